Source: an optimization exercise on an open RTL-to-GDS flow (aim: small area, a short achievable clock period and few clock cycles per item). Production flows keep margins and buffers that such runs may drop. Where RTL was checked, it was by simulation tests only, not by an equivalence proof against the original. Order is by start time. A run may have started before the one above it ended, and the first run may already hold edits. The series may have gaps, and a smaller design here may also do less where the tests do not look. The RTL of runs 4 to 6, 15 to 21, 24, 33, 34, 40, 42 and 43 was laid out without a check of its function. No activity file was given, so power comes from the tool's default toggle rates.

==> flow/design.v <==
module DT(
	input 			clk, 
	input			reset,
	output	reg		done ,
	output	reg		sti_rd ,
	output	reg 	[9:0]	sti_addr ,
	input		[15:0]	sti_di,
	output	reg		res_wr ,
	output	reg		res_rd ,
	output	reg 	[13:0]	res_addr ,
	output	reg 	[7:0]	res_do,
	input		[7:0]	res_di,
	output reg fw_finish
	);
reg [3:0] current_State;
reg [3:0] next_State;
reg [7:0] minTemp;
reg [3:0] counter;
parameter INIT = 4'd0;
parameter READ_INIT = 4'd1;
parameter WRITE_INIT = 4'd2;
parameter WRITE_INIT_FINISH = 4'd3;  
parameter READ_F = 4'd4;  
parameter FORWARD = 4'd5;
parameter WRITE_F = 4'd6;  
parameter FORWARD_FINISH = 4'd7;
parameter READ_B = 4'd8;  
parameter BACKWARD = 4'd9;
parameter WRITE_B = 4'd10;  
parameter FINISH = 4'd11;
always@(posedge clk or negedge reset)
begin
	if(!reset) current_State <= INIT;
	else current_State <= next_State;
end
always@(*)
begin
	case(current_State)
	INIT:
	begin
		next_State = READ_INIT;
	end
	READ_INIT: 
	begin
		next_State = WRITE_INIT;
	end
	WRITE_INIT:
	begin
		if(counter == 4'd15)
		begin
			if(res_addr == 14'd16383) next_State = WRITE_INIT_FINISH;
			else next_State = READ_INIT;
		end
		else next_State = WRITE_INIT;
	end
	WRITE_INIT_FINISH: 
	begin
		next_State = READ_F;
	end
	READ_F:
	begin
		if(res_di) next_State = FORWARD;
		else
		begin
			if(res_addr == 14'd16254) next_State = FORWARD_FINISH;
			else next_State = READ_F;
		end 
	end
	FORWARD:
	begin
		if(counter == 4'd5) next_State = WRITE_F;
		else next_State = FORWARD;
	end
	WRITE_F:
	begin
		if(res_addr == 14'd16254) next_State = FORWARD_FINISH;
		else next_State = READ_F;
	end
	FORWARD_FINISH:
	begin
		next_State = READ_B;
	end
	READ_B:
	begin
		if(res_di) next_State = BACKWARD;
		else
		begin
			if(res_addr == 14'd128) next_State = FINISH;
			else next_State = READ_B;
		end
	end
	BACKWARD:
	begin
		if(counter == 4'd5) next_State = WRITE_B;
		else next_State = BACKWARD;
	end
	WRITE_B:
	begin
		if(res_addr == 14'd128) next_State = FINISH;
		else next_State = READ_B;
	end
	FINISH:
	begin
		next_State = FINISH;
	end
	default: next_State = INIT;
	endcase
end
always@(posedge clk or negedge reset)
begin
	if(!reset) fw_finish <= 1'd0;
	else if(current_State == FORWARD_FINISH) fw_finish <= 1'd1;
end
always@(posedge clk or negedge reset)
begin
	if(!reset) counter <= 4'd15;
	else if(next_State == READ_INIT) counter <= 4'd15;
	else if(next_State == WRITE_INIT || current_State == WRITE_INIT) counter <= counter - 4'd1;
	else if(next_State == FORWARD || next_State == BACKWARD) counter <= counter + 4'd1;
	else if(next_State == WRITE_F || next_State == WRITE_B) counter <= 4'd0;
end
always@(posedge clk or negedge reset)
begin
	if(!reset) sti_rd <= 1'd0;
	else if(next_State == READ_INIT) sti_rd <= 1'd1;
	else sti_rd <= 1'd0;
end
always@(posedge clk or negedge reset)
begin
	if(!reset) sti_addr <= 10'd0;
	else if(current_State == READ_INIT) sti_addr <= sti_addr + 1'd1;
end
always@(posedge clk or negedge reset)
begin
	if(!reset) res_rd <= 1'd0;
	else if(next_State == READ_F || next_State == FORWARD || next_State == READ_B || next_State == BACKWARD) res_rd <= 1'd1;
	else res_rd <= 1'd0;
end
always@(posedge clk or negedge reset)
begin
	if(!reset) res_wr <= 1'd0;
	else if(next_State == WRITE_INIT || next_State == WRITE_F || next_State == WRITE_B) res_wr <= 1'd1;
	else res_wr <= 1'd0;
end
always@(posedge clk or negedge reset)
begin
	if(!reset) res_addr <= 14'd16383;
	else if(next_State == WRITE_INIT) res_addr <= res_addr + 14'd1;
	else if(current_State == WRITE_INIT_FINISH) res_addr <= 14'd128;
	else if(current_State == FORWARD_FINISH) res_addr <= 14'd16255;
	else if(next_State == FORWARD || current_State == FORWARD)
	begin
		case(counter)
		4'd0: res_addr <= res_addr - 14'd129;
		4'd1: res_addr <= res_addr + 14'd1;
		4'd2: res_addr <= res_addr + 14'd1;
		4'd3: res_addr <= res_addr + 14'd126;
		4'd4: res_addr <= res_addr + 14'd1;
		endcase
	end
	else if(next_State == BACKWARD || current_State == BACKWARD)
	begin
		case(counter)
		4'd0: res_addr <= res_addr + 14'd129;
		4'd1: res_addr <= res_addr - 14'd1;
		4'd2: res_addr <= res_addr - 14'd1;
		4'd3: res_addr <= res_addr - 14'd126;
		4'd4: res_addr <= res_addr - 14'd1;
		endcase
	end
	else if(current_State == READ_F || current_State == WRITE_F) res_addr <= res_addr + 14'd1;
	else if(current_State == READ_B || current_State == WRITE_B) res_addr <= res_addr - 14'd1;
end
always@(posedge clk or negedge reset)
begin
	if(!reset) done <= 1'd0;
	else if(current_State == FINISH) done <= 1'd1;
end
wire [7:0] res_di_addOne;
assign res_di_addOne = res_di + 1'd1;
always@(posedge clk or negedge reset)
begin
	if(!reset) minTemp <= 8'd0;
	else if(current_State == FORWARD)
	begin
		if(counter == 4'd1)  minTemp <= res_di;
		else if(minTemp>res_di) minTemp <= res_di; 
	end
	else if(current_State == READ_B) minTemp <= res_di;
	else if(current_State == BACKWARD)
	begin
		if(minTemp>res_di_addOne) minTemp <= res_di_addOne;
	end
end
always@(posedge clk or negedge reset)
begin
	if(!reset) res_do <= 8'd0;
	else if(next_State == WRITE_INIT) res_do <= sti_di[counter];
	else if(next_State == WRITE_F) res_do <= minTemp + 8'd1;
	else if(next_State == WRITE_B) res_do <= minTemp;
end
endmodule
==> flow/run.sh <==
#!/bin/bash
# synth_recipe.tcl (not shown) runs the flow's synth.tcl, then flattens the netlist and writes it again
# the make line also repeats each setting of config.mk as NAME=value (left out here)
make -C /OpenROAD-flow-scripts/flow DESIGN_CONFIG=/design/flow/config.mk WORK_HOME=/design/flow/orfs CLKGATE_MAP_FILE= SYNTH_SCRIPT=/design/flow/synth_recipe.tcl finish
==> flow/config.mk <==
export PLATFORM = sky130hd
export DESIGN_NAME = DT
export DESIGN_NICKNAME = DT
export VERILOG_FILES = /design/flow/design.v
export SDC_FILE = /design/flow/constraint.sdc
export NUM_CORES = 4
export LEC_CHECK = 0
export CAP_MARGIN = 20
export CORE_MARGIN = 2
export CORE_UTILIZATION = 40
export PLACE_DENSITY = 0.6
export SLEW_MARGIN = 20
==> flow/constraint.sdc <==
create_clock -name core_clock -period 5.0 [get_ports {clk}]
set_input_delay 1.0000 -clock core_clock [delete_from_list [all_inputs] [get_ports {clk}]]
set_output_delay 1.0000 -clock core_clock [all_outputs]
set_load 0.01 [all_outputs]
==> flow_summary.yaml, run 1 <==
status:
  status: "timing/DRC/antenna clean"
finish:
  layout.cells.non_filler: 944
  fill_cells: 1405
  final_layout_size_suffix_gt1_share_pct: 9.737
  finish.net_count: 815
  final-seq-area_um2: 1349
  flow.area_growth_from_synthesis_pct: 13.45
  final_common_cell: "nor2_1"
  antenna_cells_inserted: 0
  final_core_utilization_pct: 46.21
  final_cell_mix: "nor2_1 (63), clkdlybuf4s50_1 (61), nand2_1 (57)"
  multiInputGateArea_um2: 4207
floorplan:
  core_um2: 14480
  die_y_um: 125.4
  starting_density_pct: 40.73
  die-area_um2: 15730
  top_level_ports: 63
  dieWidth_um: 125.4
  number_of_rows_in_the_core_area: 44
critical_path:
  worst-r2r-setup-slack_ns: 1.47
  end_kind: "flop"
  crit_required_ns: 5.19
  library_cell_appearing_most_often_on_the_critical_path: "nand3_1"
  path_max_fanout: 8
  critical-path-slowest-cell: "clkdlybuf4s50_1"
  regToRegEndpoint: "res_addr[2]"
  worst-endpoint-arrival_ns: 4.15
  timing.critical_path.max_delay_family: "simple AND/OR/NAND/NOR gates"
  critPathKind: "primary input to flop"
  worstSetupStartpointType: "primary input"
  cp_slowest_stage_delay_ns: 0.65
  r2r.worst_path.cells: 9
  path_cells: "clkdlybuf4s50_1 > nand3_1 > nor3_1 > nand3_1 > xnor2_1 > ha_1 > and4_1 > o21ai_0 > a221oi_1 > o2111ai_2 > mux2_2"
  wp_buf_inv: 1
  r2r_start: "counter[0]"
logic_synthesis:
  synthesis.instances: 739
  synth-edff-count: 0
  yosys.cell_types.count: 89
  yosys_most_used_dff: "dfrtp_1"
  yosys_warnings: 1
  ys_ff_latch: 53
  postSynth.asyncResetShare_pct: 100.0
  synth_area_um2: 5897
  synth-seq-area-share_pct: 22.87
  avgSynthCellArea_um2: 7.980
timing:
  period_minus_slack_ns: 3.959
  worst_clock_skew_ns: 0.007847
  finalMaxSlewViolations: 0
  max_slew_headroom_at_the_worst_pin_pct: 29.16
  fmax_mhz: 252.6
  tightest_slew_ns: 1.058
  finalHoldWorstSlack_ns: 0.4707
  final.period_utilization_pct: 79.18
  setup_tns_ns: 0
  grt_setup_unrepaired: "no"
  setup_slack_ns: 1.041
  final-setup-viol-count: 0
  hold_viol_final: 0
global_route:
  global_route.usage.total_pct: 23.90
  grt_pass1_vias: 5730
  antenna_found_initial: 0
  grt_first_pass_wirelength_mm: 30.78
  grt_max_degree: 31
  grt_remaining_overflow: 0
drt:
  route.vias.total: 6106
  route.detailed.wl_per_inst_um: 20.20
  drc: 0
  drtAntennaViolNets: 0
  firstDrtPassIters: 6
  drt_iter0_drc: 658
  routed_via_density: 6.468
  drt-total-wl_mm: 19.07
min_path:
  worstHoldPathType: "flop to flop"
  timing.hold.worst.start: "sti_addr[9]"
  hold_path_cell_cnt: 1
  min_delay_worst_endpoint: "sti_addr[9]"
placed_design:
  portBuffers: 62
  gp_routability_congestion: 0.9143
  dpl_worst_slack_ns: 0.7347
  dp_wirelength_mm: 13.51
  number_of_placed_instances_with_taps_included: 936
pwr:
  leak_pwr_nw: 2.564
  ir_worst_vdd_mv: 0.1995
  power.density_cell_area_nw_per_um2: 187.3
clock_network:
  ctsRootBufferMaster: "clkbuf_16"
  number_of_clock_buffers_inserted_by_tritoncts: 5
  cts_resized: 0
  clk-insertion-delay-late_ns: 0.30
  ctsHoldBuffers: 0
  htreeDepth: 2
  cts_tree: "built"
  clkSinkCount: 53
  cts.clk_slew.worst_paths_ns: 0.07
  post-cts-setup-buffer-count: 0
  cts_buffer_depth: 2
run:
  max_cap_viol_count: 0
Yosys cell counts, drive strengths merged, types with 8 or more instances:
cell type / instances / area (um^2)
nor2: 65 / 249.0
nand2: 58 / 220.2
o21ai: 57 / 285.3
a21oi: 41 / 205.2
dfrtp: 35 / 875.8
xnor2: 35 / 306.5
buf: 32 / 178.9
ha: 30 / 375.4
nand3: 29 / 150.1
clkbuf: 27 / 101.4
nor3: 25 / 130.1
a211oi: 20 / 150.1
inv: 19 / 71.32
dfstp: 18 / 473.0
nand4: 17 / 121.4
xor2: 16 / 140.1
o22ai: 14 / 87.58
and3: 10 / 62.56
o211ai: 10 / 75.07
or3: 10 / 62.56
a31oi: 9 / 56.30
a21o: 8 / 60.06
mux2: 8 / 90.09
nor2b: 8 / 50.05
nor4: 8 / 92.58
flip-flops by register name (all words and copies together) (netlist names):
register       cells
res_addr          14
sti_addr          10
counter            4
fw_finish          1
res_wr             1
done               1
res_rd             1
current_State      4
sti_rd             1
res_do             8
minTemp            8
stage by stage:
stage | cell area (um^2) | power, W
detailed placement | 6548 | 0.0008928
floorplan | 5897 | 0.0007793
global route | 6690 | 0.001326
finish | 6690 | 0.001253
global placement | 6548 | 0.0008844
CTS | 6690 | 0.001263
per-layer routing:
metal / share of wire [%] / GRT usage (%)
met5: 0 / 0
met4: 2.5 / 7.582
met3: 8.6 / 3.380
met2: 45 / 37.63
met1: 44 / 33.92
cell families (layout without fill, tap and decap cells):
family                     after synthesis  count (layout)  share of synthesized area, %
AOI/OAI and AO/OA                      235             235                         27.27
xor gates and xnor gates                51              51                         7.575
adders and majority gates               31              31                         6.535
buffers and inverters                   78              99                         5.962
DFF                                     53              53                         22.87
muxes                                   18              18                         4.286
and+or+nand+nor                        273             273                         25.50
worst max path at each step:
stage / from / to / slack (ns) / cells past startpoint
global placement: res_di[2] / minTemp[7] / 0.89 / 11
floorplan: res_di[2] / minTemp[1] / 1.43 / 11
global route: res_di[2] / minTemp[1] / 0.82 / 11
CTS: res_di[2] / minTemp[2] / 1.06 / 11
finish: res_di[2] / minTemp[2] / 1.04 / 11
detailed placement: res_di[2] / minTemp[2] / 0.73 / 11
area by class of cell:
| type | count | area share (%) |
|---|---|---|
| multi-input cells | 608 | 62.88 |
| clock inverters | 2 | 0.2057 |
| flip-flops and latches | 53 | 20.16 |
| repair buffers | 72 | 10.32 |
| inverters | 19 | 1.066 |
| well taps | 184 | 3.441 |
| clock buffers | 6 | 1.926 |
report_power, final:
group / internal, W / switching [W]
Clock: 0.000188 / 0.000172
Sequential: 0.000460 / 0.0000942
Combinational: 0.000158 / 0.000181
Testbench counts, summed over its fixed seeds: cycles 3,225,320, images 32.
==> run 2: changes to the inputs <==
==> flow/design.v (replaced) <==
module DT(
	input			clk,
	input			reset,
	output	reg		done,
	output	reg		sti_rd,
	output	reg	[9:0]	sti_addr,
	input		[15:0]	sti_di,
	output	reg		res_wr,
	output	reg		res_rd,
	output	reg	[13:0]	res_addr,
	output		[7:0]	res_do,
	input		[7:0]	res_di,
	output	reg		fw_finish
	);
localparam [3:0] S_INIT  = 4'd0,
                 S_FDEC  = 4'd1,
                 S_FRA   = 4'd2,
                 S_FRB   = 4'd3,
                 S_FW    = 4'd4,
                 S_FEND  = 4'd5,
                 S_BFIND = 4'd6,
                 S_BGO   = 4'd7,
                 S_BRU   = 4'd8,
                 S_BRV   = 4'd9,
                 S_BRL   = 4'd10,
                 S_BRF   = 4'd11,
                 S_BWN   = 4'd12,
                 S_DONE  = 4'd13;
function [5:0] min6;
	input [5:0] x, y;
	min6 = (x < y) ? x : y;
endfunction
function [3:0] lsb16;
	input [15:0] v;
	integer i;
	begin
		lsb16 = 4'd0;
		for (i = 15; i >= 0; i = i - 1)
			if (v[i]) lsb16 = i[3:0];
	end
endfunction
reg [3:0] st;
reg [5:0] do_r;
reg [5:0] a, b, m;	 
reg [3:0] k;		 
reg wv;			 
reg adj;		 
reg nc;			 
assign res_do = {2'b00, do_r};
wire [5:0] di = res_di[5:0];
wire x = sti_di[~k];
wire [15:0] masked = sti_di & (16'hFFFF << k);
wire [3:0] f = lsb16(masked);
reg [13:0] abase, aoff;
wire [13:0] anext = abase + aoff;
always @(*) begin
	abase = res_addr;
	aoff = 14'd1;
	case (st)
	S_FDEC: aoff = (!x || do_r == 6'd0) ? 14'd1 : (wv ? -14'd126 : -14'd128);
	S_FRA, S_FRB: aoff = 14'd1;
	S_FW: aoff = 14'd127;
	S_BGO: begin
		abase = {sti_addr, ~k};
		aoff = !adj ? 14'd0 : (wv ? 14'd127 : 14'd129);
	end
	S_BRU, S_BRV: aoff = -14'd1;
	S_BRL: aoff = -14'd127;
	default: aoff = 14'd126;
	endcase
end
wire [5:0] t1 = min6(m, do_r) + 6'd1;
always @(posedge clk or negedge reset) begin
	if (!reset) begin
		st <= S_INIT;
		done <= 1'b0;
		fw_finish <= 1'b0;
		sti_rd <= 1'b0;
		sti_addr <= 10'd0;
		res_wr <= 1'b0;
		res_rd <= 1'b0;
		res_addr <= 14'd16383;
		k <= 4'd0;
		wv <= 1'b0;
		adj <= 1'b0;
		nc <= 1'b0;
	end else begin
		sti_rd <= 1'b0;
		case (st)
		S_INIT: begin
			sti_rd <= 1'b1;
			st <= S_FDEC;
		end
		S_FDEC: begin
			res_addr <= anext;
			if (!x || do_r == 6'd0) begin
				res_wr <= 1'b1;
				res_rd <= 1'b0;
				wv <= 1'b0;
				k <= k + 4'd1;
				if (k == 4'd15) begin
					sti_rd <= 1'b1;
					sti_addr <= sti_addr + 10'd1;
				end
				if (res_addr == 14'd16382) st <= S_FEND;
			end else begin
				res_wr <= 1'b0;
				res_rd <= 1'b1;
				st <= wv ? S_FW : S_FRA;
			end
		end
		S_FRA: begin
			res_addr <= anext;
			st <= S_FRB;
		end
		S_FRB: begin
			res_addr <= anext;
			st <= S_FW;
		end
		S_FW: begin
			res_addr <= anext;
			res_wr <= 1'b1;
			res_rd <= 1'b0;
			wv <= 1'b1;
			k <= k + 4'd1;
			if (k == 4'd15) begin
				sti_rd <= 1'b1;
				sti_addr <= sti_addr + 10'd1;
			end
			st <= S_FDEC;
		end
		S_FEND: begin
			res_wr <= 1'b0;
			fw_finish <= 1'b1;
			sti_rd <= 1'b1;
			sti_addr <= 10'd1015;
			k <= 4'd0;
			adj <= 1'b0;
			wv <= 1'b0;
			st <= S_BFIND;
		end
		S_BFIND: begin
			res_wr <= 1'b0;
			res_rd <= 1'b0;
			if (masked == 16'd0) begin
				if (sti_addr == 10'd8) begin
					done <= 1'b1;
					st <= S_DONE;
				end else begin
					sti_rd <= 1'b1;
					sti_addr <= sti_addr - 10'd1;
					k <= 4'd0;
					adj <= 1'b0;
				end
			end else begin
				k <= f;
				adj <= adj && (f == k);
				st <= S_BGO;
			end
		end
		S_BGO: begin
			res_addr <= anext;
			if (!adj) begin
				res_wr <= 1'b1;
				wv <= 1'b0;
				adj <= 1'b1;
				k <= k + 4'd1;
				if (k == 4'd15) begin
					sti_rd <= 1'b1;
					sti_addr <= sti_addr - 10'd1;
				end
				st <= S_BFIND;
			end else begin
				res_rd <= 1'b1;
				st <= wv ? S_BRL : S_BRU;
			end
		end
		S_BRU: begin
			res_addr <= anext;
			st <= S_BRV;
		end
		S_BRV: begin
			res_addr <= anext;
			st <= S_BRL;
		end
		S_BRL: begin
			res_addr <= anext;
			wv <= 1'b1;
			nc <= (k != 4'd15) && sti_di[k + 4'd1];
			st <= S_BRF;
		end
		S_BRF: begin
			if (di > t1) begin
				res_wr <= 1'b1;
				res_rd <= 1'b0;
				st <= S_BWN;
			end else if (nc) begin
				res_addr <= res_addr + 14'd126;
				k <= k + 4'd1;
				st <= S_BRL;
			end else begin
				res_rd <= 1'b0;
				k <= k + 4'd1;
				if (k == 4'd15) begin
					sti_rd <= 1'b1;
					sti_addr <= sti_addr - 10'd1;
				end
				st <= S_BFIND;
			end
		end
		S_BWN: begin
			res_wr <= 1'b0;
			if (nc) begin
				res_rd <= 1'b1;
				res_addr <= res_addr + 14'd126;
				k <= k + 4'd1;
				st <= S_BRL;
			end else begin
				k <= k + 4'd1;
				if (k == 4'd15) begin
					sti_rd <= 1'b1;
					sti_addr <= sti_addr - 10'd1;
				end
				st <= S_BFIND;
			end
		end
		S_DONE: begin
			res_wr <= 1'b0;
			res_rd <= 1'b0;
		end
		default: st <= S_INIT;
		endcase
	end
end
always @(posedge clk) begin
	case (st)
	S_INIT: do_r <= 6'd0;
	S_FDEC: begin
		if (!x || do_r == 6'd0) do_r <= {5'd0, x};
		else if (wv) a <= min6(min6(a, b), do_r);
	end
	S_FRA: a <= di;
	S_FRB: begin
		b <= di;
		a <= min6(min6(a, do_r), di);
	end
	S_FW: begin
		do_r <= min6(a, di) + 6'd1;
		a <= b;
		b <= di;
	end
	S_BGO: begin
		if (!adj) do_r <= 6'd1;
		else if (wv) m <= min6(a, b);
	end
	S_BRU: a <= di;
	S_BRV: begin
		b <= di;
		m <= min6(a, di);
	end
	S_BRL: begin
		m <= min6(m, di);
		a <= b;
		b <= di;
	end
	S_BRF: begin
		do_r <= min6(di, t1);
		if (!(di > t1) && nc) m <= min6(a, b);
	end
	S_BWN: begin
		if (nc) m <= min6(a, b);
	end
	default: ;
	endcase
end
endmodule
==> flow_summary.yaml, run 2 <==
status:
  status: "timing/DRC/antenna clean"
floorplan:
  die-area_um2: 20130
  dieWidth_um: 141.9
  core_um2: 18710
  starting_density_pct: 40.65
  die_y_um: 141.9
  number_of_rows_in_the_core_area: 50
  top_level_ports: 63
min_path:
  timing.hold.worst.start: "fw_finish"
  hold_path_cell_cnt: 1
  worstHoldPathType: "flop to flop"
  min_delay_worst_endpoint: "fw_finish"
clock_network:
  ctsRootBufferMaster: "clkbuf_16"
  cts.clk_slew.worst_paths_ns: 0.05
  htreeDepth: 3
  number_of_clock_buffers_inserted_by_tritoncts: 9
  clkSinkCount: 64
  cts_buffer_depth: 2
  cts_tree: "built"
  clk-insertion-delay-late_ns: 0.35
logic_synthesis:
  yosys.cell_count.top_type: "nand2_1"
  yosys.cell_types.count: 80
  yosys-top-cells-count: "nand2_1 (106), nor2_1 (84), a21oi_1 (73)"
  postSynth.asyncResetShare_pct: 62.50
  yosysTopAreaCellShare_pct: 11.19
  synth-seq-area-share_pct: 22.87
  yosys_most_used_dff: "dfrtp_1"
  yosys_warnings: 1
  synth_area_um2: 7604
  synthesis.instances: 954
  synth_top_area_cell: "ha_1"
  avgSynthCellArea_um2: 7.970
  synth_area_leaders: "ha_1 (11%), edfxtp_1 (9.5%), dfrtp_1 (8.6%)"
  ys_ff_latch: 64
  synth-edff-count: 24
finish:
  multiInputGateArea_um2: 5479
  flow.area_growth_from_synthesis_pct: 18.66
  final_common_cell: "nand2_1"
  finish.net_count: 1131
  fill_cells: 1854
  final_cell_mix: "nand2_1 (106), nor2_1 (84), o21ai_0 (72), a21oi_1 (72), ha_1 (68)"
  antenna_cells_inserted: 0
  final_core_utilization_pct: 48.23
  max_flop_register: "res_addr"
  final-seq-area_um2: 1739
  final_layout_size_suffix_gt1_share_pct: 13.37
  layout.cells.non_filler: 1274
  max_ffs_per_register: 14
  biggestRegsByFlops: "res_addr (14), sti_addr (10)"
global_route:
  grt_remaining_overflow: 0
  grt_pass1_vias: 7153
  grt_max_degree: 52
  grt_first_pass_wirelength_mm: 38.87
  antenna_found_initial: 0
  global_route.usage.total_pct: 24.37
timing:
  setup_slack_ns: 0.2413
  hold_viol_final: 0
  final.period_utilization_pct: 95.17
  finalMaxSlewViolations: 0
  setup_tns_ns: 0
  fmax_mhz: 210.1
  max_slew_headroom_at_the_worst_pin_pct: 35.66
  final-setup-viol-count: 0
  period_minus_slack_ns: 4.759
  worst_clock_skew_ns: 0.009175
  tightest_slew_ns: 0.9651
critical_path:
  worst-r2r-setup-slack_ns: 0.28
  r2r.worst_path.cells: 20
  path_max_fanout: 5
  timing.critical_path.max_delay_family: "compound AO/OA/AOI/OAI gates"
  critical-path-slowest-cell: "clkdlybuf4s50_1"
  end_kind: "flop"
  critPathKind: "primary input to flop"
  worstSetupStartpointType: "primary input"
  wp_buf_inv: 2
  worst-endpoint-arrival_ns: 5.03
  r2r_start: "m[1]"
  path_cells: "clkdlybuf4s50_1 > mux4_2 > mux2i_1 > mux2_2 > a31oi_2 > nor3_1 > a21oi_1 > o221ai_2 > ha_1 > inv_1 > fa_1 > nor2b_1 > o21ai_0 > a21oi_1 > nor4_1 > o31ai_1 > mux2i_1 > o31ai_1 > nand2_1"
  cp_slowest_stage_delay_ns: 0.49
  crit_required_ns: 5.27
  regToRegEndpoint: "res_addr[0]"
drt:
  drt_iter0_drc: 742
  drc: 0
  routed_via_density: 6.035
  route.vias.total: 7689
  firstDrtPassIters: 6
  drt-total-wl_mm: 24.27
  drtAntennaViolNets: 0
  route.detailed.wl_per_inst_um: 19.05
placed_design:
  dp_wirelength_mm: 17.85
  number_of_placed_instances_with_taps_included: 1256
  gp_routability_congestion: 0.9141
  dpl_worst_slack_ns: -0.1183
  portBuffers: 58
run:
  max_cap_viol_count: 0
==> run 2: changes by cell type in the layout (fill, tap and decap cells not counted), sizes merged, moves of 20 or more <==
cell	before	now
a21oi	41	76
buf	11	62
edfxtp	0	24
ha	30	68
inv	20	43
nand2	58	106
o21ai	57	77
==> run 2: cell type report <==
cell class                 count  area share (%)
sequential                    64           19.28
inverter                      45           1.872
tap                          234           3.245
timing repair buffer         119           11.59
multi-input combinational    796           60.73
clock buffer                  10           2.649
clock inverter                 6          0.6379
==> run 2: how the worst max path moves through the flow <==
stage / startpoint / cells past startpoint / slack, ns / to
3_5_place_dp: sti_di[3] / 19 / -0.12 / res_addr[12]
6_report: sti_di[3] / 19 / 0.24 / res_addr[12]
2_1_floorplan: do_r[3] / 20 / 0.26 / m[0]
4_1_cts: m[1] / 20 / 0.21 / res_addr[0]
3_3_place_gp: sti_di[3] / 19 / -0.01 / res_addr[12]
5_1_grt: sti_di[3] / 19 / -0.05 / res_addr[12]
==> run 2: kinds of logic (layout without fill, tap and decap cells) <==
group | count (synthesis) | count (layout) | share of synthesized area [%]
flops | 64 | 64 | 22.87
compound gates | 311 | 311 | 27.56
simple gates | 331 | 331 | 20.73
fa+ha+maj | 70 | 70 | 11.72
other cells | 1 | 2 | 0.04932
buf+inv | 95 | 180 | 5.249
xor+xnor | 36 | 36 | 4.147
mux | 46 | 46 | 7.668
==> run 2: worst reg2reg max path: stages (launching register included) <==
cell and delay (ns):
edfxtp_1 0.44, ha_1 0.31, a211oi_1 0.21, o21bai_1 0.09, a21o_1 0.19, a21oi_2 0.22
mux2i_1 0.27, inv_1 0.07, ha_1 0.25, nand3_1 0.11, xor2_1 0.07, mux2_2 0.29
ha_1 0.29, a21o_1 0.19, a21oi_2 0.18, o21ai_2 0.09, and3_4 0.21, a2111oi_4 0.38
buf_12 0.21, and2_1 0.22, mux2_2 0.35
==> run 2: per-layer routing <==
metal  part of all wire (%)  track usage (%)  wire (um)  vias up
li1                       -                -          -     3724
met4                    2.1            5.842        512        0
met1                     46            33.57      11050     3648
met3                    6.0            4.556       1456       40
met5                      0                0          0        -
met2                     46            39.68      11260      277
==> run 2: what timing repair did <==
item	CTS	global route
endpoints found under the hold margin	0	0
hold buffers	0	0
buffers inserted	0	2
endpoints found under the setup margin	0	5
gates resized for setup	0	2
==> run 2: metrics by stage <==
stage / hold slack, ns / area [um^2]
floorplan: 0.4826 / 7607
global placement: 0.4531 / 8701
detailed placement: 0.4577 / 8701
CTS: 0.4758 / 8997
global route: 0.5008 / 9022
finish: 0.4718 / 9022
Testbench counts for the RTL of run 2, summed over its fixed seeds: cycles 1,042,110, images 32.
Power of run 2 is not shown: the default activity estimate is doubtful for this run.
==> run 3: changes to the inputs <==
--- a/flow/design.v
+++ b/flow/design.v
@@ -23,6 +23,6 @@
                  S_BRU   = 4'd8,
                  S_BRV   = 4'd9,
-                 S_BRL   = 4'd10,
-                 S_BRF   = 4'd11,
+                 S_BF    = 4'd10,
+                 S_BL    = 4'd11,
                  S_BWN   = 4'd12,
                  S_DONE  = 4'd13;
@@ -41,7 +41,8 @@
 endfunction
 reg [3:0] st;
-reg [5:0] do_r;
-reg [5:0] a, b, m;	 
+reg [5:0] do_r;		 
+reg [5:0] a, b;		 
 reg [3:0] k;		 
+reg xr;			 
 reg wv;			 
 reg adj;		 
@@ -49,26 +50,35 @@
 assign res_do = {2'b00, do_r};
 wire [5:0] di = res_di[5:0];
-wire x = sti_di[~k];
+wire [3:0] xi = (st == S_FW) ? 4'd15 - res_addr[3:0] : 4'd13 - res_addr[3:0];
+wire xn = sti_di[xi];
+wire fobj = xr && (do_r != 6'd0);
 wire [15:0] masked = sti_di & (16'hFFFF << k);
 wire [3:0] f = lsb16(masked);
+wire lt_adi = a < di;
+wire [5:0] min_adi = lt_adi ? a : di;
+wire [5:0] a_p1 = a + 6'd1;
+wire [5:0] di_p1 = di + 6'd1;
+wire [5:0] min_adi_p1 = lt_adi ? a_p1 : di_p1;
+wire [5:0] fm1 = do_r - 6'd1;
+wire bwrite = (a < fm1) || (di < fm1);
 reg [13:0] abase, aoff;
 wire [13:0] anext = abase + aoff;
 always @(*) begin
 	abase = res_addr;
-	aoff = 14'd1;
 	case (st)
-	S_FDEC: aoff = (!x || do_r == 6'd0) ? 14'd1 : (wv ? -14'd126 : -14'd128);
-	S_FRA, S_FRB: aoff = 14'd1;
+	S_FDEC: aoff = !fobj ? 14'd1 : (wv ? -14'd126 : -14'd128);
 	S_FW: aoff = 14'd127;
 	S_BGO: begin
 		abase = {sti_addr, ~k};
-		aoff = !adj ? 14'd0 : (wv ? 14'd127 : 14'd129);
-	end
-	S_BRU, S_BRV: aoff = -14'd1;
-	S_BRL: aoff = -14'd127;
-	default: aoff = 14'd126;
+		aoff = (adj && !wv) ? 14'd129 : 14'd0;
+	end
+	S_BRU: aoff = -14'd1;
+	S_BRV: aoff = -14'd128;
+	S_BF: aoff = 14'd127;
+	S_BL: aoff = -14'd128;
+	S_BWN: aoff = -14'd1;
+	default: aoff = 14'd1;
 	endcase
 end
-wire [5:0] t1 = min6(m, do_r) + 6'd1;
 always @(posedge clk or negedge reset) begin
 	if (!reset) begin
@@ -82,4 +92,5 @@
 		res_addr <= 14'd16383;
 		k <= 4'd0;
+		xr <= 1'b0;
 		wv <= 1'b0;
 		adj <= 1'b0;
@@ -90,23 +101,22 @@
 		S_INIT: begin
 			sti_rd <= 1'b1;
+			wv <= 1'b0;
+			xr <= 1'b0;
 			st <= S_FDEC;
 		end
 		S_FDEC: begin
 			res_addr <= anext;
-			if (!x || do_r == 6'd0) begin
-				res_wr <= 1'b1;
-				res_rd <= 1'b0;
+			res_wr <= !fobj;
+			res_rd <= fobj;
+			if (!fobj) begin
 				wv <= 1'b0;
-				k <= k + 4'd1;
-				if (k == 4'd15) begin
+				xr <= xn;
+				if (res_addr[3:0] == 4'd13) begin
 					sti_rd <= 1'b1;
 					sti_addr <= sti_addr + 10'd1;
 				end
 				if (res_addr == 14'd16382) st <= S_FEND;
-			end else begin
-				res_wr <= 1'b0;
-				res_rd <= 1'b1;
+			end else
 				st <= wv ? S_FW : S_FRA;
-			end
 		end
 		S_FRA: begin
@@ -123,6 +133,6 @@
 			res_rd <= 1'b0;
 			wv <= 1'b1;
-			k <= k + 4'd1;
-			if (k == 4'd15) begin
+			xr <= xn;
+			if (res_addr[3:0] == 4'd15) begin
 				sti_rd <= 1'b1;
 				sti_addr <= sti_addr + 10'd1;
@@ -173,5 +183,5 @@
 			end else begin
 				res_rd <= 1'b1;
-				st <= wv ? S_BRL : S_BRU;
+				st <= wv ? S_BF : S_BRU;
 			end
 		end
@@ -182,21 +192,22 @@
 		S_BRV: begin
 			res_addr <= anext;
-			st <= S_BRL;
-		end
-		S_BRL: begin
-			res_addr <= anext;
+			st <= S_BF;
+		end
+		S_BF: begin
+			res_addr <= anext;
+			nc <= (k != 4'd15) && sti_di[k + 4'd1];
+			st <= S_BL;
+		end
+		S_BL: begin
 			wv <= 1'b1;
-			nc <= (k != 4'd15) && sti_di[k + 4'd1];
-			st <= S_BRF;
-		end
-		S_BRF: begin
-			if (di > t1) begin
+			if (bwrite) begin
+				res_addr <= {sti_addr, ~k};
 				res_wr <= 1'b1;
 				res_rd <= 1'b0;
 				st <= S_BWN;
 			end else if (nc) begin
-				res_addr <= res_addr + 14'd126;
+				res_addr <= anext;
 				k <= k + 4'd1;
-				st <= S_BRL;
+				st <= S_BF;
 			end else begin
 				res_rd <= 1'b0;
@@ -211,11 +222,10 @@
 		S_BWN: begin
 			res_wr <= 1'b0;
+			k <= k + 4'd1;
 			if (nc) begin
 				res_rd <= 1'b1;
-				res_addr <= res_addr + 14'd126;
-				k <= k + 4'd1;
-				st <= S_BRL;
-			end else begin
-				k <= k + 4'd1;
+				res_addr <= anext;
+				st <= S_BF;
+			end else begin
 				if (k == 4'd15) begin
 					sti_rd <= 1'b1;
@@ -237,37 +247,33 @@
 	S_INIT: do_r <= 6'd0;
 	S_FDEC: begin
-		if (!x || do_r == 6'd0) do_r <= {5'd0, x};
-		else if (wv) a <= min6(min6(a, b), do_r);
-	end
-	S_FRA: a <= di;
+		if (!fobj) do_r <= {5'd0, xr};
+		else a <= wv ? min6(a, do_r) : do_r;
+	end
+	S_FRA: a <= min_adi;
 	S_FRB: begin
-		b <= di;
-		a <= min6(min6(a, do_r), di);
+		a <= min_adi;
+		b <= di;
 	end
 	S_FW: begin
-		do_r <= min6(a, di) + 6'd1;
-		a <= b;
+		do_r <= min_adi_p1;
+		a <= min6(b, di);
 		b <= di;
 	end
 	S_BGO: begin
 		if (!adj) do_r <= 6'd1;
-		else if (wv) m <= min6(a, b);
 	end
 	S_BRU: a <= di;
 	S_BRV: begin
-		b <= di;
-		m <= min6(a, di);
-	end
-	S_BRL: begin
-		m <= min6(m, di);
-		a <= b;
-		b <= di;
-	end
-	S_BRF: begin
-		do_r <= min6(di, t1);
-		if (!(di > t1) && nc) m <= min6(a, b);
-	end
-	S_BWN: begin
-		if (nc) m <= min6(a, b);
+		a <= min_adi;
+		b <= di;
+	end
+	S_BF: begin
+		a <= min6(a, do_r);
+		do_r <= di;
+	end
+	S_BL: begin
+		if (bwrite) do_r <= min_adi_p1;
+		a <= min6(b, di);
+		b <= di;
 	end
 	default: ;
==> flow_summary.yaml, run 3 <==
drt:
  routed_via_density: 6.186
  drc: 0
  drtAntennaViolNets: 0
  route.vias.total: 6600
  firstDrtPassIters: 5
  drt_iter0_drc: 588
  route.detailed.wl_per_inst_um: 19.94
  drt-total-wl_mm: 21.27
global_route:
  grt_first_pass_wirelength_mm: 33.62
  global_route.usage.total_pct: 25.24
  grt_max_degree: 47
  grt_pass1_vias: 6303
  antenna_found_initial: 0
  grt_remaining_overflow: 0
timing:
  hold_viol_final: 0
  setup_tns_ns: 0
  finalHoldWorstSlack_ns: 0.4753
  final.period_utilization_pct: 82.49
  worst_clock_skew_ns: 0.006909
  final-setup-viol-count: 0
  tightest_slew_ns: 0.9565
  finalMaxSlewViolations: 0
  period_minus_slack_ns: 4.125
  max_slew_headroom_at_the_worst_pin_pct: 35.65
  grt_setup_unrepaired: "no"
  fmax_mhz: 242.4
critical_path:
  critPathKind: "flop to flop"
  timing.critical_path.max_delay_family: "compound AO/OA/AOI/OAI gates"
  crit_required_ns: 5.27
  worst-r2r-setup-slack_ns: 0.88
  path_cells: "or3_1 > o21ai_1 > o31ai_1 > buf_4 > o21bai_1 > ha_1 > or4_1 > o21ai_0 > o21a_1 > o21ai_0 > a211oi_1 > o21ai_1"
  worst-endpoint-arrival_ns: 4.39
  cp_slowest_stage_delay_ns: 0.54
  r2r.worst_path.cells: 12
  critical-path-slowest-cell: "edfxtp_1"
  path_max_fanout: 7
  r2r_start: "do_r[2]"
  wp_buf_inv: 1
  regToRegEndpoint: "res_addr[11]"
  end_kind: "flop"
  worstSetupStartpointType: "flop"
logic_synthesis:
  yosys-top-cells-count: "nand2_1 (96), nor2_1 (63), a21oi_1 (59)"
  synth-seq-area-share_pct: 24.75
  synth-edff-count: 18
  synth_area_um2: 6400
  yosysTopAreaCellShare_pct: 10.56
  synthesis.instances: 802
  ys_ff_latch: 59
  yosys_most_used_dff: "dfrtp_1"
  synth_top_area_cell: "dfrtp_1"
  yosys.cell_types.count: 75
  avgSynthCellArea_um2: 7.980
  yosys.cell_count.top_type: "nand2_1"
  synth_area_leaders: "dfrtp_1 (11%), ha_1 (11%), edfxtp_1 (8.4%)"
  yosys_warnings: 1
  postSynth.asyncResetShare_pct: 69.49
finish:
  biggestRegsByFlops: "res_addr (14), sti_addr (10)"
  final-seq-area_um2: 1584
  antenna_cells_inserted: 0
  layout.cells.non_filler: 1067
  finish.net_count: 928
  flow.area_growth_from_synthesis_pct: 16.38
  fill_cells: 1558
  final_layout_size_suffix_gt1_share_pct: 7.521
  max_ffs_per_register: 14
  final_common_cell: "nand2_1"
  multiInputGateArea_um2: 4487
  max_flop_register: "res_addr"
  final_cell_mix: "nand2_1 (96), nor2_1 (63), a21oi_1 (59)"
  finalInstanceArea_um2: 7448
placed_design:
  number_of_placed_instances_with_taps_included: 1051
  placedInstanceArea_um2: 7176
  gp_routability_congestion: 0.9302
  dp_wirelength_mm: 15.52
  portBuffers: 58
clock_network:
  htreeDepth: 3
  ctsHoldBuffers: 0
  cts.clk_slew.worst_paths_ns: 0.05
  number_of_clock_buffers_inserted_by_tritoncts: 9
  clkSinkCount: 59
  ctsRootBufferMaster: "clkbuf_16"
  cts_buffer_depth: 2
  post-cts-setup-buffer-count: 0
  clk-insertion-delay-late_ns: 0.35
  cts_tree: "built"
  cts_resized: 0
floorplan:
  top_level_ports: 63
  dieWidth_um: 130.5
  die-area_um2: 17030
  core_um2: 15770
  starting_density_pct: 40.58
  number_of_rows_in_the_core_area: 46
  die_y_um: 130.5
min_path:
  timing.hold.worst.start: "fw_finish"
  hold_path_cell_cnt: 1
  min_delay_worst_endpoint: "fw_finish"
  worstHoldPathType: "flop to flop"
status:
  status: "timing/DRC/antenna clean"
run:
  max_cap_viol_count: 0
-- run 3: worst max path at each step --
| stage | depth (start not counted) | startpoint | to |
|---|---|---|---|
| finish | 12 | do_r[2] | res_addr[11] |
| global route | 12 | do_r[2] | res_addr[11] |
| CTS | 12 | do_r[2] | res_addr[11] |
| detailed placement | 13 | res_di[1] | do_r[4] |
| global placement | 13 | res_di[2] | do_r[4] |
| floorplan | 17 | st[1] | res_addr[10] |
-- run 3: cell type report --
class / count / share of cell area, %
well taps: 216 / 3.628
multi-input cells: 663 / 60.24
clock buffers: 9 / 3.024
flip-flops and latches: 59 / 21.27
inverters: 41 / 2.066
clock inverters: 7 / 0.6047
repair buffers: 72 / 9.172
-- run 3: logic make-up (layout without fill, tap and decap cells) --
group           count (synthesis)  after routing  synth area share [%]
compound gates                263            263                 27.04
buf+inv                        81            129                 5.200
simple gates                  282            282                 21.13
xor+xnor                       34             34                 4.653
fa+ha+maj                      56             56                 11.18
other cells                     1              2               0.05859
mux                            26             26                 5.982
flops                          59             59                 24.75
-- run 3: metrics by stage --
| step | worst slack (ns) | util [%] |
|---|---|---|
| after floorplan | 1.658 | - |
| after global placement | 0.8408 | 45.50 |
| after detailed placement | 0.7912 | 45.50 |
| after CTS | 0.9735 | 47.22 |
| after global routing | 0.7512 | 47.23 |
| final | 0.8753 | 47.23 |
-- run 3: per-layer routing --
layer  up-vias  track usage [%]  wire length (um)
met5         -                0                 0
met4         0            10.14               587
met3        51            3.950              1398
met2       324            40.44              9737
met1      3154            34.22              9548
li1       3071                -                 -
Testbench counts for the RTL of run 3, summed over its fixed seeds: cycles 1,042,110, images 32.
Power of run 3 is not shown: the default activity estimate is doubtful for this run.
==> run 4: changes to the inputs <==
--- a/flow/design.v
+++ b/flow/design.v
@@ -52,5 +52,5 @@
 wire [3:0] xi = (st == S_FW) ? 4'd15 - res_addr[3:0] : 4'd13 - res_addr[3:0];
 wire xn = sti_di[xi];
-wire fobj = xr && (do_r != 6'd0);
+reg fobj;		 
 wire [15:0] masked = sti_di & (16'hFFFF << k);
 wire [3:0] f = lsb16(masked);
@@ -62,21 +62,38 @@
 wire [5:0] fm1 = do_r - 6'd1;
 wire bwrite = (a < fm1) || (di < fm1);
-reg [13:0] abase, aoff;
-wire [13:0] anext = abase + aoff;
+reg [6:0] rsrc, csrc;
+reg [1:0] drow;		 
+reg [1:0] dcol;		 
+wire [6:0] rnext = rsrc + {{5{drow[1]}}, drow};
+wire [6:0] cnext = csrc + {{5{dcol[1] & dcol[0]}}, dcol};
+wire [13:0] anext = {rnext, cnext};
 always @(*) begin
-	abase = res_addr;
+	rsrc = res_addr[13:7];
+	csrc = res_addr[6:0];
+	drow = 2'd0;
+	dcol = 2'd1;
 	case (st)
-	S_FDEC: aoff = !fobj ? 14'd1 : (wv ? -14'd126 : -14'd128);
-	S_FW: aoff = 14'd127;
+	S_FDEC: begin
+		if (!fobj) begin
+			dcol = 2'd1;
+			drow = (res_addr[6:0] == 7'd127) ? 2'd1 : 2'd0;
+		end else begin
+			drow = 2'd3;
+			dcol = wv ? 2'd2 : 2'd0;
+		end
+	end
+	S_FW: begin drow = 2'd1; dcol = 2'd3; end
 	S_BGO: begin
-		abase = {sti_addr, ~k};
-		aoff = (adj && !wv) ? 14'd129 : 14'd0;
-	end
-	S_BRU: aoff = -14'd1;
-	S_BRV: aoff = -14'd128;
-	S_BF: aoff = 14'd127;
-	S_BL: aoff = -14'd128;
-	S_BWN: aoff = -14'd1;
-	default: aoff = 14'd1;
+		rsrc = sti_addr[9:3];
+		csrc = {sti_addr[2:0], ~k};
+		drow = (adj && !wv) ? 2'd1 : 2'd0;
+		dcol = (adj && !wv) ? 2'd1 : 2'd0;
+	end
+	S_BRU: dcol = 2'd3;
+	S_BRV: begin drow = 2'd3; dcol = 2'd0; end
+	S_BF: begin drow = 2'd1; dcol = 2'd3; end
+	S_BL: begin drow = 2'd3; dcol = 2'd0; end
+	S_BWN: dcol = 2'd3;
+	default: ;
 	endcase
 end
@@ -93,4 +110,5 @@
 		k <= 4'd0;
 		xr <= 1'b0;
+		fobj <= 1'b0;
 		wv <= 1'b0;
 		adj <= 1'b0;
@@ -103,4 +121,5 @@
 			wv <= 1'b0;
 			xr <= 1'b0;
+			fobj <= 1'b0;
 			st <= S_FDEC;
 		end
@@ -112,4 +131,5 @@
 				wv <= 1'b0;
 				xr <= xn;
+				fobj <= xn & xr;
 				if (res_addr[3:0] == 4'd13) begin
 					sti_rd <= 1'b1;
@@ -134,4 +154,5 @@
 			wv <= 1'b1;
 			xr <= xn;
+			fobj <= xn;
 			if (res_addr[3:0] == 4'd15) begin
 				sti_rd <= 1'b1;
--- a/flow/config.mk
+++ b/flow/config.mk
@@ -8,5 +8,5 @@
 export CAP_MARGIN = 20
 export CORE_MARGIN = 2
-export CORE_UTILIZATION = 40
-export PLACE_DENSITY = 0.6
+export CORE_UTILIZATION = 60
+export PLACE_DENSITY = 0.75
 export SLEW_MARGIN = 20
==> flow_summary.yaml, run 4 <==
status:
  status: "timing/DRC/antenna clean"
critical_path:
  path_max_fanout: 26
  cp_slowest_stage_delay_ns: 0.92
  path_cells: "inv_2 > nor2_1 > o21ai_0 > inv_1 > or3_1 > ha_1 > inv_1 > fa_1 > inv_1 > a21oi_1 > o21bai_1 > a21o_1 > a21oi_1 > xnor2_1 > o21ai_1"
  crit_required_ns: 5.29
  r2r_start: "st[0]"
  worstSetupStartpointType: "flop"
  end_kind: "flop"
  library_cell_appearing_most_often_on_the_critical_path: "inv_1"
  r2r.worst_path.cells: 15
  timing.critical_path.depth: 15
  worst-r2r-setup-slack_ns: 1.14
  worst-endpoint-arrival_ns: 4.16
  critical-path-slowest-cell: "dfrtp_1"
  critPathKind: "flop to flop"
  critical_path.endpoint: "res_addr[13]"
  regToRegEndpoint: "res_addr[13]"
  wp_buf_inv: 4
  setup.worst_path.start: "st[0]"
  timing.critical_path.max_delay_family: "compound AO/OA/AOI/OAI gates"
global_route:
  global_route.usage.total_pct: 33.76
  grt_pass1_vias: 5964
  grt_max_degree: 43
  globalRoute.busiestLayer: "met2"
  grt_first_pass_wirelength_mm: 30.70
  antenna_found_initial: 0
  grt_remaining_overflow: 0
  globalRouteMet1Util_pct: 44.80
  globalRouteMet3Util_pct: 6.744
  groute.layer.met2.usage_pct: 55.08
logic_synthesis:
  yosys_most_used_dff: "dfrtp_1"
  synth_area_um2: 6292
  yosys.cell_types.count: 77
  synth_area_leaders: "dfrtp_1 (11%), ha_1 (10%), edfxtp_1 (8.6%)"
  yosys.cell_count.top_type: "nand2_1"
  yosysTopAreaCellShare_pct: 11.14
  synth_top_area_cell: "dfrtp_1"
  yosys-top-cells-count: "nand2_1 (99), a21oi_1 (60), o21ai_0 (57)"
  avgSynthCellArea_um2: 8.193
  synth-seq-area-share_pct: 25.57
  synth-edff-count: 18
  postSynth.asyncResetShare_pct: 70.00
  ys_ff_latch: 60
  yosys_warnings: 1
  synthesis.instances: 768
clock_network:
  clk-insertion-delay-late_ns: 0.36
  htreeDepth: 3
  cts_tree: "built"
  ctsHoldBuffers: 0
  number_of_clock_buffers_inserted_by_tritoncts: 9
  cts_resized: 0
  post-cts-setup-buffer-count: 0
  cts_buffer_depth: 2
  cts.clk_slew.worst_paths_ns: 0.08
  ctsRootBufferMaster: "clkbuf_8"
  clkSinkCount: 60
floorplan:
  number_of_rows_in_the_core_area: 37
  die-area_um2: 11320
  core_um2: 10230
  die_y_um: 106.4
  dieWidth_um: 106.4
  starting_density_pct: 61.50
  top_level_ports: 63
finish:
  final_layout_size_suffix_gt1_share_pct: 7.975
  biggestRegsByFlops: "res_addr (14), sti_addr (10)"
  final_common_cell: "nand2_1"
  finish.net_count: 891
  final_core_utilization_pct: 69.88
  max_flop_register: "res_addr"
  flow.area_growth_from_synthesis_pct: 13.62
  max_ffs_per_register: 14
  antenna_cells_inserted: 0
  final_cell_mix: "nand2_1 (99), a21oi_1 (60), o21ai_0 (57), clkdlybuf4s50_1 (57), ha_1 (52)"
timing:
  worst_clock_skew_ns: 0.01430
  final-setup-viol-count: 0
  grt_setup_unrepaired: "no"
  hold_viol_final: 0
  final.period_utilization_pct: 77.28
  fmax_mhz: 258.8
  tightest_slew_ns: 0.9798
  finalMaxSlewViolations: 0
  setup_tns_ns: 0
  max_slew_headroom_at_the_worst_pin_pct: 34.18
  period_minus_slack_ns: 3.864
placed_design:
  portBuffers: 58
  gp_routability_congestion: 0.9353
  dp_wirelength_mm: 13.67
drt:
  drt-total-wl_mm: 18.47
  firstDrtPassIters: 5
  routed_via_density: 6.610
  drc: 0
  route.vias.total: 6286
  drtAntennaViolNets: 0
  route.detailed.wl_per_inst_um: 19.42
  drt_iter0_drc: 479
min_path:
  worstHoldPathType: "flop to flop"
run:
  max_cap_viol_count: 0
## run 4: changes by cell type in the layout (fill, tap and decap cells not counted), sizes merged, moves of 6 or more
| cell | before | now |
|---|---|---|
| nor2 | 63 | 49 |
| a21o | 8 | 21 |
| o21a | 14 | 3 |
| o21ai | 62 | 72 |
| o2111ai | 9 | 1 |
| and2 | 9 | 3 |
## run 4: kinds of logic (layout without fill, tap and decap cells)
family	Yosys count	in the layout	synth area share, %
other	1	2	0.05960
buffers and inverters	75	121	5.230
xor gates and xnor gates	31	31	4.315
DFF	60	60	25.57
and+or+nand+nor	260	260	19.81
adders and majority gates	55	55	11.29
AOI/OAI and AO/OA	253	253	26.09
muxes	33	33	7.636
## run 4: per-layer routing
metal / share of wire [%] / wire length [um] / vias to the layer above
met4: 2.5 / 461 / 0
met1: 42 / 7672 / 2964
met2: 47 / 8686 / 333
met3: 8.9 / 1648 / 56
met5: 0 / 0 / -
li1: - / - / 2933
## run 4: cell type report
type / count / area, um^2
multi-input cells: 634 / 4358
fillers: 825 / 3082
flip-flops and latches: 60 / 1609
repair buffers: 68 / 650.6
well taps: 136 / 170.2
inverters: 37 / 138.9
clock buffers: 9 / 123.9
clock inverters: 7 / 98.84
## run 4: worst min-delay path by stage
stage           endpoint  cells after the start  slack [ns]      start
2_1_floorplan         xr                      1        0.50         xr
3_3_place_gp   fw_finish                      1        0.45  fw_finish
3_5_place_dp   fw_finish                      1        0.46  fw_finish
4_1_cts             done                      1        0.47       done
5_1_grt             done                      1        0.50       done
6_report       fw_finish                      1        0.47  fw_finish
## run 4: metrics by stage
stage	worst slack, ns	area [um^2]	hold slack (ns)	cells
global placement	0.8457	6927	0.4497	935
floorplan	1.706	6296	0.4960	769
finish	1.136	7149	0.4678	951
global route	0.9137	7149	0.5004	951
CTS	1.188	7149	0.4740	951
detailed placement	0.8241	6927	0.4553	935
## run 4: worst register-to-register path, cell delays in order, from the launching register on
cell	delay [ns]
dfrtp_1	0.92
inv_2	0.21
nor2_1	0.30
o21ai_0	0.40
inv_1	0.34
or3_1	0.17
ha_1	0.16
inv_1	0.05
fa_1	0.39
inv_1	0.07
a21oi_1	0.06
o21bai_1	0.23
a21o_1	0.17
a21oi_1	0.08
xnor2_1	0.13
o21ai_1	0.12
Power of run 4 is not shown: the default activity estimate is doubtful for this run.
==> run 5: changes to the inputs <==
--- a/flow/config.mk
+++ b/flow/config.mk
@@ -6,7 +6,9 @@
 export NUM_CORES = 4
 export LEC_CHECK = 0
+export ABC_CLOCK_PERIOD_IN_PS = 2500
 export CAP_MARGIN = 20
 export CORE_MARGIN = 2
 export CORE_UTILIZATION = 60
 export PLACE_DENSITY = 0.75
+export SETUP_SLACK_MARGIN = 2.0
 export SLEW_MARGIN = 20
==> flow_summary.yaml, run 5 <==
status:
  status: "timing/DRC/antenna clean"
critical_path:
  path_cells: "inv_1 > ha_1 > xnor2_1 > ha_1 > o21a_1 > o211ai_1 > o21ai_2 > a21oi_4 > buf_6 > o31ai_1 > buf_4 > a22oi_1 > o21ai_0"
  setup.worst_path.start: "do_r[0]"
  worstSetupStartpointType: "flop"
  cp_slowest_stage_delay_ns: 0.45
  critPathKind: "flop to flop"
  critical_path.endpoint: "res_addr[4]"
  regToRegEndpoint: "res_addr[4]"
  end_kind: "flop"
  path_max_fanout: 13
  worst-r2r-setup-slack_ns: 1.97
  critical-path-slowest-cell: "edfxtp_1"
  crit_required_ns: 5.26
  r2r_start: "do_r[0]"
  worst-endpoint-arrival_ns: 3.30
  r2r.worst_path.cells: 13
  library_cell_appearing_most_often_on_the_critical_path: "ha_1"
timing:
  grt_setup_unrepaired: "yes"
  finalMaxSlewViolations: 0
  max_slew_headroom_at_the_worst_pin_pct: 28.66
  fmax_mhz: 329.7
  period_minus_slack_ns: 3.034
  hold_viol_final: 0
  tightest_slew_ns: 1.059
  final.period_utilization_pct: 60.67
  final-setup-viol-count: 0
  setup_tns_ns: 0
  finalHoldWorstSlack_ns: 0.4703
  worst_clock_skew_ns: 0.01371
global_route:
  grt_remaining_overflow: 0
  grt_pass1_vias: 6375
  grt_first_pass_wirelength_mm: 32.08
  global_route.usage.total_pct: 35.54
  grt_max_degree: 43
  antenna_found_initial: 0
run:
  max_cap_viol_count: 0
logic_synthesis:
  yosys.cell_types.count: 77
  synth_area_um2: 6292
  yosys_most_used_dff: "dfrtp_1"
  yosysTopAreaCellShare_pct: 11.14
  ys_ff_latch: 60
  synth-edff-count: 18
  synth_area_leaders: "dfrtp_1 (11%), ha_1 (10%), edfxtp_1 (8.6%)"
  synthesis.instances: 768
  avgSynthCellArea_um2: 8.193
  yosys-top-cells-count: "nand2_1 (99), a21oi_1 (60), o21ai_0 (57)"
  synth-seq-area-share_pct: 25.57
  synth_top_area_cell: "dfrtp_1"
  postSynth.asyncResetShare_pct: 70.00
  yosys.cell_count.top_type: "nand2_1"
  yosys_warnings: 1
finish:
  flow.area_growth_from_synthesis_pct: 27.30
  final_cell_mix: "nand2_1 (97), buf_4 (55), a21oi_1 (53)"
  final_core_utilization_pct: 78.29
  max_ffs_per_register: 14
  finalInstanceArea_um2: 8010
  max_flop_register: "res_addr"
  biggestRegsByFlops: "res_addr (14), sti_addr (10)"
  antenna_cells_inserted: 0
  final_layout_size_suffix_gt1_share_pct: 22.07
  fill_cells: 711
  finish.net_count: 946
  final_common_cell: "nand2_1"
drt:
  drt_iter0_drc: 739
  route.vias.total: 6825
  route.detailed.wl_per_inst_um: 20.74
  routed_via_density: 6.784
  drt-total-wl_mm: 20.87
  firstDrtPassIters: 8
  drtAntennaViolNets: 0
  drc: 0
placed_design:
  gp_routability_congestion: 0.9590
  placedInstanceArea_um2: 6943
  dp_wirelength_mm: 13.75
  portBuffers: 58
floorplan:
  core_um2: 10230
  dieWidth_um: 106.4
  number_of_rows_in_the_core_area: 37
  starting_density_pct: 61.50
  die-area_um2: 11320
  die_y_um: 106.4
  top_level_ports: 63
clock_network:
  ctsRootBufferMaster: "clkbuf_8"
  number_of_clock_buffers_inserted_by_tritoncts: 9
  clk-insertion-delay-late_ns: 0.35
  htreeDepth: 3
  clkSinkCount: 60
  cts_buffer_depth: 2
  cts_tree: "built"
  cts.clk_slew.worst_paths_ns: 0.08
min_path:
  worstHoldPathType: "flop to flop"
-- run 5: worst min path at each step --
stage                         start   endpoint  depth (start not counted)
after detailed placement  fw_finish  fw_finish                          1
after floorplan                  xr         xr                          1
after global routing           done       done                          1
after CTS                 fw_finish  fw_finish                          1
after global placement    fw_finish  fw_finish                          1
final                     fw_finish  fw_finish                          1
-- run 5: worst max-delay path, delay by kind of cell (launching register included) --
family | cells | cell delay, ns
adder cells (fa/ha/maj) | 2 | 0.52
buffers and inverters | 3 | 0.49
flip-flops | 1 | 0.45
AO/OA/AOI/OAI | 7 | 1.27
XOR/XNOR | 1 | 0.22
-- run 5: layout make-up --
cell class                      count  area, um^2  share of cell area (%)
Multi-Input combinational cell    636        4727                   59.01
Sequential cell                    60        1622                   20.24
Timing Repair Buffer              121        1114                   13.90
Tap cell                          136       170.2                   2.124
Clock buffer                       12       155.1                   1.937
Inverter                           37       150.1                   1.874
Clock inverter                      4       72.57                  0.9060
-- run 5: per-layer routing --
| layer | vias up | wire, um | GRT usage (%) |
|---|---|---|---|
| li1 | 3056 | - | - |
| met1 | 3213 | 8225 | 46.22 |
| met2 | 456 | 9770 | 57.88 |
| met3 | 100 | 1994 | 6.438 |
| met4 | 0 | 877 | 15.51 |
| met5 | - | 0 | 0 |
-- run 5: cells by family (layout without fill, tap and decap cells) --
kind of cell / Yosys count / in the layout / share of synthesized area (%)
compound gates: 253 / 254 / 26.09
xor+xnor: 31 / 31 / 4.315
fa+ha+maj: 55 / 55 / 11.29
buf+inv: 75 / 174 / 5.230
flops: 60 / 60 / 25.57
mux: 33 / 33 / 7.636
other cells: 1 / 2 / 0.05960
simple gates: 260 / 261 / 19.81
-- run 5: what timing repair did --
action,4_1_cts,5_1_grt
pin swaps,5,20
hold buffers,0,0
gates cloned,1,2
setup endpoints to repair,55,49
buffers inserted,14,38
gates resized for setup,56,80
-- run 5: per-stage QoR --
step / worst slack [ns] / cells
final: 1.967 / 1006
after CTS: 1.878 / 966
after global placement: 0.9056 / 935
after floorplan: 1.931 / 769
after global routing: 1.860 / 1006
after detailed placement: 0.8712 / 935
Power of run 5 is not shown: the default activity estimate is doubtful for this run.
==> run 6: changes to the inputs <==
--- a/flow/design.v
+++ b/flow/design.v
@@ -50,6 +50,7 @@
 assign res_do = {2'b00, do_r};
 wire [5:0] di = res_di[5:0];
-wire [3:0] xi = (st == S_FW) ? 4'd15 - res_addr[3:0] : 4'd13 - res_addr[3:0];
-wire xn = sti_di[xi];
+wire [15:0] srot = {sti_di[14:0], sti_di[15]};	 
+wire xn = srot[~k];
+wire [15:0] sshr = {1'b0, sti_di[15:1]};	 
 reg fobj;		 
 wire [15:0] masked = sti_di & (16'hFFFF << k);
@@ -132,5 +133,6 @@
 				xr <= xn;
 				fobj <= xn & xr;
-				if (res_addr[3:0] == 4'd13) begin
+				k <= k + 4'd1;
+				if (k == 4'd14) begin
 					sti_rd <= 1'b1;
 					sti_addr <= sti_addr + 10'd1;
@@ -155,5 +157,6 @@
 			xr <= xn;
 			fobj <= xn;
-			if (res_addr[3:0] == 4'd15) begin
+			k <= k + 4'd1;
+			if (k == 4'd14) begin
 				sti_rd <= 1'b1;
 				sti_addr <= sti_addr + 10'd1;
@@ -217,5 +220,5 @@
 		S_BF: begin
 			res_addr <= anext;
-			nc <= (k != 4'd15) && sti_di[k + 4'd1];
+			nc <= sshr[k];
 			st <= S_BL;
 		end
--- a/flow/config.mk
+++ b/flow/config.mk
@@ -6,5 +6,4 @@
 export NUM_CORES = 4
 export LEC_CHECK = 0
-export ABC_CLOCK_PERIOD_IN_PS = 2500
 export CAP_MARGIN = 20
 export CORE_MARGIN = 2
==> flow_summary.yaml, run 6 <==
critical_path:
  path_max_fanout: 6
  critical-path-slowest-cell: "dfrtp_4"
  path_cells: "buf_6 > and3b_2 > o31ai_4 > inv_4 > ha_1 > a21oi_2 > nand4b_1 > a21boi_2 > buf_4 > o21a_1 > nor3_2 > o21ai_0 > mux2_2"
  worst-r2r-setup-slack_ns: 1.94
  critPathKind: "flop to flop"
  worstSetupStartpointType: "flop"
  cp_slowest_stage_delay_ns: 0.54
  worst-endpoint-arrival_ns: 3.31
  end_kind: "flop"
  crit_required_ns: 5.24
drt:
  drt-total-wl_mm: 22.44
  route.detailed.wl_per_inst_um: 21.79
  routed_via_density: 6.811
  route.vias.total: 7015
  drt_iter0_drc: 1036
  firstDrtPassIters: 6
  drtAntennaViolNets: 0
  drc: 0
floorplan:
  number_of_rows_in_the_core_area: 37
  core_um2: 10180
  top_level_ports: 63
  die_y_um: 105.8
  starting_density_pct: 61.01
  dieWidth_um: 105.8
  die-area_um2: 11190
clock_network:
  clk-insertion-delay-late_ns: 0.36
  cts_tree: "built"
  ctsHoldBuffers: 0
  clkSinkCount: 60
  cts.clk_slew.worst_paths_ns: 0.07
  ctsRootBufferMaster: "clkbuf_8"
  cts_buffer_depth: 2
  htreeDepth: 3
  number_of_clock_buffers_inserted_by_tritoncts: 9
finish:
  antenna_cells_inserted: 0
  final_layout_size_suffix_gt1_share_pct: 26.51
  max_ffs_per_register: 14
  multiInputGateArea_um2: 4732
  biggestRegsByFlops: "res_addr (14), sti_addr (10)"
  finish.net_count: 969
  max_flop_register: "res_addr"
  final-seq-area_um2: 1624
  final_cell_mix: "nand2_1 (84), buf_4 (80), o21ai_0 (72)"
  flow.area_growth_from_synthesis_pct: 33.17
  final_common_cell: "nand2_1"
  layout.cells.non_filler: 1030
  fill_cells: 673
logic_synthesis:
  yosys.cell_count.top_type: "nand2_1"
  synth-edff-count: 18
  synth_area_leaders: "dfrtp_1 (11%), ha_1 (10%), edfxtp_1 (8.7%)"
  yosys-top-cells-count: "nand2_1 (88), o21ai_0 (78), nor2_1 (58)"
  synth-seq-area-share_pct: 25.90
  synthesis.instances: 765
  synth_area_um2: 6213
  avgSynthCellArea_um2: 8.122
  postSynth.asyncResetShare_pct: 70.00
  yosysTopAreaCellShare_pct: 11.28
  yosys_most_used_dff: "dfrtp_1"
  yosys.cell_types.count: 80
  yosys_warnings: 1
  synth_top_area_cell: "dfrtp_1"
  ys_ff_latch: 60
global_route:
  grt_max_degree: 43
  grt_first_pass_wirelength_mm: 33.55
  grt_pass1_vias: 6623
  grt_remaining_overflow: 0
  antenna_found_initial: 0
  global_route.usage.total_pct: 37.78
timing:
  tightest_slew_ns: 0.9456
  max_slew_headroom_at_the_worst_pin_pct: 36.58
  final.period_utilization_pct: 61.29
  finalMaxSlewViolations: 0
  final-setup-viol-count: 0
  grt_setup_unrepaired: "yes"
  worst_clock_skew_ns: 0.01251
  fmax_mhz: 326.3
  period_minus_slack_ns: 3.064
  setup_tns_ns: 0
  hold_viol_final: 0
placed_design:
  gp_routability_congestion: 0.9801
  number_of_placed_instances_with_taps_included: 933
  dp_wirelength_mm: 13.93
  portBuffers: 58
min_path:
  worstHoldPathType: "flop to flop"
status:
  status: "timing/DRC/antenna clean"
run:
  max_cap_viol_count: 0
==> run 6: cell types whose count changed after synthesis, moves of 9 or more <==
cell | before | now
a211o_1 | 1 | 11
o21ai_1 | 15 | 2
mux2i_1 | 15 | 4
o21ai_0 | 57 | 78
nand2_1 | 99 | 88
nor2_1 | 49 | 58
a21oi_1 | 60 | 50
==> run 6: per-stage QoR <==
step	instance area, um^2	utilization [%]	worst slack [ns]	hold slack [ns]
finish	8274	81.24	1.936	0.4863
global route	8274	81.24	1.902	0.5019
CTS	7700	75.60	1.980	0.4831
detailed placement	6963	68.37	0.7331	0.4610
global placement	6963	68.37	0.7732	0.4503
floorplan	6314	-	1.813	0.4882
==> run 6: cells by family after synthesis <==
group                      count (synthesis)  synth area share, %
adders and majority gates                 54                11.24
DFF                                       60                25.90
AOI/OAI and AO/OA                        272                29.64
buffers and inverters                     80                5.256
muxes                                     16                4.450
and+or+nand+nor                          256                19.80
other                                      1              0.06035
xor gates and xnor gates                  26                3.665
==> run 6: layout make-up <==
class	instances	area share, %
multi-input combinational	626	57.19
sequential	60	19.63
timing repair buffer	151	16.45
inverter	41	2.329
tap	136	2.057
clock buffer	11	1.709
clock inverter	5	0.6351
==> run 6: repair_timing <==
| item | 4_1_cts | 5_1_grt |
|---|---|---|
| setup buffers | 39 | 42 |
| setup endpoints to repair | 61 | 49 |
| resized for setup | 82 | 67 |
| pin swaps | 21 | 39 |
==> run 6: path summary, 6_finish.rpt <==
kind,from,cells past startpoint,endpoint
max,st[1],13,sti_addr[7]
min,done,1,done
max reg2reg,st[1],13,sti_addr[7]
min reg2reg,done,1,done
max in group asynchronous,reset,1,st[1]
min in group asynchronous,reset,1,xr
==> run 6: worst max-delay path, delay by kind of cell, from the launching register on <==
family	cells	cell delay [ns]
and+or+nand+nor	3	0.60
AOI/OAI and AO/OA	5	0.83
buffers and inverters	3	0.41
muxes	1	0.29
adders and majority gates	1	0.30
DFF	1	0.54
==> run 6: layer usage <==
metal / wire (um) / vias up / share of wire, % / track usage, %
met3: 2162 / 112 / 9.6 / 6.988
met2: 10500 / 485 / 47 / 61.98
met1: 8598 / 3334 / 38 / 48.01
li1: - / 3084 / - / -
met5: 0 / - / 0 / 0
met4: 1185 / 0 / 5.3 / 18.33
Power of run 6 is not shown: the default activity estimate is doubtful for this run.
==> run 7: changes to the inputs <==
--- a/flow/design.v
+++ b/flow/design.v
@@ -2,7 +2,7 @@
 	input			clk,
 	input			reset,
-	output	reg		done,
+	output			done,
 	output	reg		sti_rd,
-	output	reg	[9:0]	sti_addr,
+	output		[9:0]	sti_addr,
 	input		[15:0]	sti_di,
 	output	reg		res_wr,
@@ -11,5 +11,5 @@
 	output		[7:0]	res_do,
 	input		[7:0]	res_di,
-	output	reg		fw_finish
+	output			fw_finish
 	);
 localparam [3:0] S_INIT  = 4'd0,
@@ -19,12 +19,12 @@
                  S_FW    = 4'd4,
                  S_FEND  = 4'd5,
-                 S_BFIND = 4'd6,
-                 S_BGO   = 4'd7,
-                 S_BRU   = 4'd8,
-                 S_BRV   = 4'd9,
-                 S_BF    = 4'd10,
-                 S_BL    = 4'd11,
-                 S_BWN   = 4'd12,
-                 S_DONE  = 4'd13;
+                 S_BFIND = 4'd8,
+                 S_BGO   = 4'd9,
+                 S_BRU   = 4'd10,
+                 S_BRV   = 4'd11,
+                 S_BF    = 4'd12,
+                 S_BL    = 4'd13,
+                 S_BWN   = 4'd14,
+                 S_DONE  = 4'd15;
 function [5:0] min6;
 	input [5:0] x, y;
@@ -49,4 +49,9 @@
 reg nc;			 
 assign res_do = {2'b00, do_r};
+assign fw_finish = st[3];
+assign done = (st == S_DONE);
+reg [9:0] wcnt;
+assign sti_addr = wcnt ^ {10{st[3]}};
+wire [9:0] sti_step = wcnt + 10'd1;
 wire [5:0] di = res_di[5:0];
 wire [15:0] srot = {sti_di[14:0], sti_di[15]};	 
@@ -86,6 +91,6 @@
 	S_FW: begin drow = 2'd1; dcol = 2'd3; end
 	S_BGO: begin
-		rsrc = sti_addr[9:3];
-		csrc = {sti_addr[2:0], ~k};
+		rsrc = ~wcnt[9:3];
+		csrc = ~{wcnt[2:0], k};
 		drow = (adj && !wv) ? 2'd1 : 2'd0;
 		dcol = (adj && !wv) ? 2'd1 : 2'd0;
@@ -102,8 +107,6 @@
 	if (!reset) begin
 		st <= S_INIT;
-		done <= 1'b0;
-		fw_finish <= 1'b0;
 		sti_rd <= 1'b0;
-		sti_addr <= 10'd0;
+		wcnt <= 10'd0;
 		res_wr <= 1'b0;
 		res_rd <= 1'b0;
@@ -136,5 +139,5 @@
 				if (k == 4'd14) begin
 					sti_rd <= 1'b1;
-					sti_addr <= sti_addr + 10'd1;
+					wcnt <= sti_step;
 				end
 				if (res_addr == 14'd16382) st <= S_FEND;
@@ -160,5 +163,5 @@
 			if (k == 4'd14) begin
 				sti_rd <= 1'b1;
-				sti_addr <= sti_addr + 10'd1;
+				wcnt <= sti_step;
 			end
 			st <= S_FDEC;
@@ -166,7 +169,6 @@
 		S_FEND: begin
 			res_wr <= 1'b0;
-			fw_finish <= 1'b1;
 			sti_rd <= 1'b1;
-			sti_addr <= 10'd1015;
+			wcnt <= 10'd8;
 			k <= 4'd0;
 			adj <= 1'b0;
@@ -178,10 +180,9 @@
 			res_rd <= 1'b0;
 			if (masked == 16'd0) begin
-				if (sti_addr == 10'd8) begin
-					done <= 1'b1;
+				if (wcnt == 10'd1015) begin
 					st <= S_DONE;
 				end else begin
 					sti_rd <= 1'b1;
-					sti_addr <= sti_addr - 10'd1;
+					wcnt <= sti_step;
 					k <= 4'd0;
 					adj <= 1'b0;
@@ -202,5 +203,5 @@
 				if (k == 4'd15) begin
 					sti_rd <= 1'b1;
-					sti_addr <= sti_addr - 10'd1;
+					wcnt <= sti_step;
 				end
 				st <= S_BFIND;
@@ -226,5 +227,5 @@
 			wv <= 1'b1;
 			if (bwrite) begin
-				res_addr <= {sti_addr, ~k};
+				res_addr <= ~{wcnt, k};
 				res_wr <= 1'b1;
 				res_rd <= 1'b0;
@@ -239,5 +240,5 @@
 				if (k == 4'd15) begin
 					sti_rd <= 1'b1;
-					sti_addr <= sti_addr - 10'd1;
+					wcnt <= sti_step;
 				end
 				st <= S_BFIND;
@@ -254,5 +255,5 @@
 				if (k == 4'd15) begin
 					sti_rd <= 1'b1;
-					sti_addr <= sti_addr - 10'd1;
+					wcnt <= sti_step;
 				end
 				st <= S_BFIND;
--- a/flow/config.mk
+++ b/flow/config.mk
@@ -8,6 +8,6 @@
 export CAP_MARGIN = 20
 export CORE_MARGIN = 2
-export CORE_UTILIZATION = 60
-export PLACE_DENSITY = 0.75
+export CORE_UTILIZATION = 55
+export PLACE_DENSITY = 0.7
 export SETUP_SLACK_MARGIN = 2.0
 export SLEW_MARGIN = 20
==> flow_summary.yaml, run 7 <==
clock_network:
  cts.clk_slew.worst_paths_ns: 0.08
  cts_buffer_depth: 2
  cts_tree: "built"
  clk-insertion-delay-late_ns: 0.37
  ctsRootBufferMaster: "clkbuf_8"
  number_of_clock_buffers_inserted_by_tritoncts: 9
  htreeDepth: 3
  clkSinkCount: 58
logic_synthesis:
  synthesis.instances: 743
  synth_area_um2: 6122
  ys_ff_latch: 58
  yosysTopAreaCellShare_pct: 10.63
  postSynth.asyncResetShare_pct: 68.97
  synth_area_leaders: "dfrtp_1 (11%), ha_1 (9.0%), edfxtp_1 (8.8%)"
  yosys_warnings: 1
  avgSynthCellArea_um2: 8.240
  yosys-top-cells-count: "nand2_1 (66), a21oi_1 (65), nor2_1 (61)"
  synth-seq-area-share_pct: 25.46
  yosys_most_used_dff: "dfrtp_1"
  yosys.cell_count.top_type: "nand2_1"
  yosys.cell_types.count: 84
  synth-edff-count: 18
  synth_top_area_cell: "dfrtp_1"
finish:
  fill_cells: 874
  final_common_cell: "nand2_1"
  max_ffs_per_register: 14
  antenna_cells_inserted: 0
  multiInputGateArea_um2: 4584
  final_cell_mix: "nand2_1 (62), nor2_1 (59), a21oi_1 (53)"
  final-seq-area_um2: 1569
  final_layout_size_suffix_gt1_share_pct: 23.23
  max_flop_register: "res_addr"
  flow.area_growth_from_synthesis_pct: 24.75
  finish.net_count: 885
  biggestRegsByFlops: "res_addr (14), wcnt (10)"
floorplan:
  die-area_um2: 11990
  number_of_rows_in_the_core_area: 38
  top_level_ports: 63
  dieWidth_um: 109.5
  starting_density_pct: 56.48
  die_y_um: 109.5
  core_um2: 10840
timing:
  worst_clock_skew_ns: 0.01711
  final.period_utilization_pct: 59.63
  tightest_slew_ns: 0.9915
  final-setup-viol-count: 0
  finalMaxSlewViolations: 0
  setup_tns_ns: 0
  fmax_mhz: 335.4
  grt_setup_unrepaired: "yes"
  max_slew_headroom_at_the_worst_pin_pct: 33.90
  period_minus_slack_ns: 2.982
  hold_viol_final: 0
global_route:
  global_route.usage.total_pct: 33.65
  antenna_found_initial: 0
  grt_first_pass_wirelength_mm: 31.40
  grt_pass1_vias: 6186
  grt_remaining_overflow: 0
  grt_max_degree: 41
drt:
  drc: 0
  drt_iter0_drc: 703
  firstDrtPassIters: 7
  routed_via_density: 6.713
  route.detailed.wl_per_inst_um: 20.86
  drt-total-wl_mm: 19.99
  drtAntennaViolNets: 0
  route.vias.total: 6431
placed_design:
  gp_routability_congestion: 0.9733
  portBuffers: 58
  dp_wirelength_mm: 13.61
critical_path:
  regToRegEndpoint: "res_addr[13]"
  cp_slowest_stage_delay_ns: 0.48
  crit_required_ns: 5.31
  library_cell_appearing_most_often_on_the_critical_path: "a21oi_2"
  critPathKind: "flop to flop"
  critical-path-slowest-cell: "dfrtp_2"
  path_cells: "or3b_4 > a221oi_4 > inv_2 > o221ai_2 > ha_2 > inv_1 > fa_2 > nor2b_2 > o31ai_2 > a21oi_2 > xnor2_2 > nand2_1 > a21oi_2 > o22a_1"
  worst-r2r-setup-slack_ns: 2.02
  end_kind: "flop"
  path_max_fanout: 6
  worst-endpoint-arrival_ns: 3.29
  r2r_start: "st[3]"
  r2r.worst_path.cells: 14
  worstSetupStartpointType: "flop"
run:
  max_cap_viol_count: 0
min_path:
  min_delay_worst_endpoint: "res_addr[5]"
  worstHoldPathType: "flop to flop"
  hold_path_cell_cnt: 2
  timing.hold.worst.start: "res_addr[5]"
status:
  status: "timing/DRC/antenna clean"
==> run 7: worst max path at each step <==
stage               cells past startpoint  slack (ns)            to       from
floorplan                              13        1.99       do_r[4]  res_di[1]
global placement                        8        0.94   res_addr[4]  res_di[1]
detailed placement                      8        0.85  res_addr[11]  res_di[1]
CTS                                    14        2.01  res_addr[13]      st[3]
global route                           13        1.88  res_addr[13]      st[1]
finish                                 14        2.02  res_addr[13]      st[3]
==> run 7: what timing repair did <==
action                     4_1_cts  5_1_grt
buffers inserted                20       15
cloned                           1        0
gates resized for setup         47       57
hold buffers                     0        0
pin swaps                        9       30
setup endpoints to repair       67       47
==> run 7: final cells by class <==
class                   count  share of cell area, %
inverters                  35                  1.966
multi-input cells         603                  60.03
clock buffers              11                  1.982
clock inverters             5                 0.6881
repair buffers            106                  12.50
flip-flops and latches     58                  20.54
well taps                 140                  2.294
==> run 7: critical path: cells and delay by family, from the launching register on <==
kind	cells	cell delay (ns)
xor gates and xnor gates	1	0.14
AOI/OAI and AO/OA	6	0.93
and+or+nand+nor	3	0.66
buffers and inverters	2	0.14
DFF	1	0.48
adders and majority gates	2	0.58
==> run 7: layer usage <==
layer / track usage [%] / part of all wire, %
met4: 12.75 / 2.2
met2: 51.46 / 46
met3: 6.343 / 9.7
met5: 0 / 0
met1: 47.11 / 43
==> run 7: metrics by stage <==
step           instances  hold WS [ns]  worst slack (ns)  area [um^2]  utilization (%)
2_1_floorplan        744        0.5219             1.994         6266                -
3_3_place_gp         906        0.4917            0.9359         6867            63.34
3_5_place_dp         906        0.5261            0.8514         6867            63.34
4_1_cts              943        0.5441             2.008         7341            67.72
5_1_grt              958        0.5779             1.876         7637            70.45
6_report             958        0.5505             2.018         7637            70.45
==> run 7: logic make-up after synthesis <==
| logic type | synth area share, % |
|---|---|
| other cells | 0.06125 |
| xor+xnor | 4.006 |
| compound gates | 28.37 |
| buf+inv | 6.008 |
| simple gates | 20.23 |
| mux | 6.213 |
| fa+ha+maj | 9.646 |
| flops | 25.46 |
Testbench counts for the RTL of run 7, summed over its fixed seeds: cycles 1,042,110, images 32.
Power of run 7 is not shown: the default activity estimate is doubtful for this run.
==> run 8: changes to the inputs <==
--- a/flow/config.mk
+++ b/flow/config.mk
@@ -10,4 +10,4 @@
 export CORE_UTILIZATION = 55
 export PLACE_DENSITY = 0.7
-export SETUP_SLACK_MARGIN = 2.0
+export SETUP_SLACK_MARGIN = 1.5
 export SLEW_MARGIN = 20
==> flow_summary.yaml, run 8 <==
timing:
  worst_clock_skew_ns: 0.01360
  fmax_mhz: 284.8
  final.period_utilization_pct: 70.22
  finalMaxSlewViolations: 0
  setup_slack_ns: 1.489
  grt_setup_unrepaired: "yes"
  period_minus_slack_ns: 3.511
  setup_tns_ns: 0
  max_slew_headroom_at_the_worst_pin_pct: 31.10
  final-setup-viol-count: 0
  tightest_slew_ns: 1.023
  hold_viol_final: 0
logic_synthesis:
  ys_ff_latch: 58
  postSynth.asyncResetShare_pct: 68.97
  synth_simple_gate_area_share_pct: 20.23
  synth_area_leaders: "dfrtp_1 (11%), ha_1 (9.0%), edfxtp_1 (8.8%)"
  yosys_most_used_dff: "dfrtp_1"
  yosys-top-cells-count: "nand2_1 (66), a21oi_1 (65), nor2_1 (61)"
  synth-edff-count: 18
  synth-compound-area-share_pct: 28.37
  yosys.cell_types.count: 84
  synthesis.instances: 743
  adder_cell_area_share_of_the_yosys_netlist_pct: 9.646
  combinational_family_with_the_most_area_after_synthesis: "compound AO/OA/AOI/OAI gates"
  synth_area_um2: 6122
  post_synth_xor_area_fraction_pct: 4.006
  avgSynthCellArea_um2: 8.240
  yosys-mux-area-fraction_pct: 6.213
  synth_top_area_cell: "dfrtp_1"
  yosys.cell_count.top_type: "nand2_1"
  synth-seq-area-share_pct: 25.46
  yosysTopAreaCellShare_pct: 10.63
  yosys_warnings: 1
finish:
  final-seq-area_um2: 1565
  antenna_cells_inserted: 0
  max_flop_register: "res_addr"
  fill_cells: 950
  flow.area_growth_from_synthesis_pct: 15.96
  final_common_cell: "nand2_1"
  biggestRegsByFlops: "res_addr (14), wcnt (10)"
  final_cell_mix: "nand2_1 (66), a21oi_1 (62), nor2_1 (60)"
  final_layout_size_suffix_gt1_share_pct: 12.91
  multiInputGateArea_um2: 4265
  finish.net_count: 857
  max_ffs_per_register: 14
clock_network:
  number_of_clock_buffers_inserted_by_tritoncts: 9
  cts_buffer_depth: 2
  clkSinkCount: 58
  clk-insertion-delay-late_ns: 0.37
  ctsRootBufferMaster: "clkbuf_8"
  htreeDepth: 3
  cts_tree: "built"
  cts.clk_slew.worst_paths_ns: 0.07
  ctsHoldBuffers: 0
global_route:
  grt_first_pass_wirelength_mm: 29.24
  grt_pass1_vias: 5778
  grt_max_degree: 42
  antenna_found_initial: 0
  global_route.usage.total_pct: 31.25
  grt_remaining_overflow: 0
placed_design:
  portBuffers: 58
  dpl_worst_slack_ns: 0.9958
  gp_routability_congestion: 0.9395
  dp_wirelength_mm: 13.23
floorplan:
  dieWidth_um: 109.5
  die-area_um2: 11990
  top_level_ports: 63
  die_y_um: 109.5
  starting_density_pct: 56.48
  number_of_rows_in_the_core_area: 38
  core_um2: 10840
drt:
  drt-total-wl_mm: 18.15
  routed_via_density: 6.613
  route.detailed.wl_per_inst_um: 19.52
  drt_iter0_drc: 701
  drtAntennaViolNets: 0
  drc: 0
  route.vias.total: 6150
  firstDrtPassIters: 6
critical_path:
  worstSetupStartpointType: "primary input"
  worst-endpoint-arrival_ns: 3.80
  end_kind: "flop"
  path_max_fanout: 20
  critPathKind: "primary input to flop"
  crit_required_ns: 5.29
run:
  max_cap_viol_count: 0
status:
  status: "timing/DRC/antenna clean"
min_path:
  worstHoldPathType: "flop to flop"
==> run 8: cell counts after synthesis <==
Identical to the previous run, type by type.
==> run 8: per-layer routing <==
| metal | GRT usage, % | vias up | share of wire, % |
|---|---|---|---|
| li1 | - | 2888 | - |
| met1 | 42.18 | 2982 | 43 |
| met2 | 49.12 | 246 | 46 |
| met4 | 10.94 | 0 | 2.4 |
| met3 | 7.172 | 34 | 8.2 |
| met5 | 0 | - | 0 |
==> run 8: kinds of logic after synthesis <==
kind of cell / Yosys count
and+or+nand+nor: 250
other: 1
xor gates and xnor gates: 28
DFF: 58
AOI/OAI and AO/OA: 250
buffers and inverters: 84
muxes: 26
adders and majority gates: 46
==> run 8: path summary, 6_finish.rpt <==
path / start / to / slack (ns) / cells past startpoint
worst min-delay path: res_rd / res_rd / 0.52 / 1
min in group asynchronous: reset / wcnt[3] / 0.65 / 1
worst max-delay path: res_di[2] / wcnt[9] / 1.49 / 9
max in group asynchronous: reset / fobj / 3.92 / 1
worst max register to register: do_r[0] / wcnt[9] / 1.64 / 12
worst min register to register: res_rd / res_rd / 0.52 / 1
==> run 8: timing repair <==
item                       4_1_cts  5_1_grt
setup buffers                    2        5
setup endpoints to repair       13       30
pin swaps                        1        2
resized for setup                7       17
==> run 8: cell type report <==
type | count | share of cell area [%]
clock inverter | 2 | 0.4935
inverter | 35 | 1.851
tap | 140 | 2.467
sequential | 58 | 22.05
multi-input combinational | 602 | 60.08
timing repair buffer | 79 | 10.63
clock buffer | 14 | 2.432
==> run 8: critical path, cell delays in order <==
cell	delay (ns)
clkdlybuf4s50_1	0.53
ha_1	0.36
o211ai_1	0.08
a21oi_1	0.23
o32ai_2	0.20
a31oi_2	0.36
nand4b_4	0.32
or4_1	0.56
a21oi_1	0.16
==> run 8: metrics by stage <==
stage	instance area [um^2]	utilization [%]	instances	hold slack (ns)
floorplan	6126	-	744	0.5219
global placement	6760	62.36	907	0.4933
detailed placement	6760	62.36	907	0.5124
CTS	7005	64.62	925	0.5290
global route	7099	65.49	930	0.5579
finish	7099	65.49	930	0.5215
Power of run 8 is not shown: the default activity estimate is doubtful for this run.
==> run 9: changes to the inputs <==
==> flow/design.v (replaced) <==
module DT(
	input			clk,
	input			reset,
	output	reg		done,
	output	reg		sti_rd,
	output		[9:0]	sti_addr,
	input		[15:0]	sti_di,
	output	reg		res_wr,
	output	reg		res_rd,
	output	reg	[13:0]	res_addr,
	output		[7:0]	res_do,
	input		[7:0]	res_di,
	output	reg		fw_finish
	);
function lt6;
	input [5:0] x, y;
	reg [5:0] gt, lt;
	integer i;
	begin
		lt6 = 1'b0;
		for (i = 0; i < 6; i = i + 1)
			lt6 = (~x[i] & y[i]) | (~(x[i] & ~y[i]) & lt6);
	end
endfunction
function [5:0] min6;
	input [5:0] x, y;
	min6 = lt6(x, y) ? x : y;
endfunction
function [3:0] lsb16;
	input [15:0] v;
	integer i;
	begin
		lsb16 = 4'd0;
		for (i = 15; i >= 0; i = i - 1)
			if (v[i]) lsb16 = i[3:0];
	end
endfunction
reg s_init, s_fdec, s_fra, s_frb, s_fw, s_fend;
reg s_bfind, s_bgo, s_bru, s_brv, s_bf, s_bl, s_bwn;
reg [5:0] do_r;		 
reg [5:0] a, b;		 
reg [9:0] wcnt;		 
reg [3:0] k;		 
reg xr;			 
reg fobj;		 
reg wv;			 
reg adj;		 
reg nc;			 
assign res_do = {2'b00, do_r};
assign sti_addr = wcnt ^ {10{fw_finish}};
wire [5:0] di = res_di[5:0];
wire [15:0] srot = {sti_di[14:0], sti_di[15]};	 
wire xn = srot[~k];
wire [15:0] sshr = {1'b0, sti_di[15:1]};	 
wire [15:0] masked = sti_di & (16'hFFFF << k);
wire mz = (masked == 16'd0);
wire [3:0] f = lsb16(masked);
wire wend = (wcnt == 10'd1015);
wire flast = (res_addr == 14'd16382);
wire [5:0] min_adi = lt6(a, di) ? a : di;
wire [5:0] min_adi_p1 = min_adi + 6'd1;
wire [5:0] fm1 = do_r - 6'd1;
wire bwrite = lt6(a, fm1) || lt6(di, fm1);
wire fwr = (s_fdec & !fobj) | s_fw;		 
wire badv = (s_bgo & !adj) | (s_bl & !bwrite & !nc) | (s_bwn & !nc);	 
wire bnext = (s_bl & !bwrite & nc) | (s_bwn & nc);	 
wire [6:0] rsrc = s_bgo ? ~wcnt[9:3] : res_addr[13:7];
wire [6:0] csrc = s_bgo ? ~{wcnt[2:0], k} : res_addr[6:0];
wire r_up = (s_fdec & fobj) | s_brv | s_bl;
wire r_dn = s_fw | s_bf | (s_bgo & adj & !wv) | (s_fdec & !fobj & (res_addr[6:0] == 7'd127));
wire c_m1 = s_fw | s_bf | s_bru | s_bwn;
wire c_p1 = (s_fdec & !fobj) | s_fra | s_frb | (s_bgo & adj & !wv);
wire c_p2 = s_fdec & fobj & wv;
wire [6:0] rnext = rsrc + (r_up ? 7'h7f : {6'd0, r_dn});
wire [6:0] cnext = csrc + (c_m1 ? 7'h7f : {5'd0, c_p2, c_p1});
always @(posedge clk or negedge reset) begin
	if (!reset) begin
		s_init <= 1'b1;
		s_fdec <= 1'b0;
		s_fra <= 1'b0;
		s_frb <= 1'b0;
		s_fw <= 1'b0;
		s_fend <= 1'b0;
		s_bfind <= 1'b0;
		s_bgo <= 1'b0;
		s_bru <= 1'b0;
		s_brv <= 1'b0;
		s_bf <= 1'b0;
		s_bl <= 1'b0;
		s_bwn <= 1'b0;
		done <= 1'b0;
		fw_finish <= 1'b0;
		sti_rd <= 1'b0;
		res_wr <= 1'b0;
		res_rd <= 1'b0;
		res_addr <= 14'd16383;
		wcnt <= 10'd0;
		k <= 4'd0;
		xr <= 1'b0;
		fobj <= 1'b0;
		wv <= 1'b0;
	end else begin
		s_init <= 1'b0;
		s_fdec <= s_init | s_fw | (s_fdec & !fobj & !flast);
		s_fra <= s_fdec & fobj & !wv;
		s_frb <= s_fra;
		s_fw <= (s_fdec & fobj & wv) | s_frb;
		s_fend <= s_fdec & !fobj & flast;
		s_bfind <= s_fend | (s_bfind & mz & !wend) | badv;
		s_bgo <= s_bfind & !mz;
		s_bru <= s_bgo & adj & !wv;
		s_brv <= s_bru;
		s_bf <= (s_bgo & adj & wv) | s_brv | bnext;
		s_bl <= s_bf;
		s_bwn <= s_bl & bwrite;
		done <= done | (s_bfind & mz & wend);
		if (s_fend) fw_finish <= 1'b1;
		res_rd <= (s_fdec & fobj) | s_fra | s_frb | (s_bgo & adj) | s_bru | s_brv | s_bf | bnext;
		res_wr <= fwr | (s_bgo & !adj) | (s_bl & bwrite);
		res_addr <= (s_bl & bwrite) ? ~{wcnt, k} : {rnext, cnext};
		sti_rd <= s_init | (fwr & (k == 4'd14)) | s_fend | (s_bfind & mz & !wend) | (badv & (k == 4'd15));
		if (s_fend)
			wcnt <= 10'd8;
		else if ((fwr & (k == 4'd14)) | (s_bfind & mz & !wend) | (badv & (k == 4'd15)))
			wcnt <= wcnt + 10'd1;
		if (s_fend | (s_bfind & mz))
			k <= 4'd0;
		else if (s_bfind)
			k <= f;
		else if (fwr | (s_bgo & !adj) | (s_bl & !bwrite) | s_bwn)
			k <= k + 4'd1;
		if (fwr) xr <= xn;
		if (s_fdec & !fobj) fobj <= xn & xr;
		else if (s_fw) fobj <= xn;
		if ((s_fdec & !fobj) | s_fend | (s_bgo & !adj)) wv <= 1'b0;
		else if (s_fw | s_bl) wv <= 1'b1;
	end
end
always @(posedge clk) begin
	if (s_fend | (s_bfind & mz)) adj <= 1'b0;
	else if (s_bfind) adj <= adj & (f == k);
	else if (s_bgo) adj <= 1'b1;
	if (s_bf) nc <= sshr[k];
	if (s_init) do_r <= 6'd0;
	else if (s_fdec & !fobj) do_r <= {5'd0, xr};
	else if (s_fw) do_r <= min_adi_p1;
	else if (s_bgo & !adj) do_r <= 6'd1;
	else if (s_bf) do_r <= di;
	else if (s_bl & bwrite) do_r <= min_adi_p1;
	if (s_fdec & fobj) a <= wv ? min6(a, do_r) : do_r;
	else if (s_fra | s_frb | s_brv) a <= min_adi;
	else if (s_fw | s_bl) a <= min6(b, di);
	else if (s_bru) a <= di;
	else if (s_bf) a <= min6(a, do_r);
	if (s_frb | s_fw | s_brv | s_bl) b <= di;
end
endmodule
--- a/flow/config.mk
+++ b/flow/config.mk
@@ -10,4 +10,4 @@
 export CORE_UTILIZATION = 55
 export PLACE_DENSITY = 0.7
-export SETUP_SLACK_MARGIN = 1.5
+export SETUP_SLACK_MARGIN = 2.0
 export SLEW_MARGIN = 20
==> flow_summary.yaml, run 9 <==
status:
  status: "timing/DRC/antenna clean"
logic_synthesis:
  postSynth.asyncResetShare_pct: 71.01
  yosys_most_used_dff: "dfrtp_1"
  synth-compound-area-share_pct: 22.14
  yosys-top-cells-count: "nand2_1 (58), a21oi_1 (51), inv_1 (46)"
  synth-edff-count: 13
  synth_top_area_cell: "dfrtp_1"
  yosys_warnings: 1
  adder_cell_area_share_of_the_yosys_netlist_pct: 6.731
  synth-seq-area-share_pct: 32.82
  yosys.cell_types.count: 79
  yosys-mux-area-fraction_pct: 8.721
  combinational_family_with_the_most_area_after_synthesis: "compound AO/OA/AOI/OAI gates"
  avgSynthCellArea_um2: 8.696
  synthesis.instances: 622
  synth_area_leaders: "dfrtp_1 (16%), dfstp_2 (7.3%), edfxtp_1 (7.2%)"
  synth_area_um2: 5409
  yosysTopAreaCellShare_pct: 15.73
  yosys.cell_count.top_type: "nand2_1"
  ys_ff_latch: 69
  post_synth_xor_area_fraction_pct: 5.182
  synth_simple_gate_area_share_pct: 18.37
min_path:
  hold_path_cell_cnt: 1
  worstHoldPathType: "flop to flop"
timing:
  finalMaxSlewViolations: 0
  final.period_utilization_pct: 67.34
  grt_setup_unrepaired: "yes"
  setup_slack_ns: 1.633
  finalHoldWorstSlack_ns: 0.4691
  period_minus_slack_ns: 3.367
  tightest_slew_ns: 0.8927
  hold_viol_final: 0
  worst_clock_skew_ns: 0.01337
  final-setup-viol-count: 0
  setup_tns_ns: 0
  max_slew_headroom_at_the_worst_pin_pct: 40.48
  fmax_mhz: 297.0
critical_path:
  r2r.worst_path.cells: 15
  cp_slowest_stage_delay_ns: 0.56
  critPathKind: "flop to flop"
  regToRegEndpoint: "res_addr[13]"
  crit_required_ns: 5.29
  worst-r2r-setup-slack_ns: 1.63
  end_kind: "flop"
  worstSetupStartpointType: "flop"
  path_cells: "nand4_1 > or4_1 > nand4_1 > ha_2 > inv_2 > fa_2 > inv_2 > a21oi_2 > o21bai_1 > a21o_1 > a21oi_2 > xnor2_2 > xor2_1 > nor3_2 > a221oi_2"
  setup.worst_path.start: "res_addr[1]"
  path_max_fanout: 3
  critical_path.endpoint: "res_addr[13]"
  r2r_start: "res_addr[1]"
  critical-path-slowest-cell: "dfstp_2"
  worst-endpoint-arrival_ns: 3.65
clock_network:
  cts_tree: "built"
  cts.clk_slew.worst_paths_ns: 0.08
  clk-insertion-delay-late_ns: 0.37
  number_of_clock_buffers_inserted_by_tritoncts: 9
  ctsRootBufferMaster: "clkbuf_8"
  clkSinkCount: 69
  cts_buffer_depth: 2
  htreeDepth: 3
  ctsHoldBuffers: 0
global_route:
  grt_pass1_vias: 5007
  grt_max_degree: 50
  grt_remaining_overflow: 0
  antenna_found_initial: 0
  global_route.usage.total_pct: 31.52
  grt_first_pass_wirelength_mm: 25.66
placed_design:
  gp_routability_congestion: 1.012
  portBuffers: 58
  dp_wirelength_mm: 10.81
  dpl_worst_slack_ns: 0.9117
finish:
  biggestRegsByFlops: "res_addr (14), wcnt (10)"
  finish.net_count: 784
  flow.area_growth_from_synthesis_pct: 32.25
  max_flop_register: "res_addr"
  final_cell_mix: "buf_4 (60), nand2_1 (57), clkdlybuf4s50_1 (49)"
  final_common_cell: "buf_4"
  antenna_cells_inserted: 0
  final_layout_size_suffix_gt1_share_pct: 28.03
  max_ffs_per_register: 14
floorplan:
  starting_density_pct: 56.11
  die-area_um2: 10640
  die_y_um: 103.2
  core_um2: 9639
  dieWidth_um: 103.2
  number_of_rows_in_the_core_area: 36
  top_level_ports: 63
drt:
  drt-total-wl_mm: 16.92
  drt_iter0_drc: 333
  route.vias.total: 5378
  route.detailed.wl_per_inst_um: 19.34
  routed_via_density: 6.146
  drc: 0
  firstDrtPassIters: 4
  drtAntennaViolNets: 0
run:
  max_cap_viol_count: 0
run 9: how the worst min path moves through the flow:
| stage | startpoint | end | slack [ns] |
|---|---|---|---|
| 6_report | done | done | 0.47 |
| 5_1_grt | s_fra | s_frb | 0.49 |
| 4_1_cts | done | done | 0.47 |
| 3_5_place_dp | done | done | 0.45 |
| 3_3_place_gp | done | done | 0.44 |
| 2_1_floorplan | s_fra | s_frb | 0.39 |
run 9: repair_timing:
item                       CTS  global route
gates resized for setup     55            70
setup endpoints to repair   28            28
pin swaps                   17            31
setup buffers               40            28
cloned                       1             0
run 9: cells by family after synthesis:
family	Yosys count
xor+xnor	32
fa+ha+maj	29
other cells	1
buf+inv	79
compound gates	179
mux	35
simple gates	198
flops	69
run 9: layer usage:
layer | track usage, % | vias to the layer above | routed length (um)
met5 | 0 | - | 0
met2 | 53.40 | 227 | 8424
met3 | 4.167 | 47 | 935
li1 | - | 2496 | -
met4 | 16.70 | 0 | 693
met1 | 39.30 | 2608 | 6870
run 9: area by class of cell:
cell class / count / area, um^2
clock buffer: 10 / 127.6
clock inverter: 6 / 62.56
fill: 735 / 2486
inverter: 47 / 182.7
multi-input combinational: 477 / 3616
sequential: 69 / 1792
tap: 133 / 166.4
timing repair buffer: 133 / 1206
run 9: per-stage QoR:
stage                     util (%)  std cells  cell area (um^2)
after floorplan                  -        624              5475
after global placement       63.27        790              6098
after detailed placement     63.27        790              6098
after CTS                    69.48        847              6698
after global routing         74.21        875              7153
final                        74.21        875              7153
run 9: worst max-delay path: cells and delay by family, from the launching register on:
family	cells	cell delay (ns)
compound gates	5	0.65
xor+xnor	2	0.46
fa+ha+maj	2	0.56
buf+inv	2	0.10
flops	1	0.56
simple gates	4	0.95
Testbench counts for the RTL of run 9, summed over its fixed seeds: cycles 1,042,110, images 32.
Power of run 9 is not shown: the default activity estimate is doubtful for this run.
==> run 10: changes to the inputs <==
--- a/flow/config.mk
+++ b/flow/config.mk
@@ -10,4 +10,4 @@
 export CORE_UTILIZATION = 55
 export PLACE_DENSITY = 0.7
-export SETUP_SLACK_MARGIN = 2.0
+export SETUP_SLACK_MARGIN = 1.5
 export SLEW_MARGIN = 20
==> flow_summary.yaml, run 10 <==
status:
  status: "timing/DRC/antenna clean"
global_route:
  antenna_found_initial: 0
  grt_remaining_overflow: 0
  global_route.usage.total_pct: 28.79
  grt_pass1_vias: 4726
  grt_max_degree: 50
  grt_first_pass_wirelength_mm: 23.78
critical_path:
  path_max_fanout: 11
  critPathKind: "primary input to flop"
  crit_required_ns: 5.23
  worst-endpoint-arrival_ns: 3.63
  critical-path-slowest-cell: "or3_4"
  path_cells: "dlygate4sd2_1 > o211ai_1 > o21ai_0 > or3_4 > maj3_2 > mux2i_2 > inv_1 > ha_2 > nor2b_1 > a21oi_1 > a2111oi_0"
  end_kind: "flop"
  cp_slowest_stage_delay_ns: 0.39
  wp_buf_inv: 2
  worstSetupStartpointType: "primary input"
  timing.critical_path.max_delay_family: "compound AO/OA/AOI/OAI gates"
  timing.critical_path.depth: 11
  r2r.worst_path.cells: 13
logic_synthesis:
  yosys.cell_count.top_type: "nand2_1"
  synth-edff-count: 13
  avgSynthCellArea_um2: 8.696
  yosys_warnings: 1
  yosys.cell_types.count: 79
  synth_area_um2: 5409
  yosysTopAreaCellShare_pct: 15.73
  post_synth_xor_area_fraction_pct: 5.182
  combinational_family_with_the_most_area_after_synthesis: "compound AO/OA/AOI/OAI gates"
  yosys-mux-area-fraction_pct: 8.721
  synth-compound-area-share_pct: 22.14
  synth_top_area_cell: "dfrtp_1"
  yosys_most_used_dff: "dfrtp_1"
  ys_ff_latch: 69
  yosys-top-cells-count: "nand2_1 (58), a21oi_1 (51), inv_1 (46)"
  synth-seq-area-share_pct: 32.82
  adder_cell_area_share_of_the_yosys_netlist_pct: 6.731
  synthesis.instances: 622
  synth_area_leaders: "dfrtp_1 (16%), dfstp_2 (7.3%), edfxtp_1 (7.2%)"
  postSynth.asyncResetShare_pct: 71.01
  synth_simple_gate_area_share_pct: 18.37
floorplan:
  top_level_ports: 63
  core_um2: 9639
  number_of_rows_in_the_core_area: 36
  die-area_um2: 10640
  dieWidth_um: 103.2
  die_y_um: 103.2
  starting_density_pct: 56.11
drt:
  dr_wl_met2_mm: 7.338
  met1_length_mm: 6.395
  drc: 0
  route.detailed.wl_per_inst_um: 18.44
  route.vias.total: 4995
  maxUsedRoutingLayer: "met4"
  routed_via_density: 6.129
  drtAntennaViolNets: 0
  met3WireLength_um: 750
  firstDrtPassIters: 5
  drt-total-wl_mm: 15.03
  drt_iter0_drc: 294
timing:
  period_minus_slack_ns: 3.399
  grt_setup_unrepaired: "no"
  final.period_utilization_pct: 67.98
  hold_viol_final: 0
  fmax_mhz: 294.2
  max_slew_headroom_at_the_worst_pin_pct: 45.12
  finalMaxSlewViolations: 0
  setup_tns_ns: 0
  final-setup-viol-count: 0
  tightest_slew_ns: 0.8231
  worst_clock_skew_ns: 0.009553
finish:
  final_common_cell: "nand2_1"
  flow.area_growth_from_synthesis_pct: 18.69
  biggestRegsByFlops: "res_addr (14), wcnt (10)"
  final_layout_size_suffix_gt1_share_pct: 14.08
  antenna_cells_inserted: 0
  final_cell_mix: "nand2_1 (57), a21oi_1 (51), clkdlybuf4s50_1 (51)"
  final_core_utilization_pct: 66.60
  layout.cells.non_filler: 815
  finish.net_count: 724
  fill_cells: 882
  max_ffs_per_register: 14
  max_flop_register: "res_addr"
clock_network:
  clk-insertion-delay-late_ns: 0.34
  clkSinkCount: 69
  cts.clk_slew.worst_paths_ns: 0.07
  htreeDepth: 3
  cts_buffer_depth: 2
  ctsHoldBuffers: 0
  ctsRootBufferMaster: "clkbuf_8"
  cts_tree: "built"
  number_of_clock_buffers_inserted_by_tritoncts: 9
min_path:
  worstHoldPathType: "flop to flop"
  hold_path_cell_cnt: 0
placed_design:
  dp_wirelength_mm: 10.96
  portBuffers: 58
  gp_routability_congestion: 1.007
  number_of_placed_instances_with_taps_included: 791
run:
  max_cap_viol_count: 0
## run 10: cell count changes in the layout (fill, tap and decap cells not counted), moves of 4 or more
cell	previous run	this run
a21oi_1	44	51
a21oi_2	8	1
buf_4	60	14
buf_6	15	1
buf_8	4	0
dfrtp_1	27	33
dfrtp_2	6	1
nor2b_1	8	12
## run 10: layout make-up
type | instances | area [um^2] | share of cell area, %
tap | 133 | 166.4 | 2.592
clock inverter | 5 | 52.55 | 0.8186
sequential | 69 | 1777 | 27.67
timing repair buffer | 74 | 719.4 | 11.21
clock buffer | 11 | 131.4 | 2.046
multi-input combinational | 476 | 3397 | 52.91
inverter | 47 | 176.4 | 2.748
## run 10: worst paths after layout
kind,start,end,slack [ns]
worst min-delay path,s_fra,s_frb,0.46
min in group asynchronous,reset,sti_rd,0.75
worst min register to register,s_fra,s_frb,0.46
worst max-delay path,res_di[4],do_r[1],1.60
worst max register to register,do_r[0],wcnt[0],1.75
max in group asynchronous,reset,k[0],3.78
## run 10: logic make-up after synthesis
kind of cell,Yosys count
AO/OA/AOI/OAI,179
buffers and inverters,79
flip-flops,69
adder cells (fa/ha/maj),29
AND/OR/NAND/NOR,198
multiplexers,35
XOR/XNOR,32
other,1
## run 10: repair_timing
action,in CTS,in global routing
hold endpoints to repair,0,0
gates resized for setup,9,18
buffers inserted,4,4
pin swaps,3,8
setup endpoints to repair,7,16
## run 10: per-layer routing
layer,vias to the layer above,GRT usage [%]
met4,0,14.78
met2,176,46.75
met1,2412,38.06
met5,-,0
li1,2377,-
met3,30,3.562
## run 10: through the flow
step,setup WS [ns],cell area (um^2),hold slack [ns]
final,1.601,6420,0.4639
after global routing,1.513,6420,0.4687
after CTS,1.472,6307,0.4654
after detailed placement,0.9033,6072,0.4489
after global placement,0.8822,6072,0.4421
after floorplan,1.657,5416,0.3906
Power of run 10 is not shown: the default activity estimate is doubtful for this run.
==> run 11: changes to the inputs <==
--- a/flow/config.mk
+++ b/flow/config.mk
@@ -10,4 +10,4 @@
 export CORE_UTILIZATION = 55
 export PLACE_DENSITY = 0.7
-export SETUP_SLACK_MARGIN = 1.5
+export SETUP_SLACK_MARGIN = 1.75
 export SLEW_MARGIN = 20
==> flow_summary.yaml, run 11 <==
status:
  status: "timing/DRC/antenna clean"
logic_synthesis:
  synth_area_um2: 5409
  yosys.cell_types.count: 79
  synth-edff-count: 13
  postSynth.asyncResetShare_pct: 71.01
  avgSynthCellArea_um2: 8.696
  yosys_warnings: 1
  synth_top_area_cell: "dfrtp_1"
  synth_area_leaders: "dfrtp_1 (16%), dfstp_2 (7.3%), edfxtp_1 (7.2%)"
  yosys.cell_count.top_type: "nand2_1"
  ys_ff_latch: 69
  yosys_most_used_dff: "dfrtp_1"
  synthesis.instances: 622
  yosysTopAreaCellShare_pct: 15.73
  yosys-top-cells-count: "nand2_1 (58), a21oi_1 (51), inv_1 (46)"
  synth-seq-area-share_pct: 32.82
global_route:
  antenna_found_initial: 0
  global_route.usage.total_pct: 29.30
  grt_pass1_vias: 4635
  grt_first_pass_wirelength_mm: 23.95
  grt_remaining_overflow: 0
  grt_max_degree: 50
floorplan:
  top_level_ports: 63
  starting_density_pct: 56.11
  core_um2: 9639
  dieWidth_um: 103.2
  number_of_rows_in_the_core_area: 36
  die_y_um: 103.2
  die-area_um2: 10640
drt:
  drt_iter0_drc: 293
  drc: 0
  route.detailed.wl_per_inst_um: 18.64
  routed_via_density: 6.120
  drtAntennaViolNets: 0
  firstDrtPassIters: 5
  route.vias.total: 5012
  drt-total-wl_mm: 15.27
critical_path:
  cp_slowest_stage_delay_ns: 0.56
  end_kind: "flop"
  worstSetupStartpointType: "flop"
  critPathKind: "flop to flop"
  critical-path-slowest-cell: "dfstp_2"
  wp_buf_inv: 3
  path_cells: "nand4_1 > or4_1 > nand4_1 > ha_2 > inv_2 > fa_2 > inv_2 > a21oi_2 > o21bai_1 > a21o_1 > a21oi_2 > xnor2_2 > buf_4 > nand2_1 > mux2i_1 > a221oi_1"
  crit_required_ns: 5.27
  path_max_fanout: 3
  worst-endpoint-arrival_ns: 3.54
  timing.critical_path.max_delay_family: "simple AND/OR/NAND/NOR gates"
clock_network:
  ctsHoldBuffers: 0
  number_of_clock_buffers_inserted_by_tritoncts: 9
  ctsRootBufferMaster: "clkbuf_8"
  clk-insertion-delay-late_ns: 0.36
  cts.clk_slew.worst_paths_ns: 0.08
  clkSinkCount: 69
  cts_tree: "built"
  htreeDepth: 3
  cts_buffer_depth: 2
timing:
  finalMaxSlewViolations: 0
  final.period_utilization_pct: 65.48
  hold_viol_final: 0
  tightest_slew_ns: 0.9120
  period_minus_slack_ns: 3.274
  setup_tns_ns: 0
  final-setup-viol-count: 0
  max_slew_headroom_at_the_worst_pin_pct: 39.20
  fmax_mhz: 305.5
  grt_setup_unrepaired: "yes"
  worst_clock_skew_ns: 0.008769
finish:
  final_common_cell: "nand2_1"
  flow.area_growth_from_synthesis_pct: 19.87
  final_cell_mix: "nand2_1 (57), clkdlybuf4s50_1 (50), a21oi_1 (49)"
  max_flop_register: "res_addr"
  fill_cells: 834
  biggestRegsByFlops: "res_addr (14), wcnt (10)"
  final_layout_size_suffix_gt1_share_pct: 17.49
  antenna_cells_inserted: 0
  finish.net_count: 728
  finalInstanceArea_um2: 6484
  max_ffs_per_register: 14
placed_design:
  gp_routability_congestion: 0.9167
  dp_wirelength_mm: 10.83
  portBuffers: 58
  placedInstanceArea_um2: 6083
min_path:
  worstHoldPathType: "flop to flop"
run:
  max_cap_viol_count: 0
## run 11: cell count changes in the layout (fill, tap and decap cells not counted), sizes merged
cell	delta
buf	+6
clkbuf	+3
dlymetal6s2s	-3
clkinv	-2
dlygate4sd2	-2
a311o	+1
clkdlybuf4s50	-1
clkinvlp	+1
inv	+1
## run 11: through the flow
step / hold slack (ns) / std cells / utilization [%] / setup slack [ns]
2_1_floorplan: 0.3906 / 624 / - / 1.691
5_1_grt: 0.4714 / 819 / 67.26 / 1.609
3_5_place_dp: 0.4314 / 789 / 63.11 / 0.8605
4_1_cts: 0.4603 / 814 / 66.38 / 1.713
6_report: 0.4557 / 819 / 67.26 / 1.726
3_3_place_gp: 0.4346 / 789 / 63.11 / 0.9088
## run 11: cell families after synthesis
logic type	after synthesis	synth area share (%)
AND/OR/NAND/NOR	198	18.37
AO/OA/AOI/OAI	179	22.14
buffers and inverters	79	5.968
flip-flops	69	32.82
multiplexers	35	8.721
XOR/XNOR	32	5.182
adder cells (fa/ha/maj)	29	6.731
other	1	0.06933
## run 11: routing by layer
metal  share of wire (%)  global-route usage [%]  wire length [um]
met5                   0                       0                 0
met2                  48                   47.60              7370
met1                  43                   39.32              6594
met3                 5.0                   3.898               766
met4                 3.5                   13.06               534
## run 11: path summary, 6_finish.rpt
path	start	to	slack, ns	cells past startpoint
worst max-delay path	res_addr[1]	res_addr[13]	1.73	16
worst min-delay path	s_fra	s_frb	0.46	0
worst min register to register	s_fra	s_frb	0.46	0
worst max register to register	res_addr[1]	res_addr[13]	1.73	16
max in group asynchronous	reset	k[2]	3.78	2
min in group asynchronous	reset	wcnt[5]	0.74	2
## run 11: cell type report
| type | count | area, um^2 | share of cell area [%] |
|---|---|---|---|
| Sequential cell | 69 | 1779 | 27.44 |
| Clock inverter | 5 | 60.06 | 0.9263 |
| Tap cell | 133 | 166.4 | 2.567 |
| Timing Repair Buffer | 77 | 690.7 | 10.65 |
| Inverter | 47 | 180.2 | 2.779 |
| Clock buffer | 11 | 131.4 | 2.026 |
| Multi-Input combinational cell | 477 | 3476 | 53.61 |
## run 11: repair_timing
item                       in CTS  in global routing
pin swaps                       7                 19
hold endpoints to repair        0                  0
gates resized for setup        25                 31
setup endpoints to repair      24                 19
buffers inserted                9                  4
gates cloned                    0                  1
Power of run 11 is not shown: the default activity estimate is doubtful for this run.
==> run 12: changes to the inputs <==
==> flow/flow/run.sh (new file) <==
#!/bin/bash
# Standard layout, with plain buffers (instead of delay cells) on the ports.
set -o pipefail
bash standard.sh "BUFFER_PORTS_ARGS=-buffer_cell sky130_fd_sc_hd__buf_1" finish > flow.log 2>&1
==> flow/standard.sh (new file) <==
#!/bin/bash
# synth_recipe.tcl (not shown) runs the flow's synth.tcl, then flattens the netlist and writes it again
# the make line also repeats each setting of config.mk as NAME=value (left out here)
make -C /OpenROAD-flow-scripts/flow DESIGN_CONFIG=/design/flow/config.mk WORK_HOME=/design/flow/orfs CLKGATE_MAP_FILE= SYNTH_SCRIPT=/design/flow/synth_recipe.tcl "${@:-finish}"
--- a/flow/config.mk
+++ b/flow/config.mk
@@ -10,4 +10,4 @@
 export CORE_UTILIZATION = 55
 export PLACE_DENSITY = 0.7
-export SETUP_SLACK_MARGIN = 1.75
+export SETUP_SLACK_MARGIN = 1.5
 export SLEW_MARGIN = 20
removed: flow/run.sh
==> flow_summary.yaml, run 12 <==
status:
  status: "timing/DRC/antenna clean"
logic_synthesis:
  yosys_most_used_dff: "dfrtp_1"
  postSynth.asyncResetShare_pct: 71.01
  synth-compound-area-share_pct: 22.14
  ys_ff_latch: 69
  synth_simple_gate_area_share_pct: 18.37
  combinational_family_with_the_most_area_after_synthesis: "compound AO/OA/AOI/OAI gates"
  synth_area_leaders: "dfrtp_1 (16%), dfstp_2 (7.3%), edfxtp_1 (7.2%)"
  yosys-mux-area-fraction_pct: 8.721
  synth-edff-count: 13
  synth_top_area_cell: "dfrtp_1"
  yosys.cell_count.top_type: "nand2_1"
  avgSynthCellArea_um2: 8.696
  post_synth_xor_area_fraction_pct: 5.182
  yosys.cell_types.count: 79
  synth_area_um2: 5409
  yosysTopAreaCellShare_pct: 15.73
  synth-seq-area-share_pct: 32.82
  adder_cell_area_share_of_the_yosys_netlist_pct: 6.731
  yosys_warnings: 1
  synthesis.instances: 622
  yosys-top-cells-count: "nand2_1 (58), a21oi_1 (51), inv_1 (46)"
finish:
  final_cell_mix: "nand2_1 (58), buf_1 (57), a21oi_1 (51)"
  final-seq-area_um2: 1777
  final_layout_size_suffix_gt1_share_pct: 13.55
  biggestRegsByFlops: "res_addr (14), wcnt (10)"
  flow.area_growth_from_synthesis_pct: 11.84
  fill_cells: 858
  finish.net_count: 721
  antenna_cells_inserted: 0
  max_flop_register: "res_addr"
  final_core_utilization_pct: 62.76
  final_common_cell: "nand2_1"
  multiInputGateArea_um2: 3386
  max_ffs_per_register: 14
timing:
  tightest_slew_ns: 0.8981
  fmax_mhz: 296.6
  finalMaxSlewViolations: 0
  worst_clock_skew_ns: 0.01073
  period_minus_slack_ns: 3.371
  hold_viol_final: 0
  final.period_utilization_pct: 67.43
  grt_setup_unrepaired: "no"
  setup_tns_ns: 0
  max_slew_headroom_at_the_worst_pin_pct: 40.12
  final-setup-viol-count: 0
clock_network:
  number_of_clock_buffers_inserted_by_tritoncts: 9
  htreeDepth: 3
  clk-insertion-delay-late_ns: 0.35
  cts.clk_slew.worst_paths_ns: 0.08
  ctsRootBufferMaster: "clkbuf_8"
  clkSinkCount: 69
  cts_tree: "built"
  cts_buffer_depth: 2
placed_design:
  dp_wirelength_mm: 10.57
  gp_routability_congestion: 0.9655
  portBuffers: 58
min_path:
  worstHoldPathType: "flop to flop"
global_route:
  grt_max_degree: 50
  globalRoute.busiestLayer: "met2"
  antenna_found_initial: 0
  grt_remaining_overflow: 0
  globalRouteMet1Util_pct: 36.62
  groute.layer.met2.usage_pct: 46.00
  global_route.usage.total_pct: 28.06
  grt_pass1_vias: 4672
  globalRouteMet3Util_pct: 5.578
  grt_first_pass_wirelength_mm: 23.31
drt:
  routed_via_density: 6.147
  drc: 0
  drt_iter0_drc: 319
  drt-total-wl_mm: 14.82
  route.detailed.wl_per_inst_um: 18.25
  route.vias.total: 4991
  firstDrtPassIters: 5
  drtAntennaViolNets: 0
critical_path:
  end_kind: "flop"
  worstSetupStartpointType: "primary input"
  path_max_fanout: 8
  worst-endpoint-arrival_ns: 3.61
  critPathKind: "primary input to flop"
  crit_required_ns: 5.23
floorplan:
  dieWidth_um: 103.2
  top_level_ports: 63
  core_um2: 9639
  die-area_um2: 10640
  number_of_rows_in_the_core_area: 36
  die_y_um: 103.2
  starting_density_pct: 56.11
run:
  max_cap_viol_count: 0
## run 12: final timing paths
path                            startpoint  slack (ns)  cells after the start  endpoint
worst max register to register        k[1]        1.71                     11   wcnt[7]
max in group asynchronous            reset        3.79                      2      k[0]
min in group asynchronous            reset        0.76                      2   wcnt[7]
worst min-delay path                  done        0.46                      1      done
worst min register to register        done        0.46                      1      done
worst max-delay path             res_di[1]        1.63                     15   do_r[4]
## run 12: final cells by class
class                           instances  area share, %
Clock inverter                          4         0.8480
Sequential cell                        69          29.37
Timing Repair Buffer                   71          5.233
Tap cell                              133          2.751
Multi-Input combinational cell        476          55.97
Inverter                               47          2.916
Clock buffer                           12          2.916
## run 12: cells by family after synthesis
logic type | Yosys count
AO/OA/AOI/OAI | 179
flip-flops | 69
other | 1
adder cells (fa/ha/maj) | 29
multiplexers | 35
AND/OR/NAND/NOR | 198
XOR/XNOR | 32
buffers and inverters | 79
## run 12: what timing repair did
item / CTS / global route
pin swaps: 1 / 4
hold buffers: 0 / 0
resized for setup: 3 / 14
setup endpoints to repair: 9 / 14
buffers inserted: 2 / 5
## run 12: worst max-delay path, stage by stage
cell and delay, ns:
buf_1 0.07, buf_4 0.16, inv_2 0.11, maj3_2 0.23, a221oi_2 0.08, or3_4 0.42
maj3_2 0.38, mux2i_2 0.18, inv_1 0.07, ha_2 0.19, nand3_1 0.08, mux2i_1 0.20
xor2_1 0.19, o211ai_1 0.11, o211a_1 0.14
## run 12: per-layer routing
layer	wire length [um]	part of all wire [%]
met4	433	2.9
met1	6340	43
met3	939	6.3
met2	7108	48
met5	0	0
## run 12: through the flow
stage	hold WS (ns)	area, um^2	worst slack [ns]	cells
after detailed placement	0.4459	5700	1.129	789
after global placement	0.4410	5700	1.198	789
after CTS	0.4645	5954	1.544	807
after global routing	0.4735	6050	1.448	812
after floorplan	0.3906	5416	1.657	624
final	0.4588	6050	1.629	812
Power of run 12 is not shown: the default activity estimate is doubtful for this run.
==> run 13: changes to the inputs <==
--- a/flow/config.mk
+++ b/flow/config.mk
@@ -6,8 +6,9 @@
 export NUM_CORES = 4
 export LEC_CHECK = 0
+export ABC_AREA = 1
 export CAP_MARGIN = 20
 export CORE_MARGIN = 2
 export CORE_UTILIZATION = 55
 export PLACE_DENSITY = 0.7
-export SETUP_SLACK_MARGIN = 1.5
+export SETUP_SLACK_MARGIN = 2.0
 export SLEW_MARGIN = 20
==> flow_summary.yaml, run 13 <==
status:
  status: "timing/DRC/antenna clean"
critical_path:
  path_max_fanout: 16
  end_kind: "flop"
  r2r.worst_path.cells: 14
  worst-r2r-setup-slack_ns: 2.27
  r2r_start: "s_bgo"
  worstSetupStartpointType: "primary input"
  critPathKind: "primary input to flop"
  crit_required_ns: 5.22
  worst-endpoint-arrival_ns: 3.06
  regToRegEndpoint: "res_addr[6]"
logic_synthesis:
  yosys.cell_count.top_type: "nand2_1"
  yosysTopAreaCellShare_pct: 15.62
  yosys-top-cells-count: "nand2_1 (200), inv_1 (86), o21ai_0 (83)"
  adder_cell_area_share_of_the_yosys_netlist_pct: 5.099
  ys_ff_latch: 69
  yosys_warnings: 1
  synth_top_area_cell: "dfrtp_1"
  postSynth.asyncResetShare_pct: 71.01
  yosys.cell_types.count: 51
  synth-compound-area-share_pct: 16.40
  post_synth_xor_area_fraction_pct: 5.122
  synth_area_um2: 5448
  yosys-mux-area-fraction_pct: 0
  synth-seq-area-share_pct: 32.59
  yosys_most_used_dff: "dfrtp_1"
  synth_simple_gate_area_share_pct: 31.37
  avgSynthCellArea_um2: 6.896
  synth-edff-count: 13
  combinational_family_with_the_most_area_after_synthesis: "simple AND/OR/NAND/NOR gates"
  synth_area_leaders: "dfrtp_1 (16%), nand2_1 (14%), o21ai_0 (7.6%)"
  synthesis.instances: 790
global_route:
  grt_pass1_vias: 5026
  grt_remaining_overflow: 0
  grt_max_degree: 50
  antenna_found_initial: 0
  global_route.usage.total_pct: 28.23
  grt_first_pass_wirelength_mm: 24.58
timing:
  final-setup-viol-count: 0
  setup_tns_ns: 0
  grt_setup_unrepaired: "no"
  worst_clock_skew_ns: 0.01451
  tightest_slew_ns: 0.7500
  period_minus_slack_ns: 2.844
  finalMaxSlewViolations: 0
  finalHoldWorstSlack_ns: 0.4756
  fmax_mhz: 351.6
  max_slew_headroom_at_the_worst_pin_pct: 49.54
  hold_viol_final: 0
  final.period_utilization_pct: 56.88
clock_network:
  clk-insertion-delay-late_ns: 0.34
  cts_tree: "built"
  cts_buffer_depth: 2
  htreeDepth: 3
  ctsRootBufferMaster: "clkbuf_8"
  clkSinkCount: 69
  number_of_clock_buffers_inserted_by_tritoncts: 9
  cts.clk_slew.worst_paths_ns: 0.07
placed_design:
  placedInstanceArea_um2: 5699
  dp_wirelength_mm: 11.45
  gp_routability_congestion: 0.9713
  number_of_placed_instances_with_taps_included: 956
  portBuffers: 58
drt:
  route.vias.total: 5523
  drt_iter0_drc: 374
  drc: 0
  routed_via_density: 5.653
  route.detailed.wl_per_inst_um: 15.84
  drtAntennaViolNets: 0
  firstDrtPassIters: 5
  drt-total-wl_mm: 15.48
floorplan:
  die-area_um2: 10720
  die_y_um: 103.5
  top_level_ports: 63
  starting_density_pct: 56.25
  core_um2: 9684
  dieWidth_um: 103.5
  number_of_rows_in_the_core_area: 36
min_path:
  hold_path_cell_cnt: 1
  timing.hold.worst.start: "done"
  worstHoldPathType: "flop to flop"
  min_delay_worst_endpoint: "done"
run:
  max_cap_viol_count: 0
finish:
  finish.net_count: 886
  layout.cells.non_filler: 977
  flow.area_growth_from_synthesis_pct: 10.17
  max_flop_register: "res_addr"
  fill_cells: 912
  max_ffs_per_register: 14
  finalInstanceArea_um2: 6002
  final-seq-area_um2: 1780
  final_common_cell: "nand2_1"
  final_cell_mix: "nand2_1 (198), inv_1 (85), o21ai_0 (83)"
  antenna_cells_inserted: 0
  final_layout_size_suffix_gt1_share_pct: 9.123
  biggestRegsByFlops: "res_addr (14), wcnt (10)"
  multiInputGateArea_um2: 3217
[run 13: metrics by stage]
step / worst slack, ns / util [%]
floorplan: 2.421 / -
global placement: 1.663 / 58.85
detailed placement: 1.589 / 58.85
CTS: 1.999 / 61.20
global route: 2.009 / 61.98
finish: 2.156 / 61.98
[run 13: critical path, stage by stage]
cell and delay [ns]:
buf_1 0.28, inv_2 0.15, o22ai_1 0.18, nand3_1 0.10
nand3_1 0.08, nand2_1 0.05, nand2_1 0.06, nand2_2 0.17
o21ai_4 0.27, ha_1 0.22, nand3_1 0.10, nand2_1 0.09
nand2_1 0.05, o22ai_1 0.16, a21oi_1 0.09
[run 13: cell families (layout without fill, tap and decap cells)]
logic type      Yosys count  in the layout
xor+xnor                 31             31
fa+ha+maj                21             21
buf+inv                 123            175
other cells               1              3
flops                    69             69
compound gates          159            159
simple gates            386            386
[run 13: final cells by class]
cell class                 instances  area share [%]
sequential                        69           29.66
tap                              133           2.773
multi-input combinational        600           53.60
inverter                          94           6.004
clock buffer                      11           2.356
timing repair buffer              65           4.607
clock inverter                     5           1.001
[run 13: what timing repair did]
action | CTS | global route
setup endpoints to repair | 22 | 22
hold buffers | 0 | 0
buffers inserted | 1 | 4
pin swaps | 0 | 1
resized for setup | 6 | 10
[run 13: metal layers]
layer	vias up	share of wire (%)	global-route usage (%)
li1	2726	-	-
met1	2548	43	35.52
met2	206	48	47.07
met3	43	4.7	3.587
met4	0	4.0	15.93
met5	-	0	0
[run 13: worst max-delay path by stage]
stage	from	to	cells after the start
finish	res_di[1]	do_r[4]	15
global placement	k[0]	wcnt[4]	15
detailed placement	k[0]	wcnt[9]	15
global route	res_di[1]	do_r[4]	15
floorplan	res_di[1]	do_r[1]	14
CTS	s_fdec	res_addr[12]	14
Power of run 13 is not shown: the default activity estimate is doubtful for this run.
==> run 14: changes to the inputs <==
--- a/flow/config.mk
+++ b/flow/config.mk
@@ -11,4 +11,4 @@
 export CORE_UTILIZATION = 55
 export PLACE_DENSITY = 0.7
-export SETUP_SLACK_MARGIN = 2.0
+export SETUP_SLACK_MARGIN = 1.5
 export SLEW_MARGIN = 20
==> flow_summary.yaml, run 14 <==
clock_network:
  cts_tree: "built"
  number_of_clock_buffers_inserted_by_tritoncts: 9
  clk-insertion-delay-late_ns: 0.34
  cts.clk_slew.worst_paths_ns: 0.07
  ctsHoldBuffers: 0
  clkSinkCount: 69
  htreeDepth: 3
  cts_buffer_depth: 2
  ctsRootBufferMaster: "clkbuf_8"
placed_design:
  portBuffers: 58
  dpl_worst_slack_ns: 1.589
  gp_routability_congestion: 0.9713
  placedInstanceArea_um2: 5699
  dp_wirelength_mm: 11.45
logic_synthesis:
  yosys.cell_types.count: 51
  ys_ff_latch: 69
  yosys-mux-area-fraction_pct: 0
  synthesis.instances: 790
  synth_area_um2: 5448
  yosys_most_used_dff: "dfrtp_1"
  synth-seq-area-share_pct: 32.59
  adder_cell_area_share_of_the_yosys_netlist_pct: 5.099
  yosys.cell_count.top_type: "nand2_1"
  synth_area_leaders: "dfrtp_1 (16%), nand2_1 (14%), o21ai_0 (7.6%)"
  avgSynthCellArea_um2: 6.896
  synth_simple_gate_area_share_pct: 31.37
  yosys_warnings: 1
  synth-edff-count: 13
  combinational_family_with_the_most_area_after_synthesis: "simple AND/OR/NAND/NOR gates"
  postSynth.asyncResetShare_pct: 71.01
  synth_top_area_cell: "dfrtp_1"
  post_synth_xor_area_fraction_pct: 5.122
  yosys-top-cells-count: "nand2_1 (200), inv_1 (86), o21ai_0 (83)"
  synth-compound-area-share_pct: 16.40
  yosysTopAreaCellShare_pct: 15.62
global_route:
  grt_max_degree: 50
  grt_first_pass_wirelength_mm: 24.51
  global_route.usage.total_pct: 28.12
  antenna_found_initial: 0
  grt_remaining_overflow: 0
  grt_pass1_vias: 5018
timing:
  tightest_slew_ns: 0.6624
  period_minus_slack_ns: 3.146
  fmax_mhz: 317.9
  grt_setup_unrepaired: "no"
  final-setup-viol-count: 0
  setup_slack_ns: 1.854
  final.period_utilization_pct: 62.92
  finalMaxSlewViolations: 0
  worst_clock_skew_ns: 0.01566
  hold_viol_final: 0
  setup_tns_ns: 0
  max_slew_headroom_at_the_worst_pin_pct: 55.60
finish:
  final_common_cell: "nand2_1"
  final-seq-area_um2: 1778
  biggestRegsByFlops: "res_addr (14), wcnt (10)"
  max_flop_register: "res_addr"
  final_core_utilization_pct: 61.12
  fill_cells: 924
  final_layout_size_suffix_gt1_share_pct: 7.628
  finalInstanceArea_um2: 5919
  final_cell_mix: "nand2_1 (200), inv_1 (86), o21ai_0 (83)"
  finish.net_count: 881
  multiInputGateArea_um2: 3187
  max_ffs_per_register: 14
  antenna_cells_inserted: 0
  flow.area_growth_from_synthesis_pct: 8.659
floorplan:
  starting_density_pct: 56.25
  die-area_um2: 10720
  number_of_rows_in_the_core_area: 36
  core_um2: 9684
  dieWidth_um: 103.5
  die_y_um: 103.5
  top_level_ports: 63
critical_path:
  worst-endpoint-arrival_ns: 3.42
  cp_slowest_stage_delay_ns: 0.62
  end_kind: "flop"
  path_cells: "inv_1 > ha_1 > inv_1 > nor2_1 > o21ai_0 > nand2_1 > nor2_1 > nand2_1 > nor4_4 > nand2_1 > nor2_1 > nor3_4 > nand2_4 > nand2_1 > nand2_1"
  critPathKind: "flop to flop"
  crit_required_ns: 5.27
  path_max_fanout: 25
  library_cell_appearing_most_often_on_the_critical_path: "nand2_1"
  critical-path-slowest-cell: "dfrtp_2"
  worstSetupStartpointType: "flop"
status:
  status: "timing/DRC/antenna clean"
drt:
  route.detailed.wl_per_inst_um: 15.61
  drc: 0
  firstDrtPassIters: 6
  drt_iter0_drc: 415
  route.vias.total: 5521
  drtAntennaViolNets: 0
  drt-total-wl_mm: 15.18
  routed_via_density: 5.680
min_path:
  worstHoldPathType: "flop to flop"
run:
  max_cap_viol_count: 0
[run 14: cell counts after synthesis]
Identical to the previous run, type by type.
[run 14: kinds of logic after synthesis]
| kind of cell | after synthesis |
|---|---|
| AO/OA/AOI/OAI | 159 |
| XOR/XNOR | 31 |
| adder cells (fa/ha/maj) | 21 |
| buffers and inverters | 123 |
| flip-flops | 69 |
| other | 1 |
| AND/OR/NAND/NOR | 386 |
[run 14: final timing paths]
| kind | from | end | slack (ns) | depth (start not counted) |
|---|---|---|---|---|
| min in group asynchronous | reset | wcnt[8] | 0.77 | 2 |
| max in group asynchronous | reset | k[0] | 3.77 | 2 |
| worst min-delay path | done | done | 0.48 | 1 |
| worst max register to register | k[0] | wcnt[9] | 1.85 | 15 |
| worst min register to register | done | done | 0.48 | 1 |
| worst max-delay path | k[0] | wcnt[9] | 1.85 | 15 |
[run 14: repair_timing]
action / CTS / global route
resized for setup: 0 / 4
setup endpoints to repair: 0 / 13
setup buffers: 0 / 0
[run 14: area by class of cell]
| type | count | share of cell area, % |
|---|---|---|
| Clock inverter | 5 | 1.015 |
| Multi-Input combinational cell | 600 | 53.84 |
| Timing Repair Buffer | 60 | 3.953 |
| Tap cell | 133 | 2.811 |
| Inverter | 94 | 5.961 |
| Clock buffer | 11 | 2.389 |
| Sequential cell | 69 | 30.04 |
[run 14: metrics by stage]
step / hold slack, ns / std cells
after floorplan: 0.3971 / 792
after global placement: 0.4391 / 956
after detailed placement: 0.4364 / 956
after CTS: 0.4640 / 972
after global routing: 0.4926 / 972
final: 0.4758 / 972
[run 14: metal layers]
metal,global-route usage (%),wire [um],vias up
met5,0,0,-
met4,15.93,707,0
met3,3.587,846,48
met2,46.78,7273,213
met1,35.42,6348,2539
li1,-,-,2721
[run 14: worst max-delay path, delay by kind of cell, from the launching register on]
family | cells | cell delay, ns
and+or+nand+nor | 11 | 1.43
DFF | 1 | 0.62
adders and majority gates | 1 | 0.30
AOI/OAI and AO/OA | 1 | 0.31
buffers and inverters | 2 | 0.41
Power of run 14 is not shown: the default activity estimate is doubtful for this run.
==> run 15: changes to the inputs <==
--- a/flow/design.v
+++ b/flow/design.v
@@ -50,7 +50,6 @@
 assign sti_addr = wcnt ^ {10{fw_finish}};
 wire [5:0] di = res_di[5:0];
-wire [15:0] srot = {sti_di[14:0], sti_di[15]};	 
-wire xn = srot[~k];
-wire [15:0] sshr = {1'b0, sti_di[15:1]};	 
+wire [3:0] kn = k + (fw_finish ? 4'd1 : 4'd15);
+wire xn = sti_di[kn];		 
 wire [15:0] masked = sti_di & (16'hFFFF << k);
 wire mz = (masked == 16'd0);
@@ -96,5 +95,5 @@
 		res_addr <= 14'd16383;
 		wcnt <= 10'd0;
-		k <= 4'd0;
+		k <= 4'd15;
 		xr <= 1'b0;
 		fobj <= 1'b0;
@@ -119,8 +118,8 @@
 		res_wr <= fwr | (s_bgo & !adj) | (s_bl & bwrite);
 		res_addr <= (s_bl & bwrite) ? ~{wcnt, k} : {rnext, cnext};
-		sti_rd <= s_init | (fwr & (k == 4'd14)) | s_fend | (s_bfind & mz & !wend) | (badv & (k == 4'd15));
+		sti_rd <= s_init | (fwr & (k == 4'd1)) | s_fend | (s_bfind & mz & !wend) | (badv & (k == 4'd15));
 		if (s_fend)
 			wcnt <= 10'd8;
-		else if ((fwr & (k == 4'd14)) | (s_bfind & mz & !wend) | (badv & (k == 4'd15)))
+		else if ((fwr & (k == 4'd1)) | (s_bfind & mz & !wend) | (badv & (k == 4'd15)))
 			wcnt <= wcnt + 10'd1;
 		if (s_fend | (s_bfind & mz))
@@ -129,5 +128,5 @@
 			k <= f;
 		else if (fwr | (s_bgo & !adj) | (s_bl & !bwrite) | s_bwn)
-			k <= k + 4'd1;
+			k <= kn;
 		if (fwr) xr <= xn;
 		if (s_fdec & !fobj) fobj <= xn & xr;
@@ -141,5 +140,5 @@
 	else if (s_bfind) adj <= adj & (f == k);
 	else if (s_bgo) adj <= 1'b1;
-	if (s_bf) nc <= sshr[k];
+	if (s_bf) nc <= xn & (k != 4'd15);
 	if (s_init) do_r <= 6'd0;
 	else if (s_fdec & !fobj) do_r <= {5'd0, xr};
--- a/flow/config.mk
+++ b/flow/config.mk
@@ -11,4 +11,4 @@
 export CORE_UTILIZATION = 55
 export PLACE_DENSITY = 0.7
-export SETUP_SLACK_MARGIN = 1.5
+export SETUP_SLACK_MARGIN = 2.3
 export SLEW_MARGIN = 20
==> flow_summary.yaml, run 15 <==
finish:
  max_ffs_per_register: 14
  final_layout_size_suffix_gt1_share_pct: 14.30
  fill_cells: 953
  final_common_cell: "nand2_1"
  final-seq-area_um2: 1799
  final_cell_mix: "nand2_1 (204), nand3_1 (73), inv_1 (73)"
  antenna_cells_inserted: 0
  flow.area_growth_from_synthesis_pct: 14.97
  finish.net_count: 880
  max_flop_register: "res_addr"
  multiInputGateArea_um2: 3346
  biggestRegsByFlops: "res_addr (14), wcnt (10)"
timing:
  period_minus_slack_ns: 2.651
  tightest_slew_ns: 0.7945
  max_slew_headroom_at_the_worst_pin_pct: 46.84
  fmax_mhz: 377.2
  finalMaxSlewViolations: 0
  final.period_utilization_pct: 53.03
  setup_tns_ns: 0
  final-setup-viol-count: 0
  hold_viol_final: 0
  grt_setup_unrepaired: "yes"
  worst_clock_skew_ns: 0.007802
critical_path:
  timing.critical_path.max_delay_family: "simple AND/OR/NAND/NOR gates"
  crit_required_ns: 5.24
  critical-path-slowest-cell: "nor2_1"
  path_max_fanout: 10
  critPathKind: "flop to flop"
  worstSetupStartpointType: "flop"
  cp_slowest_stage_delay_ns: 0.65
  path_cells: "nor2_1 > inv_1 > nor2_1 > nand3_1 > nand4_1 > nand2_1 > nand2_1"
  wp_buf_inv: 1
  end_kind: "flop"
  worst-r2r-setup-slack_ns: 2.35
  worst-endpoint-arrival_ns: 2.89
floorplan:
  dieWidth_um: 103.1
  core_um2: 9639
  starting_density_pct: 56.01
  die-area_um2: 10620
  top_level_ports: 63
  number_of_rows_in_the_core_area: 36
  die_y_um: 103.1
status:
  status: "timing/DRC/antenna clean"
logic_synthesis:
  synth_area_leaders: "nand2_1 (14%), dfrtp_1 (14%), dfstp_2 (9.2%)"
  synthesis.instances: 775
  yosys_warnings: 1
  yosys.cell_count.top_type: "nand2_1"
  synth-edff-count: 13
  yosysTopAreaCellShare_pct: 14.46
  synth_top_area_cell: "nand2_1"
  postSynth.asyncResetShare_pct: 71.01
  yosys.cell_types.count: 52
  ys_ff_latch: 69
  yosys-top-cells-count: "nand2_1 (208), inv_1 (79), nand3_1 (75)"
  yosys_most_used_dff: "dfrtp_1"
  avgSynthCellArea_um2: 6.966
  synth_area_um2: 5399
  synth-seq-area-share_pct: 32.98
clock_network:
  cts_buffer_depth: 2
  number_of_clock_buffers_inserted_by_tritoncts: 9
  ctsHoldBuffers: 0
  ctsRootBufferMaster: "clkbuf_8"
  clkSinkCount: 69
  cts.clk_slew.worst_paths_ns: 0.08
  clk-insertion-delay-late_ns: 0.36
  cts_tree: "built"
  htreeDepth: 3
drt:
  route.detailed.wl_per_inst_um: 16.51
  route.vias.total: 5530
  drc: 0
  drt_iter0_drc: 288
  firstDrtPassIters: 5
  drtAntennaViolNets: 0
  routed_via_density: 5.689
  drt-total-wl_mm: 16.05
global_route:
  antenna_found_initial: 0
  global_route.usage.total_pct: 30.59
  grt_first_pass_wirelength_mm: 24.86
  grt_max_degree: 50
  grt_pass1_vias: 5076
  grt_remaining_overflow: 0
min_path:
  worstHoldPathType: "flop to flop"
run:
  max_cap_viol_count: 0
placed_design:
  dp_wirelength_mm: 11.59
  gp_routability_congestion: 0.9455
  portBuffers: 58
run 15: cell count changes after synthesis, sizes merged, moves of 6 or more:
cell | before | now
o21ai | 94 | 76
nand3 | 72 | 85
clkbuf | 16 | 10
nand4 | 9 | 15
nand2 | 207 | 213
run 15: final cells by class:
| cell class | instances | area share, % |
|---|---|---|
| Clock buffer | 14 | 2.963 |
| Clock inverter | 2 | 0.5846 |
| Inverter | 90 | 5.483 |
| Multi-Input combinational cell | 596 | 53.90 |
| Sequential cell | 69 | 28.99 |
| Tap cell | 133 | 2.681 |
| Timing Repair Buffer | 68 | 5.402 |
run 15: metal layers:
layer	track usage [%]	up-vias	routed length [um]
met5	0	-	0
met4	13.26	0	589
met3	4.746	44	751
met2	54.70	174	8237
met1	36.30	2608	6470
li1	-	2704	-
run 15: kinds of logic after synthesis:
group,share of synthesized area [%]
AO/OA/AOI/OAI,13.95
XOR/XNOR,5.516
adder cells (fa/ha/maj),5.446
buffers and inverters,8.783
flip-flops,32.98
other,0.06946
AND/OR/NAND/NOR,33.26
run 15: repair_timing:
action	4_1_cts	5_1_grt
gates cloned	0	3
buffers inserted	2	4
pin swaps	2	9
gates resized for setup	21	42
endpoints found under the setup margin	28	29
run 15: path summary, 6_finish.rpt:
| kind | start | endpoint | cells after the start |
|---|---|---|---|
| max | s_bl | a[0] | 7 |
| min | done | done | 1 |
| max reg2reg | s_bl | a[0] | 7 |
| min reg2reg | done | done | 1 |
| max in group asynchronous | reset | fw_finish | 2 |
| min in group asynchronous | reset | sti_rd | 2 |
run 15: metrics by stage:
step	worst slack, ns	utilization [%]	hold WS [ns]	area [um^2]	instances
floorplan	2.304	-	0.3519	5406	777
global placement	1.696	58.90	0.4117	5678	947
detailed placement	1.645	58.90	0.4015	5678	947
CTS	2.307	62.02	0.4283	5978	965
global route	2.256	64.40	0.5025	6207	972
finish	2.349	64.40	0.4765	6207	972
Power of run 15 is not shown: the default activity estimate is doubtful for this run.
==> run 16: changes to the inputs <==
--- a/flow/config.mk
+++ b/flow/config.mk
@@ -11,4 +11,4 @@
 export CORE_UTILIZATION = 55
 export PLACE_DENSITY = 0.7
-export SETUP_SLACK_MARGIN = 2.3
+export SETUP_SLACK_MARGIN = 2.6
 export SLEW_MARGIN = 20
==> flow_summary.yaml, run 16 <==
status:
  status: "timing/DRC/antenna clean"
global_route:
  grt_remaining_overflow: 0
  grt_pass1_vias: 5392
  global_route.usage.total_pct: 32.70
  grt_first_pass_wirelength_mm: 26.65
  grt_max_degree: 50
  antenna_found_initial: 0
timing:
  final.period_utilization_pct: 50.35
  period_minus_slack_ns: 2.518
  finalMaxSlewViolations: 0
  grt_setup_unrepaired: "yes"
  fmax_mhz: 397.2
  max_slew_headroom_at_the_worst_pin_pct: 51.54
  setup_tns_ns: 0
  final-setup-viol-count: 0
  hold_viol_final: 0
  finalHoldWorstSlack_ns: 0.5124
  worst_clock_skew_ns: 0.01014
  tightest_slew_ns: 0.7242
critical_path:
  worst-r2r-setup-slack_ns: 2.49
  r2r.worst_path.cells: 19
  worstSetupStartpointType: "primary input"
  setup.worst_path.start: "res_di[0]"
  r2r_start: "do_r[1]"
  end_kind: "flop"
  regToRegEndpoint: "do_r[2]"
  worst-endpoint-arrival_ns: 2.78
  critPathKind: "primary input to flop"
  crit_required_ns: 5.26
  critical_path.endpoint: "do_r[2]"
  path_max_fanout: 9
floorplan:
  dieWidth_um: 103.1
  starting_density_pct: 56.01
  number_of_rows_in_the_core_area: 36
  core_um2: 9639
  die_y_um: 103.1
  top_level_ports: 63
  die-area_um2: 10620
drt:
  drt_iter0_drc: 337
  route.vias.total: 5933
  drtAntennaViolNets: 0
  firstDrtPassIters: 5
  drc: 0
  routed_via_density: 5.851
  drt-total-wl_mm: 17.62
  route.detailed.wl_per_inst_um: 17.38
clock_network:
  cts_buffer_depth: 2
  htreeDepth: 3
  number_of_clock_buffers_inserted_by_tritoncts: 9
  ctsRootBufferMaster: "clkbuf_8"
  cts.clk_slew.worst_paths_ns: 0.08
  clkSinkCount: 69
  clk-insertion-delay-late_ns: 0.36
  cts_tree: "built"
logic_synthesis:
  synth_area_leaders: "nand2_1 (14%), dfrtp_1 (14%), dfstp_2 (9.2%)"
  synth_top_area_cell: "nand2_1"
  yosys_most_used_dff: "dfrtp_1"
  yosys_warnings: 1
  synthesis.instances: 775
  yosys-top-cells-count: "nand2_1 (208), inv_1 (79), nand3_1 (75)"
  avgSynthCellArea_um2: 6.966
  yosysTopAreaCellShare_pct: 14.46
  synth_area_um2: 5399
  yosys.cell_count.top_type: "nand2_1"
  postSynth.asyncResetShare_pct: 71.01
  yosys.cell_types.count: 52
  synth-edff-count: 13
  ys_ff_latch: 69
  synth-seq-area-share_pct: 32.98
finish:
  max_flop_register: "res_addr"
  finish.net_count: 922
  antenna_cells_inserted: 0
  final_common_cell: "nand2_1"
  flow.area_growth_from_synthesis_pct: 29.52
  final_cell_mix: "nand2_1 (176), nand3_1 (66), inv_1 (64)"
  final_layout_size_suffix_gt1_share_pct: 27.58
  biggestRegsByFlops: "res_addr (14), wcnt (10)"
  max_ffs_per_register: 14
placed_design:
  dp_wirelength_mm: 11.74
  portBuffers: 58
  gp_routability_congestion: 0.9188
run:
  max_cap_viol_count: 0
min_path:
  worstHoldPathType: "flop to flop"
-- run 16: cell count changes in the layout (fill, tap and decap cells not counted), moves of 5 or more --
| cell | change |
|---|---|
| o22ai_1 | -5 |
| nand3_1 | -7 |
| nand2_4 | +10 |
| o21ai_0 | -16 |
| o21ai_1 | +9 |
| o21ai_2 | +7 |
| nand2_1 | -28 |
| nand2_2 | +17 |
| buf_4 | +32 |
| o22ai_2 | +5 |
| nand3_2 | +7 |
| buf_6 | +5 |
| inv_1 | -9 |
-- run 16: worst max-delay path: stages --
cell	delay [ns]
buf_4	0.13
inv_2	0.08
nand3_2	0.07
o21ai_2	0.05
maj3_2	0.29
nand2_1	0.06
nand2_1	0.05
o21bai_2	0.17
nand3_4	0.12
buf_4	0.16
nand2_4	0.09
buf_12	0.13
nand2_8	0.08
nand2_4	0.08
nor2_1	0.06
nor2_1	0.09
nor2_1	0.04
-- run 16: repair_timing --
item / in CTS / in global routing
endpoints found under the hold margin: 0 / 0
buffers inserted: 21 / 26
hold buffers: 0 / 0
gates cloned: 3 / 2
pin swaps: 21 / 56
resized for setup: 72 / 117
setup endpoints to repair: 59 / 44
-- run 16: worst min-delay path by stage --
stage               start  endpoint  slack (ns)  cells after the start
floorplan           s_bru     s_brv        0.35                      0
detailed placement  s_fra     s_frb        0.41                      0
CTS                 s_fra     s_frb        0.45                      0
global placement    s_fra     s_frb        0.41                      0
global route        s_fra     s_frb        0.52                      0
finish              s_fra     s_frb        0.51                      0
-- run 16: kinds of logic (layout without fill, tap and decap cells) --
family	Yosys count	in the layout	synth area share, %
adder cells (fa/ha/maj)	22	22	5.446
other	1	3	0.06946
AND/OR/NAND/NOR	404	407	33.26
XOR/XNOR	34	34	5.516
AO/OA/AOI/OAI	131	131	13.95
flip-flops	69	69	32.98
buffers and inverters	114	215	8.783
-- run 16: per-stage QoR --
stage               instance area (um^2)  cells  worst slack, ns  utilization [%]
global placement                    5720    946            1.493            59.35
global route                        6993   1014            2.392            72.55
detailed placement                  5720    946            1.485            59.35
finish                              6993   1014            2.482            72.55
CTS                                 6347    986            2.535            65.85
floorplan                           5490    777            2.451                -
-- run 16: per-layer routing --
layer / up-vias / wire (um) / GRT usage (%)
met1: 2784 / 6904 / 41.18
met4: 0 / 748 / 16.90
met3: 67 / 1197 / 4.881
met2: 289 / 8771 / 54.55
met5: - / 0 / 0
li1: 2793 / - / -
-- run 16: layout make-up --
cell class / instances / area [um^2]
Multi-Input combinational cell: 597 / 3729
Fill cell: 807 / 2646
Sequential cell: 69 / 1800
Timing Repair Buffer: 109 / 719.4
Inverter: 90 / 367.9
Tap cell: 133 / 166.4
Clock buffer: 11 / 152.6
Clock inverter: 5 / 57.56
Power of run 16 is not shown: the default activity estimate is doubtful for this run.
==> run 17: changes to the inputs <==
--- a/flow/config.mk
+++ b/flow/config.mk
@@ -10,5 +10,6 @@
 export CORE_MARGIN = 2
 export CORE_UTILIZATION = 55
+export CTS_BUF_LIST = sky130_fd_sc_hd__clkbuf_4
 export PLACE_DENSITY = 0.7
-export SETUP_SLACK_MARGIN = 2.6
+export SETUP_SLACK_MARGIN = 2.3
 export SLEW_MARGIN = 20
==> flow_summary.yaml, run 17 <==
logic_synthesis:
  ys_ff_latch: 69
  yosys.cell_types.count: 52
  synth_top_area_cell: "nand2_1"
  avgSynthCellArea_um2: 6.966
  yosys.cell_count.top_type: "nand2_1"
  yosys_most_used_dff: "dfrtp_1"
  synth-seq-area-share_pct: 32.98
  postSynth.asyncResetShare_pct: 71.01
  synth_area_leaders: "nand2_1 (14%), dfrtp_1 (14%), dfstp_2 (9.2%)"
  yosysTopAreaCellShare_pct: 14.46
  yosys-top-cells-count: "nand2_1 (208), inv_1 (79), nand3_1 (75)"
  synthesis.instances: 775
  synth-edff-count: 13
  synth_area_um2: 5399
  yosys_warnings: 1
finish:
  final-seq-area_um2: 1799
  flow.area_growth_from_synthesis_pct: 13.95
  biggestRegsByFlops: "res_addr (14), wcnt (10)"
  max_ffs_per_register: 14
  final_cell_mix: "nand2_1 (204), nand3_1 (74), inv_1 (74)"
  multiInputGateArea_um2: 3309
  antenna_cells_inserted: 0
  max_flop_register: "res_addr"
  final_layout_size_suffix_gt1_share_pct: 14.45
  fill_cells: 967
  final_common_cell: "nand2_1"
  finish.net_count: 885
critical_path:
  setup.worst_path.start: "res_di[1]"
  wp_buf_inv: 2
  r2r.worst_path.cells: 12
  worstSetupStartpointType: "primary input"
  path_cells: "buf_2 > inv_2 > nand2_1 > nand3_1 > a22oi_1 > o21bai_1 > nand3_1 > nand2_4 > nand2_1 > o21ai_4 > ha_1 > nand3_1 > nand2_1 > nand2_1 > o21ai_0 > a21oi_1"
  timing.critical_path.depth: 16
  critical-path-slowest-cell: "ha_1"
  end_kind: "flop"
  crit_required_ns: 5.32
  critPathKind: "primary input to flop"
  critical_path.endpoint: "do_r[4]"
  regToRegEndpoint: "res_addr[13]"
  cp_slowest_stage_delay_ns: 0.21
  worst-endpoint-arrival_ns: 2.91
  path_max_fanout: 9
  library_cell_appearing_most_often_on_the_critical_path: "nand2_1"
  timing.critical_path.max_delay_family: "simple AND/OR/NAND/NOR gates"
  worst-r2r-setup-slack_ns: 2.42
  r2r_start: "res_addr[6]"
timing:
  worst_clock_skew_ns: 0.01494
  setup_tns_ns: 0
  hold_viol_final: 0
  period_minus_slack_ns: 2.589
  grt_setup_unrepaired: "yes"
  max_slew_headroom_at_the_worst_pin_pct: 57.23
  final.period_utilization_pct: 51.78
  fmax_mhz: 386.3
  tightest_slew_ns: 0.6416
  finalMaxSlewViolations: 0
  final-setup-viol-count: 0
global_route:
  antenna_found_initial: 0
  grt_remaining_overflow: 0
  grt_pass1_vias: 5070
  grt_max_degree: 50
  global_route.usage.total_pct: 30.43
  grt_first_pass_wirelength_mm: 24.78
clock_network:
  cts_tree: "built"
  ctsHoldBuffers: 0
  number_of_clock_buffers_inserted_by_tritoncts: 9
  htreeDepth: 3
  ctsRootBufferMaster: "clkbuf_4"
  cts_buffer_depth: 2
  clk-insertion-delay-late_ns: 0.43
  clkSinkCount: 69
  cts.clk_slew.worst_paths_ns: 0.12
run:
  max_cap_viol_count: 0
floorplan:
  starting_density_pct: 56.01
  top_level_ports: 63
  number_of_rows_in_the_core_area: 36
  die_y_um: 103.1
  core_um2: 9639
  dieWidth_um: 103.1
  die-area_um2: 10620
min_path:
  worstHoldPathType: "flop to flop"
drt:
  drt-total-wl_mm: 15.79
  firstDrtPassIters: 5
  route.detailed.wl_per_inst_um: 16.16
  drc: 0
  route.vias.total: 5546
  drt_iter0_drc: 267
  drtAntennaViolNets: 0
  routed_via_density: 5.677
placed_design:
  portBuffers: 58
  dp_wirelength_mm: 11.59
  gp_routability_congestion: 0.9455
status:
  status: "timing/DRC/antenna clean"
==> run 17: area by class of cell <==
class,count,area share (%)
Clock buffer,11,1.342
Clock inverter,5,1.200
Inverter,90,5.491
Multi-Input combinational cell,594,53.79
Sequential cell,69,29.25
Tap cell,133,2.705
Timing Repair Buffer,75,6.223
==> run 17: routing by layer <==
| metal | vias up | routed length (um) | GRT usage (%) |
|---|---|---|---|
| li1 | 2705 | - | - |
| met1 | 2626 | 6448 | 36.13 |
| met2 | 177 | 8015 | 54.60 |
| met3 | 38 | 806 | 4.814 |
| met4 | 0 | 522 | 12.65 |
| met5 | - | 0 | 0 |
==> run 17: kinds of logic after synthesis <==
logic type | after synthesis | share of synthesized area [%]
simple gates | 404 | 33.26
compound gates | 131 | 13.95
buf+inv | 114 | 8.783
flops | 69 | 32.98
xor+xnor | 34 | 5.516
fa+ha+maj | 22 | 5.446
other cells | 1 | 0.06946
==> run 17: repair_timing <==
| item | CTS | global route |
|---|---|---|
| setup buffers | 1 | 12 |
| pin swaps | 1 | 4 |
| setup endpoints to repair | 28 | 30 |
| gates cloned | 0 | 1 |
| gates resized for setup | 21 | 32 |
==> run 17: how the worst min path moves through the flow <==
stage / startpoint / slack, ns / cells after the start / endpoint
floorplan: s_bru / 0.35 / 0 / s_brv
global placement: s_fra / 0.41 / 0 / s_frb
detailed placement: s_fra / 0.40 / 0 / s_frb
CTS: s_fra / 0.44 / 0 / s_frb
global route: done / 0.53 / 1 / done
finish: done / 0.49 / 1 / done
==> run 17: per-stage QoR <==
| step | hold slack (ns) | utilization [%] | worst slack [ns] | area [um^2] | instances |
|---|---|---|---|---|---|
| after floorplan | 0.3519 | - | 2.304 | 5406 | 777 |
| after global placement | 0.4117 | 58.90 | 1.696 | 5678 | 947 |
| after CTS | 0.4380 | 61.38 | 2.303 | 5917 | 964 |
| after detailed placement | 0.4015 | 58.90 | 1.645 | 5678 | 947 |
| after global routing | 0.5287 | 63.82 | 2.258 | 6152 | 977 |
| final | 0.4854 | 63.82 | 2.411 | 6152 | 977 |
Power of run 17 is not shown: the default activity estimate is doubtful for this run.
==> run 18: changes to the inputs <==
--- a/flow/config.mk
+++ b/flow/config.mk
@@ -9,7 +9,6 @@
 export CAP_MARGIN = 20
 export CORE_MARGIN = 2
-export CORE_UTILIZATION = 55
-export CTS_BUF_LIST = sky130_fd_sc_hd__clkbuf_4
-export PLACE_DENSITY = 0.7
+export CORE_UTILIZATION = 65
+export PLACE_DENSITY = 0.8
 export SETUP_SLACK_MARGIN = 2.3
 export SLEW_MARGIN = 20
==> flow_summary.yaml, run 18 <==
status:
  status: "timing/DRC/antenna clean"
drt:
  maxUsedRoutingLayer: "met4"
  met3WireLength_mm: 1.343
  drt-total-wl_mm: 15.73
  drc: 0
  routed_via_density: 6.026
  firstDrtPassIters: 6
  drt_iter0_drc: 669
  dr_wl_met2_mm: 7.576
  met1_length_mm: 6.224
  route.detailed.wl_per_inst_um: 16.61
  drtAntennaViolNets: 0
  route.vias.total: 5707
floorplan:
  top_level_ports: 63
  core_um2: 8134
  number_of_rows_in_the_core_area: 33
  starting_density_pct: 66.37
  die-area_um2: 9051
  die_y_um: 95.14
  dieWidth_um: 95.14
critical_path:
  worstSetupStartpointType: "flop"
  end_kind: "flop"
  critPathKind: "flop to flop"
  worst-endpoint-arrival_ns: 2.92
  path_max_fanout: 8
  crit_required_ns: 5.28
logic_synthesis:
  yosys_most_used_dff: "dfrtp_1"
  synth_area_leaders: "nand2_1 (14%), dfrtp_1 (14%), dfstp_2 (9.2%)"
  yosysTopAreaCellShare_pct: 14.46
  synth_area_um2: 5399
  ys_ff_latch: 69
  postSynth.asyncResetShare_pct: 71.01
  synthesis.instances: 775
  synth-seq-area-share_pct: 32.98
  yosys.cell_types.count: 52
  yosys_warnings: 1
  synth_top_area_cell: "nand2_1"
  yosys-top-cells-count: "nand2_1 (208), inv_1 (79), nand3_1 (75)"
  synth-edff-count: 13
  avgSynthCellArea_um2: 6.966
  yosys.cell_count.top_type: "nand2_1"
clock_network:
  cts_tree: "built"
  clk-insertion-delay-late_ns: 0.35
  number_of_clock_buffers_inserted_by_tritoncts: 9
  cts_buffer_depth: 2
  clkSinkCount: 69
  cts.clk_slew.worst_paths_ns: 0.08
  ctsRootBufferMaster: "clkbuf_8"
  htreeDepth: 3
finish:
  biggestRegsByFlops: "res_addr (14), wcnt (10)"
  final_layout_size_suffix_gt1_share_pct: 14.73
  final-seq-area_um2: 1793
  fill_cells: 646
  finish.net_count: 883
  antenna_cells_inserted: 0
  final_cell_mix: "nand2_1 (203), inv_1 (74), nand3_1 (73)"
  finalInstanceArea_um2: 6130
  final_common_cell: "nand2_1"
  multiInputGateArea_um2: 3332
  max_ffs_per_register: 14
  max_flop_register: "res_addr"
  flow.area_growth_from_synthesis_pct: 13.53
  layout.cells.non_filler: 947
placed_design:
  gp_routability_congestion: 0.9802
  dp_wirelength_mm: 11.19
  placedInstanceArea_um2: 5643
  portBuffers: 58
  number_of_placed_instances_with_taps_included: 919
global_route:
  grt_remaining_overflow: 0
  grt_first_pass_wirelength_mm: 24.16
  grt_pass1_vias: 5191
  antenna_found_initial: 0
  global_route.usage.total_pct: 34.45
  grt_max_degree: 50
timing:
  period_minus_slack_ns: 2.636
  setup_tns_ns: 0
  final-setup-viol-count: 0
  grt_setup_unrepaired: "yes"
  worst_clock_skew_ns: 0.008929
  tightest_slew_ns: 0.7892
  finalMaxSlewViolations: 0
  max_slew_headroom_at_the_worst_pin_pct: 47.19
  fmax_mhz: 379.3
  final.period_utilization_pct: 52.72
  hold_viol_final: 0
min_path:
  worstHoldPathType: "flop to flop"
run:
  max_cap_viol_count: 0
-- run 18: changes by cell type in the layout (fill, tap and decap cells not counted), moves of 2 or more --
cell	delta
dfxtp_2	+2
buf_4	-2
dfxtp_4	-2
bufinv_16	-2
clkinv_2	+3
clkbuf_4	-11
clkbuf_8	+9
clkinv_1	-2
-- run 18: kinds of logic after synthesis --
group                      count (synthesis)  synth area share [%]
and+or+nand+nor                          404                 33.26
buffers and inverters                    114                 8.783
AOI/OAI and AO/OA                        131                 13.95
adders and majority gates                 22                 5.446
DFF                                       69                 32.98
other                                      1               0.06946
xor gates and xnor gates                  34                 5.516
-- run 18: area by class of cell --
class | count | area share [%]
Clock inverter | 6 | 0.6124
Multi-Input combinational cell | 594 | 54.36
Clock buffer | 10 | 2.082
Timing Repair Buffer | 73 | 6.001
Tap cell | 105 | 2.143
Inverter | 90 | 5.552
Sequential cell | 69 | 29.25
-- run 18: repair_timing --
action / 4_1_cts / 5_1_grt
pin swaps: 0 / 9
gates cloned: 0 / 1
hold buffers: 0 / 0
endpoints found under the hold margin: 0 / 0
endpoints found under the setup margin: 27 / 31
setup buffers: 0 / 11
resized for setup: 20 / 38
-- run 18: per-layer routing --
layer  GRT usage (%)  vias up
li1                -     2698
met1           45.10     2619
met2           57.16      329
met3           4.427       61
met4           15.10        0
met5               0        -
-- run 18: through the flow --
step / hold slack [ns] / utilization (%) / worst slack, ns
after floorplan: 0.3519 / - / 2.304
after global placement: 0.3983 / 69.37 / 1.759
after detailed placement: 0.4015 / 69.37 / 1.661
after CTS: 0.4072 / 72.25 / 2.260
after global routing: 0.4480 / 75.36 / 2.182
final: 0.4415 / 75.36 / 2.364
-- run 18: final timing paths --
| kind | depth (start not counted) | from | slack, ns | end |
|---|---|---|---|---|
| setup / recovery | 16 | s_fdec | 2.36 | res_addr[13] |
| hold / removal | 0 | s_fra | 0.44 | s_frb |
| setup reg to reg | 16 | s_fdec | 2.36 | res_addr[13] |
| hold reg to reg | 0 | s_fra | 0.44 | s_frb |
| max in group asynchronous | 2 | reset | 3.75 | fw_finish |
| min in group asynchronous | 2 | reset | 0.76 | res_rd |
-- run 18: critical path: stages, from the launching register on --
cell     delay (ns)
dfrtp_1        0.44
nand2_4        0.13
inv_1          0.11
nor3_4         0.22
inv_2          0.06
nor3_1         0.19
o31ai_1        0.12
ha_1           0.20
inv_1          0.09
fa_2           0.22
o21ai_0        0.12
nand2_1        0.10
nand2_1        0.07
a21oi_2        0.19
xor2_1         0.17
nand2_1        0.06
o21ai_0        0.07
Power of run 18 is not shown: the default activity estimate is doubtful for this run.
==> run 19: changes to the inputs <==
--- a/flow/config.mk
+++ b/flow/config.mk
@@ -9,6 +9,6 @@
 export CAP_MARGIN = 20
 export CORE_MARGIN = 2
-export CORE_UTILIZATION = 65
-export PLACE_DENSITY = 0.8
-export SETUP_SLACK_MARGIN = 2.3
+export CORE_UTILIZATION = 55
+export PLACE_DENSITY = 0.7
+export SETUP_SLACK_MARGIN = 2.15
 export SLEW_MARGIN = 20
==> flow_summary.yaml, run 19 <==
finish:
  max_ffs_per_register: 14
  finish.net_count: 872
  final_layout_size_suffix_gt1_share_pct: 11.43
  final_core_utilization_pct: 62.33
  final_common_cell: "nand2_1"
  fill_cells: 973
  max_flop_register: "res_addr"
  multiInputGateArea_um2: 3226
  antenna_cells_inserted: 0
  biggestRegsByFlops: "res_addr (14), wcnt (10)"
  final_cell_mix: "nand2_1 (207), inv_1 (76), nand3_1 (74)"
  flow.area_growth_from_synthesis_pct: 11.29
  final-seq-area_um2: 1790
global_route:
  grt_remaining_overflow: 0
  grt_first_pass_wirelength_mm: 24.76
  global_route.usage.total_pct: 30.46
  grt_pass1_vias: 5069
  antenna_found_initial: 0
  grt_max_degree: 50
logic_synthesis:
  synth-edff-count: 13
  synth_area_leaders: "nand2_1 (14%), dfrtp_1 (14%), dfstp_2 (9.2%)"
  avgSynthCellArea_um2: 6.966
  synth_top_area_cell: "nand2_1"
  synth_area_um2: 5399
  yosys-top-cells-count: "nand2_1 (208), inv_1 (79), nand3_1 (75)"
  ys_ff_latch: 69
  postSynth.asyncResetShare_pct: 71.01
  yosys_warnings: 1
  yosys_most_used_dff: "dfrtp_1"
  yosysTopAreaCellShare_pct: 14.46
  yosys.cell_types.count: 52
  yosys.cell_count.top_type: "nand2_1"
  synthesis.instances: 775
  synth-seq-area-share_pct: 32.98
timing:
  final.period_utilization_pct: 54.84
  grt_setup_unrepaired: "yes"
  period_minus_slack_ns: 2.742
  max_slew_headroom_at_the_worst_pin_pct: 49.59
  tightest_slew_ns: 0.7534
  fmax_mhz: 364.7
  setup_tns_ns: 0
  worst_clock_skew_ns: 0.007829
  finalMaxSlewViolations: 0
  hold_viol_final: 0
  final-setup-viol-count: 0
critical_path:
  end_kind: "flop"
  timing.critical_path.max_delay_family: "compound AO/OA/AOI/OAI gates"
  critPathKind: "primary input to flop"
  wp_buf_inv: 2
  crit_required_ns: 5.24
  cp_slowest_stage_delay_ns: 0.24
  worstSetupStartpointType: "primary input"
  worst-endpoint-arrival_ns: 2.98
  path_max_fanout: 9
  path_cells: "buf_2 > inv_2 > nand2_1 > nand3_1 > a22oi_1 > o21bai_1 > nand3_1 > nand2_4 > o21ai_4 > ha_1 > nand3_1 > nand2_1 > nand2_1 > o21ai_0 > a21oi_1"
  critical-path-slowest-cell: "o21ai_4"
  worst-r2r-setup-slack_ns: 2.34
drt:
  drtAntennaViolNets: 0
  drc: 0
  route.vias.total: 5421
  drt_iter0_drc: 255
  drt-total-wl_mm: 15.37
  route.detailed.wl_per_inst_um: 15.94
  routed_via_density: 5.623
  firstDrtPassIters: 5
floorplan:
  starting_density_pct: 56.01
  number_of_rows_in_the_core_area: 36
  die-area_um2: 10620
  die_y_um: 103.1
  core_um2: 9639
  top_level_ports: 63
  dieWidth_um: 103.1
clock_network:
  cts_tree: "built"
  htreeDepth: 3
  cts_buffer_depth: 2
  clk-insertion-delay-late_ns: 0.36
  clkSinkCount: 69
  number_of_clock_buffers_inserted_by_tritoncts: 9
  ctsRootBufferMaster: "clkbuf_8"
  cts.clk_slew.worst_paths_ns: 0.08
status:
  status: "timing/DRC/antenna clean"
min_path:
  worstHoldPathType: "flop to flop"
placed_design:
  gp_routability_congestion: 0.9455
  portBuffers: 58
  dp_wirelength_mm: 11.59
run:
  max_cap_viol_count: 0
run 19: repair_timing:
item / in CTS / in global routing
hold buffers: 0 / 0
buffers inserted: 0 / 1
pin swaps: 0 / 1
gates resized for setup: 10 / 20
setup endpoints to repair: 22 / 22
run 19: cell type report:
type                            instances  share of cell area, %
Timing Repair Buffer                   62                  4.456
Multi-Input combinational cell        594                  53.69
Clock inverter                          2                 0.6039
Inverter                               90                  5.623
Sequential cell                        69                  29.80
Clock buffer                           14                  3.061
Tap cell                              133                  2.770
run 19: logic make-up after synthesis:
family	after synthesis	share of synthesized area [%]
simple gates	404	33.26
compound gates	131	13.95
buf+inv	114	8.783
flops	69	32.98
xor+xnor	34	5.516
fa+ha+maj	22	5.446
other cells	1	0.06946
run 19: worst paths after layout:
| kind | startpoint | end | cells past startpoint |
|---|---|---|---|
| max | res_di[1] | do_r[4] | 15 |
| min | s_fra | s_frb | 0 |
| max reg2reg | fobj | res_addr[12] | 16 |
| min reg2reg | s_fra | s_frb | 0 |
| max in group asynchronous | reset | fw_finish | 2 |
| min in group asynchronous | reset | sti_rd | 2 |
run 19: layer usage:
metal / global-route usage (%) / vias up / part of all wire (%)
met1: 36.04 / 2554 / 41
met3: 4.678 / 28 / 4.7
met5: 0 / - / 0
li1: - / 2681 / -
met4: 12.75 / 0 / 2.7
met2: 54.85 / 158 / 51
run 19: worst reg2reg max path, stage by stage (launching register included):
cell      delay, ns
dfrtp_1        0.40
nand2_2        0.17
inv_1          0.13
nor3_4         0.27
inv_2          0.12
nor3_1         0.14
o31ai_1        0.12
ha_1           0.20
inv_1          0.08
nor2_1         0.05
a211oi_1       0.26
nor2_1         0.10
o21ai_0        0.16
nand2_1        0.08
xor2_1         0.15
nand2_1        0.06
o21ai_0        0.08
run 19: stage by stage:
step	worst slack [ns]	hold WS (ns)	std cells	cell area (um^2)
6_report	2.258	0.4567	964	6008
5_1_grt	2.101	0.4788	964	6008
4_1_cts	2.095	0.4283	963	5931
3_5_place_dp	1.645	0.4015	947	5678
3_3_place_gp	1.696	0.4117	947	5678
2_1_floorplan	2.304	0.3519	777	5406
Power of run 19 is not shown: the default activity estimate is doubtful for this run.
==> run 20: changes to the inputs <==
--- a/flow/design.v
+++ b/flow/design.v
@@ -21,4 +21,37 @@
 		for (i = 0; i < 6; i = i + 1)
 			lt6 = (~x[i] & y[i]) | (~(x[i] & ~y[i]) & lt6);
+	end
+endfunction
+function [6:0] add7;
+	input [6:0] x, y;
+	reg [6:0] g, p, c;
+	reg t;
+	integer i, j, m;
+	begin
+		g = x & y;
+		p = x ^ y;
+		for (i = 0; i < 7; i = i + 1) begin
+			c[i] = 1'b0;
+			for (j = 0; j < i; j = j + 1) begin
+				t = g[j];
+				for (m = j + 1; m < i; m = m + 1)
+					t = t & p[m];
+				c[i] = c[i] | t;
+			end
+		end
+		add7 = p ^ c;
+	end
+endfunction
+function [9:0] inc10;
+	input [9:0] x;
+	reg t;
+	integer i, m;
+	begin
+		for (i = 0; i < 10; i = i + 1) begin
+			t = 1'b1;
+			for (m = 0; m < i; m = m + 1)
+				t = t & x[m];
+			inc10[i] = x[i] ^ t;
+		end
 	end
 endfunction
@@ -62,5 +95,7 @@
 wire bwrite = lt6(a, fm1) || lt6(di, fm1);
 wire fwr = (s_fdec & !fobj) | s_fw;		 
-wire badv = (s_bgo & !adj) | (s_bl & !bwrite & !nc) | (s_bwn & !nc);	 
+wire k15 = (k == 4'd15);
+wire badv = (s_bgo & !adj) | (s_bl & !bwrite & !nc & !k15) | (s_bwn & !nc);
+wire wadv = ((s_bgo & !adj) | (s_bwn & !nc)) & k15;
 wire bnext = (s_bl & !bwrite & nc) | (s_bwn & nc);	 
 wire [6:0] rsrc = s_bgo ? ~wcnt[9:3] : res_addr[13:7];
@@ -71,6 +106,6 @@
 wire c_p1 = (s_fdec & !fobj) | s_fra | s_frb | (s_bgo & adj & !wv);
 wire c_p2 = s_fdec & fobj & wv;
-wire [6:0] rnext = rsrc + (r_up ? 7'h7f : {6'd0, r_dn});
-wire [6:0] cnext = csrc + (c_m1 ? 7'h7f : {5'd0, c_p2, c_p1});
+wire [6:0] rnext = add7(rsrc, r_up ? 7'h7f : {6'd0, r_dn});
+wire [6:0] cnext = add7(csrc, c_m1 ? 7'h7f : {5'd0, c_p2, c_p1});
 always @(posedge clk or negedge reset) begin
 	if (!reset) begin
@@ -112,5 +147,5 @@
 		s_bf <= (s_bgo & adj & wv) | s_brv | bnext;
 		s_bl <= s_bf;
-		s_bwn <= s_bl & bwrite;
+		s_bwn <= s_bl & (bwrite | (!nc & k15));
 		done <= done | (s_bfind & mz & wend);
 		if (s_fend) fw_finish <= 1'b1;
@@ -118,14 +153,14 @@
 		res_wr <= fwr | (s_bgo & !adj) | (s_bl & bwrite);
 		res_addr <= (s_bl & bwrite) ? ~{wcnt, k} : {rnext, cnext};
-		sti_rd <= s_init | (fwr & (k == 4'd1)) | s_fend | (s_bfind & mz & !wend) | (badv & (k == 4'd15));
+		sti_rd <= s_init | (fwr & (k == 4'd1)) | s_fend | (s_bfind & mz & !wend) | wadv;
 		if (s_fend)
 			wcnt <= 10'd8;
-		else if ((fwr & (k == 4'd1)) | (s_bfind & mz & !wend) | (badv & (k == 4'd15)))
-			wcnt <= wcnt + 10'd1;
+		else if ((fwr & (k == 4'd1)) | (s_bfind & mz & !wend) | wadv)
+			wcnt <= inc10(wcnt);
 		if (s_fend | (s_bfind & mz))
 			k <= 4'd0;
 		else if (s_bfind)
 			k <= f;
-		else if (fwr | (s_bgo & !adj) | (s_bl & !bwrite) | s_bwn)
+		else if (fwr | (s_bgo & !adj) | (s_bl & !bwrite & (nc | !k15)) | s_bwn)
 			k <= kn;
 		if (fwr) xr <= xn;
--- a/flow/config.mk
+++ b/flow/config.mk
@@ -11,4 +11,4 @@
 export CORE_UTILIZATION = 55
 export PLACE_DENSITY = 0.7
-export SETUP_SLACK_MARGIN = 2.15
+export SETUP_SLACK_MARGIN = 2.3
 export SLEW_MARGIN = 20
==> flow_summary.yaml, run 20 <==
status:
  status: "timing/DRC/antenna clean"
floorplan:
  die_y_um: 102.3
  dieWidth_um: 102.3
  starting_density_pct: 57.21
  top_level_ports: 63
  die-area_um2: 10460
  core_um2: 9284
  number_of_rows_in_the_core_area: 35
timing:
  fmax_mhz: 379.3
  tightest_slew_ns: 0.6181
  grt_setup_unrepaired: "yes"
  final-setup-viol-count: 0
  max_slew_headroom_at_the_worst_pin_pct: 58.79
  setup_tns_ns: 0
  final.period_utilization_pct: 52.72
  finalHoldWorstSlack_ns: 0.3970
  period_minus_slack_ns: 2.636
  finalMaxSlewViolations: 0
  worst_clock_skew_ns: 0.01284
  hold_viol_final: 0
logic_synthesis:
  yosys_most_used_dff: "dfrtp_1"
  avgSynthCellArea_um2: 7.187
  yosys-top-cells-count: "nand2_1 (190), o21ai_0 (92), inv_1 (85)"
  yosysTopAreaCellShare_pct: 14.13
  yosys.cell_count.top_type: "nand2_1"
  synth_area_leaders: "dfrtp_1 (14%), nand2_1 (13%), dfstp_2 (9.4%)"
  yosys_warnings: 1
  synthesis.instances: 739
  postSynth.asyncResetShare_pct: 71.01
  synth_area_um2: 5311
  yosys.cell_types.count: 50
  ys_ff_latch: 69
  synth-seq-area-share_pct: 33.52
  synth_top_area_cell: "dfrtp_1"
  synth-edff-count: 13
placed_design:
  portBuffers: 58
  number_of_placed_instances_with_taps_included: 910
  gp_routability_congestion: 0.9685
  dp_wirelength_mm: 11.32
drt:
  drtAntennaViolNets: 0
  drc: 0
  firstDrtPassIters: 5
  route.vias.total: 5304
  drt_iter0_drc: 268
  routed_via_density: 5.625
  drt-total-wl_mm: 15.16
  route.detailed.wl_per_inst_um: 16.08
clock_network:
  clk-insertion-delay-late_ns: 0.36
  cts_tree: "built"
  cts.clk_slew.worst_paths_ns: 0.08
  clkSinkCount: 69
  ctsHoldBuffers: 0
  cts_buffer_depth: 2
  number_of_clock_buffers_inserted_by_tritoncts: 9
  htreeDepth: 3
  ctsRootBufferMaster: "clkbuf_8"
finish:
  final_cell_mix: "nand2_1 (180), o21ai_0 (82), inv_1 (81)"
  max_flop_register: "res_addr"
  layout.cells.non_filler: 943
  finish.net_count: 864
  flow.area_growth_from_synthesis_pct: 15.31
  final_common_cell: "nand2_1"
  max_ffs_per_register: 14
  biggestRegsByFlops: "res_addr (14), wcnt (10)"
  final_layout_size_suffix_gt1_share_pct: 15.36
  antenna_cells_inserted: 0
global_route:
  grt_first_pass_wirelength_mm: 24.21
  grt_max_degree: 50
  antenna_found_initial: 0
  grt_pass1_vias: 4865
  grt_remaining_overflow: 0
  global_route.usage.total_pct: 30.31
critical_path:
  path_max_fanout: 13
  end_kind: "flop"
  worst-endpoint-arrival_ns: 2.89
  critPathKind: "primary input to flop"
  worstSetupStartpointType: "primary input"
  crit_required_ns: 5.25
run:
  max_cap_viol_count: 0
min_path:
  worstHoldPathType: "flop to flop"
==> run 20: changes by cell type in the layout (fill, tap and decap cells not counted), sizes merged, moves of 17 or more <==
cell   delta
nand2    -19
o21ai    +32
buf      +17
nand3    -25
nor2     -18
==> run 20: worst max-delay path, cell delays in order <==
cell and delay (ns):
clkbuf_4 0.17, inv_2 0.10, o22ai_1 0.16, o21ai_1 0.09, o21bai_1 0.17, nand2_1 0.08, nand2_2 0.13, nand2_8 0.11
nand2_2 0.10, o21ai_4 0.07, ha_4 0.17, xnor2_1 0.14, nand2_1 0.06, o21ai_0 0.07, nor2_1 0.08, a21oi_1 0.13
nor2_1 0.05
==> run 20: final timing paths <==
| path | to | depth (start not counted) | slack (ns) | start |
|---|---|---|---|---|
| min in group asynchronous | fw_finish | 2 | 0.74 | reset |
| setup reg to reg | fobj | 10 | 2.47 | k[0] |
| hold / removal | s_frb | 0 | 0.40 | s_fra |
| hold reg to reg | s_frb | 0 | 0.40 | s_fra |
| max in group asynchronous | fw_finish | 2 | 3.80 | reset |
| setup / recovery | do_r[2] | 17 | 2.36 | res_di[1] |
==> run 20: metrics by stage <==
step                      worst slack (ns)  utilization, %  area (um^2)
after floorplan                      2.302               -         5331
after global placement               1.647           60.31         5599
after detailed placement             1.615           60.31         5599
after CTS                            2.302           63.52         5897
after global routing                 2.225           65.97         6125
final                                2.364           65.97         6125
==> run 20: layout make-up <==
class	instances	area (um^2)
Clock buffer	9	123.9
Clock inverter	7	113.9
Fill cell	853	3159
Inverter	91	356.6
Multi-Input combinational cell	561	3206
Sequential cell	69	1794
Tap cell	129	161.4
Timing Repair Buffer	77	369.1
==> run 20: logic make-up after synthesis <==
logic type,Yosys count,share of synthesized area (%)
AND/OR/NAND/NOR,334,27.66
AO/OA/AOI/OAI,168,18.02
buffers and inverters,111,9.022
flip-flops,69,33.52
adder cells (fa/ha/maj),29,7.256
XOR/XNOR,27,4.452
other,1,0.07060
==> run 20: per-layer routing <==
layer | GRT usage (%) | routed length, um
met5 | 0 | 0
met4 | 13.33 | 529
met3 | 5.746 | 764
met2 | 52.48 | 7575
met1 | 36.84 | 6290
==> run 20: what timing repair did <==
action,CTS,global route
buffers inserted,3,14
endpoints found under the setup margin,17,38
pin swaps,1,5
gates resized for setup,16,45
Power of run 20 is not shown: the default activity estimate is doubtful for this run.
==> run 21: changes to the inputs <==
--- a/flow/config.mk
+++ b/flow/config.mk
@@ -11,4 +11,4 @@
 export CORE_UTILIZATION = 55
 export PLACE_DENSITY = 0.7
-export SETUP_SLACK_MARGIN = 2.3
+export SETUP_SLACK_MARGIN = 2.45
 export SLEW_MARGIN = 20
==> flow_summary.yaml, run 21 <==
logic_synthesis:
  yosys-top-cells-count: "nand2_1 (190), o21ai_0 (92), inv_1 (85)"
  ys_ff_latch: 69
  postSynth.asyncResetShare_pct: 71.01
  yosys.cell_count.top_type: "nand2_1"
  synth_area_um2: 5311
  synth_area_leaders: "dfrtp_1 (14%), nand2_1 (13%), dfstp_2 (9.4%)"
  synth_top_area_cell: "dfrtp_1"
  synthesis.instances: 739
  yosysTopAreaCellShare_pct: 14.13
  yosys_warnings: 1
  yosys.cell_types.count: 50
  synth-seq-area-share_pct: 33.52
  synth-edff-count: 13
  yosys_most_used_dff: "dfrtp_1"
  avgSynthCellArea_um2: 7.187
timing:
  period_minus_slack_ns: 2.494
  tightest_slew_ns: 0.6357
  setup_tns_ns: 0
  grt_setup_unrepaired: "yes"
  fmax_mhz: 400.9
  worst_clock_skew_ns: 0.01080
  hold_viol_final: 0
  finalMaxSlewViolations: 0
  final.period_utilization_pct: 49.88
  max_slew_headroom_at_the_worst_pin_pct: 57.62
  final-setup-viol-count: 0
critical_path:
  crit_required_ns: 5.28
  worst-endpoint-arrival_ns: 2.78
  end_kind: "flop"
  worstSetupStartpointType: "primary input"
  critPathKind: "primary input to flop"
  path_max_fanout: 6
status:
  status: "timing/DRC/antenna clean"
clock_network:
  cts.clk_slew.worst_paths_ns: 0.08
  clkSinkCount: 69
  cts_tree: "built"
  cts_buffer_depth: 2
  clk-insertion-delay-late_ns: 0.35
  number_of_clock_buffers_inserted_by_tritoncts: 9
  ctsRootBufferMaster: "clkbuf_8"
  htreeDepth: 3
  ctsHoldBuffers: 0
drt:
  routed_via_density: 5.709
  drt_iter0_drc: 420
  route.detailed.wl_per_inst_um: 16.30
  drc: 0
  drt-total-wl_mm: 15.72
  drtAntennaViolNets: 0
  route.vias.total: 5503
  firstDrtPassIters: 6
finish:
  final_layout_size_suffix_gt1_share_pct: 20.00
  max_flop_register: "res_addr"
  final_common_cell: "nand2_1"
  final_cell_mix: "nand2_1 (174), o21ai_0 (79), inv_1 (75)"
  antenna_cells_inserted: 0
  layout.cells.non_filler: 964
  biggestRegsByFlops: "res_addr (14), wcnt (10)"
  max_ffs_per_register: 14
  fill_cells: 820
  finish.net_count: 885
  flow.area_growth_from_synthesis_pct: 21.15
global_route:
  grt_pass1_vias: 5086
  grt_first_pass_wirelength_mm: 24.70
  grt_remaining_overflow: 0
  globalRouteMet3Util_pct: 4.378
  antenna_found_initial: 0
  globalRoute.busiestLayer: "met2"
  global_route.usage.total_pct: 30.19
  globalRouteMet1Util_pct: 36.71
  grt_max_degree: 50
  groute.layer.met2.usage_pct: 53.80
floorplan:
  starting_density_pct: 57.21
  die-area_um2: 10460
  dieWidth_um: 102.3
  top_level_ports: 63
  core_um2: 9284
  die_y_um: 102.3
  number_of_rows_in_the_core_area: 35
placed_design:
  number_of_placed_instances_with_taps_included: 910
  gp_routability_congestion: 0.9811
  portBuffers: 58
  dp_wirelength_mm: 11.16
min_path:
  worstHoldPathType: "flop to flop"
run:
  max_cap_viol_count: 0
-- run 21: cell counts after synthesis --
Identical to the previous run, type by type.
-- run 21: worst paths after layout --
path	start	to	slack, ns	depth (start not counted)
setup / recovery	res_di[1]	do_r[4]	2.51	16
hold reg to reg	s_fra	s_frb	0.42	0
hold / removal	s_fra	s_frb	0.42	0
max in group asynchronous	reset	s_fdec	3.79	2
setup reg to reg	k[0]	wcnt[9]	2.53	15
min in group asynchronous	reset	wcnt[6]	0.73	2
-- run 21: critical path: stages --
cell      delay (ns)
buf_12          0.10
inv_12          0.03
o22ai_2         0.12
o21ai_1         0.10
o21bai_1        0.15
nand2_1         0.10
nand2_4         0.12
nand2_8         0.08
o21ai_4         0.24
ha_4            0.18
nand2_2         0.06
o21ai_2         0.16
nand2_1         0.07
nand2_1         0.06
nand2_1         0.04
a31oi_1         0.16
-- run 21: area by class of cell --
type,count,area (um^2),area share [%]
tap,129,161.4,2.508
sequential,69,1798,27.94
inverter,91,381.6,5.930
timing repair buffer,97,611.8,9.508
clock inverter,4,55.05,0.8555
clock buffer,12,156.4,2.430
multi-input combinational,562,3271,50.83
-- run 21: per-layer routing --
metal	part of all wire (%)	wire [um]
met1	40	6307
met2	50	7898
met3	6.4	1009
met4	3.2	501
met5	0	0
-- run 21: kinds of logic (layout without fill, tap and decap cells) --
group / count (synthesis) / in the layout / synth area share [%]
adders and majority gates: 29 / 29 / 7.256
xor gates and xnor gates: 27 / 27 / 4.452
buffers and inverters: 111 / 204 / 9.022
DFF: 69 / 69 / 33.52
AOI/OAI and AO/OA: 168 / 168 / 18.02
and+or+nand+nor: 334 / 335 / 27.66
other: 1 / 3 / 0.07060
-- run 21: what timing repair did --
item                       in CTS  in global routing
gates cloned                    1                  1
gates resized for setup        37                 60
pin swaps                       3                 22
buffers inserted               12                 24
setup endpoints to repair      41                 42
-- run 21: through the flow --
step	setup WS [ns]	hold WS (ns)	instance area, um^2	utilization (%)
floorplan	2.412	0.3546	5364	-
global placement	1.642	0.3619	5627	60.61
detailed placement	1.572	0.3795	5627	60.61
CTS	2.430	0.4178	6076	65.44
global route	2.326	0.4380	6435	69.31
finish	2.506	0.4174	6435	69.31
Power of run 21 is not shown: the default activity estimate is doubtful for this run.
==> run 22: changes to the inputs <==
--- a/flow/design.v
+++ b/flow/design.v
@@ -95,7 +95,5 @@
 wire bwrite = lt6(a, fm1) || lt6(di, fm1);
 wire fwr = (s_fdec & !fobj) | s_fw;		 
-wire k15 = (k == 4'd15);
-wire badv = (s_bgo & !adj) | (s_bl & !bwrite & !nc & !k15) | (s_bwn & !nc);
-wire wadv = ((s_bgo & !adj) | (s_bwn & !nc)) & k15;
+wire badv = (s_bgo & !adj) | (s_bl & !bwrite & !nc) | (s_bwn & !nc);	 
 wire bnext = (s_bl & !bwrite & nc) | (s_bwn & nc);	 
 wire [6:0] rsrc = s_bgo ? ~wcnt[9:3] : res_addr[13:7];
@@ -147,5 +145,5 @@
 		s_bf <= (s_bgo & adj & wv) | s_brv | bnext;
 		s_bl <= s_bf;
-		s_bwn <= s_bl & (bwrite | (!nc & k15));
+		s_bwn <= s_bl & bwrite;
 		done <= done | (s_bfind & mz & wend);
 		if (s_fend) fw_finish <= 1'b1;
@@ -153,8 +151,8 @@
 		res_wr <= fwr | (s_bgo & !adj) | (s_bl & bwrite);
 		res_addr <= (s_bl & bwrite) ? ~{wcnt, k} : {rnext, cnext};
-		sti_rd <= s_init | (fwr & (k == 4'd1)) | s_fend | (s_bfind & mz & !wend) | wadv;
+		sti_rd <= s_init | (fwr & (k == 4'd1)) | s_fend | (s_bfind & mz & !wend) | (badv & (k == 4'd15));
 		if (s_fend)
 			wcnt <= 10'd8;
-		else if ((fwr & (k == 4'd1)) | (s_bfind & mz & !wend) | wadv)
+		else if ((fwr & (k == 4'd1)) | (s_bfind & mz & !wend) | (badv & (k == 4'd15)))
 			wcnt <= inc10(wcnt);
 		if (s_fend | (s_bfind & mz))
@@ -162,5 +160,5 @@
 		else if (s_bfind)
 			k <= f;
-		else if (fwr | (s_bgo & !adj) | (s_bl & !bwrite & (nc | !k15)) | s_bwn)
+		else if (fwr | (s_bgo & !adj) | (s_bl & !bwrite) | s_bwn)
 			k <= kn;
 		if (fwr) xr <= xn;
--- a/flow/config.mk
+++ b/flow/config.mk
@@ -11,4 +11,4 @@
 export CORE_UTILIZATION = 55
 export PLACE_DENSITY = 0.7
-export SETUP_SLACK_MARGIN = 2.45
+export SETUP_SLACK_MARGIN = 2.3
 export SLEW_MARGIN = 20
==> flow_summary.yaml, run 22 <==
timing:
  finalHoldWorstSlack_ns: 0.3872
  worst_clock_skew_ns: 0.01268
  tightest_slew_ns: 0.6186
  grt_setup_unrepaired: "yes"
  period_minus_slack_ns: 2.582
  setup_tns_ns: 0
  final-setup-viol-count: 0
  max_slew_headroom_at_the_worst_pin_pct: 58.61
  hold_viol_final: 0
  final.period_utilization_pct: 51.64
  finalMaxSlewViolations: 0
  setup_slack_ns: 2.418
  fmax_mhz: 387.3
critical_path:
  setup.worst_path.start: "s_bf"
  r2r_start: "s_bf"
  crit_required_ns: 5.28
  end_kind: "flop"
  worst-endpoint-arrival_ns: 2.86
  critPathKind: "flop to flop"
  worst-r2r-setup-slack_ns: 2.42
  path_max_fanout: 7
  worstSetupStartpointType: "flop"
  regToRegEndpoint: "res_addr[6]"
  r2r.worst_path.cells: 18
logic_synthesis:
  yosys_most_used_dff: "dfrtp_1"
  yosys.cell_types.count: 49
  yosys_warnings: 1
  yosys.cell_count.top_type: "nand2_1"
  synth-seq-area-share_pct: 33.61
  synth_top_area_cell: "nand2_1"
  ys_ff_latch: 69
  synth-edff-count: 13
  yosys-top-cells-count: "nand2_1 (208), inv_1 (100), o21ai_0 (72)"
  synth_area_um2: 5298
  yosysTopAreaCellShare_pct: 14.74
  synth_area_leaders: "nand2_1 (15%), dfrtp_1 (14%), dfstp_2 (9.4%)"
  avgSynthCellArea_um2: 6.980
  synthesis.instances: 759
  postSynth.asyncResetShare_pct: 71.01
min_path:
  timing.hold.worst.start: "s_fra"
  worstHoldPathType: "flop to flop"
  hold_path_cell_cnt: 0
  min_delay_worst_endpoint: "s_frb"
drt:
  route.detailed.wl_per_inst_um: 15.82
  drtAntennaViolNets: 0
  drt-total-wl_mm: 15.14
  drt_iter0_drc: 294
  route.vias.total: 5437
  routed_via_density: 5.681
  dr_wl_met2_mm: 7.516
  met3WireLength_um: 829
  firstDrtPassIters: 6
  drc: 0
  maxUsedRoutingLayer: "met4"
  met1_length_mm: 6.094
floorplan:
  starting_density_pct: 57.06
  die-area_um2: 10430
  core_um2: 9284
  number_of_rows_in_the_core_area: 35
  die_y_um: 102.1
  top_level_ports: 63
  dieWidth_um: 102.1
clock_network:
  ctsHoldBuffers: 0
  clk-insertion-delay-late_ns: 0.35
  cts.clk_slew.worst_paths_ns: 0.09
  cts_tree: "built"
  ctsRootBufferMaster: "clkbuf_8"
  clkSinkCount: 69
  htreeDepth: 3
  number_of_clock_buffers_inserted_by_tritoncts: 9
  cts_buffer_depth: 2
finish:
  final_common_cell: "nand2_1"
  final-seq-area_um2: 1797
  max_ffs_per_register: 14
  flow.area_growth_from_synthesis_pct: 14.27
  biggestRegsByFlops: "res_addr (14), wcnt (10)"
  final_core_utilization_pct: 65.20
  fill_cells: 879
  finish.net_count: 878
  multiInputGateArea_um2: 3182
  final_cell_mix: "nand2_1 (201), inv_1 (97), o21ai_0 (68)"
  antenna_cells_inserted: 0
  final_layout_size_suffix_gt1_share_pct: 12.44
  max_flop_register: "res_addr"
placed_design:
  portBuffers: 58
  dp_wirelength_mm: 11.20
  dpl_worst_slack_ns: 1.757
  gp_routability_congestion: 0.9786
global_route:
  grt_first_pass_wirelength_mm: 24.14
  antenna_found_initial: 0
  global_route.usage.total_pct: 29.68
  grt_pass1_vias: 5071
  grt_remaining_overflow: 0
  grt_max_degree: 50
run:
  max_cap_viol_count: 0
status:
  status: "timing/DRC/antenna clean"
-- run 22: what timing repair did --
action	4_1_cts	5_1_grt
setup endpoints to repair	19	41
buffers inserted	3	5
gates cloned	0	2
pin swaps	2	7
gates resized for setup	14	37
hold endpoints to repair	0	0
-- run 22: per-layer routing --
layer	up-vias	GRT usage (%)
met5	-	0
li1	2627	-
met1	2546	36.23
met3	49	4.309
met2	215	51.57
met4	0	14.26
-- run 22: kinds of logic (layout without fill, tap and decap cells) --
logic type / after synthesis / in the layout / synth area share, %
muxes: 1 / 1 / 0.1890
adders and majority gates: 31 / 31 / 7.700
other: 1 / 3 / 0.07079
and+or+nand+nor: 373 / 375 / 30.26
buffers and inverters: 123 / 188 / 9.305
xor gates and xnor gates: 27 / 27 / 4.464
AOI/OAI and AO/OA: 134 / 134 / 14.41
DFF: 69 / 69 / 33.61
-- run 22: layout make-up --
type,instances,share of cell area (%)
inverter,104,6.532
clock buffer,10,2.460
tap,129,2.666
sequential,69,29.68
multi-input combinational,571,52.56
clock inverter,6,1.116
timing repair buffer,68,4.981
-- run 22: worst max-delay path by stage --
| stage | end | cells after the start |
|---|---|---|
| 4_1_cts | res_addr[13] | 16 |
| 6_report | res_addr[6] | 18 |
| 2_1_floorplan | do_r[4] | 15 |
| 5_1_grt | res_addr[6] | 18 |
| 3_3_place_gp | do_r[4] | 16 |
| 3_5_place_dp | do_r[4] | 18 |
-- run 22: through the flow --
step,std cells,cell area [um^2]
6_report,957,6053
5_1_grt,957,6053
4_1_cts,950,5877
3_5_place_dp,931,5602
3_3_place_gp,931,5602
2_1_floorplan,761,5309
-- run 22: critical path, cell delays in order (launching register included) --
cell and delay [ns]:
dfrtp_2 0.47, nor2_2 0.13, inv_1 0.07, nor2_2 0.12, nand2_2 0.07, inv_1 0.07, nand2_1 0.10, ha_1 0.30
ha_1 0.18, o21ai_1 0.13, nand2_1 0.08, nand2_1 0.08, nand2_1 0.06, nand2_1 0.07, nand2_1 0.09, a21oi_2 0.15
xor2_1 0.16, nand2_1 0.07, o21ai_0 0.10
Testbench counts for the RTL of run 22, summed over its fixed seeds: cycles 1,042,110, images 32.
Power of run 22 is not shown: the default activity estimate is doubtful for this run.
==> run 23: changes to the inputs <==
--- a/flow/config.mk
+++ b/flow/config.mk
@@ -10,4 +10,5 @@
 export CORE_MARGIN = 2
 export CORE_UTILIZATION = 55
+export CTS_CLUSTER_SIZE = 30
 export PLACE_DENSITY = 0.7
 export SETUP_SLACK_MARGIN = 2.3
==> flow_summary.yaml, run 23 <==
critical_path:
  r2r_start: "s_bf"
  crit_required_ns: 5.28
  worstSetupStartpointType: "flop"
  library_cell_appearing_most_often_on_the_critical_path: "nand2_1"
  critPathKind: "flop to flop"
  end_kind: "flop"
  worst-endpoint-arrival_ns: 2.86
  critical-path-slowest-cell: "dfrtp_2"
  setup.worst_path.start: "s_bf"
  path_max_fanout: 7
  cp_slowest_stage_delay_ns: 0.47
  path_cells: "nor2_2 > inv_1 > nor2_2 > nand2_2 > inv_1 > nand2_1 > ha_1 > ha_1 > o21ai_1 > nand2_1 > nand2_1 > nand2_1 > nand2_1 > nand2_1 > a21oi_2 > xor2_1 > nand2_1 > o21ai_0"
logic_synthesis:
  synth-seq-area-share_pct: 33.61
  synth-edff-count: 13
  avgSynthCellArea_um2: 6.980
  yosys_warnings: 1
  ys_ff_latch: 69
  postSynth.asyncResetShare_pct: 71.01
  synth_area_um2: 5298
  synthesis.instances: 759
  yosys.cell_count.top_type: "nand2_1"
  yosysTopAreaCellShare_pct: 14.74
  yosys.cell_types.count: 49
  synth_top_area_cell: "nand2_1"
  yosys-top-cells-count: "nand2_1 (208), inv_1 (100), o21ai_0 (72)"
  yosys_most_used_dff: "dfrtp_1"
  synth_area_leaders: "nand2_1 (15%), dfrtp_1 (14%), dfstp_2 (9.4%)"
clock_network:
  cts_buffer_depth: 2
  number_of_clock_buffers_inserted_by_tritoncts: 9
  cts_tree: "built"
  cts.clk_slew.worst_paths_ns: 0.09
  htreeDepth: 3
  ctsRootBufferMaster: "clkbuf_8"
  clk-insertion-delay-late_ns: 0.35
  clkSinkCount: 69
  ctsHoldBuffers: 0
timing:
  setup_tns_ns: 0
  hold_viol_final: 0
  worst_clock_skew_ns: 0.01268
  setup_slack_ns: 2.418
  finalMaxSlewViolations: 0
  period_minus_slack_ns: 2.582
  grt_setup_unrepaired: "yes"
  final-setup-viol-count: 0
  finalHoldWorstSlack_ns: 0.3872
  max_slew_headroom_at_the_worst_pin_pct: 58.61
  tightest_slew_ns: 0.6186
  final.period_utilization_pct: 51.64
  fmax_mhz: 387.3
floorplan:
  die_y_um: 102.1
  dieWidth_um: 102.1
  number_of_rows_in_the_core_area: 35
  core_um2: 9284
  starting_density_pct: 57.06
  die-area_um2: 10430
  top_level_ports: 63
finish:
  final-seq-area_um2: 1797
  fill_cells: 879
  max_ffs_per_register: 14
  final_layout_size_suffix_gt1_share_pct: 12.44
  finish.net_count: 878
  final_cell_mix: "nand2_1 (201), inv_1 (97), o21ai_0 (68)"
  flow.area_growth_from_synthesis_pct: 14.27
  max_flop_register: "res_addr"
  antenna_cells_inserted: 0
  biggestRegsByFlops: "res_addr (14), wcnt (10)"
  multiInputGateArea_um2: 3182
  final_common_cell: "nand2_1"
run:
  max_cap_viol_count: 0
status:
  status: "timing/DRC/antenna clean"
global_route:
  grt_remaining_overflow: 0
  grt_pass1_vias: 5071
  grt_max_degree: 50
  grt_first_pass_wirelength_mm: 24.14
  antenna_found_initial: 0
  global_route.usage.total_pct: 29.68
drt:
  firstDrtPassIters: 6
  route.detailed.wl_per_inst_um: 15.82
  routed_via_density: 5.681
  drt_iter0_drc: 294
  drc: 0
  drt-total-wl_mm: 15.14
  drtAntennaViolNets: 0
  route.vias.total: 5437
min_path:
  timing.hold.worst.start: "s_fra"
  worstHoldPathType: "flop to flop"
placed_design:
  gp_routability_congestion: 0.9786
  portBuffers: 58
  dp_wirelength_mm: 11.20
  dpl_worst_slack_ns: 1.757
[run 23: cell counts in the layout (fill, tap and decap cells not counted)]
Identical to the previous run, type by type.
[run 23: through the flow]
stage / cells / area, um^2 / utilization [%]
3_3_place_gp: 931 / 5602 / 60.34
2_1_floorplan: 761 / 5309 / -
6_report: 957 / 6053 / 65.20
5_1_grt: 957 / 6053 / 65.20
3_5_place_dp: 931 / 5602 / 60.34
4_1_cts: 950 / 5877 / 63.30
[run 23: repair_timing]
item,4_1_cts,5_1_grt
pin swaps,2,7
cloned,0,2
resized for setup,14,37
buffers inserted,3,5
endpoints found under the setup margin,19,41
hold endpoints to repair,0,0
[run 23: path summary, 6_finish.rpt]
path	slack, ns	to	cells past startpoint
hold reg to reg	0.39	s_frb	0
hold / removal	0.39	s_frb	0
setup reg to reg	2.42	res_addr[6]	18
max in group asynchronous	3.80	s_bgo	2
min in group asynchronous	0.74	wcnt[7]	2
setup / recovery	2.42	res_addr[6]	18
[run 23: routing by layer]
metal / vias to the layer above / global-route usage (%) / share of wire (%) / wire, um
li1: 2627 / - / - / -
met1: 2546 / 36.23 / 40 / 6094
met2: 215 / 51.57 / 50 / 7516
met3: 49 / 4.309 / 5.5 / 829
met4: 0 / 14.26 / 4.6 / 700
met5: - / 0 / 0 / 0
[run 23: kinds of logic after synthesis]
family / Yosys count / share of synthesized area [%]
XOR/XNOR: 27 / 4.464
AO/OA/AOI/OAI: 134 / 14.41
flip-flops: 69 / 33.61
AND/OR/NAND/NOR: 373 / 30.26
multiplexers: 1 / 0.1890
buffers and inverters: 123 / 9.305
other: 1 / 0.07079
adder cells (fa/ha/maj): 31 / 7.700
[run 23: final cells by class]
| type | instances | area share, % |
|---|---|---|
| clock inverters | 6 | 1.116 |
| inverters | 104 | 6.532 |
| flip-flops and latches | 69 | 29.68 |
| well taps | 129 | 2.666 |
| repair buffers | 68 | 4.981 |
| clock buffers | 10 | 2.460 |
| multi-input cells | 571 | 52.56 |
[run 23: critical path: cells and delay by family, from the launching register on]
family	cells	cell delay (ns)
adders and majority gates	2	0.48
DFF	1	0.47
buffers and inverters	2	0.14
xor gates and xnor gates	1	0.16
AOI/OAI and AO/OA	3	0.38
and+or+nand+nor	10	0.87
Power of run 23 is not shown: the default activity estimate is doubtful for this run.
==> run 24: changes to the inputs <==
--- a/flow/design.v
+++ b/flow/design.v
@@ -93,5 +93,5 @@
 wire [5:0] min_adi_p1 = min_adi + 6'd1;
 wire [5:0] fm1 = do_r - 6'd1;
-wire bwrite = lt6(a, fm1) || lt6(di, fm1);
+wire bwrite = lt6(min_adi, fm1);
 wire fwr = (s_fdec & !fobj) | s_fw;		 
 wire badv = (s_bgo & !adj) | (s_bl & !bwrite & !nc) | (s_bwn & !nc);	 
--- a/flow/config.mk
+++ b/flow/config.mk
@@ -10,5 +10,4 @@
 export CORE_MARGIN = 2
 export CORE_UTILIZATION = 55
-export CTS_CLUSTER_SIZE = 30
 export PLACE_DENSITY = 0.7
 export SETUP_SLACK_MARGIN = 2.3
==> flow_summary.yaml, run 24 <==
logic_synthesis:
  synthesis.instances: 740
  synth_area_um2: 5260
  synth_top_area_cell: "dfrtp_1"
  postSynth.asyncResetShare_pct: 71.01
  yosys_most_used_dff: "dfrtp_1"
  yosys_warnings: 1
  synth-seq-area-share_pct: 33.85
  yosys.cell_count.top_type: "nand2_1"
  yosys-top-cells-count: "nand2_1 (156), inv_1 (110), o21ai_0 (80)"
  yosysTopAreaCellShare_pct: 14.27
  ys_ff_latch: 69
  synth_area_leaders: "dfrtp_1 (14%), nand2_1 (11%), dfstp_2 (9.5%)"
  yosys.cell_types.count: 46
  synth-edff-count: 13
  avgSynthCellArea_um2: 7.108
clock_network:
  cts.clk_slew.worst_paths_ns: 0.08
  number_of_clock_buffers_inserted_by_tritoncts: 9
  ctsHoldBuffers: 0
  clkSinkCount: 69
  ctsRootBufferMaster: "clkbuf_8"
  clk-insertion-delay-late_ns: 0.36
  htreeDepth: 3
  cts_tree: "built"
  cts_buffer_depth: 2
timing:
  finalMaxSlewViolations: 0
  finalHoldWorstSlack_ns: 0.3841
  worst_clock_skew_ns: 0.01080
  tightest_slew_ns: 0.7654
  fmax_mhz: 362.6
  grt_setup_unrepaired: "yes"
  period_minus_slack_ns: 2.758
  setup_tns_ns: 0
  final.period_utilization_pct: 55.16
  hold_viol_final: 0
  max_slew_headroom_at_the_worst_pin_pct: 48.78
  final-setup-viol-count: 0
finish:
  biggestRegsByFlops: "res_addr (14), wcnt (10)"
  antenna_cells_inserted: 0
  final_layout_size_suffix_gt1_share_pct: 21.40
  final_cell_mix: "nand2_1 (130), inv_1 (103), o21ai_0 (73)"
  max_flop_register: "res_addr"
  finish.net_count: 891
  max_ffs_per_register: 14
  flow.area_growth_from_synthesis_pct: 24.64
  final_common_cell: "nand2_1"
global_route:
  grt_pass1_vias: 5045
  grt_first_pass_wirelength_mm: 24.50
  grt_max_degree: 50
  antenna_found_initial: 0
  grt_remaining_overflow: 0
  global_route.usage.total_pct: 30.64
drt:
  dr_wl_met2_mm: 7.822
  route.detailed.wl_per_inst_um: 16.08
  maxUsedRoutingLayer: "met4"
  firstDrtPassIters: 5
  drc: 0
  drtAntennaViolNets: 0
  route.vias.total: 5376
  routed_via_density: 5.542
  met3WireLength_um: 676
  drt-total-wl_mm: 15.59
  met1_length_mm: 6.534
  drt_iter0_drc: 336
placed_design:
  portBuffers: 58
  dp_wirelength_mm: 10.84
  gp_routability_congestion: 0.9970
critical_path:
  worstSetupStartpointType: "primary input"
  path_max_fanout: 8
  critPathKind: "primary input to flop"
  crit_required_ns: 5.24
  worst-endpoint-arrival_ns: 3.00
  end_kind: "flop"
floorplan:
  die-area_um2: 10360
  core_um2: 9240
  dieWidth_um: 101.8
  die_y_um: 101.8
  number_of_rows_in_the_core_area: 35
  starting_density_pct: 56.93
  top_level_ports: 63
status:
  status: "timing/DRC/antenna clean"
min_path:
  worstHoldPathType: "flop to flop"
run:
  max_cap_viol_count: 0
run 24: cell count changes after synthesis, sizes merged, moves of 4 or more:
cell	delta
a211oi	+4
a31oi	-4
inv	+11
nand2	-46
nand3	-20
nor2	+13
o21bai	+4
nand4	-6
o21ai	+19
a21oi	+8
run 24: final cells by class:
type,instances,area (um^2)
clock buffers,10,148.9
clock inverters,6,67.56
fillers,770,2684
inverters,116,459.2
multi-input cells,539,3264
flip-flops and latches,69,1793
well taps,129,161.4
repair buffers,100,656.9
repair inverters,1,5.005
run 24: stage by stage:
stage	util, %	cells	cell area, um^2	setup WS (ns)
2_1_floorplan	-	742	5268	2.385
3_3_place_gp	59.91	910	5535	1.362
3_5_place_dp	59.91	910	5535	1.339
4_1_cts	65.57	944	6058	2.308
5_1_grt	70.95	970	6556	2.137
6_report	70.95	970	6556	2.242
run 24: cell families after synthesis:
group           after synthesis  share of synthesized area (%)
compound gates              164                          17.89
fa+ha+maj                    29                          7.326
mux                           1                         0.1903
buf+inv                     136                          10.56
simple gates                310                          25.12
flops                        69                          33.85
xor+xnor                     30                          4.995
other cells                   1                        0.07129
run 24: worst max-delay path: stages:
cell and delay, ns:
clkbuf_4 0.16, o22ai_1 0.20, inv_1 0.09, nand2_2 0.09
nand2_4 0.09, nand2_8 0.14, nand2_4 0.07, o21ai_4 0.07
nand2_1 0.07, nand2_1 0.05, inv_1 0.04, nand2_1 0.05
nand2_1 0.05, nand2_1 0.07, nand2_2 0.09, nand4_1 0.14
nand3_2 0.14, nand2_8 0.15, clkbuf_16 0.16, nand3_1 0.07
run 24: repair_timing:
item	in CTS	in global routing
pin swaps	8	39
endpoints found under the setup margin	42	41
cloned	2	2
setup buffers	16	24
gates resized for setup	42	88
run 24: routing by layer:
metal	global-route usage (%)	vias up
met3	4.831	44
met5	0	-
met2	53.19	158
met1	37.52	2549
li1	-	2625
met4	13.51	0
run 24: path summary, 6_finish.rpt:
path	slack, ns	depth (start not counted)	end	start
worst max-delay path	2.24	20	sti_rd	res_di[4]
worst min-delay path	0.38	0	s_frb	s_fra
worst max register to register	2.37	21	sti_rd	a[1]
worst min register to register	0.38	0	s_frb	s_fra
max in group asynchronous	3.77	2	fw_finish	reset
min in group asynchronous	0.73	2	wcnt[7]	reset
Power of run 24 is not shown: the default activity estimate is doubtful for this run.
==> run 25: changes to the inputs <==
--- a/flow/design.v
+++ b/flow/design.v
@@ -93,5 +93,5 @@
 wire [5:0] min_adi_p1 = min_adi + 6'd1;
 wire [5:0] fm1 = do_r - 6'd1;
-wire bwrite = lt6(min_adi, fm1);
+wire bwrite = lt6(a, fm1) || lt6(di, fm1);
 wire fwr = (s_fdec & !fobj) | s_fw;		 
 wire badv = (s_bgo & !adj) | (s_bl & !bwrite & !nc) | (s_bwn & !nc);	 
--- a/flow/config.mk
+++ b/flow/config.mk
@@ -11,4 +11,4 @@
 export CORE_UTILIZATION = 55
 export PLACE_DENSITY = 0.7
-export SETUP_SLACK_MARGIN = 2.3
+export SETUP_SLACK_MARGIN = 2.25
 export SLEW_MARGIN = 20
==> flow_summary.yaml, run 25 <==
critical_path:
  wp_buf_inv: 2
  setup.worst_path.start: "s_fw"
  worstSetupStartpointType: "flop"
  worst-endpoint-arrival_ns: 2.90
  timing.critical_path.max_delay_family: "simple AND/OR/NAND/NOR gates"
  critical_path.endpoint: "res_addr[6]"
  end_kind: "flop"
  regToRegEndpoint: "res_addr[6]"
  cp_slowest_stage_delay_ns: 0.48
  r2r.worst_path.cells: 18
  path_max_fanout: 8
  critPathKind: "flop to flop"
  worst-r2r-setup-slack_ns: 2.38
  crit_required_ns: 5.28
  timing.critical_path.depth: 18
  r2r_start: "s_fw"
  critical-path-slowest-cell: "dfrtp_2"
  library_cell_appearing_most_often_on_the_critical_path: "nand2_1"
  path_cells: "nor2_2 > inv_1 > nor2_2 > nand2_2 > inv_1 > nand2_1 > ha_1 > ha_1 > o21ai_1 > nand2_1 > nand2_1 > nand2_1 > nand2_1 > nand2_1 > a21oi_2 > xor2_1 > nand2_1 > o21ai_0"
status:
  status: "timing/DRC/antenna clean"
global_route:
  globalRouteMet3Util_pct: 4.378
  global_route.usage.total_pct: 29.52
  grt_remaining_overflow: 0
  globalRoute.busiestLayer: "met2"
  antenna_found_initial: 0
  grt_pass1_vias: 5065
  globalRouteMet1Util_pct: 35.80
  groute.layer.met2.usage_pct: 51.37
  grt_max_degree: 50
  grt_first_pass_wirelength_mm: 24.01
clock_network:
  clk-insertion-delay-late_ns: 0.35
  cts_buffer_depth: 2
  clkSinkCount: 69
  cts.clk_slew.worst_paths_ns: 0.09
  ctsHoldBuffers: 0
  number_of_clock_buffers_inserted_by_tritoncts: 9
  cts_tree: "built"
  ctsRootBufferMaster: "clkbuf_8"
  htreeDepth: 3
drt:
  routed_via_density: 5.700
  drt-total-wl_mm: 15.11
  route.vias.total: 5461
  route.detailed.wl_per_inst_um: 15.77
  drt_iter0_drc: 397
  drc: 0
  firstDrtPassIters: 5
  drtAntennaViolNets: 0
logic_synthesis:
  synth-edff-count: 13
  synthesis.instances: 759
  yosysTopAreaCellShare_pct: 14.74
  adder_cell_area_share_of_the_yosys_netlist_pct: 7.700
  yosys-top-cells-count: "nand2_1 (208), inv_1 (100), o21ai_0 (72)"
  post_synth_xor_area_fraction_pct: 4.464
  yosys-mux-area-fraction_pct: 0.1889
  yosys_warnings: 1
  avgSynthCellArea_um2: 6.980
  postSynth.asyncResetShare_pct: 71.01
  synth_simple_gate_area_share_pct: 30.26
  synth-seq-area-share_pct: 33.61
  synth_area_um2: 5298
  ys_ff_latch: 69
  yosys.cell_count.top_type: "nand2_1"
  synth-compound-area-share_pct: 14.41
  yosys_most_used_dff: "dfrtp_1"
  synth_top_area_cell: "nand2_1"
  yosys.cell_types.count: 49
  synth_area_leaders: "nand2_1 (15%), dfrtp_1 (14%), dfstp_2 (9.4%)"
  combinational_family_with_the_most_area_after_synthesis: "simple AND/OR/NAND/NOR gates"
timing:
  max_slew_headroom_at_the_worst_pin_pct: 57.89
  period_minus_slack_ns: 2.620
  worst_clock_skew_ns: 0.01375
  grt_setup_unrepaired: "yes"
  setup_tns_ns: 0
  fmax_mhz: 381.7
  tightest_slew_ns: 0.6293
  finalMaxSlewViolations: 0
  setup_slack_ns: 2.380
  final-setup-viol-count: 0
  hold_viol_final: 0
  final.period_utilization_pct: 52.40
floorplan:
  top_level_ports: 63
  dieWidth_um: 102.1
  die-area_um2: 10430
  number_of_rows_in_the_core_area: 35
  die_y_um: 102.1
  starting_density_pct: 57.06
  core_um2: 9284
placed_design:
  gp_routability_congestion: 0.9786
  portBuffers: 58
  dp_wirelength_mm: 11.20
  dpl_worst_slack_ns: 1.757
finish:
  biggestRegsByFlops: "res_addr (14), wcnt (10)"
  final_cell_mix: "nand2_1 (204), inv_1 (97), o21ai_0 (69)"
  flow.area_growth_from_synthesis_pct: 14.22
  max_flop_register: "res_addr"
  final-seq-area_um2: 1793
  final_common_cell: "nand2_1"
  final_layout_size_suffix_gt1_share_pct: 11.94
  max_ffs_per_register: 14
  finish.net_count: 879
  antenna_cells_inserted: 0
  fill_cells: 874
  multiInputGateArea_um2: 3181
run:
  max_cap_viol_count: 0
min_path:
  worstHoldPathType: "flop to flop"
-- run 25: changes by cell type in the layout (fill, tap and decap cells not counted), sizes merged, moves of 4 or more --
cell,before,now
a31oi,1,5
nand3,49,69
inv,117,106
nand4,6,12
o21ai,98,79
nand2,168,214
nor2,72,59
a211oi,4,0
o21bai,6,2
buf,97,66
a21oi,25,17
-- run 25: worst min-delay path by stage --
| stage | startpoint | end | cells after the start |
|---|---|---|---|
| global route | s_fra | s_frb | 0 |
| floorplan | s_fra | s_frb | 0 |
| detailed placement | s_fra | s_frb | 0 |
| global placement | s_fra | s_frb | 0 |
| CTS | s_fra | s_frb | 0 |
| finish | s_fra | s_frb | 0 |
-- run 25: worst register-to-register path: cells and delay by family, from the launching register on --
family                     cells  cell delay (ns)
and+or+nand+nor               10             0.91
DFF                            1             0.48
adders and majority gates      2             0.48
AOI/OAI and AO/OA              3             0.38
xor gates and xnor gates       1             0.16
buffers and inverters          2             0.14
-- run 25: final cells by class --
class | instances | area share (%)
Multi-Input combinational cell | 571 | 52.56
Clock inverter | 6 | 1.117
Tap cell | 129 | 2.667
Clock buffer | 10 | 2.461
Inverter | 104 | 6.493
Sequential cell | 69 | 29.63
Timing Repair Buffer | 69 | 5.066
-- run 25: cell families (layout without fill, tap and decap cells) --
| family | count (synthesis) | count (layout) |
|---|---|---|
| adder cells (fa/ha/maj) | 31 | 31 |
| multiplexers | 1 | 1 |
| XOR/XNOR | 27 | 27 |
| AO/OA/AOI/OAI | 134 | 134 |
| other | 1 | 3 |
| flip-flops | 69 | 69 |
| buffers and inverters | 123 | 189 |
| AND/OR/NAND/NOR | 373 | 375 |
-- run 25: repair_timing --
action	CTS	global route
hold endpoints to repair	0	0
resized for setup	11	32
endpoints found under the setup margin	16	31
cloned	0	2
pin swaps	1	6
setup buffers	1	8
-- run 25: per-layer routing --
metal | routed length, um | share of wire (%)
met5 | 0 | 0
met4 | 716 | 4.7
met3 | 794 | 5.3
met2 | 7506 | 50
met1 | 6095 | 40
-- run 25: metrics by stage --
step           util, %  instance area, um^2  hold slack [ns]  instances
4_1_cts          63.09                 5857           0.3913        948
5_1_grt          65.18                 6051           0.4039        958
3_5_place_dp     60.34                 5602           0.3682        931
3_3_place_gp     60.34                 5602           0.3657        931
2_1_floorplan        -                 5309           0.3546        761
6_report         65.18                 6051           0.3901        958
Testbench counts for the RTL of run 25, summed over its fixed seeds: cycles 1,042,110, images 32.
Power of run 25 is not shown: the default activity estimate is doubtful for this run.
==> run 26: changes to the inputs <==
--- a/flow/config.mk
+++ b/flow/config.mk
@@ -11,4 +11,4 @@
 export CORE_UTILIZATION = 55
 export PLACE_DENSITY = 0.7
-export SETUP_SLACK_MARGIN = 2.25
+export SETUP_SLACK_MARGIN = 2.45
 export SLEW_MARGIN = 20
==> flow_summary.yaml, run 26 <==
status:
  status: "timing/DRC/antenna clean"
timing:
  worst_clock_skew_ns: 0.01340
  finalMaxSlewViolations: 0
  grt_setup_unrepaired: "yes"
  final-setup-viol-count: 0
  fmax_mhz: 390.7
  hold_viol_final: 0
  setup_tns_ns: 0
  final.period_utilization_pct: 51.19
  tightest_slew_ns: 0.7223
  max_slew_headroom_at_the_worst_pin_pct: 51.67
  period_minus_slack_ns: 2.559
min_path:
  worstHoldPathType: "flop to flop"
  timing.hold.worst.start: "s_fra"
logic_synthesis:
  yosys.cell_count.top_type: "nand2_1"
  synth_area_um2: 5298
  synthesis.instances: 759
  yosys-top-cells-count: "nand2_1 (208), inv_1 (100), o21ai_0 (72)"
  yosys_most_used_dff: "dfrtp_1"
  synth-edff-count: 13
  ys_ff_latch: 69
  yosys_warnings: 1
  yosysTopAreaCellShare_pct: 14.74
  postSynth.asyncResetShare_pct: 71.01
  synth_top_area_cell: "nand2_1"
  synth-seq-area-share_pct: 33.61
  synth_area_leaders: "nand2_1 (15%), dfrtp_1 (14%), dfstp_2 (9.4%)"
  avgSynthCellArea_um2: 6.980
  yosys.cell_types.count: 49
global_route:
  grt_first_pass_wirelength_mm: 24.56
  grt_max_degree: 36
  grt_pass1_vias: 5168
  grt_remaining_overflow: 0
  antenna_found_initial: 0
  global_route.usage.total_pct: 30.73
drt:
  route.vias.total: 5627
  drtAntennaViolNets: 0
  drt-total-wl_mm: 16.30
  routed_via_density: 5.713
  route.detailed.wl_per_inst_um: 16.55
  drc: 0
  firstDrtPassIters: 5
  drt_iter0_drc: 314
finish:
  finish.net_count: 906
  flow.area_growth_from_synthesis_pct: 22.32
  antenna_cells_inserted: 0
  final_common_cell: "nand2_1"
  final_cell_mix: "nand2_1 (177), inv_1 (89), o21ai_0 (64)"
  max_ffs_per_register: 14
  fill_cells: 792
  max_flop_register: "res_addr"
  biggestRegsByFlops: "res_addr (14), wcnt (10)"
  layout.cells.non_filler: 985
  final_layout_size_suffix_gt1_share_pct: 20.21
critical_path:
  r2r_start: "do_r[1]"
  crit_required_ns: 5.30
  setup.worst_path.start: "res_di[2]"
  end_kind: "flop"
  library_cell_appearing_most_often_on_the_critical_path: "nand2_1"
  worst-endpoint-arrival_ns: 2.86
  path_cells: "buf_2 > inv_1 > maj3_2 > nand2_1 > nand2_1 > o21bai_1 > nand3_2 > nor2_4 > nand2_2 > nand3_4 > nand2_8 > nand2_8 > nand2_2 > nand2_1"
  path_max_fanout: 7
  critPathKind: "primary input to flop"
  cp_slowest_stage_delay_ns: 0.32
  worstSetupStartpointType: "primary input"
  critical-path-slowest-cell: "maj3_2"
clock_network:
  cts_tree: "built"
  clkSinkCount: 69
  cts.clk_slew.worst_paths_ns: 0.08
  clk-insertion-delay-late_ns: 0.35
  htreeDepth: 3
  ctsRootBufferMaster: "clkbuf_8"
  number_of_clock_buffers_inserted_by_tritoncts: 9
  cts_buffer_depth: 2
floorplan:
  top_level_ports: 63
  number_of_rows_in_the_core_area: 35
  core_um2: 9284
  dieWidth_um: 102.1
  die_y_um: 102.1
  die-area_um2: 10430
  starting_density_pct: 57.06
placed_design:
  dp_wirelength_mm: 11.41
  gp_routability_congestion: 0.9924
  portBuffers: 58
  number_of_placed_instances_with_taps_included: 931
run:
  max_cap_viol_count: 0
run 26: cells by family after synthesis:
logic type,share of synthesized area [%]
flops,33.61
compound gates,14.41
other cells,0.07079
simple gates,30.26
mux,0.1890
fa+ha+maj,7.700
xor+xnor,4.464
buf+inv,9.305
run 26: timing repair:
action | 4_1_cts | 5_1_grt
resized for setup | 30 | 86
setup buffers | 6 | 29
cloned | 1 | 2
pin swaps | 4 | 28
hold buffers | 0 | 0
setup endpoints to repair | 37 | 41
run 26: layout make-up:
type | instances | area, um^2 | area share (%)
multi-input combinational | 572 | 3372 | 52.04
sequential | 69 | 1800 | 27.79
timing repair buffer | 95 | 524.3 | 8.090
inverter | 104 | 414.1 | 6.391
clock buffer | 15 | 198.9 | 3.070
tap | 129 | 161.4 | 2.491
clock inverter | 1 | 8.758 | 0.1352
run 26: path summary, 6_finish.rpt:
| path | cells past startpoint | slack (ns) | end |
|---|---|---|---|
| setup / recovery | 14 | 2.44 | wcnt[4] |
| hold reg to reg | 0 | 0.39 | s_frb |
| max in group asynchronous | 2 | 3.61 | res_addr[3] |
| min in group asynchronous | 1 | 0.55 | wcnt[6] |
| hold / removal | 0 | 0.39 | s_frb |
| setup reg to reg | 17 | 2.49 | wcnt[4] |
run 26: through the flow:
step	setup WS (ns)	hold slack [ns]	instance area, um^2	utilization, %
2_1_floorplan	2.448	0.3546	5326	-
3_3_place_gp	1.898	0.3677	5619	60.53
3_5_place_dp	1.834	0.3698	5619	60.53
4_1_cts	2.414	0.3966	5973	64.34
5_1_grt	2.387	0.4134	6480	69.80
6_report	2.441	0.3933	6480	69.80
run 26: metal layers:
metal	share of wire (%)	global-route usage, %	vias up
met5	0	0	-
met4	4.0	16.41	0
met3	5.4	4.856	49
met2	50	53.04	212
met1	40	36.86	2671
li1	-	-	2695
run 26: worst max-delay path, delay by kind of cell:
kind,cells,cell delay (ns)
fa+ha+maj,1,0.32
simple gates,10,1.03
compound gates,1,0.20
buf+inv,2,0.28
Power of run 26 is not shown: the default activity estimate is doubtful for this run.
==> run 27: changes to the inputs <==
--- a/flow/config.mk
+++ b/flow/config.mk
@@ -11,4 +11,4 @@
 export CORE_UTILIZATION = 55
 export PLACE_DENSITY = 0.7
-export SETUP_SLACK_MARGIN = 2.45
+export SETUP_SLACK_MARGIN = 2.4
 export SLEW_MARGIN = 20
==> flow_summary.yaml, run 27 <==
floorplan:
  top_level_ports: 63
  die_y_um: 102.1
  core_um2: 9284
  number_of_rows_in_the_core_area: 35
  die-area_um2: 10430
  starting_density_pct: 57.06
  dieWidth_um: 102.1
timing:
  worst_clock_skew_ns: 0.009421
  tightest_slew_ns: 0.6773
  max_slew_headroom_at_the_worst_pin_pct: 54.68
  finalMaxSlewViolations: 0
  period_minus_slack_ns: 2.528
  fmax_mhz: 395.6
  grt_setup_unrepaired: "no"
  setup_slack_ns: 2.472
  hold_viol_final: 0
  setup_tns_ns: 0
  final-setup-viol-count: 0
  final.period_utilization_pct: 50.56
critical_path:
  worst-endpoint-arrival_ns: 2.80
  worst-r2r-setup-slack_ns: 2.47
  r2r.worst_path.cells: 17
  r2r_start: "s_fdec"
  end_kind: "flop"
  critPathKind: "flop to flop"
  crit_required_ns: 5.27
  worstSetupStartpointType: "flop"
  regToRegEndpoint: "res_addr[6]"
  path_max_fanout: 7
global_route:
  antenna_found_initial: 0
  grt_remaining_overflow: 0
  globalRouteMet1Util_pct: 37.25
  grt_max_degree: 50
  grt_pass1_vias: 5031
  globalRouteMet3Util_pct: 3.283
  global_route.usage.total_pct: 30.21
  globalRoute.busiestLayer: "met2"
  grt_first_pass_wirelength_mm: 24.29
  groute.layer.met2.usage_pct: 53.49
finish:
  final_layout_size_suffix_gt1_share_pct: 17.27
  final_common_cell: "nand2_1"
  final_cell_mix: "nand2_1 (191), inv_1 (92), nand3_1 (66)"
  max_ffs_per_register: 14
  finish.net_count: 907
  max_flop_register: "res_addr"
  biggestRegsByFlops: "res_addr (14), wcnt (10)"
  antenna_cells_inserted: 0
  flow.area_growth_from_synthesis_pct: 20.60
drt:
  route.detailed.wl_per_inst_um: 15.94
  drt-total-wl_mm: 15.71
  routed_via_density: 5.623
  drt_iter0_drc: 263
  firstDrtPassIters: 8
  route.vias.total: 5544
  drc: 0
  drtAntennaViolNets: 0
logic_synthesis:
  yosysTopAreaCellShare_pct: 14.74
  synth-seq-area-share_pct: 33.61
  yosys.cell_types.count: 49
  synth_area_leaders: "nand2_1 (15%), dfrtp_1 (14%), dfstp_2 (9.4%)"
  yosys.cell_count.top_type: "nand2_1"
  yosys_warnings: 1
  yosys_most_used_dff: "dfrtp_1"
  ys_ff_latch: 69
  synth_top_area_cell: "nand2_1"
  yosys-top-cells-count: "nand2_1 (208), inv_1 (100), o21ai_0 (72)"
  synth-edff-count: 13
  avgSynthCellArea_um2: 6.980
  postSynth.asyncResetShare_pct: 71.01
  synth_area_um2: 5298
  synthesis.instances: 759
clock_network:
  clkSinkCount: 69
  ctsRootBufferMaster: "clkbuf_8"
  cts.clk_slew.worst_paths_ns: 0.08
  cts_buffer_depth: 2
  ctsHoldBuffers: 0
  number_of_clock_buffers_inserted_by_tritoncts: 9
  clk-insertion-delay-late_ns: 0.35
  cts_tree: "built"
  htreeDepth: 3
placed_design:
  gp_routability_congestion: 0.9578
  portBuffers: 58
  dp_wirelength_mm: 11.16
  dpl_worst_slack_ns: 1.820
min_path:
  worstHoldPathType: "flop to flop"
  timing.hold.worst.start: "s_fra"
  hold_path_cell_cnt: 0
  min_delay_worst_endpoint: "s_frb"
status:
  status: "timing/DRC/antenna clean"
run:
  max_cap_viol_count: 0
## run 27: cell types whose count changed in the layout (fill, tap and decap cells not counted), moves of 3 or more
cell	previous run	this run
nand2_1	177	191
nand2_2	27	16
nand2_4	7	4
inv_1	89	92
o21ai_2	4	1
clkbuf_1	3	0
clkinvlp_4	1	4
nand3_2	4	1
nand3_1	63	66
## run 27: how the worst max path moves through the flow
stage,startpoint,end,slack (ns),depth (start not counted)
2_1_floorplan,res_di[3],do_r[1],2.41,14
3_3_place_gp,res_di[3],do_r[4],1.86,16
3_5_place_dp,res_di[1],do_r[1],1.82,16
4_1_cts,s_fdec,res_addr[13],2.40,16
5_1_grt,s_bf,res_addr[6],2.33,18
6_report,s_fdec,res_addr[6],2.47,17
## run 27: per-stage QoR
step / utilization [%] / cell area, um^2 / hold WS (ns) / std cells
after floorplan: - / 5319 / 0.3546 / 761
after global placement: 60.44 / 5612 / 0.3676 / 931
after detailed placement: 60.44 / 5612 / 0.3662 / 931
after CTS: 64.18 / 5958 / 0.3899 / 953
after global routing: 68.81 / 6389 / 0.4062 / 986
final: 68.81 / 6389 / 0.3883 / 986
## run 27: cell type report
cell class | count | area, um^2
Clock buffer | 9 | 123.9
Clock inverter | 7 | 90.09
Fill cell | 810 | 2895
Inverter | 104 | 411.6
Multi-Input combinational cell | 572 | 3276
Sequential cell | 69 | 1799
Tap cell | 129 | 161.4
Timing Repair Buffer | 96 | 526.8
## run 27: critical path, stage by stage, from the launching register on
cell and delay (ns):
dfrtp_1 0.44, nand2_4 0.12, buf_4 0.12, inv_1 0.05
nand2_2 0.14, nand2_2 0.09, ha_1 0.28, ha_1 0.18
o21ai_1 0.13, nand2_1 0.08, nand2_1 0.10, nand2_1 0.09
nand2_2 0.09, nand2_2 0.07, a21oi_2 0.16, xor2_1 0.17
nand2_1 0.06, o21ai_0 0.07
## run 27: what timing repair did
action | 4_1_cts | 5_1_grt
gates cloned | 2 | 1
setup endpoints to repair | 33 | 41
endpoints found under the hold margin | 0 | 0
resized for setup | 26 | 61
setup buffers | 4 | 32
pin swaps | 5 | 22
## run 27: layer usage
| layer | up-vias | wire length [um] |
|---|---|---|
| li1 | 2686 | - |
| met1 | 2609 | 6265 |
| met2 | 202 | 8048 |
| met3 | 47 | 833 |
| met4 | 0 | 565 |
| met5 | - | 0 |
## run 27: cells by family (layout without fill, tap and decap cells)
| kind of cell | after synthesis | in the layout | share of synthesized area, % |
|---|---|---|---|
| AOI/OAI and AO/OA | 134 | 135 | 14.41 |
| and+or+nand+nor | 373 | 375 | 30.26 |
| buffers and inverters | 123 | 216 | 9.305 |
| xor gates and xnor gates | 27 | 27 | 4.464 |
| adders and majority gates | 31 | 31 | 7.700 |
| other | 1 | 3 | 0.07079 |
| muxes | 1 | 1 | 0.1890 |
| DFF | 69 | 69 | 33.61 |
Power of run 27 is not shown: the default activity estimate is doubtful for this run.
==> run 28: changes to the inputs <==
==> flow/flow/run.sh (replaced) <==
#!/bin/bash
# The standard layout with two changes:
#  - synthesis maps the logic with flow/abc_area.script (an area-recovering
#    ABC script) in place of ORFS's abc_area.script; everything else in
#    synthesis is the standard one;
#  - the ports get plain buffers instead of delay cells.
set -o pipefail
rm -rf scripts_mod
cp -r "$FLOW_HOME/scripts" scripts_mod
cp flow/abc_area.script scripts_mod/abc_area.script
bash standard.sh "SCRIPTS_DIR=$PWD/scripts_mod" synth > synth.log 2>&1 || exit 1
bash standard.sh "BUFFER_PORTS_ARGS=-buffer_cell sky130_fd_sc_hd__buf_1" finish > flow.log 2>&1
==> flow/flow/abc_area.script (new file) <==
strash
dch
map -a -B 0.9
topo
stime -c
buffer -c
upsize -c
dnsize -c
--- a/flow/config.mk
+++ b/flow/config.mk
@@ -11,4 +11,4 @@
 export CORE_UTILIZATION = 55
 export PLACE_DENSITY = 0.7
-export SETUP_SLACK_MARGIN = 2.4
+export SETUP_SLACK_MARGIN = 2.3
 export SLEW_MARGIN = 20
==> flow_summary.yaml, run 28 <==
status:
  status: "timing/DRC/antenna clean"
global_route:
  grt_pass1_vias: 4870
  grt_first_pass_wirelength_mm: 23.80
  global_route.usage.total_pct: 29.98
  antenna_found_initial: 0
  grt_remaining_overflow: 0
  grt_max_degree: 50
timing:
  period_minus_slack_ns: 2.783
  max_slew_headroom_at_the_worst_pin_pct: 38.04
  final-setup-viol-count: 0
  fmax_mhz: 359.3
  tightest_slew_ns: 0.9260
  grt_setup_unrepaired: "yes"
  hold_viol_final: 0
  finalMaxSlewViolations: 0
  final.period_utilization_pct: 55.66
  worst_clock_skew_ns: 0.02303
  setup_tns_ns: 0
finish:
  antenna_cells_inserted: 0
  final_layout_size_suffix_gt1_share_pct: 25.00
  fill_cells: 698
  biggestRegsByFlops: "res_addr (14), wcnt (10)"
  multiInputGateArea_um2: 3133
  max_flop_register: "res_addr"
  final-seq-area_um2: 1789
  final_common_cell: "nand2_1"
  finish.net_count: 838
  max_ffs_per_register: 14
  final_cell_mix: "nand2_1 (104), o21ai_0 (82), inv_1 (77)"
  flow.area_growth_from_synthesis_pct: 25.25
floorplan:
  top_level_ports: 63
  dieWidth_um: 99.91
  starting_density_pct: 57.45
  die_y_um: 99.91
  number_of_rows_in_the_core_area: 34
  die-area_um2: 9981
  core_um2: 8806
critical_path:
  worst-endpoint-arrival_ns: 3.05
  crit_required_ns: 5.26
  worst-r2r-setup-slack_ns: 2.31
  path_max_fanout: 7
  critPathKind: "primary input to flop"
  end_kind: "flop"
  critical-path-slowest-cell: "nor3_4"
  path_cells: "buf_12 > inv_12 > o22ai_2 > nand2_1 > o221ai_2 > o21ai_1 > o21ai_1 > o221ai_2 > o21ai_4 > nand2_1 > o21ai_2 > inv_1 > nor3_4 > xnor2_2 > a21oi_1 > a221oi_2"
  worstSetupStartpointType: "primary input"
  r2r.worst_path.cells: 17
  regToRegEndpoint: "do_r[4]"
  cp_slowest_stage_delay_ns: 0.24
  r2r_start: "do_r[1]"
clock_network:
  cts_tree: "built"
  cts_buffer_depth: 2
  clk-insertion-delay-late_ns: 0.36
  cts.clk_slew.worst_paths_ns: 0.08
  clkSinkCount: 69
  htreeDepth: 3
  number_of_clock_buffers_inserted_by_tritoncts: 9
  ctsRootBufferMaster: "clkbuf_8"
logic_synthesis:
  synth-compound-area-share_pct: 21.74
  post_synth_xor_area_fraction_pct: 5.021
  synth_area_leaders: "dfrtp_1 (15%), o21ai_0 (9.9%), dfstp_2 (9.9%)"
  combinational_family_with_the_most_area_after_synthesis: "compound AO/OA/AOI/OAI gates"
  synth-edff-count: 13
  yosys_most_used_dff: "dfrtp_1"
  yosys.cell_types.count: 54
  yosysTopAreaCellShare_pct: 14.84
  yosys_warnings: 1
  synth_top_area_cell: "dfrtp_1"
  synthesis.instances: 680
  postSynth.asyncResetShare_pct: 71.01
  adder_cell_area_share_of_the_yosys_netlist_pct: 8.014
  synth_area_um2: 5059
  yosys-top-cells-count: "nand2_1 (116), o21ai_0 (100), inv_1 (93)"
  yosys-mux-area-fraction_pct: 0
  avgSynthCellArea_um2: 7.439
  synth_simple_gate_area_share_pct: 20.68
  ys_ff_latch: 69
  yosys.cell_count.top_type: "nand2_1"
  synth-seq-area-share_pct: 35.20
drt:
  drc: 0
  route.vias.total: 5275
  route.detailed.wl_per_inst_um: 16.97
  firstDrtPassIters: 5
  drtAntennaViolNets: 0
  drt_iter0_drc: 342
  drt-total-wl_mm: 15.20
  routed_via_density: 5.887
min_path:
  hold_path_cell_cnt: 0
  min_delay_worst_endpoint: "s_frb"
  timing.hold.worst.start: "s_fra"
  worstHoldPathType: "flop to flop"
placed_design:
  gp_routability_congestion: 1.022
  dp_wirelength_mm: 10.41
  portBuffers: 58
run:
  max_cap_viol_count: 0
[run 28: what timing repair did]
action | 4_1_cts | 5_1_grt
buffers inserted | 19 | 30
pin swaps | 12 | 27
gates resized for setup | 45 | 71
setup endpoints to repair | 41 | 30
hold buffers | 0 | 0
hold endpoints to repair | 0 | 0
cloned | 1 | 0
[run 28: critical path: cells and delay by family]
kind / cells / cell delay, ns
AO/OA/AOI/OAI: 9 / 1.17
AND/OR/NAND/NOR: 3 / 0.43
buffers and inverters: 3 / 0.29
XOR/XNOR: 1 / 0.15
[run 28: logic make-up (layout without fill, tap and decap cells)]
kind of cell / Yosys count / count (layout)
AO/OA/AOI/OAI: 193 / 193
XOR/XNOR: 29 / 29
adder cells (fa/ha/maj): 31 / 31
buffers and inverters: 119 / 224
flip-flops: 69 / 69
other: 1 / 3
AND/OR/NAND/NOR: 238 / 239
[run 28: final cells by class]
cell class | count | area share (%)
multi-input combinational | 495 | 49.45
sequential | 69 | 28.24
timing repair buffer | 108 | 10.47
inverter | 100 | 6.635
tap | 108 | 2.133
clock buffer | 9 | 1.955
clock inverter | 7 | 1.126
[run 28: stage by stage]
step	setup slack, ns	hold WS (ns)	util (%)	std cells	cell area (um^2)
global placement	1.385	0.3621	61.35	830	5403
CTS	2.280	0.3837	67.09	866	5908
global route	2.025	0.4002	71.95	896	6336
floorplan	2.238	0.3519	-	682	5132
finish	2.217	0.3753	71.95	896	6336
detailed placement	1.314	0.3642	61.35	830	5403
[run 28: worst max-delay path by stage]
stage                          from       to  slack (ns)  depth (start not counted)
after floorplan           res_di[1]  do_r[4]        2.24                         17
final                     res_di[1]  do_r[4]        2.22                         16
after global routing           k[1]  wcnt[3]        2.03                         17
after global placement    res_di[1]  do_r[2]        1.38                         15
after CTS                 res_di[1]  do_r[4]        2.28                         18
after detailed placement  res_di[1]  do_r[2]        1.31                         15
[run 28: routing by layer]
metal / global-route usage [%] / share of wire (%) / wire length [um]
met4: 9.694 / 2.6 / 391
met3: 5.710 / 8.4 / 1271
met2: 49.32 / 48 / 7265
met5: 0 / 0 / 0
met1: 40.19 / 41 / 6272
Power of run 28 is not shown: the default activity estimate is doubtful for this run.
==> run 29: changes to the inputs <==
==> flow/flow/abc_area.script (replaced) <==
strash
dc2
dch -f
map -a -B 0.9
topo
stime -c
buffer -c
upsize -c
dnsize -c
==> flow_summary.yaml, run 29 <==
global_route:
  global_route.usage.total_pct: 31.40
  grt_pass1_vias: 4965
  grt_max_degree: 50
  antenna_found_initial: 0
  grt_remaining_overflow: 0
  grt_first_pass_wirelength_mm: 24.50
critical_path:
  crit_required_ns: 5.24
  path_max_fanout: 6
  r2r.worst_path.cells: 11
  end_kind: "flop"
  worst-endpoint-arrival_ns: 3.01
  critPathKind: "primary input to flop"
  worstSetupStartpointType: "primary input"
drt:
  routed_via_density: 5.863
  route.detailed.wl_per_inst_um: 17.21
  drt_iter0_drc: 262
  drc: 0
  route.vias.total: 5189
  firstDrtPassIters: 5
  drt-total-wl_mm: 15.23
  drtAntennaViolNets: 0
finish:
  final_layout_size_suffix_gt1_share_pct: 25.61
  max_flop_register: "res_addr"
  max_ffs_per_register: 14
  flow.area_growth_from_synthesis_pct: 25.41
  antenna_cells_inserted: 0
  final_common_cell: "nand2_1"
  finish.net_count: 827
  biggestRegsByFlops: "res_addr (14), wcnt (10)"
  final_cell_mix: "nand2_1 (98), inv_1 (68), o21ai_0 (61), buf_4 (61), nor2_1 (57)"
floorplan:
  top_level_ports: 63
  starting_density_pct: 57.15
  core_um2: 8806
  die_y_um: 99.66
  die-area_um2: 9931
  dieWidth_um: 99.66
  number_of_rows_in_the_core_area: 34
logic_synthesis:
  yosys-top-cells-count: "nand2_1 (107), inv_1 (81), o21ai_0 (79)"
  synth-edff-count: 13
  ys_ff_latch: 69
  synth-seq-area-share_pct: 35.38
  synth_area_leaders: "dfrtp_1 (15%), dfstp_2 (9.9%), nand2_1 (8.0%)"
  synth_area_um2: 5032
  yosys.cell_count.top_type: "nand2_1"
  postSynth.asyncResetShare_pct: 71.01
  yosys_most_used_dff: "dfrtp_1"
  synthesis.instances: 654
  synth_top_area_cell: "dfrtp_1"
  yosys_warnings: 1
  yosys.cell_types.count: 54
  avgSynthCellArea_um2: 7.695
  yosysTopAreaCellShare_pct: 14.92
timing:
  final-setup-viol-count: 0
  final.period_utilization_pct: 55.58
  period_minus_slack_ns: 2.779
  fmax_mhz: 359.8
  setup_tns_ns: 0
  grt_setup_unrepaired: "yes"
  worst_clock_skew_ns: 0.01403
  setup_slack_ns: 2.221
  tightest_slew_ns: 0.6224
  finalMaxSlewViolations: 0
  hold_viol_final: 0
  max_slew_headroom_at_the_worst_pin_pct: 58.51
placed_design:
  dp_wirelength_mm: 10.73
  dpl_worst_slack_ns: 1.190
  gp_routability_congestion: 0.9438
  portBuffers: 58
status:
  status: "timing/DRC/antenna clean"
clock_network:
  cts_buffer_depth: 2
  clk-insertion-delay-late_ns: 0.36
  clkSinkCount: 69
  ctsRootBufferMaster: "clkbuf_8"
  number_of_clock_buffers_inserted_by_tritoncts: 9
  cts_tree: "built"
  htreeDepth: 3
  cts.clk_slew.worst_paths_ns: 0.08
min_path:
  worstHoldPathType: "flop to flop"
  hold_path_cell_cnt: 0
run:
  max_cap_viol_count: 0
==> run 29: final timing paths <==
| check | from | to | slack, ns |
|---|---|---|---|
| setup reg to reg | k[0] | fobj | 2.32 |
| hold / removal | s_fra | s_frb | 0.38 |
| max in group asynchronous | reset | s_bl | 3.80 |
| min in group asynchronous | reset | wcnt[6] | 0.73 |
| hold reg to reg | s_fra | s_frb | 0.38 |
| setup / recovery | res_di[1] | do_r[2] | 2.22 |
==> run 29: worst max-delay path, cell delays in order <==
cell	delay [ns]
buf_12	0.09
inv_8	0.03
o22ai_4	0.16
o21ai_2	0.10
o21ai_2	0.07
o21ai_2	0.07
o21ai_2	0.06
o21ai_2	0.07
a21oi_2	0.14
o22ai_4	0.14
o21ai_2	0.19
inv_2	0.08
ha_4	0.18
buf_4	0.13
buf_4	0.12
xor2_1	0.15
o211ai_1	0.16
a21oi_1	0.09
==> run 29: layout make-up <==
class / instances / area [um^2]
clock inverters: 5 / 35.03
fillers: 709 / 2495
repair inverters: 1 / 5.005
well taps: 108 / 135.1
flip-flops and latches: 69 / 1794
multi-input cells: 482 / 3098
repair buffers: 121 / 732.0
clock buffers: 11 / 152.6
inverters: 88 / 359.1
==> run 29: cell families (layout without fill, tap and decap cells) <==
kind of cell / count (synthesis) / in the layout / synth area share, %
other: 1 / 3 / 0.07452
DFF: 69 / 69 / 35.38
xor gates and xnor gates: 33 / 33 / 5.893
adders and majority gates: 29 / 29 / 7.658
AOI/OAI and AO/OA: 191 / 191 / 23.47
and+or+nand+nor: 225 / 226 / 18.77
buffers and inverters: 106 / 226 / 8.752
==> run 29: per-layer routing <==
metal	part of all wire, %	global-route usage [%]	up-vias
li1	-	-	2493
met5	0	0	-
met2	49	53.69	213
met1	41	39.08	2432
met3	5.0	4.568	51
met4	5.1	14.96	0
==> run 29: timing repair <==
action / 4_1_cts / 5_1_grt
endpoints found under the hold margin: 0 / 0
resized for setup: 62 / 58
cloned: 2 / 0
hold buffers: 0 / 0
setup endpoints to repair: 39 / 31
setup buffers: 30 / 30
pin swaps: 17 / 26
==> run 29: stage by stage <==
step	hold WS [ns]	area [um^2]	util [%]	instances
global route	0.4016	6311	71.67	885
floorplan	0.3546	5050	-	656
CTS	0.3843	5914	67.16	855
finish	0.3812	6311	71.67	885
detailed placement	0.3717	5315	60.36	807
global placement	0.3648	5315	60.36	807
Power of run 29 is not shown: the default activity estimate is doubtful for this run.
==> run 30: changes to the inputs <==
==> flow/flow/run.sh (replaced) <==
#!/bin/bash
# Standard layout, with plain buffers (instead of delay cells) on the ports.
set -o pipefail
bash standard.sh "BUFFER_PORTS_ARGS=-buffer_cell sky130_fd_sc_hd__buf_1" finish > flow.log 2>&1
--- a/flow/config.mk
+++ b/flow/config.mk
@@ -7,8 +7,8 @@
 export LEC_CHECK = 0
 export ABC_AREA = 1
-export CAP_MARGIN = 20
+export CAP_MARGIN = 0
 export CORE_MARGIN = 2
 export CORE_UTILIZATION = 55
 export PLACE_DENSITY = 0.7
 export SETUP_SLACK_MARGIN = 2.3
-export SLEW_MARGIN = 20
+export SLEW_MARGIN = 0
removed: flow/flow/abc_area.script
==> flow_summary.yaml, run 30 <==
status:
  status: "timing/DRC/antenna clean"
placed_design:
  dpl_worst_slack_ns: 1.757
  portBuffers: 58
  dp_wirelength_mm: 11.20
  gp_routability_congestion: 0.9786
finish:
  max_ffs_per_register: 14
  fill_cells: 879
  biggestRegsByFlops: "res_addr (14), wcnt (10)"
  final_cell_mix: "nand2_1 (201), inv_1 (97), o21ai_0 (68)"
  max_flop_register: "res_addr"
  final_layout_size_suffix_gt1_share_pct: 12.44
  final_common_cell: "nand2_1"
  antenna_cells_inserted: 0
  flow.area_growth_from_synthesis_pct: 14.27
  finish.net_count: 878
logic_synthesis:
  yosysTopAreaCellShare_pct: 14.74
  synth-edff-count: 13
  synthesis.instances: 759
  yosys.cell_count.top_type: "nand2_1"
  synth_top_area_cell: "nand2_1"
  postSynth.asyncResetShare_pct: 71.01
  ys_ff_latch: 69
  yosys_most_used_dff: "dfrtp_1"
  synth_area_leaders: "nand2_1 (15%), dfrtp_1 (14%), dfstp_2 (9.4%)"
  yosys-top-cells-count: "nand2_1 (208), inv_1 (100), o21ai_0 (72)"
  avgSynthCellArea_um2: 6.980
  synth_area_um2: 5298
  yosys_warnings: 1
  synth-seq-area-share_pct: 33.61
  yosys.cell_types.count: 49
min_path:
  timing.hold.worst.start: "s_fra"
  min_delay_worst_endpoint: "s_frb"
  worstHoldPathType: "flop to flop"
  hold_path_cell_cnt: 0
clock_network:
  clkSinkCount: 69
  cts.clk_slew.worst_paths_ns: 0.09
  ctsRootBufferMaster: "clkbuf_8"
  cts_buffer_depth: 2
  cts_tree: "built"
  clk-insertion-delay-late_ns: 0.35
  number_of_clock_buffers_inserted_by_tritoncts: 9
  htreeDepth: 3
  ctsHoldBuffers: 0
drt:
  routed_via_density: 5.681
  drc: 0
  drt-total-wl_mm: 15.14
  drt_iter0_drc: 294
  drtAntennaViolNets: 0
  firstDrtPassIters: 6
  route.vias.total: 5437
  route.detailed.wl_per_inst_um: 15.82
timing:
  worst_clock_skew_ns: 0.01268
  setup_slack_ns: 2.418
  fmax_mhz: 387.3
  final.period_utilization_pct: 51.64
  tightest_slew_ns: 0.6186
  hold_viol_final: 0
  setup_tns_ns: 0
  max_slew_headroom_at_the_worst_pin_pct: 58.61
  grt_setup_unrepaired: "yes"
  period_minus_slack_ns: 2.582
  final-setup-viol-count: 0
  finalMaxSlewViolations: 0
global_route:
  grt_remaining_overflow: 0
  grt_first_pass_wirelength_mm: 24.14
  global_route.usage.total_pct: 29.68
  grt_max_degree: 50
  antenna_found_initial: 0
  grt_pass1_vias: 5071
critical_path:
  worst-endpoint-arrival_ns: 2.86
  end_kind: "flop"
  path_max_fanout: 7
  critPathKind: "flop to flop"
  worst-r2r-setup-slack_ns: 2.42
  worstSetupStartpointType: "flop"
  critical-path-slowest-cell: "dfrtp_2"
  cp_slowest_stage_delay_ns: 0.47
  r2r_start: "s_bf"
  library_cell_appearing_most_often_on_the_critical_path: "nand2_1"
  path_cells: "nor2_2 > inv_1 > nor2_2 > nand2_2 > inv_1 > nand2_1 > ha_1 > ha_1 > o21ai_1 > nand2_1 > nand2_1 > nand2_1 > nand2_1 > nand2_1 > a21oi_2 > xor2_1 > nand2_1 > o21ai_0"
  crit_required_ns: 5.28
  r2r.worst_path.cells: 18
  regToRegEndpoint: "res_addr[6]"
floorplan:
  top_level_ports: 63
  core_um2: 9284
  die_y_um: 102.1
  starting_density_pct: 57.06
  dieWidth_um: 102.1
  number_of_rows_in_the_core_area: 35
  die-area_um2: 10430
run:
  max_cap_viol_count: 0
-- run 30: changes by cell type after synthesis, sizes merged, moves of 8 or more --
cell    change
inv        +17
nand3      +43
nor2       -10
nand4       +8
a21oi      -19
nand2     +104
o221ai     -10
o21ai      -14
a211oi      -8
-- run 30: timing repair --
item | 4_1_cts | 5_1_grt
setup buffers | 3 | 5
pin swaps | 2 | 7
resized for setup | 14 | 37
endpoints found under the setup margin | 19 | 41
gates cloned | 0 | 2
-- run 30: cell type report --
type / instances / area (um^2) / area share, %
clock buffers: 10 / 148.9 / 2.460
clock inverters: 6 / 67.56 / 1.116
inverters: 104 / 395.4 / 6.532
multi-input cells: 571 / 3182 / 52.56
flip-flops and latches: 69 / 1797 / 29.68
well taps: 129 / 161.4 / 2.666
repair buffers: 68 / 301.5 / 4.981
-- run 30: routing by layer --
layer / up-vias / part of all wire (%) / routed length (um) / GRT usage [%]
met5: - / 0 / 0 / 0
met4: 0 / 4.6 / 700 / 14.26
met3: 49 / 5.5 / 829 / 4.309
met2: 215 / 50 / 7516 / 51.57
met1: 2546 / 40 / 6094 / 36.23
li1: 2627 / - / - / -
-- run 30: worst max path at each step --
stage | start | to | slack, ns | cells past startpoint
6_report | s_bf | res_addr[6] | 2.42 | 18
5_1_grt | s_bf | res_addr[6] | 2.12 | 18
4_1_cts | s_fdec | res_addr[13] | 2.31 | 16
3_5_place_dp | res_di[1] | do_r[4] | 1.76 | 18
3_3_place_gp | res_di[3] | do_r[4] | 1.77 | 16
2_1_floorplan | res_di[3] | do_r[4] | 2.34 | 15
-- run 30: per-stage QoR --
stage	hold WS, ns	std cells	area, um^2	utilization, %
5_1_grt	0.4037	957	6053	65.20
3_5_place_dp	0.3682	931	5602	60.34
2_1_floorplan	0.3546	761	5309	-
4_1_cts	0.3913	950	5877	63.30
3_3_place_gp	0.3657	931	5602	60.34
6_report	0.3872	957	6053	65.20
-- run 30: critical path: cells and delay by family (launching register included) --
family	cells	cell delay [ns]
and+or+nand+nor	10	0.87
AOI/OAI and AO/OA	3	0.38
xor gates and xnor gates	1	0.16
buffers and inverters	2	0.14
adders and majority gates	2	0.48
DFF	1	0.47
-- run 30: cell families (layout without fill, tap and decap cells) --
| group | count (synthesis) | in the layout | share of synthesized area, % |
|---|---|---|---|
| other | 1 | 3 | 0.07079 |
| XOR/XNOR | 27 | 27 | 4.464 |
| buffers and inverters | 123 | 188 | 9.305 |
| AO/OA/AOI/OAI | 134 | 134 | 14.41 |
| AND/OR/NAND/NOR | 373 | 375 | 30.26 |
| adder cells (fa/ha/maj) | 31 | 31 | 7.700 |
| flip-flops | 69 | 69 | 33.61 |
| multiplexers | 1 | 1 | 0.1890 |
Power of run 30 is not shown: the default activity estimate is doubtful for this run.
==> run 31: changes to the inputs <==
--- a/flow/config.mk
+++ b/flow/config.mk
@@ -11,4 +11,4 @@
 export CORE_UTILIZATION = 55
 export PLACE_DENSITY = 0.7
-export SETUP_SLACK_MARGIN = 2.3
+export SETUP_SLACK_MARGIN = 2.35
 export SLEW_MARGIN = 0
==> flow_summary.yaml, run 31 <==
status:
  status: "timing/DRC/antenna clean"
timing:
  final.period_utilization_pct: 50.26
  max_slew_headroom_at_the_worst_pin_pct: 53.92
  grt_setup_unrepaired: "yes"
  fmax_mhz: 397.9
  setup_tns_ns: 0
  finalMaxSlewViolations: 0
  hold_viol_final: 0
  worst_clock_skew_ns: 0.01004
  final-setup-viol-count: 0
  tightest_slew_ns: 0.6887
  period_minus_slack_ns: 2.513
logic_synthesis:
  avgSynthCellArea_um2: 6.980
  synthesis.instances: 759
  yosys_most_used_dff: "dfrtp_1"
  synth_area_um2: 5298
  yosys.cell_types.count: 49
  yosys-top-cells-count: "nand2_1 (208), inv_1 (100), o21ai_0 (72)"
  yosys_warnings: 1
  yosys.cell_count.top_type: "nand2_1"
  ys_ff_latch: 69
  postSynth.asyncResetShare_pct: 71.01
  synth-seq-area-share_pct: 33.61
  synth_top_area_cell: "nand2_1"
  synth-edff-count: 13
  yosysTopAreaCellShare_pct: 14.74
  synth_area_leaders: "nand2_1 (15%), dfrtp_1 (14%), dfstp_2 (9.4%)"
critical_path:
  path_cells: "nand2_1 > o21ai_1 > nand2_1 > nor2_1 > nand2_1 > nor4_4 > a31oi_4 > o21a_4 > nand2_4 > nand2_1 > nand2_1"
  r2r_start: "k[0]"
  cp_slowest_stage_delay_ns: 0.69
  wp_buf_inv: 0
  end_kind: "flop"
  timing.critical_path.max_delay_family: "simple AND/OR/NAND/NOR gates"
  timing.critical_path.depth: 11
  critical-path-slowest-cell: "dfstp_4"
  library_cell_appearing_most_often_on_the_critical_path: "nand2_1"
  regToRegEndpoint: "wcnt[3]"
  path_max_fanout: 10
  crit_required_ns: 5.29
  critPathKind: "flop to flop"
  worstSetupStartpointType: "flop"
  worst-endpoint-arrival_ns: 2.81
  r2r.worst_path.cells: 11
  worst-r2r-setup-slack_ns: 2.49
min_path:
  min_delay_worst_endpoint: "s_frb"
  timing.hold.worst.start: "s_fra"
  worstHoldPathType: "flop to flop"
  hold_path_cell_cnt: 0
drt:
  drt-total-wl_mm: 15.94
  routed_via_density: 5.711
  drc: 0
  drtAntennaViolNets: 0
  route.vias.total: 5545
  drt_iter0_drc: 389
  firstDrtPassIters: 5
  route.detailed.wl_per_inst_um: 16.42
global_route:
  grt_remaining_overflow: 0
  grt_pass1_vias: 5037
  antenna_found_initial: 0
  global_route.usage.total_pct: 30.24
  grt_max_degree: 50
  grt_first_pass_wirelength_mm: 24.31
finish:
  max_ffs_per_register: 14
  max_flop_register: "res_addr"
  biggestRegsByFlops: "res_addr (14), wcnt (10)"
  final_cell_mix: "nand2_1 (196), inv_1 (92), o21ai_0 (69)"
  final_layout_size_suffix_gt1_share_pct: 15.20
  antenna_cells_inserted: 0
  final_core_utilization_pct: 66.91
  fill_cells: 822
  final_common_cell: "nand2_1"
  flow.area_growth_from_synthesis_pct: 17.27
  finish.net_count: 892
placed_design:
  dp_wirelength_mm: 11.24
  portBuffers: 58
  gp_routability_congestion: 1.008
floorplan:
  number_of_rows_in_the_core_area: 35
  die_y_um: 102.1
  die-area_um2: 10430
  core_um2: 9284
  top_level_ports: 63
  starting_density_pct: 57.06
  dieWidth_um: 102.1
clock_network:
  ctsHoldBuffers: 0
  clkSinkCount: 69
  htreeDepth: 3
  cts_tree: "built"
  ctsRootBufferMaster: "clkbuf_8"
  number_of_clock_buffers_inserted_by_tritoncts: 9
  cts_buffer_depth: 2
  cts.clk_slew.worst_paths_ns: 0.08
  clk-insertion-delay-late_ns: 0.36
run:
  max_cap_viol_count: 0
run 31: repair_timing:
action,CTS,global route
buffers inserted,3,18
endpoints found under the setup margin,23,35
gates cloned,0,3
pin swaps,4,12
resized for setup,16,52
run 31: final cells by class:
type                            count  area (um^2)  area share, %
Inverter                          104        405.4          6.526
Clock inverter                      5        76.32          1.229
Clock buffer                       11        131.4          2.115
Sequential cell                    69         1799          28.96
Tap cell                          129        161.4          2.598
Multi-Input combinational cell    572         3239          52.15
Timing Repair Buffer               81        399.1          6.425
run 31: logic make-up (layout without fill, tap and decap cells):
logic type | Yosys count | in the layout | share of synthesized area, %
other | 1 | 3 | 0.07079
adders and majority gates | 31 | 31 | 7.700
buffers and inverters | 123 | 201 | 9.305
AOI/OAI and AO/OA | 134 | 135 | 14.41
DFF | 69 | 69 | 33.61
muxes | 1 | 1 | 0.1890
and+or+nand+nor | 373 | 375 | 30.26
xor gates and xnor gates | 27 | 27 | 4.464
run 31: stage by stage:
stage               instance area (um^2)  cells  hold slack, ns  setup WS, ns
global route                        6212    971          0.4101         2.334
finish                              6212    971          0.3901         2.487
global placement                    5609    931          0.3675         1.831
CTS                                 5886    950          0.3966         2.308
detailed placement                  5609    931          0.3754         1.758
floorplan                           5316    761          0.3546         2.374
run 31: worst max-delay path by stage:
stage	from	endpoint	slack, ns
3_3_place_gp	res_di[3]	do_r[4]	1.83
6_report	k[0]	wcnt[3]	2.49
5_1_grt	k[0]	wcnt[3]	2.33
3_5_place_dp	res_di[3]	do_r[4]	1.76
4_1_cts	k[0]	wcnt[2]	2.31
2_1_floorplan	res_di[3]	do_r[4]	2.37
run 31: layer usage:
metal | vias to the layer above | routed length (um) | part of all wire [%] | global-route usage, %
met1 | 2610 | 6177 | 39 | 36.76
li1 | 2658 | - | - | -
met5 | - | 0 | 0 | 0
met3 | 46 | 1051 | 6.6 | 4.241
met4 | 0 | 639 | 4.0 | 13.74
met2 | 231 | 8075 | 51 | 53.24
Power of run 31 is not shown: the default activity estimate is doubtful for this run.
==> run 32: changes to the inputs <==
--- a/flow/config.mk
+++ b/flow/config.mk
@@ -7,8 +7,8 @@
 export LEC_CHECK = 0
 export ABC_AREA = 1
-export CAP_MARGIN = 0
+export CAP_MARGIN = 20
 export CORE_MARGIN = 2
 export CORE_UTILIZATION = 55
 export PLACE_DENSITY = 0.7
 export SETUP_SLACK_MARGIN = 2.35
-export SLEW_MARGIN = 0
+export SLEW_MARGIN = 20
==> flow_summary.yaml, run 32 <==
global_route:
  grt_remaining_overflow: 0
  grt_pass1_vias: 5037
  grt_first_pass_wirelength_mm: 24.31
  global_route.usage.total_pct: 30.24
  grt_max_degree: 50
  antenna_found_initial: 0
timing:
  fmax_mhz: 397.9
  max_slew_headroom_at_the_worst_pin_pct: 53.92
  final.period_utilization_pct: 50.26
  worst_clock_skew_ns: 0.01004
  grt_setup_unrepaired: "yes"
  finalMaxSlewViolations: 0
  final-setup-viol-count: 0
  hold_viol_final: 0
  tightest_slew_ns: 0.6887
  period_minus_slack_ns: 2.513
  setup_tns_ns: 0
logic_synthesis:
  synth_area_leaders: "nand2_1 (15%), dfrtp_1 (14%), dfstp_2 (9.4%)"
  ys_ff_latch: 69
  postSynth.asyncResetShare_pct: 71.01
  yosys_most_used_dff: "dfrtp_1"
  avgSynthCellArea_um2: 6.980
  yosysTopAreaCellShare_pct: 14.74
  synth_top_area_cell: "nand2_1"
  yosys_warnings: 1
  synthesis.instances: 759
  synth-edff-count: 13
  yosys.cell_types.count: 49
  synth_area_um2: 5298
  yosys.cell_count.top_type: "nand2_1"
  synth-seq-area-share_pct: 33.61
  yosys-top-cells-count: "nand2_1 (208), inv_1 (100), o21ai_0 (72)"
critical_path:
  end_kind: "flop"
  library_cell_appearing_most_often_on_the_critical_path: "nand2_1"
  crit_required_ns: 5.29
  timing.critical_path.max_delay_family: "simple AND/OR/NAND/NOR gates"
  worstSetupStartpointType: "flop"
  path_max_fanout: 10
  critical-path-slowest-cell: "dfstp_4"
  worst-r2r-setup-slack_ns: 2.49
  path_cells: "nand2_1 > o21ai_1 > nand2_1 > nor2_1 > nand2_1 > nor4_4 > a31oi_4 > o21a_4 > nand2_4 > nand2_1 > nand2_1"
  critPathKind: "flop to flop"
  wp_buf_inv: 0
  cp_slowest_stage_delay_ns: 0.69
  worst-endpoint-arrival_ns: 2.81
drt:
  routed_via_density: 5.711
  route.detailed.wl_per_inst_um: 16.42
  drt-total-wl_mm: 15.94
  met1_length_mm: 6.177
  dr_wl_met2_mm: 8.075
  drc: 0
  firstDrtPassIters: 5
  route.vias.total: 5545
  met3WireLength_mm: 1.051
  drt_iter0_drc: 389
  drtAntennaViolNets: 0
  maxUsedRoutingLayer: "met4"
clock_network:
  clk-insertion-delay-late_ns: 0.36
  cts.clk_slew.worst_paths_ns: 0.08
  cts_tree: "built"
  number_of_clock_buffers_inserted_by_tritoncts: 9
  cts_buffer_depth: 2
  ctsRootBufferMaster: "clkbuf_8"
  clkSinkCount: 69
  htreeDepth: 3
finish:
  final_layout_size_suffix_gt1_share_pct: 15.20
  max_flop_register: "res_addr"
  finish.net_count: 892
  fill_cells: 822
  flow.area_growth_from_synthesis_pct: 17.27
  biggestRegsByFlops: "res_addr (14), wcnt (10)"
  final_common_cell: "nand2_1"
  max_ffs_per_register: 14
  antenna_cells_inserted: 0
  final_cell_mix: "nand2_1 (196), inv_1 (92), o21ai_0 (69)"
floorplan:
  die_y_um: 102.1
  starting_density_pct: 57.06
  top_level_ports: 63
  core_um2: 9284
  die-area_um2: 10430
  number_of_rows_in_the_core_area: 35
  dieWidth_um: 102.1
run:
  max_cap_viol_count: 0
min_path:
  worstHoldPathType: "flop to flop"
placed_design:
  dp_wirelength_mm: 11.24
  gp_routability_congestion: 1.008
  portBuffers: 58
status:
  status: "timing/DRC/antenna clean"
[run 32: cell counts in the layout (fill, tap and decap cells not counted)]
Identical to the previous run, type by type.
[run 32: kinds of logic (layout without fill, tap and decap cells)]
kind of cell    count (synthesis)  count (layout)  share of synthesized area, %
mux                             1               1                        0.1890
compound gates                134             135                         14.41
xor+xnor                       27              27                         4.464
other cells                     1               3                       0.07079
fa+ha+maj                      31              31                         7.700
flops                          69              69                         33.61
simple gates                  373             375                         30.26
buf+inv                       123             201                         9.305
[run 32: stage by stage]
step / instances / setup WS (ns) / hold slack (ns) / util (%) / area [um^2]
2_1_floorplan: 761 / 2.374 / 0.3546 / - / 5316
3_3_place_gp: 931 / 1.831 / 0.3675 / 60.42 / 5609
3_5_place_dp: 931 / 1.758 / 0.3754 / 60.42 / 5609
4_1_cts: 950 / 2.308 / 0.3966 / 63.40 / 5886
5_1_grt: 971 / 2.334 / 0.4101 / 66.91 / 6212
6_report: 971 / 2.487 / 0.3901 / 66.91 / 6212
[run 32: timing repair]
| action | 4_1_cts | 5_1_grt |
|---|---|---|
| setup buffers | 3 | 18 |
| pin swaps | 4 | 12 |
| cloned | 0 | 3 |
| hold buffers | 0 | 0 |
| resized for setup | 16 | 52 |
| endpoints found under the setup margin | 23 | 35 |
[run 32: path summary, 6_finish.rpt]
path / start / cells past startpoint / to
max in group asynchronous: reset / 2 / fw_finish
min in group asynchronous: reset / 2 / wcnt[7]
max reg2reg: k[0] / 11 / wcnt[3]
min reg2reg: s_fra / 0 / s_frb
max: k[0] / 11 / wcnt[3]
min: s_fra / 0 / s_frb
[run 32: layout make-up]
class	instances	area [um^2]	share of cell area, %
inverter	104	405.4	6.526
clock buffer	11	131.4	2.115
tap	129	161.4	2.598
clock inverter	5	76.32	1.229
sequential	69	1799	28.96
multi-input combinational	572	3239	52.15
timing repair buffer	81	399.1	6.425
[run 32: worst register-to-register path: cells and delay by family, from the launching register on]
family           cells  cell delay (ns)
AO/OA/AOI/OAI        3             0.60
flip-flops           1             0.69
AND/OR/NAND/NOR      8             1.18
[run 32: metal layers]
metal / up-vias / GRT usage [%]
met2: 231 / 53.24
met4: 0 / 13.74
met5: - / 0
li1: 2658 / -
met1: 2610 / 36.76
met3: 46 / 4.241
Power of run 32 is not shown: the default activity estimate is doubtful for this run.
==> run 33: changes to the inputs <==
--- a/flow/design.v
+++ b/flow/design.v
@@ -80,4 +80,5 @@
 reg adj;		 
 reg nc;			 
+reg wrapf;		 
 assign res_do = {2'b00, do_r};
 assign sti_addr = wcnt ^ {10{fw_finish}};
@@ -90,6 +91,9 @@
 wire wend = (wcnt == 10'd1015);
 wire flast = (res_addr == 14'd16382);
-wire [5:0] min_adi = lt6(a, di) ? a : di;
-wire [5:0] min_adi_p1 = min_adi + 6'd1;
+wire lt_adi = lt6(a, di);
+wire [5:0] min_adi = lt_adi ? a : di;
+wire [5:0] a_p1 = a + 6'd1;
+wire [5:0] di_p1 = di + 6'd1;
+wire [5:0] min_adi_p1 = lt_adi ? a_p1 : di_p1;
 wire [5:0] fm1 = do_r - 6'd1;
 wire bwrite = lt6(a, fm1) || lt6(di, fm1);
@@ -100,5 +104,5 @@
 wire [6:0] csrc = s_bgo ? ~{wcnt[2:0], k} : res_addr[6:0];
 wire r_up = (s_fdec & fobj) | s_brv | s_bl;
-wire r_dn = s_fw | s_bf | (s_bgo & adj & !wv) | (s_fdec & !fobj & (res_addr[6:0] == 7'd127));
+wire r_dn = s_fw | s_bf | (s_bgo & adj & !wv) | (s_fdec & !fobj & wrapf);
 wire c_m1 = s_fw | s_bf | s_bru | s_bwn;
 wire c_p1 = (s_fdec & !fobj) | s_fra | s_frb | (s_bgo & adj & !wv);
@@ -132,4 +136,5 @@
 		fobj <= 1'b0;
 		wv <= 1'b0;
+		wrapf <= 1'b1;
 	end else begin
 		s_init <= 1'b0;
@@ -162,4 +167,5 @@
 		else if (fwr | (s_bgo & !adj) | (s_bl & !bwrite) | s_bwn)
 			k <= kn;
+		if (fwr) wrapf <= s_fdec & (res_addr[6:0] == 7'd126);
 		if (fwr) xr <= xn;
 		if (s_fdec & !fobj) fobj <= xn & xr;
==> flow_summary.yaml, run 33 <==
status:
  status: "timing/DRC/antenna clean"
global_route:
  grt_pass1_vias: 4979
  global_route.usage.total_pct: 29.40
  grt_first_pass_wirelength_mm: 23.84
  antenna_found_initial: 0
  grt_remaining_overflow: 0
  grt_max_degree: 51
logic_synthesis:
  synth_area_leaders: "nand2_1 (15%), dfrtp_1 (14%), dfstp_2 (9.9%)"
  yosysTopAreaCellShare_pct: 15.31
  avgSynthCellArea_um2: 7.026
  synth-edff-count: 13
  synth_area_um2: 5319
  yosys.cell_count.top_type: "nand2_1"
  yosys.cell_types.count: 50
  ys_ff_latch: 70
  yosys_most_used_dff: "dfrtp_1"
  synth-seq-area-share_pct: 33.97
  synth_top_area_cell: "nand2_1"
  yosys_warnings: 1
  postSynth.asyncResetShare_pct: 71.43
  yosys-top-cells-count: "nand2_1 (217), inv_1 (88), o21ai_0 (72)"
  synthesis.instances: 757
floorplan:
  dieWidth_um: 102.3
  core_um2: 9328
  number_of_rows_in_the_core_area: 35
  top_level_ports: 63
  starting_density_pct: 57.02
  die_y_um: 102.3
  die-area_um2: 10470
drt:
  firstDrtPassIters: 4
  drt-total-wl_mm: 15.14
  route.detailed.wl_per_inst_um: 15.51
  drc: 0
  drt_iter0_drc: 218
  route.vias.total: 5406
  routed_via_density: 5.539
  drtAntennaViolNets: 0
timing:
  grt_setup_unrepaired: "no"
  max_slew_headroom_at_the_worst_pin_pct: 42.80
  final.period_utilization_pct: 51.38
  period_minus_slack_ns: 2.569
  finalMaxSlewViolations: 0
  fmax_mhz: 389.3
  hold_viol_final: 0
  worst_clock_skew_ns: 0.01222
  tightest_slew_ns: 0.8514
  setup_tns_ns: 0
  final-setup-viol-count: 0
clock_network:
  ctsHoldBuffers: 0
  clk-insertion-delay-late_ns: 0.35
  cts_tree: "built"
  ctsRootBufferMaster: "clkbuf_8"
  number_of_clock_buffers_inserted_by_tritoncts: 9
  cts.clk_slew.worst_paths_ns: 0.09
  htreeDepth: 3
  clkSinkCount: 70
  cts_buffer_depth: 2
critical_path:
  critical_path.endpoint: "do_r[3]"
  r2r_start: "s_fw"
  worst-r2r-setup-slack_ns: 2.52
  worstSetupStartpointType: "primary input"
  worst-endpoint-arrival_ns: 2.81
  regToRegEndpoint: "res_addr[6]"
  crit_required_ns: 5.24
  path_max_fanout: 9
  setup.worst_path.start: "res_di[3]"
  critPathKind: "primary input to flop"
  r2r.worst_path.cells: 16
  end_kind: "flop"
placed_design:
  portBuffers: 58
  dp_wirelength_mm: 10.73
  gp_routability_congestion: 0.9211
  placedInstanceArea_um2: 5637
finish:
  finalInstanceArea_um2: 6380
  flow.area_growth_from_synthesis_pct: 19.95
  final_layout_size_suffix_gt1_share_pct: 16.17
  final_core_utilization_pct: 68.40
  max_ffs_per_register: 14
  biggestRegsByFlops: "res_addr (14), wcnt (10)"
  final_cell_mix: "nand2_1 (207), inv_1 (82), nand3_1 (67)"
  finish.net_count: 897
  antenna_cells_inserted: 0
  final_common_cell: "nand2_1"
  max_flop_register: "res_addr"
min_path:
  worstHoldPathType: "flop to flop"
run:
  max_cap_viol_count: 0
-- run 33: kinds of logic (layout without fill, tap and decap cells) --
logic type / Yosys count / in the layout / share of synthesized area [%]
buf+inv: 108 / 194 / 8.327
simple gates: 390 / 392 / 31.43
fa+ha+maj: 31 / 31 / 7.622
other cells: 1 / 3 / 0.07050
xor+xnor: 29 / 29 / 4.775
compound gates: 127 / 127 / 13.62
flops: 70 / 70 / 33.97
mux: 1 / 1 / 0.1882
-- run 33: worst min path at each step --
stage	depth (start not counted)	startpoint	to	slack, ns
2_1_floorplan	0	s_fra	s_frb	0.38
3_3_place_gp	0	s_fra	s_frb	0.39
3_5_place_dp	0	s_fra	s_frb	0.40
4_1_cts	0	s_fra	s_frb	0.42
5_1_grt	0	s_fra	s_frb	0.44
6_report	0	s_fra	s_frb	0.42
-- run 33: area by class of cell --
| class | instances | area (um^2) |
|---|---|---|
| timing repair buffer | 86 | 489.2 |
| sequential | 70 | 1824 |
| tap | 129 | 161.4 |
| fill | 804 | 2948 |
| clock inverter | 5 | 81.33 |
| multi-input combinational | 583 | 3311 |
| inverter | 92 | 360.3 |
| clock buffer | 11 | 152.6 |
-- run 33: what timing repair did --
item | CTS | global route
endpoints found under the setup margin | 35 | 31
setup buffers | 5 | 19
pin swaps | 4 | 18
resized for setup | 28 | 59
gates cloned | 2 | 1
-- run 33: critical path: stages --
cell and delay (ns):
buf_2 0.23, inv_1 0.15, nand2_1 0.16, nand3_2 0.12
nand3_4 0.13, nand2_4 0.09, buf_4 0.16, nand2_1 0.05
nand2_1 0.11, nand2_1 0.12, inv_1 0.08, nand2_1 0.06
nand2_1 0.06, nand2_1 0.08, nand2_1 0.07, nand2_1 0.08
a21oi_1 0.05
-- run 33: stage by stage --
stage          hold WS (ns)  instances  worst slack (ns)
2_1_floorplan        0.3762        759             2.426
3_3_place_gp         0.3937        933             1.716
3_5_place_dp         0.4025        933             1.658
4_1_cts              0.4223        956             2.349
5_1_grt              0.4385        976             2.266
6_report             0.4184        976             2.431
-- run 33: metal layers --
| metal | global-route usage, % | part of all wire, % | up-vias |
|---|---|---|---|
| met3 | 4.993 | 5.0 | 36 |
| met5 | 0 | 0 | - |
| li1 | - | - | 2668 |
| met1 | 36.12 | 42 | 2548 |
| met2 | 51.47 | 50 | 154 |
| met4 | 11.69 | 2.8 | 0 |
Power of run 33 is not shown: the default activity estimate is doubtful for this run.
==> run 34: changes to the inputs <==
--- a/flow/config.mk
+++ b/flow/config.mk
@@ -11,4 +11,4 @@
 export CORE_UTILIZATION = 55
 export PLACE_DENSITY = 0.7
-export SETUP_SLACK_MARGIN = 2.35
+export SETUP_SLACK_MARGIN = 2.45
 export SLEW_MARGIN = 20
==> flow_summary.yaml, run 34 <==
drt:
  met3WireLength_um: 778
  maxUsedRoutingLayer: "met4"
  firstDrtPassIters: 5
  drtAntennaViolNets: 0
  drt_iter0_drc: 363
  drc: 0
  route.vias.total: 5538
  met1_length_mm: 6.760
  routed_via_density: 5.594
  route.detailed.wl_per_inst_um: 16.16
  drt-total-wl_mm: 16.00
  dr_wl_met2_mm: 7.973
finish:
  biggestRegsByFlops: "res_addr (14), wcnt (10)"
  final_common_cell: "nand2_1"
  antenna_cells_inserted: 0
  max_ffs_per_register: 14
  finish.net_count: 911
  final_cell_mix: "nand2_1 (201), inv_1 (81), nand3_1 (66)"
  fill_cells: 815
  max_flop_register: "res_addr"
  final_layout_size_suffix_gt1_share_pct: 19.28
  finalInstanceArea_um2: 6549
  flow.area_growth_from_synthesis_pct: 23.12
floorplan:
  starting_density_pct: 57.02
  die-area_um2: 10470
  number_of_rows_in_the_core_area: 35
  top_level_ports: 63
  core_um2: 9328
  dieWidth_um: 102.3
  die_y_um: 102.3
critical_path:
  cp_slowest_stage_delay_ns: 0.31
  timing.critical_path.max_delay_family: "simple AND/OR/NAND/NOR gates"
  critPathKind: "primary input to flop"
  crit_required_ns: 5.28
  library_cell_appearing_most_often_on_the_critical_path: "nand2_1"
  worst-endpoint-arrival_ns: 2.78
  worstSetupStartpointType: "primary input"
  path_max_fanout: 8
  wp_buf_inv: 2
  critical-path-slowest-cell: "maj3_2"
  end_kind: "flop"
  path_cells: "buf_2 > inv_2 > maj3_2 > nand2_1 > nand2_1 > o21bai_2 > nand3_4 > nor2_4 > nand2_2 > nand3_4 > nand2_8 > nand2_8 > nand2_1 > nand2_1"
timing:
  hold_viol_final: 0
  max_slew_headroom_at_the_worst_pin_pct: 36.36
  period_minus_slack_ns: 2.500
  fmax_mhz: 400.0
  worst_clock_skew_ns: 0.01186
  final.period_utilization_pct: 50.00
  tightest_slew_ns: 0.9473
  finalMaxSlewViolations: 0
  grt_setup_unrepaired: "yes"
  setup_tns_ns: 0
  final-setup-viol-count: 0
  setup_slack_ns: 2.500
global_route:
  global_route.usage.total_pct: 30.39
  grt_first_pass_wirelength_mm: 24.70
  grt_pass1_vias: 5109
  antenna_found_initial: 0
  grt_max_degree: 51
  grt_remaining_overflow: 0
logic_synthesis:
  synth-edff-count: 13
  yosysTopAreaCellShare_pct: 15.31
  yosys-top-cells-count: "nand2_1 (217), inv_1 (88), o21ai_0 (72)"
  synth_top_area_cell: "nand2_1"
  synth-seq-area-share_pct: 33.97
  combinational_family_with_the_most_area_after_synthesis: "simple AND/OR/NAND/NOR gates"
  postSynth.asyncResetShare_pct: 71.43
  yosys_warnings: 1
  yosys.cell_types.count: 50
  synth_simple_gate_area_share_pct: 31.43
  avgSynthCellArea_um2: 7.026
  yosys.cell_count.top_type: "nand2_1"
  synthesis.instances: 757
  synth_area_um2: 5319
  synth_area_leaders: "nand2_1 (15%), dfrtp_1 (14%), dfstp_2 (9.9%)"
  synth-compound-area-share_pct: 13.62
  ys_ff_latch: 70
  yosys-mux-area-fraction_pct: 0.1882
  yosys_most_used_dff: "dfrtp_1"
  post_synth_xor_area_fraction_pct: 4.775
  adder_cell_area_share_of_the_yosys_netlist_pct: 7.622
clock_network:
  ctsRootBufferMaster: "clkbuf_8"
  htreeDepth: 3
  clk-insertion-delay-late_ns: 0.34
  cts.clk_slew.worst_paths_ns: 0.08
  cts_tree: "built"
  number_of_clock_buffers_inserted_by_tritoncts: 9
  cts_buffer_depth: 2
  clkSinkCount: 70
placed_design:
  placedInstanceArea_um2: 5643
  gp_routability_congestion: 0.9812
  dp_wirelength_mm: 11.02
  dpl_worst_slack_ns: 1.670
  portBuffers: 58
run:
  max_cap_viol_count: 0
min_path:
  worstHoldPathType: "flop to flop"
status:
  status: "timing/DRC/antenna clean"
==> run 34: cell counts after synthesis <==
Identical to the previous run, type by type.
==> run 34: layout make-up <==
| type | instances | area (um^2) | area share [%] |
|---|---|---|---|
| inverter | 92 | 372.9 | 5.694 |
| multi-input combinational | 584 | 3363 | 51.36 |
| clock inverter | 4 | 51.30 | 0.7833 |
| tap | 129 | 161.4 | 2.465 |
| sequential | 70 | 1823 | 27.84 |
| timing repair buffer | 99 | 600.6 | 9.171 |
| clock buffer | 12 | 176.4 | 2.694 |
==> run 34: timing repair <==
action	4_1_cts	5_1_grt
pin swaps	8	25
resized for setup	47	63
setup endpoints to repair	48	31
setup buffers	11	26
hold buffers	0	0
hold endpoints to repair	0	0
gates cloned	2	2
==> run 34: final timing paths <==
check | end | from | slack (ns) | depth (start not counted)
max in group asynchronous | s_bgo | reset | 3.78 | 2
setup / recovery | wcnt[9] | res_di[2] | 2.50 | 14
min in group asynchronous | fw_finish | reset | 0.75 | 2
setup reg to reg | wcnt[9] | wcnt[0] | 2.56 | 12
hold reg to reg | s_frb | s_fra | 0.44 | 0
hold / removal | s_frb | s_fra | 0.44 | 0
==> run 34: cells by family (layout without fill, tap and decap cells) <==
kind of cell / after synthesis / in the layout
other: 1 / 3
AND/OR/NAND/NOR: 390 / 392
XOR/XNOR: 29 / 29
AO/OA/AOI/OAI: 127 / 128
flip-flops: 70 / 70
adder cells (fa/ha/maj): 31 / 31
multiplexers: 1 / 1
buffers and inverters: 108 / 207
==> run 34: routing by layer <==
| metal | GRT usage, % | vias up |
|---|---|---|
| met5 | 0 | - |
| met3 | 3.762 | 42 |
| met2 | 55.21 | 184 |
| li1 | - | 2700 |
| met1 | 37.11 | 2612 |
| met4 | 10.67 | 0 |
==> run 34: through the flow <==
step                util [%]  hold slack [ns]  cells
finish                 70.21           0.4448    990
global route           70.21           0.4713    990
CTS                    65.90           0.4452    962
detailed placement     60.50           0.4085    933
global placement       60.50           0.3948    933
floorplan                  -           0.3762    759
Power of run 34 is not shown: the default activity estimate is doubtful for this run.
==> run 35: changes to the inputs <==
--- a/flow/design.v
+++ b/flow/design.v
@@ -80,5 +80,4 @@
 reg adj;		 
 reg nc;			 
-reg wrapf;		 
 assign res_do = {2'b00, do_r};
 assign sti_addr = wcnt ^ {10{fw_finish}};
@@ -104,5 +103,5 @@
 wire [6:0] csrc = s_bgo ? ~{wcnt[2:0], k} : res_addr[6:0];
 wire r_up = (s_fdec & fobj) | s_brv | s_bl;
-wire r_dn = s_fw | s_bf | (s_bgo & adj & !wv) | (s_fdec & !fobj & wrapf);
+wire r_dn = s_fw | s_bf | (s_bgo & adj & !wv) | (s_fdec & !fobj & (res_addr[6:0] == 7'd127));
 wire c_m1 = s_fw | s_bf | s_bru | s_bwn;
 wire c_p1 = (s_fdec & !fobj) | s_fra | s_frb | (s_bgo & adj & !wv);
@@ -136,5 +135,4 @@
 		fobj <= 1'b0;
 		wv <= 1'b0;
-		wrapf <= 1'b1;
 	end else begin
 		s_init <= 1'b0;
@@ -167,5 +165,4 @@
 		else if (fwr | (s_bgo & !adj) | (s_bl & !bwrite) | s_bwn)
 			k <= kn;
-		if (fwr) wrapf <= s_fdec & (res_addr[6:0] == 7'd126);
 		if (fwr) xr <= xn;
 		if (s_fdec & !fobj) fobj <= xn & xr;
--- a/flow/config.mk
+++ b/flow/config.mk
@@ -11,4 +11,4 @@
 export CORE_UTILIZATION = 55
 export PLACE_DENSITY = 0.7
-export SETUP_SLACK_MARGIN = 2.45
+export SETUP_SLACK_MARGIN = 2.35
 export SLEW_MARGIN = 20
==> flow_summary.yaml, run 35 <==
drt:
  drtAntennaViolNets: 0
  drt_iter0_drc: 360
  firstDrtPassIters: 5
  route.detailed.wl_per_inst_um: 15.88
  drt-total-wl_mm: 15.15
  routed_via_density: 5.687
  drc: 0
  route.vias.total: 5425
finish:
  biggestRegsByFlops: "res_addr (14), wcnt (10)"
  flow.area_growth_from_synthesis_pct: 15.69
  antenna_cells_inserted: 0
  finish.net_count: 875
  final_cell_mix: "nand2_1 (192), inv_1 (71), nand3_1 (67)"
  fill_cells: 858
  final_layout_size_suffix_gt1_share_pct: 15.88
  final-seq-area_um2: 1797
  final_common_cell: "nand2_1"
  max_ffs_per_register: 14
  multiInputGateArea_um2: 3241
  max_flop_register: "res_addr"
placed_design:
  dpl_worst_slack_ns: 1.730
  portBuffers: 58
  gp_routability_congestion: 0.9844
  dp_wirelength_mm: 11.21
floorplan:
  die_y_um: 102.1
  starting_density_pct: 57.02
  number_of_rows_in_the_core_area: 35
  dieWidth_um: 102.1
  core_um2: 9284
  die-area_um2: 10430
  top_level_ports: 63
logic_synthesis:
  yosys.cell_types.count: 48
  synth-seq-area-share_pct: 33.63
  yosys_most_used_dff: "dfrtp_1"
  ys_ff_latch: 69
  avgSynthCellArea_um2: 7.125
  synth_area_um2: 5294
  yosys.cell_count.top_type: "nand2_1"
  synth_area_leaders: "dfrtp_1 (14%), nand2_1 (14%), dfstp_2 (9.4%)"
  yosys-mux-area-fraction_pct: 0.1891
  synth_top_area_cell: "dfrtp_1"
  yosys-top-cells-count: "nand2_1 (198), inv_1 (79), nand3_1 (71)"
  synth-edff-count: 13
  synth_simple_gate_area_share_pct: 30.94
  adder_cell_area_share_of_the_yosys_netlist_pct: 7.280
  postSynth.asyncResetShare_pct: 71.01
  combinational_family_with_the_most_area_after_synthesis: "simple AND/OR/NAND/NOR gates"
  synthesis.instances: 743
  yosys_warnings: 1
  synth-compound-area-share_pct: 14.51
  post_synth_xor_area_fraction_pct: 4.940
  yosysTopAreaCellShare_pct: 14.18
clock_network:
  clkSinkCount: 69
  cts.clk_slew.worst_paths_ns: 0.08
  ctsHoldBuffers: 0
  ctsRootBufferMaster: "clkbuf_8"
  cts_buffer_depth: 2
  clk-insertion-delay-late_ns: 0.36
  cts_tree: "built"
  htreeDepth: 3
  number_of_clock_buffers_inserted_by_tritoncts: 9
timing:
  finalHoldWorstSlack_ns: 0.4239
  setup_tns_ns: 0
  grt_setup_unrepaired: "yes"
  tightest_slew_ns: 0.9152
  hold_viol_final: 0
  final-setup-viol-count: 0
  finalMaxSlewViolations: 0
  fmax_mhz: 393.9
  final.period_utilization_pct: 50.78
  setup_slack_ns: 2.461
  period_minus_slack_ns: 2.539
  worst_clock_skew_ns: 0.01408
  max_slew_headroom_at_the_worst_pin_pct: 38.52
critical_path:
  crit_required_ns: 5.27
  r2r.worst_path.cells: 17
  worstSetupStartpointType: "primary input"
  end_kind: "flop"
  critPathKind: "primary input to flop"
  path_max_fanout: 6
  worst-endpoint-arrival_ns: 2.81
global_route:
  grt_first_pass_wirelength_mm: 24.13
  antenna_found_initial: 0
  global_route.usage.total_pct: 29.70
  grt_max_degree: 36
  grt_pass1_vias: 5083
  grt_remaining_overflow: 0
min_path:
  worstHoldPathType: "flop to flop"
  hold_path_cell_cnt: 0
run:
  max_cap_viol_count: 0
status:
  status: "timing/DRC/antenna clean"
-- run 35: changes by cell type in the layout (fill, tap and decap cells not counted), moves of 3 or more --
| cell | previous run | this run |
|---|---|---|
| xnor2_1 | 8 | 5 |
| nand4_1 | 8 | 18 |
| o21ai_1 | 11 | 14 |
| inv_1 | 81 | 71 |
| inv_2 | 6 | 11 |
| nand2_2 | 15 | 8 |
| nor2_1 | 61 | 56 |
| o22ai_1 | 9 | 12 |
| ha_1 | 21 | 24 |
| a21oi_1 | 15 | 19 |
| nand2_1 | 201 | 192 |
| buf_4 | 38 | 24 |
-- run 35: worst max-delay path, stage by stage --
cell      delay [ns]
clkbuf_4        0.17
inv_4           0.11
o22ai_1         0.07
nand3_1         0.14
nand3_2         0.09
nand3_2         0.09
nand3_4         0.13
buf_4           0.17
nand3_1         0.07
nand2_2         0.10
ha_4            0.27
o21ai_0         0.07
a21oi_1         0.13
nor2_1          0.06
a211oi_1        0.15
-- run 35: final timing paths --
kind / startpoint / endpoint / slack, ns
setup / recovery: res_di[0] / do_r[1] / 2.46
hold / removal: s_fra / s_frb / 0.42
setup reg to reg: s_fdec / res_addr[6] / 2.53
hold reg to reg: s_fra / s_frb / 0.42
max in group asynchronous: reset / res_addr[3] / 3.62
min in group asynchronous: reset / wcnt[8] / 0.55
-- run 35: kinds of logic (layout without fill, tap and decap cells) --
family	count (synthesis)	count (layout)
AOI/OAI and AO/OA	134	134
xor gates and xnor gates	29	29
adders and majority gates	29	29
buffers and inverters	106	185
DFF	69	69
muxes	1	1
other	1	3
and+or+nand+nor	374	375
-- run 35: timing repair --
| action | 4_1_cts | 5_1_grt |
|---|---|---|
| pin swaps | 1 | 9 |
| endpoints found under the setup margin | 29 | 31 |
| resized for setup | 17 | 55 |
| cloned | 0 | 1 |
| setup buffers | 1 | 21 |
-- run 35: area by class of cell --
| type | instances | area share (%) |
|---|---|---|
| multi-input combinational | 571 | 52.91 |
| clock buffer | 10 | 2.084 |
| timing repair buffer | 81 | 6.599 |
| sequential | 69 | 29.34 |
| tap | 129 | 2.635 |
| clock inverter | 6 | 0.6537 |
| inverter | 88 | 5.781 |
-- run 35: per-layer routing --
layer	vias up	GRT usage, %	share of wire, %
met2	210	50.40	49
met4	0	16.41	4.9
met1	2518	36.91	40
met3	54	3.557	6.0
li1	2643	-	-
met5	-	0	0
-- run 35: metrics by stage --
stage	std cells	cell area (um^2)	util, %
final	954	6125	65.97
after global routing	954	6125	65.97
after CTS	932	5803	62.51
after detailed placement	915	5578	60.08
after global placement	915	5578	60.08
after floorplan	745	5306	-
Testbench counts for the RTL of run 35, summed over its fixed seeds: cycles 1,042,110, images 32.
Power of run 35 is not shown: the default activity estimate is doubtful for this run.
==> run 36: changes to the inputs <==
--- a/flow/config.mk
+++ b/flow/config.mk
@@ -11,4 +11,4 @@
 export CORE_UTILIZATION = 55
 export PLACE_DENSITY = 0.7
-export SETUP_SLACK_MARGIN = 2.35
+export SETUP_SLACK_MARGIN = 2.3
 export SLEW_MARGIN = 20
==> flow_summary.yaml, run 36 <==
drt:
  route.detailed.wl_per_inst_um: 15.82
  route.vias.total: 5346
  drt-total-wl_mm: 15.03
  routed_via_density: 5.627
  drtAntennaViolNets: 0
  drc: 0
  drt_iter0_drc: 336
  firstDrtPassIters: 5
floorplan:
  die_y_um: 102.1
  number_of_rows_in_the_core_area: 35
  starting_density_pct: 57.02
  die-area_um2: 10430
  top_level_ports: 63
  core_um2: 9284
  dieWidth_um: 102.1
clock_network:
  cts_tree: "built"
  htreeDepth: 3
  ctsHoldBuffers: 0
  cts_buffer_depth: 2
  clkSinkCount: 69
  ctsRootBufferMaster: "clkbuf_8"
  clk-insertion-delay-late_ns: 0.36
  cts.clk_slew.worst_paths_ns: 0.08
  number_of_clock_buffers_inserted_by_tritoncts: 9
timing:
  max_slew_headroom_at_the_worst_pin_pct: 38.49
  hold_viol_final: 0
  setup_tns_ns: 0
  period_minus_slack_ns: 2.597
  worst_clock_skew_ns: 0.01395
  fmax_mhz: 385.0
  tightest_slew_ns: 0.9156
  finalMaxSlewViolations: 0
  final.period_utilization_pct: 51.95
  final-setup-viol-count: 0
  grt_setup_unrepaired: "no"
logic_synthesis:
  yosysTopAreaCellShare_pct: 14.18
  combinational_family_with_the_most_area_after_synthesis: "simple AND/OR/NAND/NOR gates"
  yosys.cell_types.count: 48
  synth_area_um2: 5294
  synth_area_leaders: "dfrtp_1 (14%), nand2_1 (14%), dfstp_2 (9.4%)"
  yosys-mux-area-fraction_pct: 0.1891
  adder_cell_area_share_of_the_yosys_netlist_pct: 7.280
  ys_ff_latch: 69
  yosys.cell_count.top_type: "nand2_1"
  yosys_warnings: 1
  yosys_most_used_dff: "dfrtp_1"
  synth_simple_gate_area_share_pct: 30.94
  postSynth.asyncResetShare_pct: 71.01
  synth_top_area_cell: "dfrtp_1"
  synthesis.instances: 743
  synth-seq-area-share_pct: 33.63
  synth-compound-area-share_pct: 14.51
  avgSynthCellArea_um2: 7.125
  synth-edff-count: 13
  yosys-top-cells-count: "nand2_1 (198), inv_1 (79), nand3_1 (71)"
  post_synth_xor_area_fraction_pct: 4.940
critical_path:
  worstSetupStartpointType: "primary input"
  critPathKind: "primary input to flop"
  timing.critical_path.max_delay_family: "simple AND/OR/NAND/NOR gates"
  worst-r2r-setup-slack_ns: 2.48
  critical-path-slowest-cell: "ha_4"
  wp_buf_inv: 3
  path_max_fanout: 6
  end_kind: "flop"
  path_cells: "buf_2 > inv_2 > o22ai_1 > nand3_1 > nand3_2 > nand3_2 > nand3_4 > buf_4 > nand3_1 > nand2_1 > ha_4 > o21ai_0 > a21oi_1 > nor2_1 > a211oi_1"
  cp_slowest_stage_delay_ns: 0.28
  crit_required_ns: 5.28
  worst-endpoint-arrival_ns: 2.88
finish:
  max_ffs_per_register: 14
  finish.net_count: 871
  antenna_cells_inserted: 0
  flow.area_growth_from_synthesis_pct: 14.58
  final_cell_mix: "nand2_1 (194), inv_1 (72), nand3_1 (67)"
  final_layout_size_suffix_gt1_share_pct: 14.62
  final_common_cell: "nand2_1"
  biggestRegsByFlops: "res_addr (14), wcnt (10)"
  max_flop_register: "res_addr"
global_route:
  grt_pass1_vias: 5077
  antenna_found_initial: 0
  grt_first_pass_wirelength_mm: 24.09
  global_route.usage.total_pct: 29.65
  grt_max_degree: 36
  grt_remaining_overflow: 0
placed_design:
  gp_routability_congestion: 0.9844
  portBuffers: 58
  dp_wirelength_mm: 11.21
min_path:
  worstHoldPathType: "flop to flop"
status:
  status: "timing/DRC/antenna clean"
run:
  max_cap_viol_count: 0
[run 36: cell counts after synthesis]
Identical to the previous run, type by type.
[run 36: cells by family after synthesis]
family          count (synthesis)
compound gates                134
xor+xnor                       29
fa+ha+maj                      29
buf+inv                       106
flops                          69
mux                             1
other cells                     1
simple gates                  374
[run 36: worst paths after layout]
kind,endpoint,depth (start not counted),start
worst max-delay path,do_r[1],15,res_di[0]
worst min-delay path,s_frb,0,s_fra
worst max register to register,res_addr[6],17,s_fdec
worst min register to register,s_frb,0,s_fra
max in group asynchronous,res_addr[3],2,reset
min in group asynchronous,wcnt[8],1,reset
[run 36: final cells by class]
cell class | instances | area [um^2]
clock buffer | 10 | 127.6
inverter | 88 | 346.6
multi-input combinational | 571 | 3228
clock inverter | 6 | 40.04
tap | 129 | 161.4
sequential | 69 | 1792
timing repair buffer | 77 | 370.4
fill | 875 | 3218
[run 36: per-stage QoR]
step           area (um^2)  utilization [%]  hold WS (ns)  cells  setup WS, ns
2_1_floorplan         5306                -        0.3762    745         2.446
3_3_place_gp          5578            60.08        0.3868    915         1.718
3_5_place_dp          5578            60.08        0.4017    915         1.730
4_1_cts               5791            62.37        0.4107    932         2.285
5_1_grt               6066            65.34        0.4250    950         2.282
6_report              6066            65.34        0.4176    950         2.403
[run 36: per-layer routing]
layer / track usage, % / vias to the layer above / part of all wire [%]
met3: 3.625 / 50 / 5.6
met4: 16.51 / 0 / 4.8
met2: 50.15 / 190 / 49
met1: 36.87 / 2479 / 40
li1: - / 2627 / -
met5: 0 / - / 0
[run 36: repair_timing]
item / in CTS / in global routing
setup buffers: 1 / 17
setup endpoints to repair: 27 / 30
gates cloned: 0 / 1
resized for setup: 13 / 44
pin swaps: 1 / 8
Power of run 36 is not shown: the default activity estimate is doubtful for this run.
==> run 37: changes to the inputs <==
--- a/flow/config.mk
+++ b/flow/config.mk
@@ -11,4 +11,4 @@
 export CORE_UTILIZATION = 55
 export PLACE_DENSITY = 0.7
-export SETUP_SLACK_MARGIN = 2.3
+export SETUP_SLACK_MARGIN = 2.5
 export SLEW_MARGIN = 20
==> flow_summary.yaml, run 37 <==
critical_path:
  worst-endpoint-arrival_ns: 2.72
  crit_required_ns: 5.29
  library_cell_appearing_most_often_on_the_critical_path: "nand2_2"
  worstSetupStartpointType: "flop"
  critPathKind: "flop to flop"
  cp_slowest_stage_delay_ns: 0.47
  worst-r2r-setup-slack_ns: 2.57
  path_cells: "nor2_2 > inv_2 > nor3_4 > nand2_2 > ha_4 > ha_4 > o21ai_2 > nand2_2 > nand2_2 > nand2_2 > nand2_2 > nand2_2 > a21oi_2 > xor2_1 > nand2_1 > o21ai_1"
  path_max_fanout: 5
  setup.worst_path.start: "s_bf"
  r2r_start: "s_bf"
  regToRegEndpoint: "res_addr[6]"
  end_kind: "flop"
  critical-path-slowest-cell: "dfrtp_2"
  r2r.worst_path.cells: 16
clock_network:
  cts_buffer_depth: 2
  cts.clk_slew.worst_paths_ns: 0.09
  htreeDepth: 3
  ctsRootBufferMaster: "clkbuf_8"
  number_of_clock_buffers_inserted_by_tritoncts: 9
  clkSinkCount: 69
  clk-insertion-delay-late_ns: 0.36
  cts_tree: "built"
logic_synthesis:
  yosysTopAreaCellShare_pct: 14.18
  synth_area_um2: 5294
  avgSynthCellArea_um2: 7.125
  yosys_warnings: 1
  synth-seq-area-share_pct: 33.63
  ys_ff_latch: 69
  postSynth.asyncResetShare_pct: 71.01
  synth_top_area_cell: "dfrtp_1"
  yosys-top-cells-count: "nand2_1 (198), inv_1 (79), nand3_1 (71)"
  yosys_most_used_dff: "dfrtp_1"
  yosys.cell_types.count: 48
  synth-edff-count: 13
  yosys.cell_count.top_type: "nand2_1"
  synthesis.instances: 743
  synth_area_leaders: "dfrtp_1 (14%), nand2_1 (14%), dfstp_2 (9.4%)"
drt:
  drc: 0
  drt-total-wl_mm: 15.54
  drtAntennaViolNets: 0
  route.vias.total: 5535
  route.detailed.wl_per_inst_um: 16.04
  routed_via_density: 5.712
  firstDrtPassIters: 5
  drt_iter0_drc: 299
floorplan:
  die_y_um: 102.1
  top_level_ports: 63
  die-area_um2: 10430
  number_of_rows_in_the_core_area: 35
  starting_density_pct: 57.02
  dieWidth_um: 102.1
  core_um2: 9284
global_route:
  grt_max_degree: 36
  grt_remaining_overflow: 0
  global_route.usage.total_pct: 29.60
  antenna_found_initial: 0
  grt_pass1_vias: 5041
  grt_first_pass_wirelength_mm: 23.94
timing:
  hold_viol_final: 0
  tightest_slew_ns: 0.8908
  period_minus_slack_ns: 2.432
  finalMaxSlewViolations: 0
  fmax_mhz: 411.2
  final.period_utilization_pct: 48.64
  grt_setup_unrepaired: "yes"
  max_slew_headroom_at_the_worst_pin_pct: 40.16
  final-setup-viol-count: 0
  worst_clock_skew_ns: 0.01997
  setup_tns_ns: 0
min_path:
  worstHoldPathType: "flop to flop"
  min_delay_worst_endpoint: "s_frb"
  timing.hold.worst.start: "s_fra"
  hold_path_cell_cnt: 0
placed_design:
  portBuffers: 58
  gp_routability_congestion: 0.9598
  placedInstanceArea_um2: 5595
  dp_wirelength_mm: 11.11
finish:
  finish.net_count: 890
  max_flop_register: "res_addr"
  antenna_cells_inserted: 0
  final_layout_size_suffix_gt1_share_pct: 20.48
  final_cell_mix: "nand2_1 (183), inv_1 (69), nand3_1 (66)"
  max_ffs_per_register: 14
  finalInstanceArea_um2: 6490
  biggestRegsByFlops: "res_addr (14), wcnt (10)"
  final_common_cell: "nand2_1"
  flow.area_growth_from_synthesis_pct: 22.60
  fill_cells: 782
run:
  max_cap_viol_count: 0
status:
  status: "timing/DRC/antenna clean"
-- run 37: cell counts after synthesis --
Identical to the previous run, type by type.
-- run 37: cell type report --
class	instances	area, um^2	area share [%]
Timing Repair Buffer	96	590.6	9.100
Inverter	88	364.1	5.610
Sequential cell	69	1800	27.74
Multi-Input combinational cell	571	3372	51.96
Clock buffer	11	141.4	2.179
Clock inverter	5	60.06	0.9254
Tap cell	129	161.4	2.487
-- run 37: how the worst max path moves through the flow --
stage,end,depth (start not counted)
after global routing,res_addr[6],16
final,res_addr[6],16
after detailed placement,do_r[0],15
after CTS,res_addr[6],16
after floorplan,do_r[2],16
after global placement,do_r[0],15
-- run 37: repair_timing --
action,CTS,global route
setup endpoints to repair,52,33
gates resized for setup,36,72
hold buffers,0,0
setup buffers,9,28
pin swaps,8,30
cloned,1,0
-- run 37: stage by stage --
step	setup WS [ns]	std cells	hold WS (ns)	util (%)
global route	2.351	969	0.4397	69.91
global placement	1.782	915	0.3947	60.27
CTS	2.367	941	0.4089	64.58
finish	2.568	969	0.4335	69.91
detailed placement	1.778	915	0.4004	60.27
floorplan	2.489	745	0.3762	-
-- run 37: kinds of logic after synthesis --
family	Yosys count	share of synthesized area, %
xor gates and xnor gates	29	4.940
other	1	0.07084
adders and majority gates	29	7.280
buffers and inverters	106	8.437
muxes	1	0.1891
AOI/OAI and AO/OA	134	14.51
DFF	69	33.63
and+or+nand+nor	374	30.94
-- run 37: critical path, delay by kind of cell (launching register included) --
| kind | cells | cell delay, ns |
|---|---|---|
| AO/OA/AOI/OAI | 3 | 0.33 |
| XOR/XNOR | 1 | 0.15 |
| adder cells (fa/ha/maj) | 2 | 0.41 |
| buffers and inverters | 1 | 0.07 |
| flip-flops | 1 | 0.47 |
| AND/OR/NAND/NOR | 9 | 0.91 |
-- run 37: routing by layer --
| layer | up-vias | track usage, % | part of all wire, % |
|---|---|---|---|
| met1 | 2621 | 36.72 | 41 |
| met3 | 41 | 4.172 | 5.5 |
| met2 | 202 | 52.07 | 51 |
| met4 | 0 | 11.79 | 2.9 |
| met5 | - | 0 | 0 |
| li1 | 2671 | - | - |
Power of run 37 is not shown: the default activity estimate is doubtful for this run.
==> run 38: changes to the inputs <==
--- a/flow/config.mk
+++ b/flow/config.mk
@@ -11,4 +11,4 @@
 export CORE_UTILIZATION = 55
 export PLACE_DENSITY = 0.7
-export SETUP_SLACK_MARGIN = 2.5
+export SETUP_SLACK_MARGIN = 2.45
 export SLEW_MARGIN = 20
==> flow_summary.yaml, run 38 <==
global_route:
  grt_pass1_vias: 5075
  grt_remaining_overflow: 0
  antenna_found_initial: 0
  grt_max_degree: 50
  grt_first_pass_wirelength_mm: 24.22
  global_route.usage.total_pct: 29.77
critical_path:
  worst-endpoint-arrival_ns: 2.71
  critPathKind: "primary input to flop"
  path_max_fanout: 7
  worstSetupStartpointType: "primary input"
  crit_required_ns: 5.23
  cp_slowest_stage_delay_ns: 0.30
  path_cells: "buf_2 > inv_1 > nand2_1 > nand3_2 > nand3_4 > nand2_4 > o21ai_4 > ha_2 > o21ai_1 > a21oi_1 > nor2_1 > a211oi_2"
  end_kind: "flop"
  critical-path-slowest-cell: "ha_2"
finish:
  max_ffs_per_register: 14
  multiInputGateArea_um2: 3279
  biggestRegsByFlops: "res_addr (14), wcnt (10)"
  antenna_cells_inserted: 0
  finish.net_count: 894
  final-seq-area_um2: 1802
  flow.area_growth_from_synthesis_pct: 20.35
  max_flop_register: "res_addr"
  final_layout_size_suffix_gt1_share_pct: 19.08
  final_core_utilization_pct: 68.63
  final_cell_mix: "nand2_1 (186), inv_1 (71), nand3_1 (68)"
  fill_cells: 836
  final_common_cell: "nand2_1"
min_path:
  worstHoldPathType: "flop to flop"
timing:
  grt_setup_unrepaired: "yes"
  final.period_utilization_pct: 49.62
  max_slew_headroom_at_the_worst_pin_pct: 42.91
  final-setup-viol-count: 0
  hold_viol_final: 0
  tightest_slew_ns: 0.8498
  worst_clock_skew_ns: 0.01128
  setup_slack_ns: 2.519
  finalMaxSlewViolations: 0
  fmax_mhz: 403.1
  setup_tns_ns: 0
  period_minus_slack_ns: 2.481
clock_network:
  cts.clk_slew.worst_paths_ns: 0.08
  ctsRootBufferMaster: "clkbuf_8"
  ctsHoldBuffers: 0
  htreeDepth: 3
  clkSinkCount: 69
  cts_buffer_depth: 2
  number_of_clock_buffers_inserted_by_tritoncts: 9
  cts_tree: "built"
  clk-insertion-delay-late_ns: 0.35
floorplan:
  die-area_um2: 10430
  starting_density_pct: 57.02
  core_um2: 9284
  number_of_rows_in_the_core_area: 35
  dieWidth_um: 102.1
  die_y_um: 102.1
  top_level_ports: 63
logic_synthesis:
  synth-edff-count: 13
  ys_ff_latch: 69
  avgSynthCellArea_um2: 7.125
  yosys-top-cells-count: "nand2_1 (198), inv_1 (79), nand3_1 (71)"
  yosysTopAreaCellShare_pct: 14.18
  yosys_warnings: 1
  postSynth.asyncResetShare_pct: 71.01
  yosys.cell_types.count: 48
  yosys.cell_count.top_type: "nand2_1"
  synthesis.instances: 743
  synth_area_um2: 5294
  synth-seq-area-share_pct: 33.63
  synth_top_area_cell: "dfrtp_1"
  synth_area_leaders: "dfrtp_1 (14%), nand2_1 (14%), dfstp_2 (9.4%)"
  yosys_most_used_dff: "dfrtp_1"
drt:
  firstDrtPassIters: 5
  drc: 0
  drtAntennaViolNets: 0
  route.vias.total: 5508
  route.detailed.wl_per_inst_um: 15.96
  drt_iter0_drc: 263
  drt-total-wl_mm: 15.53
  routed_via_density: 5.661
placed_design:
  dp_wirelength_mm: 11.10
  portBuffers: 58
  gp_routability_congestion: 0.9877
  dpl_worst_slack_ns: 1.743
status:
  status: "timing/DRC/antenna clean"
run:
  max_cap_viol_count: 0
-- run 38: worst max-delay path, delay by kind of cell --
kind | cells | cell delay (ns)
buffers and inverters | 2 | 0.39
AOI/OAI and AO/OA | 4 | 0.44
adders and majority gates | 1 | 0.30
and+or+nand+nor | 5 | 0.56
-- run 38: repair_timing --
| item | CTS | global route |
|---|---|---|
| gates resized for setup | 26 | 60 |
| pin swaps | 4 | 16 |
| buffers inserted | 6 | 34 |
| setup endpoints to repair | 40 | 34 |
| gates cloned | 1 | 0 |
-- run 38: logic make-up after synthesis --
group	share of synthesized area, %
multiplexers	0.1891
AND/OR/NAND/NOR	30.94
flip-flops	33.63
XOR/XNOR	4.940
buffers and inverters	8.437
AO/OA/AOI/OAI	14.51
other	0.07084
adder cells (fa/ha/maj)	7.280
-- run 38: path summary, 6_finish.rpt --
kind                       startpoint     endpoint  slack (ns)  cells after the start
min in group asynchronous       reset      wcnt[7]        0.74                      2
max in group asynchronous       reset    fw_finish        3.78                      2
min reg2reg                     s_fra        s_frb        0.44                      0
min                             s_fra        s_frb        0.44                      0
max reg2reg                      s_fw  res_addr[6]        2.56                     16
max                         res_di[3]      do_r[1]        2.52                     12
-- run 38: metal layers --
metal	GRT usage, %	routed length, um
met2	50.96	7752
met4	15.59	670
met1	36.94	6363
met5	0	0
met3	3.557	745
-- run 38: area by class of cell --
| class | count | area share [%] |
|---|---|---|
| timing repair buffer | 100 | 9.132 |
| clock buffer | 10 | 2.003 |
| tap | 129 | 2.533 |
| multi-input combinational | 571 | 51.47 |
| clock inverter | 6 | 1.002 |
| inverter | 88 | 5.577 |
| sequential | 69 | 28.28 |
-- run 38: metrics by stage --
step,instances,hold WS (ns),instance area (um^2)
after global placement,916,0.4038,5592
after floorplan,745,0.3762,5313
after global routing,973,0.4548,6371
final,973,0.4424,6371
after CTS,939,0.4205,5926
after detailed placement,916,0.4151,5592
Power of run 38 is not shown: the default activity estimate is doubtful for this run.
==> run 39: changes to the inputs <==
--- a/flow/config.mk
+++ b/flow/config.mk
@@ -11,4 +11,4 @@
 export CORE_UTILIZATION = 55
 export PLACE_DENSITY = 0.7
-export SETUP_SLACK_MARGIN = 2.45
+export SETUP_SLACK_MARGIN = 2.4
 export SLEW_MARGIN = 20
==> flow_summary.yaml, run 39 <==
status:
  status: "timing/DRC/antenna clean"
clock_network:
  cts_buffer_depth: 2
  clkSinkCount: 69
  cts.clk_slew.worst_paths_ns: 0.08
  ctsRootBufferMaster: "clkbuf_8"
  cts_tree: "built"
  clk-insertion-delay-late_ns: 0.36
  ctsHoldBuffers: 0
  htreeDepth: 3
  number_of_clock_buffers_inserted_by_tritoncts: 9
critical_path:
  path_max_fanout: 6
  end_kind: "flop"
  worstSetupStartpointType: "primary input"
  worst-endpoint-arrival_ns: 2.76
  setup.worst_path.start: "res_di[0]"
  worst-r2r-setup-slack_ns: 2.55
  r2r_start: "s_fdec"
  critPathKind: "primary input to flop"
  crit_required_ns: 5.27
logic_synthesis:
  avgSynthCellArea_um2: 7.125
  synth_area_um2: 5294
  yosys-top-cells-count: "nand2_1 (198), inv_1 (79), nand3_1 (71)"
  synth-seq-area-share_pct: 33.63
  yosys_warnings: 1
  yosys.cell_types.count: 48
  postSynth.asyncResetShare_pct: 71.01
  yosys_most_used_dff: "dfrtp_1"
  synth-edff-count: 13
  yosys.cell_count.top_type: "nand2_1"
  synth_top_area_cell: "dfrtp_1"
  yosysTopAreaCellShare_pct: 14.18
  synthesis.instances: 743
  synth_area_leaders: "dfrtp_1 (14%), nand2_1 (14%), dfstp_2 (9.4%)"
  ys_ff_latch: 69
finish:
  biggestRegsByFlops: "res_addr (14), wcnt (10)"
  final_layout_size_suffix_gt1_share_pct: 16.91
  flow.area_growth_from_synthesis_pct: 16.57
  max_ffs_per_register: 14
  layout.cells.non_filler: 957
  final_common_cell: "nand2_1"
  final_cell_mix: "nand2_1 (189), inv_1 (71), nand3_1 (67)"
  finish.net_count: 878
  antenna_cells_inserted: 0
  max_flop_register: "res_addr"
floorplan:
  die-area_um2: 10430
  core_um2: 9284
  starting_density_pct: 57.02
  number_of_rows_in_the_core_area: 35
  dieWidth_um: 102.1
  die_y_um: 102.1
  top_level_ports: 63
drt:
  route.vias.total: 5399
  firstDrtPassIters: 6
  drc: 0
  drt_iter0_drc: 328
  drtAntennaViolNets: 0
  drt-total-wl_mm: 15.22
  routed_via_density: 5.642
  route.detailed.wl_per_inst_um: 15.91
timing:
  hold_viol_final: 0
  tightest_slew_ns: 0.8998
  final-setup-viol-count: 0
  max_slew_headroom_at_the_worst_pin_pct: 39.55
  worst_clock_skew_ns: 0.01531
  grt_setup_unrepaired: "yes"
  fmax_mhz: 401.2
  setup_tns_ns: 0
  finalMaxSlewViolations: 0
  final.period_utilization_pct: 49.85
  period_minus_slack_ns: 2.493
  finalHoldWorstSlack_ns: 0.4357
global_route:
  grt_max_degree: 36
  grt_pass1_vias: 5095
  grt_remaining_overflow: 0
  grt_first_pass_wirelength_mm: 24.17
  global_route.usage.total_pct: 29.76
  antenna_found_initial: 0
placed_design:
  gp_routability_congestion: 0.9844
  portBuffers: 58
  dp_wirelength_mm: 11.21
  number_of_placed_instances_with_taps_included: 915
run:
  max_cap_viol_count: 0
min_path:
  timing.hold.worst.start: "s_fra"
  worstHoldPathType: "flop to flop"
-- run 39: cell counts after synthesis --
No cell type changed its count.
-- run 39: stage by stage --
stage	util, %	worst slack, ns	cell area, um^2
final	66.47	2.507	6171
after global routing	66.47	2.362	6171
after CTS	63.06	2.417	5854
after detailed placement	60.08	1.730	5578
after global placement	60.08	1.718	5578
after floorplan	-	2.446	5306
-- run 39: worst paths after layout --
kind	cells past startpoint	endpoint
hold / removal	0	s_frb
min in group asynchronous	1	wcnt[8]
hold reg to reg	0	s_frb
max in group asynchronous	2	res_addr[3]
setup reg to reg	15	res_addr[12]
setup / recovery	15	do_r[1]
-- run 39: logic make-up after synthesis --
| family | count (synthesis) | share of synthesized area, % |
|---|---|---|
| AND/OR/NAND/NOR | 374 | 30.94 |
| buffers and inverters | 106 | 8.437 |
| multiplexers | 1 | 0.1891 |
| adder cells (fa/ha/maj) | 29 | 7.280 |
| flip-flops | 69 | 33.63 |
| AO/OA/AOI/OAI | 134 | 14.51 |
| XOR/XNOR | 29 | 4.940 |
| other | 1 | 0.07084 |
-- run 39: final cells by class --
cell class | count | area (um^2)
Multi-Input combinational cell | 570 | 3252
Fill cell | 856 | 3113
Sequential cell | 69 | 1798
Timing Repair Buffer | 85 | 437.9
Inverter | 88 | 354.1
Tap cell | 129 | 161.4
Clock buffer | 10 | 127.6
Clock inverter | 6 | 40.04
-- run 39: layer usage --
metal / global-route usage [%] / vias to the layer above / wire, um / share of wire (%)
met1: 36.43 / 2507 / 6082 / 40
met3: 3.899 / 53 / 919 / 6.0
met4: 16.51 / 0 / 777 / 5.1
met2: 50.86 / 196 / 7444 / 49
met5: 0 / - / 0 / 0
li1: - / 2643 / - / -
-- run 39: critical path: stages --
cell and delay (ns):
buf_4 0.16, inv_4 0.10, o22ai_1 0.07, nand3_1 0.13, nand3_2 0.10, nand3_2 0.08, nand3_4 0.12, buf_4 0.17
nand3_1 0.08, nand2_2 0.09, ha_4 0.26, o21ai_1 0.06, a21oi_1 0.14, nor2_1 0.06, a211oi_1 0.15
-- run 39: repair_timing --
action,4_1_cts,5_1_grt
pin swaps,3,14
resized for setup,27,53
hold endpoints to repair,0,0
setup buffers,4,22
endpoints found under the setup margin,35,31
Power of run 39 is not shown: the default activity estimate is doubtful for this run.
==> run 40: changes to the inputs <==
--- a/flow/design.v
+++ b/flow/design.v
@@ -86,5 +86,6 @@
 wire xn = sti_di[kn];		 
 wire [15:0] masked = sti_di & (16'hFFFF << k);
-wire mz = (masked == 16'd0);
+reg rem;		 
+wire mz = sti_rd ? (sti_di == 16'd0) : !rem;
 wire [3:0] f = lsb16(masked);
 wire wend = (wcnt == 10'd1015);
@@ -177,4 +178,5 @@
 	else if (s_bgo) adj <= 1'b1;
 	if (s_bf) nc <= xn & (k != 4'd15);
+	rem <= |(sti_di & (16'hFFFE << k));
 	if (s_init) do_r <= 6'd0;
 	else if (s_fdec & !fobj) do_r <= {5'd0, xr};
==> flow_summary.yaml, run 40 <==
clock_network:
  htreeDepth: 3
  ctsRootBufferMaster: "clkbuf_8"
  clk-insertion-delay-late_ns: 0.35
  ctsHoldBuffers: 0
  cts_tree: "built"
  cts_buffer_depth: 2
  cts.clk_slew.worst_paths_ns: 0.08
  number_of_clock_buffers_inserted_by_tritoncts: 9
  clkSinkCount: 70
placed_design:
  dp_wirelength_mm: 11.57
  gp_routability_congestion: 0.9088
  dpl_worst_slack_ns: 1.829
  portBuffers: 58
finish:
  final_layout_size_suffix_gt1_share_pct: 15.69
  antenna_cells_inserted: 0
  flow.area_growth_from_synthesis_pct: 15.72
  biggestRegsByFlops: "res_addr (14), wcnt (10)"
  final_cell_mix: "nand2_1 (190), inv_1 (77), nand3_1 (77)"
  max_ffs_per_register: 14
  max_flop_register: "res_addr"
  finish.net_count: 904
  final_common_cell: "nand2_1"
critical_path:
  worst-r2r-setup-slack_ns: 2.56
  regToRegEndpoint: "res_addr[6]"
  setup.worst_path.start: "sti_di[10]"
  cp_slowest_stage_delay_ns: 0.31
  library_cell_appearing_most_often_on_the_critical_path: "nand2_1"
  end_kind: "flop"
  path_max_fanout: 8
  worst-endpoint-arrival_ns: 2.74
  critical-path-slowest-cell: "nor4_1"
  worstSetupStartpointType: "primary input"
  path_cells: "buf_1 > nor4_1 > nand2_1 > o32ai_2 > and2_4 > nand2_1 > nand2_1 > clkinvlp_4 > buf_12 > nand3_1 > nand3_1"
  crit_required_ns: 5.21
  critical_path.endpoint: "wcnt[3]"
  r2r.worst_path.cells: 16
  r2r_start: "s_fw"
  critPathKind: "primary input to flop"
global_route:
  antenna_found_initial: 0
  grt_max_degree: 50
  grt_remaining_overflow: 0
  grt_pass1_vias: 5129
  grt_first_pass_wirelength_mm: 24.84
  global_route.usage.total_pct: 28.50
drt:
  met1_length_mm: 6.468
  maxUsedRoutingLayer: "met4"
  drc: 0
  drtAntennaViolNets: 0
  met3WireLength_um: 824
  route.detailed.wl_per_inst_um: 15.75
  route.vias.total: 5572
  firstDrtPassIters: 5
  drt_iter0_drc: 355
  drt-total-wl_mm: 15.54
  routed_via_density: 5.645
  dr_wl_met2_mm: 7.813
logic_synthesis:
  synth_area_leaders: "nand2_1 (14%), dfrtp_1 (14%), dfstp_2 (9.1%)"
  postSynth.asyncResetShare_pct: 70.00
  synthesis.instances: 777
  yosys_warnings: 1
  yosysTopAreaCellShare_pct: 13.86
  yosys.cell_types.count: 50
  ys_ff_latch: 70
  synth-seq-area-share_pct: 32.92
  avgSynthCellArea_um2: 7.039
  synth_top_area_cell: "nand2_1"
  yosys.cell_count.top_type: "nand2_1"
  synth_area_um2: 5469
  synth-edff-count: 13
  yosys-top-cells-count: "nand2_1 (202), inv_1 (85), nand3_1 (77)"
  yosys_most_used_dff: "dfrtp_1"
timing:
  final-setup-viol-count: 0
  grt_setup_unrepaired: "yes"
  tightest_slew_ns: 0.6856
  worst_clock_skew_ns: 0.01342
  hold_viol_final: 0
  finalMaxSlewViolations: 0
  finalHoldWorstSlack_ns: 0.4399
  setup_tns_ns: 0
  final.period_utilization_pct: 50.69
  period_minus_slack_ns: 2.534
  max_slew_headroom_at_the_worst_pin_pct: 54.08
  setup_slack_ns: 2.466
  fmax_mhz: 394.6
run:
  max_cap_viol_count: 0
floorplan:
  number_of_rows_in_the_core_area: 36
  dieWidth_um: 103.7
  die_y_um: 103.7
  die-area_um2: 10760
  starting_density_pct: 56.21
  top_level_ports: 63
  core_um2: 9729
status:
  status: "timing/DRC/antenna clean"
min_path:
  worstHoldPathType: "flop to flop"
## run 40: cell count changes in the layout (fill, tap and decap cells not counted), moves of 3 or more
cell / delta
nor3_1: +3
buf_4: -13
nand3b_1: +5
inv_2: +3
nand3_1: +10
inv_1: +6
nand4_1: -3
nand2_2: +3
## run 40: cell families after synthesis
family                     share of synthesized area (%)
AOI/OAI and AO/OA                                  13.96
xor gates and xnor gates                           4.781
adders and majority gates                          7.046
buffers and inverters                              8.648
DFF                                                32.92
muxes                                             0.1830
other                                            0.06857
and+or+nand+nor                                    32.40
## run 40: repair_timing
item | in CTS | in global routing
resized for setup | 15 | 56
buffers inserted | 2 | 15
cloned | 0 | 2
pin swaps | 2 | 9
setup endpoints to repair | 27 | 36
## run 40: metrics by stage
stage / std cells / cell area, um^2 / util (%)
2_1_floorplan: 779 / 5482 / -
3_3_place_gp: 952 / 5766 / 59.26
3_5_place_dp: 952 / 5766 / 59.26
4_1_cts: 970 / 6026 / 61.93
5_1_grt: 987 / 6329 / 65.05
6_report: 987 / 6329 / 65.05
## run 40: metal layers
| metal | global-route usage, % | vias up |
|---|---|---|
| met1 | 35.06 | 2640 |
| met4 | 11.58 | 0 |
| met3 | 4.154 | 29 |
| met2 | 50.19 | 164 |
| met5 | 0 | - |
| li1 | - | 2739 |
## run 40: worst max-delay path: cells and delay by family
kind / cells / cell delay [ns]
AO/OA/AOI/OAI: 1 / 0.29
buffers and inverters: 3 / 0.47
AND/OR/NAND/NOR: 7 / 0.97
## run 40: worst min-delay path by stage
stage | from | end | slack, ns | cells past startpoint
after floorplan | s_fra | s_frb | 0.38 | 0
after global placement | s_fra | s_frb | 0.39 | 0
after detailed placement | s_fra | s_frb | 0.40 | 0
after CTS | s_fra | s_frb | 0.42 | 0
after global routing | s_fra | s_frb | 0.47 | 0
final | s_fra | s_frb | 0.44 | 0
## run 40: area by class of cell
cell class | count | area [um^2]
clock inverter | 3 | 42.54
timing repair buffer | 76 | 390.4
clock buffer | 13 | 160.2
inverter | 97 | 382.9
multi-input combinational | 595 | 3371
fill | 916 | 3401
sequential | 70 | 1815
tap | 133 | 166.4
Power of run 40 is not shown: the default activity estimate is doubtful for this run.
==> run 41: changes to the inputs <==
--- a/flow/design.v
+++ b/flow/design.v
@@ -86,6 +86,5 @@
 wire xn = sti_di[kn];		 
 wire [15:0] masked = sti_di & (16'hFFFF << k);
-reg rem;		 
-wire mz = sti_rd ? (sti_di == 16'd0) : !rem;
+wire mz = (masked == 16'd0);
 wire [3:0] f = lsb16(masked);
 wire wend = (wcnt == 10'd1015);
@@ -178,5 +177,4 @@
 	else if (s_bgo) adj <= 1'b1;
 	if (s_bf) nc <= xn & (k != 4'd15);
-	rem <= |(sti_di & (16'hFFFE << k));
 	if (s_init) do_r <= 6'd0;
 	else if (s_fdec & !fobj) do_r <= {5'd0, xr};
--- a/flow/config.mk
+++ b/flow/config.mk
@@ -10,4 +10,5 @@
 export CORE_MARGIN = 2
 export CORE_UTILIZATION = 55
+export CTS_BUF_LIST = sky130_fd_sc_hd__clkbuf_4 sky130_fd_sc_hd__clkbuf_8
 export PLACE_DENSITY = 0.7
 export SETUP_SLACK_MARGIN = 2.4
==> flow_summary.yaml, run 41 <==
status:
  status: "timing/DRC/antenna clean"
drt:
  route.vias.total: 5383
  drt-total-wl_mm: 15.21
  drt_iter0_drc: 327
  routed_via_density: 5.625
  route.detailed.wl_per_inst_um: 15.90
  drtAntennaViolNets: 0
  drc: 0
  firstDrtPassIters: 5
logic_synthesis:
  synth_area_um2: 5294
  yosysTopAreaCellShare_pct: 14.18
  yosys.cell_types.count: 48
  synth-edff-count: 13
  ys_ff_latch: 69
  yosys_warnings: 1
  avgSynthCellArea_um2: 7.125
  synth_top_area_cell: "dfrtp_1"
  yosys.cell_count.top_type: "nand2_1"
  synthesis.instances: 743
  yosys_most_used_dff: "dfrtp_1"
  synth_area_leaders: "dfrtp_1 (14%), nand2_1 (14%), dfstp_2 (9.4%)"
  synth-seq-area-share_pct: 33.63
  yosys-top-cells-count: "nand2_1 (198), inv_1 (79), nand3_1 (71)"
  postSynth.asyncResetShare_pct: 71.01
critical_path:
  end_kind: "flop"
  path_max_fanout: 6
  worstSetupStartpointType: "primary input"
  path_cells: "buf_4 > inv_4 > o22ai_1 > nand3_1 > nand3_2 > nand3_2 > nand3_4 > buf_4 > nand3_1 > nand2_2 > ha_4 > o21ai_1 > a21oi_1 > nor2_1 > a211oi_1"
  timing.critical_path.max_delay_family: "simple AND/OR/NAND/NOR gates"
  wp_buf_inv: 3
  critical-path-slowest-cell: "ha_4"
  critPathKind: "primary input to flop"
  cp_slowest_stage_delay_ns: 0.26
  worst-endpoint-arrival_ns: 2.76
  crit_required_ns: 5.27
timing:
  finalMaxSlewViolations: 0
  final-setup-viol-count: 0
  final.period_utilization_pct: 49.86
  tightest_slew_ns: 0.8927
  period_minus_slack_ns: 2.493
  worst_clock_skew_ns: 0.01570
  max_slew_headroom_at_the_worst_pin_pct: 40.03
  fmax_mhz: 401.1
  grt_setup_unrepaired: "yes"
  setup_tns_ns: 0
  hold_viol_final: 0
global_route:
  grt_remaining_overflow: 0
  grt_first_pass_wirelength_mm: 24.17
  global_route.usage.total_pct: 29.76
  antenna_found_initial: 0
  grt_pass1_vias: 5095
  grt_max_degree: 36
clock_network:
  cts.clk_slew.worst_paths_ns: 0.08
  cts_buffer_depth: 2
  htreeDepth: 3
  clk-insertion-delay-late_ns: 0.36
  clkSinkCount: 69
  ctsRootBufferMaster: "clkbuf_8"
  number_of_clock_buffers_inserted_by_tritoncts: 9
  cts_tree: "built"
finish:
  final_cell_mix: "nand2_1 (189), inv_1 (71), nand3_1 (67)"
  finish.net_count: 878
  max_flop_register: "res_addr"
  max_ffs_per_register: 14
  final_common_cell: "nand2_1"
  layout.cells.non_filler: 957
  flow.area_growth_from_synthesis_pct: 16.64
  final_layout_size_suffix_gt1_share_pct: 17.03
  antenna_cells_inserted: 0
  biggestRegsByFlops: "res_addr (14), wcnt (10)"
placed_design:
  portBuffers: 58
  gp_routability_congestion: 0.9844
  dp_wirelength_mm: 11.21
  number_of_placed_instances_with_taps_included: 915
floorplan:
  core_um2: 9284
  die-area_um2: 10430
  top_level_ports: 63
  dieWidth_um: 102.1
  die_y_um: 102.1
  number_of_rows_in_the_core_area: 35
  starting_density_pct: 57.02
min_path:
  worstHoldPathType: "flop to flop"
run:
  max_cap_viol_count: 0
-- run 41: worst register-to-register path: cells and delay by family (launching register included) --
| kind | cells | cell delay (ns) |
|---|---|---|
| simple gates | 9 | 1.12 |
| buf+inv | 2 | 0.16 |
| fa+ha+maj | 2 | 0.48 |
| flops | 1 | 0.42 |
| compound gates | 2 | 0.22 |
-- run 41: cells by family (layout without fill, tap and decap cells) --
group | after synthesis | after routing | share of synthesized area, %
flops | 69 | 69 | 33.63
other cells | 1 | 3 | 0.07084
mux | 1 | 1 | 0.1891
xor+xnor | 29 | 29 | 4.940
fa+ha+maj | 29 | 29 | 7.280
simple gates | 374 | 374 | 30.94
buf+inv | 106 | 189 | 8.437
compound gates | 134 | 134 | 14.51
-- run 41: final timing paths --
path                                 from            to  slack, ns  cells past startpoint
worst max-delay path            res_di[0]       do_r[1]       2.51                     15
worst min-delay path                s_fra         s_frb       0.44                      0
worst max register to register     s_fdec  res_addr[12]       2.55                     15
max in group asynchronous           reset   res_addr[3]       3.62                      2
worst min register to register      s_fra         s_frb       0.44                      0
min in group asynchronous           reset       wcnt[8]       0.55                      1
-- run 41: area by class of cell --
cell class                 instances  area (um^2)
sequential                        69         1798
timing repair buffer              85        437.9
fill                             855         3109
multi-input combinational        570         3252
clock buffer                      10        131.4
inverter                          88        354.1
tap                              129        161.4
clock inverter                     6        40.04
-- run 41: stage by stage --
step / hold slack, ns / cell area [um^2] / util [%] / setup slack, ns
2_1_floorplan: 0.3762 / 5306 / - / 2.446
3_3_place_gp: 0.3868 / 5578 / 60.08 / 1.718
3_5_place_dp: 0.4017 / 5578 / 60.08 / 1.730
4_1_cts: 0.4107 / 5858 / 63.10 / 2.417
5_1_grt: 0.4463 / 6175 / 66.51 / 2.362
6_report: 0.4357 / 6175 / 66.51 / 2.507
-- run 41: layer usage --
layer	part of all wire, %	up-vias	global-route usage (%)
li1	-	2644	-
met1	40	2496	36.43
met2	49	190	50.86
met3	6.0	53	3.899
met4	5.1	0	16.51
met5	0	-	0
-- run 41: timing repair --
| item | 4_1_cts | 5_1_grt |
|---|---|---|
| endpoints found under the setup margin | 35 | 31 |
| pin swaps | 3 | 14 |
| resized for setup | 27 | 53 |
| hold buffers | 0 | 0 |
| buffers inserted | 4 | 22 |
Testbench counts for the RTL of run 41, summed over its fixed seeds: cycles 1,042,110, images 32.
Power of run 41 is not shown: the default activity estimate is doubtful for this run.
==> run 42: changes to the inputs <==
--- a/flow/design.v
+++ b/flow/design.v
@@ -7,5 +7,5 @@
 	input		[15:0]	sti_di,
 	output	reg		res_wr,
-	output	reg		res_rd,
+	output			res_rd,
 	output	reg	[13:0]	res_addr,
 	output		[7:0]	res_do,
@@ -69,6 +69,7 @@
 	end
 endfunction
-reg s_init, s_fdec, s_fra, s_frb, s_fw, s_fend;
-reg s_bfind, s_bgo, s_bru, s_brv, s_bf, s_bl, s_bwn;
+reg s_init, s_fdec, s_fw, s_fend;
+reg s_bfind, s_bgo, s_bf, s_bl, s_bwn;
+reg s_ra, s_rb;
 reg [5:0] do_r;		 
 reg [5:0] a, b;		 
@@ -81,4 +82,5 @@
 reg nc;			 
 assign res_do = {2'b00, do_r};
+assign res_rd = s_ra | s_rb | s_fw | s_bf | s_bl;
 assign sti_addr = wcnt ^ {10{fw_finish}};
 wire [5:0] di = res_di[5:0];
@@ -102,8 +104,8 @@
 wire [6:0] rsrc = s_bgo ? ~wcnt[9:3] : res_addr[13:7];
 wire [6:0] csrc = s_bgo ? ~{wcnt[2:0], k} : res_addr[6:0];
-wire r_up = (s_fdec & fobj) | s_brv | s_bl;
+wire r_up = (s_fdec & fobj) | (s_rb & fw_finish) | s_bl;
 wire r_dn = s_fw | s_bf | (s_bgo & adj & !wv) | (s_fdec & !fobj & (res_addr[6:0] == 7'd127));
-wire c_m1 = s_fw | s_bf | s_bru | s_bwn;
-wire c_p1 = (s_fdec & !fobj) | s_fra | s_frb | (s_bgo & adj & !wv);
+wire c_m1 = s_fw | s_bf | (s_ra & fw_finish) | s_bwn;
+wire c_p1 = (s_fdec & !fobj) | ((s_ra | s_rb) & !fw_finish) | (s_bgo & adj & !wv);
 wire c_p2 = s_fdec & fobj & wv;
 wire [6:0] rnext = add7(rsrc, r_up ? 7'h7f : {6'd0, r_dn});
@@ -113,12 +115,10 @@
 		s_init <= 1'b1;
 		s_fdec <= 1'b0;
-		s_fra <= 1'b0;
-		s_frb <= 1'b0;
+		s_ra <= 1'b0;
+		s_rb <= 1'b0;
 		s_fw <= 1'b0;
 		s_fend <= 1'b0;
 		s_bfind <= 1'b0;
 		s_bgo <= 1'b0;
-		s_bru <= 1'b0;
-		s_brv <= 1'b0;
 		s_bf <= 1'b0;
 		s_bl <= 1'b0;
@@ -128,5 +128,4 @@
 		sti_rd <= 1'b0;
 		res_wr <= 1'b0;
-		res_rd <= 1'b0;
 		res_addr <= 14'd16383;
 		wcnt <= 10'd0;
@@ -138,18 +137,15 @@
 		s_init <= 1'b0;
 		s_fdec <= s_init | s_fw | (s_fdec & !fobj & !flast);
-		s_fra <= s_fdec & fobj & !wv;
-		s_frb <= s_fra;
-		s_fw <= (s_fdec & fobj & wv) | s_frb;
+		s_ra <= (s_fdec & fobj & !wv) | (s_bgo & adj & !wv);
+		s_rb <= s_ra;
+		s_fw <= (s_fdec & fobj & wv) | (s_rb & !fw_finish);
 		s_fend <= s_fdec & !fobj & flast;
 		s_bfind <= s_fend | (s_bfind & mz & !wend) | badv;
 		s_bgo <= s_bfind & !mz;
-		s_bru <= s_bgo & adj & !wv;
-		s_brv <= s_bru;
-		s_bf <= (s_bgo & adj & wv) | s_brv | bnext;
+		s_bf <= (s_bgo & adj & wv) | (s_rb & fw_finish) | bnext;
 		s_bl <= s_bf;
 		s_bwn <= s_bl & bwrite;
 		done <= done | (s_bfind & mz & wend);
 		if (s_fend) fw_finish <= 1'b1;
-		res_rd <= (s_fdec & fobj) | s_fra | s_frb | (s_bgo & adj) | s_bru | s_brv | s_bf | bnext;
 		res_wr <= fwr | (s_bgo & !adj) | (s_bl & bwrite);
 		res_addr <= (s_bl & bwrite) ? ~{wcnt, k} : {rnext, cnext};
@@ -184,9 +180,9 @@
 	else if (s_bl & bwrite) do_r <= min_adi_p1;
 	if (s_fdec & fobj) a <= wv ? min6(a, do_r) : do_r;
-	else if (s_fra | s_frb | s_brv) a <= min_adi;
+	else if (s_bgo & !wv) a <= do_r;
+	else if (s_ra | s_rb) a <= min_adi;
 	else if (s_fw | s_bl) a <= min6(b, di);
-	else if (s_bru) a <= di;
 	else if (s_bf) a <= min6(a, do_r);
-	if (s_frb | s_fw | s_brv | s_bl) b <= di;
+	if (s_rb | s_fw | s_bl) b <= di;
 end
 endmodule
--- a/flow/config.mk
+++ b/flow/config.mk
@@ -10,5 +10,4 @@
 export CORE_MARGIN = 2
 export CORE_UTILIZATION = 55
-export CTS_BUF_LIST = sky130_fd_sc_hd__clkbuf_4 sky130_fd_sc_hd__clkbuf_8
 export PLACE_DENSITY = 0.7
 export SETUP_SLACK_MARGIN = 2.4
==> flow_summary.yaml, run 42 <==
timing:
  setup_tns_ns: 0
  worst_clock_skew_ns: 0.01103
  finalHoldWorstSlack_ns: 0.4802
  grt_setup_unrepaired: "yes"
  final-setup-viol-count: 0
  max_slew_headroom_at_the_worst_pin_pct: 54.21
  finalMaxSlewViolations: 0
  period_minus_slack_ns: 2.518
  hold_viol_final: 0
  tightest_slew_ns: 0.6843
  fmax_mhz: 397.1
  final.period_utilization_pct: 50.37
critical_path:
  path_cells: "nor2_4 > nand2_4 > nor2_4 > nand2_1 > buf_1"
  crit_required_ns: 4.00
  critical-path-slowest-cell: "dfrtp_2"
  cp_slowest_stage_delay_ns: 0.47
  worst-endpoint-arrival_ns: 1.52
  critPathKind: "flop to primary output"
  worstSetupStartpointType: "flop"
  library_cell_appearing_most_often_on_the_critical_path: "nor2_4"
  end_kind: "primary output"
  path_max_fanout: 7
drt:
  firstDrtPassIters: 5
  drc: 0
  routed_via_density: 5.567
  route.vias.total: 5394
  drtAntennaViolNets: 0
  drt-total-wl_mm: 15.50
  route.detailed.wl_per_inst_um: 15.99
  drt_iter0_drc: 294
floorplan:
  dieWidth_um: 101.6
  number_of_rows_in_the_core_area: 35
  die_y_um: 101.6
  starting_density_pct: 56.68
  die-area_um2: 10320
  core_um2: 9240
  top_level_ports: 63
clock_network:
  cts_tree: "built"
  ctsHoldBuffers: 0
  cts_buffer_depth: 2
  htreeDepth: 3
  cts.clk_slew.worst_paths_ns: 0.08
  clkSinkCount: 66
  clk-insertion-delay-late_ns: 0.36
  number_of_clock_buffers_inserted_by_tritoncts: 9
  ctsRootBufferMaster: "clkbuf_8"
finish:
  final_common_cell: "nand2_1"
  finish.net_count: 890
  antenna_cells_inserted: 0
  finalInstanceArea_um2: 6325
  max_flop_register: "res_addr"
  final_layout_size_suffix_gt1_share_pct: 19.52
  biggestRegsByFlops: "res_addr (14), wcnt (10)"
  final_cell_mix: "nand2_1 (188), inv_1 (86), o21ai_0 (70)"
  max_ffs_per_register: 14
  flow.area_growth_from_synthesis_pct: 20.76
logic_synthesis:
  synth_area_leaders: "nand2_1 (14%), dfrtp_1 (13%), dfstp_2 (9.5%)"
  yosys.cell_types.count: 52
  avgSynthCellArea_um2: 7.002
  postSynth.asyncResetShare_pct: 69.70
  yosys-top-cells-count: "nand2_1 (201), inv_1 (93), o21ai_0 (76)"
  yosys_warnings: 1
  yosys.cell_count.top_type: "nand2_1"
  synth-seq-area-share_pct: 32.56
  synth_area_um2: 5238
  synth_top_area_cell: "nand2_1"
  synth-edff-count: 13
  synthesis.instances: 748
  yosys_most_used_dff: "dfrtp_1"
  yosysTopAreaCellShare_pct: 14.41
  ys_ff_latch: 66
global_route:
  grt_first_pass_wirelength_mm: 24.55
  grt_pass1_vias: 5063
  grt_max_degree: 47
  global_route.usage.total_pct: 30.25
  antenna_found_initial: 0
  grt_remaining_overflow: 0
placed_design:
  gp_routability_congestion: 0.9267
  portBuffers: 58
  dp_wirelength_mm: 11.05
  placedInstanceArea_um2: 5520
min_path:
  worstHoldPathType: "flop to flop"
status:
  status: "timing/DRC/antenna clean"
run:
  max_cap_viol_count: 0
-- run 42: cell types whose count changed after synthesis, moves of 3 or more --
cell,delta
dfrtp_1,-3
nand3_1,-20
o21ai_0,+10
nand4_1,-10
nor2_1,+9
nand2_1,+3
a31oi_1,+3
o21bai_1,+4
nand3b_1,-4
o21ai_1,-5
inv_1,+14
-- run 42: worst max-delay path, delay by kind of cell, from the launching register on --
kind / cells / cell delay, ns
buffers and inverters: 1 / 0.14
DFF: 1 / 0.47
and+or+nand+nor: 4 / 0.54
-- run 42: layout make-up --
cell class / instances / area [um^2]
Sequential cell: 66 / 1725
Tap cell: 129 / 161.4
Clock inverter: 4 / 55.05
Clock buffer: 12 / 177.7
Multi-Input combinational cell: 565 / 3317
Timing Repair inverter: 1 / 7.507
Fill cell: 789 / 2915
Timing Repair Buffer: 90 / 480.5
Inverter: 102 / 400.4
-- run 42: layer usage --
layer	vias to the layer above	track usage (%)	wire, um
met5	-	0	0
met4	0	13.31	529
met3	37	3.865	977
met2	217	50.35	7464
met1	2513	39.42	6528
li1	2627	-	-
-- run 42: logic make-up (layout without fill, tap and decap cells) --
logic type	after synthesis	after routing	share of synthesized area (%)
AOI/OAI and AO/OA	145	145	16.22
DFF	66	66	32.56
and+or+nand+nor	356	358	29.17
other	1	3	0.07160
adders and majority gates	31	31	7.764
xor gates and xnor gates	28	28	4.682
buffers and inverters	121	209	9.532
-- run 42: what timing repair did --
item | in CTS | in global routing
resized for setup | 32 | 64
buffers inserted | 7 | 24
pin swaps | 0 | 18
setup endpoints to repair | 49 | 32
cloned | 1 | 2
-- run 42: final timing paths --
path	to	slack, ns	start	depth (start not counted)
setup / recovery	res_rd	2.48	s_bl	5
hold / removal	s_bl	0.48	s_bf	0
setup reg to reg	wcnt[7]	2.53	do_r[0]	17
hold reg to reg	s_bl	0.48	s_bf	0
max in group asynchronous	fw_finish	3.83	reset	2
min in group asynchronous	wcnt[5]	0.71	reset	2
-- run 42: stage by stage --
stage | instances | utilization [%] | worst slack (ns)
final | 969 | 68.45 | 2.482
after floorplan | 750 | - | 2.366
after detailed placement | 919 | 59.74 | 1.708
after global routing | 969 | 68.45 | 2.384
after global placement | 919 | 59.74 | 1.757
after CTS | 943 | 63.94 | 2.337
Power of run 42 is not shown: the default activity estimate is doubtful for this run.
==> run 43: changes to the inputs <==
--- a/flow/config.mk
+++ b/flow/config.mk
@@ -11,4 +11,4 @@
 export CORE_UTILIZATION = 55
 export PLACE_DENSITY = 0.7
-export SETUP_SLACK_MARGIN = 2.4
+export SETUP_SLACK_MARGIN = 2.35
 export SLEW_MARGIN = 20
==> flow_summary.yaml, run 43 <==
drt:
  route.detailed.wl_per_inst_um: 15.86
  drt_iter0_drc: 298
  route.vias.total: 5450
  drt-total-wl_mm: 15.35
  drtAntennaViolNets: 0
  routed_via_density: 5.630
  drc: 0
  firstDrtPassIters: 5
critical_path:
  r2r.worst_path.cells: 17
  critPathKind: "flop to flop"
  r2r_start: "do_r[1]"
  regToRegEndpoint: "wcnt[9]"
  end_kind: "flop"
  worst-r2r-setup-slack_ns: 2.32
  path_max_fanout: 7
  crit_required_ns: 5.29
  setup.worst_path.start: "do_r[1]"
  worst-endpoint-arrival_ns: 2.96
  worstSetupStartpointType: "flop"
clock_network:
  clk-insertion-delay-late_ns: 0.36
  clkSinkCount: 66
  cts.clk_slew.worst_paths_ns: 0.08
  cts_tree: "built"
  ctsRootBufferMaster: "clkbuf_8"
  htreeDepth: 3
  number_of_clock_buffers_inserted_by_tritoncts: 9
  ctsHoldBuffers: 0
  cts_buffer_depth: 2
global_route:
  antenna_found_initial: 0
  grt_max_degree: 47
  global_route.usage.total_pct: 29.60
  grt_remaining_overflow: 0
  grt_pass1_vias: 4977
  grt_first_pass_wirelength_mm: 23.89
floorplan:
  core_um2: 9240
  die_y_um: 101.6
  starting_density_pct: 56.68
  number_of_rows_in_the_core_area: 35
  die-area_um2: 10320
  top_level_ports: 63
  dieWidth_um: 101.6
timing:
  setup_tns_ns: 0
  fmax_mhz: 373.5
  worst_clock_skew_ns: 0.02093
  max_slew_headroom_at_the_worst_pin_pct: 52.28
  grt_setup_unrepaired: "yes"
  tightest_slew_ns: 0.7132
  final.period_utilization_pct: 53.54
  finalMaxSlewViolations: 0
  hold_viol_final: 0
  period_minus_slack_ns: 2.677
  final-setup-viol-count: 0
placed_design:
  dp_wirelength_mm: 10.86
  number_of_placed_instances_with_taps_included: 919
  portBuffers: 58
  gp_routability_congestion: 0.9601
finish:
  flow.area_growth_from_synthesis_pct: 20.59
  final_common_cell: "nand2_1"
  final_core_utilization_pct: 68.35
  layout.cells.non_filler: 968
  final_cell_mix: "nand2_1 (183), inv_1 (85), o21ai_0 (69)"
  biggestRegsByFlops: "res_addr (14), wcnt (10)"
  antenna_cells_inserted: 0
  max_flop_register: "res_addr"
  final_layout_size_suffix_gt1_share_pct: 19.67
  max_ffs_per_register: 14
  finish.net_count: 889
logic_synthesis:
  synthesis.instances: 748
  synth-compound-area-share_pct: 16.22
  yosys_most_used_dff: "dfrtp_1"
  yosys_warnings: 1
  combinational_family_with_the_most_area_after_synthesis: "simple AND/OR/NAND/NOR gates"
  synth-edff-count: 13
  yosysTopAreaCellShare_pct: 14.41
  synth_area_leaders: "nand2_1 (14%), dfrtp_1 (13%), dfstp_2 (9.5%)"
  synth_area_um2: 5238
  yosys.cell_types.count: 52
  synth-seq-area-share_pct: 32.56
  yosys-top-cells-count: "nand2_1 (201), inv_1 (93), o21ai_0 (76)"
  yosys.cell_count.top_type: "nand2_1"
  synth_top_area_cell: "nand2_1"
  postSynth.asyncResetShare_pct: 69.70
  avgSynthCellArea_um2: 7.002
  adder_cell_area_share_of_the_yosys_netlist_pct: 7.764
  ys_ff_latch: 66
  synth_simple_gate_area_share_pct: 29.17
  post_synth_xor_area_fraction_pct: 4.682
  yosys-mux-area-fraction_pct: 0
status:
  status: "timing/DRC/antenna clean"
min_path:
  timing.hold.worst.start: "s_bf"
  hold_path_cell_cnt: 0
  worstHoldPathType: "flop to flop"
  min_delay_worst_endpoint: "s_bl"
run:
  max_cap_viol_count: 0
## run 43: cell counts after synthesis
No cell type changed its count.
## run 43: metrics by stage
stage                     area, um^2  setup WS, ns  hold WS (ns)
after detailed placement        5520         1.654        0.4215
after global placement          5520         1.729        0.4178
final                           6316         2.323        0.4697
after global routing            6316         2.219        0.4780
after CTS                       5892         2.293        0.4874
after floorplan                 5249         2.352        0.3955
## run 43: cell families (layout without fill, tap and decap cells)
kind of cell / count (synthesis) / after routing
simple gates: 356 / 358
compound gates: 145 / 145
buf+inv: 121 / 208
flops: 66 / 66
fa+ha+maj: 31 / 31
xor+xnor: 28 / 28
other cells: 1 / 3
## run 43: per-layer routing
| metal | track usage, % | vias to the layer above | wire [um] | share of wire [%] |
|---|---|---|---|---|
| li1 | - | 2632 | - | - |
| met1 | 37.58 | 2587 | 6500 | 42 |
| met2 | 50.46 | 201 | 7594 | 49 |
| met4 | 10.08 | 0 | 328 | 2.1 |
| met3 | 5.728 | 30 | 927 | 6.0 |
| met5 | 0 | - | 0 | 0 |
## run 43: worst max-delay path by stage
stage	depth (start not counted)	end
3_3_place_gp	15	do_r[2]
2_1_floorplan	11	nc
6_report	17	wcnt[9]
3_5_place_dp	15	do_r[2]
4_1_cts	16	res_addr[6]
5_1_grt	17	wcnt[9]
## run 43: what timing repair did
| item | 4_1_cts | 5_1_grt |
|---|---|---|
| cloned | 1 | 2 |
| endpoints found under the setup margin | 40 | 30 |
| buffers inserted | 5 | 25 |
| gates resized for setup | 27 | 66 |
| pin swaps | 0 | 20 |
## run 43: cell type report
type	count	area [um^2]
inverter	102	396.6
timing repair buffer	89	476.7
tap	129	161.4
clock inverter	4	55.05
timing repair inverter	1	7.507
sequential	66	1725
fill	797	2924
clock buffer	12	177.7
multi-input combinational	565	3316
## run 43: critical path: stages, from the launching register on
cell and delay (ns):
dfxtp_4 0.42, clkinvlp_4 0.17, ha_4 0.32, nand2_2 0.05, nand3_2 0.07, o21ai_1 0.07, maj3_2 0.32, nand2_2 0.08
nand2_2 0.07, o21bai_4 0.15, nand3_4 0.14, nor2_4 0.17, nand2_2 0.09, nand3_4 0.12, nand2_8 0.11, nand2_8 0.14
nand2_1 0.05, nand2_1 0.06
Power of run 43 is not shown: the default activity estimate is doubtful for this run.

[re-timing with driven ports]
No port has a modelled driver above. Below, the same layouts with a new extraction and two added sets of constraints.
Step 1 (the two cells are an assumption about what drives the block):
set clk [get_ports {clk}]
set_driving_cell -lib_cell sky130_fd_sc_hd__clkbuf_16 $clk
set_driving_cell -lib_cell sky130_fd_sc_hd__buf_2 [delete_from_list [all_inputs] $clk]
Step 2 moves the port delays by t, midway between the first and last clock arrival at a register: inputs arrive t later, outputs are due t later. That takes back most of the time a late clock gives input paths.
a / b / c = ideal ports / drivers / drivers and shift; a / b = the first two.
| run | t, ns | setup slack, ns | hold WS [ns] | worst setup path after step 2 | cell pins on the clock port's net |
|---|---|---|---|---|---|
| run 1 | 0.344 | 1.041 / 1.060 / 0.717 | 0.471 / 0.471 / 0.471 | input to register | 1 |
| run 2 | 0.383 | 0.241 / 0.262 / -0.121 | 0.472 / 0.472 / 0.472 | input to register | 1 |
| run 3 | 0.385 | 0.875 / 0.875 / 0.690 | 0.475 / 0.475 / 0.475 | input to register | 1 |
| run 4 | 0.391 | 1.136 / 1.136 / 0.769 | 0.468 / 0.468 / 0.468 | input to register | 1 |
| run 5 | 0.384 | 1.967 / 1.967 / 1.665 | 0.470 / 0.470 / 0.470 | input to register | 1 |
| run 6 | 0.387 | 1.936 / 1.926 / 1.539 | 0.486 / 0.486 / 0.486 | input to register | 1 |
| run 7 | 0.402 | 2.018 / 2.004 / 1.713 | 0.550 / 0.550 / 0.550 | input to register | 1 |
| run 8 | 0.396 | 1.489 / 1.504 / 1.108 | 0.521 / 0.521 / 0.521 | input to register | 1 |
| run 9 | 0.393 | 1.633 / 1.633 / 1.561 | 0.469 / 0.469 / 0.469 | input to register | 1 |
| run 10 | 0.366 | 1.601 / 1.610 / 1.244 | 0.464 / 0.464 / 0.464 | input to register | 1 |
| run 11 | 0.389 | 1.726 / 1.726 / 1.427 | 0.456 / 0.456 / 0.456 | input to register | 1 |
| run 12 | 0.377 | 1.629 / 1.641 / 1.264 | 0.459 / 0.459 / 0.459 | input to register | 1 |
| run 13 | 0.371 | 2.156 / 2.170 / 1.799 | 0.476 / 0.476 / 0.476 | input to register | 1 |
| run 14 | 0.370 | 1.854 / 1.854 / 1.546 | 0.476 / 0.476 / 0.476 | input to register | 1 |
| run 15 | 0.391 | 2.349 / 2.349 / 2.055 | 0.477 / 0.477 / 0.477 | input to register | 1 |
| run 16 | 0.392 | 2.482 / 2.489 / 2.097 | 0.512 / 0.512 / 0.512 | input to register | 1 |
| run 17 | 0.456 | 2.411 / 2.423 / 1.967 | 0.485 / 0.485 / 0.485 | input to register | 1 |
| run 18 | 0.379 | 2.364 / 2.364 / 2.043 | 0.441 / 0.441 / 0.441 | input to register | 1 |
| run 19 | 0.387 | 2.258 / 2.270 / 1.884 | 0.457 / 0.457 / 0.457 | input to register | 1 |
| run 20 | 0.386 | 2.364 / 2.375 / 1.989 | 0.397 / 0.397 / 0.397 | input to register | 1 |
| run 21 | 0.383 | 2.506 / 2.475 / 2.092 | 0.417 / 0.417 / 0.417 | input to register | 1 |
| run 22 | 0.380 | 2.418 / 2.418 / 2.098 | 0.387 / 0.387 / 0.387 | input to register | 1 |
| run 23 | 0.380 | 2.418 / 2.418 / 2.098 | 0.387 / 0.387 / 0.387 | input to register | 1 |
| run 24 | 0.394 | 2.242 / 2.244 / 1.851 | 0.384 / 0.384 / 0.384 | input to register | 1 |
| run 25 | 0.383 | 2.380 / 2.380 / 2.049 | 0.390 / 0.390 / 0.390 | input to register | 1 |
| run 26 | 0.387 | 2.441 / 2.454 / 2.067 | 0.393 / 0.393 / 0.393 | input to register | 1 |
| run 27 | 0.378 | 2.472 / 2.472 / 2.125 | 0.388 / 0.388 / 0.388 | input to register | 1 |
| run 28 | 0.379 | 2.217 / 2.183 / 1.805 | 0.375 / 0.375 / 0.375 | input to register | 1 |
| run 29 | 0.383 | 2.221 / 2.186 / 1.803 | 0.381 / 0.381 / 0.381 | input to register | 1 |
| run 30 | 0.380 | 2.418 / 2.418 / 2.098 | 0.387 / 0.387 / 0.387 | input to register | 1 |
| run 31 | 0.391 | 2.487 / 2.487 / 2.110 | 0.390 / 0.390 / 0.390 | input to register | 1 |
| run 32 | 0.391 | 2.487 / 2.487 / 2.110 | 0.390 / 0.390 / 0.390 | input to register | 1 |
| run 33 | 0.381 | 2.431 / 2.443 / 2.063 | 0.418 / 0.418 / 0.418 | input to register | 1 |
| run 34 | 0.373 | 2.500 / 2.496 / 2.123 | 0.445 / 0.445 / 0.445 | input to register | 1 |
| run 35 | 0.389 | 2.461 / 2.470 / 2.082 | 0.424 / 0.424 / 0.424 | input to register | 1 |
| run 36 | 0.388 | 2.403 / 2.410 / 2.022 | 0.418 / 0.418 / 0.418 | input to register | 1 |
| run 37 | 0.388 | 2.568 / 2.568 / 2.209 | 0.434 / 0.434 / 0.434 | input to register | 1 |
| run 38 | 0.382 | 2.519 / 2.526 / 2.145 | 0.442 / 0.442 / 0.442 | input to register | 1 |
| run 39 | 0.389 | 2.507 / 2.513 / 2.124 | 0.436 / 0.436 / 0.436 | input to register | 1 |
| run 40 | 0.382 | 2.466 / 2.481 / 2.099 | 0.440 / 0.440 / 0.440 | input to register | 1 |
| run 41 | 0.389 | 2.507 / 2.515 / 2.126 | 0.436 / 0.436 / 0.436 | input to register | 1 |
| run 42 | 0.390 | 2.482 / 2.447 / 2.123 | 0.480 / 0.480 / 0.480 | input to register | 1 |
| run 43 | 0.379 | 2.323 / 2.323 / 2.034 | 0.470 / 0.470 / 0.470 | input to register | 1 |
With both steps, setup timing fails in run 2, where it was met with ideal ports. For run 17, which loses most, drivers alone change the setup slack by +0.012 ns; drivers and shift together by -0.444 ns.
